Context: an optimization exercise on an open-source flow, tuned for small area, a short achievable clock period and few clock cycles per item. The choices shown serve that exercise and are no tape-out recipe.
At most, simulation tests tie the RTL to the original design; equivalence was not proved.
The runs stand in the order in which they began. Some may have run side by side, so a run need not build on the results above it, and the first need not be the original design.
The series may have gaps, and a smaller design here may also do less where the tests do not look.
Function not checked in runs 2, 4, 6 to 8, 11, 18, 20, 23, 30, 31, 36, 40, 41 and 44: the RTL went through the layout flow alone.
No activity file was given, so power comes from the tool's default toggle rates.

[flow/design.v]
module mux2X1 #(parameter ADDER_WIDTH=1)(
    input wire[ADDER_WIDTH-1:0] iIn0,
    input wire[ADDER_WIDTH-1:0] iIn1,
    input iSel,
    output wire[ADDER_WIDTH-1:0] oOut
    );
    assign oOut = (iSel == 1)?iIn1:iIn0;
endmodule
module carry_lookahead_adder_8_bit(a,b,cin,sum,cout);
  input [7:0] a,b;
  input cin;
  output [7:0] sum;
  output cout;
  wire [7:0] p,g,c;
  assign p=a^b;
  assign g=a&b;
  assign c[0]=cin;
  assign c[1]=g[0]|(p[0]&c[0]);
  assign c[2]=g[1]|(p[1]&g[0])|(p[1]&p[0]&c[0]);
  assign c[3]=g[2]|(p[2]&g[1])|(p[2]&p[1]&g[0])|(p[2]&p[1]&p[0]&c[0]);
  assign c[4]=g[3]|(p[3]&g[2])|(p[3]&p[2]&g[1])|(p[3]&p[2]&p[1]&g[0])|(p[3]&p[2]&p[1]&p[0]&c[0]);
  assign c[5]=g[4]|(p[4]&g[3])|(p[4]&p[3]&g[2])|(p[4]&p[3]&p[2]&g[1])|(p[4]&p[3]&p[2]&p[1]&g[0])|(p[4]&p[3]&p[2]&p[1]&p[0]&c[0]);
  assign c[6]=g[5]|(p[5]&g[4])|(p[5]&p[4]&g[3])|(p[5]&p[4]&p[3]&g[2])|(p[5]&p[4]&p[3]&p[2]&g[1])|(p[5]&p[4]&p[3]&p[2]&p[1]&g[0])|(p[5]&p[4]&p[3]&p[2]&p[1]&p[0]&c[0]);
  assign c[7]=g[6]|(p[6]&g[5])|(p[6]&p[5]&g[4])|(p[6]&p[5]&p[4]&g[3])|(p[6]&p[5]&p[4]&p[3]&g[2])|(p[6]&p[5]&p[4]&p[3]&p[2]&g[1])|(p[6]&p[5]&p[4]&p[3]&p[2]&p[1]&g[0])|(p[6]&p[5]&p[4]&p[3]&p[2]&p[1]&p[0]&c[0]);
  assign cout=g[7]|(p[7]&g[6])|(p[7]&p[6]&g[5])|(p[7]&p[6]&p[5]&g[4])|(p[7]&p[6]&p[5]&p[4]&g[3])|(p[7]&p[6]&p[5]&p[4]&p[3]&g[2])|(p[7]&p[6]&p[5]&p[4]&p[3]&p[2]&g[1])|(p[7]&p[6]&p[5]&p[4]&p[3]&p[2]&p[1]&g[0])|(p[7]&p[6]&p[5]&p[4]&p[3]&p[2]&p[1]&p[0]&c[0]);
assign sum=p^c; 
endmodule
module CLA_8bit_slice#(
    parameter   ADDER_WIDTH = 8
    )
    (
    input   wire [ADDER_WIDTH-1:0]  iA, iB, 
    input   wire                    iCarry,
    output  wire [ADDER_WIDTH-1:0]  oSum, 
    output  wire                    oCarry
    );
    wire [ADDER_WIDTH-1:0] wS0, wS1;
    wire wC0, wC1;
    carry_lookahead_adder_8_bit carry_lookahead_adder_8b_inst1 (
        .a( iA ), 
        .b( iB ),
        .cin( 1'b0 ),
        .sum( wS0 ),
        .cout( wC0 )
        );
    carry_lookahead_adder_8_bit carry_lookahead_adder_8b_inst2 (
        .a( iA ), 
        .b( iB ),
        .cin( 1'b1 ),
        .sum( wS1 ),
        .cout( wC1 )
        );
    mux2X1 #(ADDER_WIDTH) mux2X1_inst_sum(
        .iIn0( wS0 ),
        .iIn1( wS1 ),
        .iSel( iCarry ),
        .oOut( oSum )
        );
    mux2X1 #(1) mux2X1_inst_carry(
        .iIn0( wC0 ),
        .iIn1( wC1 ),
        .iSel( iCarry ),
        .oOut( oCarry )
        );
endmodule
module carry_lookahead_adder_32_bit(
    input wire[31:0] a,
    input wire[31:0] b,
    input wire cin,
    output wire[31:0] sum,
    output wire cout
);
wire c1,c2,c3,c4,c5,C6;
CLA_8bit_slice cla7(.iA(a[7:0]), .iB(b[7:0]), .iCarry(cin), .oSum(sum[7:0]), .oCarry(c1)); 
CLA_8bit_slice cla2(.iA(a[15:8]), .iB(b[15:8]), .iCarry(c1), .oSum(sum[15:8]), .oCarry(c2));
CLA_8bit_slice cla3(.iA(a[23:16]), .iB(b[23:16]), .iCarry(c2), .oSum(sum[23:16]), .oCarry(c3));
CLA_8bit_slice cla4(.iA(a[31:24]), .iB(b[31:24]), .iCarry(c3), .oSum(sum[31:24]), .oCarry(cout));
endmodule
`timescale 1ns / 1ps
module mp_adder (
    input  wire         iAddSub,
    input  wire         iClk,
    input  wire         iRst,
    input  wire         iStart,
    input  wire [511:0] iOpA,
    input  wire [511:0] iOpB,
    output wire [512:0] oRes,
    output wire         oDone);
    wire [511:0] bx = iOpB ^ {512{iAddSub}};
    wire [511:0] p  = iOpA ^ bx;
    wire [511:0] g  = iOpA & bx;
    wire [63:0] cg, cp;
    genvar j;
    generate for (j = 0; j < 64; j = j + 1) begin : grp
        wire [7:0] gg, pp;
        assign gg[0] = g[j*8];
        assign pp[0] = p[j*8];
        genvar i;
        for (i = 1; i < 8; i = i + 1) begin : r
            assign gg[i] = g[j*8+i] | (p[j*8+i] & gg[i-1]);
            assign pp[i] = p[j*8+i] & pp[i-1];
        end
        assign cg[j] = gg[7];
        assign cp[j] = pp[7];
    end endgenerate
    wire c0g = cg[0] | (cp[0] & iAddSub);
    wire sg0_1 = cg[1] | (cp[1] & c0g);
    wire sp0_1 = cp[1] & cp[0];
    wire sg0_3 = cg[3] | (cp[3] & cg[2]);
    wire sp0_3 = cp[3] & cp[2];
    wire sg0_5 = cg[5] | (cp[5] & cg[4]);
    wire sp0_5 = cp[5] & cp[4];
    wire sg0_7 = cg[7] | (cp[7] & cg[6]);
    wire sp0_7 = cp[7] & cp[6];
    wire sg0_9 = cg[9] | (cp[9] & cg[8]);
    wire sp0_9 = cp[9] & cp[8];
    wire sg0_11 = cg[11] | (cp[11] & cg[10]);
    wire sp0_11 = cp[11] & cp[10];
    wire sg0_13 = cg[13] | (cp[13] & cg[12]);
    wire sp0_13 = cp[13] & cp[12];
    wire sg0_15 = cg[15] | (cp[15] & cg[14]);
    wire sp0_15 = cp[15] & cp[14];
    wire sg0_17 = cg[17] | (cp[17] & cg[16]);
    wire sp0_17 = cp[17] & cp[16];
    wire sg0_19 = cg[19] | (cp[19] & cg[18]);
    wire sp0_19 = cp[19] & cp[18];
    wire sg0_21 = cg[21] | (cp[21] & cg[20]);
    wire sp0_21 = cp[21] & cp[20];
    wire sg0_23 = cg[23] | (cp[23] & cg[22]);
    wire sp0_23 = cp[23] & cp[22];
    wire sg0_25 = cg[25] | (cp[25] & cg[24]);
    wire sp0_25 = cp[25] & cp[24];
    wire sg0_27 = cg[27] | (cp[27] & cg[26]);
    wire sp0_27 = cp[27] & cp[26];
    wire sg0_29 = cg[29] | (cp[29] & cg[28]);
    wire sp0_29 = cp[29] & cp[28];
    wire sg0_31 = cg[31] | (cp[31] & cg[30]);
    wire sp0_31 = cp[31] & cp[30];
    wire sg0_33 = cg[33] | (cp[33] & cg[32]);
    wire sp0_33 = cp[33] & cp[32];
    wire sg0_35 = cg[35] | (cp[35] & cg[34]);
    wire sp0_35 = cp[35] & cp[34];
    wire sg0_37 = cg[37] | (cp[37] & cg[36]);
    wire sp0_37 = cp[37] & cp[36];
    wire sg0_39 = cg[39] | (cp[39] & cg[38]);
    wire sp0_39 = cp[39] & cp[38];
    wire sg0_41 = cg[41] | (cp[41] & cg[40]);
    wire sp0_41 = cp[41] & cp[40];
    wire sg0_43 = cg[43] | (cp[43] & cg[42]);
    wire sp0_43 = cp[43] & cp[42];
    wire sg0_45 = cg[45] | (cp[45] & cg[44]);
    wire sp0_45 = cp[45] & cp[44];
    wire sg0_47 = cg[47] | (cp[47] & cg[46]);
    wire sp0_47 = cp[47] & cp[46];
    wire sg0_49 = cg[49] | (cp[49] & cg[48]);
    wire sp0_49 = cp[49] & cp[48];
    wire sg0_51 = cg[51] | (cp[51] & cg[50]);
    wire sp0_51 = cp[51] & cp[50];
    wire sg0_53 = cg[53] | (cp[53] & cg[52]);
    wire sp0_53 = cp[53] & cp[52];
    wire sg0_55 = cg[55] | (cp[55] & cg[54]);
    wire sp0_55 = cp[55] & cp[54];
    wire sg0_57 = cg[57] | (cp[57] & cg[56]);
    wire sp0_57 = cp[57] & cp[56];
    wire sg0_59 = cg[59] | (cp[59] & cg[58]);
    wire sp0_59 = cp[59] & cp[58];
    wire sg0_61 = cg[61] | (cp[61] & cg[60]);
    wire sp0_61 = cp[61] & cp[60];
    wire sg0_63 = cg[63] | (cp[63] & cg[62]);
    wire sp0_63 = cp[63] & cp[62];
    wire sg1_2 = cg[2] | (cp[2] & sg0_1);
    wire sp1_2 = cp[2] & sp0_1;
    wire sg1_3 = sg0_3 | (sp0_3 & sg0_1);
    wire sp1_3 = sp0_3 & sp0_1;
    wire sg1_6 = cg[6] | (cp[6] & sg0_5);
    wire sp1_6 = cp[6] & sp0_5;
    wire sg1_7 = sg0_7 | (sp0_7 & sg0_5);
    wire sp1_7 = sp0_7 & sp0_5;
    wire sg1_10 = cg[10] | (cp[10] & sg0_9);
    wire sp1_10 = cp[10] & sp0_9;
    wire sg1_11 = sg0_11 | (sp0_11 & sg0_9);
    wire sp1_11 = sp0_11 & sp0_9;
    wire sg1_14 = cg[14] | (cp[14] & sg0_13);
    wire sp1_14 = cp[14] & sp0_13;
    wire sg1_15 = sg0_15 | (sp0_15 & sg0_13);
    wire sp1_15 = sp0_15 & sp0_13;
    wire sg1_18 = cg[18] | (cp[18] & sg0_17);
    wire sp1_18 = cp[18] & sp0_17;
    wire sg1_19 = sg0_19 | (sp0_19 & sg0_17);
    wire sp1_19 = sp0_19 & sp0_17;
    wire sg1_22 = cg[22] | (cp[22] & sg0_21);
    wire sp1_22 = cp[22] & sp0_21;
    wire sg1_23 = sg0_23 | (sp0_23 & sg0_21);
    wire sp1_23 = sp0_23 & sp0_21;
    wire sg1_26 = cg[26] | (cp[26] & sg0_25);
    wire sp1_26 = cp[26] & sp0_25;
    wire sg1_27 = sg0_27 | (sp0_27 & sg0_25);
    wire sp1_27 = sp0_27 & sp0_25;
    wire sg1_30 = cg[30] | (cp[30] & sg0_29);
    wire sp1_30 = cp[30] & sp0_29;
    wire sg1_31 = sg0_31 | (sp0_31 & sg0_29);
    wire sp1_31 = sp0_31 & sp0_29;
    wire sg1_34 = cg[34] | (cp[34] & sg0_33);
    wire sp1_34 = cp[34] & sp0_33;
    wire sg1_35 = sg0_35 | (sp0_35 & sg0_33);
    wire sp1_35 = sp0_35 & sp0_33;
    wire sg1_38 = cg[38] | (cp[38] & sg0_37);
    wire sp1_38 = cp[38] & sp0_37;
    wire sg1_39 = sg0_39 | (sp0_39 & sg0_37);
    wire sp1_39 = sp0_39 & sp0_37;
    wire sg1_42 = cg[42] | (cp[42] & sg0_41);
    wire sp1_42 = cp[42] & sp0_41;
    wire sg1_43 = sg0_43 | (sp0_43 & sg0_41);
    wire sp1_43 = sp0_43 & sp0_41;
    wire sg1_46 = cg[46] | (cp[46] & sg0_45);
    wire sp1_46 = cp[46] & sp0_45;
    wire sg1_47 = sg0_47 | (sp0_47 & sg0_45);
    wire sp1_47 = sp0_47 & sp0_45;
    wire sg1_50 = cg[50] | (cp[50] & sg0_49);
    wire sp1_50 = cp[50] & sp0_49;
    wire sg1_51 = sg0_51 | (sp0_51 & sg0_49);
    wire sp1_51 = sp0_51 & sp0_49;
    wire sg1_54 = cg[54] | (cp[54] & sg0_53);
    wire sp1_54 = cp[54] & sp0_53;
    wire sg1_55 = sg0_55 | (sp0_55 & sg0_53);
    wire sp1_55 = sp0_55 & sp0_53;
    wire sg1_58 = cg[58] | (cp[58] & sg0_57);
    wire sp1_58 = cp[58] & sp0_57;
    wire sg1_59 = sg0_59 | (sp0_59 & sg0_57);
    wire sp1_59 = sp0_59 & sp0_57;
    wire sg1_62 = cg[62] | (cp[62] & sg0_61);
    wire sp1_62 = cp[62] & sp0_61;
    wire sg1_63 = sg0_63 | (sp0_63 & sg0_61);
    wire sp1_63 = sp0_63 & sp0_61;
    wire sg2_4 = cg[4] | (cp[4] & sg1_3);
    wire sp2_4 = cp[4] & sp1_3;
    wire sg2_5 = sg0_5 | (sp0_5 & sg1_3);
    wire sp2_5 = sp0_5 & sp1_3;
    wire sg2_6 = sg1_6 | (sp1_6 & sg1_3);
    wire sp2_6 = sp1_6 & sp1_3;
    wire sg2_7 = sg1_7 | (sp1_7 & sg1_3);
    wire sp2_7 = sp1_7 & sp1_3;
    wire sg2_12 = cg[12] | (cp[12] & sg1_11);
    wire sp2_12 = cp[12] & sp1_11;
    wire sg2_13 = sg0_13 | (sp0_13 & sg1_11);
    wire sp2_13 = sp0_13 & sp1_11;
    wire sg2_14 = sg1_14 | (sp1_14 & sg1_11);
    wire sp2_14 = sp1_14 & sp1_11;
    wire sg2_15 = sg1_15 | (sp1_15 & sg1_11);
    wire sp2_15 = sp1_15 & sp1_11;
    wire sg2_20 = cg[20] | (cp[20] & sg1_19);
    wire sp2_20 = cp[20] & sp1_19;
    wire sg2_21 = sg0_21 | (sp0_21 & sg1_19);
    wire sp2_21 = sp0_21 & sp1_19;
    wire sg2_22 = sg1_22 | (sp1_22 & sg1_19);
    wire sp2_22 = sp1_22 & sp1_19;
    wire sg2_23 = sg1_23 | (sp1_23 & sg1_19);
    wire sp2_23 = sp1_23 & sp1_19;
    wire sg2_28 = cg[28] | (cp[28] & sg1_27);
    wire sp2_28 = cp[28] & sp1_27;
    wire sg2_29 = sg0_29 | (sp0_29 & sg1_27);
    wire sp2_29 = sp0_29 & sp1_27;
    wire sg2_30 = sg1_30 | (sp1_30 & sg1_27);
    wire sp2_30 = sp1_30 & sp1_27;
    wire sg2_31 = sg1_31 | (sp1_31 & sg1_27);
    wire sp2_31 = sp1_31 & sp1_27;
    wire sg2_36 = cg[36] | (cp[36] & sg1_35);
    wire sp2_36 = cp[36] & sp1_35;
    wire sg2_37 = sg0_37 | (sp0_37 & sg1_35);
    wire sp2_37 = sp0_37 & sp1_35;
    wire sg2_38 = sg1_38 | (sp1_38 & sg1_35);
    wire sp2_38 = sp1_38 & sp1_35;
    wire sg2_39 = sg1_39 | (sp1_39 & sg1_35);
    wire sp2_39 = sp1_39 & sp1_35;
    wire sg2_44 = cg[44] | (cp[44] & sg1_43);
    wire sp2_44 = cp[44] & sp1_43;
    wire sg2_45 = sg0_45 | (sp0_45 & sg1_43);
    wire sp2_45 = sp0_45 & sp1_43;
    wire sg2_46 = sg1_46 | (sp1_46 & sg1_43);
    wire sp2_46 = sp1_46 & sp1_43;
    wire sg2_47 = sg1_47 | (sp1_47 & sg1_43);
    wire sp2_47 = sp1_47 & sp1_43;
    wire sg2_52 = cg[52] | (cp[52] & sg1_51);
    wire sp2_52 = cp[52] & sp1_51;
    wire sg2_53 = sg0_53 | (sp0_53 & sg1_51);
    wire sp2_53 = sp0_53 & sp1_51;
    wire sg2_54 = sg1_54 | (sp1_54 & sg1_51);
    wire sp2_54 = sp1_54 & sp1_51;
    wire sg2_55 = sg1_55 | (sp1_55 & sg1_51);
    wire sp2_55 = sp1_55 & sp1_51;
    wire sg2_60 = cg[60] | (cp[60] & sg1_59);
    wire sp2_60 = cp[60] & sp1_59;
    wire sg2_61 = sg0_61 | (sp0_61 & sg1_59);
    wire sp2_61 = sp0_61 & sp1_59;
    wire sg2_62 = sg1_62 | (sp1_62 & sg1_59);
    wire sp2_62 = sp1_62 & sp1_59;
    wire sg2_63 = sg1_63 | (sp1_63 & sg1_59);
    wire sp2_63 = sp1_63 & sp1_59;
    wire sg3_8 = cg[8] | (cp[8] & sg2_7);
    wire sp3_8 = cp[8] & sp2_7;
    wire sg3_9 = sg0_9 | (sp0_9 & sg2_7);
    wire sp3_9 = sp0_9 & sp2_7;
    wire sg3_10 = sg1_10 | (sp1_10 & sg2_7);
    wire sp3_10 = sp1_10 & sp2_7;
    wire sg3_11 = sg1_11 | (sp1_11 & sg2_7);
    wire sp3_11 = sp1_11 & sp2_7;
    wire sg3_12 = sg2_12 | (sp2_12 & sg2_7);
    wire sp3_12 = sp2_12 & sp2_7;
    wire sg3_13 = sg2_13 | (sp2_13 & sg2_7);
    wire sp3_13 = sp2_13 & sp2_7;
    wire sg3_14 = sg2_14 | (sp2_14 & sg2_7);
    wire sp3_14 = sp2_14 & sp2_7;
    wire sg3_15 = sg2_15 | (sp2_15 & sg2_7);
    wire sp3_15 = sp2_15 & sp2_7;
    wire sg3_24 = cg[24] | (cp[24] & sg2_23);
    wire sp3_24 = cp[24] & sp2_23;
    wire sg3_25 = sg0_25 | (sp0_25 & sg2_23);
    wire sp3_25 = sp0_25 & sp2_23;
    wire sg3_26 = sg1_26 | (sp1_26 & sg2_23);
    wire sp3_26 = sp1_26 & sp2_23;
    wire sg3_27 = sg1_27 | (sp1_27 & sg2_23);
    wire sp3_27 = sp1_27 & sp2_23;
    wire sg3_28 = sg2_28 | (sp2_28 & sg2_23);
    wire sp3_28 = sp2_28 & sp2_23;
    wire sg3_29 = sg2_29 | (sp2_29 & sg2_23);
    wire sp3_29 = sp2_29 & sp2_23;
    wire sg3_30 = sg2_30 | (sp2_30 & sg2_23);
    wire sp3_30 = sp2_30 & sp2_23;
    wire sg3_31 = sg2_31 | (sp2_31 & sg2_23);
    wire sp3_31 = sp2_31 & sp2_23;
    wire sg3_40 = cg[40] | (cp[40] & sg2_39);
    wire sp3_40 = cp[40] & sp2_39;
    wire sg3_41 = sg0_41 | (sp0_41 & sg2_39);
    wire sp3_41 = sp0_41 & sp2_39;
    wire sg3_42 = sg1_42 | (sp1_42 & sg2_39);
    wire sp3_42 = sp1_42 & sp2_39;
    wire sg3_43 = sg1_43 | (sp1_43 & sg2_39);
    wire sp3_43 = sp1_43 & sp2_39;
    wire sg3_44 = sg2_44 | (sp2_44 & sg2_39);
    wire sp3_44 = sp2_44 & sp2_39;
    wire sg3_45 = sg2_45 | (sp2_45 & sg2_39);
    wire sp3_45 = sp2_45 & sp2_39;
    wire sg3_46 = sg2_46 | (sp2_46 & sg2_39);
    wire sp3_46 = sp2_46 & sp2_39;
    wire sg3_47 = sg2_47 | (sp2_47 & sg2_39);
    wire sp3_47 = sp2_47 & sp2_39;
    wire sg3_56 = cg[56] | (cp[56] & sg2_55);
    wire sp3_56 = cp[56] & sp2_55;
    wire sg3_57 = sg0_57 | (sp0_57 & sg2_55);
    wire sp3_57 = sp0_57 & sp2_55;
    wire sg3_58 = sg1_58 | (sp1_58 & sg2_55);
    wire sp3_58 = sp1_58 & sp2_55;
    wire sg3_59 = sg1_59 | (sp1_59 & sg2_55);
    wire sp3_59 = sp1_59 & sp2_55;
    wire sg3_60 = sg2_60 | (sp2_60 & sg2_55);
    wire sp3_60 = sp2_60 & sp2_55;
    wire sg3_61 = sg2_61 | (sp2_61 & sg2_55);
    wire sp3_61 = sp2_61 & sp2_55;
    wire sg3_62 = sg2_62 | (sp2_62 & sg2_55);
    wire sp3_62 = sp2_62 & sp2_55;
    wire sg3_63 = sg2_63 | (sp2_63 & sg2_55);
    wire sp3_63 = sp2_63 & sp2_55;
    wire sg4_16 = cg[16] | (cp[16] & sg3_15);
    wire sp4_16 = cp[16] & sp3_15;
    wire sg4_17 = sg0_17 | (sp0_17 & sg3_15);
    wire sp4_17 = sp0_17 & sp3_15;
    wire sg4_18 = sg1_18 | (sp1_18 & sg3_15);
    wire sp4_18 = sp1_18 & sp3_15;
    wire sg4_19 = sg1_19 | (sp1_19 & sg3_15);
    wire sp4_19 = sp1_19 & sp3_15;
    wire sg4_20 = sg2_20 | (sp2_20 & sg3_15);
    wire sp4_20 = sp2_20 & sp3_15;
    wire sg4_21 = sg2_21 | (sp2_21 & sg3_15);
    wire sp4_21 = sp2_21 & sp3_15;
    wire sg4_22 = sg2_22 | (sp2_22 & sg3_15);
    wire sp4_22 = sp2_22 & sp3_15;
    wire sg4_23 = sg2_23 | (sp2_23 & sg3_15);
    wire sp4_23 = sp2_23 & sp3_15;
    wire sg4_24 = sg3_24 | (sp3_24 & sg3_15);
    wire sp4_24 = sp3_24 & sp3_15;
    wire sg4_25 = sg3_25 | (sp3_25 & sg3_15);
    wire sp4_25 = sp3_25 & sp3_15;
    wire sg4_26 = sg3_26 | (sp3_26 & sg3_15);
    wire sp4_26 = sp3_26 & sp3_15;
    wire sg4_27 = sg3_27 | (sp3_27 & sg3_15);
    wire sp4_27 = sp3_27 & sp3_15;
    wire sg4_28 = sg3_28 | (sp3_28 & sg3_15);
    wire sp4_28 = sp3_28 & sp3_15;
    wire sg4_29 = sg3_29 | (sp3_29 & sg3_15);
    wire sp4_29 = sp3_29 & sp3_15;
    wire sg4_30 = sg3_30 | (sp3_30 & sg3_15);
    wire sp4_30 = sp3_30 & sp3_15;
    wire sg4_31 = sg3_31 | (sp3_31 & sg3_15);
    wire sp4_31 = sp3_31 & sp3_15;
    wire sg4_48 = cg[48] | (cp[48] & sg3_47);
    wire sp4_48 = cp[48] & sp3_47;
    wire sg4_49 = sg0_49 | (sp0_49 & sg3_47);
    wire sp4_49 = sp0_49 & sp3_47;
    wire sg4_50 = sg1_50 | (sp1_50 & sg3_47);
    wire sp4_50 = sp1_50 & sp3_47;
    wire sg4_51 = sg1_51 | (sp1_51 & sg3_47);
    wire sp4_51 = sp1_51 & sp3_47;
    wire sg4_52 = sg2_52 | (sp2_52 & sg3_47);
    wire sp4_52 = sp2_52 & sp3_47;
    wire sg4_53 = sg2_53 | (sp2_53 & sg3_47);
    wire sp4_53 = sp2_53 & sp3_47;
    wire sg4_54 = sg2_54 | (sp2_54 & sg3_47);
    wire sp4_54 = sp2_54 & sp3_47;
    wire sg4_55 = sg2_55 | (sp2_55 & sg3_47);
    wire sp4_55 = sp2_55 & sp3_47;
    wire sg4_56 = sg3_56 | (sp3_56 & sg3_47);
    wire sp4_56 = sp3_56 & sp3_47;
    wire sg4_57 = sg3_57 | (sp3_57 & sg3_47);
    wire sp4_57 = sp3_57 & sp3_47;
    wire sg4_58 = sg3_58 | (sp3_58 & sg3_47);
    wire sp4_58 = sp3_58 & sp3_47;
    wire sg4_59 = sg3_59 | (sp3_59 & sg3_47);
    wire sp4_59 = sp3_59 & sp3_47;
    wire sg4_60 = sg3_60 | (sp3_60 & sg3_47);
    wire sp4_60 = sp3_60 & sp3_47;
    wire sg4_61 = sg3_61 | (sp3_61 & sg3_47);
    wire sp4_61 = sp3_61 & sp3_47;
    wire sg4_62 = sg3_62 | (sp3_62 & sg3_47);
    wire sp4_62 = sp3_62 & sp3_47;
    wire sg4_63 = sg3_63 | (sp3_63 & sg3_47);
    wire sp4_63 = sp3_63 & sp3_47;
    wire sg5_32 = cg[32] | (cp[32] & sg4_31);
    wire sp5_32 = cp[32] & sp4_31;
    wire sg5_33 = sg0_33 | (sp0_33 & sg4_31);
    wire sp5_33 = sp0_33 & sp4_31;
    wire sg5_34 = sg1_34 | (sp1_34 & sg4_31);
    wire sp5_34 = sp1_34 & sp4_31;
    wire sg5_35 = sg1_35 | (sp1_35 & sg4_31);
    wire sp5_35 = sp1_35 & sp4_31;
    wire sg5_36 = sg2_36 | (sp2_36 & sg4_31);
    wire sp5_36 = sp2_36 & sp4_31;
    wire sg5_37 = sg2_37 | (sp2_37 & sg4_31);
    wire sp5_37 = sp2_37 & sp4_31;
    wire sg5_38 = sg2_38 | (sp2_38 & sg4_31);
    wire sp5_38 = sp2_38 & sp4_31;
    wire sg5_39 = sg2_39 | (sp2_39 & sg4_31);
    wire sp5_39 = sp2_39 & sp4_31;
    wire sg5_40 = sg3_40 | (sp3_40 & sg4_31);
    wire sp5_40 = sp3_40 & sp4_31;
    wire sg5_41 = sg3_41 | (sp3_41 & sg4_31);
    wire sp5_41 = sp3_41 & sp4_31;
    wire sg5_42 = sg3_42 | (sp3_42 & sg4_31);
    wire sp5_42 = sp3_42 & sp4_31;
    wire sg5_43 = sg3_43 | (sp3_43 & sg4_31);
    wire sp5_43 = sp3_43 & sp4_31;
    wire sg5_44 = sg3_44 | (sp3_44 & sg4_31);
    wire sp5_44 = sp3_44 & sp4_31;
    wire sg5_45 = sg3_45 | (sp3_45 & sg4_31);
    wire sp5_45 = sp3_45 & sp4_31;
    wire sg5_46 = sg3_46 | (sp3_46 & sg4_31);
    wire sp5_46 = sp3_46 & sp4_31;
    wire sg5_47 = sg3_47 | (sp3_47 & sg4_31);
    wire sp5_47 = sp3_47 & sp4_31;
    wire sg5_48 = sg4_48 | (sp4_48 & sg4_31);
    wire sp5_48 = sp4_48 & sp4_31;
    wire sg5_49 = sg4_49 | (sp4_49 & sg4_31);
    wire sp5_49 = sp4_49 & sp4_31;
    wire sg5_50 = sg4_50 | (sp4_50 & sg4_31);
    wire sp5_50 = sp4_50 & sp4_31;
    wire sg5_51 = sg4_51 | (sp4_51 & sg4_31);
    wire sp5_51 = sp4_51 & sp4_31;
    wire sg5_52 = sg4_52 | (sp4_52 & sg4_31);
    wire sp5_52 = sp4_52 & sp4_31;
    wire sg5_53 = sg4_53 | (sp4_53 & sg4_31);
    wire sp5_53 = sp4_53 & sp4_31;
    wire sg5_54 = sg4_54 | (sp4_54 & sg4_31);
    wire sp5_54 = sp4_54 & sp4_31;
    wire sg5_55 = sg4_55 | (sp4_55 & sg4_31);
    wire sp5_55 = sp4_55 & sp4_31;
    wire sg5_56 = sg4_56 | (sp4_56 & sg4_31);
    wire sp5_56 = sp4_56 & sp4_31;
    wire sg5_57 = sg4_57 | (sp4_57 & sg4_31);
    wire sp5_57 = sp4_57 & sp4_31;
    wire sg5_58 = sg4_58 | (sp4_58 & sg4_31);
    wire sp5_58 = sp4_58 & sp4_31;
    wire sg5_59 = sg4_59 | (sp4_59 & sg4_31);
    wire sp5_59 = sp4_59 & sp4_31;
    wire sg5_60 = sg4_60 | (sp4_60 & sg4_31);
    wire sp5_60 = sp4_60 & sp4_31;
    wire sg5_61 = sg4_61 | (sp4_61 & sg4_31);
    wire sp5_61 = sp4_61 & sp4_31;
    wire sg5_62 = sg4_62 | (sp4_62 & sg4_31);
    wire sp5_62 = sp4_62 & sp4_31;
    wire sg5_63 = sg4_63 | (sp4_63 & sg4_31);
    wire sp5_63 = sp4_63 & sp4_31;
    wire [63:0] cc;   
    assign cc[0] = c0g;
    assign cc[1] = sg0_1;
    assign cc[2] = sg1_2;
    assign cc[3] = sg1_3;
    assign cc[4] = sg2_4;
    assign cc[5] = sg2_5;
    assign cc[6] = sg2_6;
    assign cc[7] = sg2_7;
    assign cc[8] = sg3_8;
    assign cc[9] = sg3_9;
    assign cc[10] = sg3_10;
    assign cc[11] = sg3_11;
    assign cc[12] = sg3_12;
    assign cc[13] = sg3_13;
    assign cc[14] = sg3_14;
    assign cc[15] = sg3_15;
    assign cc[16] = sg4_16;
    assign cc[17] = sg4_17;
    assign cc[18] = sg4_18;
    assign cc[19] = sg4_19;
    assign cc[20] = sg4_20;
    assign cc[21] = sg4_21;
    assign cc[22] = sg4_22;
    assign cc[23] = sg4_23;
    assign cc[24] = sg4_24;
    assign cc[25] = sg4_25;
    assign cc[26] = sg4_26;
    assign cc[27] = sg4_27;
    assign cc[28] = sg4_28;
    assign cc[29] = sg4_29;
    assign cc[30] = sg4_30;
    assign cc[31] = sg4_31;
    assign cc[32] = sg5_32;
    assign cc[33] = sg5_33;
    assign cc[34] = sg5_34;
    assign cc[35] = sg5_35;
    assign cc[36] = sg5_36;
    assign cc[37] = sg5_37;
    assign cc[38] = sg5_38;
    assign cc[39] = sg5_39;
    assign cc[40] = sg5_40;
    assign cc[41] = sg5_41;
    assign cc[42] = sg5_42;
    assign cc[43] = sg5_43;
    assign cc[44] = sg5_44;
    assign cc[45] = sg5_45;
    assign cc[46] = sg5_46;
    assign cc[47] = sg5_47;
    assign cc[48] = sg5_48;
    assign cc[49] = sg5_49;
    assign cc[50] = sg5_50;
    assign cc[51] = sg5_51;
    assign cc[52] = sg5_52;
    assign cc[53] = sg5_53;
    assign cc[54] = sg5_54;
    assign cc[55] = sg5_55;
    assign cc[56] = sg5_56;
    assign cc[57] = sg5_57;
    assign cc[58] = sg5_58;
    assign cc[59] = sg5_59;
    assign cc[60] = sg5_60;
    assign cc[61] = sg5_61;
    assign cc[62] = sg5_62;
    assign cc[63] = sg5_63;
    reg [63:1] rC;
    reg        rCout;
    reg        rDone;
    always @(posedge iClk) begin
        rC    <= cc[62:0];
        rCout <= cc[63] & ~iAddSub;
        if (iRst) rDone <= 1'b0;
        else      rDone <= iStart;
    end
    wire [63:0] cin = {rC, iAddSub};
    wire [511:0] c;   
    generate for (j = 0; j < 64; j = j + 1) begin : sum
        assign c[j*8] = cin[j];
        genvar i;
        for (i = 1; i < 8; i = i + 1) begin : r
            assign c[j*8+i] = g[j*8+i-1] | (p[j*8+i-1] & c[j*8+i-1]);
        end
    end endgenerate
    assign oRes  = {rCout, p ^ c};
    assign oDone = rDone;
endmodule
[flow/run.sh]
#!/bin/bash
# synth_recipe.tcl (not shown) runs the flow's synth.tcl, then flattens the netlist and writes it again
# the make line also repeats each setting of config.mk as NAME=value (left out here)
make -C /OpenROAD-flow-scripts/flow DESIGN_CONFIG=/design/flow/config.mk WORK_HOME=/design/flow/orfs CLKGATE_MAP_FILE= SYNTH_SCRIPT=/design/flow/synth_recipe.tcl finish
[flow/config.mk]
export PLATFORM = sky130hd
export DESIGN_NAME = mp_adder
export DESIGN_NICKNAME = mp_adder
export VERILOG_FILES = /design/flow/design.v
export SDC_FILE = /design/flow/constraint.sdc
export NUM_CORES = 4
export LEC_CHECK = 0
export CAP_MARGIN = 20
export CORE_AREA = 10 10 550 550
export DIE_AREA = 0 0 560 560
export SLEW_MARGIN = 20
[flow/constraint.sdc]
create_clock -name core_clock -period 5.0 [get_ports {iClk}]
set_input_delay 1.0000 -clock core_clock [delete_from_list [all_inputs] [get_ports {iClk}]]
set_output_delay 1.0000 -clock core_clock [all_outputs]
set_load 0.01 [all_outputs]
==> impl_metrics.ini, run 1 <==
[cts]
htreeDepth = 3
clk_path_buf_depth = 2
clk_pin_slew_worst_paths_ps = 120
cts_buffers = 9
cts-root-buf = clkbuf_16
clock-sinks = 65
cts_tree = done

[outcome]
outcome = failed layout checks
violations = negative setup slack

[min_path]
hold_class = in2reg

[routing]
drtIter0Drc = 2476
final_antenna_net_count = 0
drt_pass1_iterations = 5
viasPerCell = 3.68
drcViolationCount = 0
vias = 38100
routedWlPerCell_um = 31.2
wirelength_um = 324000

[critical_path]
crit_path_start_kind = primary input
critPathSlowestCell = fa_2
path_class = in2out
critical-path-max-stage-delay_ps = 550
setup.worst_path.end_class = primary output
cp.required_ps = 4000
crit_path_frequent_cell = fa_2
cp_max_fo = 8
crit_chain = buf_16 > buf_4 > buf_8 > buf_12 > xor2_4 > fa_2 > inv_2 > fa_2 > fa_2 > fa_2 > fa_2 > fa_2 > fa_2 > inv_2 > buf_6
arrival_ps = 4700

[global_routing]
grt_pass1_wl_um = 408000
grt_max_degree = 19
grt_pass1_vias = 39400
antenna_found_initial = 319
grt_usage = 0.198
grt-ovfl-total = 0

[pwr]
p_int_uw = 7710
pwr-share-seq = 0.047
switching_share = 0.497
p_total_uw = 15300
comb_power_share = 0.894
power_leakage_uw = 0.0313
powerDensity_mw_per_mm2 = 230
p_sw_uw = 7610
ir_drop_uv = 150
power_frac_clock = 0.060

[synth]
syn_area_mm2 = 0.0326
avgSynthCellArea_um2 = 8.34
ys_async_sr_fraction = 0
yosys_warnings = 1
syn_inst = 3913
yosysUniqueCellTypes = 74
ys_top_cells_by_area = fa_1 27%, ha_1 20%, inv_1 15%
yosysTopAreaCellShare = 0.274
synth_seq_area_share = 0.0399
synth_ff_type = dfxtp_1
syn_nets = 5900
synth-seq-cells = 65
synth_edf_count = 0
synth_area_leader_cell = fa_1

[finish]
num-fill-cells = 31800
drive_gt1_frac = 0.350
nets = 8333
syn_to_final_growth_pct = 104

[floorplanning]
die-area_mm2 = 0.314
rows = 198
start_util = 0.112
core_area_mm2 = 0.291
io_pins = 1542
die_w_um = 560
die_y_um = 560

[sta]
max_freq_mhz = 175
period_minus_slack_ps = 5700
fin_ws_ps = -702
fin_hold_ws_ps = 1080
worst_pin_slew_ps = 739
setup_viol = 204
hold_violations = 0
maxSlewViolCount = 0
max_slew_margin = 0.505
rsz0062_at_grt = yes
period_share = 1.14

[job]
cap_violations = 0

[placement]
hpwl_um = 304000
io_buffers = 1541
gp_congestion = 1.01
==> routing by layer <==
metal / GRT usage / wire (um) / vias to the layer above
met2: 0.322 / 145000 / 1876
met3: 0.114 / 43000 / 551
met5: 0 / 1530 / -
li1: - / - / 17100
met4: 0.0471 / 9870 / 226
met1: 0.224 / 124000 / 18400
==> area by class of cell <==
class | instances | area (um2) | area share
clock inverter | 2 | 37.5 | 0.000564
clock buffer | 13 | 260 | 0.00391
sequential | 65 | 1300 | 0.0196
timing repair buffer | 2483 | 24800 | 0.373
tap | 3900 | 4880 | 0.0734
antenna | 110 | 275 | 0.00414
inverter | 1263 | 4750 | 0.0714
multi-input combinational | 2524 | 30200 | 0.454
==> final timing paths <==
path / slack [ps] / end / cells past startpoint / from
setup / recovery: -700 / oRes[486] / 15 / iAddSub
hold / removal: 1080 / rDone$_SDFF_PP0_ / 2 / iStart
==> timing repair <==
item                                   in CTS  in global routing
pin swaps                                 185                194
hold buffers                                0                  0
cloned                                      6                  0
endpoints found under the hold margin       0                  0
resized for setup                        1082                241
setup buffers                             152                 56
setup endpoints to repair                 314                276
==> flip-flops by register name, summed over array words and instances, names as in the netlist <==
signal / flops
rC: 63
rCout: 1
rDone: 1
==> critical path, delay by kind of cell <==
family / cells / cell delay, ps
xor+xnor: 1 / 290
fa+ha+maj: 7 / 2590
buf+inv: 7 / 760
==> cells in the mapped netlist (36+ instances only) <==
library cell  count
a211oi_1         36
a21o_1           78
a21oi_1         114
buf_1            47
dfxtp_1          65
fa_1            447
ha_1            512
inv_1          1263
nand2_1          95
nand3_1          56
nand4_1          94
nor2_1           95
nor3_1           43
o21ai_0          96
xnor2_1          64
xor2_1          513
==> cell usage in the layout, fill, tap and decap left out, drive strengths merged, types with 12 or more instances in the layout <==
cell / synthesis / routed
o21a: 19 / 19
dlymetal6s2s: 0 / 12
a21o: 78 / 78
or3: 17 / 17
a221oi: 13 / 13
nand2: 95 / 95
o21bai: 18 / 18
nor4: 14 / 14
fa: 447 / 447
dlygate4sd2: 0 / 50
xor2: 513 / 513
nor2: 96 / 96
nor3: 45 / 45
nand3: 56 / 56
diode: 0 / 110
inv: 1263 / 1263
o211ai: 24 / 24
clkdlybuf4s50: 0 / 1139
ha: 512 / 512
dfxtp: 65 / 65
buf: 48 / 1267
a211oi: 37 / 37
clkbuf: 13 / 21
a21oi: 116 / 116
xnor2: 64 / 64
o21ai: 98 / 98
o221ai: 12 / 12
nand4: 94 / 94
nand2b: 13 / 13
==> metrics by stage <==
stage | setup slack [ps] | setup TNS [ps] | cells | utilization | area (um2)
5_1_grt | -782 | -100140 | 10300 | 0.228 | 66400
3_3_place_gp | -1140 | -217660 | 10000 | 0.214 | 62100
6_report | -702 | -84570 | 10400 | 0.229 | 66500
4_1_cts | -793 | -93070 | 10200 | 0.225 | 65300
2_1_floorplan | -323 | -35180 | 3913 | - | 35300
3_5_place_dp | -1210 | -225580 | 10000 | 0.214 | 62100
==> kinds of logic after synthesis <==
family | Yosys count | synth area share
adders and majority gates | 959 | 0.471
and+or+nand+nor | 478 | 0.0745
AOI/OAI and AO/OA | 509 | 0.107
DFF | 65 | 0.0399
xor gates and xnor gates | 577 | 0.155
muxes | 1 | 0.000307
buffers and inverters | 1324 | 0.152
==> power by group through the flow <==
stage	logic (uW)	clock network (uW)	registers [uW]
after floorplan	4720	0	694
after CTS	13700	1010	713
after global placement	13300	0	734
final	13700	915	714
after global routing	14600	976	726
after detailed placement	13300	0	730
Testbench counts, summed over its fixed seeds: cycles 768, items 384.
==> run 2: too many edits to list; what changed since run 1 <==
flow/design.v: 576 -> 1033 lines; modules unchanged: 4
  mp_adder: edited, 497 -> 954 lines, shown in part
==> module mp_adder, changes in run 2, first 34 of 1140 lines <==
@@ -9,158 +9,272 @@
     output wire         oDone);
-    wire [511:0] bx = iOpB ^ {512{iAddSub}};
-    wire [511:0] p  = iOpA ^ bx;
-    wire [511:0] g  = iOpA & bx;
-    wire [63:0] cg, cp;
+    wire [511:0] x  = iOpA ^ iOpB;
+    wire [511:0] pr = x ^ {512{iAddSub}};    
+    wire [511:0] gn = ~pr & iOpB;            
+    wire [127:0] gg, gp;
     genvar j;
-    generate for (j = 0; j < 64; j = j + 1) begin : grp
-        wire [7:0] gg, pp;
-        assign gg[0] = g[j*8];
-        assign pp[0] = p[j*8];
-        genvar i;
-        for (i = 1; i < 8; i = i + 1) begin : r
-            assign gg[i] = g[j*8+i] | (p[j*8+i] & gg[i-1]);
-            assign pp[i] = p[j*8+i] & pp[i-1];
-        end
-        assign cg[j] = gg[7];
-        assign cp[j] = pp[7];
+    generate for (j = 0; j < 128; j = j + 1) begin : grp
+        wire [3:0] g = gn[j*4 +: 4];
+        wire [3:0] p = pr[j*4 +: 4];
+        assign gg[j] = g[3] | g[2] & p[3] | g[1] & p[2] & p[3] | g[0] & p[1] & p[2] & p[3];
+        assign gp[j] = &p;
     end endgenerate
-    wire c0g = cg[0] | (cp[0] & iAddSub);
-    wire sg0_1 = cg[1] | (cp[1] & c0g);
-    wire sp0_1 = cp[1] & cp[0];
-    wire sg0_3 = cg[3] | (cp[3] & cg[2]);
-    wire sp0_3 = cp[3] & cp[2];
-    wire sg0_5 = cg[5] | (cp[5] & cg[4]);
--- a/flow/config.mk
+++ b/flow/config.mk
@@ -7,2 +7,3 @@
 export LEC_CHECK = 0
+export ABC_AREA = 1
 export CAP_MARGIN = 20
==> impl_metrics.ini, run 2 <==
[critical_path]
cp_max_fo = 46
crit_start = iAddSub
critPathSlowestCell = buf_4
path_buf_inv = 8
critical-path-max-stage-delay_ps = 390
crit_path_frequent_cell = nand2_1
arrival_ps = 5120
crit_chain = buf_8 > buf_12 > buf_4 > xor2_1 > inv_1 > nand3_1 > nand3_1 > nor2_1 > buf_4 > nand2_1 > nand2_1 > nand2_1 > a21oi_1 > nand2_1 > buf_12 > a21oi_1 > nand2_4 > buf_12 > buf_4 > nand3_1 > nand2_1 > nand3_1 > o21bai_1
cp.required_ps = 5630
crit_family = buffers and inverters
crit_path_start_kind = primary input
setup.worst_path.end_class = flop
path_class = in2reg

[cts]
clock-sinks = 513
clk_path_buf_depth = 4
cts_hold_buf = 0
cts-root-buf = clkbuf_16
htreeDepth = 3
cts_tree = done
post_cts_buffers = 0
cts_buffers = 80
cts_resized = 0
clk_pin_slew_worst_paths_ps = 60

[synth]
syn_nets = 8690
yosysTopAreaCellShare = 0.220
yosysUniqueCellTypes = 62
synth_edf_count = 0
synth_area_leader_cell = dfxtp_1
ys_async_sr_fraction = 0
syn_area_mm2 = 0.0468
post-synth-top-count-cell = nand2_1
synth_ff_type = dfxtp_1
avgSynthCellArea_um2 = 6.10
syn_inst = 7662
ys_top_cells_by_area = dfxtp_1 22%, nand2_1 22%, xnor2_1 14%
yosys_warnings = 1
synth-seq-cells = 513
synth_seq_area_share = 0.220
synth_common_cells = 2719 x nand2_1, 1010 x inv_1, 762 x xnor2_1

[finish]
layout_commonest_cell = nand2_1
drive_gt1_frac = 0.0947
largest_register = rD
largest_reg_flops = 511
reg_top3 = rD (511), rCout (1), rDone (1)
nets = 10800
layout_common_cells = 2717 x nand2_1, 1530 x clkdlybuf4s50_1, 1010 x inv_1
syn_to_final_growth_pct = 57.9
instances_no_fill = 13900

[routing]
viasPerCell = 4.13
routedWlPerCell_um = 25.5
drcViolationCount = 0
drtIter0Drc = 4597
wirelength_um = 354000
final_antenna_net_count = 0
drt_pass1_iterations = 6
vias = 57300

[global_routing]
grt-ovfl-total = 0
grt_pass1_vias = 53100
grt_max_degree = 84
antenna_found_initial = 250
grt_usage = 0.213
grt_pass1_wl_um = 462000

[sta]
maxSlewViolCount = 0
setup_viol = 0
rsz0062_at_grt = no
period_minus_slack_ps = 4490
max_slew_margin = 0.438
worst_pin_slew_ps = 837
hold_violations = 0
period_share = 0.899
fin_ws_ps = 507
max_freq_mhz = 223

[placement]
io_buffers = 1541
numPlacedInstances = 13600
hpwl_um = 319000
dp_slack_ps = -668
gp_congestion = 1.02

[pwr]
powerDensity_mw_per_mm2 = 327
p_total_uw = 24100
ir_drop_uv = 242
power_leakage_uw = 0.0350

[job]
cap_violations = 0

[floorplanning]
start_util = 0.161
die_w_um = 560
core_area_mm2 = 0.291
die_y_um = 560
rows = 198
io_pins = 1542
die-area_mm2 = 0.314

[min_path]
holdCritStartpoint = iStart
hold_class = in2reg
holdPathEnd = rDone$_SDFF_PP0_
holdPathStages = 3

[outcome]
outcome = timing/DRC/antenna clean
==> run 2: worst max path at each step <==
stage | endpoint | slack (ps) | cells after the start
floorplan | rD[507]$_DFF_P_ | 1540 | 15
finish | rD[279]$_DFF_P_ | 510 | 23
global placement | rD[279]$_DFF_P_ | -700 | 22
detailed placement | rD[279]$_DFF_P_ | -670 | 22
CTS | rD[279]$_DFF_P_ | 140 | 22
global route | rD[279]$_DFF_P_ | 50 | 22
==> run 2: cell families (layout without fill, tap and decap cells) <==
| family | count (synthesis) | count (layout) | share of synthesized area |
|---|---|---|---|
| compound gates | 425 | 425 | 0.0534 |
| mux | 4 | 4 | 0.000963 |
| xor+xnor | 1239 | 1239 | 0.235 |
| other cells | 0 | 100 | 0 |
| buf+inv | 1145 | 3341 | 0.105 |
| flops | 513 | 513 | 0.220 |
| simple gates | 4336 | 4336 | 0.386 |
==> run 2: area by class of cell <==
class | instances | area, um2
flip-flops and latches | 513 | 10300
clock buffers | 118 | 2340
repair buffers | 2170 | 20400
inverters | 1036 | 3920
well taps | 3900 | 4880
diodes | 100 | 250
clock inverters | 17 | 160
fillers | 32500 | 217000
multi-input cells | 6004 | 31600
==> run 2: power breakdown <==
part / internal, uW / switching, uW
combinational: 5420 / 7700
sequential: 4950 / 380
clock: 3280 / 2420
total: 13700 / 10500
==> run 2: routing by layer <==
metal	wire length [um]	vias to the layer above	track usage
met5	758	-	0
met4	14400	114	0.0814
met3	44800	567	0.107
met2	157000	2494	0.340
met1	137000	26000	0.243
li1	-	28000	-
==> run 2: per-stage QoR <==
stage / util / setup TNS (ps) / area [um2] / hold slack (ps)
after floorplan: - / 0 / 46800 / 1070
after global placement: 0.245 / -57000 / 71100 / 1520
after detailed placement: 0.245 / -57720 / 71100 / 1530
after CTS: 0.253 / 0 / 73600 / 699
after global routing: 0.254 / 0 / 73700 / 736
final: 0.254 / 0 / 73900 / 772
==> run 3, diff against run 2 <==
--- a/flow/design.v
+++ b/flow/design.v
@@ -1013,8 +1013,10 @@
     end endgenerate
-    reg [511:1] rD;
+    reg [127:1] rD;
     reg        rCout;
+    reg        rSub;
     reg        rDone;
     always @(posedge iClk) begin
-        rD    <= d[511:1];
+        rD    <= {d[508], d[504], d[500], d[496], d[492], d[488], d[484], d[480], d[476], d[472], d[468], d[464], d[460], d[456], d[452], d[448], d[444], d[440], d[436], d[432], d[428], d[424], d[420], d[416], d[412], d[408], d[404], d[400], d[396], d[392], d[388], d[384], d[380], d[376], d[372], d[368], d[364], d[360], d[356], d[352], d[348], d[344], d[340], d[336], d[332], d[328], d[324], d[320], d[316], d[312], d[308], d[304], d[300], d[296], d[292], d[288], d[284], d[280], d[276], d[272], d[268], d[264], d[260], d[256], d[252], d[248], d[244], d[240], d[236], d[232], d[228], d[224], d[220], d[216], d[212], d[208], d[204], d[200], d[196], d[192], d[188], d[184], d[180], d[176], d[172], d[168], d[164], d[160], d[156], d[152], d[148], d[144], d[140], d[136], d[132], d[128], d[124], d[120], d[116], d[112], d[108], d[104], d[100], d[96], d[92], d[88], d[84], d[80], d[76], d[72], d[68], d[64], d[60], d[56], d[52], d[48], d[44], d[40], d[36], d[32], d[28], d[24], d[20], d[16], d[12], d[8], d[4]};
         rCout <= d[512] & ~iAddSub;
+        rSub  <= iAddSub;
         if (iRst) rDone <= 1'b0;
@@ -1023,3 +1025,4 @@
     wire [511:0] dq;
-    generate for (j = 0; j < 512; j = j + 1) begin : chk
+    wire [511:0] prq = x ^ {512{rSub}};
+    generate for (j = 0; j < 128; j = j + 1) begin : chk
         if (j == 0) begin : c0
@@ -1027,3 +1030,7 @@
         end else begin : cn
-            assign dq[j*1] = rD[j];
+            assign dq[j*4] = rD[j];
+        end
+        genvar i;
+        for (i = 1; i < 4; i = i + 1) begin : r
+            assign dq[j*4+i] = prq[j*4+i-1] ? dq[j*4+i-1] : iOpB[j*4+i-1];
         end
==> impl_metrics.ini, run 3 <==
[outcome]
outcome = timing/DRC/antenna clean

[cts]
clk_path_buf_depth = 3
cts_buffers = 25
clk_pin_slew_worst_paths_ps = 70
clock-sinks = 130
post_cts_buffers = 0
cts-root-buf = clkbuf_16
htreeDepth = 4
cts_tree = done

[finish]
syn_to_final_growth_pct = 58.2
nets = 9271
layout_commonest_cell = nand2_1
final_area_mm2 = 0.0605
layout_common_cells = 2089 x nand2_1, 1421 x clkdlybuf4s50_1, 1167 x xor2_1
multi_input_area_mm2 = 0.0310
regArea_mm2 = 0.00261
drive_gt1_frac = 0.0495
largest_register = rD
largest_reg_flops = 127
num-fill-cells = 33100

[critical_path]
crit_family = buffers and inverters
path_class = in2out
crit_path_start_kind = primary input
critical-path-max-stage-delay_ps = 570
critPathSlowestCell = clkdlybuf4s50_1
crit_chain = clkdlybuf4s50_1 > xnor2_1 > buf_4 > xor2_1 > nor2_1 > a21oi_1 > o21ai_0 > xor2_1 > buf_4 > clkdlybuf4s50_1
path_buf_inv = 4
crit_start = iOpB[293]
cp.required_ps = 4000
arrival_ps = 3800
setup.worst_path.end_class = primary output
cp_max_fo = 4

[synth]
syn_area_mm2 = 0.0382
synth_area_leader_cell = xor2_1
ys_top_cells_by_area = xor2_1 27%, nand2_1 21%, xnor2_1 11%
synth_common_cells = 2089 x nand2_1, 1168 x xor2_1, 906 x inv_1
synthMuxAreaShare = 0.00628
avgSynthCellArea_um2 = 5.74
synth_top_family_by_area = XOR/XNOR gates
synth_ff_type = dfxtp_1
synth_seq_area_share = 0.0681
synth-seq-cells = 130
synth-xor-area-share = 0.379
ys_async_sr_fraction = 0
yosysTopAreaCellShare = 0.268
post-synth-top-count-cell = nand2_1
synth_compound_area_frac = 0.103
synth_fa_ha_area_frac = 0
syn_nets = 7682
yosys_warnings = 1
synth-simple-area-share = 0.323
synth_edf_count = 0
syn_inst = 6654
yosysUniqueCellTypes = 54

[floorplanning]
die_y_um = 560
start_util = 0.132
die_w_um = 560
die-area_mm2 = 0.314
io_pins = 1542
rows = 198
core_area_mm2 = 0.291

[pwr]
ir_drop_uv = 180
powerDensity_mw_per_mm2 = 270
power_leakage_uw = 0.0283
p_total_uw = 16300

[global_routing]
grt-ovfl-total = 0
grt_usage = 0.194
antenna_found_initial = 188
grt_pass1_vias = 44400
grt_pass1_wl_um = 415000
grt_max_degree = 50

[routing]
viasPerCell = 3.93
drt_pass1_iterations = 6
drcViolationCount = 0
final_antenna_net_count = 0
wirelength_um = 321000
routedWlPerCell_um = 26.2
drtIter0Drc = 4120
vias = 48100

[sta]
period_share = 0.960
maxSlewViolCount = 0
rsz0062_at_grt = no
period_minus_slack_ps = 4800
hold_violations = 0
setup_viol = 0
setup_tns_ps = 0
fin_ws_ps = 200
max_slew_margin = 0.436
max_freq_mhz = 208
worst_pin_slew_ps = 846

[placement]
place_area_mm2 = 0.0595
dp_slack_ps = -125
io_buffers = 1541
hpwl_um = 292000
gp_congestion = 0.997

[job]
cap_violations = 0

[min_path]
holdCritStartpoint = iStart
hold_class = in2reg
run 3: cells by family after synthesis:
group                  count (synthesis)
flip-flops                           130
buffers and inverters               1043
AO/OA/AOI/OAI                        716
multiplexers                          24
XOR/XNOR                            1649
AND/OR/NAND/NOR                     3092
run 3: through the flow:
step | hold WS (ps) | util | cells
floorplan | 1030 | - | 6654
global placement | 1530 | 0.205 | 12100
detailed placement | 1530 | 0.205 | 12100
CTS | 883 | 0.207 | 12100
global route | 939 | 0.208 | 12200
finish | 962 | 0.208 | 12200
run 3: per-layer routing:
layer | up-vias | global-route usage | share of wire
met1 | 22000 | 0.217 | 0.38
met4 | 86 | 0.0713 | 0.043
met2 | 2102 | 0.324 | 0.46
met3 | 414 | 0.0838 | 0.11
li1 | 23500 | - | -
met5 | - | 0 | 0.0017
run 3: worst min-delay path: stages:
cell and delay, ps:
clkdlybuf4s50_1 400, inv_1 50, nor2_1 30
run 3: report_power, final:
| part | switching (uW) | leakage (uW) | internal [uW] |
|---|---|---|---|
| logic | 7750 | 0.0268 | 5300 |
| clock network | 794 | 0.000355 | 996 |
| registers | 201 | 0.00110 | 1280 |
| total | 8750 | 0.0283 | 7580 |
run 3: layout make-up:
type,instances,area share
Multi-Input combinational cell,5481,0.513
Tap cell,3900,0.0807
Inverter,916,0.0572
Clock inverter,3,0.000662
Sequential cell,130,0.0431
Antenna cell,93,0.00385
Timing Repair Buffer,1689,0.290
Clock buffer,30,0.0112
run 3: timing repair:
| action | 4_1_cts | 5_1_grt |
|---|---|---|
| setup endpoints to repair | 0 | 2 |
| gates resized for setup | 0 | 2 |
| hold buffers | 0 | 0 |
run 3: final timing paths:
kind | end | slack [ps] | cells past startpoint
setup / recovery | oRes[295] | 200 | 10
hold / removal | rDone$_SDFF_PP0_ | 960 | 3
Testbench counts for the RTL of run 3, summed over its fixed seeds: cycles 768, items 384.
==> run 4, diff against run 3 <==
--- a/flow/design.v
+++ b/flow/design.v
@@ -1013,10 +1013,6 @@
     end endgenerate
-    reg [127:1] rD;
-    reg        rCout;
-    reg        rSub;
-    reg        rDone;
+    reg [512:0] rRes;
+    reg         rDone;
     always @(posedge iClk) begin
-        rD    <= {d[508], d[504], d[500], d[496], d[492], d[488], d[484], d[480], d[476], d[472], d[468], d[464], d[460], d[456], d[452], d[448], d[444], d[440], d[436], d[432], d[428], d[424], d[420], d[416], d[412], d[408], d[404], d[400], d[396], d[392], d[388], d[384], d[380], d[376], d[372], d[368], d[364], d[360], d[356], d[352], d[348], d[344], d[340], d[336], d[332], d[328], d[324], d[320], d[316], d[312], d[308], d[304], d[300], d[296], d[292], d[288], d[284], d[280], d[276], d[272], d[268], d[264], d[260], d[256], d[252], d[248], d[244], d[240], d[236], d[232], d[228], d[224], d[220], d[216], d[212], d[208], d[204], d[200], d[196], d[192], d[188], d[184], d[180], d[176], d[172], d[168], d[164], d[160], d[156], d[152], d[148], d[144], d[140], d[136], d[132], d[128], d[124], d[120], d[116], d[112], d[108], d[104], d[100], d[96], d[92], d[88], d[84], d[80], d[76], d[72], d[68], d[64], d[60], d[56], d[52], d[48], d[44], d[40], d[36], d[32], d[28], d[24], d[20], d[16], d[12], d[8], d[4]};
-        rCout <= d[512] & ~iAddSub;
-        rSub  <= iAddSub;
+        rRes <= {d[512] & ~iAddSub, x ^ d[511:0]};
         if (iRst) rDone <= 1'b0;
@@ -1024,16 +1020,3 @@
     end
-    wire [511:0] dq;
-    wire [511:0] prq = x ^ {512{rSub}};
-    generate for (j = 0; j < 128; j = j + 1) begin : chk
-        if (j == 0) begin : c0
-            assign dq[0] = 1'b0;
-        end else begin : cn
-            assign dq[j*4] = rD[j];
-        end
-        genvar i;
-        for (i = 1; i < 4; i = i + 1) begin : r
-            assign dq[j*4+i] = prq[j*4+i-1] ? dq[j*4+i-1] : iOpB[j*4+i-1];
-        end
-    end endgenerate
-    assign oRes  = {rCout, x ^ dq};
+    assign oRes  = rRes;
     assign oDone = rDone;
==> flow/flow/run.sh (new file) <==
#!/bin/bash
# Standard ORFS layout (standard.sh), with the port buffers that
# buffer_ports inserts on every input and output made buf_1 cells instead of
# the cell it picks by default; the resizer still sizes them as timing needs.
set -euo pipefail
export BUFFER_PORTS_ARGS="-buffer_cell sky130_fd_sc_hd__buf_1"
bash standard.sh > standard_flow.log 2>&1
==> flow/standard.sh (new file) <==
#!/bin/bash
# synth_recipe.tcl (not shown) runs the flow's synth.tcl, then flattens the netlist and writes it again
# the make line also repeats each setting of config.mk as NAME=value (left out here)
make -C /OpenROAD-flow-scripts/flow DESIGN_CONFIG=/design/flow/config.mk WORK_HOME=/design/flow/orfs CLKGATE_MAP_FILE= SYNTH_SCRIPT=/design/flow/synth_recipe.tcl "${@:-finish}"
removed: flow/run.sh
==> impl_metrics.ini, run 4 <==
[outcome]
outcome = timing/DRC/antenna clean

[finish]
reg_top3 = rRes (513), rDone (1)
instances_no_fill = 13900
regArea_mm2 = 0.0103
layout_commonest_cell = nand2_1
syn_to_final_growth_pct = 37.6
num-fill-cells = 33500
largest_reg_flops = 513
drive_gt1_frac = 0.0966
layout_common_cells = 2711 x nand2_1, 1534 x buf_1, 921 x inv_1
largest_register = rRes
nets = 10900
multi_input_area_mm2 = 0.0321

[critical_path]
crit_path_frequent_cell = nand2_1
critPathSlowestCell = a21boi_0
setup.worst_path.end_class = flop
critical-path-max-stage-delay_ps = 300
arrival_ps = 5050
crit_path_start_kind = primary input
cp.required_ps = 5660
path_buf_inv = 8
path_class = in2reg
cp_max_fo = 31
crit_family = simple AND/OR/NAND/NOR gates
crit_chain = clkbuf_4 > buf_12 > buf_12 > buf_12 > buf_4 > nand2_1 > nand2_1 > clkinv_1 > nor2_1 > nor2_1 > a21boi_0 > nand2_1 > a21oi_1 > nand2_1 > a21oi_1 > nand2_2 > buf_4 > nand3_1 > nand2_1 > nand3_1 > nand2_1 > or2_2 > xor2_1 > buf_4

[sta]
period_share = 0.878
period_minus_slack_ps = 4390
hold_violations = 0
fin_hold_ws_ps = 441
worst_pin_slew_ps = 951
max_freq_mhz = 228
setup_viol = 0
setup_tns_ps = 0
max_slew_margin = 0.369
maxSlewViolCount = 0
rsz0062_at_grt = no

[global_routing]
grt-busiest-layer = met2
met3_usage = 0.0730
grt_max_degree = 81
grt-ovfl-total = 0
grt_usage = 0.204
antenna_found_initial = 143
grt_pass1_wl_um = 446000
use_met1 = 0.236
grt_use_met2 = 0.341
grt_pass1_vias = 53400

[cts]
clk_path_buf_depth = 4
cts_tree = done
htreeDepth = 3
clk_pin_slew_worst_paths_ps = 60
clock-sinks = 514
cts-root-buf = clkbuf_16
cts_hold_buf = 0
post_cts_buffers = 0
cts_resized = 0
cts_buffers = 87

[floorplanning]
io_pins = 1542
rows = 198
core_area_mm2 = 0.291
die_w_um = 560
start_util = 0.162
die-area_mm2 = 0.314
die_y_um = 560

[pwr]
powerDensity_mw_per_mm2 = 369
ir_drop_uv = 307
power_leakage_uw = 0.0314

[routing]
viasPerCell = 4.15
wirelength_um = 339000
vias = 57500
drtIter0Drc = 4493
final_antenna_net_count = 0
routedWlPerCell_um = 24.4
drcViolationCount = 0
drt_pass1_iterations = 9

[synth]
yosysUniqueCellTypes = 62
post-synth-top-count-cell = nand2_1
syn_nets = 8759
synth-seq-cells = 514
syn_area_mm2 = 0.0471
synth_area_leader_cell = dfxtp_1
synth_ff_type = dfxtp_1
ys_async_sr_fraction = 0
yosysTopAreaCellShare = 0.219
avgSynthCellArea_um2 = 6.09
syn_inst = 7731
yosys_warnings = 1
synth_edf_count = 0
synth_seq_area_share = 0.219
ys_top_cells_by_area = dfxtp_1 22%, nand2_1 22%, xor2_1 12%
synth_common_cells = 2711 x nand2_1, 921 x inv_1, 699 x nand3_1

[min_path]
hold_class = in2reg

[placement]
io_buffers = 1541
gp_congestion = 1.00
hpwl_um = 303000
numPlacedInstances = 13600

[job]
cap_violations = 0
run 4: cell types whose count changed in the layout (fill, tap and decap cells not counted), moves of 126 or more:
cell	before	now
o21ai_0	197	71
buf_1	0	1534
a21oi_1	379	196
buf_4	163	553
xor2_1	1167	631
nand2_1	2089	2711
clkdlybuf4s50_1	1421	0
nand3_1	245	699
nand4_1	5	141
dfxtp_1	129	514
run 4: logic make-up after synthesis:
kind of cell / Yosys count / share of synthesized area
AO/OA/AOI/OAI: 444 / 0.0571
AND/OR/NAND/NOR: 4503 / 0.403
XOR/XNOR: 1179 / 0.220
multiplexers: 4 / 0.000850
buffers and inverters: 1087 / 0.100
flip-flops: 514 / 0.219
run 4: cell type report:
| type | instances | area share |
|---|---|---|
| diodes | 65 | 0.00251 |
| clock buffers | 120 | 0.0385 |
| clock inverters | 31 | 0.00848 |
| inverters | 972 | 0.0564 |
| multi-input cells | 6130 | 0.495 |
| flip-flops and latches | 514 | 0.159 |
| well taps | 3900 | 0.0753 |
| repair buffers | 2126 | 0.165 |
run 4: final timing paths:
check  slack (ps)     from           endpoint  cells after the start
max           610  iAddSub  rRes[186]$_DFF_P_                     24
min           440   iStart   rDone$_SDFF_PP0_                      3
run 4: report_power, final:
group	switching (uW)	internal, uW
Clock	2610	4150
Sequential	883	5300
Combinational	7550	3420
Total	11000	12900
run 4: metrics by stage:
stage | area, um2 | setup slack (ps) | util | power, uW
detailed placement | 61600 | -157 | 0.212 | 17300
global placement | 61600 | -138 | 0.212 | 17400
global route | 64700 | 276 | 0.223 | 25300
CTS | 64600 | 688 | 0.222 | 24400
finish | 64800 | 612 | 0.223 | 23900
floorplan | 47100 | 1440 | - | 10800
run 4: routing by layer:
layer | vias to the layer above | part of all wire
li1 | 28300 | -
met2 | 2354 | 0.46
met4 | 36 | 0.048
met1 | 26300 | 0.40
met3 | 512 | 0.095
met5 | - | 0.00074
==> run 5, diff against run 4 <==
--- a/flow/design.v
+++ b/flow/design.v
@@ -1013,6 +1013,10 @@
     end endgenerate
-    reg [512:0] rRes;
-    reg         rDone;
+    reg [127:1] rD;
+    reg        rCout;
+    reg        rSub;
+    reg        rDone;
     always @(posedge iClk) begin
-        rRes <= {d[512] & ~iAddSub, x ^ d[511:0]};
+        rD    <= {d[508], d[504], d[500], d[496], d[492], d[488], d[484], d[480], d[476], d[472], d[468], d[464], d[460], d[456], d[452], d[448], d[444], d[440], d[436], d[432], d[428], d[424], d[420], d[416], d[412], d[408], d[404], d[400], d[396], d[392], d[388], d[384], d[380], d[376], d[372], d[368], d[364], d[360], d[356], d[352], d[348], d[344], d[340], d[336], d[332], d[328], d[324], d[320], d[316], d[312], d[308], d[304], d[300], d[296], d[292], d[288], d[284], d[280], d[276], d[272], d[268], d[264], d[260], d[256], d[252], d[248], d[244], d[240], d[236], d[232], d[228], d[224], d[220], d[216], d[212], d[208], d[204], d[200], d[196], d[192], d[188], d[184], d[180], d[176], d[172], d[168], d[164], d[160], d[156], d[152], d[148], d[144], d[140], d[136], d[132], d[128], d[124], d[120], d[116], d[112], d[108], d[104], d[100], d[96], d[92], d[88], d[84], d[80], d[76], d[72], d[68], d[64], d[60], d[56], d[52], d[48], d[44], d[40], d[36], d[32], d[28], d[24], d[20], d[16], d[12], d[8], d[4]};
+        rCout <= d[512] & ~iAddSub;
+        rSub  <= iAddSub;
         if (iRst) rDone <= 1'b0;
@@ -1020,3 +1024,16 @@
     end
-    assign oRes  = rRes;
+    wire [511:0] dq;
+    wire [511:0] prq = x ^ {512{rSub}};
+    generate for (j = 0; j < 128; j = j + 1) begin : chk
+        if (j == 0) begin : c0
+            assign dq[0] = 1'b0;
+        end else begin : cn
+            assign dq[j*4] = rD[j];
+        end
+        genvar i;
+        for (i = 1; i < 4; i = i + 1) begin : r
+            assign dq[j*4+i] = prq[j*4+i-1] ? dq[j*4+i-1] : iOpB[j*4+i-1];
+        end
+    end endgenerate
+    assign oRes  = {rCout, x ^ dq};
     assign oDone = rDone;
--- a/flow/config.mk
+++ b/flow/config.mk
@@ -11,2 +11,3 @@
 export DIE_AREA = 0 0 560 560
+export SETUP_SLACK_MARGIN = 1.5
 export SLEW_MARGIN = 20
==> impl_metrics.ini, run 5 <==
[outcome]
outcome = timing/DRC/antenna clean

[placement]
gp_congestion = 1.00
numPlacedInstances = 12100
dp_slack_ps = -77.5
io_buffers = 1541
hpwl_um = 292000

[synth]
synth_edf_count = 0
synth_ff_type = dfxtp_1
avgSynthCellArea_um2 = 5.74
synth_area_leader_cell = xor2_1
synth_seq_area_share = 0.0681
ys_top_cells_by_area = xor2_1 27%, nand2_1 21%, xnor2_1 11%
synth_compound_area_frac = 0.103
synth_common_cells = 2089 x nand2_1, 1168 x xor2_1, 906 x inv_1
synth-seq-cells = 130
yosysUniqueCellTypes = 54
synth_top_family_by_area = XOR/XNOR gates
syn_nets = 7682
ys_async_sr_fraction = 0
synth-simple-area-share = 0.323
synth-xor-area-share = 0.379
synthMuxAreaShare = 0.00628
yosys_warnings = 1
syn_area_mm2 = 0.0382
yosysTopAreaCellShare = 0.268
post-synth-top-count-cell = nand2_1
synth_fa_ha_area_frac = 0
syn_inst = 6654

[sta]
setup_viol = 0
period_share = 0.797
hold_violations = 0
max_slew_margin = 0.390
rsz0062_at_grt = yes
period_minus_slack_ps = 3990
max_freq_mhz = 251
setup_tns_ps = 0
fin_ws_ps = 1010
maxSlewViolCount = 0
worst_pin_slew_ps = 909

[min_path]
hold_class = in2reg

[floorplanning]
die-area_mm2 = 0.314
core_area_mm2 = 0.291
die_w_um = 560
start_util = 0.132
io_pins = 1542
die_y_um = 560
rows = 198

[cts]
cts_buffers = 25
cts_tree = done
htreeDepth = 4
cts-root-buf = clkbuf_16
clk_pin_slew_worst_paths_ps = 80
clock-sinks = 130
clk_path_buf_depth = 3

[routing]
vias = 52200
viasPerCell = 4.12
drtIter0Drc = 4589
drt_pass1_iterations = 6
routedWlPerCell_um = 27.6
final_antenna_net_count = 0
drcViolationCount = 0
wirelength_um = 350000

[global_routing]
grt_pass1_vias = 48100
grt_pass1_wl_um = 442000
grt-ovfl-total = 0
grt_usage = 0.207
antenna_found_initial = 196
grt_max_degree = 42

[finish]
layout_common_cells = 2019 x nand2_1, 1140 x buf_1, 897 x inv_1
instances_no_fill = 12700
num-fill-cells = 32400
largest_reg_flops = 127
final_util = 0.230
nets = 9685
largest_register = rD
syn_to_final_growth_pct = 74.7
layout_commonest_cell = nand2_1
drive_gt1_frac = 0.257

[critical_path]
arrival_ps = 2990
setup.worst_path.end_class = primary output
crit_path_start_kind = primary input
path_class = in2out
cp_max_fo = 3
cp.required_ps = 4000

[pwr]
powerDensity_mw_per_mm2 = 265
ir_drop_uv = 198
p_total_uw = 17700
power_leakage_uw = 0.0302

[job]
cap_violations = 0
[run 5: cell types whose count changed in the layout (fill, tap and decap cells not counted), sizes merged, moves of 119 or more]
cell and delta:
nand2 -637, xor2 +534, nand3 -458, dfxtp -384, a21oi +182, nand4 -137, o21ai +119
[run 5: final cells by class]
cell class	count	area, um2	area share
inverter	916	3490	0.0523
timing repair buffer	2095	14800	0.222
multi-input combinational	5483	39800	0.596
clock buffer	30	684	0.0102
timing repair inverter	6	141	0.00212
sequential	130	2610	0.0390
tap	3900	4880	0.0731
clock inverter	2	36.3	0.000543
antenna	117	293	0.00438
[run 5: timing repair]
| action | 4_1_cts | 5_1_grt |
|---|---|---|
| pin swaps | 242 | 280 |
| buffers inserted | 284 | 119 |
| gates cloned | 41 | 6 |
| endpoints found under the setup margin | 476 | 460 |
| hold buffers | 0 | 0 |
| gates resized for setup | 1705 | 820 |
[run 5: per-layer routing]
layer,global-route usage,vias up,wire length [um]
met4,0.0982,88,23200
met1,0.227,24700,127000
met5,0,-,606
met2,0.343,2688,159000
li1,-,24000,-
met3,0.0893,682,40400
[run 5: kinds of logic after synthesis]
kind of cell | Yosys count
and+or+nand+nor | 3092
xor gates and xnor gates | 1649
buffers and inverters | 1043
AOI/OAI and AO/OA | 716
DFF | 130
muxes | 24
[run 5: power by group]
group          internal, uW  total [uW]  switching, uW
Clock                  1010        1810            806
Combinational          5300       14400           9060
Sequential             1280        1520            236
Total                  7590       17700          10100
[run 5: critical path: stages]
cell,delay [ps]
buf_1,140
xnor2_1,760
xor2_4,170
o21ai_4,290
a21oi_2,120
xnor2_2,300
buf_2,210
[run 5: through the flow]
step,hold WS (ps),area (um2)
after floorplan,1030,38200
after global placement,1160,49300
after detailed placement,1160,49300
after CTS,500,60600
after global routing,537,66700
final,575,66800
[run 5: worst paths after layout]
check / startpoint / to / slack [ps] / cells past startpoint
max: iOpB[457] / oRes[459] / 1010 / 7
min: iRst / rDone$_SDFF_PP0_ / 570 / 2
Testbench counts for the RTL of run 5, summed over its fixed seeds: cycles 768, items 384.
--- run 6: outline of the changes from run 5 ---
flow/design.v: 1040 -> 1039 lines; modules unchanged: 4
  mpa_pg: new, 8 lines
  mpa_gp: new, 6 lines
  mpa_sum: new, 12 lines, not shown
  mpa_pfx: new, 903 lines, shown in part
  mp_adder: edited, 961 -> 31 lines, not shown
==> module mpa_pg as of run 6 <==
module mpa_pg (
    input  wire         s,
    input  wire [3:0] a, b,
    output wire [3:0] p, g);
    wire [3:0] bx = b ^ {4{s}};
    assign p = a ^ bx;
    assign g = a & bx;
endmodule
==> module mpa_gp as of run 6 <==
module mpa_gp (
    input  wire [3:0] p, g,
    output wire        G, Pc);
    assign G  = g[3] | g[2] & p[3] | g[1] & p[2] & p[3] | g[0] & p[1] & p[2] & p[3];
    assign Pc = &p;
endmodule
==> module mpa_pfx as of run 6, first 20 of 903 lines <==
module mpa_pfx (
    input  wire        cin,
    input  wire [127:0] g, p,
    output wire [127:0] c);
    wire G0c = g[0] | (p[0] & cin);
    wire G0 = g[1] | (p[1] & G0c);
    wire G1 = g[3] | (p[3] & g[2]);
    wire P1 = p[3] & p[2];
    wire G2 = g[5] | (p[5] & g[4]);
    wire P2 = p[5] & p[4];
    wire G3 = g[7] | (p[7] & g[6]);
    wire P3 = p[7] & p[6];
    wire G4 = g[9] | (p[9] & g[8]);
    wire P4 = p[9] & p[8];
    wire G5 = g[11] | (p[11] & g[10]);
    wire P5 = p[11] & p[10];
    wire G6 = g[13] | (p[13] & g[12]);
    wire P6 = p[13] & p[12];
    wire G7 = g[15] | (p[15] & g[14]);
    wire P7 = p[15] & p[14];
--- a/flow/config.mk
+++ b/flow/config.mk
@@ -7,3 +7,2 @@
 export LEC_CHECK = 0
-export ABC_AREA = 1
 export CAP_MARGIN = 20
@@ -11,3 +10,3 @@
 export DIE_AREA = 0 0 560 560
-export SETUP_SLACK_MARGIN = 1.5
 export SLEW_MARGIN = 20
+export SYNTH_HIERARCHICAL = 1
==> impl_metrics.ini, run 6 <==
[sta]
max_slew_margin = 0.517
period_share = 0.989
setup_tns_ps = 0
hold_violations = 0
worst_pin_slew_ps = 722
period_minus_slack_ps = 4940
maxSlewViolCount = 0
fin_ws_ps = 56.1
max_freq_mhz = 202
setup_viol = 0
rsz0062_at_grt = yes
fin_hold_ws_ps = 617

[pwr]
comb_power_share = 0.804
p_sw_uw = 8350
powerDensity_mw_per_mm2 = 316
power_leader = combinational cells
switching_share = 0.524
ir_drop_uv = 162
p_int_uw = 7590
power_frac_clock = 0.113
pg_comb_uw = 12800
pg_seq_uw = 1330
power_leakage_uw = 0.0231
pg_clk_uw = 1800
pwr-share-seq = 0.084

[finish]
layout_common_cells = 1258 x buf_1, 1088 x buf_4, 891 x ha_1
nets = 7726
largest_register = rC
syn_to_final_growth_pct = 75.0
layout_commonest_cell = buf_1
final_area_mm2 = 0.0504
num-fill-cells = 33300
reg_top3 = rC (127), rCout (1), rDone (1)
regArea_mm2 = 0.00258
drive_gt1_frac = 0.260
largest_reg_flops = 127
multi_input_area_mm2 = 0.0256

[cts]
cts-root-buf = clkbuf_16
clock-sinks = 129
cts_buffers = 21
clk_path_buf_depth = 3
cts_tree = done
htreeDepth = 4
cts_hold_buf = 0
clk_pin_slew_worst_paths_ps = 60

[job]
cap_violations = 0

[placement]
io_buffers = 1541
hpwl_um = 300000
gp_congestion = 1.04
dp_slack_ps = -1280
place_area_mm2 = 0.0483

[routing]
drtIter0Drc = 2657
vias = 36300
viasPerCell = 3.69
wirelength_um = 318000
drcViolationCount = 0
routedWlPerCell_um = 32.4
drt_pass1_iterations = 5
final_antenna_net_count = 0

[synth]
synth-seq-cells = 129
syn_inst = 3392
syn_area_mm2 = 0.0288
avgSynthCellArea_um2 = 8.49
yosysTopAreaCellShare = 0.389
yosys_warnings = 7
synth_edf_count = 0
post-synth-top-count-cell = ha_1
synth_ff_type = dfxtp_1
synth_area_leader_cell = ha_1
syn_nets = 5316
ys_async_sr_fraction = 0
synth_common_cells = 896 x ha_1, 512 x xor2_1, 303 x a21oi_1
yosysUniqueCellTypes = 65
synth_seq_area_share = 0.0896
ys_top_cells_by_area = ha_1 39%, xor2_1 16%, dfxtp_1 9.0%

[critical_path]
cp.required_ps = 4000
crit_start = iAddSub
crit_path_start_kind = primary input
path_class = in2out
arrival_ps = 3940
setup.worst_path.end_class = primary output
cp_max_fo = 17

[outcome]
outcome = timing/DRC/antenna clean

[floorplanning]
start_util = 0.0991
die-area_mm2 = 0.314
die_w_um = 560
rows = 198
die_y_um = 560
io_pins = 1542
core_area_mm2 = 0.291

[global_routing]
grt-ovfl-total = 0
antenna_found_initial = 320
grt_max_degree = 44
grt_usage = 0.192
grt_pass1_wl_um = 390000
grt_pass1_vias = 35500

[min_path]
holdPathStages = 2
holdCritStartpoint = iRst
hold_class = in2reg
holdPathEnd = rDone$_SDFF_PP0_
==> run 6: cell count changes after synthesis, sizes merged, moves of 349 or more <==
cell | before | now
xor2 | 1172 | 512
nor2 | 648 | 289
xnor2 | 477 | 128
nand2 | 2109 | 298
ha | 0 | 896
inv | 914 | 35
==> run 6: per-stage QoR <==
stage,total power [uW],util,instances
after floorplan,5880,-,3392
after global placement,14100,0.166,9637
after detailed placement,14100,0.166,9637
after CTS,16100,0.170,9681
after global routing,16900,0.173,9750
final,15900,0.174,9815
==> run 6: routing by layer <==
layer,global-route usage,wire length (um),up-vias
li1,-,-,16800
met1,0.206,116000,16600
met2,0.306,140000,2066
met3,0.129,48900,635
met4,0.0594,11500,188
met5,0,1240,-
==> run 6: cell families (layout without fill, tap and decap cells) <==
family                     Yosys count  count (layout)  synth area share
and+or+nand+nor                    931             931             0.162
adders and majority gates          896             896             0.389
xor gates and xnor gates           640             640             0.195
AOI/OAI and AO/OA                  631             631             0.126
buffers and inverters              165            2585            0.0383
DFF                                129             129            0.0896
other                                0             103                 0
==> run 6: cell type report <==
class	instances	share of cell area
diodes	103	0.00511
clock buffers	23	0.0108
clock inverters	10	0.00283
inverters	35	0.00261
multi-input cells	3098	0.508
flip-flops and latches	129	0.0512
well taps	3900	0.0968
repair buffers	2517	0.323
==> run 6: worst max-delay path by stage <==
| stage | endpoint | slack, ps | cells after the start |
|---|---|---|---|
| after floorplan | rCout$_DFF_P_ | 910 | 16 |
| after global placement | rC[118]$_DFF_P_ | -1240 | 23 |
| after detailed placement | rCout$_DFF_P_ | -1280 | 23 |
| after CTS | oRes[359] | -70 | 15 |
| after global routing | oRes[151] | -60 | 16 |
| final | oRes[11] | 60 | 16 |
==> run 6: repair_timing <==
action                                  4_1_cts  5_1_grt
buffers inserted                              9       29
endpoints found under the hold margin         0        0
gates cloned                                  2        2
endpoints found under the setup margin      214       93
pin swaps                                     4       27
gates resized for setup                      57       89
==> run 6: per-module statistics from Yosys, one instance, submodules excluded <==
module / times used / cells / flops+latches / area, um2
mpa_pg: 128 / 8 / 0 / 85.1
mp_adder: 1 / 132 / 129 / 2620
mpa_sum: 128 / 7 / 0 / 65.1
mpa_gp: 128 / 6 / 0 / 26.3
mpa_pfx: 1 / 572 / 0 / 3610
==> run 6: worst max-delay path: stages <==
cell and delay [ps]:
clkbuf_16 180, buf_16 190, buf_12 160, buf_12 150, buf_6 130, xor2_1 160
ha_1 320, buf_4 150, ha_1 190, or2_1 220, ha_1 170, or2_1 210
ha_2 200, nor2_4 110, xnor2_2 160, buf_12 160
==> run 7, diff against run 6 <==
--- a/flow/design.v
+++ b/flow/design.v
@@ -79,9 +79,17 @@
 `timescale 1ns / 1ps
-module mpa_pg (
+module mpa_bx (
     input  wire         s,
+    input  wire [3:0] b,
+    output wire [3:0] bx);
+    assign bx = b ^ {4{s}};
+endmodule
+module mpa_xor (
+    input  wire [3:0] a, b,
+    output wire [3:0] y);
+    assign y = a ^ b;
+endmodule
+module mpa_and (
     input  wire [3:0] a, b,
-    output wire [3:0] p, g);
-    wire [3:0] bx = b ^ {4{s}};
-    assign p = a ^ bx;
-    assign g = a & bx;
+    output wire [3:0] y);
+    assign y = a & b;
 endmodule
@@ -93,8 +101,6 @@
 endmodule
-module mpa_sum (
+module mpa_cy (
     input  wire        ci,
-    input  wire [3:0] p,
-    input  wire [2:0] g,
-    output wire [3:0] s);
-    wire [3:0] c;
+    input  wire [2:0] p, g,
+    output wire [3:0] c);
     assign c[0] = ci;
@@ -103,3 +109,2 @@
     assign c[3] = g[2] | (p[2] & c[2]);
-    assign s = p ^ c;
 endmodule
@@ -1017,3 +1022,3 @@
     output wire         oDone);
-    wire [511:0] p, g, sum;
+    wire [511:0] bx, p, g, c, sum;
     wire [127:0] cg, cp, cc;
@@ -1025,5 +1030,8 @@
     generate for (j = 0; j < 128; j = j + 1) begin : chunk
-        mpa_pg  u_pg  (.s(iAddSub), .a(iOpA[4*j +: 4]), .b(iOpB[4*j +: 4]), .p(p[4*j +: 4]), .g(g[4*j +: 4]));
+        mpa_bx  u_bx  (.s(iAddSub), .b(iOpB[4*j +: 4]), .bx(bx[4*j +: 4]));
+        mpa_xor u_p   (.a(iOpA[4*j +: 4]), .b(bx[4*j +: 4]), .y(p[4*j +: 4]));
+        mpa_and u_g   (.a(iOpA[4*j +: 4]), .b(bx[4*j +: 4]), .y(g[4*j +: 4]));
         mpa_gp  u_gp  (.p(p[4*j +: 4]), .g(g[4*j +: 4]), .G(cg[j]), .Pc(cp[j]));
-        mpa_sum u_sum (.ci(ci[j]), .p(p[4*j +: 4]), .g(g[4*j +: 3]), .s(sum[4*j +: 4]));
+        mpa_cy  u_cy  (.ci(ci[j]), .p(p[4*j +: 3]), .g(g[4*j +: 3]), .c(c[4*j +: 4]));
+        mpa_xor u_s   (.a(p[4*j +: 4]), .b(c[4*j +: 4]), .y(sum[4*j +: 4]));
     end endgenerate
--- a/flow/config.mk
+++ b/flow/config.mk
@@ -10,2 +10,3 @@
 export DIE_AREA = 0 0 560 560
+export GPL_TIMING_DRIVEN = 0
 export SLEW_MARGIN = 20
==> impl_metrics.ini, run 7 <==
[pwr]
powerDensity_mw_per_mm2 = 296
power_leakage_uw = 0.0208
ir_drop_uv = 148
p_total_uw = 14500

[cts]
cts_buffers = 21
clk_path_buf_depth = 3
clk_pin_slew_worst_paths_ps = 90
clock-sinks = 129
post_cts_buffers = 104
cts_resized = 343
cts_tree = done
htreeDepth = 4
cts_hold_buf = 0
cts-root-buf = clkbuf_16

[routing]
routedWlPerCell_um = 31.1
vias = 38500
viasPerCell = 3.86
drt_pass1_iterations = 6
wirelength_um = 310000
final_antenna_net_count = 0
drcViolationCount = 0
drtIter0Drc = 3410

[placement]
gp_congestion = 1.02
hpwl_um = 280000
place_area_mm2 = 0.0425
numPlacedInstances = 9628
dp_slack_ps = -4070
io_buffers = 1541

[synth]
syn_nets = 5188
yosysTopAreaCellShare = 0.431
synth_common_cells = 1536 x xor2_1, 516 x and2_1, 457 x a21o_1
synth_edf_count = 0
yosys_warnings = 7
syn_area_mm2 = 0.0312
yosysUniqueCellTypes = 62
synth-seq-cells = 129
synth_seq_area_share = 0.0827
syn_inst = 4160
post-synth-top-count-cell = xor2_1
synth_area_leader_cell = xor2_1
ys_top_cells_by_area = xor2_1 43%, a21o_1 11%, and2_1 10%
ys_async_sr_fraction = 0
synth_ff_type = dfxtp_1
avgSynthCellArea_um2 = 7.50

[outcome]
outcome = failed layout checks
violations = negative setup slack

[floorplanning]
die_y_um = 560
die_w_um = 560
core_area_mm2 = 0.291
rows = 198
start_util = 0.107
io_pins = 1542
die-area_mm2 = 0.314

[sta]
setup_viol = 4
maxSlewViolCount = 0
rsz0062_at_grt = yes
hold_violations = 0
setup_tns_ps = -109
max_freq_mhz = 198
period_minus_slack_ps = 5050
period_share = 1.01
worst_pin_slew_ps = 1000
max_slew_margin = 0.333
fin_ws_ps = -45.2

[finish]
layout_commonest_cell = buf_1
final_area_mm2 = 0.0491
reg_top3 = rC (127), rCout (1), rDone (1)
multi_input_area_mm2 = 0.0300
syn_to_final_growth_pct = 57.2
drive_gt1_frac = 0.157
regArea_mm2 = 0.00258
instances_no_fill = 9964
nets = 6955
largest_reg_flops = 127
largest_register = rC
num-fill-cells = 33400
layout_common_cells = 1536 x buf_1, 1306 x xor2_1, 511 x and2_1

[min_path]
hold_class = in2reg

[global_routing]
grt-ovfl-total = 0
antenna_found_initial = 267
grt_pass1_wl_um = 381000
grt_pass1_vias = 36100
grt_usage = 0.185
grt_max_degree = 26

[critical_path]
crit_path_start_kind = primary input
arrival_ps = 5560
cp.required_ps = 5510
path_class = in2reg
setup.worst_path.end_class = flop
cp_max_fo = 7

[job]
cap_violations = 0
[run 7: cell count changes in the layout (fill, tap and decap cells not counted), moves of 45 or more]
| cell | previous run | this run |
|---|---|---|
| or2_1 | 257 | 1 |
| buf_12 | 138 | 17 |
| xor2_2 | 14 | 184 |
| a31o_1 | 2 | 130 |
| xor2_4 | 1 | 46 |
| ha_1 | 891 | 0 |
| buf_1 | 1258 | 1536 |
| a21o_1 | 73 | 457 |
| buf_4 | 1088 | 382 |
| and2_1 | 4 | 511 |
| nor2_2 | 134 | 18 |
| xnor2_1 | 115 | 0 |
| xor2_1 | 497 | 1306 |
[run 7: path summary, 6_finish.rpt]
| path | end | depth (start not counted) | slack (ps) | startpoint |
|---|---|---|---|---|
| min | rDone$_SDFF_PP0_ | 2 | 620 | iRst |
| max | rC[122]$_DFF_P_ | 25 | -50 | iAddSub |
[run 7: stage by stage]
step | hold WS, ps | utilization
3_3_place_gp | 1230 | 0.144
5_1_grt | 587 | 0.168
3_5_place_dp | 1230 | 0.146
4_1_cts | 551 | 0.160
6_report | 622 | 0.169
2_1_floorplan | 1060 | -
[run 7: cells by family after synthesis]
group / after synthesis / synth area share
and+or+nand+nor: 1059 / 0.175
xor gates and xnor gates: 1536 / 0.431
buffers and inverters: 293 / 0.0662
DFF: 129 / 0.0827
AOI/OAI and AO/OA: 1143 / 0.245
[run 7: worst max-delay path, stage by stage]
cell       delay [ps]
buf_16            120
buf_16            150
buf_16            150
buf_16            140
buf_16            160
buf_16            160
buf_8             190
xor2_4            340
xor2_2            240
nand2_1           110
nor2_2            200
nand2_2           180
nor4_4            310
buf_4             200
nand2_4           130
nor3_4            220
a21boi_2          240
a221oi_4           80
clkbuf_16         210
o21a_4            250
inv_4              90
a31oi_4           100
buf_12            150
buf_6             110
a21oi_4           180
[run 7: cell type report]
cell class / instances / area share
repair buffers: 1762 / 0.177
plain buffers: 240 / 0.0369
inverters: 35 / 0.00278
well taps: 3900 / 0.0994
multi-input cells: 3738 / 0.611
flip-flops and latches: 129 / 0.0526
diodes: 127 / 0.00648
clock inverters: 9 / 0.00217
clock buffers: 24 / 0.0113
[run 7: layer usage]
metal / track usage / share of wire / up-vias / wire length, um
met5: 0 / 0.0036 / - / 1100
met4: 0.0660 / 0.042 / 164 / 13000
met3: 0.102 / 0.13 / 570 / 40700
met2: 0.295 / 0.44 / 2247 / 138000
met1: 0.207 / 0.38 / 18200 / 117000
li1: - / - / 17300 / -
[run 7: where the power goes]
group / switching, uW / internal (uW)
logic: 7760 / 3580
clock network: 911 / 911
registers: 130 / 1240
==> run 8, diff against run 7 <==
--- a/flow/config.mk
+++ b/flow/config.mk
@@ -10,3 +10,2 @@
 export DIE_AREA = 0 0 560 560
-export GPL_TIMING_DRIVEN = 0
 export SLEW_MARGIN = 20
==> impl_metrics.ini, run 8 <==
[cts]
cts-root-buf = clkbuf_16
clk_pin_slew_worst_paths_ps = 90
cts_tree = done
htreeDepth = 4
clk_path_buf_depth = 3
cts_hold_buf = 0
clock-sinks = 129
cts_buffers = 21

[critical_path]
cp.required_ps = 5460
critical-path-max-stage-delay_ps = 470
path_buf_inv = 7
crit_chain = buf_6 > buf_16 > buf_4 > buf_4 > xor2_1 > xor2_1 > nand2_1 > nor2_1 > a21oi_1 > o21a_1 > o21ai_1 > a221oi_4 > o2bb2ai_4 > a221oi_4 > buf_12 > buf_4 > nand2_2 > buf_4 > a31o_2 > a21o_1
crit_path_frequent_cell = buf_4
setup.worst_path.end_class = flop
cp_max_fo = 17
crit_family = compound AO/OA/AOI/OAI gates
path_class = in2reg
crit_path_start_kind = primary input
arrival_ps = 5370
critPathSlowestCell = a21oi_1

[global_routing]
grt-ovfl-total = 0
grt_usage = 0.185
grt_pass1_wl_um = 387000
grt_pass1_vias = 38300
antenna_found_initial = 245
grt_max_degree = 34

[finish]
final_area_mm2 = 0.0510
nets = 7498
layout_common_cells = 1502 x xor2_1, 1356 x buf_1, 1081 x buf_4
layout_commonest_cell = xor2_1
instances_no_fill = 10500
syn_to_final_growth_pct = 63.4
regArea_mm2 = 0.00258
num-fill-cells = 33600
reg_top3 = rC (127), rCout (1), rDone (1)
drive_gt1_frac = 0.202
largest_register = rC
final_util = 0.175
multi_input_area_mm2 = 0.0270
largest_reg_flops = 127

[routing]
vias = 40000
routedWlPerCell_um = 29.5
wirelength_um = 309000
viasPerCell = 3.81
final_antenna_net_count = 0
drtIter0Drc = 3319
drcViolationCount = 0
drt_pass1_iterations = 6

[min_path]
holdPathEnd = rDone$_SDFF_PP0_
hold_class = in2reg
holdPathStages = 2
holdCritStartpoint = iRst

[sta]
hold_violations = 0
period_minus_slack_ps = 4910
worst_pin_slew_ps = 769
fin_ws_ps = 94.5
maxSlewViolCount = 0
max_slew_margin = 0.485
fin_hold_ws_ps = 614
setup_viol = 0
max_freq_mhz = 204
period_share = 0.981
rsz0062_at_grt = yes

[placement]
gp_congestion = 1.02
place_area_mm2 = 0.0492
hpwl_um = 289000
numPlacedInstances = 10300
dp_slack_ps = -888
io_buffers = 1541

[synth]
syn_inst = 4160
ys_top_cells_by_area = xor2_1 43%, a21o_1 11%, and2_1 10%
synth_edf_count = 0
synth_area_leader_cell = xor2_1
avgSynthCellArea_um2 = 7.50
synth_seq_area_share = 0.0827
yosysUniqueCellTypes = 62
synth_common_cells = 1536 x xor2_1, 516 x and2_1, 457 x a21o_1
yosys_warnings = 7
syn_nets = 5188
synth_ff_type = dfxtp_1
syn_area_mm2 = 0.0312
ys_async_sr_fraction = 0
synth-seq-cells = 129
yosysTopAreaCellShare = 0.431
post-synth-top-count-cell = xor2_1

[floorplanning]
die_y_um = 560
die-area_mm2 = 0.314
rows = 198
start_util = 0.107
core_area_mm2 = 0.291
io_pins = 1542
die_w_um = 560

[pwr]
ir_drop_uv = 149
power_leakage_uw = 0.0235
powerDensity_mw_per_mm2 = 308

[job]
cap_violations = 0

[outcome]
outcome = timing/DRC/antenna clean
[run 8: per-layer routing]
| metal | up-vias | global-route usage | part of all wire |
|---|---|---|---|
| met2 | 2126 | 0.294 | 0.44 |
| met4 | 138 | 0.0628 | 0.040 |
| li1 | 18500 | - | - |
| met3 | 503 | 0.0923 | 0.12 |
| met5 | - | 0 | 0.0029 |
| met1 | 18700 | 0.215 | 0.40 |
[run 8: worst max path at each step]
stage,from,end,slack [ps],cells after the start
after floorplan,iAddSub,rCout$_DFF_P_,980,16
after global placement,iAddSub,rCout$_DFF_P_,-930,19
after detailed placement,iAddSub,rCout$_DFF_P_,-890,19
after CTS,iAddSub,rCout$_DFF_P_,-10,19
after global routing,iAddSub,rC[87]$_DFF_P_,1,21
final,iAddSub,rC[91]$_DFF_P_,90,20
[run 8: cells by family after synthesis]
logic type | Yosys count | synth area share
AND/OR/NAND/NOR | 1059 | 0.175
flip-flops | 129 | 0.0827
buffers and inverters | 293 | 0.0662
AO/OA/AOI/OAI | 1143 | 0.245
XOR/XNOR | 1536 | 0.431
[run 8: per-module statistics from Yosys, one instance, submodules excluded]
module    copies in the design  cell area (um2)  cells
mpa_pfx                      1             3610    572
mp_adder                     1             2620    132
mpa_cy                     128             38.8      5
mpa_bx                     128             35.0      4
mpa_xor                    256             35.0      4
mpa_gp                     128             26.3      6
mpa_and                    128             25.0      4
[run 8: what timing repair did]
action	in CTS	in global routing
pin swaps	2	22
setup buffers	0	10
gates cloned	1	4
gates resized for setup	12	89
endpoints found under the setup margin	14	50
[run 8: layout make-up]
cell class,count,area share
sequential,129,0.0506
multi-input combinational,3738,0.530
tap,3900,0.0957
clock inverter,9,0.00260
timing repair buffer,2545,0.301
inverter,35,0.00258
clock buffer,24,0.0111
antenna,117,0.00574
[run 8: power by group]
part / switching, uW / internal, uW / total (uW) / leakage, uW
Combinational: 7640 / 4820 / 12500 / 0.0220
Sequential: 182 / 1240 / 1420 / 0.00109
Clock: 874 / 976 / 1850 / 0.000340
Total: 8690 / 7030 / 15700 / 0.0235
[run 8: per-stage QoR]
step / total power, uW / TNS, ps
detailed placement: 13900 / -35340
global route: 16700 / 0
CTS: 15900 / -12.8
finish: 15700 / 0
global placement: 13900 / -34570
floorplan: 6500 / 0
==> run 9, diff against run 8 <==
==> flow/design.v: back to that of run 3 <==
--- a/flow/config.mk
+++ b/flow/config.mk
@@ -7,2 +7,3 @@
 export LEC_CHECK = 0
+export ABC_AREA = 1
 export CAP_MARGIN = 20
@@ -11,2 +12 @@
 export SLEW_MARGIN = 20
-export SYNTH_HIERARCHICAL = 1
==> impl_metrics.ini, run 9 <==
[routing]
viasPerCell = 3.98
drt_pass1_iterations = 8
drcViolationCount = 0
vias = 48600
drtIter0Drc = 3931
final_antenna_net_count = 0
wirelength_um = 319000
routedWlPerCell_um = 26.1

[outcome]
outcome = timing/DRC/antenna clean

[sta]
max_freq_mhz = 226
period_minus_slack_ps = 4430
fin_hold_ws_ps = 578
fin_ws_ps = 568
period_share = 0.886
max_slew_margin = 0.366
setup_viol = 0
rsz0062_at_grt = no
maxSlewViolCount = 0
worst_pin_slew_ps = 955
hold_violations = 0

[critical_path]
arrival_ps = 4930
cp_max_fo = 32
critical-path-max-stage-delay_ps = 530
crit_family = simple AND/OR/NAND/NOR gates
cp.required_ps = 5500
crit_path_frequent_cell = nand2_1
crit_path_start_kind = primary input
setup.worst_path.end_class = flop
path_buf_inv = 5
critPathSlowestCell = nor2_1
crit_chain = clkbuf_4 > buf_12 > buf_12 > buf_12 > xor2_1 > nor2_1 > nand2_1 > nor2_1 > nand2_1 > nor2_1 > nand2_1 > nand2_2 > nand2_1 > nand2_1 > nand2_2 > nand2_2 > buf_12 > a21oi_1 > a21oi_1
path_class = in2reg

[cts]
clk_pin_slew_worst_paths_ps = 80
clk_path_buf_depth = 3
clock-sinks = 130
post_cts_buffers = 0
htreeDepth = 4
cts_tree = done
cts_resized = 0
cts_buffers = 25
cts-root-buf = clkbuf_16
cts_hold_buf = 0

[placement]
place_area_mm2 = 0.0493
dp_slack_ps = -77.5
io_buffers = 1541
gp_congestion = 1.00
hpwl_um = 292000
numPlacedInstances = 12100

[synth]
syn_inst = 6654
syn_nets = 7682
ys_async_sr_fraction = 0
avgSynthCellArea_um2 = 5.74
syn_area_mm2 = 0.0382
synth_ff_type = dfxtp_1
post-synth-top-count-cell = nand2_1
yosys_warnings = 1
synth_common_cells = 2089 x nand2_1, 1168 x xor2_1, 906 x inv_1
synth_seq_area_share = 0.0681
ys_top_cells_by_area = xor2_1 27%, nand2_1 21%, xnor2_1 11%
yosysTopAreaCellShare = 0.268
synth_edf_count = 0
synth_area_leader_cell = xor2_1
yosysUniqueCellTypes = 54
synth-seq-cells = 130

[floorplanning]
io_pins = 1542
rows = 198
die_y_um = 560
die-area_mm2 = 0.314
start_util = 0.132
core_area_mm2 = 0.291
die_w_um = 560

[finish]
instances_no_fill = 12200
syn_to_final_growth_pct = 31.5
layout_common_cells = 2089 x nand2_1, 1469 x buf_1, 1168 x xor2_1
layout_commonest_cell = nand2_1
nets = 9235
largest_reg_flops = 127
largest_register = rD
drive_gt1_frac = 0.0396
final_area_mm2 = 0.0503

[min_path]
hold_class = in2reg

[global_routing]
antenna_found_initial = 184
grt-ovfl-total = 0
grt_max_degree = 50
grt_usage = 0.192
grt_pass1_vias = 44000
grt_pass1_wl_um = 410000

[pwr]
comb_power_share = 0.765
power_leakage_uw = 0.0237
p_int_uw = 5290
p_sw_uw = 8670
pwr-share-seq = 0.107
switching_share = 0.621
power_frac_clock = 0.129
ir_drop_uv = 196
powerDensity_mw_per_mm2 = 278

[job]
cap_violations = 0
run 9: logic make-up after synthesis:
group,synth area share
xor gates and xnor gates,0.379
and+or+nand+nor,0.323
buffers and inverters,0.120
muxes,0.00628
DFF,0.0681
AOI/OAI and AO/OA,0.103
run 9: metal layers:
metal  track usage  routed length [um]  part of all wire
met3        0.0812               35100              0.11
met2         0.319              145000              0.45
met4        0.0762               16200             0.051
met1         0.216              122000              0.38
met5             0                 531            0.0017
run 9: path summary, 6_finish.rpt:
check             startpoint                to  slack, ps  cells past startpoint
setup / recovery     iAddSub     rCout$_DFF_P_        570                     19
hold / removal          iRst  rDone$_SDFF_PP0_        580                      2
run 9: layout make-up:
class | instances | area [um2]
antenna | 100 | 250
clock buffer | 30 | 684
clock inverter | 2 | 36.3
fill | 34200 | 240000
inverter | 916 | 3460
multi-input combinational | 5481 | 31000
sequential | 130 | 2610
tap | 3900 | 4880
timing repair buffer | 1653 | 7340
run 9: power groups by stage:
stage          combinational (uW)  sequential, uW  clock [uW]
3_5_place_dp                10800            1510           0
5_1_grt                     11500            1510        1920
6_report                    10700            1490        1800
4_1_cts                     10900            1490        1940
2_1_floorplan                5200            1410           0
3_3_place_gp                10800            1510           0
run 9: metrics by stage:
step           utilization  total power [uW]  setup TNS (ps)
2_1_floorplan            -              6610               0
3_3_place_gp         0.170             12300            -159
3_5_place_dp         0.170             12300           -77.5
4_1_cts              0.172             14300               0
5_1_grt              0.173             14900               0
6_report             0.173             14000               0
Testbench counts for the RTL of run 9, summed over its fixed seeds: cycles 768, items 384.
--- run 10: outline of the changes from run 9 ---
flow/design.v: 1040 -> 1174 lines; modules unchanged: 4
  mpa_bx: new, 6 lines, not shown
  mpa_xor: new, 5 lines
  mpa_and: new, 5 lines
  mpa_gp: new, 6 lines, not shown
  mpa_nd: new, 6 lines, not shown
  mpa_ng: new, 5 lines, not shown
  mp_adder: edited, 961 -> 1062 lines, shown in part
==> module mpa_xor as of run 10 <==
module mpa_xor (
    input  wire [3:0] a, b,
    output wire [3:0] y);
    assign y = a ^ b;
endmodule
==> module mpa_and as of run 10 <==
module mpa_and (
    input  wire [3:0] a, b,
    output wire [3:0] y);
    assign y = a & b;
endmodule
==> module mp_adder, changes in run 10, first 8 of 1998 lines <==
@@ -9,935 +9,1049 @@
     output wire         oDone);
-    wire [511:0] x  = iOpA ^ iOpB;
-    wire [511:0] pr = x ^ {512{iAddSub}};    
-    wire [511:0] gn = ~pr & iOpB;            
-    wire [127:0] gg, gp;
+    wire [511:0] bx, p, g, c, sum;
+    wire [127:0] cg, cp, cc;
==> flow/flow/run.sh (replaced) <==
#!/bin/bash
# Standard ORFS layout (standard.sh) with two changes to how it is done:
# - buffer_ports gives every input and output port a buf_1 cell (the resizer
#   still sizes them as timing needs) instead of the cell it picks by default;
# - place_pins may put pins one routing track apart, so that the 1542 ports fit
#   on a smaller die.
set -euo pipefail
export BUFFER_PORTS_ARGS="-buffer_cell sky130_fd_sc_hd__buf_1"
export PLACE_PINS_ARGS="-min_distance 1 -min_distance_in_tracks"
bash standard.sh > standard_flow.log 2>&1
--- a/flow/config.mk
+++ b/flow/config.mk
@@ -7,6 +7,6 @@
 export LEC_CHECK = 0
-export ABC_AREA = 1
 export CAP_MARGIN = 20
-export CORE_AREA = 10 10 550 550
-export DIE_AREA = 0 0 560 560
+export CORE_AREA = 4 4 396 396
+export DIE_AREA = 0 0 400 400
 export SLEW_MARGIN = 20
+export SYNTH_HIERARCHICAL = 1
==> impl_metrics.ini, run 10 <==
[outcome]
outcome = aborted with a tool error
stop_stage = 5_1_grt
tool.error = [ERROR GRT-0116] Global routing finished with congestion. Check the congestion regions in the DRC Viewer.

[placement]
gp_congestion = 1.02
hpwl_um = 167000
dp_slack_ps = 205
io_buffers = 1541

[synth]
ys_top_cells_by_area = xor2_1 44%, a21o_1 20%, and2_1 17%
yosysTopAreaCellShare = 0.435
avgSynthCellArea_um2 = 7.53
synth_common_cells = 1536 x xor2_1, 833 x a21o_1, 833 x and2_1
syn_nets = 5130
post-synth-top-count-cell = xor2_1
syn_inst = 4102
synth_area_leader_cell = xor2_1
yosys_warnings = 7
synth_ff_type = dfxtp_1
ys_async_sr_fraction = 0
yosysUniqueCellTypes = 10
syn_area_mm2 = 0.0309
synth-seq-cells = 129
synth_edf_count = 0
synth_seq_area_share = 0.0836

[global_routing]
grt_pass1_vias = 36900
grt_pass1_wl_um = 251000
grt_usage = 0.221
grt_max_degree = 63
grt-ovfl-total = 2

[floorplanning]
rows = 143
start_util = 0.203
die_w_um = 400
io_pins = 1542
die_y_um = 400

[cts]
clock-sinks = 129
clk_path_buf_depth = 2
cts_hold_buf = 0
post_cts_buffers = 0
cts_resized = 0
htreeDepth = 4
cts_buffers = 17
cts-root-buf = clkbuf_16
run 10: changes by cell type after synthesis, sizes merged, moves of 24 or more:
| cell | before | now |
|---|---|---|
| nand2 | 2109 | 256 |
| inv | 914 | 0 |
| a21o | 3 | 833 |
| and2 | 4 | 833 |
| nor2 | 648 | 128 |
| xnor2 | 477 | 0 |
| xor2 | 1172 | 1536 |
| nand3 | 247 | 0 |
| a21oi | 390 | 256 |
| buf | 112 | 1 |
| o21ai | 203 | 128 |
| nor3 | 47 | 0 |
| o21a | 44 | 0 |
| mux2i | 24 | 0 |
run 10: worst max-delay path by stage:
stage | end | depth (start not counted)
CTS | oRes[435] | 10
global placement | rCout$_DFF_P_ | 16
floorplan | rCout$_DFF_P_ | 13
detailed placement | rC[74]$_DFF_P_ | 15
run 10: kinds of logic after synthesis:
logic type	synth area share
flip-flops	0.0836
XOR/XNOR	0.435
buffers and inverters	0.000243
AND/OR/NAND/NOR	0.216
AO/OA/AOI/OAI	0.265
run 10: through the flow:
stage	cell area, um2	std cells	hold slack, ps	power (uW)	utilization
3_5_place_dp	40400	7773	1220	10200	0.265
2_1_floorplan	30900	4102	1060	6020	-
4_1_cts	41000	7805	638	11800	0.269
3_3_place_gp	40400	7773	1220	10100	0.265
run 10: per-layer routing:
metal / track usage / GRT overflow
met5: 0.00277 / 0
met4: 0.208 / 0
met3: 0.0842 / 0
met2: 0.364 / 2
met1: 0.211 / 0
run 10: per-module statistics from Yosys (local to each module, per instance), a selection:
module	copies in the design	flops+latches	cells inside	area, um2
mpa_bx	128	0	4	35.0
mpa_xor	256	0	4	35.0
mpa_gp	128	0	6	26.3
mp_adder	1	129	132	2620
mpa_and	128	0	4	25.0
mpa_nd	321	0	2	13.8
run 10: power by group through the flow:
stage / combinational (uW) / clock [uW] / sequential, uW
4_1_cts: 8770 / 1570 / 1430
3_5_place_dp: 8710 / 0 / 1450
3_3_place_gp: 8680 / 0 / 1460
2_1_floorplan: 4650 / 0 / 1370
Testbench counts for the RTL of run 10, summed over its fixed seeds: cycles 768, items 384.
==> run 11: too many edits to list; what changed since run 10 <==
flow/design.v: 1174 -> 1816 lines; modules unchanged: 10
  mp_adder: edited, 1062 -> 1704 lines, not shown
==> impl_metrics.ini, run 11 <==
[placement]
numPlacedInstances = 8351
gp_congestion = 1.05
hpwl_um = 201000
io_buffers = 1541

[synth]
synth_common_cells = 1536 x xor2_1, 1154 x a21o_1, 1154 x and2_1
syn_nets = 5772
syn_area_mm2 = 0.0353
yosysUniqueCellTypes = 10
yosysTopAreaCellShare = 0.381
ys_async_sr_fraction = 0
syn_inst = 4744
synth_seq_area_share = 0.0731
post-synth-top-count-cell = xor2_1
avgSynthCellArea_um2 = 7.44
yosys_warnings = 7
synth_area_leader_cell = xor2_1
ys_top_cells_by_area = xor2_1 38%, a21o_1 25%, and2_1 20%
synth_edf_count = 0
synth-seq-cells = 129
synth_ff_type = dfxtp_1

[global_routing]
grt_max_degree = 58
grt_pass1_vias = 41800
grt_pass1_wl_um = 299000
grt-ovfl-total = 5
grt_usage = 0.267

[cts]
cts_buffers = 17
cts_hold_buf = 0
cts-root-buf = clkbuf_16
htreeDepth = 4
clock-sinks = 129
clk_path_buf_depth = 2
cts_resized = 0
post_cts_buffers = 0

[outcome]
stop_stage = 5_1_grt
outcome = aborted with a tool error
tool.error = [ERROR GRT-0116] Global routing finished with congestion. Check the congestion regions in the DRC Viewer.

[floorplanning]
start_util = 0.232
die_y_um = 400
rows = 143
io_pins = 1542
die_w_um = 400
run 11: cell count changes after synthesis, sizes merged:
cell and delta:
a21o +321, and2 +321
run 11: kinds of logic after synthesis:
logic type / synth area share
flops: 0.0731
xor+xnor: 0.381
simple gates: 0.246
compound gates: 0.300
buf+inv: 0.000213
run 11: per-stage QoR:
step | area (um2) | hold WS [ps] | util | setup slack (ps) | total power, uW
global placement | 44200 | 1220 | 0.290 | 399 | 10900
floorplan | 35300 | 1060 | - | 1700 | 6510
detailed placement | 44200 | 1230 | 0.290 | 424 | 10900
CTS | 44800 | 726 | 0.295 | 555 | 12500
run 11: power groups by stage:
stage          Combinational, uW  Sequential, uW  Clock, uW
4_1_cts                     9250            1720       1550
3_5_place_dp                9180            1730          0
3_3_place_gp                9180            1750          0
2_1_floorplan               5140            1370          0
run 11: routing by layer:
layer | overflow | global-route usage
met4 | 2 | 0.238
met3 | 0 | 0.0776
met2 | 3 | 0.428
met1 | 0 | 0.285
met5 | 0 | 0.00123
run 11: how the worst min path moves through the flow:
stage | end | slack [ps] | cells after the start
4_1_cts | rDone$_SDFF_PP0_ | 730 | 2
3_5_place_dp | rDone$_SDFF_PP0_ | 1230 | 2
3_3_place_gp | rDone$_SDFF_PP0_ | 1220 | 2
2_1_floorplan | rCout$_DFF_P_ | 1060 | 1
run 11: Yosys stat by module, one instance, submodules excluded:
module	flops+latches	cells	copies in the design	area, um2
mpa_xor	0	4	256	35.0
mpa_nd	0	2	642	13.8
mpa_and	0	4	128	25.0
mpa_gp	0	6	128	26.3
mpa_bx	0	4	128	35.0
mpa_ng	0	1	512	7.51
mp_adder	129	132	1	2620
==> run 12, diff against run 11 <==
==> flow/design.v: back to that of run 10 <==
==> flow/flow/run.sh (replaced) <==
#!/bin/bash
# Standard ORFS layout (standard.sh), with the port buffers that
# buffer_ports inserts on every input and output made buf_1 cells instead of
# the cell it picks by default; the resizer still sizes them as timing needs.
set -euo pipefail
export BUFFER_PORTS_ARGS="-buffer_cell sky130_fd_sc_hd__buf_1"
bash standard.sh > standard_flow.log 2>&1
--- a/flow/config.mk
+++ b/flow/config.mk
@@ -8,4 +8,4 @@
 export CAP_MARGIN = 20
-export CORE_AREA = 4 4 396 396
-export DIE_AREA = 0 0 400 400
+export CORE_AREA = 10 10 550 550
+export DIE_AREA = 0 0 560 560
 export SLEW_MARGIN = 20
==> impl_metrics.ini, run 12 <==
[floorplanning]
start_util = 0.106
die_w_um = 560
io_pins = 1542
rows = 198
die-area_mm2 = 0.314
die_y_um = 560
core_area_mm2 = 0.291

[finish]
regArea_mm2 = 0.00258
layout_common_cells = 1536 x xor2_1, 1243 x buf_1, 831 x and2_1
multi_input_area_mm2 = 0.0283
reg_top3 = rC (127), rCout (1), rDone (1)
largest_register = rC
nets = 6879
syn_to_final_growth_pct = 53.3
layout_commonest_cell = xor2_1
instances_no_fill = 9810
largest_reg_flops = 127
num-fill-cells = 33500
drive_gt1_frac = 0.0894

[routing]
drtIter0Drc = 2583
wirelength_um = 291000
routedWlPerCell_um = 29.6
viasPerCell = 3.76
vias = 36800
drt_pass1_iterations = 5
drcViolationCount = 0
final_antenna_net_count = 0

[synth]
synth_ff_type = dfxtp_1
yosysUniqueCellTypes = 10
yosysTopAreaCellShare = 0.435
synth_edf_count = 0
syn_nets = 5130
synth_seq_area_share = 0.0836
yosys_warnings = 7
synth_common_cells = 1536 x xor2_1, 833 x a21o_1, 833 x and2_1
synth-seq-cells = 129
ys_async_sr_fraction = 0
avgSynthCellArea_um2 = 7.53
synth_area_leader_cell = xor2_1
syn_area_mm2 = 0.0309
post-synth-top-count-cell = xor2_1
syn_inst = 4102
ys_top_cells_by_area = xor2_1 44%, a21o_1 20%, and2_1 17%

[critical_path]
crit_path_start_kind = primary input
cp_max_fo = 26
setup.worst_path.end_class = primary output
cp-endpoint = oRes[195]
crit_start = iAddSub
cp.required_ps = 4000
arrival_ps = 3710
path_class = in2out

[pwr]
powerDensity_mw_per_mm2 = 334
ir_drop_uv = 178
power_leakage_uw = 0.0230

[cts]
clk_pin_slew_worst_paths_ps = 70
cts_buffers = 21
post_cts_buffers = 0
htreeDepth = 4
clock-sinks = 129
cts_tree = done
cts_resized = 0
cts_hold_buf = 0
clk_path_buf_depth = 3
cts-root-buf = clkbuf_16

[min_path]
hold_class = in2reg
holdCritStartpoint = iRst

[placement]
gp_congestion = 0.994
hpwl_um = 272000
io_buffers = 1541
numPlacedInstances = 9728

[sta]
worst_pin_slew_ps = 741
period_minus_slack_ps = 4710
max_freq_mhz = 212
setup_tns_ps = 0
rsz0062_at_grt = no
hold_violations = 0
period_share = 0.943
setup_viol = 0
max_slew_margin = 0.504
maxSlewViolCount = 0

[global_routing]
grt_pass1_vias = 36000
grt-ovfl-total = 0
grt_pass1_wl_um = 365000
grt_max_degree = 45
grt_usage = 0.175
antenna_found_initial = 202

[job]
cap_violations = 0

[outcome]
outcome = timing/DRC/antenna clean
run 12: cell count changes after synthesis, sizes merged:
cell	before	now
a21o	1154	833
and2	1154	833
run 12: cell type report:
class                   instances  area share
well taps                    3900       0.103
repair buffers               1727       0.228
multi-input cells            3972       0.598
diodes                         49     0.00259
clock inverters                 8     0.00214
clock buffers                  25      0.0120
flip-flops and latches        129      0.0545
run 12: cell families (layout without fill, tap and decap cells):
group                  count (synthesis)  count (layout)  synth area share
flip-flops                           129             129            0.0836
AND/OR/NAND/NOR                     1219            1219             0.216
other                                  0              49                 0
AO/OA/AOI/OAI                       1217            1217             0.265
buffers and inverters                  1            1760          0.000243
XOR/XNOR                            1536            1536             0.435
run 12: worst min path at each step:
stage          depth (start not counted)  slack [ps]          endpoint
2_1_floorplan                          1        1060     rCout$_DFF_P_
3_3_place_gp                           2        1250  rDone$_SDFF_PP0_
3_5_place_dp                           2        1250  rDone$_SDFF_PP0_
4_1_cts                                2         590  rDone$_SDFF_PP0_
5_1_grt                                2         620  rDone$_SDFF_PP0_
6_report                               2         670  rDone$_SDFF_PP0_
run 12: report_power, final:
part	leakage, uW	switching [uW]	internal (uW)	total, uW
Clock	0.000323	816	922	1740
Combinational	0.0216	7820	4830	12700
Sequential	0.00109	207	1240	1450
Total	0.0230	8850	6990	15800
run 12: metrics by stage:
step | cell area (um2) | power [uW] | utilization | hold WS [ps] | setup WS [ps]
2_1_floorplan | 30900 | 6020 | - | 1060 | 228
3_3_place_gp | 46600 | 14400 | 0.160 | 1250 | -58.9
3_5_place_dp | 46600 | 14400 | 0.160 | 1250 | -76.0
4_1_cts | 47200 | 16400 | 0.163 | 586 | 281
5_1_grt | 47300 | 16800 | 0.163 | 622 | 158
6_report | 47400 | 15800 | 0.163 | 666 | 286
run 12: layer usage:
layer,track usage,share of wire
met5,0,0.0031
met4,0.0513,0.036
met3,0.0932,0.13
met1,0.186,0.37
met2,0.299,0.47
run 12: critical path: stages:
cell,delay [ps]
clkbuf_4,140
buf_12,200
buf_12,230
buf_4,450
xor2_1,320
xor2_1,360
a21o_1,200
a21o_1,150
a21o_1,130
xor2_1,240
buf_12,180
run 12: Yosys stat by module, one instance, submodules excluded:
| module | area (um2) | flops+latches |
|---|---|---|
| mp_adder | 2620 | 129 |
| mpa_bx | 35.0 | 0 |
| mpa_xor | 35.0 | 0 |
| mpa_gp | 26.3 | 0 |
| mpa_and | 25.0 | 0 |
| mpa_nd | 13.8 | 0 |
| mpa_ng | 7.51 | 0 |
Testbench counts for the RTL of run 12, summed over its fixed seeds: cycles 768, items 384.
==> run 13, diff against run 12 <==
--- a/flow/config.mk
+++ b/flow/config.mk
@@ -10,2 +10,3 @@
 export DIE_AREA = 0 0 560 560
+export GPL_TIMING_DRIVEN = 0
 export SLEW_MARGIN = 20
==> impl_metrics.ini, run 13 <==
[synth]
yosysTopAreaCellShare = 0.435
synth-simple-area-share = 0.216
syn_nets = 5130
yosysUniqueCellTypes = 10
synth_ff_type = dfxtp_1
synth-seq-cells = 129
synth-xor-area-share = 0.435
synth_seq_area_share = 0.0836
synth_compound_area_frac = 0.265
syn_inst = 4102
ys_async_sr_fraction = 0
synthMuxAreaShare = 0
post-synth-top-count-cell = xor2_1
synth_common_cells = 1536 x xor2_1, 833 x a21o_1, 833 x and2_1
synth_edf_count = 0
synth_area_leader_cell = xor2_1
ys_top_cells_by_area = xor2_1 44%, a21o_1 20%, and2_1 17%
yosys_warnings = 7
synth_fa_ha_area_frac = 0
synth_top_family_by_area = XOR/XNOR gates
syn_area_mm2 = 0.0309
avgSynthCellArea_um2 = 7.53

[critical_path]
critPathSlowestCell = bufbuf_16
crit_path_start_kind = primary input
setup.worst_path.end_class = flop
cp.required_ps = 5460
crit_start = iAddSub
cp-endpoint = rC[76]$_DFF_P_
arrival_ps = 5480
critical-path-max-stage-delay_ps = 290
cp_max_fo = 15
crit_path_frequent_cell = buf_16
path_class = in2reg
crit_chain = buf_12 > buf_16 > buf_16 > buf_16 > buf_16 > buf_16 > buf_16 > bufbuf_16 > xor2_4 > xor2_4 > a21oi_4 > o21ai_4 > a21o_1 > a21o_4 > a21o_4 > a21o_4 > a21o_4 > a21o_4 > buf_12 > buf_12 > bufbuf_16 > a21o_1

[floorplanning]
start_util = 0.106
die_y_um = 560
rows = 198
io_pins = 1542
die-area_mm2 = 0.314
core_area_mm2 = 0.291
die_w_um = 560

[global_routing]
grt-ovfl-total = 0
antenna_found_initial = 199
grt_usage = 0.176
grt_pass1_wl_um = 365000
grt_pass1_vias = 35100
grt_max_degree = 30

[routing]
vias = 37100
wirelength_um = 293000
top_layer_used = met5
drtIter0Drc = 2754
final_antenna_net_count = 0
drt-met1-wl_um = 108000
met2WireLength_um = 132000
routedWlPerCell_um = 30.1
viasPerCell = 3.80
wl_met3_um = 38100
drt_pass1_iterations = 5
drcViolationCount = 0

[sta]
period_share = 1.00
setup_viol = 13
max_slew_margin = 0.316
worst_pin_slew_ps = 1030
fin_hold_ws_ps = 681
max_freq_mhz = 199
period_minus_slack_ps = 5020
fin_ws_ps = -22.1
hold_violations = 0
maxSlewViolCount = 0

[outcome]
violations = negative setup slack
outcome = failed layout checks

[pwr]
power_leakage_uw = 0.0213
ir_drop_uv = 169
powerDensity_mw_per_mm2 = 310

[min_path]
hold_class = in2reg
holdPathStages = 2

[finish]
layout_common_cells = 1512 x buf_1, 1490 x xor2_1, 821 x and2_1
reg_top3 = rC (127), rCout (1), rDone (1)
largest_register = rC
syn_to_final_growth_pct = 45.9
layout_commonest_cell = buf_1
largest_reg_flops = 127
final_area_mm2 = 0.0451
final_util = 0.155
instances_no_fill = 9759
drive_gt1_frac = 0.0460
nets = 6807

[cts]
cts_buffers = 21
cts_tree = done
cts_hold_buf = 0
clock-sinks = 129
cts-root-buf = clkbuf_16
htreeDepth = 4
clk_pin_slew_worst_paths_ps = 70
clk_path_buf_depth = 3

[placement]
io_buffers = 1541
gp_congestion = 0.985
hpwl_um = 264000
numPlacedInstances = 9575
place_area_mm2 = 0.0423

[job]
cap_violations = 0
==> run 13: cell counts after synthesis <==
Identical to the previous run, type by type.
==> run 13: logic make-up after synthesis <==
kind of cell,count (synthesis)
AO/OA/AOI/OAI,1217
XOR/XNOR,1536
buffers and inverters,1
flip-flops,129
AND/OR/NAND/NOR,1219
==> run 13: modules after synthesis, one instance, submodules excluded <==
module,area [um2],times used
mp_adder,2620,1
mpa_and,25.0,128
mpa_bx,35.0,128
mpa_gp,26.3,128
mpa_nd,13.8,321
mpa_ng,7.51,512
mpa_xor,35.0,256
==> run 13: final cells by class <==
class,count,area [um2]
Antenna cell,71,178
Buffer,1,7.51
Clock buffer,25,561
Clock inverter,7,116
Fill cell,33800,246000
Multi-Input combinational cell,3973,29000
Sequential cell,129,2580
Tap cell,3900,4880
Timing Repair Buffer,1653,7790
==> run 13: worst min path at each step <==
stage / startpoint / end / slack (ps)
floorplan: iAddSub / rCout$_DFF_P_ / 1060
global placement: iRst / rDone$_SDFF_PP0_ / 1250
detailed placement: iRst / rDone$_SDFF_PP0_ / 1250
CTS: iRst / rDone$_SDFF_PP0_ / 590
global route: iRst / rDone$_SDFF_PP0_ / 610
finish: iRst / rDone$_SDFF_PP0_ / 680
==> run 13: repair_timing <==
item	CTS	global route
gates cloned	23	0
pin swaps	23	19
gates resized for setup	108	63
setup endpoints to repair	372	84
setup buffers	49	13
==> run 13: per-layer routing <==
metal	vias to the layer above	GRT usage
met1	17400	0.191
li1	17100	-
met4	106	0.0694
met2	1989	0.287
met5	-	0
met3	506	0.0937
==> run 13: critical path, delay by kind of cell <==
family,cells,cell delay (ps)
buf+inv,11,1950
compound gates,9,1970
xor+xnor,2,390
==> run 13: metrics by stage <==
step	setup TNS, ps	setup slack [ps]	power [uW]
3_3_place_gp	-	-38380	12000
4_1_cts	0	3.20	14300
6_report	-129	-22.1	14000
3_5_place_dp	-489940	-3900	12000
5_1_grt	-79.7	-20.2	14900
2_1_floorplan	0	228	6020
==> run 13: power breakdown <==
| part | leakage, uW | internal [uW] | switching [uW] |
|---|---|---|---|
| Combinational | 0.0199 | 3060 | 7730 |
| Sequential | 0.00109 | 1240 | 158 |
| Clock | 0.000330 | 958 | 839 |
==> run 14, diff against run 13 <==
--- a/flow/config.mk
+++ b/flow/config.mk
@@ -11,2 +11,3 @@
 export GPL_TIMING_DRIVEN = 0
+export SETUP_SLACK_MARGIN = 1.0
 export SLEW_MARGIN = 20
==> impl_metrics.ini, run 14 <==
[floorplanning]
die_w_um = 560
die_y_um = 560
rows = 198
die-area_mm2 = 0.314
start_util = 0.106
io_pins = 1542
core_area_mm2 = 0.291

[min_path]
hold_class = in2reg
holdCritStartpoint = iRst
holdPathEnd = rDone$_SDFF_PP0_
holdPathStages = 2

[cts]
htreeDepth = 4
cts_tree = done
post_cts_buffers = 101
clock-sinks = 129
clk_pin_slew_worst_paths_ps = 80
cts-root-buf = clkbuf_16
clk_path_buf_depth = 3
cts_hold_buf = 0
cts_resized = 367
cts_buffers = 21

[sta]
worst_pin_slew_ps = 867
maxSlewViolCount = 0
period_share = 0.938
fin_hold_ws_ps = 638
hold_violations = 0
rsz0062_at_grt = yes
setup_viol = 0
period_minus_slack_ps = 4690
max_slew_margin = 0.418
fin_ws_ps = 308
max_freq_mhz = 213

[global_routing]
antenna_found_initial = 246
met3_usage = 0.0935
grt_usage = 0.179
grt-ovfl-total = 0
use_met1 = 0.208
grt_pass1_vias = 35600
grt_use_met2 = 0.288
grt_max_degree = 34
grt-busiest-layer = met2
grt_pass1_wl_um = 371000

[synth]
synth-xor-area-share = 0.435
yosysUniqueCellTypes = 10
ys_top_cells_by_area = xor2_1 44%, a21o_1 20%, and2_1 17%
synth_common_cells = 1536 x xor2_1, 833 x a21o_1, 833 x and2_1
synth_fa_ha_area_frac = 0
synth_area_leader_cell = xor2_1
syn_inst = 4102
avgSynthCellArea_um2 = 7.53
yosysTopAreaCellShare = 0.435
synthMuxAreaShare = 0
syn_area_mm2 = 0.0309
synth-simple-area-share = 0.216
synth_top_family_by_area = XOR/XNOR gates
post-synth-top-count-cell = xor2_1
ys_async_sr_fraction = 0
synth_compound_area_frac = 0.265
synth_ff_type = dfxtp_1
yosys_warnings = 7
synth_edf_count = 0
syn_nets = 5130
synth_seq_area_share = 0.0836
synth-seq-cells = 129

[critical_path]
critical-path-max-stage-delay_ps = 210
crit_path_frequent_cell = buf_16
cp_max_fo = 8
crit_path_start_kind = primary input
critPathSlowestCell = a21o_1
path_buf_inv = 10
path_class = in2out
cp.required_ps = 4000
setup.worst_path.end_class = primary output
arrival_ps = 3690
crit_family = buffers and inverters
crit_chain = buf_16 > buf_12 > buf_16 > buf_16 > buf_16 > buf_16 > buf_16 > buf_16 > buf_16 > xor2_4 > xor2_2 > a21o_1 > a21o_1 > a21o_1 > xor2_2 > buf_2

[finish]
reg_top3 = rC (127), rCout (1), rDone (1)
largest_register = rC
final_area_mm2 = 0.0580
layout_common_cells = 1159 x buf_1, 904 x xor2_1, 813 x a21o_1
num-fill-cells = 32100
drive_gt1_frac = 0.267
largest_reg_flops = 127
nets = 7250
layout_commonest_cell = buf_1
syn_to_final_growth_pct = 87.6
instances_no_fill = 10200

[routing]
routedWlPerCell_um = 30.5
final_antenna_net_count = 0
vias = 39800
wirelength_um = 311000
drtIter0Drc = 2965
viasPerCell = 3.89
drt_pass1_iterations = 5
drcViolationCount = 0

[pwr]
comb_power_share = 0.804
power_frac_clock = 0.107
ir_drop_uv = 135
power_leakage_uw = 0.0263
p_int_uw = 7220
powerDensity_mw_per_mm2 = 284
pwr-share-seq = 0.089
p_sw_uw = 9250
switching_share = 0.562

[placement]
dp_slack_ps = -3290
place_area_mm2 = 0.0422
io_buffers = 1541
hpwl_um = 268000
gp_congestion = 0.996
numPlacedInstances = 9570

[outcome]
outcome = timing/DRC/antenna clean

[job]
cap_violations = 0
-- run 14: cell counts after synthesis --
No cell type changed its count.
-- run 14: per-layer routing --
| layer | vias to the layer above | routed length [um] |
|---|---|---|
| li1 | 17500 | - |
| met1 | 19200 | 118000 |
| met5 | - | 926 |
| met4 | 138 | 13700 |
| met3 | 597 | 42600 |
| met2 | 2290 | 137000 |
-- run 14: stage by stage --
stage	total power, uW	TNS [ps]	util
final	16500	0	0.199
after global routing	17400	0	0.199
after CTS	14200	0	0.159
after detailed placement	11600	-367090	0.145
after global placement	11600	-	0.143
after floorplan	6020	0	-
-- run 14: cell type report --
cell class | count | area, um2 | area share
Multi-Input combinational cell | 3976 | 35600 | 0.615
Timing Repair Buffer | 2093 | 14000 | 0.242
Tap cell | 3900 | 4880 | 0.0842
Sequential cell | 129 | 2580 | 0.0445
Clock buffer | 26 | 564 | 0.00973
Antenna cell | 81 | 203 | 0.00350
Clock inverter | 7 | 95.1 | 0.00164
Buffer | 1 | 7.51 | 0.000130
-- run 14: power groups by stage --
stage / clock network [uW] / logic (uW) / registers [uW]
after global placement: 0 / 10200 / 1430
after CTS: 1870 / 10900 / 1410
after global routing: 1860 / 14100 / 1490
after floorplan: 0 / 4650 / 1370
final: 1760 / 13200 / 1470
after detailed placement: 0 / 10200 / 1430
-- run 14: cell families (layout without fill, tap and decap cells) --
kind of cell           after synthesis  count (layout)
AO/OA/AOI/OAI                     1217            1221
flip-flops                         129             129
XOR/XNOR                          1536            1536
AND/OR/NAND/NOR                   1219            1219
buffers and inverters                1            2127
other                                0              81
-- run 14: Yosys stat by module, one instance, submodules excluded --
| module | area, um2 | cells inside | times used | flops+latches |
|---|---|---|---|---|
| mp_adder | 2620 | 132 | 1 | 129 |
| mpa_and | 25.0 | 4 | 128 | 0 |
| mpa_bx | 35.0 | 4 | 128 | 0 |
| mpa_gp | 26.3 | 6 | 128 | 0 |
| mpa_nd | 13.8 | 2 | 321 | 0 |
| mpa_ng | 7.51 | 1 | 512 | 0 |
| mpa_xor | 35.0 | 4 | 256 | 0 |
-- run 14: worst max-delay path by stage --
stage | from | to | slack [ps] | cells past startpoint
5_1_grt | iAddSub | rC[95]$_DFF_P_ | 250 | 22
4_1_cts | iAddSub | rCout$_DFF_P_ | 370 | 26
3_5_place_dp | iAddSub | rC[67]$_DFF_P_ | -3290 | 18
3_3_place_gp | iAddSub | rCout$_DFF_P_ | -38180 | 13
2_1_floorplan | iAddSub | rCout$_DFF_P_ | 1070 | 13
6_report | iAddSub | oRes[111] | 310 | 16
==> run 15, diff against run 14 <==
--- a/flow/config.mk
+++ b/flow/config.mk
@@ -11,3 +11,3 @@
 export GPL_TIMING_DRIVEN = 0
-export SETUP_SLACK_MARGIN = 1.0
+export SETUP_SLACK_MARGIN = 0.5
 export SLEW_MARGIN = 20
==> impl_metrics.ini, run 15 <==
[finish]
layout_common_cells = 1393 x buf_1, 1354 x xor2_1, 814 x and2_1
instances_no_fill = 9895
num-fill-cells = 33400
reg_top3 = rC (127), rCout (1), rDone (1)
syn_to_final_growth_pct = 55.4
drive_gt1_frac = 0.115
regArea_mm2 = 0.00258
multi_input_area_mm2 = 0.0302
layout_commonest_cell = buf_1
largest_register = rC
largest_reg_flops = 127
nets = 6939

[routing]
vias = 37300
viasPerCell = 3.77
final_antenna_net_count = 0
routedWlPerCell_um = 29.7
drtIter0Drc = 2344
wirelength_um = 294000
drt_pass1_iterations = 5
drcViolationCount = 0

[sta]
max_freq_mhz = 215
max_slew_margin = 0.364
hold_violations = 0
setup_tns_ps = 0
rsz0062_at_grt = yes
setup_viol = 0
period_share = 0.932
fin_ws_ps = 338
period_minus_slack_ps = 4660
worst_pin_slew_ps = 957
maxSlewViolCount = 0

[placement]
numPlacedInstances = 9570
dp_slack_ps = -3020
hpwl_um = 260000
io_buffers = 1541
gp_congestion = 0.977

[synth]
syn_nets = 5130
synth_common_cells = 1536 x xor2_1, 833 x a21o_1, 833 x and2_1
avgSynthCellArea_um2 = 7.53
ys_top_cells_by_area = xor2_1 44%, a21o_1 20%, and2_1 17%
syn_inst = 4102
ys_async_sr_fraction = 0
syn_area_mm2 = 0.0309
yosysTopAreaCellShare = 0.435
yosys_warnings = 7
yosysUniqueCellTypes = 10
synth_ff_type = dfxtp_1
post-synth-top-count-cell = xor2_1
synth_area_leader_cell = xor2_1
synth_edf_count = 0
synth_seq_area_share = 0.0836
synth-seq-cells = 129

[critical_path]
path_buf_inv = 12
arrival_ps = 5110
critPathSlowestCell = a21o_4
cp.required_ps = 5450
crit_family = compound AO/OA/AOI/OAI gates
crit_path_frequent_cell = buf_16
critical-path-max-stage-delay_ps = 280
setup.worst_path.end_class = flop
cp_max_fo = 11
crit_path_start_kind = primary input
path_class = in2reg
crit_chain = buf_16 > buf_16 > buf_16 > buf_16 > buf_16 > buf_16 > buf_16 > buf_16 > xor2_4 > xor2_4 > a21oi_2 > o21ai_4 > buf_12 > a21o_4 > a21o_4 > a21o_1 > a21o_4 > a21o_4 > a21o_4 > buf_6 > buf_12 > buf_16 > a21o_1

[floorplanning]
die_w_um = 560
die-area_mm2 = 0.314
io_pins = 1542
start_util = 0.106
die_y_um = 560
core_area_mm2 = 0.291
rows = 198

[cts]
cts_hold_buf = 0
clock-sinks = 129
cts_tree = done
cts_buffers = 21
clk_pin_slew_worst_paths_ps = 80
clk_path_buf_depth = 3
htreeDepth = 4
cts-root-buf = clkbuf_16

[pwr]
ir_drop_uv = 219
powerDensity_mw_per_mm2 = 307
power_leakage_uw = 0.0227

[global_routing]
grt-ovfl-total = 0
grt_pass1_vias = 36200
grt_usage = 0.175
grt_max_degree = 28
antenna_found_initial = 153
grt_pass1_wl_um = 365000

[job]
cap_violations = 0

[outcome]
outcome = timing/DRC/antenna clean

[min_path]
hold_class = in2reg
run 15: cell counts after synthesis:
No cell type changed its count.
run 15: modules after synthesis (local to each module, per instance), excerpt:
module    flops+latches  cells
mpa_nd                0      2
mp_adder            129    132
mpa_xor               0      4
mpa_ng                0      1
mpa_gp                0      6
mpa_bx                0      4
run 15: final timing paths:
| kind | start | end | slack, ps | depth (start not counted) |
|---|---|---|---|---|
| worst min-delay path | iStart | rDone$_SDFF_PP0_ | 670 | 2 |
| worst max-delay path | iAddSub | rC[75]$_DFF_P_ | 340 | 23 |
run 15: repair_timing:
action                     CTS  global route
setup endpoints to repair  544           202
pin swaps                   91           123
cloned                      27             5
resized for setup          344           232
setup buffers              129            57
run 15: where the power goes:
part	switching, uW	total (uW)	internal, uW
clock network	833	1810	974
logic	7980	11500	3530
registers	168	1410	1240
total	8980	14700	5740
run 15: routing by layer:
metal / up-vias / track usage / part of all wire
li1: 17200 / - / -
met1: 17800 / 0.182 / 0.36
met2: 1797 / 0.315 / 0.49
met3: 419 / 0.0676 / 0.095
met4: 50 / 0.0724 / 0.057
met5: - / 0 / 0.0011
run 15: cell families after synthesis:
group / count (synthesis) / share of synthesized area
AND/OR/NAND/NOR: 1219 / 0.216
buffers and inverters: 1 / 0.000243
flip-flops: 129 / 0.0836
XOR/XNOR: 1536 / 0.435
AO/OA/AOI/OAI: 1217 / 0.265
run 15: layout make-up:
class                      instances  share of cell area
multi-input combinational       3973               0.629
timing repair buffer            1785               0.197
tap                             3900               0.102
sequential                       129              0.0538
clock buffer                      26              0.0120
antenna                           74             0.00386
clock inverter                     7             0.00247
buffer                             1            0.000156
run 15: per-stage QoR:
stage	hold WS [ps]	utilization	cell area, um2	power (uW)
floorplan	1060	-	30900	6020
finish	668	0.165	48000	14700
global placement	1250	0.143	41600	12100
CTS	581	0.159	46100	14800
global route	619	0.165	48000	15600
detailed placement	1250	0.145	42200	12100
==> run 16, diff against run 15 <==
==> flow/flow/run.sh (replaced) <==
#!/bin/bash
# Standard ORFS layout (standard.sh) with two changes to how it is done:
# - buffer_ports gives every input and output port a buf_1 cell (the resizer
#   still sizes them as timing needs) instead of the cell it picks by default;
# - before the resize step's repair_design, high-fanout nets are buffered with
#   gain-based buffer trees (flow/pre_resize.tcl).
set -euo pipefail
export BUFFER_PORTS_ARGS="-buffer_cell sky130_fd_sc_hd__buf_1"
export PRE_RESIZE_TCL="$(pwd)/flow/pre_resize.tcl"
bash standard.sh > standard_flow.log 2>&1
==> flow/flow/pre_resize.tcl (new file) <==
# Runs inside ORFS's resize step (3_4), after global placement and before its
# repair_design: gain-based buffering of the high-fanout nets, which builds
# buffer trees from the sink locations instead of chains along the wire.
log_cmd repair_design -buffer_gain 4.0 -verbose
--- a/flow/config.mk
+++ b/flow/config.mk
@@ -11,3 +11,2 @@
 export GPL_TIMING_DRIVEN = 0
-export SETUP_SLACK_MARGIN = 0.5
 export SLEW_MARGIN = 20
==> impl_metrics.ini, run 16 <==
[placement]
dp_slack_ps = -3050
gp_congestion = 0.985
place_area_mm2 = 0.0430
io_buffers = 1541
hpwl_um = 291000

[routing]
drtIter0Drc = 2898
routedWlPerCell_um = 33.7
drt_pass1_iterations = 6
final_antenna_net_count = 0
viasPerCell = 3.89
vias = 38700
drcViolationCount = 0
wirelength_um = 335000

[global_routing]
grt_max_degree = 20
use_met1 = 0.215
antenna_found_initial = 215
grt_pass1_vias = 36900
grt_pass1_wl_um = 409000
grt-busiest-layer = met2
grt_usage = 0.201
met3_usage = 0.101
grt-ovfl-total = 0
grt_use_met2 = 0.330

[pwr]
powerDensity_mw_per_mm2 = 301
switching_share = 0.624
ir_drop_uv = 145
power_leakage_uw = 0.0221
power_frac_clock = 0.116
p_sw_uw = 9130
comb_power_share = 0.788
pwr-share-seq = 0.096
p_int_uw = 5490

[finish]
multi_input_area_mm2 = 0.0304
nets = 6993
final_area_mm2 = 0.0487
syn_to_final_growth_pct = 57.5
layout_commonest_cell = buf_1
regArea_mm2 = 0.00258
reg_top3 = rC (127), rCout (1), rDone (1)
layout_common_cells = 1432 x buf_1, 1358 x xor2_1, 788 x a21o_1
num-fill-cells = 33500
largest_register = rC
drive_gt1_frac = 0.123
largest_reg_flops = 127

[floorplanning]
die-area_mm2 = 0.314
die_y_um = 560
core_area_mm2 = 0.291
rows = 198
die_w_um = 560
start_util = 0.106
io_pins = 1542

[synth]
ys_top_cells_by_area = xor2_1 44%, a21o_1 20%, and2_1 17%
syn_nets = 5130
ys_async_sr_fraction = 0
synth_common_cells = 1536 x xor2_1, 833 x a21o_1, 833 x and2_1
syn_inst = 4102
synth_area_leader_cell = xor2_1
synth_edf_count = 0
yosysUniqueCellTypes = 10
avgSynthCellArea_um2 = 7.53
synth_ff_type = dfxtp_1
yosys_warnings = 7
synth_seq_area_share = 0.0836
yosysTopAreaCellShare = 0.435
syn_area_mm2 = 0.0309
synth-seq-cells = 129
post-synth-top-count-cell = xor2_1

[cts]
clk_pin_slew_worst_paths_ps = 80
clock-sinks = 129
cts_tree = done
htreeDepth = 4
cts_hold_buf = 0
clk_path_buf_depth = 3
cts_buffers = 21
cts-root-buf = clkbuf_16

[critical_path]
path_class = in2reg
crit_start = iAddSub
crit_path_start_kind = primary input
cp-endpoint = rC[91]$_DFF_P_
arrival_ps = 5520
setup.worst_path.end_class = flop
cp_max_fo = 17
cp.required_ps = 5470

[outcome]
violations = negative setup slack
outcome = failed layout checks

[job]
cap_violations = 0

[sta]
fin_ws_ps = -51.9
worst_pin_slew_ps = 1060
period_minus_slack_ps = 5050
setup_tns_ps = -272
fin_hold_ws_ps = 630
rsz0062_at_grt = yes
period_share = 1.01
max_slew_margin = 0.298
max_freq_mhz = 198
hold_violations = 0
setup_viol = 13
maxSlewViolCount = 0

[min_path]
holdCritStartpoint = iRst
holdPathStages = 2
holdPathEnd = rDone$_SDFF_PP0_
hold_class = in2reg
## run 16: changes by cell type in the layout (fill, tap and decap cells not counted), sizes merged, moves of 2 or more
| cell | previous run | this run |
|---|---|---|
| buf | 1721 | 1801 |
| clkbuf | 72 | 51 |
| bufbuf | 14 | 6 |
| clkdlybuf4s15 | 5 | 9 |
| bufinv | 3 | 1 |
| clkinvlp | 2 | 0 |
## run 16: power by group through the flow
stage,sequential (uW),clock [uW],combinational [uW]
after global placement,1420,0,10600
final,1400,1700,11500
after CTS,1390,1830,11600
after global routing,1420,1810,12200
after floorplan,1370,0,4650
after detailed placement,1420,0,10900
## run 16: Yosys stat by module (local to each module, per instance), a selection
| module | times used | cell area [um2] |
|---|---|---|
| mpa_gp | 128 | 26.3 |
| mpa_and | 128 | 25.0 |
| mpa_ng | 512 | 7.51 |
| mpa_nd | 321 | 13.8 |
| mpa_xor | 256 | 35.0 |
| mpa_bx | 128 | 35.0 |
## run 16: timing repair
action / CTS / global route
gates cloned: 8 / 1
endpoints found under the setup margin: 540 / 151
endpoints found under the hold margin: 0 / 0
setup buffers: 187 / 31
pin swaps: 58 / 33
resized for setup: 357 / 142
## run 16: worst max-delay path, stage by stage
cell	delay, ps
buf_4	150
buf_8	150
buf_16	160
buf_16	180
buf_16	180
buf_16	160
buf_12	150
buf_12	160
xor2_2	190
xor2_1	180
buf_4	160
a21oi_2	240
o21ai_0	140
a21o_1	180
a21o_4	230
a21o_1	200
a21o_4	210
buf_12	160
a21o_1	180
a21o_4	250
buf_16	180
buf_16	190
buf_12	160
a21o_1	160
## run 16: logic make-up after synthesis
kind of cell / after synthesis / share of synthesized area
flip-flops: 129 / 0.0836
XOR/XNOR: 1536 / 0.435
buffers and inverters: 1 / 0.000243
AO/OA/AOI/OAI: 1217 / 0.265
AND/OR/NAND/NOR: 1219 / 0.216
## run 16: metal layers
layer / vias up / share of wire
met3: 609 / 0.13
met4: 140 / 0.058
met1: 18400 / 0.36
met5: - / 0.0029
met2: 2241 / 0.45
li1: 17300 / -
## run 16: stage by stage
step	util	total power, uW	std cells
final	0.167	14600	9948
after global routing	0.167	15500	9912
after CTS	0.163	14800	9841
after detailed placement	0.148	12300	9615
after global placement	0.143	12000	9543
after floorplan	-	6020	4102
## run 16: area by class of cell
type	instances	share of cell area
antenna	75	0.00386
buffer	1	0.000154
clock buffer	26	0.0116
clock inverter	5	0.00111
multi-input combinational	3972	0.624
sequential	129	0.0531
tap	3900	0.100
timing repair buffer	1840	0.206
==> run 17, diff against run 16 <==
--- a/flow/flow/run.sh
+++ b/flow/flow/run.sh
@@ -4,4 +4,4 @@
 #   still sizes them as timing needs) instead of the cell it picks by default;
-# - before the resize step's repair_design, high-fanout nets are buffered with
-#   gain-based buffer trees (flow/pre_resize.tcl).
+# - before the resize step's repair_design, high-fanout nets get buffer trees
+#   built from their sinks' locations (flow/pre_resize.tcl, flow/tree.tcl).
 set -euo pipefail
==> flow/flow/pre_resize.tcl (replaced) <==
# Runs inside ORFS's resize step (3_4), after global placement and before its
# repair_design: every signal net with more than 12 sinks gets a buffer tree
# built from its sinks' placed locations (flow/tree.tcl), instead of the
# chain of buffers that repair_design would lay along the net.
source [file join [file dirname [info script]] tree.tcl]
bt_all 12 12 8 {sky130_fd_sc_hd__buf_4 sky130_fd_sc_hd__buf_8}
==> flow/flow/tree.tcl (new file) <==
# Buffer trees for high-fanout signal nets, built by recursive bisection of
# the sinks' placed locations (a leaf buffer drives at most LEAF sinks that
# lie close together; upper levels drive at most UP buffers each).
proc bt_split {pts maxn} {
  # pts: list of {pin x y}; returns a list of clusters of at most maxn points
  if {[llength $pts] <= $maxn} { return [list $pts] }
  set xs [lmap p $pts {lindex $p 1}]
  set ys [lmap p $pts {lindex $p 2}]
  set dx [expr {[tcl::mathfunc::max {*}$xs] - [tcl::mathfunc::min {*}$xs]}]
  set dy [expr {[tcl::mathfunc::max {*}$ys] - [tcl::mathfunc::min {*}$ys]}]
  set k [expr {$dx >= $dy ? 1 : 2}]
  set s [lsort -real -index $k $pts]
  # split into halves whose sizes are multiples of maxn where possible
  set n [llength $s]
  set nc [expr {($n + $maxn - 1) / $maxn}]
  set h [expr {(($nc + 1) / 2) * $maxn}]
  if {$h >= $n} { set h [expr {$n / 2}] }
  return [concat [bt_split [lrange $s 0 [expr {$h - 1}]] $maxn] [bt_split [lrange $s $h end] $maxn]]
}

proc bt_sinks {net} {
  set pts {}
  foreach it [$net getITerms] {
    if {[$it isOutputSignal]} { continue }
    set inst [$it getInst]
    set bb [$inst getBBox]
    set x [expr {([$bb xMin] + [$bb xMax]) / 2.0}]
    set y [expr {([$bb yMin] + [$bb yMax]) / 2.0}]
    lappend pts [list "[$inst getName]/[[$it getMTerm] getName]" $x $y]
  }
  return $pts
}

proc bt_net {netname leaf up cells} {
  set block [ord::get_db_block]
  set dbu [$block getDbUnitsPerMicron]
  set lvl 0
  set maxn $leaf
  while {1} {
    set net [$block findNet $netname]
    set pts [bt_sinks $net]
    if {[llength $pts] <= $maxn} { break }
    set cell [lindex $cells [expr {min($lvl, [llength $cells] - 1)}]]
    set i 0
    foreach cl [bt_split $pts $maxn] {
      set sx 0.0; set sy 0.0
      foreach p $cl { set sx [expr {$sx + [lindex $p 1]}]; set sy [expr {$sy + [lindex $p 2]}] }
      set cx [expr {$sx / [llength $cl] / $dbu}]
      set cy [expr {$sy / [llength $cl] / $dbu}]
      set pins [get_pins [lmap p $cl {lindex $p 0}]]
      insert_buffer -buffer_cell $cell -net [get_nets $netname] -load_pins $pins -location [list $cx $cy] \
        -buffer_name "bt_${lvl}_${i}_$netname"
      incr i
    }
    puts "bt_net $netname: level $lvl, $i buffers of $cell"
    incr lvl
    set maxn $up
  }
}

# all signal nets with more than minfo sinks (clock nets excluded)
proc bt_all {minfo leaf up cells} {
  set block [ord::get_db_block]
  set names {}
  foreach net [$block getNets] {
    if {[$net getSigType] != "SIGNAL"} { continue }
    if {[$net isSpecial]} { continue }
    set n 0
    set drv 0
    foreach it [$net getITerms] { if {[$it isOutputSignal]} { incr drv } else { incr n } }
    if {$drv != 1 || $n <= $minfo} { continue }
    if {[llength [$net getBTerms]] > 0} { continue }
    lappend names [$net getName]
  }
  foreach nm $names { bt_net $nm $leaf $up $cells }
}
--- a/flow/config.mk
+++ b/flow/config.mk
@@ -11,2 +11,3 @@
 export GPL_TIMING_DRIVEN = 0
+export SETUP_SLACK_MARGIN = 0.3
 export SLEW_MARGIN = 20
==> impl_metrics.ini, run 17 <==
[global_routing]
grt-ovfl-total = 0
antenna_found_initial = 156
grt_pass1_wl_um = 361000
grt_pass1_vias = 35500
grt_max_degree = 13
grt_usage = 0.174

[pwr]
p_int_uw = 5130
ir_drop_uv = 193
p_sw_uw = 8750
comb_power_share = 0.768
powerDensity_mw_per_mm2 = 316
p_total_uw = 13900
pwr-share-seq = 0.101
switching_share = 0.630
power_frac_clock = 0.131
power_leakage_uw = 0.0208

[critical_path]
critical-path-max-stage-delay_ps = 490
crit_chain = buf_12 > buf_12 > buf_4 > buf_12 > buf_4 > xor2_1 > xor2_1 > a21o_1 > a21o_1 > a21o_1 > xor2_1 > buf_1
arrival_ps = 3710
crit_family = buffers and inverters
path_buf_inv = 6
setup.worst_path.end_class = primary output
cp_max_fo = 5
path_class = in2out
critPathSlowestCell = xor2_1
crit_path_start_kind = primary input
cp.required_ps = 4000

[synth]
synth_ff_type = dfxtp_1
synth-seq-cells = 129
avgSynthCellArea_um2 = 7.53
synth_common_cells = 1536 x xor2_1, 833 x a21o_1, 833 x and2_1
post-synth-top-count-cell = xor2_1
syn_nets = 5130
synth_edf_count = 0
yosysTopAreaCellShare = 0.435
yosys_warnings = 7
ys_async_sr_fraction = 0
syn_inst = 4102
ys_top_cells_by_area = xor2_1 44%, a21o_1 20%, and2_1 17%
synth_area_leader_cell = xor2_1
syn_area_mm2 = 0.0309
synth_seq_area_share = 0.0836
yosysUniqueCellTypes = 10

[finish]
nets = 6800
reg_top3 = rC (127), rCout (1), rDone (1)
num-fill-cells = 34000
final_util = 0.151
drive_gt1_frac = 0.0406
layout_common_cells = 1512 x xor2_1, 1503 x buf_1, 823 x and2_1
largest_register = rC
layout_commonest_cell = xor2_1
largest_reg_flops = 127
final_area_mm2 = 0.0439
syn_to_final_growth_pct = 42.1

[routing]
wirelength_um = 289000
drtIter0Drc = 2118
routedWlPerCell_um = 29.6
drcViolationCount = 0
drt_pass1_iterations = 5
vias = 36300
final_antenna_net_count = 0
viasPerCell = 3.72

[sta]
setup_viol = 0
rsz0062_at_grt = yes
max_freq_mhz = 213
fin_hold_ws_ps = 669
worst_pin_slew_ps = 999
max_slew_margin = 0.337
hold_violations = 0
period_share = 0.941
period_minus_slack_ps = 4710
maxSlewViolCount = 0

[cts]
clock-sinks = 129
htreeDepth = 4
cts_buffers = 21
cts_tree = done
cts_hold_buf = 0
cts-root-buf = clkbuf_16
clk_path_buf_depth = 3
clk_pin_slew_worst_paths_ps = 70

[floorplanning]
start_util = 0.106
io_pins = 1542
core_area_mm2 = 0.291
rows = 198
die_y_um = 560
die-area_mm2 = 0.314
die_w_um = 560

[placement]
io_buffers = 1541
gp_congestion = 0.977
place_area_mm2 = 0.0422
hpwl_um = 268000

[outcome]
outcome = timing/DRC/antenna clean

[job]
cap_violations = 0

[min_path]
hold_class = in2reg
==> run 17: logic make-up after synthesis <==
group                  Yosys count  share of synthesized area
XOR/XNOR                      1536                      0.435
AND/OR/NAND/NOR               1219                      0.216
AO/OA/AOI/OAI                 1217                      0.265
flip-flops                     129                     0.0836
buffers and inverters            1                   0.000243
==> run 17: worst paths after layout <==
check | startpoint | end | slack [ps] | cells after the start
worst max-delay path | iAddSub | oRes[407] | 290 | 12
worst min-delay path | iStart | rDone$_SDFF_PP0_ | 670 | 2
==> run 17: metal layers <==
| layer | global-route usage | wire length [um] | vias to the layer above |
|---|---|---|---|
| li1 | - | - | 17100 |
| met1 | 0.182 | 104000 | 17000 |
| met2 | 0.312 | 141000 | 1733 |
| met3 | 0.0652 | 27800 | 423 |
| met4 | 0.0720 | 15900 | 52 |
| met5 | 0 | 345 | - |
==> run 17: per-stage QoR <==
step | cells | setup WS (ps) | setup TNS [ps]
2_1_floorplan | 4102 | 601 | 0
3_3_place_gp | 9543 | -37340 | -
3_5_place_dp | 9622 | -3190 | -271430
4_1_cts | 9681 | 301 | 0
5_1_grt | 9731 | 291 | 0
6_report | 9755 | 295 | 0
==> run 17: area by class of cell <==
class,count,area [um2],share of cell area
multi-input cells,3972,28700,0.653
repair buffers,1647,6900,0.157
well taps,3900,4880,0.111
flip-flops and latches,129,2580,0.0588
clock buffers,26,574,0.0131
diodes,73,183,0.00416
clock inverters,7,119,0.00271
plain buffers,1,7.51,0.000171
==> run 17: timing repair <==
item | in CTS | in global routing
pin swaps | 14 | 5
setup buffers | 26 | 1
gates resized for setup | 113 | 32
setup endpoints to repair | 349 | 84
==> run 17: per-module statistics from Yosys (local to each module, per instance) <==
| module | times used | flops+latches |
|---|---|---|
| mp_adder | 1 | 129 |
| mpa_and | 128 | 0 |
| mpa_bx | 128 | 0 |
| mpa_gp | 128 | 0 |
| mpa_nd | 321 | 0 |
| mpa_ng | 512 | 0 |
| mpa_xor | 256 | 0 |
==> run 17: power groups by stage <==
stage	logic [uW]	registers (uW)	clock network, uW
3_3_place_gp	10700	1430	0
2_1_floorplan	4650	1370	0
4_1_cts	11000	1410	1930
6_report	10700	1400	1820
5_1_grt	11400	1430	1920
3_5_place_dp	10800	1430	0
==> run 18: too many edits to list; what changed since run 17 <==
flow/design.v: 1174 -> 2193 lines; modules unchanged: 4
  mpa_xor2: new, 3 lines
  mpa_xnor2: new, 3 lines, not shown
  mpa_and2: new, 3 lines, not shown
  mpa_nand2: new, 3 lines, not shown
  mpa_nor2: new, 3 lines, not shown
  mpa_inv: new, 3 lines
  mpa_aoi21: new, 3 lines, not shown
  mpa_oai21: new, 3 lines, not shown
  mpa_gp: edited, 6 -> 7 lines, not shown
  mp_adder: edited, 1062 -> 2083 lines, not shown
  removed: mpa_bx, mpa_xor, mpa_and, mpa_nd, mpa_ng
==> module mpa_xor2 as of run 18 <==
module mpa_xor2 (input wire a, b, output wire y);
    assign y = a ^ b;
endmodule
==> module mpa_inv as of run 18 <==
module mpa_inv (input wire a, output wire y);
    assign y = ~a;
endmodule
new, not shown: flow/flow/pinorder.tcl
==> flow/flow/run.sh (replaced) <==
#!/bin/bash
# Standard ORFS layout (standard.sh) with three changes to how it is done:
# - buffer_ports gives every input and output port a buf_1 cell (the resizer
#   still sizes them as timing needs) instead of the cell it picks by default;
# - the ports are placed in bit order round the die edge, each bit's
#   iOpA/iOpB/oRes side by side (flow/pinorder.tcl, before place_pins);
# - before the resize step's repair_design, high-fanout nets get buffer trees
#   built from their sinks' locations (flow/pre_resize.tcl, flow/tree.tcl).
set -euo pipefail
export BUFFER_PORTS_ARGS="-buffer_cell sky130_fd_sc_hd__buf_1"
export PRE_IO_PLACEMENT_TCL="$(pwd)/flow/pinorder.tcl"
export PRE_RESIZE_TCL="$(pwd)/flow/pre_resize.tcl"
bash standard.sh > standard_flow.log 2>&1
--- a/flow/config.mk
+++ b/flow/config.mk
@@ -11,3 +11,2 @@
 export GPL_TIMING_DRIVEN = 0
-export SETUP_SLACK_MARGIN = 0.3
 export SLEW_MARGIN = 20
==> impl_metrics.ini, run 18 <==
[pwr]
switching_share = 0.520
power_leakage_uw = 0.0160
powerDensity_mw_per_mm2 = 240
pwr-share-seq = 0.132
ir_drop_uv = 127
p_sw_uw = 5560
comb_power_share = 0.704
p_int_uw = 5140
power_frac_clock = 0.164

[cts]
clk_path_buf_depth = 3
cts_hold_buf = 0
htreeDepth = 4
cts_tree = done
clock-sinks = 129
clk_pin_slew_worst_paths_ps = 80
cts_buffers = 25
cts-root-buf = clkbuf_16

[finish]
drive_gt1_frac = 0.149
layout_common_cells = 1540 x buf_1, 1256 x xor2_1, 698 x nand2_1
instances_no_fill = 9857
layout_commonest_cell = buf_1
final_util = 0.154
syn_to_final_growth_pct = 41.3
num-fill-cells = 33500
final_area_mm2 = 0.0446
largest_register = rC
largest_reg_flops = 127
reg_top3 = rC (127), rCout (1), rDone (1)
nets = 6978

[placement]
gp_congestion = 0.760
numPlacedInstances = 9796
hpwl_um = 93200
io_buffers = 1541
dp_slack_ps = -2860
place_area_mm2 = 0.0429

[min_path]
hold_class = in2reg
holdCritStartpoint = iRst

[critical_path]
arrival_ps = 5180
setup.worst_path.end_class = flop
path_class = in2reg
cp_max_fo = 12
critical-path-max-stage-delay_ps = 340
crit_start = iAddSub
crit_family = buffers and inverters
crit_path_start_kind = primary input
critPathSlowestCell = xnor2_1
path_buf_inv = 12
cp.required_ps = 5440
crit_path_frequent_cell = buf_4

[synth]
ys_top_cells_by_area = xor2_1 35%, a21oi_2 14%, nand2_1 8.4%
yosysUniqueCellTypes = 15
synth_area_leader_cell = xor2_1
synth_edf_count = 0
synth-seq-cells = 129
syn_area_mm2 = 0.0316
syn_nets = 5312
synth_ff_type = dfxtp_1
syn_inst = 4284
synth_seq_area_share = 0.0818
avgSynthCellArea_um2 = 7.37
ys_async_sr_fraction = 0
yosys_warnings = 7
yosysTopAreaCellShare = 0.355
post-synth-top-count-cell = xor2_1
synth_common_cells = 1280 x xor2_1, 704 x nand2_1, 513 x a21oi_2

[floorplanning]
die-area_mm2 = 0.314
io_pins = 0
rows = 198
start_util = 0.109
die_w_um = 560
core_area_mm2 = 0.291
die_y_um = 560

[sta]
max_freq_mhz = 211
fin_ws_ps = 260
period_share = 0.948
worst_pin_slew_ps = 597
setup_viol = 0
period_minus_slack_ps = 4740
maxSlewViolCount = 0
hold_violations = 0
setup_tns_ps = 0
max_slew_margin = 0.599

[global_routing]
grt_pass1_wl_um = 169000
grt-ovfl-total = 0
grt_usage = 0.0648
antenna_found_initial = 3
grt_pass1_vias = 34700
grt_max_degree = 13

[outcome]
outcome = timing/DRC/antenna clean

[routing]
drcViolationCount = 0
wirelength_um = 108000
drt_pass1_iterations = 5
vias = 33300
viasPerCell = 3.37
routedWlPerCell_um = 11.0
drtIter0Drc = 850
final_antenna_net_count = 0

[job]
cap_violations = 0
-- run 18: changes by cell type after synthesis, moves of 182 or more --
cell     change
and2_1     -577
a21oi_1    -256
a21o_1     -705
nand2_1    +448
a21oi_2    +513
xnor2_1    +256
xor2_1     -256
inv_1      +182
o21ai_1    +192
-- run 18: Yosys stat by module, one instance, submodules excluded, a selection --
| module | times used | area, um2 |
|---|---|---|
| mpa_gp | 128 | 38.8 |
| mpa_and2 | 256 | 6.26 |
| mpa_aoi21 | 513 | 8.76 |
| mpa_oai21 | 320 | 5.00 |
| mpa_nand2 | 448 | 3.75 |
| mp_adder | 1 | 2620 |
| mpa_inv | 182 | 3.75 |
| mpa_xor2 | 1280 | 8.76 |
-- run 18: routing by layer --
layer	share of wire	up-vias	wire length (um)	global-route usage
met3	0.056	87	6050	0.0161
met5	0	-	0	0
met1	0.38	15000	40800	0.0655
li1	-	17300	-	-
met2	0.55	810	59400	0.130
met4	0.020	0	2220	0.0171
-- run 18: logic make-up after synthesis --
group	Yosys count	share of synthesized area
flip-flops	129	0.0818
AO/OA/AOI/OAI	961	0.223
XOR/XNOR	1536	0.426
AND/OR/NAND/NOR	1475	0.247
buffers and inverters	183	0.0219
-- run 18: repair_timing --
action,4_1_cts,5_1_grt
gates resized for setup,50,87
buffers inserted,16,11
endpoints found under the setup margin,82,44
cloned,0,0
pin swaps,11,39
-- run 18: worst paths after layout --
check / endpoint / depth (start not counted)
worst max-delay path: rC[127]$_DFF_P_ / 25
worst min-delay path: rDone$_SDFF_PP0_ / 2
-- run 18: area by class of cell --
| class | instances | area, um2 | area share |
|---|---|---|---|
| clock inverters | 5 | 77.6 | 0.00174 |
| flip-flops and latches | 129 | 2580 | 0.0579 |
| plain buffers | 1 | 7.51 | 0.000168 |
| repair buffers | 1639 | 6720 | 0.151 |
| multi-input cells | 3972 | 29000 | 0.650 |
| inverters | 182 | 694 | 0.0156 |
| diodes | 1 | 2.50 | 0.0000561 |
| well taps | 3900 | 4880 | 0.109 |
| clock buffers | 28 | 647 | 0.0145 |
-- run 18: through the flow --
stage,hold WS (ps),total power [uW]
2_1_floorplan,1060,6370
3_3_place_gp,1220,8800
3_5_place_dp,1220,8900
4_1_cts,542,10900
5_1_grt,566,11800
6_report,636,10700
-- run 18: power by group through the flow --
stage / registers, uW / clock network [uW] / logic [uW]
floorplan: 1400 / 0 / 4960
global placement: 1440 / 0 / 7360
detailed placement: 1440 / 0 / 7460
CTS: 1420 / 1930 / 7590
global route: 1440 / 1930 / 8390
finish: 1420 / 1750 / 7530
==> run 19, diff against run 18 <==
==> flow/design.v: back to that of run 10 <==
==> impl_metrics.ini, run 19 <==
[routing]
drt-met1-wl_um = 38400
drtIter0Drc = 807
routedWlPerCell_um = 10.5
drt_pass1_iterations = 4
wirelength_um = 101000
top_layer_used = met4
met2WireLength_um = 54800
final_antenna_net_count = 0
wl_met3_um = 5750
vias = 32200
viasPerCell = 3.33
drcViolationCount = 0

[synth]
synth_edf_count = 0
yosysTopAreaCellShare = 0.435
synth_ff_type = dfxtp_1
synth_fa_ha_area_frac = 0
ys_top_cells_by_area = xor2_1 44%, a21o_1 20%, and2_1 17%
synth-seq-cells = 129
yosys_warnings = 7
synth_seq_area_share = 0.0836
syn_nets = 5130
syn_inst = 4102
syn_area_mm2 = 0.0309
synth-xor-area-share = 0.435
synthMuxAreaShare = 0
synth_common_cells = 1536 x xor2_1, 833 x a21o_1, 833 x and2_1
yosysUniqueCellTypes = 10
post-synth-top-count-cell = xor2_1
synth-simple-area-share = 0.216
avgSynthCellArea_um2 = 7.53
synth_top_family_by_area = XOR/XNOR gates
synth_area_leader_cell = xor2_1
synth_compound_area_frac = 0.265
ys_async_sr_fraction = 0

[critical_path]
crit_family = compound AO/OA/AOI/OAI gates
crit_chain = buf_4 > buf_8 > buf_4 > xor2_1 > xor2_1 > a21oi_1 > o21ai_1 > a21o_1 > a21o_1 > a21o_1 > a21o_2 > a21o_2 > buf_4 > a21o_4 > buf_4 > a21o_4 > buf_12 > buf_4 > a21o_1 > nor2b_4
cp_max_fo = 12
path_class = in2reg
critical-path-max-stage-delay_ps = 310
cp.required_ps = 5460
crit_path_start_kind = primary input
path_buf_inv = 7
arrival_ps = 5240
setup.worst_path.end_class = flop
critPathSlowestCell = a21o_2
crit_cells = 20
crit_path_frequent_cell = buf_4

[floorplanning]
die_y_um = 560
die-area_mm2 = 0.314
die_w_um = 560
rows = 198
start_util = 0.106
core_area_mm2 = 0.291
io_pins = 0

[outcome]
outcome = timing/DRC/antenna clean

[finish]
largest_reg_flops = 127
syn_to_final_growth_pct = 39.2
nets = 6778
instances_no_fill = 9657
largest_register = rC
multi_input_area_mm2 = 0.0283
reg_top3 = rC (127), rCout (1), rDone (1)
regArea_mm2 = 0.00258
layout_common_cells = 1540 x buf_1, 1536 x xor2_1, 831 x and2_1
num-fill-cells = 33700
layout_commonest_cell = buf_1
drive_gt1_frac = 0.0214

[sta]
maxSlewViolCount = 0
max_freq_mhz = 209
worst_pin_slew_ps = 398
setup_viol = 0
period_minus_slack_ps = 4770
rsz0062_at_grt = no
max_slew_margin = 0.735
hold_violations = 0
fin_hold_ws_ps = 637
period_share = 0.955

[cts]
clk_path_buf_depth = 3
cts_tree = done
cts-root-buf = clkbuf_16
cts_hold_buf = 0
clock-sinks = 129
clk_pin_slew_worst_paths_ps = 80
cts_buffers = 25
htreeDepth = 4

[global_routing]
grt_pass1_vias = 33500
grt_pass1_wl_um = 160000
grt-ovfl-total = 0
grt_usage = 0.0605
grt_max_degree = 13
antenna_found_initial = 2

[placement]
io_buffers = 1541
hpwl_um = 87500
numPlacedInstances = 9622
gp_congestion = 0.742

[pwr]
ir_drop_uv = 120
powerDensity_mw_per_mm2 = 236
power_leakage_uw = 0.0205
p_total_uw = 10100

[min_path]
holdPathStages = 2
hold_class = in2reg

[job]
cap_violations = 0
[run 19: cell types whose count changed after synthesis, moves of 448 or more]
cell	change
nand2_1	-448
a21o_1	+705
and2_1	+577
a21oi_2	-513
[run 19: cell type report]
class,instances,share of cell area
well taps,3900,0.113
repair buffers,1621,0.150
flip-flops and latches,129,0.0601
multi-input cells,3972,0.659
clock inverters,5,0.00180
diodes,1,0.0000582
plain buffers,1,0.000175
clock buffers,28,0.0150
[run 19: per-layer routing]
layer	GRT usage	up-vias
met5	0	-
met4	0.0172	0
met3	0.0154	93
met2	0.120	769
met1	0.0616	14400
li1	-	17000
[run 19: worst paths after layout]
check,from,end,slack [ps]
hold / removal,iRst,rDone$_SDFF_PP0_,640
setup / recovery,iAddSub,rCout$_DFF_P_,230
[run 19: stage by stage]
stage / util / area (um2) / TNS (ps) / setup WS (ps)
6_report: 0.148 / 43000 / 0 / 225
5_1_grt: 0.148 / 43000 / 0 / 19.2
4_1_cts: 0.148 / 43000 / 0 / 55.0
3_5_place_dp: 0.145 / 42200 / -101250 / -1590
3_3_place_gp: 0.143 / 41600 / - / -28830
2_1_floorplan: - / 30900 / 0 / 228
[run 19: where the power goes]
group	switching, uW	internal [uW]	total [uW]
registers	141	1240	1380
clock network	759	1020	1780
logic	4170	2810	6980
[run 19: cells by family after synthesis]
group	after synthesis
simple gates	1219
xor+xnor	1536
compound gates	1217
flops	129
buf+inv	1
[run 19: repair_timing]
action,CTS,global route
endpoints found under the setup margin,65,60
pin swaps,1,1
hold endpoints to repair,0,0
resized for setup,7,5
buffers inserted,0,1
[run 19: per-module statistics from Yosys, one instance, submodules excluded]
module	cell area, um2	cells inside	times used	flip-flops and latches
mpa_xor	35.0	4	256	0
mpa_and	25.0	4	128	0
mpa_nd	13.8	2	321	0
mpa_bx	35.0	4	128	0
mpa_ng	7.51	1	512	0
mp_adder	2620	132	1	129
mpa_gp	26.3	6	128	0
Testbench counts for the RTL of run 19, summed over its fixed seeds: cycles 768, items 384.
==> run 20, diff against run 19 <==
==> flow/design.v: back to that of run 18 <==
--- a/flow/config.mk
+++ b/flow/config.mk
@@ -11,2 +11,3 @@
 export GPL_TIMING_DRIVEN = 0
+export SETUP_SLACK_MARGIN = 0.5
 export SLEW_MARGIN = 20
==> impl_metrics.ini, run 20 <==
[sta]
max_freq_mhz = 226
max_slew_margin = 0.602
rsz0062_at_grt = yes
fin_ws_ps = 573
period_share = 0.885
period_minus_slack_ps = 4430
hold_violations = 0
maxSlewViolCount = 0
setup_tns_ps = 0
worst_pin_slew_ps = 594
setup_viol = 0

[synth]
synth_area_leader_cell = xor2_1
syn_inst = 4284
synth-seq-cells = 129
synth_seq_area_share = 0.0818
yosysTopAreaCellShare = 0.355
post-synth-top-count-cell = xor2_1
syn_nets = 5312
synth_ff_type = dfxtp_1
syn_area_mm2 = 0.0316
yosysUniqueCellTypes = 15
avgSynthCellArea_um2 = 7.37
ys_top_cells_by_area = xor2_1 35%, a21oi_2 14%, nand2_1 8.4%
synth_edf_count = 0
ys_async_sr_fraction = 0
synth_common_cells = 1280 x xor2_1, 704 x nand2_1, 513 x a21oi_2
yosys_warnings = 7

[critical_path]
crit_chain = buf_8 > buf_16 > buf_16 > buf_6 > xor2_1 > xor2_1 > nand2_1 > nor3b_4 > nand2_1 > nor2_4 > nand2_1 > o21ai_4 > buf_6 > a21oi_4 > buf_12 > buf_12 > clkinvlp_4 > buf_6 > a21oi_2 > o21ai_1
cp-endpoint = rC[126]$_DFF_P_
arrival_ps = 4920
critPathSlowestCell = xor2_1
path_class = in2reg
crit_start = iAddSub
cp_max_fo = 12
cp.required_ps = 5490
critical-path-max-stage-delay_ps = 290
crit_path_start_kind = primary input
setup.worst_path.end_class = flop

[cts]
cts-root-buf = clkbuf_16
clock-sinks = 129
cts_tree = done
clk_pin_slew_worst_paths_ps = 80
cts_buffers = 25
htreeDepth = 4
clk_path_buf_depth = 3

[floorplanning]
die_y_um = 560
rows = 198
die_w_um = 560
start_util = 0.109
core_area_mm2 = 0.291
io_pins = 0
die-area_mm2 = 0.314

[finish]
layout_commonest_cell = buf_1
largest_register = rC
layout_common_cells = 1540 x buf_1, 1200 x xor2_1, 691 x nand2_1
drive_gt1_frac = 0.178
syn_to_final_growth_pct = 46.2
nets = 7026
final_area_mm2 = 0.0462
reg_top3 = rC (127), rCout (1), rDone (1)
num-fill-cells = 33500
largest_reg_flops = 127

[global_routing]
use_met1 = 0.0660
grt_max_degree = 13
met3_usage = 0.0154
grt-ovfl-total = 0
grt_pass1_wl_um = 171000
grt_use_met2 = 0.132
antenna_found_initial = 4
grt-busiest-layer = met2
grt_usage = 0.0659
grt_pass1_vias = 34800

[routing]
vias = 33500
final_antenna_net_count = 0
drcViolationCount = 0
drt_pass1_iterations = 5
viasPerCell = 3.38
drtIter0Drc = 774
wirelength_um = 111000
routedWlPerCell_um = 11.3

[min_path]
holdCritStartpoint = iRst
holdPathEnd = rDone$_SDFF_PP0_
holdPathStages = 2
hold_class = in2reg

[placement]
io_buffers = 1541
gp_congestion = 0.757
place_area_mm2 = 0.0431
dp_slack_ps = -2490
hpwl_um = 93800

[pwr]
ir_drop_uv = 139
p_total_uw = 11000
power_leakage_uw = 0.0166
powerDensity_mw_per_mm2 = 238

[job]
cap_violations = 0

[outcome]
outcome = timing/DRC/antenna clean
run 20: final cells by class:
| type | instances | area [um2] | share of cell area |
|---|---|---|---|
| Antenna cell | 1 | 2.50 | 0.0000542 |
| Buffer | 1 | 7.51 | 0.000163 |
| Clock buffer | 28 | 647 | 0.0140 |
| Clock inverter | 5 | 77.6 | 0.00168 |
| Inverter | 182 | 694 | 0.0150 |
| Multi-Input combinational cell | 3972 | 30100 | 0.651 |
| Sequential cell | 129 | 2580 | 0.0559 |
| Tap cell | 3900 | 4880 | 0.106 |
| Timing Repair Buffer | 1687 | 7230 | 0.157 |
run 20: Yosys stat by module (local to each module, per instance):
module / area [um2] / flops+latches / copies in the design / cells
mpa_xnor2: 8.76 / 0 / 256 / 1
mpa_xor2: 8.76 / 0 / 1280 / 1
mpa_and2: 6.26 / 0 / 256 / 1
mpa_inv: 3.75 / 0 / 182 / 1
mpa_nor2: 3.75 / 0 / 129 / 1
mpa_gp: 38.8 / 0 / 128 / 6
mpa_nand2: 3.75 / 0 / 448 / 1
mp_adder: 2620 / 129 / 1 / 132
mpa_aoi21: 8.76 / 0 / 513 / 1
mpa_oai21: 5.00 / 0 / 320 / 1
run 20: metal layers:
metal,wire length [um],share of wire,vias up
li1,-,-,17400
met5,0,0,-
met4,2900,0.026,0
met1,41600,0.37,15200
met2,61000,0.55,816
met3,5980,0.054,108
run 20: repair_timing:
action,4_1_cts,5_1_grt
hold buffers,0,0
buffers inserted,43,33
gates resized for setup,131,176
pin swaps,44,86
endpoints found under the setup margin,210,79
hold endpoints to repair,0,0
run 20: cells by family (layout without fill, tap and decap cells):
group                     after synthesis  count (layout)  share of synthesized area
AOI/OAI and AO/OA                     961             961                      0.223
and+or+nand+nor                      1475            1475                      0.247
xor gates and xnor gates             1536            1536                      0.426
DFF                                   129             129                     0.0818
buffers and inverters                 183            1903                     0.0219
other                                   0               1                          0
run 20: per-stage QoR:
stage	utilization	std cells	hold WS (ps)
4_1_cts	0.154	9871	544
5_1_grt	0.159	9905	574
3_5_place_dp	0.148	9795	1230
6_report	0.159	9905	642
2_1_floorplan	-	4284	1060
3_3_place_gp	0.146	9725	1220
run 20: power breakdown:
| part | switching [uW] | internal, uW | total [uW] |
|---|---|---|---|
| combinational | 4770 | 3050 | 7810 |
| clock | 755 | 1020 | 1770 |
| sequential | 177 | 1240 | 1420 |
| total | 5700 | 5300 | 11000 |
run 20: critical path: cells and delay by family:
family / cells / cell delay, ps
AO/OA/AOI/OAI: 4 / 490
XOR/XNOR: 2 / 530
buffers and inverters: 9 / 1680
AND/OR/NAND/NOR: 5 / 1000
==> run 21, diff against run 20 <==
==> flow/design.v: back to that of run 10 <==
==> impl_metrics.ini, run 21 <==
[synth]
avgSynthCellArea_um2 = 7.53
syn_area_mm2 = 0.0309
synth_seq_area_share = 0.0836
synth_ff_type = dfxtp_1
ys_async_sr_fraction = 0
synth-seq-cells = 129
synth_common_cells = 1536 x xor2_1, 833 x a21o_1, 833 x and2_1
yosys_warnings = 7
synth_area_leader_cell = xor2_1
yosysUniqueCellTypes = 10
ys_top_cells_by_area = xor2_1 44%, a21o_1 20%, and2_1 17%
post-synth-top-count-cell = xor2_1
syn_inst = 4102
yosysTopAreaCellShare = 0.435
synth_edf_count = 0
syn_nets = 5130

[sta]
worst_pin_slew_ps = 403
setup_viol = 0
period_minus_slack_ps = 4440
period_share = 0.887
max_slew_margin = 0.731
setup_tns_ps = 0
maxSlewViolCount = 0
rsz0062_at_grt = yes
max_freq_mhz = 225
hold_violations = 0

[critical_path]
cp_max_fo = 12
crit_start = iAddSub
crit_path_frequent_cell = a21o_4
cp.required_ps = 5460
crit_chain = buf_8 > buf_12 > buf_8 > xor2_2 > xor2_1 > a21oi_1 > o21ai_1 > a21o_1 > a21o_1 > a21o_4 > a21o_4 > a21o_4 > buf_4 > a21o_4 > buf_4 > a21o_4 > buf_12 > buf_6 > a21o_1 > nor2b_4
crit_path_start_kind = primary input
critical-path-max-stage-delay_ps = 270
arrival_ps = 4900
crit_family = compound AO/OA/AOI/OAI gates
path_buf_inv = 7
path_class = in2reg
critPathSlowestCell = a21o_4
setup.worst_path.end_class = flop

[cts]
htreeDepth = 4
clk_pin_slew_worst_paths_ps = 80
cts_tree = done
cts_buffers = 25
clk_path_buf_depth = 3
clock-sinks = 129
cts_hold_buf = 0
cts-root-buf = clkbuf_16

[routing]
final_antenna_net_count = 0
viasPerCell = 3.33
drt_pass1_iterations = 6
routedWlPerCell_um = 10.5
wirelength_um = 101000
drtIter0Drc = 780
vias = 32200
drcViolationCount = 0

[global_routing]
grt_usage = 0.0602
antenna_found_initial = 3
grt-ovfl-total = 0
grt_pass1_vias = 33400
grt_max_degree = 13
grt_pass1_wl_um = 160000

[pwr]
power_frac_clock = 0.168
pwr-share-seq = 0.137
p_int_uw = 5020
p_sw_uw = 5060
ir_drop_uv = 116
comb_power_share = 0.695
power_leakage_uw = 0.0205
powerDensity_mw_per_mm2 = 234
switching_share = 0.502

[floorplanning]
io_pins = 0
die_w_um = 560
start_util = 0.106
die_y_um = 560
rows = 198
die-area_mm2 = 0.314
core_area_mm2 = 0.291

[min_path]
holdCritStartpoint = iRst
hold_class = in2reg

[finish]
final_area_mm2 = 0.0431
layout_commonest_cell = buf_1
drive_gt1_frac = 0.0247
num-fill-cells = 33700
largest_reg_flops = 127
syn_to_final_growth_pct = 39.5
reg_top3 = rC (127), rCout (1), rDone (1)
nets = 6780
final_util = 0.148
largest_register = rC
instances_no_fill = 9659
layout_common_cells = 1540 x buf_1, 1528 x xor2_1, 826 x and2_1

[placement]
io_buffers = 1541
gp_congestion = 0.743
numPlacedInstances = 9622
hpwl_um = 87500
place_area_mm2 = 0.0422

[job]
cap_violations = 0

[outcome]
outcome = timing/DRC/antenna clean
-- run 21: Yosys stat by module, one instance, submodules excluded --
module	cells	cell area [um2]	flops+latches	copies in the design
mp_adder	132	2620	129	1
mpa_bx	4	35.0	0	128
mpa_xor	4	35.0	0	256
mpa_nd	2	13.8	0	321
mpa_gp	6	26.3	0	128
mpa_ng	1	7.51	0	512
mpa_and	4	25.0	0	128
-- run 21: final timing paths --
check,endpoint,slack [ps],cells after the start
max,rCout$_DFF_P_,560,20
min,rDone$_SDFF_PP0_,640,2
-- run 21: cell type report --
cell class                      count  area, um2  area share
Multi-Input combinational cell   3972      28400       0.660
Timing Repair Buffer             1623       6520       0.151
Tap cell                         3900       4880       0.113
Sequential cell                   129       2580      0.0599
Clock buffer                       27        633      0.0147
Clock inverter                      6       57.6     0.00133
Buffer                              1       7.51    0.000174
Antenna cell                        1       2.50   0.0000580
-- run 21: per-layer routing --
layer	wire, um	vias up	GRT usage
met3	5990	88	0.0164
met5	0	-	0
met4	2280	0	0.0178
met1	38400	14400	0.0604
li1	-	17000	-
met2	54400	762	0.119
-- run 21: logic make-up (layout without fill, tap and decap cells) --
group	count (synthesis)	count (layout)	share of synthesized area
XOR/XNOR	1536	1536	0.435
AND/OR/NAND/NOR	1219	1219	0.216
AO/OA/AOI/OAI	1217	1217	0.265
flip-flops	129	129	0.0836
buffers and inverters	1	1657	0.000243
other	0	1	0
-- run 21: power by group through the flow --
| stage | registers (uW) | logic, uW | clock network [uW] |
|---|---|---|---|
| final | 1380 | 7000 | 1700 |
| after global routing | 1410 | 7840 | 1880 |
| after CTS | 1380 | 7130 | 1880 |
| after detailed placement | 1400 | 7060 | 0 |
| after global placement | 1400 | 6940 | 0 |
| after floorplan | 1370 | 4650 | 0 |
-- run 21: metrics by stage --
stage               setup WS, ps  hold WS (ps)  power, uW
global placement          -28030          1220       8350
detailed placement         -1620          1220       8460
global route                 487           566      11100
floorplan                    601          1060       6020
CTS                          516           537      10400
finish                       563           640      10100
-- run 21: timing repair --
item / CTS / global route
buffers inserted: 1 / 2
endpoints found under the setup margin: 181 / 60
gates resized for setup: 18 / 24
pin swaps: 1 / 9
hold endpoints to repair: 0 / 0
Testbench counts for the RTL of run 21, summed over its fixed seeds: cycles 768, items 384.
==> run 22, diff against run 21 <==
--- a/flow/config.mk
+++ b/flow/config.mk
@@ -11,3 +11,3 @@
 export GPL_TIMING_DRIVEN = 0
-export SETUP_SLACK_MARGIN = 0.5
+export SETUP_SLACK_MARGIN = 1.0
 export SLEW_MARGIN = 20
==> impl_metrics.ini, run 22 <==
[cts]
cts-root-buf = clkbuf_16
clk_pin_slew_worst_paths_ps = 80
clock-sinks = 129
clk_path_buf_depth = 3
cts_buffers = 25
cts_tree = done
htreeDepth = 4

[sta]
max_slew_margin = 0.748
hold_violations = 0
max_freq_mhz = 238
period_minus_slack_ps = 4200
rsz0062_at_grt = yes
maxSlewViolCount = 0
worst_pin_slew_ps = 378
period_share = 0.840
setup_tns_ps = 0
setup_viol = 0

[pwr]
switching_share = 0.493
power_leakage_uw = 0.0219
pwr-share-seq = 0.130
powerDensity_mw_per_mm2 = 228
power_frac_clock = 0.158
ir_drop_uv = 144
p_sw_uw = 5240
p_int_uw = 5380
comb_power_share = 0.712
p_total_uw = 10600

[routing]
final_antenna_net_count = 0
viasPerCell = 3.35
drcViolationCount = 0
drt_pass1_iterations = 5
drtIter0Drc = 731
routedWlPerCell_um = 10.8
vias = 32900
wirelength_um = 105000

[synth]
syn_inst = 4102
synth_edf_count = 0
yosysTopAreaCellShare = 0.435
yosys_warnings = 7
post-synth-top-count-cell = xor2_1
yosysUniqueCellTypes = 10
synth_seq_area_share = 0.0836
syn_nets = 5130
synth_area_leader_cell = xor2_1
synth_common_cells = 1536 x xor2_1, 833 x a21o_1, 833 x and2_1
synth_ff_type = dfxtp_1
ys_async_sr_fraction = 0
synth-seq-cells = 129
avgSynthCellArea_um2 = 7.53
ys_top_cells_by_area = xor2_1 44%, a21o_1 20%, and2_1 17%
syn_area_mm2 = 0.0309

[global_routing]
grt_usage = 0.0616
grt_pass1_wl_um = 163000
grt_max_degree = 13
grt-ovfl-total = 0
antenna_found_initial = 3
grt_pass1_vias = 34300

[critical_path]
arrival_ps = 4650
setup.worst_path.end_class = flop
cp_max_fo = 9
cp.required_ps = 5450
critical-path-max-stage-delay_ps = 340
critPathSlowestCell = bufbuf_16
path_class = in2reg
crit_path_start_kind = primary input
crit_chain = buf_16 > buf_12 > bufbuf_16 > xor2_1 > xor2_1 > a21oi_1 > o21ai_1 > a21o_1 > a21o_1 > a21o_4 > a21o_4 > buf_6 > a21o_4 > buf_8 > a21o_4 > buf_12 > bufbuf_16 > a21o_1
crit_path_frequent_cell = a21o_4

[finish]
syn_to_final_growth_pct = 50.5
final_area_mm2 = 0.0465
layout_common_cells = 1476 x buf_1, 1308 x xor2_1, 820 x a21o_1
largest_register = rC
largest_reg_flops = 127
reg_top3 = rC (127), rCout (1), rDone (1)
drive_gt1_frac = 0.0986
layout_commonest_cell = buf_1
nets = 6923

[outcome]
outcome = timing/DRC/antenna clean

[min_path]
holdCritStartpoint = iRst
holdPathEnd = rDone$_SDFF_PP0_
hold_class = in2reg
holdPathStages = 2

[placement]
place_area_mm2 = 0.0422
gp_congestion = 0.742
io_buffers = 1541
hpwl_um = 87300

[job]
cap_violations = 0

[floorplanning]
rows = 198
start_util = 0.106
die-area_mm2 = 0.314
io_pins = 0
die_w_um = 560
core_area_mm2 = 0.291
die_y_um = 560
==> run 22: cell counts after synthesis <==
Identical to the previous run, type by type.
==> run 22: kinds of logic after synthesis <==
kind of cell | Yosys count | synth area share
flops | 129 | 0.0836
compound gates | 1217 | 0.265
buf+inv | 1 | 0.000243
simple gates | 1219 | 0.216
xor+xnor | 1536 | 0.435
==> run 22: how the worst max path moves through the flow <==
stage	startpoint	end	slack, ps	cells past startpoint
4_1_cts	iAddSub	rCout$_DFF_P_	850	20
6_report	iAddSub	rC[118]$_DFF_P_	800	18
5_1_grt	iAddSub	oRes[231]	740	10
3_5_place_dp	iAddSub	rCout$_DFF_P_	-1030	19
2_1_floorplan	iAddSub	rCout$_DFF_P_	1070	13
3_3_place_gp	iAddSub	rCout$_DFF_P_	-27650	13
==> run 22: power by group through the flow <==
stage	combinational (uW)	sequential, uW	clock [uW]
4_1_cts	7380	1380	1860
2_1_floorplan	4650	1370	0
3_3_place_gp	6940	1400	0
5_1_grt	8400	1410	1860
6_report	7560	1380	1680
3_5_place_dp	7060	1400	0
==> run 22: worst max-delay path, delay by kind of cell <==
family,cells,cell delay [ps]
xor+xnor,2,380
buf+inv,7,1330
compound gates,9,1800
==> run 22: repair_timing <==
item                                    in CTS  in global routing
hold buffers                                 0                  0
cloned                                       2                  0
endpoints found under the setup margin     533                272
setup buffers                               93                 51
hold endpoints to repair                     0                  0
pin swaps                                  104                156
resized for setup                          149                297
==> run 22: final cells by class <==
type / count / area [um2]
diodes: 2 / 5.00
flip-flops and latches: 129 / 2580
repair buffers: 1766 / 8090
clock buffers: 27 / 633
fillers: 33300 / 244000
plain buffers: 1 / 7.51
multi-input cells: 3972 / 30300
clock inverters: 6 / 57.6
well taps: 3900 / 4880
==> run 22: per-layer routing <==
layer,up-vias,GRT usage,routed length (um)
met5,-,0,0
met4,0,0.0213,3090
met3,109,0.0164,5980
met2,776,0.121,57300
met1,15000,0.0614,39000
li1,17000,-,-
==> run 22: per-stage QoR <==
stage / cells / hold slack [ps] / utilization / setup WS [ps]
floorplan: 4102 / 1060 / - / 1070
global placement: 9543 / 1220 / 0.143 / -27650
detailed placement: 9622 / 1220 / 0.145 / -1030
CTS: 9750 / 539 / 0.153 / 854
global route: 9803 / 561 / 0.160 / 744
finish: 9803 / 639 / 0.160 / 802
==> run 22: Yosys stat by module (local to each module, per instance) <==
module	cells	times used	cell area (um2)	flops+latches
mpa_and	4	128	25.0	0
mpa_gp	6	128	26.3	0
mpa_ng	1	512	7.51	0
mp_adder	132	1	2620	129
mpa_xor	4	256	35.0	0
mpa_nd	2	321	13.8	0
mpa_bx	4	128	35.0	0
==> run 23, diff against run 22 <==
--- a/flow/design.v
+++ b/flow/design.v
@@ -90,2 +90,9 @@
 endmodule
+module mpa_pg2 (
+    input  wire s,
+    input  wire [3:0] y, a,
+    output wire [3:0] p, g);
+    assign p = y ^ {4{s}};
+    assign g = a & ~p;
+endmodule
 module mpa_and (
@@ -93,3 +100,3 @@
     output wire [3:0] y);
-    assign y = a & b;
+    assign y = a & ~b;
 endmodule
@@ -121,3 +128,3 @@
     output wire         oDone);
-    wire [511:0] bx, p, g, c, sum;
+    wire [511:0] bx, p, g, c, sum;   
     wire [127:0] cg, cp, cc;
@@ -129,5 +136,4 @@
     generate for (j = 0; j < 128; j = j + 1) begin : chunk
-        mpa_bx  u_bx  (.s(iAddSub), .b(iOpB[4*j +: 4]), .bx(bx[4*j +: 4]));
-        mpa_xor u_p   (.a(iOpA[4*j +: 4]), .b(bx[4*j +: 4]), .y(p[4*j +: 4]));
-        mpa_and u_g   (.a(iOpA[4*j +: 4]), .b(bx[4*j +: 4]), .y(g[4*j +: 4]));
+        mpa_xor u_y   (.a(iOpA[4*j +: 4]), .b(iOpB[4*j +: 4]), .y(bx[4*j +: 4]));
+        mpa_pg2 u_pg  (.s(iAddSub), .y(bx[4*j +: 4]), .a(iOpA[4*j +: 4]), .p(p[4*j +: 4]), .g(g[4*j +: 4]));
         mpa_gp  u_gp  (.p(p[4*j +: 4]), .g(g[4*j +: 4]), .G(cg[j]), .Pc(cp[j]));
--- a/flow/config.mk
+++ b/flow/config.mk
@@ -11,3 +11,3 @@
 export GPL_TIMING_DRIVEN = 0
-export SETUP_SLACK_MARGIN = 1.0
+export SETUP_SLACK_MARGIN = 0.5
 export SLEW_MARGIN = 20
==> impl_metrics.ini, run 23 <==
[outcome]
outcome = timing/DRC/antenna clean

[synth]
syn_area_mm2 = 0.0315
synth_area_leader_cell = xor2_1
ys_top_cells_by_area = xor2_1 43%, a21o_1 20%, dfxtp_1 8.2%
synth_seq_area_share = 0.0819
yosys_warnings = 7
synth-seq-cells = 129
synth_ff_type = dfxtp_1
post-synth-top-count-cell = xor2_1
synth_edf_count = 0
syn_nets = 5642
yosysTopAreaCellShare = 0.427
avgSynthCellArea_um2 = 6.84
ys_async_sr_fraction = 0
syn_inst = 4614
synth_common_cells = 1536 x xor2_1, 833 x a21o_1, 640 x nor2_1
yosysUniqueCellTypes = 11

[finish]
largest_reg_flops = 127
num-fill-cells = 33600
reg_top3 = rC (127), rCout (1), rDone (1)
drive_gt1_frac = 0.0294
layout_common_cells = 1540 x buf_1, 1477 x xor2_1, 827 x a21o_1
syn_to_final_growth_pct = 40.1
instances_no_fill = 10200
layout_commonest_cell = buf_1
nets = 7291
largest_register = rC
final_util = 0.152

[job]
cap_violations = 0

[floorplanning]
rows = 198
core_area_mm2 = 0.291
die_w_um = 560
die_y_um = 560
io_pins = 0
start_util = 0.109
die-area_mm2 = 0.314

[placement]
io_buffers = 1541
hpwl_um = 87100
numPlacedInstances = 10100
gp_congestion = 0.751

[routing]
routedWlPerCell_um = 10.0
drtIter0Drc = 938
wirelength_um = 102000
final_antenna_net_count = 0
viasPerCell = 3.29
drcViolationCount = 0
drt_pass1_iterations = 4
vias = 33500

[sta]
rsz0062_at_grt = yes
maxSlewViolCount = 0
fin_hold_ws_ps = 639
worst_pin_slew_ps = 492
period_share = 0.894
setup_viol = 0
setup_tns_ps = 0
hold_violations = 0
max_slew_margin = 0.672
period_minus_slack_ps = 4470
max_freq_mhz = 224

[critical_path]
critical-path-max-stage-delay_ps = 330
crit_chain = buf_6 > buf_16 > buf_12 > buf_8 > xor2_4 > nor2_1 > a21oi_1 > o21ai_1 > a21o_1 > a21o_1 > a21o_4 > a21o_4 > buf_4 > a21o_4 > buf_4 > a21o_4 > buf_12 > a21o_1 > nor2b_4
cp.required_ps = 5460
critPathSlowestCell = a21o_4
setup.worst_path.end_class = flop
arrival_ps = 4930
path_class = in2reg
crit_path_start_kind = primary input
crit_start = iAddSub
crit_path_frequent_cell = a21o_4
cp_max_fo = 12

[min_path]
hold_class = in2reg
holdCritStartpoint = iRst

[cts]
cts-root-buf = clkbuf_16
clock-sinks = 129
cts_buffers = 25
clk_path_buf_depth = 3
clk_pin_slew_worst_paths_ps = 80
cts_tree = done
htreeDepth = 4

[global_routing]
grt_max_degree = 13
antenna_found_initial = 2
grt-ovfl-total = 0
grt_pass1_vias = 34000
grt_usage = 0.0603
grt_pass1_wl_um = 160000

[pwr]
ir_drop_uv = 136
power_leakage_uw = 0.0230
powerDensity_mw_per_mm2 = 248
==> run 23: metrics by stage <==
stage | setup slack [ps] | power (uW) | cell area [um2]
after floorplan | 584 | 6620 | 31500
after global placement | -29910 | 9590 | 42200
after detailed placement | -1550 | 9300 | 42900
after CTS | 508 | 11300 | 43700
after global routing | 424 | 12100 | 44200
final | 532 | 11000 | 44200
==> run 23: path summary, 6_finish.rpt <==
| check | endpoint | slack, ps | cells past startpoint |
|---|---|---|---|
| max | rCout$_DFF_P_ | 530 | 19 |
| min | rDone$_SDFF_PP0_ | 640 | 2 |
==> run 23: power by group <==
| part | internal [uW] | switching, uW | leakage (uW) |
|---|---|---|---|
| registers | 1280 | 168 | 0.00109 |
| logic | 3070 | 4760 | 0.0216 |
| clock network | 951 | 755 | 0.000340 |
| total | 5300 | 5680 | 0.0230 |
==> run 23: critical path: cells and delay by family <==
kind	cells	cell delay [ps]
AOI/OAI and AO/OA	9	1940
xor gates and xnor gates	1	190
and+or+nand+nor	2	190
buffers and inverters	7	1400
==> run 23: layout make-up <==
type / count / area [um2] / share of cell area
clock inverter: 6 / 57.6 / 0.00130
inverter: 512 / 1920 / 0.0435
sequential: 129 / 2580 / 0.0584
multi-input combinational: 3972 / 27600 / 0.624
antenna: 2 / 5.00 / 0.000113
buffer: 1 / 7.51 / 0.000170
timing repair buffer: 1622 / 6520 / 0.148
clock buffer: 27 / 633 / 0.0143
tap: 3900 / 4880 / 0.110
==> run 23: timing repair <==
item                       CTS  global route
hold buffers                 0             0
gates cloned                 0             0
buffers inserted             2             0
setup endpoints to repair  169            82
pin swaps                    1             1
resized for setup           32            64
==> run 23: cell families after synthesis <==
logic type	synth area share
simple gates	0.171
xor+xnor	0.427
compound gates	0.259
flops	0.0819
buf+inv	0.0612
==> run 23: per-layer routing <==
metal / GRT usage / share of wire / vias up
met5: 0 / 0 / -
met4: 0.0168 / 0.020 / 0
met3: 0.0150 / 0.055 / 83
met2: 0.120 / 0.54 / 755
met1: 0.0612 / 0.39 / 14700
li1: - / - / 17900
==> run 23: modules after synthesis, one instance, submodules excluded <==
module / cell area (um2) / flip-flops and latches / copies in the design / cells
mpa_pg2: 65.1 / 0 / 128 / 12
mp_adder: 2620 / 129 / 1 / 132
mpa_ng: 7.51 / 0 / 512 / 1
mpa_nd: 13.8 / 0 / 321 / 2
mpa_xor: 35.0 / 0 / 256 / 4
mpa_gp: 26.3 / 0 / 128 / 6
==> run 24, diff against run 23 <==
--- a/flow/design.v
+++ b/flow/design.v
@@ -90,9 +90,2 @@
 endmodule
-module mpa_pg2 (
-    input  wire s,
-    input  wire [3:0] y, a,
-    output wire [3:0] p, g);
-    assign p = y ^ {4{s}};
-    assign g = a & ~p;
-endmodule
 module mpa_and (
@@ -100,3 +93,3 @@
     output wire [3:0] y);
-    assign y = a & ~b;
+    assign y = a & b;
 endmodule
@@ -128,3 +121,3 @@
     output wire         oDone);
-    wire [511:0] bx, p, g, c, sum;   
+    wire [511:0] bx, p, g, c, sum;
     wire [127:0] cg, cp, cc;
@@ -136,4 +129,5 @@
     generate for (j = 0; j < 128; j = j + 1) begin : chunk
-        mpa_xor u_y   (.a(iOpA[4*j +: 4]), .b(iOpB[4*j +: 4]), .y(bx[4*j +: 4]));
-        mpa_pg2 u_pg  (.s(iAddSub), .y(bx[4*j +: 4]), .a(iOpA[4*j +: 4]), .p(p[4*j +: 4]), .g(g[4*j +: 4]));
+        mpa_bx  u_bx  (.s(iAddSub), .b(iOpB[4*j +: 4]), .bx(bx[4*j +: 4]));
+        mpa_xor u_p   (.a(iOpA[4*j +: 4]), .b(bx[4*j +: 4]), .y(p[4*j +: 4]));
+        mpa_and u_g   (.a(iOpA[4*j +: 4]), .b(bx[4*j +: 4]), .y(g[4*j +: 4]));
         mpa_gp  u_gp  (.p(p[4*j +: 4]), .g(g[4*j +: 4]), .G(cg[j]), .Pc(cp[j]));
--- a/flow/config.mk
+++ b/flow/config.mk
@@ -8,4 +8,4 @@
 export CAP_MARGIN = 20
-export CORE_AREA = 10 10 550 550
-export DIE_AREA = 0 0 560 560
+export CORE_AREA = 10 10 460 460
+export DIE_AREA = 0 0 470 470
 export GPL_TIMING_DRIVEN = 0
==> impl_metrics.ini, run 24 <==
[floorplanning]
die_w_um = 470
core_area_mm2 = 0.202
die-area_mm2 = 0.221
io_pins = 0
rows = 165
start_util = 0.153
die_y_um = 470

[pwr]
ir_drop_uv = 279
power_leakage_uw = 0.0205
powerDensity_mw_per_mm2 = 239

[routing]
final_antenna_net_count = 0
viasPerCell = 3.84
drt_pass1_iterations = 4
drcViolationCount = 0
vias = 32300
routedWlPerCell_um = 12.1
wirelength_um = 102000
drtIter0Drc = 801

[global_routing]
grt_max_degree = 17
grt_pass1_wl_um = 161000
grt_usage = 0.0869
grt_pass1_vias = 33300
grt-ovfl-total = 0
antenna_found_initial = 1

[placement]
hpwl_um = 90000
io_buffers = 1541
gp_congestion = 0.786
dp_slack_ps = -1230

[finish]
num-fill-cells = 23100
nets = 6771
reg_top3 = rC (127), rCout (1), rDone (1)
regArea_mm2 = 0.00258
final_util = 0.205
multi_input_area_mm2 = 0.0284
largest_register = rC
layout_common_cells = 1540 x buf_1, 1530 x xor2_1, 828 x and2_1
syn_to_final_growth_pct = 34.2
layout_commonest_cell = buf_1
largest_reg_flops = 127
drive_gt1_frac = 0.0231

[synth]
synth-seq-cells = 129
yosysUniqueCellTypes = 10
synth_ff_type = dfxtp_1
syn_inst = 4102
post-synth-top-count-cell = xor2_1
avgSynthCellArea_um2 = 7.53
synth_area_leader_cell = xor2_1
syn_nets = 5130
synth_edf_count = 0
syn_area_mm2 = 0.0309
synth_seq_area_share = 0.0836
ys_async_sr_fraction = 0
ys_top_cells_by_area = xor2_1 44%, a21o_1 20%, and2_1 17%
synth_common_cells = 1536 x xor2_1, 833 x a21o_1, 833 x and2_1
yosys_warnings = 7
yosysTopAreaCellShare = 0.435

[sta]
worst_pin_slew_ps = 383
period_share = 0.879
maxSlewViolCount = 0
fin_ws_ps = 604
max_slew_margin = 0.745
max_freq_mhz = 227
period_minus_slack_ps = 4400
setup_viol = 0
hold_violations = 0
fin_hold_ws_ps = 681
rsz0062_at_grt = no
setup_tns_ps = 0

[cts]
clk_pin_slew_worst_paths_ps = 80
cts-root-buf = clkbuf_16
cts_buffers = 17
cts_tree = done
clock-sinks = 129
htreeDepth = 4
cts_hold_buf = 0
clk_path_buf_depth = 2

[min_path]
holdPathEnd = rDone$_SDFF_PP0_
holdCritStartpoint = iRst
hold_class = in2reg
holdPathStages = 2

[critical_path]
setup.worst_path.end_class = flop
arrival_ps = 4820
cp.required_ps = 5420
crit_chain = buf_8 > buf_12 > buf_8 > xor2_2 > xor2_1 > a21oi_1 > o21ai_1 > a21o_1 > a21o_1 > a21o_1 > a21o_4 > a21o_4 > buf_4 > a21o_4 > buf_4 > a21o_4 > buf_12 > buf_4 > a21o_1 > nor2b_4
critPathSlowestCell = a21o_4
crit_path_start_kind = primary input
crit_family = compound AO/OA/AOI/OAI gates
critical-path-max-stage-delay_ps = 270
path_class = in2reg
crit_cells = 20
cp_max_fo = 12
path_buf_inv = 7
crit_start = iAddSub

[outcome]
outcome = timing/DRC/antenna clean

[job]
cap_violations = 0
-- run 24: worst max path at each step --
| stage | endpoint | slack (ps) |
|---|---|---|
| after floorplan | rCout$_DFF_P_ | 600 |
| final | rCout$_DFF_P_ | 600 |
| after global routing | rCout$_DFF_P_ | 520 |
| after CTS | rCout$_DFF_P_ | 530 |
| after detailed placement | rCout$_DFF_P_ | -1230 |
| after global placement | rCout$_DFF_P_ | -27640 |
-- run 24: timing repair --
action                                  CTS  global route
pin swaps                                 2             5
buffers inserted                          1             1
endpoints found under the setup margin  102            62
resized for setup                        15            21
-- run 24: logic make-up (layout without fill, tap and decap cells) --
| logic type | Yosys count | count (layout) | share of synthesized area |
|---|---|---|---|
| AND/OR/NAND/NOR | 1219 | 1219 | 0.216 |
| AO/OA/AOI/OAI | 1217 | 1217 | 0.265 |
| other | 0 | 2 | 0 |
| XOR/XNOR | 1536 | 1536 | 0.435 |
| buffers and inverters | 1 | 1654 | 0.000243 |
| flip-flops | 129 | 129 | 0.0836 |
-- run 24: per-module statistics from Yosys, one instance, submodules excluded --
| module | cell area (um2) | copies in the design | flops+latches | cells inside |
|---|---|---|---|---|
| mp_adder | 2620 | 1 | 129 | 132 |
| mpa_and | 25.0 | 128 | 0 | 4 |
| mpa_bx | 35.0 | 128 | 0 | 4 |
| mpa_gp | 26.3 | 128 | 0 | 6 |
| mpa_nd | 13.8 | 321 | 0 | 2 |
| mpa_ng | 7.51 | 512 | 0 | 1 |
| mpa_xor | 35.0 | 256 | 0 | 4 |
-- run 24: area by class of cell --
type / instances / area share
Antenna cell: 2 / 0.000121
Buffer: 1 / 0.000181
Clock buffer: 19 / 0.0104
Clock inverter: 12 / 0.00392
Multi-Input combinational cell: 3972 / 0.685
Sequential cell: 129 / 0.0623
Tap cell: 2672 / 0.0807
Timing Repair Buffer: 1622 / 0.157
-- run 24: power by group --
part	switching, uW	internal (uW)
Clock	631	781
Combinational	4270	2820
Sequential	151	1240
Total	5050	4840
-- run 24: metal layers --
| layer | global-route usage | part of all wire |
|---|---|---|
| met1 | 0.0861 | 0.38 |
| met2 | 0.169 | 0.53 |
| met5 | 0 | 0 |
| met4 | 0.0291 | 0.029 |
| met3 | 0.0270 | 0.061 |
-- run 24: stage by stage --
stage               cell area, um2  std cells  power [uW]
floorplan                    30900       4102        6020
global placement             40000       8315        8460
detailed placement           40700       8394        8540
CTS                          41300       8426       10100
global route                 41400       8428       10800
finish                       41500       8429        9890
Testbench counts for the RTL of run 24, summed over its fixed seeds: cycles 768, items 384.
==> run 25, diff against run 24 <==
--- a/flow/config.mk
+++ b/flow/config.mk
@@ -8,4 +8,4 @@
 export CAP_MARGIN = 20
-export CORE_AREA = 10 10 460 460
-export DIE_AREA = 0 0 470 470
+export CORE_AREA = 10 10 490 490
+export DIE_AREA = 0 0 500 500
 export GPL_TIMING_DRIVEN = 0
==> impl_metrics.ini, run 25 <==
[critical_path]
crit_chain = buf_8 > buf_12 > buf_8 > xor2_2 > xor2_1 > a21oi_1 > o21ai_1 > a21o_1 > a21o_1 > a21o_4 > a21o_4 > a21o_4 > buf_4 > a21o_4 > buf_4 > a21o_4 > buf_12 > buf_4 > a21o_1 > nor2b_4
cp_max_fo = 12
arrival_ps = 4860
crit_path_frequent_cell = a21o_4
path_buf_inv = 7
crit_family = compound AO/OA/AOI/OAI gates
path_class = in2reg
critical-path-max-stage-delay_ps = 260
setup.worst_path.end_class = flop
crit_path_start_kind = primary input
cp.required_ps = 5420
critPathSlowestCell = a21o_4

[sta]
period_minus_slack_ps = 4430
setup_viol = 0
setup_tns_ps = 0
hold_violations = 0
worst_pin_slew_ps = 367
rsz0062_at_grt = no
max_slew_margin = 0.755
period_share = 0.887
max_freq_mhz = 225
maxSlewViolCount = 0

[synth]
yosysUniqueCellTypes = 10
syn_inst = 4102
synth_area_leader_cell = xor2_1
synth-seq-cells = 129
synth_edf_count = 0
avgSynthCellArea_um2 = 7.53
synth_common_cells = 1536 x xor2_1, 833 x a21o_1, 833 x and2_1
synth_seq_area_share = 0.0836
yosys_warnings = 7
yosysTopAreaCellShare = 0.435
synth_ff_type = dfxtp_1
ys_top_cells_by_area = xor2_1 44%, a21o_1 20%, and2_1 17%
syn_area_mm2 = 0.0309
post-synth-top-count-cell = xor2_1
syn_nets = 5130
ys_async_sr_fraction = 0

[placement]
numPlacedInstances = 8748
io_buffers = 1541
hpwl_um = 88100
gp_congestion = 0.772

[routing]
drcViolationCount = 0
routedWlPerCell_um = 11.4
final_antenna_net_count = 0
drtIter0Drc = 968
wirelength_um = 101000
vias = 32100
drt_pass1_iterations = 7
viasPerCell = 3.66

[floorplanning]
core_area_mm2 = 0.230
start_util = 0.135
die-area_mm2 = 0.250
io_pins = 0
die_w_um = 500
rows = 176
die_y_um = 500

[min_path]
hold_class = in2reg

[cts]
htreeDepth = 4
cts-root-buf = clkbuf_16
clock-sinks = 129
cts_hold_buf = 0
cts_tree = done
cts_buffers = 17
clk_path_buf_depth = 2
clk_pin_slew_worst_paths_ps = 80

[finish]
instances_no_fill = 8785
layout_common_cells = 1540 x buf_1, 1533 x xor2_1, 827 x and2_1
drive_gt1_frac = 0.0233
largest_reg_flops = 127
layout_commonest_cell = buf_1
reg_top3 = rC (127), rCout (1), rDone (1)
syn_to_final_growth_pct = 35.9
largest_register = rC
nets = 6772

[pwr]
powerDensity_mw_per_mm2 = 241
ir_drop_uv = 232
power_leakage_uw = 0.0205

[global_routing]
grt_usage = 0.0747
grt-ovfl-total = 0
antenna_found_initial = 1
grt_pass1_wl_um = 157000
grt_pass1_vias = 33200
grt_max_degree = 17

[job]
cap_violations = 0

[outcome]
outcome = timing/DRC/antenna clean
-- run 25: cell type report --
type / count / area (um2)
Antenna cell: 2 / 5.00
Clock inverter: 12 / 253
Tap cell: 3026 / 3790
Sequential cell: 129 / 2580
Clock buffer: 20 / 447
Timing Repair Buffer: 1623 / 6520
Multi-Input combinational cell: 3972 / 28400
Fill cell: 26400 / 188000
Buffer: 1 / 7.51
-- run 25: worst paths after layout --
check             startpoint          endpoint  slack, ps  depth (start not counted)
setup / recovery     iAddSub     rCout$_DFF_P_        570                         20
hold / removal          iRst  rDone$_SDFF_PP0_        680                          2
-- run 25: metal layers --
layer,global-route usage,part of all wire,vias to the layer above
li1,-,-,17000
met1,0.0737,0.37,14300
met2,0.148,0.54,760
met3,0.0237,0.066,78
met4,0.0204,0.018,0
met5,0,0,-
-- run 25: Yosys stat by module (local to each module, per instance) --
module	area, um2	copies in the design
mpa_xor	35.0	256
mpa_gp	26.3	128
mpa_nd	13.8	321
mp_adder	2620	1
mpa_ng	7.51	512
mpa_bx	35.0	128
mpa_and	25.0	128
-- run 25: what timing repair did --
action | in CTS | in global routing
endpoints found under the hold margin | 0 | 0
pin swaps | 1 | 4
setup endpoints to repair | 128 | 65
buffers inserted | 2 | 1
gates resized for setup | 17 | 17
-- run 25: report_power, final --
part           switching (uW)  total (uW)  internal [uW]
Clock                     676        1680           1000
Sequential                146        1380           1240
Combinational            4220        7040           2830
Total                    5040       10100           5070
-- run 25: stage by stage --
step	utilization	setup WS, ps	hold WS, ps	power, uW	area [um2]
after floorplan	-	601	1060	6020	30900
after global placement	0.176	-27730	1220	8410	40500
after detailed placement	0.179	-1370	1220	8510	41100
after CTS	0.182	508	576	10400	41900
after global routing	0.183	507	594	11100	42000
final	0.183	565	683	10100	42000
-- run 25: cells by family after synthesis --
logic type | count (synthesis) | synth area share
flops | 129 | 0.0836
simple gates | 1219 | 0.216
buf+inv | 1 | 0.000243
compound gates | 1217 | 0.265
xor+xnor | 1536 | 0.435
==> run 26, diff against run 25 <==
--- a/flow/design.v
+++ b/flow/design.v
@@ -90,2 +90,8 @@
 endmodule
+module mpa_ha (
+    input  wire [3:0] a, b,
+    output wire [3:0] p, g);
+    assign p = a ^ b;
+    assign g = a & b;
+endmodule
 module mpa_and (
@@ -130,4 +136,3 @@
         mpa_bx  u_bx  (.s(iAddSub), .b(iOpB[4*j +: 4]), .bx(bx[4*j +: 4]));
-        mpa_xor u_p   (.a(iOpA[4*j +: 4]), .b(bx[4*j +: 4]), .y(p[4*j +: 4]));
-        mpa_and u_g   (.a(iOpA[4*j +: 4]), .b(bx[4*j +: 4]), .y(g[4*j +: 4]));
+        mpa_ha  u_pg  (.a(iOpA[4*j +: 4]), .b(bx[4*j +: 4]), .p(p[4*j +: 4]), .g(g[4*j +: 4]));
         mpa_gp  u_gp  (.p(p[4*j +: 4]), .g(g[4*j +: 4]), .G(cg[j]), .Pc(cp[j]));
--- a/flow/config.mk
+++ b/flow/config.mk
@@ -8,4 +8,4 @@
 export CAP_MARGIN = 20
-export CORE_AREA = 10 10 490 490
-export DIE_AREA = 0 0 500 500
+export CORE_AREA = 10 10 460 460
+export DIE_AREA = 0 0 470 470
 export GPL_TIMING_DRIVEN = 0
==> impl_metrics.ini, run 26 <==
[critical_path]
critical-path-max-stage-delay_ps = 320
crit_path_frequent_cell = a21o_1
arrival_ps = 4810
setup.worst_path.end_class = flop
critPathSlowestCell = a21o_2
crit_family = compound AO/OA/AOI/OAI gates
crit_path_start_kind = primary input
path_buf_inv = 6
crit_chain = buf_8 > buf_12 > buf_8 > buf_4 > xor2_1 > ha_1 > a21oi_1 > o21ai_1 > a21o_1 > a21o_1 > a21o_2 > a21o_4 > buf_4 > a21o_4 > buf_4 > a21o_1 > a21o_1 > nor2b_4
path_class = in2reg
cp.required_ps = 5410
cp_max_fo = 12

[synth]
yosysUniqueCellTypes = 11
synth-seq-cells = 129
ys_async_sr_fraction = 0
avgSynthCellArea_um2 = 8.25
synth_ff_type = dfxtp_1
post-synth-top-count-cell = xor2_1
syn_nets = 5130
synth_edf_count = 0
yosysTopAreaCellShare = 0.303
synth_area_leader_cell = xor2_1
syn_area_mm2 = 0.0296
syn_inst = 3590
synth_seq_area_share = 0.0872
synth_common_cells = 1024 x xor2_1, 833 x a21o_1, 512 x ha_1
ys_top_cells_by_area = xor2_1 30%, ha_1 22%, a21o_1 21%
yosys_warnings = 7

[placement]
dp_slack_ps = -1110
io_buffers = 1541
numPlacedInstances = 7882
hpwl_um = 85800
gp_congestion = 0.799
place_area_mm2 = 0.0394

[sta]
max_slew_margin = 0.735
rsz0062_at_grt = no
hold_violations = 0
fin_ws_ps = 602
setup_viol = 0
worst_pin_slew_ps = 397
period_minus_slack_ps = 4400
maxSlewViolCount = 0
period_share = 0.880
max_freq_mhz = 227

[routing]
drt_pass1_iterations = 6
routedWlPerCell_um = 12.2
drcViolationCount = 0
drtIter0Drc = 666
wirelength_um = 96700
vias = 30100
final_antenna_net_count = 0
viasPerCell = 3.80

[finish]
instances_no_fill = 7916
drive_gt1_frac = 0.0235
nets = 6770
syn_to_final_growth_pct = 35.5
final_area_mm2 = 0.0401
largest_register = rC
largest_reg_flops = 127
layout_commonest_cell = buf_1
layout_common_cells = 1540 x buf_1, 1024 x xor2_1, 825 x a21o_1
reg_top3 = rC (127), rCout (1), rDone (1)

[global_routing]
grt_max_degree = 17
grt_pass1_wl_um = 152000
antenna_found_initial = 1
grt_pass1_vias = 31200
grt-busiest-layer = met2
met3_usage = 0.0246
use_met1 = 0.0828
grt_usage = 0.0824
grt-ovfl-total = 0
grt_use_met2 = 0.163

[floorplanning]
core_area_mm2 = 0.202
rows = 165
die-area_mm2 = 0.221
die_y_um = 470
die_w_um = 470
io_pins = 0
start_util = 0.147

[cts]
clock-sinks = 129
htreeDepth = 4
cts_buffers = 17
cts-root-buf = clkbuf_16
clk_pin_slew_worst_paths_ps = 70
clk_path_buf_depth = 2
cts_tree = done
cts_hold_buf = 0

[job]
cap_violations = 0

[outcome]
outcome = timing/DRC/antenna clean

[min_path]
hold_class = in2reg

[pwr]
ir_drop_uv = 287
powerDensity_mw_per_mm2 = 244
power_leakage_uw = 0.0209
[run 26: per-layer routing]
metal / part of all wire / vias up
li1: - / 15900
met1: 0.38 / 13400
met2: 0.54 / 742
met3: 0.059 / 82
met4: 0.019 / 0
met5: 0 / -
[run 26: power by group]
group	switching (uW)	internal, uW	total, uW	leakage, uW
Sequential	149	1240	1390	0.00109
Combinational	4050	2910	6960	0.0195
Clock	618	833	1450	0.000286
[run 26: logic make-up after synthesis]
| family | Yosys count | share of synthesized area |
|---|---|---|
| adders and majority gates | 512 | 0.216 |
| DFF | 129 | 0.0872 |
| AOI/OAI and AO/OA | 1217 | 0.276 |
| xor gates and xnor gates | 1024 | 0.303 |
| and+or+nand+nor | 707 | 0.117 |
| buffers and inverters | 1 | 0.000254 |
[run 26: per-stage QoR]
| stage | setup TNS [ps] | util | power (uW) | hold slack [ps] |
|---|---|---|---|---|
| 2_1_floorplan | 0 | - | 5960 | 1060 |
| 3_3_place_gp | - | 0.192 | 8310 | 1220 |
| 3_5_place_dp | -61510 | 0.195 | 8420 | 1220 |
| 4_1_cts | 0 | 0.198 | 10000 | 586 |
| 5_1_grt | 0 | 0.199 | 10800 | 601 |
| 6_report | 0 | 0.199 | 9800 | 688 |
[run 26: area by class of cell]
type | count | area [um2]
tap | 2672 | 3340
clock buffer | 19 | 433
buffer | 1 | 7.51
multi-input combinational | 3460 | 27100
fill | 23000 | 162000
timing repair buffer | 1621 | 6500
sequential | 129 | 2580
clock inverter | 12 | 185
antenna | 2 | 5.00
[run 26: modules after synthesis, one instance, submodules excluded, excerpt]
module	copies in the design	flops+latches
mpa_bx	128	0
mpa_ha	128	0
mpa_nd	321	0
mpa_ng	512	0
mpa_xor	128	0
mp_adder	1	129
[run 26: final timing paths]
check / from / end / cells past startpoint
min: iRst / rDone$_SDFF_PP0_ / 2
max: iAddSub / rCout$_DFF_P_ / 18
[run 26: what timing repair did]
action	4_1_cts	5_1_grt
pin swaps	1	1
gates resized for setup	16	10
setup buffers	0	0
cloned	0	1
setup endpoints to repair	103	60
Testbench counts for the RTL of run 26, summed over its fixed seeds: cycles 768, items 384.
==> run 27, diff against run 26 <==
==> flow/flow/pre_resize.tcl (replaced) <==
# Runs inside ORFS's resize step (3_4), after global placement and before its
# repair_design: every signal net with more than 8 sinks gets a buffer tree
# built from its sinks' placed locations (flow/tree.tcl), instead of the
# chain of buffers that repair_design would lay along the net.
source [file join [file dirname [info script]] tree.tcl]
bt_all 8 8 6 {sky130_fd_sc_hd__buf_4 sky130_fd_sc_hd__buf_8}
==> impl_metrics.ini, run 27 <==
[critical_path]
path_class = in2reg
arrival_ps = 4840
critPathSlowestCell = ha_1
cp_max_fo = 7
crit_family = compound AO/OA/AOI/OAI gates
crit_chain = buf_16 > buf_16 > buf_8 > buf_8 > xor2_1 > ha_1 > a21oi_2 > o21ai_1 > a21o_1 > a21o_1 > a21o_4 > a21o_4 > buf_6 > a21o_4 > buf_6 > a21o_4 > buf_6 > a21o_4 > buf_12 > buf_8 > a21o_1 > nor2b_4
setup.worst_path.end_class = flop
crit_path_start_kind = primary input
crit_cells = 22
cp.required_ps = 5410
cp-endpoint = rCout$_DFF_P_
crit_start = iAddSub
crit_path_frequent_cell = a21o_4
critical-path-max-stage-delay_ps = 320
path_buf_inv = 9

[synth]
synth-seq-cells = 129
synth_seq_area_share = 0.0872
yosys_warnings = 7
synth_ff_type = dfxtp_1
synth_edf_count = 0
avgSynthCellArea_um2 = 8.25
syn_inst = 3590
post-synth-top-count-cell = xor2_1
ys_top_cells_by_area = xor2_1 30%, ha_1 22%, a21o_1 21%
yosysUniqueCellTypes = 11
syn_area_mm2 = 0.0296
syn_nets = 5130
yosysTopAreaCellShare = 0.303
ys_async_sr_fraction = 0
synth_common_cells = 1024 x xor2_1, 833 x a21o_1, 512 x ha_1
synth_area_leader_cell = xor2_1

[global_routing]
grt_max_degree = 17
grt_pass1_wl_um = 157000
grt-ovfl-total = 0
antenna_found_initial = 1
grt_pass1_vias = 31900
grt_usage = 0.0851

[sta]
max_freq_mhz = 226
period_minus_slack_ps = 4430
setup_viol = 0
maxSlewViolCount = 0
rsz0062_at_grt = no
worst_pin_slew_ps = 411
fin_hold_ws_ps = 690
period_share = 0.887
fin_ws_ps = 566
hold_violations = 0
max_slew_margin = 0.726

[cts]
clk_path_buf_depth = 2
cts_tree = done
clock-sinks = 129
clk_pin_slew_worst_paths_ps = 70
htreeDepth = 4
cts-root-buf = clkbuf_16
cts_buffers = 17

[pwr]
power_leakage_uw = 0.0215
p_total_uw = 9930
ir_drop_uv = 280
powerDensity_mw_per_mm2 = 242

[routing]
drcViolationCount = 0
final_antenna_net_count = 0
wirelength_um = 99300
viasPerCell = 3.81
vias = 30500
drt_pass1_iterations = 5
routedWlPerCell_um = 12.4
drtIter0Drc = 597

[finish]
drive_gt1_frac = 0.0438
largest_register = rC
final_util = 0.203
nets = 6872
reg_top3 = rC (127), rCout (1), rDone (1)
final_area_mm2 = 0.0410
layout_common_cells = 1540 x buf_1, 1023 x xor2_1, 825 x a21o_1
largest_reg_flops = 127
syn_to_final_growth_pct = 38.6
layout_commonest_cell = buf_1

[placement]
place_area_mm2 = 0.0400
hpwl_um = 87900
gp_congestion = 0.799
io_buffers = 1541
dp_slack_ps = -1340

[outcome]
outcome = timing/DRC/antenna clean

[floorplanning]
die_w_um = 470
die_y_um = 470
core_area_mm2 = 0.202
start_util = 0.147
die-area_mm2 = 0.221
io_pins = 0
rows = 165

[job]
cap_violations = 0

[min_path]
hold_class = in2reg
## run 27: cell type report
| cell class | instances | area, um2 |
|---|---|---|
| timing repair buffer | 1723 | 7370 |
| clock buffer | 20 | 437 |
| multi-input combinational | 3460 | 27100 |
| fill | 23000 | 161000 |
| tap | 2672 | 3340 |
| clock inverter | 12 | 160 |
| buffer | 1 | 7.51 |
| sequential | 129 | 2580 |
| antenna | 1 | 2.50 |
## run 27: worst min-delay path by stage
stage,start,endpoint,depth (start not counted)
after floorplan,iAddSub,rCout$_DFF_P_,1
after global placement,iRst,rDone$_SDFF_PP0_,2
after detailed placement,iRst,rDone$_SDFF_PP0_,2
after CTS,iRst,rDone$_SDFF_PP0_,2
after global routing,iRst,rDone$_SDFF_PP0_,2
final,iRst,rDone$_SDFF_PP0_,2
## run 27: logic make-up (layout without fill, tap and decap cells)
logic type,count (synthesis),after routing,synth area share
AOI/OAI and AO/OA,1217,1217,0.276
buffers and inverters,1,1756,0.000254
and+or+nand+nor,707,707,0.117
DFF,129,129,0.0872
adders and majority gates,512,512,0.216
xor gates and xnor gates,1024,1024,0.303
other,0,1,0
## run 27: timing repair
item	CTS	global route
setup endpoints to repair	202	64
pin swaps	13	22
resized for setup	22	22
hold buffers	0	0
buffers inserted	15	12
## run 27: Yosys stat by module (local to each module, per instance)
module / times used / cells
mpa_bx: 128 / 4
mpa_xor: 128 / 4
mp_adder: 1 / 132
mpa_gp: 128 / 6
mpa_ng: 512 / 1
mpa_ha: 128 / 4
mpa_nd: 321 / 2
## run 27: where the power goes
part / switching (uW) / total (uW) / internal [uW]
logic: 4100 / 7130 / 3030
registers: 149 / 1390 / 1240
clock network: 620 / 1400 / 784
total: 4870 / 9930 / 5060
## run 27: stage by stage
stage                     std cells  TNS [ps]
after floorplan                3590         0
after global placement         7803         -
after detailed placement       7958    -85720
after CTS                      8005         0
after global routing           8018         0
final                          8018         0
## run 27: layer usage
layer / vias up / track usage / share of wire / routed length (um)
li1: 16100 / - / - / -
met2: 747 / 0.168 / 0.54 / 53500
met1: 13500 / 0.0845 / 0.38 / 37700
met3: 103 / 0.0254 / 0.058 / 5760
met4: 0 / 0.0256 / 0.024 / 2430
met5: - / 0 / 0 / 0
==> run 28, diff against run 27 <==
==> flow/flow/pre_resize.tcl (replaced) <==
# Runs inside ORFS's resize step (3_4), after global placement and before its
# repair_design: every signal net with more than 12 sinks gets a buffer tree
# built from its sinks' placed locations (flow/tree.tcl), instead of the
# chain of buffers that repair_design would lay along the net.
source [file join [file dirname [info script]] tree.tcl]
bt_all 12 12 8 {sky130_fd_sc_hd__buf_4 sky130_fd_sc_hd__buf_8}
--- a/flow/config.mk
+++ b/flow/config.mk
@@ -11,3 +11,3 @@
 export GPL_TIMING_DRIVEN = 0
-export SETUP_SLACK_MARGIN = 0.5
+export SETUP_SLACK_MARGIN = 0.65
 export SLEW_MARGIN = 20
==> impl_metrics.ini, run 28 <==
[synth]
synth_common_cells = 1024 x xor2_1, 833 x a21o_1, 512 x ha_1
avgSynthCellArea_um2 = 8.25
yosysTopAreaCellShare = 0.303
synth_ff_type = dfxtp_1
ys_async_sr_fraction = 0
post-synth-top-count-cell = xor2_1
synth_area_leader_cell = xor2_1
synth_seq_area_share = 0.0872
yosysUniqueCellTypes = 11
syn_inst = 3590
syn_area_mm2 = 0.0296
ys_top_cells_by_area = xor2_1 30%, ha_1 22%, a21o_1 21%
yosys_warnings = 7
synth-seq-cells = 129
syn_nets = 5130
synth_edf_count = 0

[min_path]
hold_class = in2reg
holdCritStartpoint = iRst
holdPathStages = 2
holdPathEnd = rDone$_SDFF_PP0_

[sta]
period_minus_slack_ps = 4380
worst_pin_slew_ps = 437
max_freq_mhz = 229
hold_violations = 0
rsz0062_at_grt = yes
setup_tns_ps = 0
setup_viol = 0
period_share = 0.875
max_slew_margin = 0.709
maxSlewViolCount = 0

[global_routing]
antenna_found_initial = 1
grt_max_degree = 17
grt_usage = 0.0828
grt_pass1_vias = 31000
grt-ovfl-total = 0
grt_pass1_wl_um = 153000

[routing]
drcViolationCount = 0
vias = 30200
drt_pass1_iterations = 5
final_antenna_net_count = 0
viasPerCell = 3.81
drtIter0Drc = 720
wirelength_um = 97200
routedWlPerCell_um = 12.3

[placement]
io_buffers = 1541
hpwl_um = 85600
gp_congestion = 0.800
place_area_mm2 = 0.0394

[finish]
nets = 6779
layout_commonest_cell = buf_1
largest_reg_flops = 127
multi_input_area_mm2 = 0.0271
layout_common_cells = 1536 x buf_1, 1024 x xor2_1, 826 x a21o_1
syn_to_final_growth_pct = 36.1
final_area_mm2 = 0.0403
reg_top3 = rC (127), rCout (1), rDone (1)
drive_gt1_frac = 0.0261
regArea_mm2 = 0.00258
num-fill-cells = 23000
largest_register = rC

[job]
cap_violations = 0

[cts]
clk_path_buf_depth = 2
cts_tree = done
clk_pin_slew_worst_paths_ps = 80
cts_buffers = 17
clock-sinks = 129
htreeDepth = 4
cts-root-buf = clkbuf_16
cts_hold_buf = 0

[floorplanning]
die_y_um = 470
die-area_mm2 = 0.221
die_w_um = 470
core_area_mm2 = 0.202
io_pins = 0
start_util = 0.147
rows = 165

[pwr]
p_total_uw = 9860
p_int_uw = 5010
switching_share = 0.492
powerDensity_mw_per_mm2 = 245
p_sw_uw = 4850
pwr-share-seq = 0.141
comb_power_share = 0.709
power_leakage_uw = 0.0210
ir_drop_uv = 278
power_frac_clock = 0.151

[outcome]
outcome = timing/DRC/antenna clean

[critical_path]
arrival_ps = 4790
setup.worst_path.end_class = flop
crit_path_start_kind = primary input
path_class = in2reg
cp.required_ps = 5420
cp_max_fo = 12
[run 28: Yosys stat by module, one instance, submodules excluded]
module	cells	copies in the design	area [um2]	flip-flops and latches
mpa_bx	4	128	35.0	0
mp_adder	132	1	2620	129
mpa_gp	6	128	26.3	0
mpa_xor	4	128	35.0	0
mpa_nd	2	321	13.8	0
mpa_ng	1	512	7.51	0
mpa_ha	4	128	50.0	0
[run 28: repair_timing]
action                     in CTS  in global routing
setup endpoints to repair     209                 94
setup buffers                   2                  6
gates cloned                    1                  1
pin swaps                       2                  9
gates resized for setup        21                 29
hold endpoints to repair        0                  0
[run 28: worst max-delay path by stage]
stage / start / endpoint / slack, ps
after global placement: iAddSub / rCout$_DFF_P_ / -26370
after global routing: iAddSub / rCout$_DFF_P_ / 580
final: iAddSub / rCout$_DFF_P_ / 620
after floorplan: iAddSub / rCout$_DFF_P_ / 890
after detailed placement: iAddSub / rCout$_DFF_P_ / -890
after CTS: iAddSub / rCout$_DFF_P_ / 610
[run 28: kinds of logic after synthesis]
logic type,count (synthesis),synth area share
and+or+nand+nor,707,0.117
buffers and inverters,1,0.000254
AOI/OAI and AO/OA,1217,0.276
DFF,129,0.0872
adders and majority gates,512,0.216
xor gates and xnor gates,1024,0.303
[run 28: worst max-delay path, cell delays in order]
cell	delay, ps
buf_8	150
buf_12	150
buf_8	160
xor2_1	190
ha_1	290
a21oi_1	150
o21ai_1	70
a21o_1	180
a21o_1	220
a21o_1	230
a21o_4	270
a21o_4	260
buf_6	140
a21o_4	260
buf_8	140
a21o_4	310
buf_8	220
a21o_1	160
nor2b_4	120
[run 28: per-layer routing]
metal  track usage  part of all wire
met2         0.162              0.54
met4        0.0212             0.019
met1        0.0843              0.39
met3        0.0252             0.060
met5             0                 0
[run 28: layout make-up]
class | count | area share
multi-input cells | 3461 | 0.672
repair buffers | 1629 | 0.165
well taps | 2672 | 0.0829
flip-flops and latches | 129 | 0.0641
clock buffers | 19 | 0.0107
clock inverters | 12 | 0.00459
plain buffers | 1 | 0.000186
diodes | 1 | 0.0000621
[run 28: metrics by stage]
step	setup WS (ps)	utilization	instances	hold slack (ps)
after floorplan	891	-	3590	1060
after global placement	-26370	0.192	7803	1220
after detailed placement	-892	0.195	7882	1220
after CTS	613	0.199	7916	587
after global routing	582	0.200	7924	600
final	625	0.200	7924	685
[run 28: power groups by stage]
stage / combinational, uW / sequential, uW / clock (uW)
3_3_place_gp: 6900 / 1410 / 0
3_5_place_dp: 7000 / 1410 / 0
2_1_floorplan: 4590 / 1370 / 0
6_report: 6990 / 1390 / 1490
4_1_cts: 7080 / 1390 / 1610
5_1_grt: 7810 / 1410 / 1620
## Run 29: large edit since run 28, in outline
flow/design.v: 1179 -> 1179 lines; modules unchanged: 11
  mp_adder: edited, 1061 -> 1061 lines, not shown
--- a/flow/config.mk
+++ b/flow/config.mk
@@ -11,3 +11,3 @@
 export GPL_TIMING_DRIVEN = 0
-export SETUP_SLACK_MARGIN = 0.65
+export SETUP_SLACK_MARGIN = 0.5
 export SLEW_MARGIN = 20
==> impl_metrics.ini, run 29 <==
[synth]
synth_ff_type = dfxtp_1
post-synth-top-count-cell = xor2_1
ys_async_sr_fraction = 0
synth_area_leader_cell = xor2_1
synth-seq-cells = 129
avgSynthCellArea_um2 = 8.25
syn_area_mm2 = 0.0296
synth_seq_area_share = 0.0872
yosysUniqueCellTypes = 11
ys_top_cells_by_area = xor2_1 30%, ha_1 22%, a21o_1 21%
syn_inst = 3590
syn_nets = 5130
synth_common_cells = 1024 x xor2_1, 833 x a21o_1, 512 x ha_1
synth_edf_count = 0
yosys_warnings = 7
yosysTopAreaCellShare = 0.303

[sta]
worst_pin_slew_ps = 944
period_share = 0.863
setup_viol = 0
max_freq_mhz = 232
rsz0062_at_grt = yes
fin_hold_ws_ps = 666
hold_violations = 0
max_slew_margin = 0.373
fin_ws_ps = 686
period_minus_slack_ps = 4310
maxSlewViolCount = 0

[cts]
cts_tree = done
cts-root-buf = clkbuf_16
clk_path_buf_depth = 2
post_cts_buffers = 0
clock-sinks = 129
cts_hold_buf = 0
clk_pin_slew_worst_paths_ps = 80
cts_buffers = 17
htreeDepth = 4

[finish]
layout_commonest_cell = buf_1
layout_common_cells = 1540 x buf_1, 1024 x xor2_1, 803 x a21o_1
largest_reg_flops = 127
nets = 6740
reg_top3 = rC (127), rCout (1), rDone (1)
largest_register = rC
final_area_mm2 = 0.0400
drive_gt1_frac = 0.0223
syn_to_final_growth_pct = 35.1

[critical_path]
cp.required_ps = 4000
arrival_ps = 3310
path_class = in2out
crit_cells = 11
crit_path_frequent_cell = a21o_1
crit_path_start_kind = primary input
crit_family = buffers and inverters
setup.worst_path.end_class = primary output
path_buf_inv = 5
critPathSlowestCell = ha_1
cp_max_fo = 12
critical-path-max-stage-delay_ps = 280
crit_chain = buf_6 > buf_12 > buf_8 > buf_4 > xor2_1 > ha_1 > a21o_1 > a21o_1 > a21o_1 > xor2_1 > buf_1

[floorplanning]
start_util = 0.147
core_area_mm2 = 0.202
die_y_um = 470
die_w_um = 470
rows = 165
io_pins = 0
die-area_mm2 = 0.221

[min_path]
hold_class = in2reg
holdPathEnd = rDone$_SDFF_PP0_
holdPathStages = 2
holdCritStartpoint = iRst

[placement]
place_area_mm2 = 0.0392
gp_congestion = 0.846
io_buffers = 1541
dp_slack_ps = -1450
hpwl_um = 131000

[routing]
vias = 30700
wirelength_um = 141000
drt_pass1_iterations = 4
final_antenna_net_count = 0
routedWlPerCell_um = 17.9
drtIter0Drc = 630
viasPerCell = 3.88
drcViolationCount = 0

[job]
cap_violations = 0

[global_routing]
grt_pass1_vias = 32000
grt_pass1_wl_um = 200000
antenna_found_initial = 28
grt_usage = 0.121
grt_max_degree = 17
grt-ovfl-total = 0

[pwr]
ir_drop_uv = 229
powerDensity_mw_per_mm2 = 261
power_leakage_uw = 0.0207

[outcome]
outcome = timing/DRC/antenna clean
-- run 29: cell counts after synthesis --
Identical to the previous run, type by type.
-- run 29: layout make-up --
| cell class | count | area, um2 |
|---|---|---|
| diodes | 16 | 40.0 |
| plain buffers | 1 | 7.51 |
| clock buffers | 19 | 443 |
| clock inverters | 12 | 231 |
| fillers | 23300 | 162000 |
| multi-input cells | 3460 | 27100 |
| flip-flops and latches | 129 | 2580 |
| well taps | 2672 | 3340 |
| repair buffers | 1591 | 6230 |
-- run 29: per-layer routing --
| metal | global-route usage | vias to the layer above | wire length (um) | part of all wire |
|---|---|---|---|---|
| li1 | - | 15900 | - | - |
| met1 | 0.137 | 13800 | 57600 | 0.41 |
| met2 | 0.230 | 871 | 73400 | 0.52 |
| met3 | 0.0289 | 119 | 7940 | 0.056 |
| met4 | 0.0237 | 4 | 2330 | 0.016 |
| met5 | 0 | - | 27 | 0.00019 |
-- run 29: worst max-delay path by stage --
stage	start	endpoint	slack (ps)
after floorplan	iAddSub	rCout$_DFF_P_	1600
after CTS	iAddSub	rCout$_DFF_P_	470
after global routing	iAddSub	rC[113]$_DFF_P_	480
after detailed placement	iAddSub	rCout$_DFF_P_	-1450
final	iAddSub	oRes[251]	690
after global placement	iAddSub	rCout$_DFF_P_	-26590
-- run 29: through the flow --
stage               total power [uW]  TNS, ps  std cells   util
CTS                            10800        0       7884  0.198
floorplan                       5960        0       3590      -
finish                         10400        0       7900  0.198
detailed placement              9010   -39690       7853  0.194
global placement                8970        -       7803  0.192
global route                   11400        0       7886  0.198
-- run 29: Yosys stat by module, one instance, submodules excluded --
module    times used  cell area, um2  cells
mp_adder           1            2620    132
mpa_nd           321            13.8      2
mpa_xor          128            35.0      4
mpa_gp           128            26.3      6
mpa_ha           128            50.0      4
mpa_ng           512            7.51      1
mpa_bx           128            35.0      4
-- run 29: kinds of logic after synthesis --
| family | after synthesis | share of synthesized area |
|---|---|---|
| buf+inv | 1 | 0.000254 |
| xor+xnor | 1024 | 0.303 |
| simple gates | 707 | 0.117 |
| flops | 129 | 0.0872 |
| compound gates | 1217 | 0.276 |
| fa+ha+maj | 512 | 0.216 |
-- run 29: power by group --
part	leakage (uW)	internal [uW]	switching, uW
registers	0.00109	1240	140
logic	0.0193	2890	4580
clock network	0.000324	947	639
total	0.0207	5070	5360
-- run 29: repair_timing --
action,4_1_cts,5_1_grt
endpoints found under the hold margin,0,0
endpoints found under the setup margin,118,35
gates resized for setup,34,11
Testbench counts for the RTL of run 29, summed over its fixed seeds: cycles 768, items 384.
## Run 30: large edit since run 29, in outline
flow/design.v: 1179 -> 1179 lines; modules unchanged: 11
  mp_adder: edited, 1061 -> 1061 lines, not shown
==> impl_metrics.ini, run 30 <==
[synth]
post-synth-top-count-cell = xor2_1
syn_nets = 5129
ys_top_cells_by_area = xor2_1 30%, ha_1 22%, a21o_1 21%
synth_common_cells = 1024 x xor2_1, 833 x a21o_1, 512 x ha_1
synth_seq_area_share = 0.0872
synth_edf_count = 0
ys_async_sr_fraction = 0
synth_ff_type = dfxtp_1
avgSynthCellArea_um2 = 8.25
yosysUniqueCellTypes = 10
syn_inst = 3589
yosys_warnings = 7
syn_area_mm2 = 0.0296
synth_area_leader_cell = xor2_1
yosysTopAreaCellShare = 0.303
synth-seq-cells = 129

[sta]
setup_tns_ps = 0
worst_pin_slew_ps = 385
max_freq_mhz = 224
fin_ws_ps = 545
max_slew_margin = 0.743
hold_violations = 0
setup_viol = 0
period_minus_slack_ps = 4450
period_share = 0.891
maxSlewViolCount = 0
rsz0062_at_grt = no

[finish]
largest_register = rC
reg_top3 = rC (127), rCout (1), rDone (1)
multi_input_area_mm2 = 0.0271
instances_no_fill = 7912
nets = 6768
drive_gt1_frac = 0.0231
regArea_mm2 = 0.00258
layout_commonest_cell = buf_1
num-fill-cells = 23100
layout_common_cells = 1540 x buf_1, 1023 x xor2_1, 826 x a21o_1
syn_to_final_growth_pct = 35.4
largest_reg_flops = 127

[floorplanning]
core_area_mm2 = 0.202
die-area_mm2 = 0.221
io_pins = 0
die_w_um = 470
rows = 165
start_util = 0.147
die_y_um = 470

[cts]
cts_buffers = 17
clock-sinks = 129
htreeDepth = 4
post_cts_buffers = 0
clk_pin_slew_worst_paths_ps = 70
clk_path_buf_depth = 2
cts-root-buf = clkbuf_16
cts_tree = done

[job]
cap_violations = 0

[critical_path]
cp_max_fo = 12
critical-path-max-stage-delay_ps = 320
cp.required_ps = 5410
crit_path_frequent_cell = a21o_4
path_class = in2reg
critPathSlowestCell = a21o_4
arrival_ps = 4860
crit_path_start_kind = primary input
setup.worst_path.end_class = flop
crit_chain = buf_6 > buf_8 > buf_8 > xor2_1 > ha_1 > a21oi_1 > o21ai_1 > a21o_1 > a21o_1 > a21o_4 > a21o_4 > a21o_2 > buf_4 > a21o_4 > buf_4 > a21o_4 > buf_8 > a21o_1

[outcome]
outcome = timing/DRC/antenna clean

[routing]
vias = 30100
routedWlPerCell_um = 12.2
final_antenna_net_count = 0
drcViolationCount = 0
viasPerCell = 3.80
wirelength_um = 96700
drtIter0Drc = 781
drt_pass1_iterations = 4

[global_routing]
grt_pass1_vias = 31100
grt_pass1_wl_um = 152000
grt-ovfl-total = 0
antenna_found_initial = 1
grt_max_degree = 17
grt_usage = 0.0824

[pwr]
pwr-share-seq = 0.142
power_frac_clock = 0.149
switching_share = 0.491
p_sw_uw = 4800
p_int_uw = 4990
power_leakage_uw = 0.0209
comb_power_share = 0.709
ir_drop_uv = 282
powerDensity_mw_per_mm2 = 244
p_total_uw = 9790

[placement]
hpwl_um = 85700
io_buffers = 1541
dp_slack_ps = -1000
gp_congestion = 0.798
numPlacedInstances = 7881

[min_path]
hold_class = in2reg
holdCritStartpoint = iRst
holdPathStages = 2
holdPathEnd = rDone$_SDFF_PP0_
-- run 30: power by group through the flow --
stage | logic, uW | clock network (uW) | registers [uW]
2_1_floorplan | 4590 | 0 | 1370
3_3_place_gp | 6900 | 0 | 1410
3_5_place_dp | 7000 | 0 | 1410
4_1_cts | 7050 | 1590 | 1390
5_1_grt | 7750 | 1610 | 1410
6_report | 6940 | 1460 | 1390
-- run 30: Yosys stat by module (local to each module, per instance), excerpt --
| module | flip-flops and latches | area (um2) |
|---|---|---|
| mp_adder | 129 | 2610 |
| mpa_ha | 0 | 50.0 |
| mpa_ng | 0 | 7.51 |
| mpa_gp | 0 | 26.3 |
| mpa_bx | 0 | 35.0 |
| mpa_xor | 0 | 35.0 |
-- run 30: cell type report --
type / instances / share of cell area
repair buffers: 1620 / 0.162
clock buffers: 18 / 0.0110
multi-input cells: 3460 / 0.675
well taps: 2672 / 0.0834
diodes: 1 / 0.0000624
flip-flops and latches: 129 / 0.0644
clock inverters: 12 / 0.00462
-- run 30: timing repair --
| action | CTS | global route |
|---|---|---|
| gates resized for setup | 10 | 14 |
| gates cloned | 0 | 0 |
| hold buffers | 0 | 0 |
| pin swaps | 1 | 1 |
| endpoints found under the setup margin | 105 | 62 |
-- run 30: routing by layer --
metal  GRT usage  part of all wire  vias to the layer above
met2       0.161              0.53                      730
li1            -                 -                    15900
met3      0.0262             0.062                       92
met4      0.0243             0.024                        0
met1      0.0823              0.38                    13300
met5           0                 0                        -
-- run 30: through the flow --
step | area, um2 | hold WS [ps] | utilization
final | 40100 | 692 | 0.199
after global routing | 40100 | 602 | 0.199
after CTS | 40000 | 584 | 0.198
after detailed placement | 39400 | 1220 | 0.195
after global placement | 38700 | 1220 | 0.192
after floorplan | 29600 | 1060 | -
-- run 30: worst max-delay path by stage --
stage                           end  depth (start not counted)  slack [ps]     from
finish              rC[126]$_DFF_P_                         18         550  iAddSub
global route        rC[126]$_DFF_P_                         18         490  iAddSub
CTS                 rC[127]$_DFF_P_                         18         530  iAddSub
detailed placement  rC[127]$_DFF_P_                         18       -1000  iAddSub
global placement    rC[127]$_DFF_P_                         13      -26260  iAddSub
floorplan            rC[96]$_DFF_P_                         12         750  iAddSub
-- run 30: critical path, delay by kind of cell --
family,cells,cell delay (ps)
XOR/XNOR,1,180
adder cells (fa/ha/maj),1,300
AO/OA/AOI/OAI,10,2140
buffers and inverters,6,1150
-- run 30: cell families after synthesis --
| kind of cell | synth area share |
|---|---|
| AND/OR/NAND/NOR | 0.117 |
| adder cells (fa/ha/maj) | 0.216 |
| XOR/XNOR | 0.303 |
| AO/OA/AOI/OAI | 0.276 |
| flip-flops | 0.0872 |
==> run 31: too many edits to list; what changed since run 30 <==
flow/design.v: 1179 -> 1179 lines; modules unchanged: 11
  mp_adder: edited, 1061 -> 1061 lines, not shown
==> impl_metrics.ini, run 31 <==
[outcome]
outcome = timing/DRC/antenna clean

[job]
cap_violations = 0

[sta]
maxSlewViolCount = 0
setup_viol = 0
setup_tns_ps = 0
max_freq_mhz = 229
period_minus_slack_ps = 4370
hold_violations = 0
worst_pin_slew_ps = 848
max_slew_margin = 0.437
period_share = 0.874
rsz0062_at_grt = yes

[finish]
drive_gt1_frac = 0.0234
layout_commonest_cell = buf_1
layout_common_cells = 1540 x buf_1, 1024 x xor2_1, 797 x a21o_1
syn_to_final_growth_pct = 35.1
final_util = 0.198
nets = 6739
largest_register = rC
largest_reg_flops = 127
reg_top3 = rC (127), rCout (1), rDone (1)

[placement]
gp_congestion = 0.845
io_buffers = 1541
hpwl_um = 131000

[global_routing]
grt_max_degree = 17
grt_pass1_vias = 32200
grt_pass1_wl_um = 201000
antenna_found_initial = 12
grt_usage = 0.122
grt-ovfl-total = 0

[pwr]
power_frac_clock = 0.148
comb_power_share = 0.719
ir_drop_uv = 265
p_sw_uw = 5350
power_leakage_uw = 0.0207
switching_share = 0.516
powerDensity_mw_per_mm2 = 259
pwr-share-seq = 0.133
p_total_uw = 10400
p_int_uw = 5030

[floorplanning]
die_w_um = 470
io_pins = 0
die-area_mm2 = 0.221
start_util = 0.147
die_y_um = 470
rows = 165
core_area_mm2 = 0.202

[synth]
synth_seq_area_share = 0.0872
syn_area_mm2 = 0.0296
synth_common_cells = 1024 x xor2_1, 833 x a21o_1, 512 x ha_1
synth_edf_count = 0
synth_ff_type = dfxtp_1
yosysUniqueCellTypes = 10
ys_top_cells_by_area = xor2_1 30%, ha_1 22%, a21o_1 21%
synth_area_leader_cell = xor2_1
yosys_warnings = 7
avgSynthCellArea_um2 = 8.25
post-synth-top-count-cell = xor2_1
synth-seq-cells = 129
ys_async_sr_fraction = 0
syn_nets = 5129
yosysTopAreaCellShare = 0.303
syn_inst = 3589

[routing]
drt_pass1_iterations = 5
drtIter0Drc = 814
drcViolationCount = 0
routedWlPerCell_um = 17.9
final_antenna_net_count = 0
vias = 30800
viasPerCell = 3.90
wirelength_um = 141000

[min_path]
holdCritStartpoint = iRst
hold_class = in2reg
holdPathEnd = rDone$_SDFF_PP0_
holdPathStages = 2

[critical_path]
critPathSlowestCell = ha_1
crit_chain = buf_4 > buf_12 > buf_8 > buf_4 > xor2_1 > ha_1 > a21o_1 > a21o_1 > a21o_1 > xor2_1 > buf_1
cp_max_fo = 12
crit_cells = 11
crit_path_start_kind = primary input
cp.required_ps = 4000
path_buf_inv = 5
crit_path_frequent_cell = a21o_1
critical-path-max-stage-delay_ps = 280
setup.worst_path.end_class = primary output
crit_family = buffers and inverters
arrival_ps = 3370
path_class = in2out

[cts]
cts_tree = done
htreeDepth = 4
clk_pin_slew_worst_paths_ps = 80
cts-root-buf = clkbuf_16
cts_hold_buf = 0
cts_buffers = 17
post_cts_buffers = 0
clock-sinks = 129
clk_path_buf_depth = 2
-- run 31: cell counts after synthesis --
No cell type changed its count.
-- run 31: logic make-up (layout without fill, tap and decap cells) --
logic type,Yosys count,in the layout,synth area share
flip-flops,129,129,0.0872
adder cells (fa/ha/maj),512,512,0.216
other,0,16,0
AND/OR/NAND/NOR,707,707,0.117
buffers and inverters,0,1622,0
AO/OA/AOI/OAI,1217,1217,0.276
XOR/XNOR,1024,1024,0.303
-- run 31: cell type report --
class	count	area, um2
Fill cell	23200	162000
Multi-Input combinational cell	3460	27200
Timing Repair Buffer	1591	6240
Tap cell	2672	3340
Sequential cell	129	2580
Antenna cell	16	40.0
Clock inverter	12	209
Clock buffer	19	443
-- run 31: metrics by stage --
stage          std cells  area [um2]  hold WS [ps]  setup WS [ps]
6_report            7899       40000           667            631
5_1_grt             7884       40000           602            492
4_1_cts             7883       39900           584            514
3_5_place_dp        7852       39200          1220          -1310
3_3_place_gp        7802       38700          1220         -25920
2_1_floorplan       3589       29600          1060           1710
-- run 31: worst max path at each step --
stage | start | endpoint | slack [ps]
finish | iAddSub | oRes[283] | 630
CTS | iAddSub | rC[107]$_DFF_P_ | 510
global placement | iAddSub | rCout$_DFF_P_ | -25920
detailed placement | iAddSub | rCout$_DFF_P_ | -1310
floorplan | iAddSub | rCout$_DFF_P_ | 1710
global route | iAddSub | rC[117]$_DFF_P_ | 490
-- run 31: per-layer routing --
layer / share of wire / vias up / wire length (um) / global-route usage
met2: 0.52 / 863 / 73500 / 0.228
met5: 0 / - / 0 / 0
met3: 0.050 / 118 / 7100 / 0.0278
met4: 0.017 / 0 / 2440 / 0.0264
li1: - / 15900 / - / -
met1: 0.41 / 14000 / 58500 / 0.139
-- run 31: repair_timing --
item | in CTS | in global routing
setup endpoints to repair | 112 | 32
endpoints found under the hold margin | 0 | 0
resized for setup | 39 | 19
-- run 31: power by group through the flow --
stage                     registers, uW  logic [uW]  clock network [uW]
after floorplan                    1370        4590                   0
after global placement             1400        7570                   0
after detailed placement           1410        7600                   0
after CTS                          1380        7680                1660
after global routing               1410        8310                1670
final                              1380        7460                1530
-- run 31: per-module statistics from Yosys, one instance, submodules excluded --
module    copies in the design  cells inside  cell area (um2)
mpa_ng                     512             1             7.51
mpa_gp                     128             6             26.3
mpa_xor                    128             4             35.0
mpa_bx                     128             4             35.0
mp_adder                     1           131             2610
mpa_ha                     128             4             50.0
mpa_nd                     321             2             13.8
==> run 32, diff against run 31 <==
--- a/flow/design.v
+++ b/flow/design.v
@@ -130,3 +130,3 @@
     reg  [127:1] rC;      
-    reg         rCout;   
+    reg         rCout;
     reg         rDone;
@@ -1172,3 +1172,3 @@
         rC    <= cc[126:0];
-        rCout <= cc[127];
+        rCout <= cc[127] & ~iAddSub;
         if (iRst) rDone <= 1'b0;
@@ -1176,3 +1176,3 @@
     end
-    assign oRes  = {rCout & ~iAddSub, sum};   
+    assign oRes  = {rCout, sum};
     assign oDone = rDone;
--- a/flow/config.mk
+++ b/flow/config.mk
@@ -11,3 +11,3 @@
 export GPL_TIMING_DRIVEN = 0
-export SETUP_SLACK_MARGIN = 0.5
+export SETUP_SLACK_MARGIN = 1.1
 export SLEW_MARGIN = 20
==> impl_metrics.ini, run 32 <==
[outcome]
outcome = timing/DRC/antenna clean

[sta]
max_slew_margin = 0.445
setup_viol = 0
max_freq_mhz = 244
maxSlewViolCount = 0
period_share = 0.821
fin_ws_ps = 897
setup_tns_ps = 0
rsz0062_at_grt = yes
period_minus_slack_ps = 4100
hold_violations = 0
worst_pin_slew_ps = 835

[pwr]
p_total_uw = 11400
ir_drop_uv = 230
power_leakage_uw = 0.0234
powerDensity_mw_per_mm2 = 256

[routing]
wl_met3_um = 7450
wirelength_um = 148000
met2WireLength_um = 77400
top_layer_used = met5
drcViolationCount = 0
drt-met1-wl_um = 59600
routedWlPerCell_um = 17.9
viasPerCell = 3.94
vias = 32400
final_antenna_net_count = 0
drtIter0Drc = 647
drt_pass1_iterations = 4

[global_routing]
antenna_found_initial = 19
grt-ovfl-total = 0
grt_max_degree = 17
grt_usage = 0.122
grt_pass1_vias = 32500
grt_pass1_wl_um = 203000

[critical_path]
arrival_ps = 3100
path_buf_inv = 5
cp.required_ps = 4000
cp_max_fo = 6
crit_path_frequent_cell = a21o_1
path_class = in2out
crit_cells = 11
critical-path-max-stage-delay_ps = 310
setup.worst_path.end_class = primary output
critPathSlowestCell = ha_1
crit_family = buffers and inverters
crit_path_start_kind = primary input
crit_chain = buf_16 > buf_16 > clkbuf_16 > buf_12 > xor2_2 > ha_1 > a21o_1 > a21o_1 > a21o_1 > xor2_1 > buf_2

[synth]
syn_area_mm2 = 0.0296
synth_common_cells = 1024 x xor2_1, 833 x a21o_1, 512 x ha_1
syn_inst = 3590
synth_edf_count = 0
post-synth-top-count-cell = xor2_1
ys_async_sr_fraction = 0
synth-seq-cells = 129
synth_seq_area_share = 0.0872
ys_top_cells_by_area = xor2_1 30%, ha_1 22%, a21o_1 21%
synth_area_leader_cell = xor2_1
synth_ff_type = dfxtp_1
yosys_warnings = 7
yosysTopAreaCellShare = 0.303
yosysUniqueCellTypes = 11
syn_nets = 5130
avgSynthCellArea_um2 = 8.25

[floorplanning]
io_pins = 0
rows = 165
die-area_mm2 = 0.221
start_util = 0.147
die_y_um = 470
core_area_mm2 = 0.202
die_w_um = 470

[placement]
dp_slack_ps = -1450
hpwl_um = 131000
gp_congestion = 0.846
io_buffers = 1541

[cts]
htreeDepth = 4
cts_buffers = 17
cts_hold_buf = 0
clock-sinks = 129
clk_path_buf_depth = 2
cts_tree = done
cts-root-buf = clkbuf_16
clk_pin_slew_worst_paths_ps = 80

[finish]
layout_common_cells = 1320 x buf_1, 1005 x xor2_1, 725 x a21o_1
final_util = 0.222
largest_reg_flops = 127
reg_top3 = rC (127), rCout (1), rDone (1)
largest_register = rC
syn_to_final_growth_pct = 51.1
layout_commonest_cell = buf_1
nets = 7077
drive_gt1_frac = 0.150

[min_path]
hold_class = in2reg
holdPathStages = 2

[job]
cap_violations = 0
run 32: cell count changes in the layout (fill, tap and decap cells not counted), sizes merged:
cell,previous run,this run
inv,0,1
buf,1591,1865
clkbuf,19,83
clkinv,5,4
clkinvlp,2,1
bufinv,5,6
run 32: cells by family after synthesis:
kind of cell / count (synthesis) / synth area share
AO/OA/AOI/OAI: 1217 / 0.276
adder cells (fa/ha/maj): 512 / 0.216
XOR/XNOR: 1024 / 0.303
flip-flops: 129 / 0.0872
AND/OR/NAND/NOR: 707 / 0.117
buffers and inverters: 1 / 0.000254
run 32: worst paths after layout:
path	from	to	slack, ps
max	iAddSub	oRes[243]	900
min	iRst	rDone$_SDFF_PP0_	670
run 32: power breakdown:
part | internal [uW] | switching, uW
clock network | 948 | 641
registers | 1240 | 141
logic | 3670 | 4800
total | 5860 | 5580
run 32: through the flow:
step                      std cells  hold slack, ps  instance area (um2)
after floorplan                3590            1060                29600
after global placement         7803            1220                38700
after detailed placement       7853            1220                39200
after CTS                      7944             583                41200
after global routing           8224             600                44700
final                          8237             669                44800
run 32: per-module statistics from Yosys (local to each module, per instance):
module | area (um2) | flops+latches | cells | copies in the design
mpa_gp | 26.3 | 0 | 6 | 128
mpa_bx | 35.0 | 0 | 4 | 128
mpa_xor | 35.0 | 0 | 4 | 128
mpa_nd | 13.8 | 0 | 2 | 321
mp_adder | 2620 | 129 | 132 | 1
mpa_ng | 7.51 | 0 | 1 | 512
mpa_ha | 50.0 | 0 | 4 | 128
run 32: timing repair:
item,4_1_cts,5_1_grt
pin swaps,50,293
gates cloned,1,12
resized for setup,278,510
setup buffers,59,265
endpoints found under the setup margin,540,306
run 32: routing by layer:
metal / GRT usage / up-vias
met5: 0 / -
met4: 0.0257 / 4
met2: 0.233 / 858
met1: 0.138 / 14900
li1: - / 16600
met3: 0.0284 / 139
run 32: cell type report:
class / instances / area (um2)
tap: 2672 / 3340
fill: 22600 / 157000
clock buffer: 19 / 443
sequential: 129 / 2580
clock inverter: 12 / 231
timing repair buffer: 1928 / 9950
multi-input combinational: 3460 / 28200
buffer: 1 / 7.51
antenna: 16 / 40.0
Testbench counts for the RTL of run 32, summed over its fixed seeds: cycles 768, items 384.
==> run 33, diff against run 32 <==
--- a/flow/config.mk
+++ b/flow/config.mk
@@ -11,3 +11,3 @@
 export GPL_TIMING_DRIVEN = 0
-export SETUP_SLACK_MARGIN = 1.1
+export SETUP_SLACK_MARGIN = 0.8
 export SLEW_MARGIN = 20
==> impl_metrics.ini, run 33 <==
[sta]
worst_pin_slew_ps = 919
setup_viol = 0
hold_violations = 0
maxSlewViolCount = 0
rsz0062_at_grt = yes
fin_ws_ps = 843
period_share = 0.831
max_freq_mhz = 241
period_minus_slack_ps = 4160
fin_hold_ws_ps = 668
max_slew_margin = 0.390
setup_tns_ps = 0

[synth]
syn_nets = 5130
yosysTopAreaCellShare = 0.303
synth_fa_ha_area_frac = 0.216
ys_top_cells_by_area = xor2_1 30%, ha_1 22%, a21o_1 21%
yosys_warnings = 7
syn_area_mm2 = 0.0296
synth-simple-area-share = 0.117
synth_common_cells = 1024 x xor2_1, 833 x a21o_1, 512 x ha_1
avgSynthCellArea_um2 = 8.25
post-synth-top-count-cell = xor2_1
synthMuxAreaShare = 0
syn_inst = 3590
synth_edf_count = 0
synth_seq_area_share = 0.0872
synth_area_leader_cell = xor2_1
ys_async_sr_fraction = 0
synth_top_family_by_area = XOR/XNOR gates
synth_ff_type = dfxtp_1
synth_compound_area_frac = 0.276
synth-seq-cells = 129
synth-xor-area-share = 0.303
yosysUniqueCellTypes = 11

[min_path]
holdCritStartpoint = iRst
hold_class = in2reg
holdPathEnd = rDone$_SDFF_PP0_
holdPathStages = 2

[pwr]
ir_drop_uv = 228
powerDensity_mw_per_mm2 = 259
power_leakage_uw = 0.0212

[placement]
io_buffers = 1541
hpwl_um = 131000
gp_congestion = 0.846
dp_slack_ps = -1450
numPlacedInstances = 7853

[finish]
layout_commonest_cell = buf_1
reg_top3 = rC (127), rCout (1), rDone (1)
syn_to_final_growth_pct = 37.9
drive_gt1_frac = 0.0464
largest_register = rC
instances_no_fill = 7927
layout_common_cells = 1477 x buf_1, 1017 x xor2_1, 783 x a21o_1
nets = 6768
largest_reg_flops = 127
final_util = 0.202

[cts]
cts_hold_buf = 0
cts_tree = done
cts_buffers = 17
htreeDepth = 4
clk_pin_slew_worst_paths_ps = 80
cts-root-buf = clkbuf_16
clk_path_buf_depth = 2
clock-sinks = 129

[floorplanning]
die_w_um = 470
start_util = 0.147
core_area_mm2 = 0.202
io_pins = 0
die-area_mm2 = 0.221
rows = 165
die_y_um = 470

[routing]
viasPerCell = 3.89
wirelength_um = 142000
drcViolationCount = 0
drt_pass1_iterations = 4
final_antenna_net_count = 0
routedWlPerCell_um = 17.9
drtIter0Drc = 635
vias = 30900

[global_routing]
grt_pass1_vias = 32100
grt-ovfl-total = 0
antenna_found_initial = 20
grt_pass1_wl_um = 201000
grt_usage = 0.122
grt_max_degree = 17

[critical_path]
crit_start = iAddSub
crit_chain = buf_12 > buf_16 > buf_16 > buf_8 > xor2_1 > ha_1 > a21o_1 > a21o_1 > a21o_1 > xor2_1 > clkbuf_2
cp_max_fo = 12
critical-path-max-stage-delay_ps = 310
crit_path_start_kind = primary input
cp.required_ps = 4000
setup.worst_path.end_class = primary output
critPathSlowestCell = ha_1
path_class = in2out
arrival_ps = 3160
crit_path_frequent_cell = a21o_1

[outcome]
outcome = timing/DRC/antenna clean

[job]
cap_violations = 0
-- run 33: logic make-up (layout without fill, tap and decap cells) --
logic type                 after synthesis  in the layout
AOI/OAI and AO/OA                     1217           1217
xor gates and xnor gates              1024           1024
adders and majority gates              512            512
buffers and inverters                    1           1651
DFF                                    129            129
other                                    0             15
and+or+nand+nor                        707            707
-- run 33: worst max-delay path by stage --
stage	endpoint
floorplan	rCout$_DFF_P_
global placement	rCout$_DFF_P_
detailed placement	rCout$_DFF_P_
CTS	oRes[215]
global route	oRes[235]
finish	oRes[299]
-- run 33: critical path: cells and delay by family --
family,cells,cell delay (ps)
xor gates and xnor gates,2,320
AOI/OAI and AO/OA,3,560
buffers and inverters,5,850
adders and majority gates,1,310
-- run 33: per-stage QoR --
stage,power (uW),area [um2]
final,10600,40800
after global routing,11600,40800
after CTS,10800,40200
after detailed placement,9010,39200
after global placement,8970,38700
after floorplan,5960,29600
-- run 33: layout make-up --
class                   count  area (um2)
repair buffers           1619        6900
flip-flops and latches    129        2580
clock buffers              19         443
fillers                 23100      161000
clock inverters            12         231
diodes                     15        37.5
multi-input cells        3460       27300
plain buffers               1        7.51
well taps                2672        3340
-- run 33: what timing repair did --
action	CTS	global route
setup endpoints to repair	331	111
pin swaps	2	39
setup buffers	3	22
gates cloned	0	3
gates resized for setup	120	128
-- run 33: routing by layer --
metal,vias up,part of all wire,global-route usage
met4,0,0.015,0.0243
met1,14000,0.41,0.137
met3,114,0.050,0.0285
met2,848,0.52,0.230
li1,15900,-,-
met5,-,0,0
-- run 33: modules after synthesis (local to each module, per instance) --
module / flops+latches / copies in the design / cells
mpa_ng: 0 / 512 / 1
mp_adder: 129 / 1 / 132
mpa_nd: 0 / 321 / 2
mpa_bx: 0 / 128 / 4
mpa_ha: 0 / 128 / 4
mpa_gp: 0 / 128 / 6
mpa_xor: 0 / 128 / 4
-- run 33: power by group --
group	switching [uW]	internal (uW)
registers	140	1240
logic	4600	3030
clock network	642	948
==> run 34, diff against run 33 <==
--- a/flow/flow/pinorder.tcl
+++ b/flow/flow/pinorder.tcl
@@ -3,3 +3,4 @@
 # left to right, right edge upwards, top right to left, left edge downwards),
-# and the control ports fill the gap between bit 511 and bit 0.
+# and the control ports fill the gap between bit 511 and bit 0, in the
+# middle of the left edge.
 proc po_slots {} {
@@ -43,2 +44,9 @@
   set ns [llength $slots]
+  # start the ring at the middle of the left edge, so that the control ports
+  # (placed last) sit in the middle of the left edge, as close to the die
+  # centre as an edge port can be
+  set nl 0
+  foreach sl $slots { if {[lindex $sl 0] == "met3" && [lindex $sl 1] == 0.0} { incr nl } }
+  set rot [expr {$ns - $nl / 2 + 3}]
+  set slots [concat [lrange $slots $rot end] [lrange $slots 0 [expr {$rot - 1}]]]
   set ctrl {iClk iRst iStart iAddSub oDone oRes[512]}
==> impl_metrics.ini, run 34 <==
[finish]
nets = 6803
largest_register = rC
largest_reg_flops = 127
instances_no_fill = 7968
drive_gt1_frac = 0.0520
layout_common_cells = 1506 x buf_1, 1016 x xor2_1, 763 x a21o_1
layout_commonest_cell = buf_1
syn_to_final_growth_pct = 38.9
final_area_mm2 = 0.0411
reg_top3 = rC (127), rCout (1), rDone (1)

[global_routing]
grt-ovfl-total = 0
grt_pass1_wl_um = 200000
grt_pass1_vias = 32200
grt_usage = 0.121
antenna_found_initial = 19
grt_max_degree = 17

[synth]
ys_async_sr_fraction = 0
synth_seq_area_share = 0.0872
ys_top_cells_by_area = xor2_1 30%, ha_1 22%, a21o_1 21%
yosys_warnings = 7
avgSynthCellArea_um2 = 8.25
synth_ff_type = dfxtp_1
post-synth-top-count-cell = xor2_1
yosysTopAreaCellShare = 0.303
syn_area_mm2 = 0.0296
synth_common_cells = 1024 x xor2_1, 833 x a21o_1, 512 x ha_1
syn_inst = 3590
syn_nets = 5130
synth_area_leader_cell = xor2_1
synth_edf_count = 0
synth-seq-cells = 129
yosysUniqueCellTypes = 11

[routing]
drcViolationCount = 0
routedWlPerCell_um = 17.9
wirelength_um = 143000
vias = 31200
final_antenna_net_count = 0
drtIter0Drc = 836
drt_pass1_iterations = 5
viasPerCell = 3.91

[placement]
place_area_mm2 = 0.0392
hpwl_um = 130000
io_buffers = 1541
gp_congestion = 0.835
numPlacedInstances = 7853

[floorplanning]
core_area_mm2 = 0.202
rows = 165
die_w_um = 470
die_y_um = 470
die-area_mm2 = 0.221
start_util = 0.147
io_pins = 0

[job]
cap_violations = 0

[cts]
clk_path_buf_depth = 2
htreeDepth = 4
cts_tree = done
cts_buffers = 17
clock-sinks = 129
cts-root-buf = clkbuf_16
clk_pin_slew_worst_paths_ps = 70

[pwr]
ir_drop_uv = 306
powerDensity_mw_per_mm2 = 255
power_leakage_uw = 0.0212

[critical_path]
cp_max_fo = 8
setup.worst_path.end_class = primary output
path_class = in2out
cp.required_ps = 4000
crit_path_start_kind = primary input
arrival_ps = 3200
crit_start = iAddSub

[sta]
fin_hold_ws_ps = 680
worst_pin_slew_ps = 601
max_freq_mhz = 238
max_slew_margin = 0.599
setup_viol = 0
rsz0062_at_grt = yes
period_share = 0.839
period_minus_slack_ps = 4200
hold_violations = 0
maxSlewViolCount = 0

[min_path]
holdCritStartpoint = iRst
hold_class = in2reg

[outcome]
outcome = timing/DRC/antenna clean
## run 34: cell counts after synthesis
Identical to the previous run, type by type.
## run 34: per-layer routing
metal	GRT usage	vias up	wire length [um]
met4	0.0280	6	3060
li1	-	16000	-
met3	0.0373	146	9500
met2	0.228	905	74400
met5	0.00368	-	145
met1	0.131	14100	55700
## run 34: worst max-delay path, cell delays in order
cell,delay (ps)
buf_8,100
buf_16,150
buf_16,180
clkbuf_16,190
buf_12,150
xor2_1,160
ha_1,340
a21o_1,200
a21o_1,190
a21o_1,170
xor2_1,150
buf_2,150
## run 34: area by class of cell
class | count | area [um2]
diodes | 22 | 55.1
plain buffers | 1 | 7.51
clock buffers | 18 | 429
clock inverters | 12 | 139
fillers | 23000 | 161000
multi-input cells | 3460 | 27400
flip-flops and latches | 129 | 2580
well taps | 2672 | 3340
repair buffers | 1654 | 7130
## run 34: kinds of logic (layout without fill, tap and decap cells)
| group | Yosys count | count (layout) | synth area share |
|---|---|---|---|
| xor gates and xnor gates | 1024 | 1024 | 0.303 |
| buffers and inverters | 1 | 1685 | 0.000254 |
| DFF | 129 | 129 | 0.0872 |
| and+or+nand+nor | 707 | 707 | 0.117 |
| adders and majority gates | 512 | 512 | 0.216 |
| other | 0 | 22 | 0 |
| AOI/OAI and AO/OA | 1217 | 1217 | 0.276 |
## run 34: per-stage QoR
step / setup slack, ps / utilization / total power [uW] / setup TNS [ps]
2_1_floorplan: 1600 / - / 5960 / 0
3_3_place_gp: -26980 / 0.192 / 8990 / -
3_5_place_dp: -1350 / 0.194 / 9020 / -37630
4_1_cts: 708 / 0.199 / 10600 / 0
5_1_grt: 706 / 0.204 / 11500 / 0
6_report: 803 / 0.204 / 10500 / 0
## run 34: worst paths after layout
kind	end	depth (start not counted)
setup / recovery	oRes[315]	12
hold / removal	rDone$_SDFF_PP0_	2
## run 34: per-module statistics from Yosys (local to each module, per instance), excerpt
module | copies in the design | cells inside | flops+latches
mp_adder | 1 | 132 | 129
mpa_ha | 128 | 4 | 0
mpa_bx | 128 | 4 | 0
mpa_gp | 128 | 6 | 0
mpa_nd | 321 | 2 | 0
mpa_ng | 512 | 1 | 0
## run 34: where the power goes
part           switching [uW]  internal (uW)
combinational            4660           3070
sequential                143           1240
clock                     638            727
## run 34: timing repair
item,in CTS,in global routing
gates resized for setup,153,83
buffers inserted,4,55
setup endpoints to repair,216,158
cloned,0,4
pin swaps,1,66
hold buffers,0,0
==> run 35, diff against run 34 <==
--- a/flow/flow/pinorder.tcl
+++ b/flow/flow/pinorder.tcl
@@ -3,4 +3,3 @@
 # left to right, right edge upwards, top right to left, left edge downwards),
-# and the control ports fill the gap between bit 511 and bit 0, in the
-# middle of the left edge.
+# and the control ports fill the gap between bit 511 and bit 0.
 proc po_slots {} {
@@ -44,9 +43,2 @@
   set ns [llength $slots]
-  # start the ring at the middle of the left edge, so that the control ports
-  # (placed last) sit in the middle of the left edge, as close to the die
-  # centre as an edge port can be
-  set nl 0
-  foreach sl $slots { if {[lindex $sl 0] == "met3" && [lindex $sl 1] == 0.0} { incr nl } }
-  set rot [expr {$ns - $nl / 2 + 3}]
-  set slots [concat [lrange $slots $rot end] [lrange $slots 0 [expr {$rot - 1}]]]
   set ctrl {iClk iRst iStart iAddSub oDone oRes[512]}
--- a/flow/config.mk
+++ b/flow/config.mk
@@ -11,3 +11,3 @@
 export GPL_TIMING_DRIVEN = 0
-export SETUP_SLACK_MARGIN = 0.8
+export SETUP_SLACK_MARGIN = 0.9
 export SLEW_MARGIN = 20
==> impl_metrics.ini, run 35 <==
[global_routing]
grt_pass1_wl_um = 201000
grt_usage = 0.122
grt_pass1_vias = 32100
antenna_found_initial = 28
grt_max_degree = 17
grt-ovfl-total = 0

[synth]
synthMuxAreaShare = 0
synth_seq_area_share = 0.0872
yosysUniqueCellTypes = 11
post-synth-top-count-cell = xor2_1
synth_fa_ha_area_frac = 0.216
synth-simple-area-share = 0.117
synth_compound_area_frac = 0.276
synth-xor-area-share = 0.303
synth_common_cells = 1024 x xor2_1, 833 x a21o_1, 512 x ha_1
synth-seq-cells = 129
synth_edf_count = 0
syn_area_mm2 = 0.0296
synth_ff_type = dfxtp_1
avgSynthCellArea_um2 = 8.25
ys_top_cells_by_area = xor2_1 30%, ha_1 22%, a21o_1 21%
syn_nets = 5130
synth_top_family_by_area = XOR/XNOR gates
syn_inst = 3590
synth_area_leader_cell = xor2_1
yosysTopAreaCellShare = 0.303
yosys_warnings = 7
ys_async_sr_fraction = 0

[finish]
final_util = 0.207
layout_commonest_cell = buf_1
layout_common_cells = 1459 x buf_1, 1017 x xor2_1, 758 x a21o_1
syn_to_final_growth_pct = 40.8
largest_reg_flops = 127
drive_gt1_frac = 0.0697
reg_top3 = rC (127), rCout (1), rDone (1)
nets = 6838
largest_register = rC

[critical_path]
arrival_ps = 3150
cp.required_ps = 4000
cp_max_fo = 6
crit_path_start_kind = primary input
path_class = in2out
setup.worst_path.end_class = primary output

[routing]
final_antenna_net_count = 0
drt_pass1_iterations = 5
met2WireLength_um = 75200
top_layer_used = met5
drt-met1-wl_um = 58800
drtIter0Drc = 731
drcViolationCount = 0
wirelength_um = 144000
routedWlPerCell_um = 17.9
viasPerCell = 3.91
vias = 31300
wl_met3_um = 7420

[floorplanning]
start_util = 0.147
die-area_mm2 = 0.221
die_y_um = 470
core_area_mm2 = 0.202
io_pins = 0
rows = 165
die_w_um = 470

[sta]
maxSlewViolCount = 0
rsz0062_at_grt = yes
setup_viol = 0
period_share = 0.829
max_slew_margin = 0.456
max_freq_mhz = 241
period_minus_slack_ps = 4150
setup_tns_ps = 0
worst_pin_slew_ps = 820
hold_violations = 0

[job]
cap_violations = 0

[cts]
htreeDepth = 4
clock-sinks = 129
clk_path_buf_depth = 2
cts_hold_buf = 0
clk_pin_slew_worst_paths_ps = 80
cts_buffers = 17
cts_tree = done
cts-root-buf = clkbuf_16

[pwr]
ir_drop_uv = 230
p_total_uw = 10800
powerDensity_mw_per_mm2 = 258
power_leakage_uw = 0.0216

[outcome]
outcome = timing/DRC/antenna clean

[placement]
hpwl_um = 131000
io_buffers = 1541
gp_congestion = 0.846

[min_path]
hold_class = in2reg
-- run 35: cells by family after synthesis --
logic type | count (synthesis)
xor+xnor | 1024
compound gates | 1217
simple gates | 707
fa+ha+maj | 512
flops | 129
buf+inv | 1
-- run 35: final timing paths --
kind                          endpoint  depth (start not counted)  startpoint  slack, ps
worst min-delay path  rDone$_SDFF_PP0_                          2        iRst        670
worst max-delay path         oRes[250]                         11     iAddSub        850
-- run 35: stage by stage --
step | hold WS (ps) | instances | worst slack, ps | area (um2)
2_1_floorplan | 1060 | 3590 | 1600 | 29600
3_3_place_gp | 1220 | 7803 | -26590 | 38700
3_5_place_dp | 1220 | 7853 | -1450 | 39200
4_1_cts | 583 | 7900 | 831 | 40600
5_1_grt | 600 | 7984 | 766 | 41700
6_report | 671 | 8001 | 854 | 41700
-- run 35: worst max-delay path, cell delays in order --
cell	delay, ps
buf_16	120
buf_16	160
clkbuf_16	260
buf_12	140
xor2_1	160
ha_1	330
a21o_1	180
a21o_1	200
buf_4	140
xor2_1	160
buf_1	190
-- run 35: cell type report --
cell class                      instances  area, um2
Antenna cell                           19       47.5
Tap cell                             2672       3340
Buffer                                  1       7.51
Timing Repair Buffer                 1689       7590
Clock inverter                         12        231
Sequential cell                       129       2580
Fill cell                           23000     160000
Multi-Input combinational cell       3460      27500
Clock buffer                           19        443
-- run 35: timing repair --
action                                  4_1_cts  5_1_grt
pin swaps                                    12       73
gates cloned                                  0        8
endpoints found under the setup margin      401      120
buffers inserted                             16       74
resized for setup                           235       73
-- run 35: report_power, final --
part / internal [uW] / total, uW / switching [uW]
clock network: 947 / 1590 / 639
registers: 1240 / 1380 / 140
logic: 3150 / 7790 / 4650
-- run 35: metal layers --
layer | up-vias | track usage
met3 | 115 | 0.0285
met5 | - | 0
met4 | 2 | 0.0234
met1 | 14200 | 0.137
met2 | 874 | 0.231
li1 | 16100 | -
-- run 35: modules after synthesis (local to each module, per instance), a selection --
module | cells inside | flip-flops and latches | cell area (um2) | times used
mpa_gp | 6 | 0 | 26.3 | 128
mp_adder | 132 | 129 | 2620 | 1
mpa_bx | 4 | 0 | 35.0 | 128
mpa_ha | 4 | 0 | 50.0 | 128
mpa_xor | 4 | 0 | 35.0 | 128
mpa_ng | 1 | 0 | 7.51 | 512
==> run 36, diff against run 35 <==
--- a/flow/design.v
+++ b/flow/design.v
@@ -136,3 +136,4 @@
         mpa_bx  u_bx  (.s(iAddSub), .b(iOpB[4*j +: 4]), .bx(bx[4*j +: 4]));
-        mpa_ha  u_pg  (.a(iOpA[4*j +: 4]), .b(bx[4*j +: 4]), .p(p[4*j +: 4]), .g(g[4*j +: 4]));
+        mpa_xor u_p   (.a(iOpA[4*j +: 4]), .b(bx[4*j +: 4]), .y(p[4*j +: 4]));
+        mpa_and u_g   (.a(iOpA[4*j +: 4]), .b(bx[4*j +: 4]), .y(g[4*j +: 4]));
         mpa_gp  u_gp  (.p(p[4*j +: 4]), .g(g[4*j +: 4]), .G(cg[j]), .Pc(cp[j]));
--- a/flow/config.mk
+++ b/flow/config.mk
@@ -11,3 +11,3 @@
 export GPL_TIMING_DRIVEN = 0
-export SETUP_SLACK_MARGIN = 0.9
+export SETUP_SLACK_MARGIN = 0.8
 export SLEW_MARGIN = 20
==> impl_metrics.ini, run 36 <==
[floorplanning]
start_util = 0.153
die-area_mm2 = 0.221
rows = 165
die_y_um = 470
io_pins = 0
die_w_um = 470
core_area_mm2 = 0.202

[synth]
ys_async_sr_fraction = 0
synthMuxAreaShare = 0
yosys_warnings = 7
synth_common_cells = 1536 x xor2_1, 833 x a21o_1, 833 x and2_1
synth_fa_ha_area_frac = 0
synth-simple-area-share = 0.216
synth_compound_area_frac = 0.265
avgSynthCellArea_um2 = 7.53
synth_edf_count = 0
synth_seq_area_share = 0.0836
syn_inst = 4102
yosysUniqueCellTypes = 10
synth_area_leader_cell = xor2_1
yosysTopAreaCellShare = 0.435
synth-seq-cells = 129
synth_ff_type = dfxtp_1
ys_top_cells_by_area = xor2_1 44%, a21o_1 20%, and2_1 17%
synth_top_family_by_area = XOR/XNOR gates
syn_area_mm2 = 0.0309
synth-xor-area-share = 0.435
syn_nets = 5130
post-synth-top-count-cell = xor2_1

[sta]
rsz0062_at_grt = yes
hold_violations = 0
period_minus_slack_ps = 4180
setup_viol = 0
period_share = 0.836
max_freq_mhz = 239
max_slew_margin = 0.485
worst_pin_slew_ps = 776
fin_ws_ps = 818
maxSlewViolCount = 0

[routing]
drt_pass1_iterations = 4
wirelength_um = 147000
viasPerCell = 3.90
final_antenna_net_count = 0
drtIter0Drc = 778
drcViolationCount = 0
vias = 33100
routedWlPerCell_um = 17.4

[finish]
nets = 6808
reg_top3 = rC (127), rCout (1), rDone (1)
layout_commonest_cell = buf_1
drive_gt1_frac = 0.0599
largest_reg_flops = 127
largest_register = rC
layout_common_cells = 1537 x buf_1, 1450 x xor2_1, 791 x and2_1
instances_no_fill = 8478
num-fill-cells = 23100
syn_to_final_growth_pct = 38.4

[critical_path]
crit_chain = buf_6 > buf_12 > buf_12 > buf_6 > xor2_1 > xor2_1 > a21o_1 > a21o_1 > a21o_1 > xor2_1 > buf_1
cp_max_fo = 12
crit_family = buffers and inverters
cp.required_ps = 4000
setup.worst_path.end_class = primary output
crit_path_start_kind = primary input
critPathSlowestCell = buf_6
critical-path-max-stage-delay_ps = 230
arrival_ps = 3180
path_buf_inv = 5
path_class = in2out

[cts]
cts_hold_buf = 0
cts_tree = done
cts-root-buf = clkbuf_16
clk_pin_slew_worst_paths_ps = 80
cts_buffers = 17
clock-sinks = 129
htreeDepth = 4
clk_path_buf_depth = 2

[placement]
hpwl_um = 134000
dp_slack_ps = -1630
gp_congestion = 0.848
numPlacedInstances = 8365
io_buffers = 1541

[global_routing]
grt_max_degree = 17
grt-ovfl-total = 0
antenna_found_initial = 25
grt_pass1_vias = 34200
grt_pass1_wl_um = 209000
grt_usage = 0.126

[pwr]
power_leakage_uw = 0.0208
powerDensity_mw_per_mm2 = 252
ir_drop_uv = 271

[outcome]
outcome = timing/DRC/antenna clean

[job]
cap_violations = 0

[min_path]
hold_class = in2reg
[run 36: changes by cell type in the layout (fill, tap and decap cells not counted), moves of 10 or more]
cell | previous run | this run
a21o_1 | 758 | 769
a21o_4 | 34 | 24
and2_1 | 299 | 791
and2_2 | 22 | 42
buf_1 | 1459 | 1537
buf_12 | 20 | 3
buf_2 | 81 | 1
buf_4 | 102 | 87
buf_6 | 5 | 18
ha_1 | 509 | 0
xor2_1 | 1017 | 1450
xor2_2 | 6 | 84
[run 36: worst paths after layout]
path	from	endpoint	slack (ps)	depth (start not counted)
worst max-delay path	iAddSub	oRes[251]	820	11
worst min-delay path	iRst	rDone$_SDFF_PP0_	670	2
[run 36: report_power, final]
group          internal, uW  total (uW)  switching [uW]
sequential             1240        1380             141
clock                   896        1530             637
combinational          2960        7840            4880
total                  5100       10800            5650
[run 36: per-stage QoR]
step / util / cell area, um2 / setup TNS [ps] / power, uW / hold slack, ps
after detailed placement: 0.200 / 40500 / -51260 / 9120 / 1220
after global placement: 0.198 / 40000 / - / 9120 / 1220
final: 0.212 / 42800 / 0 / 10800 / 672
after CTS: 0.207 / 41700 / 0 / 11000 / 582
after global routing: 0.212 / 42700 / 0 / 11700 / 597
after floorplan: - / 30900 / 0 / 6020 / 1060
[run 36: cell families after synthesis]
group                  Yosys count
AO/OA/AOI/OAI                 1217
XOR/XNOR                      1536
buffers and inverters            1
flip-flops                     129
AND/OR/NAND/NOR               1219
[run 36: cell type report]
class / count / area (um2) / share of cell area
tap: 2672 / 3340 / 0.0782
buffer: 1 / 7.51 / 0.000176
sequential: 129 / 2580 / 0.0604
antenna: 14 / 35.0 / 0.000819
multi-input combinational: 3972 / 29300 / 0.684
timing repair buffer: 1659 / 6870 / 0.161
clock buffer: 19 / 443 / 0.0104
clock inverter: 12 / 208 / 0.00486
[run 36: Yosys stat by module (local to each module, per instance)]
module	copies in the design	cell area, um2	cells
mpa_and	128	25.0	4
mpa_bx	128	35.0	4
mpa_gp	128	26.3	6
mp_adder	1	2620	132
mpa_nd	321	13.8	2
mpa_ng	512	7.51	1
mpa_xor	256	35.0	4
[run 36: routing by layer]
layer,routed length (um),track usage,share of wire,vias up
li1,-,-,-,17000
met1,59800,0.141,0.41,15100
met2,77300,0.239,0.53,895
met3,7430,0.0292,0.051,120
met4,2640,0.0272,0.018,0
met5,0,0,0,-
[run 36: repair_timing]
action / 4_1_cts / 5_1_grt
buffers inserted: 50 / 18
resized for setup: 102 / 156
gates cloned: 0 / 0
pin swaps: 48 / 69
endpoints found under the setup margin: 324 / 150
==> run 37, diff against run 36 <==
--- a/flow/design.v
+++ b/flow/design.v
@@ -136,4 +136,3 @@
         mpa_bx  u_bx  (.s(iAddSub), .b(iOpB[4*j +: 4]), .bx(bx[4*j +: 4]));
-        mpa_xor u_p   (.a(iOpA[4*j +: 4]), .b(bx[4*j +: 4]), .y(p[4*j +: 4]));
-        mpa_and u_g   (.a(iOpA[4*j +: 4]), .b(bx[4*j +: 4]), .y(g[4*j +: 4]));
+        mpa_ha  u_pg  (.a(iOpA[4*j +: 4]), .b(bx[4*j +: 4]), .p(p[4*j +: 4]), .g(g[4*j +: 4]));
         mpa_gp  u_gp  (.p(p[4*j +: 4]), .g(g[4*j +: 4]), .G(cg[j]), .Pc(cp[j]));
--- a/flow/config.mk
+++ b/flow/config.mk
@@ -8,4 +8,4 @@
 export CAP_MARGIN = 20
-export CORE_AREA = 10 10 460 460
-export DIE_AREA = 0 0 470 470
+export CORE_AREA = 10 10 442 442
+export DIE_AREA = 0 0 452 452
 export GPL_TIMING_DRIVEN = 0
==> impl_metrics.ini, run 37 <==
[routing]
drt-met1-wl_um = 58700
final_antenna_net_count = 0
wirelength_um = 149000
viasPerCell = 4.12
routedWlPerCell_um = 19.2
top_layer_used = met5
met2WireLength_um = 78900
drcViolationCount = 0
vias = 31900
drt_pass1_iterations = 5
wl_met3_um = 7680
drtIter0Drc = 1027

[synth]
post-synth-top-count-cell = xor2_1
synth-xor-area-share = 0.303
avgSynthCellArea_um2 = 8.25
synth_seq_area_share = 0.0872
yosysTopAreaCellShare = 0.303
synth-seq-cells = 129
syn_inst = 3590
yosysUniqueCellTypes = 11
synth_ff_type = dfxtp_1
synth_edf_count = 0
synth-simple-area-share = 0.117
yosys_warnings = 7
synth_top_family_by_area = XOR/XNOR gates
synth_common_cells = 1024 x xor2_1, 833 x a21o_1, 512 x ha_1
ys_async_sr_fraction = 0
synth_compound_area_frac = 0.276
ys_top_cells_by_area = xor2_1 30%, ha_1 22%, a21o_1 21%
syn_nets = 5130
synthMuxAreaShare = 0
synth_fa_ha_area_frac = 0.216
synth_area_leader_cell = xor2_1
syn_area_mm2 = 0.0296

[floorplanning]
io_pins = 0
die_w_um = 452
core_area_mm2 = 0.185
die_y_um = 452
start_util = 0.160
rows = 158
die-area_mm2 = 0.204

[global_routing]
grt_usage = 0.134
grt_pass1_wl_um = 208000
met3_usage = 0.0299
use_met1 = 0.146
grt-busiest-layer = met2
grt-ovfl-total = 0
grt_pass1_vias = 34700
grt_use_met2 = 0.260
antenna_found_initial = 19
grt_max_degree = 17

[pwr]
power_leakage_uw = 0.0213
powerDensity_mw_per_mm2 = 262
ir_drop_uv = 207

[sta]
setup_tns_ps = 0
period_share = 0.835
hold_violations = 0
rsz0062_at_grt = yes
period_minus_slack_ps = 4180
maxSlewViolCount = 0
setup_viol = 0
worst_pin_slew_ps = 829
max_freq_mhz = 239
max_slew_margin = 0.449

[finish]
reg_top3 = rC (127), rCout (1), rDone (1)
drive_gt1_frac = 0.0498
syn_to_final_growth_pct = 37.9
nets = 6785
layout_commonest_cell = buf_1
num-fill-cells = 20800
final_area_mm2 = 0.0408
layout_common_cells = 1479 x buf_1, 1009 x xor2_1, 784 x a21o_1
largest_register = rC
largest_reg_flops = 127

[critical_path]
setup.worst_path.end_class = primary output
path_class = in2out
crit_start = iAddSub
cp_max_fo = 12
crit_path_start_kind = primary input
arrival_ps = 3180
cp-endpoint = oRes[275]
cp.required_ps = 4000

[cts]
cts-root-buf = clkbuf_16
clock-sinks = 129
htreeDepth = 4
clk_path_buf_depth = 2
cts_tree = done
cts_buffers = 17
clk_pin_slew_worst_paths_ps = 80

[min_path]
hold_class = in2reg

[outcome]
outcome = timing/DRC/antenna clean

[placement]
hpwl_um = 135000
gp_congestion = 0.873
io_buffers = 1541
place_area_mm2 = 0.0389

[job]
cap_violations = 0
[run 37: modules after synthesis (local to each module, per instance)]
| module | cells | times used | flip-flops and latches | cell area (um2) |
|---|---|---|---|---|
| mpa_xor | 4 | 128 | 0 | 35.0 |
| mpa_ha | 4 | 128 | 0 | 50.0 |
| mpa_ng | 1 | 512 | 0 | 7.51 |
| mpa_nd | 2 | 321 | 0 | 13.8 |
| mp_adder | 132 | 1 | 129 | 2620 |
| mpa_bx | 4 | 128 | 0 | 35.0 |
| mpa_gp | 6 | 128 | 0 | 26.3 |
[run 37: timing repair]
action,in CTS,in global routing
resized for setup,115,137
endpoints found under the hold margin,0,0
pin swaps,0,45
cloned,0,4
hold buffers,0,0
endpoints found under the setup margin,316,92
buffers inserted,0,41
[run 37: worst min path at each step]
stage	from	end	slack, ps	depth (start not counted)
2_1_floorplan	iAddSub	rCout$_DFF_P_	1060	1
3_3_place_gp	iRst	rDone$_SDFF_PP0_	1220	2
3_5_place_dp	iStart	rDone$_SDFF_PP0_	1220	2
4_1_cts	iRst	rDone$_SDFF_PP0_	600	2
5_1_grt	iRst	rDone$_SDFF_PP0_	620	2
6_report	iRst	rDone$_SDFF_PP0_	690	2
[run 37: metrics by stage]
| stage | setup WS, ps | hold WS (ps) | std cells | util | power (uW) |
|---|---|---|---|---|---|
| floorplan | 1600 | 1060 | 3590 | - | 5960 |
| global placement | -26060 | 1220 | 7611 | 0.208 | 8880 |
| detailed placement | -1350 | 1220 | 7661 | 0.210 | 9050 |
| CTS | 752 | 604 | 7692 | 0.215 | 10800 |
| global route | 751 | 624 | 7738 | 0.220 | 11700 |
| finish | 824 | 685 | 7753 | 0.220 | 10700 |
[run 37: critical path, stage by stage]
cell    delay [ps]
buf_12         130
buf_16         160
buf_16         230
buf_12         160
xor2_2         170
ha_1           320
a21o_1         210
a21o_1         190
a21o_1         170
xor2_1         160
buf_2          160
[run 37: where the power goes]
part | internal (uW) | switching, uW
Clock | 897 | 645
Sequential | 1240 | 148
Combinational | 3060 | 4700
[run 37: final cells by class]
type                            count  area, um2  area share
Clock buffer                       19        443      0.0108
Tap cell                         2480       3100      0.0760
Clock inverter                     12        208     0.00509
Buffer                              1       7.51    0.000184
Sequential cell                   129       2580      0.0632
Antenna cell                       16       40.0    0.000980
Multi-Input combinational cell   3460      27400       0.671
Timing Repair Buffer             1636       7050       0.173
Testbench counts for the RTL of run 37, summed over its fixed seeds: cycles 768, items 384.
==> run 38, diff against run 37 <==
--- a/flow/flow/pre_resize.tcl
+++ b/flow/flow/pre_resize.tcl
@@ -5,2 +5,2 @@
 source [file join [file dirname [info script]] tree.tcl]
-bt_all 12 12 8 {sky130_fd_sc_hd__buf_4 sky130_fd_sc_hd__buf_8}
+bt_all 12 12 8 {sky130_fd_sc_hd__buf_8 sky130_fd_sc_hd__buf_16}
--- a/flow/config.mk
+++ b/flow/config.mk
@@ -8,4 +8,4 @@
 export CAP_MARGIN = 20
-export CORE_AREA = 10 10 442 442
-export DIE_AREA = 0 0 452 452
+export CORE_AREA = 10 10 460 460
+export DIE_AREA = 0 0 470 470
 export GPL_TIMING_DRIVEN = 0
==> impl_metrics.ini, run 38 <==
[global_routing]
antenna_found_initial = 26
grt_pass1_wl_um = 201000
grt-ovfl-total = 0
grt_max_degree = 17
grt_usage = 0.122
grt_pass1_vias = 32100

[cts]
cts-root-buf = clkbuf_16
clk_path_buf_depth = 2
cts_tree = done
cts_hold_buf = 0
cts_buffers = 17
clock-sinks = 129
htreeDepth = 4
clk_pin_slew_worst_paths_ps = 70

[sta]
max_freq_mhz = 239
rsz0062_at_grt = yes
hold_violations = 0
maxSlewViolCount = 0
setup_viol = 0
period_share = 0.838
period_minus_slack_ps = 4190
max_slew_margin = 0.383
setup_tns_ps = 0
worst_pin_slew_ps = 929

[pwr]
p_sw_uw = 5400
ir_drop_uv = 228
powerDensity_mw_per_mm2 = 257
p_int_uw = 5170
power_leakage_uw = 0.0213
pwr-share-seq = 0.131
comb_power_share = 0.724
power_frac_clock = 0.145
switching_share = 0.511

[placement]
gp_congestion = 0.846
io_buffers = 1541
place_area_mm2 = 0.0396
hpwl_um = 131000

[synth]
yosysTopAreaCellShare = 0.303
syn_nets = 5130
synth-simple-area-share = 0.117
synth_top_family_by_area = XOR/XNOR gates
ys_top_cells_by_area = xor2_1 30%, ha_1 22%, a21o_1 21%
synth_compound_area_frac = 0.276
syn_inst = 3590
yosysUniqueCellTypes = 11
synth_seq_area_share = 0.0872
synthMuxAreaShare = 0
syn_area_mm2 = 0.0296
ys_async_sr_fraction = 0
synth_common_cells = 1024 x xor2_1, 833 x a21o_1, 512 x ha_1
synth_area_leader_cell = xor2_1
synth-xor-area-share = 0.303
yosys_warnings = 7
synth_edf_count = 0
avgSynthCellArea_um2 = 8.25
synth-seq-cells = 129
synth_ff_type = dfxtp_1
post-synth-top-count-cell = xor2_1
synth_fa_ha_area_frac = 0.216

[finish]
layout_common_cells = 1482 x buf_1, 1010 x xor2_1, 784 x a21o_1
reg_top3 = rC (127), rCout (1), rDone (1)
regArea_mm2 = 0.00258
nets = 6778
final_area_mm2 = 0.0411
drive_gt1_frac = 0.0491
largest_register = rC
largest_reg_flops = 127
num-fill-cells = 23000
syn_to_final_growth_pct = 38.9
multi_input_area_mm2 = 0.0274
layout_commonest_cell = buf_1

[critical_path]
crit_chain = buf_12 > buf_16 > buf_16 > buf_12 > buf_4 > xor2_1 > ha_1 > nand2_1 > nor2_1 > and2_1 > and2_1 > and2_1 > and2_1 > and2_1 > and2_1 > a21o_1 > a21o_1
critical-path-max-stage-delay_ps = 460
path_class = in2reg
path_buf_inv = 5
crit_path_frequent_cell = and2_1
crit_family = simple AND/OR/NAND/NOR gates
cp_max_fo = 11
cp.required_ps = 5480
critPathSlowestCell = and2_1
crit_path_start_kind = primary input
setup.worst_path.end_class = flop
arrival_ps = 4670

[floorplanning]
die_y_um = 470
die-area_mm2 = 0.221
io_pins = 0
start_util = 0.147
die_w_um = 470
core_area_mm2 = 0.202
rows = 165

[routing]
wirelength_um = 142000
final_antenna_net_count = 0
routedWlPerCell_um = 17.9
drcViolationCount = 0
drt_pass1_iterations = 4
vias = 31000
viasPerCell = 3.90
drtIter0Drc = 751

[outcome]
outcome = timing/DRC/antenna clean

[job]
cap_violations = 0

[min_path]
hold_class = in2reg
## run 38: cell count changes in the layout (fill, tap and decap cells not counted), moves of 4 or more
| cell | previous run | this run |
|---|---|---|
| buf_4 | 59 | 37 |
| buf_8 | 6 | 23 |
| and2_1 | 317 | 309 |
| and2_2 | 4 | 12 |
| clkbuf_2 | 33 | 27 |
| a21o_2 | 25 | 30 |
| a21o_4 | 24 | 19 |
| diode_2 | 16 | 20 |
## run 38: final timing paths
check	from	end	slack, ps	depth (start not counted)
setup / recovery	iAddSub	rC[73]$_DFF_P_	810	17
hold / removal	iRst	rDone$_SDFF_PP0_	670	2
## run 38: routing by layer
layer / track usage / share of wire / up-vias
li1: - / - / 16000
met1: 0.138 / 0.41 / 14000
met2: 0.230 / 0.52 / 865
met3: 0.0273 / 0.049 / 118
met4: 0.0271 / 0.018 / 2
met5: 0 / 0.000091 / -
## run 38: cells by family (layout without fill, tap and decap cells)
| logic type | count (synthesis) | count (layout) |
|---|---|---|
| fa+ha+maj | 512 | 512 |
| xor+xnor | 1024 | 1024 |
| buf+inv | 1 | 1661 |
| other cells | 0 | 20 |
| simple gates | 707 | 707 |
| flops | 129 | 129 |
| compound gates | 1217 | 1217 |
## run 38: final cells by class
type,instances,share of cell area
antenna,20,0.00122
buffer,1,0.000183
clock buffer,19,0.0108
clock inverter,12,0.00508
multi-input combinational,3460,0.665
sequential,129,0.0628
tap,2672,0.0813
timing repair buffer,1629,0.173
## run 38: metrics by stage
step                power [uW]   util  std cells  hold WS [ps]  worst slack (ps)
detailed placement        9050  0.196       7853          1220             -1430
finish                   10600  0.204       7942           671               811
global placement          8970  0.192       7803          1220            -26590
global route             11500  0.203       7924           601               740
floorplan                 5960      -       3590          1060              1600
CTS                      10800  0.201       7894           585               792
## run 38: timing repair
action | CTS | global route
endpoints found under the setup margin | 320 | 90
buffers inserted | 10 | 27
cloned | 0 | 1
resized for setup | 97 | 89
pin swaps | 8 | 29
## run 38: power by group through the flow
stage | sequential (uW) | clock [uW] | combinational, uW
2_1_floorplan | 1370 | 0 | 4590
3_3_place_gp | 1400 | 0 | 7570
3_5_place_dp | 1400 | 0 | 7650
4_1_cts | 1380 | 1660 | 7780
5_1_grt | 1410 | 1670 | 8470
6_report | 1380 | 1540 | 7650
==> run 39, diff against run 38 <==
==> flow/flow/pre_resize.tcl (replaced) <==
# Runs inside ORFS's resize step (3_4), after global placement and before its
# repair_design: every signal net with more than 16 sinks gets a buffer tree
# built from its sinks' placed locations (flow/tree.tcl), instead of the
# chain of buffers that repair_design would lay along the net.
source [file join [file dirname [info script]] tree.tcl]
bt_all 16 16 6 {sky130_fd_sc_hd__buf_4 sky130_fd_sc_hd__buf_8}
==> impl_metrics.ini, run 39 <==
[floorplanning]
io_pins = 0
die_y_um = 470
die-area_mm2 = 0.221
start_util = 0.147
core_area_mm2 = 0.202
rows = 165
die_w_um = 470

[placement]
dp_slack_ps = -1530
gp_congestion = 0.846
hpwl_um = 130000
io_buffers = 1541

[critical_path]
path_buf_inv = 6
critPathSlowestCell = ha_1
setup.worst_path.end_class = flop
cp_max_fo = 7
crit_chain = buf_16 > buf_16 > buf_16 > buf_16 > buf_4 > xor2_1 > ha_1 > buf_4 > nand2_1 > nor2_1 > and2_1 > and2_1 > and2_1 > a21o_4 > a21o_4 > a21o_4 > a21o_4 > a21o_1
path_class = in2reg
crit_path_start_kind = primary input
cp.required_ps = 5420
critical-path-max-stage-delay_ps = 340
arrival_ps = 4660
crit_family = compound AO/OA/AOI/OAI gates

[cts]
cts_buffers = 17
cts_hold_buf = 0
htreeDepth = 4
clock-sinks = 129
clk_pin_slew_worst_paths_ps = 80
clk_path_buf_depth = 2
cts_tree = done
cts-root-buf = clkbuf_16

[pwr]
powerDensity_mw_per_mm2 = 260
ir_drop_uv = 230
p_total_uw = 10600
power_leakage_uw = 0.0212

[routing]
final_antenna_net_count = 0
drt_pass1_iterations = 5
routedWlPerCell_um = 17.9
drtIter0Drc = 753
drcViolationCount = 0
wirelength_um = 142000
viasPerCell = 3.89
vias = 30900

[finish]
layout_common_cells = 1492 x buf_1, 1017 x xor2_1, 779 x a21o_1
num-fill-cells = 23100
drive_gt1_frac = 0.0448
layout_commonest_cell = buf_1
syn_to_final_growth_pct = 38.2
largest_reg_flops = 127
nets = 6770
largest_register = rC
reg_top3 = rC (127), rCout (1), rDone (1)

[synth]
avgSynthCellArea_um2 = 8.25
yosys_warnings = 7
yosysTopAreaCellShare = 0.303
synth_area_leader_cell = xor2_1
yosysUniqueCellTypes = 11
post-synth-top-count-cell = xor2_1
syn_inst = 3590
ys_top_cells_by_area = xor2_1 30%, ha_1 22%, a21o_1 21%
synth_seq_area_share = 0.0872
syn_nets = 5130
synth_edf_count = 0
ys_async_sr_fraction = 0
synth_ff_type = dfxtp_1
synth_common_cells = 1024 x xor2_1, 833 x a21o_1, 512 x ha_1
synth-seq-cells = 129
syn_area_mm2 = 0.0296

[global_routing]
grt_pass1_wl_um = 200000
grt-busiest-layer = met2
met3_usage = 0.0279
antenna_found_initial = 30
use_met1 = 0.138
grt_pass1_vias = 32000
grt_max_degree = 17
grt-ovfl-total = 0
grt_use_met2 = 0.231
grt_usage = 0.121

[sta]
max_freq_mhz = 236
worst_pin_slew_ps = 838
max_slew_margin = 0.444
maxSlewViolCount = 0
fin_ws_ps = 769
period_share = 0.846
rsz0062_at_grt = yes
period_minus_slack_ps = 4230
hold_violations = 0
setup_viol = 0

[outcome]
outcome = timing/DRC/antenna clean

[job]
cap_violations = 0

[min_path]
hold_class = in2reg
[run 39: path summary, 6_finish.rpt]
kind,start,end,slack (ps),depth (start not counted)
max,iAddSub,rC[123]$_DFF_P_,770,18
min,iRst,rDone$_SDFF_PP0_,670,2
[run 39: logic make-up after synthesis]
| kind of cell | count (synthesis) | share of synthesized area |
|---|---|---|
| AOI/OAI and AO/OA | 1217 | 0.276 |
| xor gates and xnor gates | 1024 | 0.303 |
| adders and majority gates | 512 | 0.216 |
| buffers and inverters | 1 | 0.000254 |
| DFF | 129 | 0.0872 |
| and+or+nand+nor | 707 | 0.117 |
[run 39: layout make-up]
type	count	area [um2]	share of cell area
Multi-Input combinational cell	3460	27400	0.669
Buffer	1	7.51	0.000183
Timing Repair Buffer	1621	6930	0.169
Tap cell	2672	3340	0.0817
Sequential cell	129	2580	0.0631
Clock inverter	12	231	0.00565
Clock buffer	19	443	0.0108
Antenna cell	13	32.5	0.000795
[run 39: stage by stage]
stage / util / hold slack (ps) / TNS (ps) / instance area (um2) / instances
final: 0.203 / 668 / 0 / 40900 / 7927
after global routing: 0.203 / 604 / 0 / 40900 / 7916
after CTS: 0.199 / 584 / 0 / 40200 / 7874
after detailed placement: 0.194 / 1220 / -49700 / 39100 / 7843
after global placement: 0.192 / 1220 / - / 38700 / 7803
after floorplan: - / 1060 / 0 / 29600 / 3590
[run 39: power by group]
part | internal (uW) | total (uW) | leakage [uW] | switching (uW)
Sequential | 1240 | 1380 | 0.00109 | 140
Combinational | 3030 | 7650 | 0.0198 | 4620
Clock | 948 | 1600 | 0.000324 | 654
Total | 5210 | 10600 | 0.0212 | 5420
[run 39: what timing repair did]
item	in CTS	in global routing
setup endpoints to repair	379	111
pin swaps	0	32
cloned	0	5
endpoints found under the hold margin	0	0
gates resized for setup	120	111
buffers inserted	0	35
[run 39: layer usage]
metal	vias to the layer above	wire, um
met5	-	27
met1	14000	58800
met2	863	74300
met3	101	7050
met4	4	2060
li1	15900	-
[run 39: per-module statistics from Yosys, one instance, submodules excluded]
module    copies in the design  cell area, um2  cells  flops+latches
mpa_ng                     512            7.51      1              0
mp_adder                     1            2620    132            129
mpa_xor                    128            35.0      4              0
mpa_bx                     128            35.0      4              0
mpa_ha                     128            50.0      4              0
mpa_nd                     321            13.8      2              0
mpa_gp                     128            26.3      6              0
==> run 40, diff against run 39 <==
--- a/flow/design.v
+++ b/flow/design.v
@@ -90,7 +90,8 @@
 endmodule
-module mpa_ha (
-    input  wire [3:0] a, b,
+module mpa_pg2 (
+    input  wire s,
+    input  wire [3:0] y, a,
     output wire [3:0] p, g);
-    assign p = a ^ b;
-    assign g = a & b;
+    assign p = y ^ {4{s}};
+    assign g = a & ~p;
 endmodule
@@ -99,3 +100,3 @@
     output wire [3:0] y);
-    assign y = a & b;
+    assign y = a & ~b;
 endmodule
@@ -127,3 +128,3 @@
     output wire         oDone);
-    wire [511:0] bx, p, g, c, sum;
+    wire [511:0] bx, p, g, c, sum;   
     wire [127:0] cg, cp, cc;
@@ -135,4 +136,4 @@
     generate for (j = 0; j < 128; j = j + 1) begin : chunk
-        mpa_bx  u_bx  (.s(iAddSub), .b(iOpB[4*j +: 4]), .bx(bx[4*j +: 4]));
-        mpa_ha  u_pg  (.a(iOpA[4*j +: 4]), .b(bx[4*j +: 4]), .p(p[4*j +: 4]), .g(g[4*j +: 4]));
+        mpa_xor u_y   (.a(iOpA[4*j +: 4]), .b(iOpB[4*j +: 4]), .y(bx[4*j +: 4]));
+        mpa_pg2 u_pg  (.s(iAddSub), .y(bx[4*j +: 4]), .a(iOpA[4*j +: 4]), .p(p[4*j +: 4]), .g(g[4*j +: 4]));
         mpa_gp  u_gp  (.p(p[4*j +: 4]), .g(g[4*j +: 4]), .G(cg[j]), .Pc(cp[j]));
==> flow/flow/pre_resize.tcl (replaced) <==
# Runs inside ORFS's resize step (3_4), after global placement and before its
# repair_design: every signal net with more than 12 sinks gets a buffer tree
# built from its sinks' placed locations (flow/tree.tcl), instead of the
# chain of buffers that repair_design would lay along the net.
source [file join [file dirname [info script]] tree.tcl]
bt_all 12 12 8 {sky130_fd_sc_hd__buf_4 sky130_fd_sc_hd__buf_8}
==> impl_metrics.ini, run 40 <==
[placement]
io_buffers = 1541
gp_congestion = 0.856
hpwl_um = 134000
dp_slack_ps = -1430

[floorplanning]
io_pins = 0
die-area_mm2 = 0.221
die_w_um = 470
core_area_mm2 = 0.202
die_y_um = 470
rows = 165
start_util = 0.156

[synth]
syn_inst = 4614
yosysUniqueCellTypes = 11
synth_compound_area_frac = 0.259
ys_top_cells_by_area = xor2_1 43%, a21o_1 20%, dfxtp_1 8.2%
yosys_warnings = 7
post-synth-top-count-cell = xor2_1
ys_async_sr_fraction = 0
synth_area_leader_cell = xor2_1
synth_top_family_by_area = XOR/XNOR gates
synth-xor-area-share = 0.427
synth_ff_type = dfxtp_1
syn_area_mm2 = 0.0315
synth_common_cells = 1536 x xor2_1, 833 x a21o_1, 640 x nor2_1
syn_nets = 5642
yosysTopAreaCellShare = 0.427
synthMuxAreaShare = 0
avgSynthCellArea_um2 = 6.84
synth_fa_ha_area_frac = 0
synth-simple-area-share = 0.171
synth_edf_count = 0
synth-seq-cells = 129
synth_seq_area_share = 0.0819

[pwr]
p_int_uw = 5160
power_leakage_uw = 0.0229
power_frac_clock = 0.123
ir_drop_uv = 294
p_total_uw = 11500
switching_share = 0.551
powerDensity_mw_per_mm2 = 266
pwr-share-seq = 0.126
p_sw_uw = 6350
comb_power_share = 0.751

[outcome]
outcome = timing/DRC/antenna clean

[sta]
maxSlewViolCount = 0
period_minus_slack_ps = 4240
worst_pin_slew_ps = 726
fin_hold_ws_ps = 665
fin_ws_ps = 764
max_slew_margin = 0.518
hold_violations = 0
period_share = 0.847
setup_tns_ps = 0
max_freq_mhz = 236
rsz0062_at_grt = yes
setup_viol = 0

[cts]
cts_hold_buf = 0
cts_tree = done
cts_buffers = 17
htreeDepth = 4
clock-sinks = 129
clk_path_buf_depth = 2
cts-root-buf = clkbuf_16
clk_pin_slew_worst_paths_ps = 80

[routing]
final_antenna_net_count = 0
routedWlPerCell_um = 16.6
vias = 34000
drt_pass1_iterations = 5
drcViolationCount = 0
drtIter0Drc = 958
wirelength_um = 148000
viasPerCell = 3.81

[finish]
layout_commonest_cell = buf_1
layout_common_cells = 1539 x buf_1, 1397 x xor2_1, 788 x a21o_1
num-fill-cells = 23000
syn_to_final_growth_pct = 37.4
nets = 7252
drive_gt1_frac = 0.0451
reg_top3 = rC (127), rCout (1), rDone (1)
largest_reg_flops = 127
largest_register = rC

[min_path]
holdPathStages = 2
holdPathEnd = rDone$_SDFF_PP0_
holdCritStartpoint = iRst
hold_class = in2reg

[critical_path]
crit_path_start_kind = primary input
cp.required_ps = 5420
arrival_ps = 4660
path_class = in2reg
setup.worst_path.end_class = flop
crit_start = iAddSub
cp_max_fo = 12

[global_routing]
grt-ovfl-total = 0
grt_max_degree = 17
grt_pass1_wl_um = 210000
grt_pass1_vias = 34500
grt_usage = 0.126
antenna_found_initial = 24

[job]
cap_violations = 0
## run 40: worst max-delay path, cell delays in order
cell	delay (ps)
buf_6	170
buf_12	190
buf_8	220
buf_8	240
xor2_2	230
nor2_1	90
a21oi_1	150
o21ai_1	130
a21o_1	280
a21o_1	320
a21o_1	360
a21o_1	330
a21o_1	200
a21o_1	150
a21o_1	280
a21o_1	210
## run 40: modules after synthesis (local to each module, per instance)
module | times used | flops+latches | cells | cell area [um2]
mp_adder | 1 | 129 | 132 | 2620
mpa_pg2 | 128 | 0 | 12 | 65.1
mpa_xor | 256 | 0 | 4 | 35.0
mpa_gp | 128 | 0 | 6 | 26.3
mpa_nd | 321 | 0 | 2 | 13.8
mpa_ng | 512 | 0 | 1 | 7.51
## run 40: cell type report
type,instances,area [um2],share of cell area
multi-input combinational,3972,28500,0.657
timing repair buffer,1591,6370,0.147
tap,2672,3340,0.0771
sequential,129,2580,0.0596
inverter,512,1920,0.0443
clock buffer,19,433,0.00999
clock inverter,12,163,0.00375
antenna,22,55.1,0.00127
buffer,1,7.51,0.000173
## run 40: per-stage QoR
step | cell area, um2 | util | std cells
final | 43300 | 0.215 | 8930
after floorplan | 31500 | - | 4614
after CTS | 42400 | 0.210 | 8908
after global placement | 40700 | 0.201 | 8827
after global routing | 43300 | 0.214 | 8909
after detailed placement | 41100 | 0.204 | 8877
## run 40: power by group through the flow
stage | Clock, uW | Sequential [uW] | Combinational, uW
detailed placement | 0 | 1470 | 8600
finish | 1420 | 1440 | 8650
global placement | 0 | 1470 | 9030
global route | 1560 | 1480 | 9570
CTS | 1540 | 1450 | 8770
floorplan | 0 | 1430 | 5190
## run 40: worst max-delay path by stage
| stage | cells past startpoint | end | slack (ps) |
|---|---|---|---|
| after floorplan | 14 | rCout$_DFF_P_ | 1540 |
| after global placement | 13 | rCout$_DFF_P_ | -29530 |
| after detailed placement | 15 | rCout$_DFF_P_ | -1430 |
| after CTS | 11 | oRes[475] | 770 |
| after global routing | 11 | oRes[235] | 690 |
| final | 16 | rC[115]$_DFF_P_ | 760 |
## run 40: routing by layer
layer,vias up,wire length [um],track usage
met1,15200,61100,0.144
met5,-,17,0
met2,885,77400,0.240
met4,2,1990,0.0227
met3,90,7520,0.0277
li1,17800,-,-
## run 40: repair_timing
| item | CTS | global route |
|---|---|---|
| buffers inserted | 0 | 0 |
| pin swaps | 0 | 0 |
| resized for setup | 145 | 129 |
| endpoints found under the setup margin | 284 | 112 |
| cloned | 0 | 0 |
==> run 41, diff against run 40 <==
--- a/flow/design.v
+++ b/flow/design.v
@@ -108,2 +108,10 @@
 endmodule
+module mpa_cla (
+    input  wire        ci,
+    input  wire [2:0] p, g,
+    output wire [2:0] c);
+    assign c[0] = ci & p[0] | g[0];
+    assign c[1] = ci & p[0] & p[1] | g[1] | g[0] & p[1];
+    assign c[2] = ci & p[0] & p[1] & p[2] | g[2] | g[1] & p[2] | g[0] & p[1] & p[2];
+endmodule
 module mpa_nd (
@@ -140,5 +148,3 @@
         assign c[4*j] = ci[j];
-        mpa_ng  u_c1  (.gh(g[4*j+0]), .ph(p[4*j+0]), .gl(c[4*j+0]), .g(c[4*j+1]));
-        mpa_ng  u_c2  (.gh(g[4*j+1]), .ph(p[4*j+1]), .gl(c[4*j+1]), .g(c[4*j+2]));
-        mpa_ng  u_c3  (.gh(g[4*j+2]), .ph(p[4*j+2]), .gl(c[4*j+2]), .g(c[4*j+3]));
+        mpa_cla u_cla (.ci(ci[j]), .p(p[4*j +: 3]), .g(g[4*j +: 3]), .c(c[4*j+1 +: 3]));
         mpa_xor u_s   (.a(p[4*j +: 4]), .b(c[4*j +: 4]), .y(sum[4*j +: 4]));
==> impl_metrics.ini, run 41 <==
[routing]
wl_met3_um = 6920
met2WireLength_um = 78100
vias = 35200
wirelength_um = 151000
drcViolationCount = 0
viasPerCell = 3.88
drtIter0Drc = 1059
drt-met1-wl_um = 63900
final_antenna_net_count = 0
routedWlPerCell_um = 16.7
top_layer_used = met5
drt_pass1_iterations = 5

[finish]
nets = 7380
layout_commonest_cell = buf_1
instances_no_fill = 9056
largest_register = rC
layout_common_cells = 1540 x buf_1, 1287 x xor2_1, 786 x a21o_1
syn_to_final_growth_pct = 38.9
drive_gt1_frac = 0.0619
largest_reg_flops = 127
reg_top3 = rC (127), rCout (1), rDone (1)

[synth]
synth_area_leader_cell = xor2_1
synth_ff_type = dfxtp_1
synth_edf_count = 0
ys_async_sr_fraction = 0
synth-seq-cells = 129
yosysTopAreaCellShare = 0.412
syn_area_mm2 = 0.0327
yosysUniqueCellTypes = 12
avgSynthCellArea_um2 = 6.89
synth_common_cells = 1536 x xor2_1, 833 x a21o_1, 640 x nor2_1
ys_top_cells_by_area = xor2_1 41%, a21o_1 19%, dfxtp_1 7.9%
synth_seq_area_share = 0.0791
yosys_warnings = 7
syn_inst = 4742
post-synth-top-count-cell = xor2_1
syn_nets = 5770

[placement]
hpwl_um = 136000
io_buffers = 1541
gp_congestion = 0.872
numPlacedInstances = 9005

[critical_path]
crit_chain = buf_6 > buf_12 > buf_8 > buf_4 > xor2_1 > nor2_1 > a21o_1 > a31o_1 > xor2_1 > buf_1
critical-path-max-stage-delay_ps = 350
crit_path_start_kind = primary input
crit_path_frequent_cell = xor2_1
critPathSlowestCell = xor2_1
cp.required_ps = 4000
path_class = in2out
arrival_ps = 3180
setup.worst_path.end_class = primary output
cp_max_fo = 12

[global_routing]
grt-busiest-layer = met2
grt_use_met2 = 0.239
grt_pass1_wl_um = 215000
grt-ovfl-total = 0
grt_pass1_vias = 35000
antenna_found_initial = 13
use_met1 = 0.149
grt_max_degree = 17
met3_usage = 0.0271
grt_usage = 0.128

[cts]
cts-root-buf = clkbuf_16
cts_tree = done
clock-sinks = 129
post_cts_buffers = 0
htreeDepth = 4
clk_pin_slew_worst_paths_ps = 80
clk_path_buf_depth = 2
cts_buffers = 17

[sta]
setup_viol = 0
rsz0062_at_grt = yes
max_slew_margin = 0.537
worst_pin_slew_ps = 697
period_share = 0.837
setup_tns_ps = 0
maxSlewViolCount = 0
hold_violations = 0
period_minus_slack_ps = 4180
max_freq_mhz = 239

[pwr]
switching_share = 0.550
ir_drop_uv = 346
pwr-share-seq = 0.123
power_leakage_uw = 0.0234
p_sw_uw = 6540
p_int_uw = 5340
power_frac_clock = 0.120
comb_power_share = 0.757
powerDensity_mw_per_mm2 = 262

[min_path]
hold_class = in2reg

[floorplanning]
die_w_um = 470
io_pins = 0
rows = 165
die_y_um = 470
core_area_mm2 = 0.202
start_util = 0.162
die-area_mm2 = 0.221

[job]
cap_violations = 0

[outcome]
outcome = timing/DRC/antenna clean
==> run 41: cell types whose count changed in the layout (fill, tap and decap cells not counted), sizes merged <==
cell | before | now
inv | 512 | 513
buf | 1591 | 1592
clkinv | 4 | 1
clkinvlp | 5 | 7
a31o | 0 | 128
diode | 22 | 20
clkbuf | 20 | 19
==> run 41: area by class of cell <==
type	count	area, um2
clock buffers	19	443
multi-input cells	4100	30500
clock inverters	12	160
fillers	22800	157000
flip-flops and latches	129	2580
diodes	20	50.0
repair buffers	1591	6350
well taps	2672	3340
plain buffers	1	7.51
inverters	512	1920
==> run 41: worst paths after layout <==
path	from	to	slack, ps	depth (start not counted)
min	iRst	rDone$_SDFF_PP0_	670	2
max	iAddSub	oRes[347]	820	10
==> run 41: cell families after synthesis <==
| kind of cell | count (synthesis) | share of synthesized area |
|---|---|---|
| AOI/OAI and AO/OA | 1345 | 0.285 |
| xor gates and xnor gates | 1536 | 0.412 |
| buffers and inverters | 513 | 0.0591 |
| DFF | 129 | 0.0791 |
| and+or+nand+nor | 1219 | 0.165 |
==> run 41: critical path, delay by kind of cell <==
kind	cells	cell delay, ps
XOR/XNOR	2	500
AND/OR/NAND/NOR	1	100
AO/OA/AOI/OAI	2	430
buffers and inverters	5	1080
==> run 41: metrics by stage <==
stage	hold slack (ps)	total power [uW]	instance area, um2	setup slack [ps]	util
floorplan	1060	6870	32700	1480	-
global placement	1220	10800	41800	-30460	0.207
detailed placement	1220	10300	42200	-1450	0.209
CTS	583	12100	43900	791	0.217
global route	611	13000	45300	674	0.225
finish	669	11900	45400	816	0.225
==> run 41: per-module statistics from Yosys (local to each module, per instance) <==
| module | flops+latches | times used | cells | cell area, um2 |
|---|---|---|---|---|
| mp_adder | 129 | 1 | 132 | 2620 |
| mpa_cla | 0 | 128 | 4 | 31.3 |
| mpa_gp | 0 | 128 | 6 | 26.3 |
| mpa_nd | 0 | 321 | 2 | 13.8 |
| mpa_ng | 0 | 128 | 1 | 7.51 |
| mpa_pg2 | 0 | 128 | 12 | 65.1 |
| mpa_xor | 0 | 256 | 4 | 35.0 |
==> run 41: power by group through the flow <==
stage,clock [uW],sequential (uW),combinational [uW]
after detailed placement,0,1480,8860
after global placement,0,1480,9330
after global routing,1580,1490,9970
final,1430,1460,9000
after floorplan,0,1430,5440
after CTS,1560,1460,9060
==> run 41: repair_timing <==
item,CTS,global route
cloned,0,0
hold buffers,0,0
gates resized for setup,184,206
endpoints found under the hold margin,0,0
endpoints found under the setup margin,270,117
==> run 42, diff against run 41 <==
--- a/flow/design.v
+++ b/flow/design.v
@@ -90,8 +90,7 @@
 endmodule
-module mpa_pg2 (
-    input  wire s,
-    input  wire [3:0] y, a,
+module mpa_ha (
+    input  wire [3:0] a, b,
     output wire [3:0] p, g);
-    assign p = y ^ {4{s}};
-    assign g = a & ~p;
+    assign p = a ^ b;
+    assign g = a & b;
 endmodule
@@ -100,3 +99,3 @@
     output wire [3:0] y);
-    assign y = a & ~b;
+    assign y = a & b;
 endmodule
@@ -108,10 +107,2 @@
 endmodule
-module mpa_cla (
-    input  wire        ci,
-    input  wire [2:0] p, g,
-    output wire [2:0] c);
-    assign c[0] = ci & p[0] | g[0];
-    assign c[1] = ci & p[0] & p[1] | g[1] | g[0] & p[1];
-    assign c[2] = ci & p[0] & p[1] & p[2] | g[2] | g[1] & p[2] | g[0] & p[1] & p[2];
-endmodule
 module mpa_nd (
@@ -136,3 +127,3 @@
     output wire         oDone);
-    wire [511:0] bx, p, g, c, sum;   
+    wire [511:0] bx, p, g, c, sum;
     wire [127:0] cg, cp, cc;
@@ -144,7 +135,9 @@
     generate for (j = 0; j < 128; j = j + 1) begin : chunk
-        mpa_xor u_y   (.a(iOpA[4*j +: 4]), .b(iOpB[4*j +: 4]), .y(bx[4*j +: 4]));
-        mpa_pg2 u_pg  (.s(iAddSub), .y(bx[4*j +: 4]), .a(iOpA[4*j +: 4]), .p(p[4*j +: 4]), .g(g[4*j +: 4]));
+        mpa_bx  u_bx  (.s(iAddSub), .b(iOpB[4*j +: 4]), .bx(bx[4*j +: 4]));
+        mpa_ha  u_pg  (.a(iOpA[4*j +: 4]), .b(bx[4*j +: 4]), .p(p[4*j +: 4]), .g(g[4*j +: 4]));
         mpa_gp  u_gp  (.p(p[4*j +: 4]), .g(g[4*j +: 4]), .G(cg[j]), .Pc(cp[j]));
         assign c[4*j] = ci[j];
-        mpa_cla u_cla (.ci(ci[j]), .p(p[4*j +: 3]), .g(g[4*j +: 3]), .c(c[4*j+1 +: 3]));
+        mpa_ng  u_c1  (.gh(g[4*j+0]), .ph(p[4*j+0]), .gl(c[4*j+0]), .g(c[4*j+1]));
+        mpa_ng  u_c2  (.gh(g[4*j+1]), .ph(p[4*j+1]), .gl(c[4*j+1]), .g(c[4*j+2]));
+        mpa_ng  u_c3  (.gh(g[4*j+2]), .ph(p[4*j+2]), .gl(c[4*j+2]), .g(c[4*j+3]));
         mpa_xor u_s   (.a(p[4*j +: 4]), .b(c[4*j +: 4]), .y(sum[4*j +: 4]));
--- a/flow/config.mk
+++ b/flow/config.mk
@@ -11,2 +11,3 @@
 export GPL_TIMING_DRIVEN = 0
+export PLACE_DENSITY = 0.4
 export SETUP_SLACK_MARGIN = 0.8
==> impl_metrics.ini, run 42 <==
[floorplanning]
start_util = 0.147
die_y_um = 470
core_area_mm2 = 0.202
rows = 165
die_w_um = 470
die-area_mm2 = 0.221
nWellTaps = 2672
io_pins = 0

[synth]
syn_inst = 3590
synth_ff_type = dfxtp_1
ys_top_cells_by_area = xor2_1 30%, ha_1 22%, a21o_1 21%
synth-seq-cells = 129
synth-xor-area-share = 0.303
syn_area_mm2 = 0.0296
synth_edf_count = 0
post-synth-top-count-cell = xor2_1
syn_nets = 5130
yosysUniqueCellTypes = 11
synth_area_leader_cell = xor2_1
synth_common_cells = 1024 x xor2_1, 833 x a21o_1, 512 x ha_1
synthMuxAreaShare = 0
synth_fa_ha_area_frac = 0.216
yosysTopAreaCellShare = 0.303
synth_top_family_by_area = XOR/XNOR gates
synth_compound_area_frac = 0.276
ys_async_sr_fraction = 0
yosys_warnings = 7
synth-simple-area-share = 0.117
synth_seq_area_share = 0.0872
avgSynthCellArea_um2 = 8.25

[global_routing]
grt_pass1_vias = 33800
grt_pass1_wl_um = 223000
antenna_found_initial = 18
grt_usage = 0.136
grt-ovfl-total = 0
grt_max_degree = 17

[finish]
dominant-cell-class = multi-input gates
largest_reg_flops = 127
antenna_cells = 24
final_area_mm2 = 0.0412
num-fill-cells = 23100
multi_input_area_share = 0.665
buf_share = 0.175
clock_buffers = 18
layout_common_cells = 1473 x buf_1, 1011 x xor2_1, 787 x a21o_1
multi_input_cells = 3460
inverters = 0
nets = 6804
regArea_mm2 = 0.00258
reg_top3 = rC (127), rCout (1), rDone (1)
drive_gt1_frac = 0.0536
multi_input_area_mm2 = 0.0274
layout_commonest_cell = buf_1
syn_to_final_growth_pct = 39.2
largest_register = rC
final-clk-cell-share = 0.0149
final_util = 0.204
n_all_buffers = 1656
sh_seq_area = 0.0627
seq_cell_count = 129

[cts]
cts_tree = done
clk_path_buf_depth = 2
cts-root-buf = clkbuf_16
htreeDepth = 4
clk_pin_slew_worst_paths_ps = 80
cts_hold_buf = 0
clock-sinks = 129
cts_buffers = 17

[sta]
max_slew_margin = 0.529
worst_pin_slew_ps = 710
hold_violations = 0
period_share = 0.840
period_minus_slack_ps = 4200
rsz0062_at_grt = yes
maxSlewViolCount = 0
fin_hold_ws_ps = 677
setup_viol = 0
fin_ws_ps = 802
max_freq_mhz = 238

[pwr]
ir_drop_uv = 295
switching_share = 0.522
comb_power_share = 0.737
p_int_uw = 5140
p_total_uw = 10800
p_sw_uw = 5620
power_leakage_uw = 0.0214
powerDensity_mw_per_mm2 = 261
power_frac_clock = 0.134
pwr-share-seq = 0.129

[routing]
drtIter0Drc = 924
drcViolationCount = 0
viasPerCell = 3.96
routedWlPerCell_um = 20.1
drt_pass1_iterations = 5
final_antenna_net_count = 0
vias = 31600
wirelength_um = 160000

[critical_path]
path_class = in2reg
cp.required_ps = 5410
arrival_ps = 4610
cp_max_fo = 6
crit_path_start_kind = primary input
setup.worst_path.end_class = flop

[min_path]
hold_class = in2reg

[placement]
dp_slack_ps = -1170
gp_congestion = 0.810
hpwl_um = 147000
place_area_mm2 = 0.0392
io_buffers = 1541

[outcome]
outcome = timing/DRC/antenna clean

[job]
cap_violations = 0
==> run 42: cell types whose count changed after synthesis, sizes merged <==
cell,before,now
a31o,128,0
ha,0,512
inv,512,0
nor2,640,128
xor2,1536,1024
==> run 42: cells by family (layout without fill, tap and decap cells) <==
family                     Yosys count  in the layout
and+or+nand+nor                    707            707
DFF                                129            129
adders and majority gates          512            512
other                                0             24
AOI/OAI and AO/OA                 1217           1217
buffers and inverters                1           1686
xor gates and xnor gates          1024           1024
==> run 42: stage by stage <==
| step | cells | setup TNS (ps) |
|---|---|---|
| after floorplan | 3590 | 0 |
| final | 7971 | 0 |
| after CTS | 7888 | 0 |
| after global placement | 7803 | - |
| after global routing | 7953 | 0 |
| after detailed placement | 7853 | -26230 |
==> run 42: routing by layer <==
| layer | share of wire | vias up | track usage |
|---|---|---|---|
| met2 | 0.53 | 868 | 0.260 |
| met5 | 0 | - | 0 |
| met3 | 0.052 | 125 | 0.0322 |
| met4 | 0.023 | 0 | 0.0341 |
| li1 | - | 16000 | - |
| met1 | 0.40 | 14600 | 0.150 |
==> run 42: worst max-delay path: stages <==
cell and delay (ps):
buf_16 140, buf_16 160, clkbuf_16 260, clkbuf_16 170, buf_4 130, xor2_1 150
ha_1 340, a21oi_1 160, o21ai_1 110, a21o_1 260, a21o_1 280, a21o_1 220
a21o_1 200, a21o_1 220, a21o_1 160, a21o_1 300, a21o_1 220
==> run 42: path summary, 6_finish.rpt <==
path,cells past startpoint,slack [ps],from,to
hold / removal,2,680,iRst,rDone$_SDFF_PP0_
setup / recovery,17,800,iAddSub,rC[93]$_DFF_P_
==> run 42: what timing repair did <==
item	CTS	global route
pin swaps	0	66
setup buffers	5	53
resized for setup	140	106
endpoints found under the hold margin	0	0
cloned	0	6
endpoints found under the setup margin	349	105
==> run 42: power by group through the flow <==
stage | sequential [uW] | clock, uW | combinational (uW)
floorplan | 1370 | 0 | 4590
global placement | 1430 | 0 | 7810
detailed placement | 1420 | 0 | 7850
CTS | 1400 | 1560 | 7990
global route | 1420 | 1590 | 8740
finish | 1390 | 1440 | 7930
==> run 42: modules after synthesis (local to each module, per instance) <==
module    area, um2  cells inside  flip-flops and latches  times used
mp_adder       2620           132                     129           1
mpa_bx         35.0             4                       0         128
mpa_gp         26.3             6                       0         128
mpa_ha         50.0             4                       0         128
mpa_nd         13.8             2                       0         321
mpa_ng         7.51             1                       0         512
mpa_xor        35.0             4                       0         128
Testbench counts for the RTL of run 42, summed over its fixed seeds: cycles 768, items 384.
==> run 43, diff against run 42 <==
--- a/flow/config.mk
+++ b/flow/config.mk
@@ -11,3 +11,3 @@
 export GPL_TIMING_DRIVEN = 0
-export PLACE_DENSITY = 0.4
+export PLACE_DENSITY = 0.8
 export SETUP_SLACK_MARGIN = 0.8
==> impl_metrics.ini, run 43 <==
[outcome]
outcome = timing/DRC/antenna clean

[sta]
fin_ws_ps = 746
period_minus_slack_ps = 4250
fin_hold_ws_ps = 680
maxSlewViolCount = 0
rsz0062_at_grt = yes
setup_tns_ps = 0
hold_violations = 0
setup_viol = 0
max_freq_mhz = 235
worst_pin_slew_ps = 690
period_share = 0.851
max_slew_margin = 0.542

[routing]
routedWlPerCell_um = 18.0
final_antenna_net_count = 0
vias = 31700
drt_pass1_iterations = 5
wirelength_um = 142000
viasPerCell = 4.00
drtIter0Drc = 875
drcViolationCount = 0

[floorplanning]
die_y_um = 470
start_util = 0.147
die-area_mm2 = 0.221
core_area_mm2 = 0.202
die_w_um = 470
io_pins = 0
rows = 165

[cts]
cts_tree = done
cts_buffers = 17
cts_hold_buf = 0
clk_pin_slew_worst_paths_ps = 80
cts-root-buf = clkbuf_16
clock-sinks = 129
clk_path_buf_depth = 2
htreeDepth = 4

[finish]
final_util = 0.201
final_area_mm2 = 0.0407
drive_gt1_frac = 0.0451
largest_reg_flops = 127
reg_top3 = rC (127), rCout (1), rDone (1)
nets = 6757
layout_commonest_cell = buf_1
layout_common_cells = 1482 x buf_1, 1017 x xor2_1, 785 x a21o_1
largest_register = rC
syn_to_final_growth_pct = 37.3

[global_routing]
grt_pass1_vias = 33200
grt_pass1_wl_um = 199000
grt_usage = 0.120
grt_max_degree = 17
grt-ovfl-total = 0
antenna_found_initial = 22

[placement]
hpwl_um = 129000
io_buffers = 1541
dp_slack_ps = -1470
place_area_mm2 = 0.0392
gp_congestion = 0.878

[critical_path]
crit_path_start_kind = primary input
setup.worst_path.end_class = flop
path_class = in2reg
cp.required_ps = 5430
arrival_ps = 4690
crit_start = iAddSub
cp_max_fo = 12
cp-endpoint = rCout$_DFF_P_

[job]
cap_violations = 0

[pwr]
ir_drop_uv = 307
pwr-share-seq = 0.132
switching_share = 0.518
power_frac_clock = 0.138
comb_power_share = 0.730
power_leakage_uw = 0.0211
p_int_uw = 5040
p_sw_uw = 5420
powerDensity_mw_per_mm2 = 257

[synth]
yosys_warnings = 7
post-synth-top-count-cell = xor2_1
synth_seq_area_share = 0.0872
synth_ff_type = dfxtp_1
ys_top_cells_by_area = xor2_1 30%, ha_1 22%, a21o_1 21%
synth-seq-cells = 129
syn_inst = 3590
yosysTopAreaCellShare = 0.303
avgSynthCellArea_um2 = 8.25
synth_area_leader_cell = xor2_1
syn_area_mm2 = 0.0296
syn_nets = 5130
ys_async_sr_fraction = 0
synth_edf_count = 0
synth_common_cells = 1024 x xor2_1, 833 x a21o_1, 512 x ha_1
yosysUniqueCellTypes = 11

[min_path]
hold_class = in2reg
==> run 43: worst min path at each step <==
stage	from	to	cells past startpoint
after floorplan	iAddSub	rCout$_DFF_P_	1
after global placement	iRst	rDone$_SDFF_PP0_	2
after detailed placement	iRst	rDone$_SDFF_PP0_	2
after CTS	iRst	rDone$_SDFF_PP0_	2
after global routing	iRst	rDone$_SDFF_PP0_	2
final	iRst	rDone$_SDFF_PP0_	2
==> run 43: final cells by class <==
class	count	area, um2
clock inverter	12	163
fill	22400	161000
clock buffer	18	439
antenna	18	45.0
sequential	129	2580
tap	2672	3340
timing repair buffer	1608	6750
buffer	1	7.51
multi-input combinational	3460	27300
==> run 43: cells by family after synthesis <==
family,Yosys count,share of synthesized area
AOI/OAI and AO/OA,1217,0.276
xor gates and xnor gates,1024,0.303
and+or+nand+nor,707,0.117
adders and majority gates,512,0.216
DFF,129,0.0872
buffers and inverters,1,0.000254
==> run 43: worst max-delay path: stages <==
cell	delay, ps
buf_12	130
buf_8	160
buf_6	170
xor2_2	180
ha_1	360
a21oi_1	200
o21ai_1	100
a21o_1	200
a21o_4	300
a21o_4	320
a21o_4	310
a21o_2	320
a21o_4	330
a21o_4	290
a21o_1	170
nor2b_4	110
==> run 43: metrics by stage <==
| stage | instances | power, uW |
|---|---|---|
| after floorplan | 3590 | 5960 |
| after global placement | 7803 | 8810 |
| after detailed placement | 7853 | 8960 |
| after CTS | 7883 | 10600 |
| after global routing | 7900 | 11400 |
| final | 7918 | 10500 |
==> run 43: Yosys stat by module, one instance, submodules excluded, a selection <==
module	flip-flops and latches	times used	cells inside	cell area (um2)
mpa_bx	0	128	4	35.0
mpa_gp	0	128	6	26.3
mpa_ha	0	128	4	50.0
mpa_nd	0	321	2	13.8
mpa_ng	0	512	1	7.51
mpa_xor	0	128	4	35.0
==> run 43: power groups by stage <==
stage	clock network [uW]	logic, uW	registers, uW
final	1450	7630	1380
after global routing	1580	8400	1400
after CTS	1560	7670	1380
after detailed placement	0	7560	1400
after global placement	0	7410	1400
after floorplan	0	4590	1370
==> run 43: repair_timing <==
action | CTS | global route
setup buffers | 0 | 14
pin swaps | 0 | 22
endpoints found under the setup margin | 317 | 107
gates cloned | 0 | 3
gates resized for setup | 102 | 136
==> run 43: metal layers <==
metal,global-route usage,share of wire,vias to the layer above
li1,-,-,15900
met3,0.0268,0.052,182
met1,0.135,0.40,14500
met4,0.0381,0.032,2
met2,0.223,0.52,1066
met5,0,0.000091,-
==> run 44, diff against run 43 <==
==> flow/design.v (replaced) <==
module mux2X1 #(parameter ADDER_WIDTH=1)(
    input wire[ADDER_WIDTH-1:0] iIn0,
    input wire[ADDER_WIDTH-1:0] iIn1,
    input iSel,
    output wire[ADDER_WIDTH-1:0] oOut
    );
    assign oOut = (iSel == 1)?iIn1:iIn0;
endmodule
module carry_lookahead_adder_8_bit(a,b,cin,sum,cout);
  input [7:0] a,b;
  input cin;
  output [7:0] sum;
  output cout;
  wire [7:0] p,g,c;
  assign p=a^b;
  assign g=a&b;
  assign c[0]=cin;
  assign c[1]=g[0]|(p[0]&c[0]);
  assign c[2]=g[1]|(p[1]&g[0])|(p[1]&p[0]&c[0]);
  assign c[3]=g[2]|(p[2]&g[1])|(p[2]&p[1]&g[0])|(p[2]&p[1]&p[0]&c[0]);
  assign c[4]=g[3]|(p[3]&g[2])|(p[3]&p[2]&g[1])|(p[3]&p[2]&p[1]&g[0])|(p[3]&p[2]&p[1]&p[0]&c[0]);
  assign c[5]=g[4]|(p[4]&g[3])|(p[4]&p[3]&g[2])|(p[4]&p[3]&p[2]&g[1])|(p[4]&p[3]&p[2]&p[1]&g[0])|(p[4]&p[3]&p[2]&p[1]&p[0]&c[0]);
  assign c[6]=g[5]|(p[5]&g[4])|(p[5]&p[4]&g[3])|(p[5]&p[4]&p[3]&g[2])|(p[5]&p[4]&p[3]&p[2]&g[1])|(p[5]&p[4]&p[3]&p[2]&p[1]&g[0])|(p[5]&p[4]&p[3]&p[2]&p[1]&p[0]&c[0]);
  assign c[7]=g[6]|(p[6]&g[5])|(p[6]&p[5]&g[4])|(p[6]&p[5]&p[4]&g[3])|(p[6]&p[5]&p[4]&p[3]&g[2])|(p[6]&p[5]&p[4]&p[3]&p[2]&g[1])|(p[6]&p[5]&p[4]&p[3]&p[2]&p[1]&g[0])|(p[6]&p[5]&p[4]&p[3]&p[2]&p[1]&p[0]&c[0]);
  assign cout=g[7]|(p[7]&g[6])|(p[7]&p[6]&g[5])|(p[7]&p[6]&p[5]&g[4])|(p[7]&p[6]&p[5]&p[4]&g[3])|(p[7]&p[6]&p[5]&p[4]&p[3]&g[2])|(p[7]&p[6]&p[5]&p[4]&p[3]&p[2]&g[1])|(p[7]&p[6]&p[5]&p[4]&p[3]&p[2]&p[1]&g[0])|(p[7]&p[6]&p[5]&p[4]&p[3]&p[2]&p[1]&p[0]&c[0]);
assign sum=p^c; 
endmodule
module CLA_8bit_slice#(
    parameter   ADDER_WIDTH = 8
    )
    (
    input   wire [ADDER_WIDTH-1:0]  iA, iB, 
    input   wire                    iCarry,
    output  wire [ADDER_WIDTH-1:0]  oSum, 
    output  wire                    oCarry
    );
    wire [ADDER_WIDTH-1:0] wS0, wS1;
    wire wC0, wC1;
    carry_lookahead_adder_8_bit carry_lookahead_adder_8b_inst1 (
        .a( iA ), 
        .b( iB ),
        .cin( 1'b0 ),
        .sum( wS0 ),
        .cout( wC0 )
        );
    carry_lookahead_adder_8_bit carry_lookahead_adder_8b_inst2 (
        .a( iA ), 
        .b( iB ),
        .cin( 1'b1 ),
        .sum( wS1 ),
        .cout( wC1 )
        );
    mux2X1 #(ADDER_WIDTH) mux2X1_inst_sum(
        .iIn0( wS0 ),
        .iIn1( wS1 ),
        .iSel( iCarry ),
        .oOut( oSum )
        );
    mux2X1 #(1) mux2X1_inst_carry(
        .iIn0( wC0 ),
        .iIn1( wC1 ),
        .iSel( iCarry ),
        .oOut( oCarry )
        );
endmodule
module carry_lookahead_adder_32_bit(
    input wire[31:0] a,
    input wire[31:0] b,
    input wire cin,
    output wire[31:0] sum,
    output wire cout
);
wire c1,c2,c3,c4,c5,C6;
CLA_8bit_slice cla7(.iA(a[7:0]), .iB(b[7:0]), .iCarry(cin), .oSum(sum[7:0]), .oCarry(c1)); 
CLA_8bit_slice cla2(.iA(a[15:8]), .iB(b[15:8]), .iCarry(c1), .oSum(sum[15:8]), .oCarry(c2));
CLA_8bit_slice cla3(.iA(a[23:16]), .iB(b[23:16]), .iCarry(c2), .oSum(sum[23:16]), .oCarry(c3));
CLA_8bit_slice cla4(.iA(a[31:24]), .iB(b[31:24]), .iCarry(c3), .oSum(sum[31:24]), .oCarry(cout));
endmodule
`timescale 1ns / 1ps
module mpa_bx (
    input  wire         s,
    input  wire [7:0] b,
    output wire [7:0] bx);
    assign bx = b ^ {8{s}};
endmodule
module mpa_xor (
    input  wire [7:0] a, b,
    output wire [7:0] y);
    assign y = a ^ b;
endmodule
module mpa_ha (
    input  wire [7:0] a, b,
    output wire [7:0] p, g);
    assign p = a ^ b;
    assign g = a & b;
endmodule
module mpa_and (
    input  wire [7:0] a, b,
    output wire [7:0] y);
    assign y = a & b;
endmodule
module mpa_gp (
    input  wire [7:0] p, g,
    output wire        G, Pc);
    assign G  = g[7] | g[6] & p[7] | g[5] & p[6] & p[7] | g[4] & p[5] & p[6] & p[7] | g[3] & p[4] & p[5] & p[6] & p[7] | g[2] & p[3] & p[4] & p[5] & p[6] & p[7] | g[1] & p[2] & p[3] & p[4] & p[5] & p[6] & p[7] | g[0] & p[1] & p[2] & p[3] & p[4] & p[5] & p[6] & p[7];
    assign Pc = &p;
endmodule
module mpa_cla (
    input  wire        ci,
    input  wire [6:0] p, g,
    output wire [6:0] c);
    assign c[0] = ci & p[0] | g[0];
    assign c[1] = ci & p[0] & p[1] | g[1] | g[0] & p[1];
    assign c[2] = ci & p[0] & p[1] & p[2] | g[2] | g[1] & p[2] | g[0] & p[1] & p[2];
    assign c[3] = ci & p[0] & p[1] & p[2] & p[3] | g[3] | g[2] & p[3] | g[1] & p[2] & p[3] | g[0] & p[1] & p[2] & p[3];
    assign c[4] = ci & p[0] & p[1] & p[2] & p[3] & p[4] | g[4] | g[3] & p[4] | g[2] & p[3] & p[4] | g[1] & p[2] & p[3] & p[4] | g[0] & p[1] & p[2] & p[3] & p[4];
    assign c[5] = ci & p[0] & p[1] & p[2] & p[3] & p[4] & p[5] | g[5] | g[4] & p[5] | g[3] & p[4] & p[5] | g[2] & p[3] & p[4] & p[5] | g[1] & p[2] & p[3] & p[4] & p[5] | g[0] & p[1] & p[2] & p[3] & p[4] & p[5];
    assign c[6] = ci & p[0] & p[1] & p[2] & p[3] & p[4] & p[5] & p[6] | g[6] | g[5] & p[6] | g[4] & p[5] & p[6] | g[3] & p[4] & p[5] & p[6] | g[2] & p[3] & p[4] & p[5] & p[6] | g[1] & p[2] & p[3] & p[4] & p[5] & p[6] | g[0] & p[1] & p[2] & p[3] & p[4] & p[5] & p[6];
endmodule
module mpa_nd (
    input  wire gh, ph, gl, pl,
    output wire g, p);
    assign g = gh | (ph & gl);
    assign p = ph & pl;
endmodule
module mpa_ng (
    input  wire gh, ph, gl,
    output wire g);
    assign g = gh | (ph & gl);
endmodule
module mp_adder (
    input  wire         iAddSub,
    input  wire         iClk,
    input  wire         iRst,
    input  wire         iStart,
    input  wire [511:0] iOpA,
    input  wire [511:0] iOpB,
    output wire [512:0] oRes,
    output wire         oDone);
    wire [511:0] bx, p, g, c, sum;
    wire [63:0] cg, cp, cc;
    reg  [63:1] rC;      
    reg         rCout;
    reg         rDone;
    wire [63:0] ci = {rC, iAddSub};
    genvar j;
    generate for (j = 0; j < 64; j = j + 1) begin : chunk
        mpa_bx  u_bx  (.s(iAddSub), .b(iOpB[8*j +: 8]), .bx(bx[8*j +: 8]));
        mpa_ha  u_pg  (.a(iOpA[8*j +: 8]), .b(bx[8*j +: 8]), .p(p[8*j +: 8]), .g(g[8*j +: 8]));
        mpa_gp  u_gp  (.p(p[8*j +: 8]), .g(g[8*j +: 8]), .G(cg[j]), .Pc(cp[j]));
        assign c[8*j] = ci[j];
        mpa_cla u_cla (.ci(ci[j]), .p(p[8*j +: 7]), .g(g[8*j +: 7]), .c(c[8*j+1 +: 7]));
        mpa_xor u_s   (.a(p[8*j +: 8]), .b(c[8*j +: 8]), .y(sum[8*j +: 8]));
    end endgenerate
    wire G0c;
    mpa_ng n0c (.gh(cg[0]), .ph(cp[0]), .gl(iAddSub), .g(G0c));
    wire G0;
    mpa_ng n0 (.gh(cg[1]), .ph(cp[1]), .gl(G0c), .g(G0));
    wire G1, P1;
    mpa_nd n1 (.gh(cg[3]), .ph(cp[3]), .gl(cg[2]), .pl(cp[2]), .g(G1), .p(P1));
    wire G2, P2;
    mpa_nd n2 (.gh(cg[5]), .ph(cp[5]), .gl(cg[4]), .pl(cp[4]), .g(G2), .p(P2));
    wire G3, P3;
    mpa_nd n3 (.gh(cg[7]), .ph(cp[7]), .gl(cg[6]), .pl(cp[6]), .g(G3), .p(P3));
    wire G4, P4;
    mpa_nd n4 (.gh(cg[9]), .ph(cp[9]), .gl(cg[8]), .pl(cp[8]), .g(G4), .p(P4));
    wire G5, P5;
    mpa_nd n5 (.gh(cg[11]), .ph(cp[11]), .gl(cg[10]), .pl(cp[10]), .g(G5), .p(P5));
    wire G6, P6;
    mpa_nd n6 (.gh(cg[13]), .ph(cp[13]), .gl(cg[12]), .pl(cp[12]), .g(G6), .p(P6));
    wire G7, P7;
    mpa_nd n7 (.gh(cg[15]), .ph(cp[15]), .gl(cg[14]), .pl(cp[14]), .g(G7), .p(P7));
    wire G8, P8;
    mpa_nd n8 (.gh(cg[17]), .ph(cp[17]), .gl(cg[16]), .pl(cp[16]), .g(G8), .p(P8));
    wire G9, P9;
    mpa_nd n9 (.gh(cg[19]), .ph(cp[19]), .gl(cg[18]), .pl(cp[18]), .g(G9), .p(P9));
    wire G10, P10;
    mpa_nd n10 (.gh(cg[21]), .ph(cp[21]), .gl(cg[20]), .pl(cp[20]), .g(G10), .p(P10));
    wire G11, P11;
    mpa_nd n11 (.gh(cg[23]), .ph(cp[23]), .gl(cg[22]), .pl(cp[22]), .g(G11), .p(P11));
    wire G12, P12;
    mpa_nd n12 (.gh(cg[25]), .ph(cp[25]), .gl(cg[24]), .pl(cp[24]), .g(G12), .p(P12));
    wire G13, P13;
    mpa_nd n13 (.gh(cg[27]), .ph(cp[27]), .gl(cg[26]), .pl(cp[26]), .g(G13), .p(P13));
    wire G14, P14;
    mpa_nd n14 (.gh(cg[29]), .ph(cp[29]), .gl(cg[28]), .pl(cp[28]), .g(G14), .p(P14));
    wire G15, P15;
    mpa_nd n15 (.gh(cg[31]), .ph(cp[31]), .gl(cg[30]), .pl(cp[30]), .g(G15), .p(P15));
    wire G16, P16;
    mpa_nd n16 (.gh(cg[33]), .ph(cp[33]), .gl(cg[32]), .pl(cp[32]), .g(G16), .p(P16));
    wire G17, P17;
    mpa_nd n17 (.gh(cg[35]), .ph(cp[35]), .gl(cg[34]), .pl(cp[34]), .g(G17), .p(P17));
    wire G18, P18;
    mpa_nd n18 (.gh(cg[37]), .ph(cp[37]), .gl(cg[36]), .pl(cp[36]), .g(G18), .p(P18));
    wire G19, P19;
    mpa_nd n19 (.gh(cg[39]), .ph(cp[39]), .gl(cg[38]), .pl(cp[38]), .g(G19), .p(P19));
    wire G20, P20;
    mpa_nd n20 (.gh(cg[41]), .ph(cp[41]), .gl(cg[40]), .pl(cp[40]), .g(G20), .p(P20));
    wire G21, P21;
    mpa_nd n21 (.gh(cg[43]), .ph(cp[43]), .gl(cg[42]), .pl(cp[42]), .g(G21), .p(P21));
    wire G22, P22;
    mpa_nd n22 (.gh(cg[45]), .ph(cp[45]), .gl(cg[44]), .pl(cp[44]), .g(G22), .p(P22));
    wire G23, P23;
    mpa_nd n23 (.gh(cg[47]), .ph(cp[47]), .gl(cg[46]), .pl(cp[46]), .g(G23), .p(P23));
    wire G24, P24;
    mpa_nd n24 (.gh(cg[49]), .ph(cp[49]), .gl(cg[48]), .pl(cp[48]), .g(G24), .p(P24));
    wire G25, P25;
    mpa_nd n25 (.gh(cg[51]), .ph(cp[51]), .gl(cg[50]), .pl(cp[50]), .g(G25), .p(P25));
    wire G26, P26;
    mpa_nd n26 (.gh(cg[53]), .ph(cp[53]), .gl(cg[52]), .pl(cp[52]), .g(G26), .p(P26));
    wire G27, P27;
    mpa_nd n27 (.gh(cg[55]), .ph(cp[55]), .gl(cg[54]), .pl(cp[54]), .g(G27), .p(P27));
    wire G28, P28;
    mpa_nd n28 (.gh(cg[57]), .ph(cp[57]), .gl(cg[56]), .pl(cp[56]), .g(G28), .p(P28));
    wire G29, P29;
    mpa_nd n29 (.gh(cg[59]), .ph(cp[59]), .gl(cg[58]), .pl(cp[58]), .g(G29), .p(P29));
    wire G30, P30;
    mpa_nd n30 (.gh(cg[61]), .ph(cp[61]), .gl(cg[60]), .pl(cp[60]), .g(G30), .p(P30));
    wire G31, P31;
    mpa_nd n31 (.gh(cg[63]), .ph(cp[63]), .gl(cg[62]), .pl(cp[62]), .g(G31), .p(P31));
    wire G32;
    mpa_ng n32 (.gh(G1), .ph(P1), .gl(G0), .g(G32));
    wire G33, P33;
    mpa_nd n33 (.gh(G2), .ph(P2), .gl(G1), .pl(P1), .g(G33), .p(P33));
    wire G34, P34;
    mpa_nd n34 (.gh(G3), .ph(P3), .gl(G2), .pl(P2), .g(G34), .p(P34));
    wire G35, P35;
    mpa_nd n35 (.gh(G4), .ph(P4), .gl(G3), .pl(P3), .g(G35), .p(P35));
    wire G36, P36;
    mpa_nd n36 (.gh(G5), .ph(P5), .gl(G4), .pl(P4), .g(G36), .p(P36));
    wire G37, P37;
    mpa_nd n37 (.gh(G6), .ph(P6), .gl(G5), .pl(P5), .g(G37), .p(P37));
    wire G38, P38;
    mpa_nd n38 (.gh(G7), .ph(P7), .gl(G6), .pl(P6), .g(G38), .p(P38));
    wire G39, P39;
    mpa_nd n39 (.gh(G8), .ph(P8), .gl(G7), .pl(P7), .g(G39), .p(P39));
    wire G40, P40;
    mpa_nd n40 (.gh(G9), .ph(P9), .gl(G8), .pl(P8), .g(G40), .p(P40));
    wire G41, P41;
    mpa_nd n41 (.gh(G10), .ph(P10), .gl(G9), .pl(P9), .g(G41), .p(P41));
    wire G42, P42;
    mpa_nd n42 (.gh(G11), .ph(P11), .gl(G10), .pl(P10), .g(G42), .p(P42));
    wire G43, P43;
    mpa_nd n43 (.gh(G12), .ph(P12), .gl(G11), .pl(P11), .g(G43), .p(P43));
    wire G44, P44;
    mpa_nd n44 (.gh(G13), .ph(P13), .gl(G12), .pl(P12), .g(G44), .p(P44));
    wire G45, P45;
    mpa_nd n45 (.gh(G14), .ph(P14), .gl(G13), .pl(P13), .g(G45), .p(P45));
    wire G46, P46;
    mpa_nd n46 (.gh(G15), .ph(P15), .gl(G14), .pl(P14), .g(G46), .p(P46));
    wire G47, P47;
    mpa_nd n47 (.gh(G16), .ph(P16), .gl(G15), .pl(P15), .g(G47), .p(P47));
    wire G48, P48;
    mpa_nd n48 (.gh(G17), .ph(P17), .gl(G16), .pl(P16), .g(G48), .p(P48));
    wire G49, P49;
    mpa_nd n49 (.gh(G18), .ph(P18), .gl(G17), .pl(P17), .g(G49), .p(P49));
    wire G50, P50;
    mpa_nd n50 (.gh(G19), .ph(P19), .gl(G18), .pl(P18), .g(G50), .p(P50));
    wire G51, P51;
    mpa_nd n51 (.gh(G20), .ph(P20), .gl(G19), .pl(P19), .g(G51), .p(P51));
    wire G52, P52;
    mpa_nd n52 (.gh(G21), .ph(P21), .gl(G20), .pl(P20), .g(G52), .p(P52));
    wire G53, P53;
    mpa_nd n53 (.gh(G22), .ph(P22), .gl(G21), .pl(P21), .g(G53), .p(P53));
    wire G54, P54;
    mpa_nd n54 (.gh(G23), .ph(P23), .gl(G22), .pl(P22), .g(G54), .p(P54));
    wire G55, P55;
    mpa_nd n55 (.gh(G24), .ph(P24), .gl(G23), .pl(P23), .g(G55), .p(P55));
    wire G56, P56;
    mpa_nd n56 (.gh(G25), .ph(P25), .gl(G24), .pl(P24), .g(G56), .p(P56));
    wire G57, P57;
    mpa_nd n57 (.gh(G26), .ph(P26), .gl(G25), .pl(P25), .g(G57), .p(P57));
    wire G58, P58;
    mpa_nd n58 (.gh(G27), .ph(P27), .gl(G26), .pl(P26), .g(G58), .p(P58));
    wire G59, P59;
    mpa_nd n59 (.gh(G28), .ph(P28), .gl(G27), .pl(P27), .g(G59), .p(P59));
    wire G60, P60;
    mpa_nd n60 (.gh(G29), .ph(P29), .gl(G28), .pl(P28), .g(G60), .p(P60));
    wire G61, P61;
    mpa_nd n61 (.gh(G30), .ph(P30), .gl(G29), .pl(P29), .g(G61), .p(P61));
    wire G62, P62;
    mpa_nd n62 (.gh(G31), .ph(P31), .gl(G30), .pl(P30), .g(G62), .p(P62));
    wire G63;
    mpa_ng n63 (.gh(G33), .ph(P33), .gl(G0), .g(G63));
    wire G64;
    mpa_ng n64 (.gh(G34), .ph(P34), .gl(G32), .g(G64));
    wire G65, P65;
    mpa_nd n65 (.gh(G35), .ph(P35), .gl(G33), .pl(P33), .g(G65), .p(P65));
    wire G66, P66;
    mpa_nd n66 (.gh(G36), .ph(P36), .gl(G34), .pl(P34), .g(G66), .p(P66));
    wire G67, P67;
    mpa_nd n67 (.gh(G37), .ph(P37), .gl(G35), .pl(P35), .g(G67), .p(P67));
    wire G68, P68;
    mpa_nd n68 (.gh(G38), .ph(P38), .gl(G36), .pl(P36), .g(G68), .p(P68));
    wire G69, P69;
    mpa_nd n69 (.gh(G39), .ph(P39), .gl(G37), .pl(P37), .g(G69), .p(P69));
    wire G70, P70;
    mpa_nd n70 (.gh(G40), .ph(P40), .gl(G38), .pl(P38), .g(G70), .p(P70));
    wire G71, P71;
    mpa_nd n71 (.gh(G41), .ph(P41), .gl(G39), .pl(P39), .g(G71), .p(P71));
    wire G72, P72;
    mpa_nd n72 (.gh(G42), .ph(P42), .gl(G40), .pl(P40), .g(G72), .p(P72));
    wire G73, P73;
    mpa_nd n73 (.gh(G43), .ph(P43), .gl(G41), .pl(P41), .g(G73), .p(P73));
    wire G74, P74;
    mpa_nd n74 (.gh(G44), .ph(P44), .gl(G42), .pl(P42), .g(G74), .p(P74));
    wire G75, P75;
    mpa_nd n75 (.gh(G45), .ph(P45), .gl(G43), .pl(P43), .g(G75), .p(P75));
    wire G76, P76;
    mpa_nd n76 (.gh(G46), .ph(P46), .gl(G44), .pl(P44), .g(G76), .p(P76));
    wire G77, P77;
    mpa_nd n77 (.gh(G47), .ph(P47), .gl(G45), .pl(P45), .g(G77), .p(P77));
    wire G78, P78;
    mpa_nd n78 (.gh(G48), .ph(P48), .gl(G46), .pl(P46), .g(G78), .p(P78));
    wire G79, P79;
    mpa_nd n79 (.gh(G49), .ph(P49), .gl(G47), .pl(P47), .g(G79), .p(P79));
    wire G80, P80;
    mpa_nd n80 (.gh(G50), .ph(P50), .gl(G48), .pl(P48), .g(G80), .p(P80));
    wire G81, P81;
    mpa_nd n81 (.gh(G51), .ph(P51), .gl(G49), .pl(P49), .g(G81), .p(P81));
    wire G82, P82;
    mpa_nd n82 (.gh(G52), .ph(P52), .gl(G50), .pl(P50), .g(G82), .p(P82));
    wire G83, P83;
    mpa_nd n83 (.gh(G53), .ph(P53), .gl(G51), .pl(P51), .g(G83), .p(P83));
    wire G84, P84;
    mpa_nd n84 (.gh(G54), .ph(P54), .gl(G52), .pl(P52), .g(G84), .p(P84));
    wire G85, P85;
    mpa_nd n85 (.gh(G55), .ph(P55), .gl(G53), .pl(P53), .g(G85), .p(P85));
    wire G86, P86;
    mpa_nd n86 (.gh(G56), .ph(P56), .gl(G54), .pl(P54), .g(G86), .p(P86));
    wire G87, P87;
    mpa_nd n87 (.gh(G57), .ph(P57), .gl(G55), .pl(P55), .g(G87), .p(P87));
    wire G88, P88;
    mpa_nd n88 (.gh(G58), .ph(P58), .gl(G56), .pl(P56), .g(G88), .p(P88));
    wire G89, P89;
    mpa_nd n89 (.gh(G59), .ph(P59), .gl(G57), .pl(P57), .g(G89), .p(P89));
    wire G90, P90;
    mpa_nd n90 (.gh(G60), .ph(P60), .gl(G58), .pl(P58), .g(G90), .p(P90));
    wire G91, P91;
    mpa_nd n91 (.gh(G61), .ph(P61), .gl(G59), .pl(P59), .g(G91), .p(P91));
    wire G92, P92;
    mpa_nd n92 (.gh(G62), .ph(P62), .gl(G60), .pl(P60), .g(G92), .p(P92));
    wire G93;
    mpa_ng n93 (.gh(G65), .ph(P65), .gl(G0), .g(G93));
    wire G94;
    mpa_ng n94 (.gh(G66), .ph(P66), .gl(G32), .g(G94));
    wire G95;
    mpa_ng n95 (.gh(G67), .ph(P67), .gl(G63), .g(G95));
    wire G96;
    mpa_ng n96 (.gh(G68), .ph(P68), .gl(G64), .g(G96));
    wire G97, P97;
    mpa_nd n97 (.gh(G69), .ph(P69), .gl(G65), .pl(P65), .g(G97), .p(P97));
    wire G98, P98;
    mpa_nd n98 (.gh(G70), .ph(P70), .gl(G66), .pl(P66), .g(G98), .p(P98));
    wire G99, P99;
    mpa_nd n99 (.gh(G71), .ph(P71), .gl(G67), .pl(P67), .g(G99), .p(P99));
    wire G100, P100;
    mpa_nd n100 (.gh(G72), .ph(P72), .gl(G68), .pl(P68), .g(G100), .p(P100));
    wire G101, P101;
    mpa_nd n101 (.gh(G73), .ph(P73), .gl(G69), .pl(P69), .g(G101), .p(P101));
    wire G102, P102;
    mpa_nd n102 (.gh(G74), .ph(P74), .gl(G70), .pl(P70), .g(G102), .p(P102));
    wire G103, P103;
    mpa_nd n103 (.gh(G75), .ph(P75), .gl(G71), .pl(P71), .g(G103), .p(P103));
    wire G104, P104;
    mpa_nd n104 (.gh(G76), .ph(P76), .gl(G72), .pl(P72), .g(G104), .p(P104));
    wire G105, P105;
    mpa_nd n105 (.gh(G77), .ph(P77), .gl(G73), .pl(P73), .g(G105), .p(P105));
    wire G106, P106;
    mpa_nd n106 (.gh(G78), .ph(P78), .gl(G74), .pl(P74), .g(G106), .p(P106));
    wire G107, P107;
    mpa_nd n107 (.gh(G79), .ph(P79), .gl(G75), .pl(P75), .g(G107), .p(P107));
    wire G108, P108;
    mpa_nd n108 (.gh(G80), .ph(P80), .gl(G76), .pl(P76), .g(G108), .p(P108));
    wire G109, P109;
    mpa_nd n109 (.gh(G81), .ph(P81), .gl(G77), .pl(P77), .g(G109), .p(P109));
    wire G110, P110;
    mpa_nd n110 (.gh(G82), .ph(P82), .gl(G78), .pl(P78), .g(G110), .p(P110));
    wire G111, P111;
    mpa_nd n111 (.gh(G83), .ph(P83), .gl(G79), .pl(P79), .g(G111), .p(P111));
    wire G112, P112;
    mpa_nd n112 (.gh(G84), .ph(P84), .gl(G80), .pl(P80), .g(G112), .p(P112));
    wire G113, P113;
    mpa_nd n113 (.gh(G85), .ph(P85), .gl(G81), .pl(P81), .g(G113), .p(P113));
    wire G114, P114;
    mpa_nd n114 (.gh(G86), .ph(P86), .gl(G82), .pl(P82), .g(G114), .p(P114));
    wire G115, P115;
    mpa_nd n115 (.gh(G87), .ph(P87), .gl(G83), .pl(P83), .g(G115), .p(P115));
    wire G116, P116;
    mpa_nd n116 (.gh(G88), .ph(P88), .gl(G84), .pl(P84), .g(G116), .p(P116));
    wire G117, P117;
    mpa_nd n117 (.gh(G89), .ph(P89), .gl(G85), .pl(P85), .g(G117), .p(P117));
    wire G118, P118;
    mpa_nd n118 (.gh(G90), .ph(P90), .gl(G86), .pl(P86), .g(G118), .p(P118));
    wire G119, P119;
    mpa_nd n119 (.gh(G91), .ph(P91), .gl(G87), .pl(P87), .g(G119), .p(P119));
    wire G120, P120;
    mpa_nd n120 (.gh(G92), .ph(P92), .gl(G88), .pl(P88), .g(G120), .p(P120));
    wire G121;
    mpa_ng n121 (.gh(G97), .ph(P97), .gl(G0), .g(G121));
    wire G122;
    mpa_ng n122 (.gh(G98), .ph(P98), .gl(G32), .g(G122));
    wire G123;
    mpa_ng n123 (.gh(G99), .ph(P99), .gl(G63), .g(G123));
    wire G124;
    mpa_ng n124 (.gh(G100), .ph(P100), .gl(G64), .g(G124));
    wire G125;
    mpa_ng n125 (.gh(G101), .ph(P101), .gl(G93), .g(G125));
    wire G126;
    mpa_ng n126 (.gh(G102), .ph(P102), .gl(G94), .g(G126));
    wire G127;
    mpa_ng n127 (.gh(G103), .ph(P103), .gl(G95), .g(G127));
    wire G128;
    mpa_ng n128 (.gh(G104), .ph(P104), .gl(G96), .g(G128));
    wire G129, P129;
    mpa_nd n129 (.gh(G105), .ph(P105), .gl(G97), .pl(P97), .g(G129), .p(P129));
    wire G130, P130;
    mpa_nd n130 (.gh(G106), .ph(P106), .gl(G98), .pl(P98), .g(G130), .p(P130));
    wire G131, P131;
    mpa_nd n131 (.gh(G107), .ph(P107), .gl(G99), .pl(P99), .g(G131), .p(P131));
    wire G132, P132;
    mpa_nd n132 (.gh(G108), .ph(P108), .gl(G100), .pl(P100), .g(G132), .p(P132));
    wire G133, P133;
    mpa_nd n133 (.gh(G109), .ph(P109), .gl(G101), .pl(P101), .g(G133), .p(P133));
    wire G134, P134;
    mpa_nd n134 (.gh(G110), .ph(P110), .gl(G102), .pl(P102), .g(G134), .p(P134));
    wire G135, P135;
    mpa_nd n135 (.gh(G111), .ph(P111), .gl(G103), .pl(P103), .g(G135), .p(P135));
    wire G136, P136;
    mpa_nd n136 (.gh(G112), .ph(P112), .gl(G104), .pl(P104), .g(G136), .p(P136));
    wire G137, P137;
    mpa_nd n137 (.gh(G113), .ph(P113), .gl(G105), .pl(P105), .g(G137), .p(P137));
    wire G138, P138;
    mpa_nd n138 (.gh(G114), .ph(P114), .gl(G106), .pl(P106), .g(G138), .p(P138));
    wire G139, P139;
    mpa_nd n139 (.gh(G115), .ph(P115), .gl(G107), .pl(P107), .g(G139), .p(P139));
    wire G140, P140;
    mpa_nd n140 (.gh(G116), .ph(P116), .gl(G108), .pl(P108), .g(G140), .p(P140));
    wire G141, P141;
    mpa_nd n141 (.gh(G117), .ph(P117), .gl(G109), .pl(P109), .g(G141), .p(P141));
    wire G142, P142;
    mpa_nd n142 (.gh(G118), .ph(P118), .gl(G110), .pl(P110), .g(G142), .p(P142));
    wire G143, P143;
    mpa_nd n143 (.gh(G119), .ph(P119), .gl(G111), .pl(P111), .g(G143), .p(P143));
    wire G144, P144;
    mpa_nd n144 (.gh(G120), .ph(P120), .gl(G112), .pl(P112), .g(G144), .p(P144));
    wire G145;
    mpa_ng n145 (.gh(G129), .ph(P129), .gl(G0), .g(G145));
    wire G146;
    mpa_ng n146 (.gh(G130), .ph(P130), .gl(G32), .g(G146));
    wire G147;
    mpa_ng n147 (.gh(G131), .ph(P131), .gl(G63), .g(G147));
    wire G148;
    mpa_ng n148 (.gh(G132), .ph(P132), .gl(G64), .g(G148));
    wire G149;
    mpa_ng n149 (.gh(G133), .ph(P133), .gl(G93), .g(G149));
    wire G150;
    mpa_ng n150 (.gh(G134), .ph(P134), .gl(G94), .g(G150));
    wire G151;
    mpa_ng n151 (.gh(G135), .ph(P135), .gl(G95), .g(G151));
    wire G152;
    mpa_ng n152 (.gh(G136), .ph(P136), .gl(G96), .g(G152));
    wire G153;
    mpa_ng n153 (.gh(G137), .ph(P137), .gl(G121), .g(G153));
    wire G154;
    mpa_ng n154 (.gh(G138), .ph(P138), .gl(G122), .g(G154));
    wire G155;
    mpa_ng n155 (.gh(G139), .ph(P139), .gl(G123), .g(G155));
    wire G156;
    mpa_ng n156 (.gh(G140), .ph(P140), .gl(G124), .g(G156));
    wire G157;
    mpa_ng n157 (.gh(G141), .ph(P141), .gl(G125), .g(G157));
    wire G158;
    mpa_ng n158 (.gh(G142), .ph(P142), .gl(G126), .g(G158));
    wire G159;
    mpa_ng n159 (.gh(G143), .ph(P143), .gl(G127), .g(G159));
    wire G160;
    mpa_ng n160 (.gh(G144), .ph(P144), .gl(G128), .g(G160));
    wire G161;
    mpa_ng n161 (.gh(cg[2]), .ph(cp[2]), .gl(G0), .g(G161));
    wire G162;
    mpa_ng n162 (.gh(cg[4]), .ph(cp[4]), .gl(G32), .g(G162));
    wire G163;
    mpa_ng n163 (.gh(cg[6]), .ph(cp[6]), .gl(G63), .g(G163));
    wire G164;
    mpa_ng n164 (.gh(cg[8]), .ph(cp[8]), .gl(G64), .g(G164));
    wire G165;
    mpa_ng n165 (.gh(cg[10]), .ph(cp[10]), .gl(G93), .g(G165));
    wire G166;
    mpa_ng n166 (.gh(cg[12]), .ph(cp[12]), .gl(G94), .g(G166));
    wire G167;
    mpa_ng n167 (.gh(cg[14]), .ph(cp[14]), .gl(G95), .g(G167));
    wire G168;
    mpa_ng n168 (.gh(cg[16]), .ph(cp[16]), .gl(G96), .g(G168));
    wire G169;
    mpa_ng n169 (.gh(cg[18]), .ph(cp[18]), .gl(G121), .g(G169));
    wire G170;
    mpa_ng n170 (.gh(cg[20]), .ph(cp[20]), .gl(G122), .g(G170));
    wire G171;
    mpa_ng n171 (.gh(cg[22]), .ph(cp[22]), .gl(G123), .g(G171));
    wire G172;
    mpa_ng n172 (.gh(cg[24]), .ph(cp[24]), .gl(G124), .g(G172));
    wire G173;
    mpa_ng n173 (.gh(cg[26]), .ph(cp[26]), .gl(G125), .g(G173));
    wire G174;
    mpa_ng n174 (.gh(cg[28]), .ph(cp[28]), .gl(G126), .g(G174));
    wire G175;
    mpa_ng n175 (.gh(cg[30]), .ph(cp[30]), .gl(G127), .g(G175));
    wire G176;
    mpa_ng n176 (.gh(cg[32]), .ph(cp[32]), .gl(G128), .g(G176));
    wire G177;
    mpa_ng n177 (.gh(cg[34]), .ph(cp[34]), .gl(G145), .g(G177));
    wire G178;
    mpa_ng n178 (.gh(cg[36]), .ph(cp[36]), .gl(G146), .g(G178));
    wire G179;
    mpa_ng n179 (.gh(cg[38]), .ph(cp[38]), .gl(G147), .g(G179));
    wire G180;
    mpa_ng n180 (.gh(cg[40]), .ph(cp[40]), .gl(G148), .g(G180));
    wire G181;
    mpa_ng n181 (.gh(cg[42]), .ph(cp[42]), .gl(G149), .g(G181));
    wire G182;
    mpa_ng n182 (.gh(cg[44]), .ph(cp[44]), .gl(G150), .g(G182));
    wire G183;
    mpa_ng n183 (.gh(cg[46]), .ph(cp[46]), .gl(G151), .g(G183));
    wire G184;
    mpa_ng n184 (.gh(cg[48]), .ph(cp[48]), .gl(G152), .g(G184));
    wire G185;
    mpa_ng n185 (.gh(cg[50]), .ph(cp[50]), .gl(G153), .g(G185));
    wire G186;
    mpa_ng n186 (.gh(cg[52]), .ph(cp[52]), .gl(G154), .g(G186));
    wire G187;
    mpa_ng n187 (.gh(cg[54]), .ph(cp[54]), .gl(G155), .g(G187));
    wire G188;
    mpa_ng n188 (.gh(cg[56]), .ph(cp[56]), .gl(G156), .g(G188));
    wire G189;
    mpa_ng n189 (.gh(cg[58]), .ph(cp[58]), .gl(G157), .g(G189));
    wire G190;
    mpa_ng n190 (.gh(cg[60]), .ph(cp[60]), .gl(G158), .g(G190));
    wire G191;
    mpa_ng n191 (.gh(cg[62]), .ph(cp[62]), .gl(G159), .g(G191));
    assign cc[0] = G0c;
    assign cc[1] = G0;
    assign cc[2] = G161;
    assign cc[3] = G32;
    assign cc[4] = G162;
    assign cc[5] = G63;
    assign cc[6] = G163;
    assign cc[7] = G64;
    assign cc[8] = G164;
    assign cc[9] = G93;
    assign cc[10] = G165;
    assign cc[11] = G94;
    assign cc[12] = G166;
    assign cc[13] = G95;
    assign cc[14] = G167;
    assign cc[15] = G96;
    assign cc[16] = G168;
    assign cc[17] = G121;
    assign cc[18] = G169;
    assign cc[19] = G122;
    assign cc[20] = G170;
    assign cc[21] = G123;
    assign cc[22] = G171;
    assign cc[23] = G124;
    assign cc[24] = G172;
    assign cc[25] = G125;
    assign cc[26] = G173;
    assign cc[27] = G126;
    assign cc[28] = G174;
    assign cc[29] = G127;
    assign cc[30] = G175;
    assign cc[31] = G128;
    assign cc[32] = G176;
    assign cc[33] = G145;
    assign cc[34] = G177;
    assign cc[35] = G146;
    assign cc[36] = G178;
    assign cc[37] = G147;
    assign cc[38] = G179;
    assign cc[39] = G148;
    assign cc[40] = G180;
    assign cc[41] = G149;
    assign cc[42] = G181;
    assign cc[43] = G150;
    assign cc[44] = G182;
    assign cc[45] = G151;
    assign cc[46] = G183;
    assign cc[47] = G152;
    assign cc[48] = G184;
    assign cc[49] = G153;
    assign cc[50] = G185;
    assign cc[51] = G154;
    assign cc[52] = G186;
    assign cc[53] = G155;
    assign cc[54] = G187;
    assign cc[55] = G156;
    assign cc[56] = G188;
    assign cc[57] = G157;
    assign cc[58] = G189;
    assign cc[59] = G158;
    assign cc[60] = G190;
    assign cc[61] = G159;
    assign cc[62] = G191;
    assign cc[63] = G160;
    always @(posedge iClk) begin
        rC    <= cc[62:0];
        rCout <= cc[63] & ~iAddSub;
        if (iRst) rDone <= 1'b0;
        else      rDone <= iStart;
    end
    assign oRes  = {rCout, sum};
    assign oDone = rDone;
endmodule
--- a/flow/config.mk
+++ b/flow/config.mk
@@ -11,3 +11,2 @@
 export GPL_TIMING_DRIVEN = 0
-export PLACE_DENSITY = 0.8
 export SETUP_SLACK_MARGIN = 0.8
==> impl_metrics.ini, run 44 <==
[sta]
period_share = 0.839
worst_pin_slew_ps = 788
fin_hold_ws_ps = 757
max_freq_mhz = 238
fin_ws_ps = 804
max_slew_margin = 0.477
rsz0062_at_grt = yes
setup_viol = 0
hold_violations = 0
period_minus_slack_ps = 4200
maxSlewViolCount = 0

[critical_path]
cp.required_ps = 4000
cp_max_fo = 8
arrival_ps = 3200
crit_start = iAddSub
crit_path_frequent_cell = buf_16
path_class = in2out
critPathSlowestCell = ha_4
critical-path-max-stage-delay_ps = 250
setup.worst_path.end_class = primary output
cp-endpoint = oRes[292]
crit_path_start_kind = primary input
crit_cells = 11
crit_family = buffers and inverters
crit_chain = buf_16 > buf_16 > clkbuf_16 > buf_6 > xor2_2 > ha_4 > a211oi_2 > o21bai_1 > a21o_1 > xor2_1 > clkbuf_2
path_buf_inv = 5

[pwr]
p_int_uw = 4460
p_sw_uw = 5460
powerDensity_mw_per_mm2 = 233
ir_drop_uv = 139
p_total_uw = 9920
switching_share = 0.550
pwr-share-seq = 0.074
comb_power_share = 0.852
power_leakage_uw = 0.0191
power_frac_clock = 0.075

[finish]
reg_top3 = rC (63), rCout (1), rDone (1)
nets = 6919
largest_register = rC
num-fill-cells = 22800
layout_common_cells = 1434 x buf_1, 1000 x xor2_1, 473 x ha_1
layout_commonest_cell = buf_1
syn_to_final_growth_pct = 37.7
regArea_mm2 = 0.00130
largest_reg_flops = 63
multi_input_area_mm2 = 0.0300
drive_gt1_frac = 0.130

[placement]
hpwl_um = 114000
dp_slack_ps = -1190
io_buffers = 1541
gp_congestion = 0.823

[cts]
clock-sinks = 65
clk_path_buf_depth = 2
clk_pin_slew_worst_paths_ps = 80
cts_buffers = 9
cts_tree = done
htreeDepth = 3
cts-root-buf = clkbuf_16

[routing]
viasPerCell = 4.06
top_layer_used = met4
met2WireLength_um = 68500
wl_met3_um = 6520
routedWlPerCell_um = 15.9
vias = 32700
drtIter0Drc = 884
drt-met1-wl_um = 50800
final_antenna_net_count = 0
drt_pass1_iterations = 5
wirelength_um = 128000
drcViolationCount = 0

[synth]
synth_seq_area_share = 0.0420
ys_async_sr_fraction = 0
syn_nets = 5258
synth_common_cells = 1024 x xor2_1, 512 x ha_1, 449 x a21o_1
yosys_warnings = 7
post-synth-top-count-cell = xor2_1
yosysUniqueCellTypes = 21
synth_area_leader_cell = xor2_1
synth_edf_count = 0
synth_ff_type = dfxtp_1
ys_top_cells_by_area = xor2_1 29%, ha_1 21%, a21o_1 11%
synth-seq-cells = 65
syn_area_mm2 = 0.0310
yosysTopAreaCellShare = 0.290
avgSynthCellArea_um2 = 8.33
syn_inst = 3718

[global_routing]
grt_usage = 0.106
grt-ovfl-total = 0
grt_pass1_wl_um = 187000
antenna_found_initial = 14
grt_pass1_vias = 33800
grt_max_degree = 13

[floorplanning]
die_w_um = 470
start_util = 0.153
core_area_mm2 = 0.202
io_pins = 0
die-area_mm2 = 0.221
rows = 165
die_y_um = 470

[job]
cap_violations = 0

[outcome]
outcome = timing/DRC/antenna clean

[min_path]
hold_class = in2reg
run 44: metrics by stage:
step	setup TNS, ps	cells	util	instance area [um2]
after floorplan	0	3718	-	31000
after global placement	-2476570	7931	0.199	40100
after detailed placement	-20960	7938	0.199	40200
after CTS	0	7979	0.203	41000
after global routing	0	8058	0.211	42600
final	0	8064	0.211	42700
run 44: worst min-delay path by stage:
| stage | start | endpoint | slack [ps] | cells past startpoint |
|---|---|---|---|---|
| 4_1_cts | iRst | rDone$_SDFF_PP0_ | 670 | 2 |
| 3_5_place_dp | iRst | rDone$_SDFF_PP0_ | 1220 | 2 |
| 6_report | iRst | rDone$_SDFF_PP0_ | 760 | 2 |
| 5_1_grt | iRst | rDone$_SDFF_PP0_ | 690 | 2 |
| 3_3_place_gp | iRst | rDone$_SDFF_PP0_ | 1220 | 2 |
| 2_1_floorplan | iAddSub | rCout$_DFF_P_ | 1060 | 1 |
run 44: Yosys stat by module (local to each module, per instance):
module,times used,flops+latches,cells inside
mp_adder,1,65,68
mpa_cla,64,0,16
mpa_ng,64,0,1
mpa_gp,64,0,11
mpa_nd,129,0,2
mpa_xor,64,0,8
mpa_ha,64,0,8
mpa_bx,64,0,9
run 44: layout make-up:
class	instances	area share
multi-input combinational	3588	0.703
timing repair buffer	1650	0.162
tap	2672	0.0784
sequential	65	0.0305
buffer	65	0.0189
clock buffer	12	0.00554
clock inverter	4	0.000469
antenna	8	0.000469
run 44: repair_timing:
item,in CTS,in global routing
setup endpoints to repair,506,150
buffers inserted,24,75
cloned,1,2
hold buffers,0,0
pin swaps,30,166
resized for setup,139,252
run 44: per-layer routing:
metal	vias up	track usage
met3	102	0.0255
met5	-	0
met4	0	0.0223
met1	14900	0.116
met2	845	0.207
li1	16900	-
run 44: kinds of logic (layout without fill, tap and decap cells):
logic type | count (synthesis) | in the layout | synth area share
compound gates | 1281 | 1281 | 0.323
xor+xnor | 1024 | 1024 | 0.290
buf+inv | 65 | 1731 | 0.0235
simple gates | 771 | 771 | 0.115
flops | 65 | 65 | 0.0420
other cells | 0 | 8 | 0
fa+ha+maj | 512 | 512 | 0.207
run 44: power groups by stage:
stage | clock (uW) | combinational, uW | sequential [uW]
after global placement | 0 | 8060 | 744
after global routing | 836 | 9310 | 749
final | 740 | 8450 | 733
after floorplan | 0 | 5310 | 718
after CTS | 838 | 8230 | 732
after detailed placement | 0 | 8040 | 742
==> run 45, diff against run 44 <==
==> flow/design.v: back to that of run 29 <==
--- a/flow/config.mk
+++ b/flow/config.mk
@@ -7,3 +7,3 @@
 export LEC_CHECK = 0
-export CAP_MARGIN = 20
+export CAP_MARGIN = 5
 export CORE_AREA = 10 10 460 460
@@ -12,3 +12,3 @@
 export SETUP_SLACK_MARGIN = 0.8
-export SLEW_MARGIN = 20
+export SLEW_MARGIN = 5
 export SYNTH_HIERARCHICAL = 1
==> impl_metrics.ini, run 45 <==
[outcome]
outcome = timing/DRC/antenna clean

[sta]
fin_ws_ps = 890
period_share = 0.822
max_freq_mhz = 243
maxSlewViolCount = 0
rsz0062_at_grt = yes
worst_pin_slew_ps = 842
setup_viol = 0
period_minus_slack_ps = 4110
max_slew_margin = 0.441
hold_violations = 0

[placement]
hpwl_um = 130000
numPlacedInstances = 7852
io_buffers = 1541
gp_congestion = 0.846
dp_slack_ps = -2030

[synth]
ys_async_sr_fraction = 0
syn_area_mm2 = 0.0296
yosysUniqueCellTypes = 11
synth_area_leader_cell = xor2_1
synth-seq-cells = 129
synth_common_cells = 1024 x xor2_1, 833 x a21o_1, 512 x ha_1
avgSynthCellArea_um2 = 8.25
post-synth-top-count-cell = xor2_1
synth_ff_type = dfxtp_1
ys_top_cells_by_area = xor2_1 30%, ha_1 22%, a21o_1 21%
yosys_warnings = 7
syn_nets = 5130
syn_inst = 3590
synth_edf_count = 0
yosysTopAreaCellShare = 0.303
synth_seq_area_share = 0.0872

[critical_path]
critical-path-max-stage-delay_ps = 380
cp.required_ps = 5480
arrival_ps = 4590
cp_max_fo = 12
path_class = in2reg
crit_path_frequent_cell = and2_1
crit_path_start_kind = primary input
crit_chain = buf_16 > buf_8 > buf_4 > xor2_1 > ha_1 > nand2_1 > nor2_1 > and2_1 > and2_1 > and2_2 > and2_1 > and2_1 > and2_1 > a21o_2 > a21o_1
setup.worst_path.end_class = flop
critPathSlowestCell = and2_1

[routing]
final_antenna_net_count = 0
vias = 30800
drtIter0Drc = 705
drcViolationCount = 0
wirelength_um = 142000
drt_pass1_iterations = 4
viasPerCell = 3.90
routedWlPerCell_um = 17.9

[pwr]
power_leakage_uw = 0.0208
ir_drop_uv = 182
powerDensity_mw_per_mm2 = 261

[finish]
nets = 6740
num-fill-cells = 23200
reg_top3 = rC (127), rCout (1), rDone (1)
instances_no_fill = 7900
multi_input_area_mm2 = 0.0273
largest_reg_flops = 127
drive_gt1_frac = 0.0290
regArea_mm2 = 0.00258
layout_common_cells = 1538 x buf_1, 1024 x xor2_1, 779 x a21o_1
layout_commonest_cell = buf_1
syn_to_final_growth_pct = 35.8
largest_register = rC

[cts]
htreeDepth = 4
cts_buffers = 17
clk_path_buf_depth = 2
clock-sinks = 129
cts_tree = done
cts-root-buf = clkbuf_16
clk_pin_slew_worst_paths_ps = 80

[global_routing]
grt_max_degree = 17
grt-ovfl-total = 0
grt_pass1_wl_um = 201000
grt-busiest-layer = met2
grt_use_met2 = 0.229
use_met1 = 0.138
met3_usage = 0.0278
grt_pass1_vias = 32100
antenna_found_initial = 26
grt_usage = 0.122

[floorplanning]
io_pins = 0
rows = 165
die_y_um = 470
start_util = 0.147
die_w_um = 470
die-area_mm2 = 0.221
core_area_mm2 = 0.202

[job]
cap_violations = 0

[min_path]
hold_class = in2reg
==> run 45: cell types whose count changed after synthesis, moves of 128 or more <==
| cell | before | now |
|---|---|---|
| a211oi_2 | 128 | 0 |
| nor2_1 | 256 | 128 |
| nor3_1 | 128 | 0 |
| a21oi_1 | 128 | 256 |
| and2_1 | 129 | 321 |
| a21o_1 | 449 | 833 |
| nand2_1 | 128 | 256 |
| o21bai_1 | 128 | 0 |
| nand3_1 | 128 | 0 |
==> run 45: path summary, 6_finish.rpt <==
path / startpoint / end / slack (ps) / cells past startpoint
worst max-delay path: iAddSub / rC[115]$_DFF_P_ / 890 / 15
worst min-delay path: iRst / rDone$_SDFF_PP0_ / 660 / 2
==> run 45: logic make-up after synthesis <==
group,share of synthesized area
buf+inv,0.000254
xor+xnor,0.303
flops,0.0872
simple gates,0.117
compound gates,0.276
fa+ha+maj,0.216
==> run 45: cell type report <==
cell class / instances / area share
Clock buffer: 19 / 0.0110
Sequential cell: 129 / 0.0642
Antenna cell: 16 / 0.000995
Clock inverter: 12 / 0.00575
Buffer: 1 / 0.000187
Multi-Input combinational cell: 3460 / 0.678
Tap cell: 2672 / 0.0831
Timing Repair Buffer: 1591 / 0.157
==> run 45: worst max-delay path, delay by kind of cell <==
family / cells / cell delay (ps)
simple gates: 8 / 1990
buf+inv: 3 / 650
compound gates: 2 / 370
fa+ha+maj: 1 / 340
xor+xnor: 1 / 110
==> run 45: modules after synthesis, one instance, submodules excluded <==
module	cell area, um2	cells	flip-flops and latches	times used
mp_adder	2620	132	129	1
mpa_bx	35.0	4	0	128
mpa_gp	26.3	6	0	128
mpa_ha	50.0	4	0	128
mpa_nd	13.8	2	0	321
mpa_ng	7.51	1	0	512
mpa_xor	35.0	4	0	128
==> run 45: stage by stage <==
stage,hold WS [ps],util,power [uW],setup TNS [ps],cell area (um2)
floorplan,1060,-,5960,0,29600
global placement,1220,0.192,8970,-,38700
detailed placement,1220,0.194,9010,-96000,39200
CTS,584,0.198,10800,0,40100
global route,602,0.199,11500,0,40200
finish,664,0.199,10500,0,40200
==> run 45: report_power, final <==
group / switching (uW) / internal, uW / total (uW)
registers: 140 / 1240 / 1380
logic: 4600 / 2920 / 7520
clock network: 659 / 948 / 1610
==> run 45: timing repair <==
item | in CTS | in global routing
pin swaps | 0 | 1
gates resized for setup | 80 | 39
hold buffers | 0 | 0
endpoints found under the setup margin | 632 | 60
setup buffers | 0 | 1
==> run 45: metal layers <==
layer	vias to the layer above	share of wire
met5	-	0.00024
met4	4	0.018
met3	126	0.053
met2	868	0.52
met1	14000	0.41
li1	15900	-
Testbench counts for the RTL of run 45, summed over its fixed seeds: cycles 768, items 384.
==> run 46, diff against run 45 <==
--- a/flow/config.mk
+++ b/flow/config.mk
@@ -7,3 +7,3 @@
 export LEC_CHECK = 0
-export CAP_MARGIN = 5
+export CAP_MARGIN = 0
 export CORE_AREA = 10 10 460 460
@@ -12,3 +12,3 @@
 export SETUP_SLACK_MARGIN = 0.8
-export SLEW_MARGIN = 5
+export SLEW_MARGIN = 0
 export SYNTH_HIERARCHICAL = 1
==> impl_metrics.ini, run 46 <==
[critical_path]
crit_chain = buf_16 > buf_8 > buf_4 > xor2_1 > ha_1 > nand2_1 > nor2_1 > and2_1 > and2_1 > and2_2 > and2_1 > and2_1 > and2_1 > a21o_2 > a21o_1
setup.worst_path.end_class = flop
critPathSlowestCell = and2_1
cp.required_ps = 5480
crit_path_start_kind = primary input
arrival_ps = 4590
cp_max_fo = 12
critical-path-max-stage-delay_ps = 380
crit_path_frequent_cell = and2_1
path_class = in2reg

[finish]
layout_commonest_cell = buf_1
reg_top3 = rC (127), rCout (1), rDone (1)
nets = 6740
largest_reg_flops = 127
layout_common_cells = 1538 x buf_1, 1024 x xor2_1, 779 x a21o_1
final_util = 0.199
largest_register = rC
syn_to_final_growth_pct = 35.8
num-fill-cells = 23200
drive_gt1_frac = 0.0290

[global_routing]
grt_usage = 0.122
grt-ovfl-total = 0
grt_pass1_vias = 32100
grt_pass1_wl_um = 201000
grt_max_degree = 17
antenna_found_initial = 26

[pwr]
power_leakage_uw = 0.0208
p_total_uw = 10500
powerDensity_mw_per_mm2 = 261
ir_drop_uv = 182

[min_path]
hold_class = in2reg
holdPathStages = 2
holdPathEnd = rDone$_SDFF_PP0_
holdCritStartpoint = iRst

[routing]
vias = 30800
drtIter0Drc = 705
drt_pass1_iterations = 4
drcViolationCount = 0
routedWlPerCell_um = 17.9
wirelength_um = 142000
final_antenna_net_count = 0
viasPerCell = 3.90

[cts]
cts_hold_buf = 0
cts_buffers = 17
cts_tree = done
clock-sinks = 129
clk_pin_slew_worst_paths_ps = 80
htreeDepth = 4
clk_path_buf_depth = 2
cts-root-buf = clkbuf_16

[floorplanning]
rows = 165
die_w_um = 470
start_util = 0.147
core_area_mm2 = 0.202
die-area_mm2 = 0.221
die_y_um = 470
io_pins = 0

[sta]
maxSlewViolCount = 0
period_minus_slack_ps = 4110
hold_violations = 0
fin_ws_ps = 890
max_slew_margin = 0.441
period_share = 0.822
setup_viol = 0
worst_pin_slew_ps = 842
rsz0062_at_grt = yes
fin_hold_ws_ps = 664
max_freq_mhz = 243

[synth]
synth_fa_ha_area_frac = 0.216
ys_async_sr_fraction = 0
synth_seq_area_share = 0.0872
syn_nets = 5130
syn_inst = 3590
synth_top_family_by_area = XOR/XNOR gates
post-synth-top-count-cell = xor2_1
yosys_warnings = 7
synth_edf_count = 0
synthMuxAreaShare = 0
avgSynthCellArea_um2 = 8.25
synth-simple-area-share = 0.117
yosysTopAreaCellShare = 0.303
synth_compound_area_frac = 0.276
synth_area_leader_cell = xor2_1
ys_top_cells_by_area = xor2_1 30%, ha_1 22%, a21o_1 21%
synth_common_cells = 1024 x xor2_1, 833 x a21o_1, 512 x ha_1
synth_ff_type = dfxtp_1
synth-seq-cells = 129
syn_area_mm2 = 0.0296
yosysUniqueCellTypes = 11
synth-xor-area-share = 0.303

[placement]
dp_slack_ps = -2030
gp_congestion = 0.846
io_buffers = 1541
hpwl_um = 130000

[job]
cap_violations = 0

[outcome]
outcome = timing/DRC/antenna clean
run 46: cell counts in the layout (fill, tap and decap cells not counted):
Identical to the previous run, type by type.
run 46: kinds of logic after synthesis:
group | Yosys count
adders and majority gates | 512
buffers and inverters | 1
DFF | 129
and+or+nand+nor | 707
xor gates and xnor gates | 1024
AOI/OAI and AO/OA | 1217
run 46: metal layers:
metal,global-route usage,vias to the layer above,routed length (um)
met5,0,-,34
met4,0.0265,4,2600
met3,0.0278,126,7470
met2,0.229,868,73300
met1,0.138,14000,58100
li1,-,15900,-
run 46: critical path, delay by kind of cell:
family | cells | cell delay [ps]
simple gates | 8 | 1990
fa+ha+maj | 1 | 340
buf+inv | 3 | 650
xor+xnor | 1 | 110
compound gates | 2 | 370
run 46: area by class of cell:
class | count | area [um2] | area share
clock inverters | 12 | 231 | 0.00575
clock buffers | 19 | 443 | 0.0110
diodes | 16 | 40.0 | 0.000995
well taps | 2672 | 3340 | 0.0831
plain buffers | 1 | 7.51 | 0.000187
multi-input cells | 3460 | 27300 | 0.678
flip-flops and latches | 129 | 2580 | 0.0642
repair buffers | 1591 | 6320 | 0.157
run 46: worst max path at each step:
stage | startpoint | depth (start not counted) | end
6_report | iAddSub | 15 | rC[115]$_DFF_P_
2_1_floorplan | iAddSub | 13 | rCout$_DFF_P_
4_1_cts | iAddSub | 16 | rCout$_DFF_P_
5_1_grt | iAddSub | 16 | rCout$_DFF_P_
3_3_place_gp | iAddSub | 14 | rCout$_DFF_P_
3_5_place_dp | iAddSub | 16 | rCout$_DFF_P_
run 46: Yosys stat by module (local to each module, per instance):
module,area (um2),times used
mp_adder,2620,1
mpa_ng,7.51,512
mpa_nd,13.8,321
mpa_bx,35.0,128
mpa_xor,35.0,128
mpa_gp,26.3,128
mpa_ha,50.0,128
run 46: report_power, final:
| group | total [uW] | internal, uW | switching (uW) | leakage, uW |
|---|---|---|---|---|
| sequential | 1380 | 1240 | 140 | 0.00109 |
| clock | 1610 | 948 | 659 | 0.000324 |
| combinational | 7520 | 2920 | 4600 | 0.0194 |
run 46: timing repair:
| action | CTS | global route |
|---|---|---|
| pin swaps | 0 | 1 |
| setup buffers | 0 | 1 |
| gates cloned | 0 | 0 |
| endpoints found under the setup margin | 632 | 60 |
| resized for setup | 80 | 39 |
run 46: per-stage QoR:
stage | area (um2) | cells | setup TNS [ps]
6_report | 40200 | 7900 | 0
5_1_grt | 40200 | 7886 | 0
4_1_cts | 40100 | 7883 | 0
3_5_place_dp | 39200 | 7852 | -96000
3_3_place_gp | 38700 | 7803 | -
2_1_floorplan | 29600 | 3590 | 0
==> run 47, diff against run 46 <==
--- a/flow/config.mk
+++ b/flow/config.mk
@@ -7,3 +7,3 @@
 export LEC_CHECK = 0
-export CAP_MARGIN = 0
+export CAP_MARGIN = 5
 export CORE_AREA = 10 10 460 460
@@ -11,4 +11,4 @@
 export GPL_TIMING_DRIVEN = 0
-export SETUP_SLACK_MARGIN = 0.8
-export SLEW_MARGIN = 0
+export SETUP_SLACK_MARGIN = 0.9
+export SLEW_MARGIN = 5
 export SYNTH_HIERARCHICAL = 1
==> impl_metrics.ini, run 47 <==
[synth]
yosysTopAreaCellShare = 0.303
synth_ff_type = dfxtp_1
synth_seq_area_share = 0.0872
syn_area_mm2 = 0.0296
yosysUniqueCellTypes = 11
synth_edf_count = 0
synth_area_leader_cell = xor2_1
ys_async_sr_fraction = 0
synth_common_cells = 1024 x xor2_1, 833 x a21o_1, 512 x ha_1
synth-seq-cells = 129
syn_nets = 5130
yosys_warnings = 7
syn_inst = 3590
avgSynthCellArea_um2 = 8.25
post-synth-top-count-cell = xor2_1
ys_top_cells_by_area = xor2_1 30%, ha_1 22%, a21o_1 21%

[finish]
nets = 6807
largest_register = rC
syn_to_final_growth_pct = 40.6
largest_reg_flops = 127
num-fill-cells = 23000
drive_gt1_frac = 0.0631
reg_top3 = rC (127), rCout (1), rDone (1)
final_area_mm2 = 0.0416
multi_input_area_mm2 = 0.0275
layout_common_cells = 1458 x buf_1, 1005 x xor2_1, 773 x a21o_1
final_util = 0.206
layout_commonest_cell = buf_1
regArea_mm2 = 0.00258

[placement]
place_area_mm2 = 0.0392
hpwl_um = 130000
gp_congestion = 0.846
dp_slack_ps = -2030
io_buffers = 1541

[sta]
max_freq_mhz = 244
period_minus_slack_ps = 4100
rsz0062_at_grt = yes
setup_tns_ps = 0
worst_pin_slew_ps = 838
hold_violations = 0
fin_ws_ps = 896
period_share = 0.821
max_slew_margin = 0.444
setup_viol = 0
maxSlewViolCount = 0

[critical_path]
cp.required_ps = 5480
path_buf_inv = 4
crit_family = simple AND/OR/NAND/NOR gates
critPathSlowestCell = and2_1
setup.worst_path.end_class = flop
crit_path_start_kind = primary input
arrival_ps = 4580
crit_chain = buf_16 > buf_12 > buf_16 > buf_12 > xor2_1 > ha_1 > nand2_1 > nor2_1 > and2_1 > and2_1 > and2_2 > and2_1 > and2_1 > and2_1 > a21o_2 > a21o_1
cp_max_fo = 12
critical-path-max-stage-delay_ps = 380
crit_path_frequent_cell = and2_1
path_class = in2reg

[cts]
cts_hold_buf = 0
clk_pin_slew_worst_paths_ps = 80
cts-root-buf = clkbuf_16
clk_path_buf_depth = 2
cts_tree = done
clock-sinks = 129
cts_buffers = 17
htreeDepth = 4

[floorplanning]
die_y_um = 470
io_pins = 0
die_w_um = 470
core_area_mm2 = 0.202
die-area_mm2 = 0.221
rows = 165
start_util = 0.147

[routing]
final_antenna_net_count = 0
wirelength_um = 143000
drt_pass1_iterations = 5
drcViolationCount = 0
vias = 31100
routedWlPerCell_um = 18.0
viasPerCell = 3.90
drtIter0Drc = 731

[global_routing]
antenna_found_initial = 25
use_met1 = 0.139
grt_pass1_wl_um = 201000
grt_max_degree = 17
grt_pass1_vias = 32200
grt_use_met2 = 0.229
grt-ovfl-total = 0
grt-busiest-layer = met2
met3_usage = 0.0270
grt_usage = 0.122

[pwr]
ir_drop_uv = 182
power_frac_clock = 0.149
power_leakage_uw = 0.0216
p_int_uw = 5300
p_sw_uw = 5460
switching_share = 0.507
powerDensity_mw_per_mm2 = 258
comb_power_share = 0.722
pwr-share-seq = 0.128

[min_path]
hold_class = in2reg

[job]
cap_violations = 0

[outcome]
outcome = timing/DRC/antenna clean
-- run 47: through the flow --
step / hold slack [ps] / total power, uW / std cells
2_1_floorplan: 1060 / 5960 / 3590
3_3_place_gp: 1220 / 8970 / 7803
3_5_place_dp: 1220 / 9010 / 7852
4_1_cts: 584 / 10800 / 7883
5_1_grt: 600 / 11700 / 7953
6_report: 665 / 10800 / 7971
-- run 47: power by group through the flow --
stage,Sequential (uW),Clock (uW),Combinational (uW)
final,1380,1610,7770
after global routing,1410,1730,8580
after CTS,1380,1720,7740
after detailed placement,1400,0,7610
after global placement,1400,0,7570
after floorplan,1370,0,4590
-- run 47: cell type report --
cell class / instances / share of cell area
buffer: 1 / 0.000180
clock buffer: 19 / 0.0106
antenna: 20 / 0.00120
sequential: 129 / 0.0620
timing repair buffer: 1658 / 0.179
multi-input combinational: 3460 / 0.661
tap: 2672 / 0.0803
clock inverter: 12 / 0.00556
-- run 47: worst paths after layout --
check  cells after the start          endpoint    start  slack [ps]
max                       16   rC[115]$_DFF_P_  iAddSub         900
min                        2  rDone$_SDFF_PP0_     iRst         670
-- run 47: timing repair --
action / CTS / global route
cloned: 0 / 10
setup endpoints to repair: 633 / 149
setup buffers: 0 / 58
endpoints found under the hold margin: 0 / 0
pin swaps: 0 / 47
resized for setup: 122 / 216
-- run 47: per-module statistics from Yosys (local to each module, per instance) --
module	times used	cells
mpa_ha	128	4
mpa_nd	321	2
mpa_ng	512	1
mpa_xor	128	4
mpa_bx	128	4
mpa_gp	128	6
mp_adder	1	132
-- run 47: cells by family (layout without fill, tap and decap cells) --
group,count (synthesis),count (layout),synth area share
DFF,129,129,0.0872
AOI/OAI and AO/OA,1217,1217,0.276
xor gates and xnor gates,1024,1024,0.303
other,0,20,0
buffers and inverters,1,1690,0.000254
and+or+nand+nor,707,707,0.117
adders and majority gates,512,512,0.216
-- run 47: per-layer routing --
layer / vias to the layer above / wire length, um / part of all wire
li1: 16000 / - / -
met1: 14100 / 58700 / 0.41
met2: 872 / 74800 / 0.52
met3: 135 / 7170 / 0.050
met4: 4 / 2720 / 0.019
met5: - / 34 / 0.00024
==> run 48, diff against run 47 <==
--- a/flow/config.mk
+++ b/flow/config.mk
@@ -8,6 +8,6 @@
 export CAP_MARGIN = 5
-export CORE_AREA = 10 10 460 460
-export DIE_AREA = 0 0 470 470
+export CORE_AREA = 10 10 442 442
+export DIE_AREA = 0 0 452 452
 export GPL_TIMING_DRIVEN = 0
-export SETUP_SLACK_MARGIN = 0.9
+export SETUP_SLACK_MARGIN = 0.8
 export SLEW_MARGIN = 5
==> impl_metrics.ini, run 48 <==
[synth]
synth_area_leader_cell = xor2_1
avgSynthCellArea_um2 = 8.25
syn_inst = 3590
syn_area_mm2 = 0.0296
synth_ff_type = dfxtp_1
syn_nets = 5130
synth_common_cells = 1024 x xor2_1, 833 x a21o_1, 512 x ha_1
yosys_warnings = 7
synth_seq_area_share = 0.0872
ys_top_cells_by_area = xor2_1 30%, ha_1 22%, a21o_1 21%
synth-seq-cells = 129
synth_edf_count = 0
yosysUniqueCellTypes = 11
post-synth-top-count-cell = xor2_1
ys_async_sr_fraction = 0
yosysTopAreaCellShare = 0.303

[critical_path]
arrival_ps = 4550
cp_max_fo = 12
crit_path_start_kind = primary input
path_class = in2reg
setup.worst_path.end_class = flop
cp.required_ps = 5420

[finish]
largest_reg_flops = 127
drive_gt1_frac = 0.0261
layout_commonest_cell = buf_1
final_area_mm2 = 0.0399
nets = 6739
reg_top3 = rC (127), rCout (1), rDone (1)
layout_common_cells = 1538 x buf_1, 1023 x xor2_1, 787 x a21o_1
syn_to_final_growth_pct = 34.7
largest_register = rC

[cts]
clock-sinks = 129
cts_tree = done
cts-root-buf = clkbuf_16
clk_path_buf_depth = 2
cts_buffers = 17
htreeDepth = 4
post_cts_buffers = 0
clk_pin_slew_worst_paths_ps = 80

[global_routing]
grt_pass1_vias = 34700
grt_max_degree = 17
grt-ovfl-total = 0
antenna_found_initial = 19
grt_pass1_wl_um = 207000
grt_usage = 0.134

[routing]
drtIter0Drc = 1153
wirelength_um = 147000
drcViolationCount = 0
drt_pass1_iterations = 5
routedWlPerCell_um = 19.1
vias = 31800
final_antenna_net_count = 0
viasPerCell = 4.13

[pwr]
p_sw_uw = 5430
ir_drop_uv = 174
pwr-share-seq = 0.134
comb_power_share = 0.730
power_leakage_uw = 0.0207
switching_share = 0.523
power_frac_clock = 0.136
p_int_uw = 4940
powerDensity_mw_per_mm2 = 260

[sta]
period_share = 0.825
rsz0062_at_grt = yes
worst_pin_slew_ps = 715
setup_tns_ps = 0
period_minus_slack_ps = 4130
max_slew_margin = 0.526
maxSlewViolCount = 0
hold_violations = 0
max_freq_mhz = 242
setup_viol = 0

[job]
cap_violations = 0

[floorplanning]
core_area_mm2 = 0.185
die_w_um = 452
die-area_mm2 = 0.204
die_y_um = 452
io_pins = 0
rows = 158
start_util = 0.160

[min_path]
hold_class = in2reg

[placement]
hpwl_um = 134000
io_buffers = 1541
gp_congestion = 0.873
place_area_mm2 = 0.0389

[outcome]
outcome = timing/DRC/antenna clean
[run 48: cell counts after synthesis]
No cell type changed its count.
[run 48: per-stage QoR]
step	hold WS (ps)	total power [uW]	std cells	worst slack, ps	util
2_1_floorplan	1060	5960	3590	1600	-
3_3_place_gp	1220	8880	7611	-26060	0.208
3_5_place_dp	1220	9050	7660	-1920	0.210
4_1_cts	596	10700	7690	736	0.214
5_1_grt	618	11400	7691	750	0.215
6_report	676	10400	7701	873	0.215
[run 48: power groups by stage]
| stage | clock [uW] | combinational, uW | sequential (uW) |
|---|---|---|---|
| floorplan | 0 | 4590 | 1370 |
| global placement | 0 | 7470 | 1410 |
| detailed placement | 0 | 7640 | 1410 |
| CTS | 1530 | 7730 | 1390 |
| global route | 1560 | 8380 | 1410 |
| finish | 1410 | 7570 | 1390 |
[run 48: cells by family after synthesis]
group | count (synthesis) | synth area share
compound gates | 1217 | 0.276
xor+xnor | 1024 | 0.303
fa+ha+maj | 512 | 0.216
buf+inv | 1 | 0.000254
flops | 129 | 0.0872
simple gates | 707 | 0.117
[run 48: per-module statistics from Yosys, one instance, submodules excluded]
| module | times used | cells |
|---|---|---|
| mpa_bx | 128 | 4 |
| mpa_nd | 321 | 2 |
| mpa_ng | 512 | 1 |
| mpa_gp | 128 | 6 |
| mpa_ha | 128 | 4 |
| mpa_xor | 128 | 4 |
| mp_adder | 1 | 132 |
[run 48: path summary, 6_finish.rpt]
kind / startpoint / endpoint / slack [ps] / cells past startpoint
setup / recovery: iAddSub / rC[101]$_DFF_P_ / 870 / 15
hold / removal: iRst / rDone$_SDFF_PP0_ / 680 / 2
[run 48: repair_timing]
| action | CTS | global route |
|---|---|---|
| resized for setup | 68 | 42 |
| hold buffers | 0 | 0 |
| endpoints found under the setup margin | 629 | 66 |
| hold endpoints to repair | 0 | 0 |
| pin swaps | 0 | 0 |
[run 48: critical path: stages]
cell and delay, ps:
buf_16 200, buf_8 200, buf_6 200, xor2_1 170
ha_1 280, a21oi_1 200, o21ai_1 110, a21o_1 220
a21o_1 300, a21o_2 320, a21o_1 210, a21o_1 200
a21o_1 370, a21o_4 350, a21o_1 170
[run 48: cell type report]
class	instances	area (um2)
multi-input cells	3460	27300
flip-flops and latches	129	2580
well taps	2480	3100
diodes	11	27.5
clock inverters	12	163
clock buffers	18	429
fillers	20800	146000
plain buffers	1	7.51
repair buffers	1590	6320
[run 48: layer usage]
metal  global-route usage  vias up  share of wire
met3               0.0332      210          0.057
li1                     -    15900              -
met4               0.0384        6          0.026
met5                    0        -        0.00023
met2                0.257     1011           0.53
met1                0.143    14700           0.39

==> static timing again, ports no longer ideal <==
The results above use ideal ports. As a check the final layouts listed here were re-extracted and re-timed, cells and wires unchanged. Step 1 assumes that a clkbuf_16 drives the clock port and a buf_2 every other input. Step 2, shift: input delay + t, output delay - t, t = (earliest + latest rising clock arrival at the registers) / 2. This alone moves slack from input paths to output paths. Slacks: no drivers / after step 1 / after step 2; pairs: no drivers / after step 1.
run	shift t [ns]	slack for setup (ns)	worst setup path at the end	worst data-port slew with drivers (ns)
run 1	0.530	-0.702 / -0.912 / -0.912	input to output	0.44
run 2	0.842	0.507 / 0.511 / -0.331	input to register	0.38
run 3	0.641	0.200 / 0.090 / -0.043	input to register	0.44
run 4	0.886	0.612 / 0.677 / -0.209	input to register	0.38
run 5	0.649	1.014 / 0.971 / 0.752	input to register	0.48
run 6	0.660	0.056 / 0.000 / -0.500	input to register	0.39
run 7	0.641	-0.045 / -0.126 / -0.766	input to register	0.42
run 8	0.651	0.094 / 0.126 / -0.526	input to register	0.43
run 9	0.645	0.568 / 0.445 / -0.030	input to register	0.47
run 12	0.654	0.286 / 0.213 / -0.080	input to register	0.37
run 13	0.640	-0.022 / -0.080 / -0.637	input to register	0.54
run 14	0.653	0.308 / 0.244 / -0.317	input to register	0.41
run 15	0.636	0.338 / 0.311 / -0.320	input to register	0.46
run 16	0.647	-0.052 / -0.001 / -0.648	input to register	0.41
run 17	0.644	0.295 / 0.241 / -0.327	input to register	0.51
run 18	0.651	0.260 / 0.308 / -0.343	input to register	0.06
run 19	0.645	0.225 / 0.289 / -0.356	input to register	0.05
run 20	0.652	0.573 / 0.585 / -0.041	input to register	0.06
run 21	0.646	0.563 / 0.612 / -0.034	input to register	0.06
run 22	0.645	0.802 / 0.815 / 0.170	input to register	0.09
run 23	0.647	0.532 / 0.585 / -0.062	input to register	0.07
run 24	0.605	0.604 / 0.654 / 0.050	input to register	0.07
run 25	0.595	0.565 / 0.609 / 0.014	input to register	0.06
run 26	0.588	0.602 / 0.629 / 0.041	input to register	0.07
run 27	0.600	0.566 / 0.594 / -0.006	input to register	0.09
run 28	0.603	0.625 / 0.659 / 0.055	input to register	0.08
run 29	0.609	0.686 / 0.637 / 0.113	input to register	0.07
run 30	0.599	0.545 / 0.580 / -0.018	input to register	0.07
run 31	0.605	0.631 / 0.594 / 0.109	input to register	0.07
run 32	0.605	0.897 / 0.826 / 0.346	input to register	0.10
run 33	0.605	0.843 / 0.790 / 0.272	input to register	0.07
run 34	0.583	0.803 / 0.760 / 0.245	input to register	0.08
run 35	0.606	0.854 / 0.787 / 0.269	input to register	0.09
run 36	0.622	0.818 / 0.764 / 0.257	input to register	0.07
run 37	0.593	0.824 / 0.769 / 0.278	input to register	0.07
run 38	0.608	0.811 / 0.796 / 0.237	input to register	0.07
run 39	0.609	0.769 / 0.764 / 0.175	input to register	0.09
run 40	0.634	0.764 / 0.793 / 0.190	input to register	0.07
run 41	0.608	0.816 / 0.773 / 0.266	input to register	0.07
run 42	0.604	0.802 / 0.750 / 0.209	input to register	0.11
run 43	0.601	0.746 / 0.763 / 0.162	input to register	0.07
run 44	0.528	0.804 / 0.714 / 0.317	input to register	0.09
run 45	0.611	0.890 / 0.803 / 0.271	input to register	0.08
run 46	0.611	0.890 / 0.803 / 0.271	input to register	0.08
run 47	0.611	0.896 / 0.874 / 0.303	input to register	0.08
run 48	0.597	0.873 / 0.795 / 0.260	input to register	0.10
Met with ideal ports but missed after step 2: setup timing in 17 of these runs. For run 2, which loses most, drivers alone change the setup slack by +0.004 ns; drivers and shift together by -0.838 ns.
